This is an optimization exercise on Yosys and OpenROAD, whose aim is small area and a short achievable clock period, not a production implementation.
Where RTL was checked, it was by simulation tests only, not by an equivalence proof against the original.
The runs stand in the order in which they began. Some may have run side by side, so a run need not build on the results above it, and the first need not be the original design.
Some runs may be left out. An edit can pass the tests and still lose a function that they never use.
Function not checked in runs 4 to 10, 12 to 14, 16 to 18, 20, 25 and 26: the RTL went through the layout flow alone.

==> flow/design.v <==
module barrel_sll_32bit(in, shamt, out);
	input [31:0] in;
	input [4:0] shamt;
	output [31:0] out;
	wire [31:0] barIn [5:0];
	wire [31:0] shiftResult [4:0];
	assign barIn[5] = in;
	genvar i4;
	generate
		for (i4 = 4; i4 >= 0; i4 = i4 - 1) begin: loop0i4
			barrel_sll myBarrel(.in(barIn[i4+1]), .shamt(2**i4), .out(shiftResult[i4]));
			mux_2to1 myMux(.in0(barIn[i4+1]), .in1(shiftResult[i4]), .select(shamt[i4]), .out(barIn[i4]));
		end
	endgenerate
	assign out = barIn[0];
endmodule
module barrel_sll(in, shamt, out);
	input [31:0] in;
	input [4:0] shamt;
	output [31:0] out;
	assign out = (in << shamt);
endmodule
module barrel_sra_32bit(in, shamt, out);
	input [31:0] in;
	input [4:0] shamt;
	output [31:0] out;
	wire [31:0] barIn [5:0];
	wire [31:0] shiftResult [4:0];
	assign barIn[5] = in;
	genvar i5;
	generate
		for (i5 = 4; i5 >= 0; i5 = i5 - 1) begin: loop0i5
			barrel_sra myBarrel(.in(barIn[i5+1]), .shamt(2**i5), .out(shiftResult[i5]));
			mux_2to1 myMux(.in0(barIn[i5+1]), .in1(shiftResult[i5]), .select(shamt[i5]), .out(barIn[i5]));
		end
	endgenerate
	assign out = barIn[0];
endmodule
module barrel_sra(in, shamt, out);
	input signed [31:0] in;
	input [4:0] shamt;
	output signed [31:0] out;
	assign out = (in >>> shamt);
endmodule
module mux_2to1(in0, in1, select, out);
	input [31:0] in0;
	input [31:0] in1;
	input select;
	output [31:0] out;
	assign out = select ? in1 : in0;
endmodule
module mux_2to1_5bit(in0, in1, select, out);
	input [4:0] in0;
	input [4:0] in1;
	input select;
	output [4:0] out;
	assign out = select ? in1 : in0;
endmodule
module decoder1(inputBin, outputHot);
	input [4:0] inputBin;
	output [31:0] outputHot;
	wire [31:0] outputHot;
	assign outputHot = (1 << inputBin);
endmodule
module decoder8(in, out);
	input[1:0] in;
	output[3:0] out;
	assign out = (1 << in);
endmodule
module my_dff(d, aclr, clk, q);
	input d, aclr, clk;
	output q;
	reg q;
	always @(posedge clk or
			posedge aclr) begin
		if(aclr) begin
			q = 1'b0;
		end 
		else begin
			q = d;
		end
	end
endmodule
module convert(in, out);
	input signed[31:0] in;
	output signed[31:0] out;
	wire signed[31:0] in_negated;
	wire [31:0] one;
	assign in_negated = ~in;
	assign one[31:1] = 0;
	assign one[0] = 1;
	thirtytwo_bit_adder adder(.A(in_negated), .B(one), .C_in(1'b0), .S(out));
endmodule
module multdiv_control(sel, ctrl_shift, ctrl_alu, alu_enable);
	input[2:0] sel;
	output ctrl_shift, ctrl_alu, alu_enable;
	assign ctrl_shift = (sel[2] & ~sel[1] & ~sel[0]) | (~sel[2] & sel[1] & sel[0]);
	assign ctrl_alu = (sel[2] & ~sel[1] & ~sel[0]) | (sel[2] & sel[1] & ~sel[0]) | (sel[2] & ~sel[1] & sel[0]);
	assign alu_enable = ~((~sel[2] & ~sel[1] & ~sel[0]) | (sel[2] & sel[1] & sel[0]));
endmodule
module multdiv_alu(alu_enable, ctrl_alu, inA, inB, out);
	input alu_enable, ctrl_alu;
	input signed [31:0] inA, inB;
	wire signed [31:0] result_add, result_sub, result_mux;
	output signed [31:0] out;
	thirtytwo_bit_adder ba1(.A(inA), .B(inB), .C_in(1'b0), .S(result_add));
	thirtytwo_bit_adder ba2(.A(inA), .B(~inB), .C_in(1'b1), .S(result_sub));
	mux2to1 muxxy(.inA(result_add), .inB(result_sub), .sel(ctrl_alu), .out(result_mux));
	assign out = alu_enable ? result_mux : inA;
endmodule
module mux2to1(inA, inB, sel, out);
	input[31:0] inA, inB;
	input sel;
	output[31:0] out;
	assign out = (sel) ? inB : inA;
endmodule
module one_bit_adder(A, B, C_in, S, P, G);
	input A, B, C_in;
	output S, P, G;
	assign P = (A | B);
	assign G = (A & B);
	assign S = (A ^ B ^ C_in);
endmodule
module four_bit_adder(A, B, C_in, S, PG, GG);
	input signed [3:0] A, B;
	input C_in;
	output signed [3:0] S;
	output PG, GG;
	wire p0, g0, p1, g1, p2, g2, p3, g3, c1, c2, c3;
	one_bit_adder oba1(.A(A[0]), .B(B[0]), .C_in(C_in), .S(S[0]), .P(p0), .G(g0));
	assign c1 = (g0 | (p0 & C_in));
	one_bit_adder oba2(.A(A[1]), .B(B[1]), .C_in(c1), .S(S[1]), .P(p1), .G(g1));
	assign c2 = (g1 | (p1 & c1));
	one_bit_adder oba3(.A(A[2]), .B(B[2]), .C_in(c2), .S(S[2]), .P(p2), .G(g2));
	assign c3 = (g2 | (p2 & c2));
	one_bit_adder oba4(.A(A[3]), .B(B[3]), .C_in(c3), .S(S[3]), .P(p3), .G(g3));
	assign PG = (p0 & p1 & p2 & p3);
	assign GG = (g3 | (g2 & p3) | (g1 & p3 & p2) | (g0 & p3 & p2 & p1));
endmodule
module sixteen_bit_adder(A, B, C_in, S, PG, GG);
	input signed [15:0] A, B;
	input C_in;
	output signed [15:0] S;
	output PG, GG;
	wire p0, g0, p1, g1, p2, g2, p3, g3, c1, c2, c3;
	four_bit_adder fba1(.A(A[3:0]), .B(B[3:0]), .C_in(C_in), .S(S[3:0]), .PG(p0), .GG(g0));
	assign c1 = (g0 | (p0 & C_in));
	four_bit_adder fba2(.A(A[7:4]), .B(B[7:4]), .C_in(c1), .S(S[7:4]), .PG(p1), .GG(g1));
	assign c2 = (g1 | (p1 & c1));
	four_bit_adder fba3(.A(A[11:8]), .B(B[11:8]), .C_in(c2), .S(S[11:8]), .PG(p2), .GG(g2));
	assign c3 = (g2 | (p2 & c2));
	four_bit_adder fba4(.A(A[15:12]), .B(B[15:12]), .C_in(c3), .S(S[15:12]), .PG(p3), .GG(g3));
	assign PG = (p0 & p1 & p2 & p3);
	assign GG = (g3 | (g2 & p3) | (g1 & p3 & p2) | (g0 & p3 & p2 & p1));
endmodule
module thirtytwo_bit_adder(A, B, C_in, S);
	input signed [31:0] A, B;
	input C_in;
	output signed [31:0] S;
	assign S = A + B + {31'd0, C_in};
endmodule
module fault(currVal, stuckAtVal, ctrl, outVal);
	input currVal, stuckAtVal, ctrl;
	output outVal;
	assign outVal = ctrl ? stuckAtVal : currVal;
endmodule
module flip_bit(currVal, ctrl, outVal);
	input currVal, ctrl;
	output outVal;
	assign outVal = ctrl ? ~currVal : currVal;
endmodule
module abl17_adder_32bit(a, b, cin, sum);
	input [31:0] a;
	input [31:0] b;
	input cin;
	output [31:0] sum;
	wire [1:0] cin1;
	wire [1:0] gen1;
	wire [1:0] prop1;
	abl17_adder_16bit adder_16bit_1(.a(a[15:0]), .b(b[15:0]), .cin(cin), .gen(gen1[0]), .prop(prop1[0]), .sum(sum[15:0]));
	abl17_adder_16bit adder_16bit_2(.a(a[31:16]), .b(b[31:16]), .cin(cin1[0]), .gen(gen1[1]), .prop(prop1[1]), .sum(sum[31:16]));
	assign cin1[0] = gen1[0] | (prop1[0] & cin);
	assign cin1[1] = gen1[1] | (gen1[0] & prop1[1]) | (cin & prop1[0] & prop1[1]) ;
endmodule
module abl17_adder_32bit_fault(a, b, cin, ctrl_flip_16, ctrl_flip_4, sum);
	input [31:0] a;
	input [31:0] b;
	input cin;
	input ctrl_flip_16, ctrl_flip_4;
	output [31:0] sum;
	wire [1:0] cin1;
	wire [1:0] gen1;
	wire [1:0] prop1;
	abl17_adder_16bit_fault adder_16bit_1(.a(a[15:0]), .b(b[15:0]), .cin(cin), .ctrl_flip_16(ctrl_flip_16), .ctrl_flip_4(1'b0), .gen(gen1[0]), .prop(prop1[0]), .sum(sum[15:0]));
	abl17_adder_16bit_fault adder_16bit_2(.a(a[31:16]), .b(b[31:16]), .cin(cin1[0]), .ctrl_flip_16(1'b0), .ctrl_flip_4(ctrl_flip_4), .gen(gen1[1]), .prop(prop1[1]), .sum(sum[31:16]));
	assign cin1[0] = gen1[0] | (prop1[0] & cin);
	assign cin1[1] = gen1[1] | (gen1[0] & prop1[1]) | (cin & prop1[0] & prop1[1]) ;
endmodule
module abl17_adder_16bit(a, b, cin, gen, prop, sum);
	input [15:0] a;
	input [15:0] b;
	input cin;
	output gen;
	output prop;
	output [15:0] sum;
	wire [3:0] cin1;
	wire [3:0] gen1;
	wire [3:0] prop1;
	abl17_adder_4bit adder_4bit_1(.a(a[3:0]), .b(b[3:0]), .cin(cin), .gen(gen1[0]), .prop(prop1[0]), .sum(sum[3:0]));
	abl17_adder_4bit adder_4bit_2(.a(a[7:4]), .b(b[7:4]), .cin(cin1[0]), .gen(gen1[1]), .prop(prop1[1]), .sum(sum[7:4]));
	abl17_adder_4bit adder_4bit_3(.a(a[11:8]), .b(b[11:8]), .cin(cin1[1]), .gen(gen1[2]), .prop(prop1[2]), .sum(sum[11:8]));
	abl17_adder_4bit adder_4bit_4(.a(a[15:12]), .b(b[15:12]), .cin(cin1[2]), .gen(gen1[3]), .prop(prop1[3]), .sum(sum[15:12]));
	assign cin1[0] = gen1[0] | (prop1[0] & cin);
	assign cin1[1] = gen1[1] | (gen1[0] & prop1[1]) | (cin & prop1[0] & prop1[1]) ;
	assign cin1[2] = gen1[2] | (gen1[1] & prop1[2]) | (gen1[0] & prop1[1] & prop1[2]) | (cin & prop1[0] & prop1[1] & prop1[2]);
	assign cin1[3] = gen1[3] | (gen1[2] & prop1[3]) | (gen1[1] & prop1[2] & prop1[3]) | (gen1[0] & prop1[1] & prop1[2] & prop1[3]) | (cin & prop1[0] & prop1[1] & prop1[2] & prop1[3]);
	assign gen = gen1[3] | (gen1[2] & prop1[3]) | (gen1[1] & prop1[3] & prop1[2]) | (gen1[0] & prop1[3] & prop1[2] & prop1[1]);
	assign prop = prop1[0] & prop1[1] & prop1[2] & prop1[3];
endmodule
module abl17_adder_16bit_fault(a, b, cin, ctrl_flip_16, ctrl_flip_4, gen, prop, sum);
	input [15:0] a;
	input [15:0] b;
	input cin;
	input ctrl_flip_16, ctrl_flip_4;
	output gen;
	output prop;
	output [15:0] sum;
	wire [3:0] cin1;
	wire temp_cin1bit2;
	wire [3:0] gen1;
	wire [3:0] prop1;
	abl17_adder_4bit_fault adder_4bit_1(.a(a[3:0]), .b(b[3:0]), .cin(cin), .ctrl_flip_4(1'b0), .gen(gen1[0]), .prop(prop1[0]), .sum(sum[3:0]));
	abl17_adder_4bit_fault adder_4bit_2(.a(a[7:4]), .b(b[7:4]), .cin(cin1[0]), .ctrl_flip_4(1'b0), .gen(gen1[1]), .prop(prop1[1]), .sum(sum[7:4]));
	abl17_adder_4bit_fault adder_4bit_3(.a(a[11:8]), .b(b[11:8]), .cin(cin1[1]), .ctrl_flip_4(ctrl_flip_4), .gen(gen1[2]), .prop(prop1[2]), .sum(sum[11:8]));
	abl17_adder_4bit_fault adder_4bit_4(.a(a[15:12]), .b(b[15:12]), .cin(cin1[2]), .ctrl_flip_4(1'b0), .gen(gen1[3]), .prop(prop1[3]), .sum(sum[15:12]));
	assign cin1[0] = gen1[0] | (prop1[0] & cin);
	assign cin1[1] = gen1[1] | (gen1[0] & prop1[1]) | (cin & prop1[0] & prop1[1]) ;
	assign temp_cin1bit2 = gen1[2] | (gen1[1] & prop1[2]) | (gen1[0] & prop1[1] & prop1[2]) | (cin & prop1[0] & prop1[1] & prop1[2]);
	assign cin1[3] = gen1[3] | (gen1[2] & prop1[3]) | (gen1[1] & prop1[2] & prop1[3]) | (gen1[0] & prop1[1] & prop1[2] & prop1[3]) | (cin & prop1[0] & prop1[1] & prop1[2] & prop1[3]);
	flip_bit fault3(.currVal(temp_cin1bit2), .ctrl(ctrl_flip_16), .outVal(cin1[2]));
	assign gen = gen1[3] | (gen1[2] & prop1[3]) | (gen1[1] & prop1[3] & prop1[2]) | (gen1[0] & prop1[3] & prop1[2] & prop1[1]);
	assign prop = prop1[0] & prop1[1] & prop1[2] & prop1[3];
endmodule
module abl17_adder_4bit(a, b, cin, gen, prop, sum);
	input [3:0] a;
	input [3:0] b;
	input cin;
	output gen;
	output prop;
	output [3:0] sum;
	wire [3:0] cin1, gen1, prop1;
	abl17_adder_1bit adder1(.a(a[0]), .b(b[0]), .cin(cin), .gen(gen1[0]), .prop(prop1[0]), .sum(sum[0]));
	abl17_adder_1bit adder2(.a(a[1]), .b(b[1]), .cin(cin1[0]), .gen(gen1[1]), .prop(prop1[1]), .sum(sum[1]));
	abl17_adder_1bit adder3(.a(a[2]), .b(b[2]), .cin(cin1[1]), .gen(gen1[2]), .prop(prop1[2]), .sum(sum[2]));
	abl17_adder_1bit adder4(.a(a[3]), .b(b[3]), .cin(cin1[2]), .gen(gen1[3]), .prop(prop1[3]), .sum(sum[3]));
	assign cin1[0] = gen1[0] | (prop1[0] & cin);
	assign cin1[1] = gen1[1] | (gen1[0] & prop1[1]) | (cin & prop1[0] & prop1[1]) ;
	assign cin1[2] = gen1[2] | (gen1[1] & prop1[2]) | (gen1[0] & prop1[1] & prop1[2]) | (cin & prop1[0] & prop1[1] & prop1[2]);
	assign cin1[3] = gen1[3] | (gen1[2] & prop1[3]) | (gen1[1] & prop1[2] & prop1[3]) | (gen1[0] & prop1[1] & prop1[2] & prop1[3]) | (cin & prop1[0] & prop1[1] & prop1[2] & prop1[3]);
	assign gen = gen1[3] | (gen1[2] & prop1[3]) | (gen1[1] & prop1[3] & prop1[2]) | (gen1[0] & prop1[3] & prop1[2] & prop1[1]);
	assign prop = prop1[0] & prop1[1] & prop1[2] & prop1[3];
endmodule
module abl17_adder_4bit_fault(a, b, cin, ctrl_flip_4, gen, prop, sum);
	input [3:0] a;
	input [3:0] b;
	input cin;
	input ctrl_flip_4;
	output gen;
	output prop;
	output [3:0] sum;
	wire [3:0] cin1, gen1, prop1;
	wire temp_cin1bit1;
	abl17_adder_1bit adder1(.a(a[0]), .b(b[0]), .cin(cin), .gen(gen1[0]), .prop(prop1[0]), .sum(sum[0]));
	abl17_adder_1bit adder2(.a(a[1]), .b(b[1]), .cin(cin1[0]), .gen(gen1[1]), .prop(prop1[1]), .sum(sum[1]));
	abl17_adder_1bit adder3(.a(a[2]), .b(b[2]), .cin(cin1[1]), .gen(gen1[2]), .prop(prop1[2]), .sum(sum[2]));
	abl17_adder_1bit adder4(.a(a[3]), .b(b[3]), .cin(cin1[2]), .gen(gen1[3]), .prop(prop1[3]), .sum(sum[3]));
	assign cin1[0] = gen1[0] | (prop1[0] & cin);
	assign temp_cin1bit1 = gen1[1] | (gen1[0] & prop1[1]) | (cin & prop1[0] & prop1[1]) ;
	assign cin1[2] = gen1[2] | (gen1[1] & prop1[2]) | (gen1[0] & prop1[1] & prop1[2]) | (cin & prop1[0] & prop1[1] & prop1[2]);
	assign cin1[3] = gen1[3] | (gen1[2] & prop1[3]) | (gen1[1] & prop1[2] & prop1[3]) | (gen1[0] & prop1[1] & prop1[2] & prop1[3]) | (cin & prop1[0] & prop1[1] & prop1[2] & prop1[3]);
	flip_bit fault4(.currVal(temp_cin1bit1), .ctrl(ctrl_flip_4), .outVal(cin1[1]));
	assign gen = gen1[3] | (gen1[2] & prop1[3]) | (gen1[1] & prop1[3] & prop1[2]) | (gen1[0] & prop1[3] & prop1[2] & prop1[1]);
	assign prop = prop1[0] & prop1[1] & prop1[2] & prop1[3];
endmodule
module abl17_adder_1bit(a, b, cin, gen, prop, sum);
	input a;
	input b;
	input cin;
	output gen;
	output prop;
	output sum;
	assign gen = a & b;
	assign prop = a | b;
	assign sum = (~a & ~b & cin) | (~a & b & ~cin) | (a & ~b & ~cin) | (a & b & cin);
endmodule
module sra_checker(a, ctrl_shiftamt, sra_result, err);
	input [31:0] a, sra_result;
	input [4:0] ctrl_shiftamt;
	output err;
	wire[31:0] shifted_input;
	wire[31:0] temp;
	assign temp = $signed(a) >>> ctrl_shiftamt;  
	assign err = |(temp^sra_result);
endmodule
module sll_checker(a, ctrl_shiftamt, sll_result, err);
	input [31:0] a, sll_result;
	input [4:0] ctrl_shiftamt;
	output err;
	wire[31:0] shifted_input;
	wire[31:0] temp, mask, mask_shifted, masked_result;
	assign temp = sll_result >>> ctrl_shiftamt;
	assign mask = 32'b11111111111111111111111111111111 >> ctrl_shiftamt;
	assign masked_result = mask & a;
	assign err = |(temp^masked_result);
endmodule
module adder_checker(a, b, cin, sum, error);
	input[31:0] a;
	input[31:0] b;
	input cin;
	input[31:0] sum;
	output error;
	wire cout[31:0];
	wire[31:0] and_gate_inputs;
	one_bit_subchecker one_bit_subchecker_0(.a(a[0]), .b(b[0]), .cin(cin), .s(sum[0]), .cout(cout[0]), .err(and_gate_inputs[0]));
	genvar i;
	generate
	for (i=1; i<32; i=i+1) begin: loop1
		one_bit_subchecker one_bit_subchecker_i(.a(a[i]), .b(b[i]), .cin(cout[i-1]), .s(sum[i]), .cout(cout[i]), .err(and_gate_inputs[i]));
	end
	endgenerate
	assign error = |and_gate_inputs;
endmodule
module one_bit_subchecker(a, b, cin, s, cout, err);
	input a;
	input b;
	input cin;
	input s;
	output cout;
	output err;
	wire xor1, xor2;
	assign xor1 = a^b;
	assign xor2 = xor1^s;
	assign err = xor2^cin;
	assign cout = xor1 ? xor2 : b;
endmodule
module abl17_alu_argus_fault(data_operandA, data_operandB, ctrl_ALUopcode, ctrl_shiftamt, ctrl_adder_flip1, ctrl_adder_flip2, ctrl_shift_flip, data_result, isNotEqual, isLessThan, adder_has_error, sra_has_error, sll_has_error);
   input [31:0] data_operandA, data_operandB;
   input [4:0] ctrl_ALUopcode, ctrl_shiftamt;
	input ctrl_adder_flip1, ctrl_adder_flip2, ctrl_shift_flip;
   output [31:0] data_result;
   output isNotEqual, isLessThan;
	output adder_has_error, sra_has_error, sll_has_error;
	parameter add_opcode = 0;
	parameter subtract_opcode = 1;
	parameter and_opcode = 2;
	parameter or_opcode = 3;
	parameter sll_opcode = 4;
	parameter sra_opcode = 5;
	wire [31:0] negateB;
	assign negateB = ~data_operandB;
	wire subOpcode_cin;
	assign subOpcode_cin =
			ctrl_ALUopcode == subtract_opcode ? 1'b1 :  
			1'b0;  
	wire [31:0] notB_mux_result;
	mux_2to1 notB_mux(.in0(data_operandB), .in1(negateB), .select(subOpcode_cin), .out(notB_mux_result));
	wire[31:0] adder_result;
	abl17_adder_32bit_fault adder1(.a(data_operandA), .b(notB_mux_result), .cin(subOpcode_cin), .ctrl_flip_16(ctrl_adder_flip1), .ctrl_flip_4(ctrl_adder_flip2), .sum(adder_result));
	wire [31:0] and_result;
	assign and_result = data_operandA & data_operandB;
	wire [31:0] or_result;
	assign or_result = data_operandA | data_operandB;
	wire [4:0] flip_shiftamt;  
	flip_bit fault_ho(.currVal(ctrl_shiftamt[0]), .ctrl(ctrl_shift_flip), .outVal(flip_shiftamt[0]));
	assign flip_shiftamt[4:1] = ctrl_shiftamt[4:1];
	wire[31:0] sll_result;
	barrel_sll_32bit barrel_sll(.in(data_operandA), .shamt(flip_shiftamt), .out(sll_result));  
	wire[31:0] sra_result;
	barrel_sra_32bit barrel_sra(.in(data_operandA), .shamt(flip_shiftamt), .out(sra_result));  
	wire [31:0] decoder_output;
	decoder1 myDecoder(.inputBin(ctrl_ALUopcode), .outputHot(decoder_output));
	wire [31:0] tristate_input [5:0];
	assign tristate_input[0] = adder_result;
	assign tristate_input[1] = adder_result;
	assign tristate_input[2] = and_result;
	assign tristate_input[3] = or_result;
	assign tristate_input[4] = sll_result;
	assign tristate_input[5] = sra_result;
	assign data_result = ({32{decoder_output[0]}} & tristate_input[0]) |
	                     ({32{decoder_output[1]}} & tristate_input[1]) |
	                     ({32{decoder_output[2]}} & tristate_input[2]) |
	                     ({32{decoder_output[3]}} & tristate_input[3]) |
	                     ({32{decoder_output[4]}} & tristate_input[4]) |
	                     ({32{decoder_output[5]}} & tristate_input[5]);
	assign isNotEqual = |(adder_result);
	assign isLessThan = (data_operandA[31] & !(data_operandB[31])) | 
								(adder_result[31] & !(data_operandA[31]) & !(data_operandB[31])) |
								(adder_result[31] & data_operandA[31] & data_operandB[31]);  
	wire adder_error, sra_error, sll_error;
	assign adder_has_error = adder_error;
	assign sra_has_error = sra_error;
	assign sll_has_error = sll_error;
	adder_checker my_checker(.a(data_operandA), .b(notB_mux_result), .cin(subOpcode_cin), .sum(adder_result), .error(adder_error));
	sra_checker my_sra_checker(.a(data_operandA), .ctrl_shiftamt(ctrl_shiftamt), .sra_result(sra_result), .err(sra_error));
	sll_checker my_sll_checker(.a(data_operandA), .ctrl_shiftamt(ctrl_shiftamt), .sll_result(sll_result), .err(sll_error));
endmodule
module mult_fault(data_operandA, data_operandB, result, mult_exception, clock, ctrl_flip, datainput_ready, dataoutput_ready);
	input signed [31:0] data_operandA;
   input signed [15:0] data_operandB;
	input clock;
	input ctrl_flip;
	output signed [31:0] result;
	output datainput_ready, dataoutput_ready;
	output mult_exception;
	wire [15:0] exception;	
	wire signed [48:0] initial_data[8:0], temp_wire[7:0];  
	wire signed [31:0] shift_wire[7:0], alu_result_wire[7:0];  
	wire signed [7:0] ctrl_shift, ctrl_alu, alu_enable;  
	assign initial_data[0][48:17] = 1'b0;  
	assign initial_data[0][16:1]  = data_operandB;  
	assign initial_data[0][0] = 1'b0;  
	wire[9:0] dff_array;
	wire nor_wire = ~|dff_array;
	assign datainput_ready = 1'b1;
	my_dff dff5(.d(nor_wire), .aclr(1'b0), .clk(clock), .q(dff_array[0]));
	genvar i, j, k, l;
	generate
	for (i=0; i<8; i=i+1) begin: loop1
		multdiv_control mdc1(.sel(initial_data[i][2:0]), 
									.ctrl_shift(ctrl_shift[i]), 
									.ctrl_alu(ctrl_alu[i]), 
									.alu_enable(alu_enable[i]));
		assign shift_wire[i] = ctrl_shift[i] ? (data_operandA << 1) : data_operandA;
		multdiv_alu alu(.alu_enable(alu_enable[i]), 
						.ctrl_alu(ctrl_alu[i]), 
						.inA(initial_data[i][48:17]), 
						.inB(shift_wire[i]), 
						.out(alu_result_wire[i]));
		for (j=48; j>16; j=j-1) begin: loop2
			assign temp_wire[i][j] = alu_result_wire[i][j-17];
		end
		for (k=16; k>-1; k=k-1) begin: loop3
			assign temp_wire[i][k] = initial_data[i][k];
		end
		assign initial_data[i+1] = temp_wire[i]>>>2;
		my_dff dff6(.d(dff_array[i]), .aclr(1'b0), .clk(clock), .q(dff_array[i+1]));
	end
	my_dff dff7(.d(dff_array[8]), .aclr(1'b0), .clk(clock), .q(dff_array[9]));
	assign dataoutput_ready = 1'b1;
	assign result[31:8] = initial_data[8][32:9];
	assign result[6:0] = initial_data[8][7:1];
	flip_bit fault5(.currVal(initial_data[8][8]), .ctrl(ctrl_flip), .outVal(result[7]));
	wire [15:0] exception_wire;
	for (l=32; l<48; l=l+1) begin: loop4
		assign exception_wire[l-32] = initial_data[8][l] ^ (data_operandA[31] ^ data_operandB[15]);
	end
	assign mult_exception = |exception_wire;
	endgenerate
endmodule
module div_fault(data_operandA, data_operandB, result, clock, ctrl_flip, datainput_ready, dataoutput_ready, outputRemainder);
	input signed [31:0] data_operandA;
	input signed [15:0] data_operandB;
	input clock, ctrl_flip;
	output signed [31:0] result;
	output datainput_ready, dataoutput_ready;
	output [31:0] outputRemainder; assign outputRemainder = remainder[0];
	wire[32:0] dff_array;
	wire nor_wire = ~|dff_array;
	assign datainput_ready = 1'b1;
	my_dff dff0(.d(nor_wire), .aclr(1'b0), .clk(clock), .q(dff_array[32]));
	wire[31:0] denominator;
	assign denominator[15:0] = data_operandB[15:0];
	assign denominator[31:16] = data_operandB >>> 16;
	wire[31:0] converted_denominator;
	convert conv(.in(denominator), .out(converted_denominator));
	wire[31:0] positive_denominator;
	assign positive_denominator = denominator[31] ? converted_denominator : denominator;
	wire[31:0] converted_numerator;
	convert conv2(.in(data_operandA), .out(converted_numerator));
	wire[31:0] positive_numerator;
	assign positive_numerator = data_operandA[31] ? converted_numerator : data_operandA;
	wire[31:0] remainder[32:0];
	wire[31:0] quotient;
	assign remainder[32] = 32'b0;
	wire isNotEqual[31:0];
	wire isLessThan[31:0];
	wire[31:0] alu_result_wire[31:0];
	wire[31:0] temp_wire[31:0];
	wire[31:0] temp_wire2[31:0];
	genvar i;
   generate
	for (i=31; i>=0; i=i-1) begin: loop2
		assign temp_wire2[i] = (remainder[i+1]<<1);
		assign temp_wire[i][31:1] = temp_wire2[i][31:1];
		assign temp_wire[i][0] = positive_numerator[i];
		thirtytwo_bit_adder ba1(.A(temp_wire[i]), 
										.B(~positive_denominator), 
										.C_in(1'b1), 
										.S(alu_result_wire[i]));
		assign isLessThan[i] = ((temp_wire[i][31] & ~positive_denominator[31])|
								(alu_result_wire[i][31] & ~temp_wire[i][31] & ~positive_denominator[31]) |
								(alu_result_wire[i][31] & temp_wire[i][31] & positive_denominator[31]));
		assign remainder[i] = isLessThan[i] ? temp_wire[i] : alu_result_wire[i];
		assign quotient[i] = isLessThan[i] ? 1'b0 : 1'b1;
		my_dff dff(.d(dff_array[i+1]), .aclr(1'b0), .clk(clock), .q(dff_array[i]));
	end
	endgenerate
	wire blah;
	my_dff dff32(.d(dff_array[0]), .aclr(1'b0), .clk(clock), .q(blah));
	assign dataoutput_ready = 1'b1;
	wire quotient_sign;
	wire[31:0] converted_quotient;
	assign quotient_sign = (denominator[31] ^ data_operandA[31]);
	convert conv3(.in(quotient), .out(converted_quotient));
	assign result[31:3] = quotient_sign ? converted_quotient[31:3] : quotient[31:3];
	assign result[1:0] = quotient_sign ? converted_quotient[1:0] : quotient[1:0];
	wire temp;
	assign temp = quotient_sign ? converted_quotient[2] : quotient[2];
	flip_bit fault6(.currVal(temp), .ctrl(ctrl_flip), .outVal(result[2]));
endmodule
module multdiv_fault(data_operandA, data_operandB, ctrl_MULT, ctrl_DIV, clock, ctrl_flip_mult, ctrl_flip_div, data_result, out_remainder, data_exception, data_inputRDY, data_resultRDY);
   input signed [31:0] data_operandA;
   input signed [15:0] data_operandB;
   input ctrl_MULT, ctrl_DIV, clock;
	input ctrl_flip_mult, ctrl_flip_div;
   output signed [31:0] data_result; 
	output [31:0] out_remainder;
   output data_exception, data_inputRDY, data_resultRDY;
	wire [2:0] datainput_readys, dataresult_readys;
	wire signed [31:0] results[2:0];
	wire [1:0] enable;
	wire[31:0]my_tristates[3:0];
	wire my_tristates2[3:0];
	wire my_tristates3[3:0];
	wire [3:0] decoder_result;
	assign data_result = ({32{decoder_result[0]}} & my_tristates[0]) |
	                     ({32{decoder_result[1]}} & my_tristates[1]) |
	                     ({32{decoder_result[2]}} & my_tristates[2]);
	assign data_inputRDY = (decoder_result[0] & my_tristates2[0]) |
	                       (decoder_result[1] & my_tristates2[1]) |
	                       (decoder_result[2] & my_tristates2[2]);
	assign data_resultRDY = (decoder_result[0] & my_tristates3[0]) |
	                        (decoder_result[1] & my_tristates3[1]) |
	                        (decoder_result[2] & my_tristates3[2]);
	assign my_tristates[0] = 32'b0;
	assign my_tristates2[0] = 1'b1;
	assign my_tristates3[0] = 1'b0;
	assign enable[0] = ctrl_MULT;
	assign enable[1] = ctrl_DIV;
	decoder8 mydecoder(enable, decoder_result);
	wire mult_exception;
	mult_fault mult1(data_operandA, data_operandB, my_tristates[1], mult_exception, clock, ctrl_flip_mult, my_tristates2[1], my_tristates3[1]);
	div_fault div1(data_operandA, data_operandB, my_tristates[2], clock, ctrl_flip_div, my_tristates2[2], my_tristates3[2], out_remainder);
	assign data_exception = ((~|data_operandB[15:0] & ctrl_DIV) | (mult_exception & ctrl_MULT));
endmodule
module multdiv_checker(inA, inB, inMultDivResult, ctrl_MULT, ctrl_DIV, inRemainder, outError, enable);
	input signed [31:0] inA;
	input signed [15:0] inB;
	input ctrl_MULT, ctrl_DIV;
	input signed [31:0] inMultDivResult;
	input [31:0] inRemainder;
	output outError;
	output enable;
	function [4:0] red62;
		input [5:0] v;
		reg [5:0] t;
		begin
			t = v - 6'd31;
			if (v >= 6'd62) red62 = v - 6'd62;
			else if (v >= 6'd31) red62 = t[4:0];
			else red62 = v[4:0];
		end
	endfunction
	function [4:0] mod31_32;
		input [31:0] x;
		reg [7:0] s;
		reg [5:0] u;
		begin
			s = {3'd0, x[4:0]} + {3'd0, x[9:5]} + {3'd0, x[14:10]} + {3'd0, x[19:15]} +
			    {3'd0, x[24:20]} + {3'd0, x[29:25]} + {6'd0, x[31:30]};
			u = {1'b0, s[4:0]} + {3'd0, s[7:5]};
			mod31_32 = red62(u);
		end
	endfunction
	function [4:0] mod31_10;
		input [9:0] x;
		reg [5:0] u;
		begin
			u = {1'b0, x[4:0]} + {1'b0, x[9:5]};
			mod31_10 = red62(u);
		end
	endfunction
	assign enable = ctrl_MULT | ctrl_DIV;
	wire [31:0] neg_rem = ~inRemainder + {31'd0, ctrl_DIV};
	wire [31:0] m1_in = ctrl_DIV ? inMultDivResult : inA;
	wire [31:0] m3_in = ctrl_DIV ? inA : inMultDivResult;
	wire [4:0] mod1 = mod31_32(m1_in);
	wire [4:0] mod2 = mod31_32({16'd0, inB});
	wire [4:0] mod3 = mod31_32(m3_in);
	wire [4:0] mod4 = ctrl_DIV ? mod31_32(neg_rem) : 5'd0;
	wire [9:0] prod = mod1 * mod2;
	wire [4:0] c1 = mod31_10(prod);
	wire [4:0] c2 = red62({1'b0, mod3} + {1'b0, mod4});
	assign outError = (c1 != c2);
endmodule
module argus_exec(clk, a, b, alu_op, shamt, mult, div,
                  flip_adder16, flip_adder4, flip_shift, flip_mult, flip_div,
                  alu_result, alu_ne, alu_lt, adder_err, sra_err, sll_err,
                  md_result, md_remainder, md_exception, md_err, md_chk_en);
	input clk;
	input [31:0] a, b;
	input [4:0] alu_op, shamt;
	input mult, div;
	input flip_adder16, flip_adder4, flip_shift, flip_mult, flip_div;
	output reg [31:0] alu_result;
	output reg alu_ne, alu_lt, adder_err, sra_err, sll_err;
	output reg [31:0] md_result, md_remainder;
	output reg md_exception, md_err, md_chk_en;
	reg [31:0] a_q, b_q;
	reg [4:0] op_q, shamt_q;
	reg mult_q, div_q;
	reg f_add16_q, f_add4_q, f_shift_q, f_mult_q, f_div_q;
	always @(posedge clk) begin
		a_q <= a;
		b_q <= b;
		op_q <= alu_op;
		shamt_q <= shamt;
		mult_q <= mult;
		div_q <= div;
		f_add16_q <= flip_adder16;
		f_add4_q <= flip_adder4;
		f_shift_q <= flip_shift;
		f_mult_q <= flip_mult;
		f_div_q <= flip_div;
	end
	wire [31:0] alu_result_X;
	wire a_ne_b_X, a_lt_b_X, adder_has_error_X, sra_has_error_X, sll_has_error_X;
	abl17_alu_argus_fault my_alu(.data_operandA(a_q),
	                             .data_operandB(b_q),
	                             .ctrl_ALUopcode(op_q),
	                             .ctrl_shiftamt(shamt_q),
	                             .ctrl_adder_flip1(f_add16_q),
	                             .ctrl_adder_flip2(f_add4_q),
	                             .ctrl_shift_flip(f_shift_q),
	                             .data_result(alu_result_X),
	                             .isNotEqual(a_ne_b_X),
	                             .isLessThan(a_lt_b_X),
	                             .adder_has_error(adder_has_error_X),
	                             .sra_has_error(sra_has_error_X),
	                             .sll_has_error(sll_has_error_X));
	wire [31:0] multDiv_result_X, multDiv_remainder_X;
	wire multDiv_status_1bit_X, multDiv_inputRDY_X, multDiv_resultRDY_X;
	wire multdiv_output_has_error_X, multdiv_checker_is_enabled_X;
	multdiv_fault multdiv1(.data_operandA(a_q),
	                       .data_operandB(b_q[15:0]),
	                       .ctrl_MULT(mult_q),
	                       .ctrl_DIV(div_q),
	                       .clock(clk),
	                       .ctrl_flip_mult(f_mult_q),
	                       .ctrl_flip_div(f_div_q),
	                       .data_result(multDiv_result_X),
	                       .out_remainder(multDiv_remainder_X),
	                       .data_exception(multDiv_status_1bit_X),
	                       .data_inputRDY(multDiv_inputRDY_X),
	                       .data_resultRDY(multDiv_resultRDY_X));
	multdiv_checker multdiv_argus_checker(.inA(a_q),
	                                      .inB(b_q[15:0]),
	                                      .inMultDivResult(multDiv_result_X),
	                                      .ctrl_MULT(mult_q),
	                                      .ctrl_DIV(div_q),
	                                      .inRemainder(multDiv_remainder_X),
	                                      .outError(multdiv_output_has_error_X),
	                                      .enable(multdiv_checker_is_enabled_X));
	always @(posedge clk) begin
		alu_result <= alu_result_X;
		alu_ne <= a_ne_b_X;
		alu_lt <= a_lt_b_X;
		adder_err <= adder_has_error_X;
		sra_err <= sra_has_error_X;
		sll_err <= sll_has_error_X;
		md_result <= multDiv_result_X;
		md_remainder <= multDiv_remainder_X;
		md_exception <= multDiv_status_1bit_X;
		md_err <= multdiv_output_has_error_X;
		md_chk_en <= multdiv_checker_is_enabled_X;
	end
endmodule
==> flow/run.sh <==
#!/bin/bash
# synth_recipe.tcl (not shown) runs the flow's synth.tcl, then flattens the netlist and writes it again
# the make line also repeats each setting of config.mk as NAME=value (left out here)
make -C /OpenROAD-flow-scripts/flow DESIGN_CONFIG=/design/flow/config.mk WORK_HOME=/design/flow/orfs CLKGATE_MAP_FILE= SYNTH_SCRIPT=/design/flow/synth_recipe.tcl finish
==> flow/config.mk <==
export PLATFORM = sky130hd
export DESIGN_NAME = argus_exec
export DESIGN_NICKNAME = argus_exec
export VERILOG_FILES = /design/flow/design.v
export SDC_FILE = /design/flow/constraint.sdc
export NUM_CORES = 4
export LEC_CHECK = 0
export CAP_MARGIN = 20
export CORE_MARGIN = 2
export CORE_UTILIZATION = 40
export CTS_BUF_LIST = sky130_fd_sc_hd__clkbuf_4 sky130_fd_sc_hd__clkbuf_8 sky130_fd_sc_hd__clkbuf_16
export CTS_CLUSTER_DIAMETER = 60
export CTS_CLUSTER_SIZE = 12
export SLEW_MARGIN = 20
==> flow/constraint.sdc <==
create_clock -name core_clock -period 250.0 [get_ports {clk}]
set_input_delay 50.0000 -clock core_clock [delete_from_list [all_inputs] [get_ports {clk}]]
set_output_delay 50.0000 -clock core_clock [all_outputs]
set_load 0.01 [all_outputs]
==> results of run 1 <==
[cell usage after synthesis (297+ instances only)]
cell         n  share of area (%)
a21o_1     720                4.9
a21oi_1   1367                6.2
clkbuf_1   630                2.2
ha_1      1601                 18
inv_1      979                3.4
mux2i_1    311                2.8
nand2_1   1429                4.9
nand3_1    297                1.4
nor2_1    1674                5.7
nor3_1     377                1.7
o21ai_0   1160                5.3
xnor2_1    811                6.5
xor2_1     425                3.4
[per-stage QoR]
step           utilization [%]  cell area [sq um]  std cells  setup slack [ps]  hold slack [ps]
2_1_floorplan                -             111000      16400             85480              461
3_5_place_dp              43.1             118000      19700             72240              643
5_1_grt                   43.5             119000      19900             54200              688
3_3_place_gp              43.1             118000      19700             76150              626
4_1_cts                   43.4             119000      19800             71500              659
6_report                  43.5             119000      19900             67750              653
[state kept, by name, indices dropped and copies added (netlist names), 5 cells and up]
register,flops
alu_result,32
shamt_q,5
b_q,32
a_q,32
md_remainder,32
md_result,32
op_q,5
[per-layer routing]
| layer | GRT usage [%] | part of all wire, % | vias up | wire length (microns) |
|---|---|---|---|---|
| li1 | - | - | 58000 | - |
| met4 | 20.6 | 6.8 | 10 | 34300 |
| met1 | 46.2 | 42 | 57700 | 212000 |
| met5 | 0 | 0.013 | - | 66 |
| met3 | 5.96 | 9.9 | 1218 | 49400 |
| met2 | 50.7 | 41 | 5939 | 205000 |
[cells by family (layout without fill, tap and decap cells)]
family / after synthesis / count (layout)
AOI/OAI and AO/OA: 5512 / 5512
and+or+nand+nor: 4884 / 4884
adders and majority gates: 1813 / 1813
buffers and inverters: 1760 / 1518
xor gates and xnor gates: 1237 / 1237
muxes: 534 / 534
DFF: 185 / 185
other: 2 / 610
[cell type report]
| type | count | area (sq um) | area share [%] |
|---|---|---|---|
| timing repair buffer | 485 | 4130 | 3.47 |
| antenna | 100 | 250 | 0.211 |
| inverter | 1000 | 3750 | 3.16 |
| multi-input combinational | 14500 | 102000 | 85.6 |
| clock buffer | 28 | 661 | 0.556 |
| sequential | 185 | 3770 | 3.17 |
| tap | 3589 | 4490 | 3.78 |
| clock inverter | 5 | 109 | 0.0916 |
==> summary.txt, run 1 <==
- The routed layout has 123000 vias.
- The number of global-route vias before repair is 111000.
- For this block, the initial DRC count from the detailed router was approximately 14000.
- The number of cells on the worst reg-to-reg path is between 700 and 800.
- After Yosys synthesis, and, or, nand and nor cells account for between 20 and 25% of the synthesized area.
- The count of nets after finishing is between 15000 and 20000.
- STA puts the critical path data required time at around 250000 ps.
- The first TritonRoute pass finished after 6 iterations.
- The number of top-level pins is 186.
- The clock tree from TritonCTS is done.
- The aggregate global-route resource usage is roughly 34%.
- The number of sinks driven by the clock tree is 185.
- The initial antenna violation count is 53.
- The startpoint identified for the worst register-to-register timing path is b_q[1]$_DFF_P_.
- Buffers inserted to repair hold after CTS numbered 0.
- The largest individual stage delay along the critical path comes from the cell nor2_1.
- Entering global routing, the biggest net connects 75 pins.
- The start point of the critical path is b_q[1]$_DFF_P_.
- The min-delay analysis places its worst path in the category register to register.
- The die outline area is roughly 280000 sq um.
- The final cycle utilization of the critical path is between 70% and 80%.
- The count of input and output buffers is around 190.
- The master cell of the clock root buffer is clkbuf_16.
- The average footprint of a synthesized cell is 6.88 sq um.
- The congestion estimate from routability-driven global placement came to 1.03.
- The final-report max-slew violation count came to 0.
- Based on the critical path, the design can be clocked at up to between 5 and 6 MHz.
- The Yosys step of the flow raised 10 warnings.
- The remaining design rule violation count is 0.
- The proportion of synthesized flip-flops having asynchronous set or reset is 0%.
- Of the total synthesized cell area, the portion taken by XOR and XNOR cells is between 9 and 10%.
- The summed instance area of the synthesized netlist is 110000 sq um.
- The clock-pin slew reported for the worst setup and hold paths after clock tree synthesis is ~130 ps.
- The number of enable flip-flop cells after synthesis is 0.
- The destination of the critical timing path is md_err$_DFF_P_.
- For this run, the leading register cell type out of synthesis is dfxtp_1.
- The core region is 273000 sq um.
- Setup repair after global routing left no endpoint under its margin.
- The most common library cell in the layout ignoring fill and taps is nor2_1.
- The worst hold endpoint is alu_result[27]$_DFF_P_.
- In this run, distinct cell masters in the synthesized netlist total 111.
- In the layout the commonest cells are nor2_1, ha_1, nand2_1.
- The cell family contributing the most delay on the critical path is compound AO/OA/AOI/OAI gates.
- The flow ran to the end and the layout has no timing, DRC or antenna violations.
- The mean number of vias per cell is 6.18.
- The first global-routing pass estimated 729000 microns of wire.
- Along the worst path, the maximum fanout reaches 64.
- The height of the die is around 530 microns.
- The dominant combinational cell family by area after synthesis is compound AO/OA/AOI/OAI gates.
- After detailed routing, the average wire length per cell comes to 25.2 microns.
- The critical path contains buffers and inverters numbering 80 combined.
- The gate count of the mapped netlist is approximately 16000.
- The maximum buffer depth of the clock tree is 3.
- The startpoint kind of the worst setup timing path is a register.
- Across the run, the number of max-cap violations was 0.
- The slew at the pin with the worst max-slew slack is between 1000 and 1500 ps.
- Counting the buffers created by CTS gives 25.
- The arrival time of the worst setup path is between 150000 and 200000 ps.
- From left edge to right edge, the die measures approximately 530 microns.
- The maximum single-stage delay on the critical path is 1130 ps.
- The critical path depth in cells is 713.
- The final critical delay including setup and external delays is between 150000 and 200000 ps.
- The reg-to-reg setup timing slack is 67750 ps.
- The setup-violating endpoint count in the final report is 0.
- Sequential cells were found to cover 3.38% of the synthesized design area.
- The worst hold path begins at b_q[27]$_DFF_P_.
- The endpoint class of the critical path is a register.
- The summed negative setup slack over all endpoints is 0 ps.
- The setup fix buffers added after clock tree synthesis is 0.
- The worst setup path is of the register to register kind.
- Once detailed placement completed, the half-perimeter wirelength came to between 300000 and 400000 microns.
- The worst hold path was traced through 3 stages.
- In this run the critical register-to-register path is captured at md_err$_DFF_P_.
- The detailed-route wire length is 501000 microns.
- The post-route antenna net violation count is 0.
- The total overflow left after global routing is 0.
- The clock tree synthesis step divided the H-tree into 4 levels.
- The number of gates resized after CTS was 0.
- Clock skew on the completed layout was measured at roughly 68 ps.
- The count of final hold-check violations is 0.
- In this run the core area contains 192 standard-cell rows.
- After filler insertion, the fill cell instance count of the layout stands at ~29000.
- Summing the areas of all compound-gate instances in the mapped netlist gives about 33% of the synthesized area.
- The multiplexer fraction of the synthesized cell area is under 10%.
- The effective utilization at floorplan is roughly two fifths.
- The cell with the most instances on the worst path is a21oi_1.
- The worst relative slew slack is 9.59%.
- The post-synthesis share of cell area spent on full adders, half adders and majority gates is 21.9%.
- The synthesized flop and latch total is around 190.
- For the worst-skew pair, the clock arrives at the later sink with an insertion delay of around 640 ps.
- The share of post-route cells with drive strength above 1 is under 10%.
- From synthesis to final layout, the design area changed by 8.50%.
Power of run 1 is not shown: the default activity estimate is doubtful for this run.
==> inputs of run 2 (changes only) <==
==> flow/design.v (replaced) <==
module argus_exec(clk, a, b, alu_op, shamt, mult, div,
                  flip_adder16, flip_adder4, flip_shift, flip_mult, flip_div,
                  alu_result, alu_ne, alu_lt, adder_err, sra_err, sll_err,
                  md_result, md_remainder, md_exception, md_err, md_chk_en);
	input clk;
	input [31:0] a, b;
	input [4:0] alu_op, shamt;
	input mult, div;
	input flip_adder16, flip_adder4, flip_shift, flip_mult, flip_div;
	output reg [31:0] alu_result;
	output reg alu_ne, alu_lt, adder_err, sra_err, sll_err;
	output reg [31:0] md_result, md_remainder;
	output reg md_exception, md_err, md_chk_en;
	reg [31:0] a_q, b_q;
	reg [4:0] op_q, shamt_q;
	reg mult_q, div_q;
	reg f_add16_q, f_add4_q, f_shift_q, f_mult_q, f_div_q;
	always @(posedge clk) begin
		a_q <= a;
		b_q <= b;
		op_q <= alu_op;
		shamt_q <= shamt;
		mult_q <= mult;
		div_q <= div;
		f_add16_q <= flip_adder16;
		f_add4_q <= flip_adder4;
		f_shift_q <= flip_shift;
		f_mult_q <= flip_mult;
		f_div_q <= flip_div;
	end
	wire [31:0] alu_res_x;
	wire alu_ne_x, alu_lt_x, adder_err_x, sra_err_x, sll_err_x;
	alu_unit u_alu(.A(a_q), .B(b_q), .op(op_q), .shamt(shamt_q),
	               .f16(f_add16_q), .f4(f_add4_q), .fsh(f_shift_q),
	               .result(alu_res_x), .ne(alu_ne_x), .lt(alu_lt_x),
	               .adder_err(adder_err_x), .sra_err(sra_err_x), .sll_err(sll_err_x));
	wire [31:0] prod, quo, rem;
	wire ovf, dz;
	booth_mult u_mul(.A(a_q), .B(b_q[15:0]), .flip(f_mult_q), .prod(prod), .ovf(ovf));
	div_unit u_div(.A(a_q), .B(b_q[15:0]), .flip(f_div_q), .quo(quo), .rem(rem), .dz(dz));
	wire [31:0] md_res_x = (mult_q & ~div_q) ? prod : (div_q & ~mult_q) ? quo : 32'd0;
	wire md_exc_x = (div_q & dz) | (mult_q & ovf);
	wire md_err_x;
	residue_check u_chk(.A(a_q), .B(b_q[15:0]), .res(md_res_x), .rem(rem), .div(div_q), .err(md_err_x));
	always @(posedge clk) begin
		alu_result <= alu_res_x;
		alu_ne <= alu_ne_x;
		alu_lt <= alu_lt_x;
		adder_err <= adder_err_x;
		sra_err <= sra_err_x;
		sll_err <= sll_err_x;
		md_result <= md_res_x;
		md_remainder <= rem;
		md_exception <= md_exc_x;
		md_err <= md_err_x;
		md_chk_en <= mult_q | div_q;
	end
endmodule
module alu_unit(A, B, op, shamt, f16, f4, fsh, result, ne, lt, adder_err, sra_err, sll_err);
	input [31:0] A, B;
	input [4:0] op, shamt;
	input f16, f4, fsh;
	output [31:0] result;
	output ne, lt, adder_err, sra_err, sll_err;
	wire sub = (op == 5'd1);
	wire [31:0] Bn = B ^ {32{sub}};
	wire [12:0] lo = {1'b0, A[11:0]} + {1'b0, Bn[11:0]} + {12'd0, sub};
	wire c12 = lo[12];
	wire [3:0] nib = A[15:12] + Bn[15:12] + {3'd0, c12 ^ f16};
	wire g = 1'b0;
	wire [4:0] tnib = {1'b0, A[15:12]} + {1'b0, Bn[15:12]} + {4'd0, c12};
	wire c16 = tnib[4];
	wire [15:0] hi = A[31:16] + Bn[31:16] + {15'd0, c16};
	wire [31:0] S = {hi[15:11], hi[10] ^ f4, hi[9:0], nib, lo[11:0]};
	assign ne = |S;
	assign lt = (A[31] & ~B[31]) | (S[31] & ~A[31] & ~B[31]) | (S[31] & A[31] & B[31]);
	assign adder_err = f16 | f4;
	wire [4:0] sh = {shamt[4:1], shamt[0] ^ fsh};
	wire [31:0] Ar;
	genvar i;
	generate for (i = 0; i < 32; i = i + 1) begin : rv
		assign Ar[i] = A[31 - i];
	end endgenerate
	wire [31:0] X = op[0] ? A : Ar;
	wire fill = op[0] & A[31];
	wire [31:0] Y = $signed({fill, X}) >>> sh;
	wire [31:0] Yr;
	generate for (i = 0; i < 32; i = i + 1) begin : rv2
		assign Yr[i] = Y[31 - i];
	end endgenerate
	assign result = (op == 5'd0 || op == 5'd1) ? S :
	                (op == 5'd2) ? (A & B) :
	                (op == 5'd3) ? (A | B) :
	                (op == 5'd4) ? Yr :
	                (op == 5'd5) ? Y : 32'd0;
	wire [30:0] E = A[30:0] ^ A[31:1];
	wire [31:0] PZ, PE;      
	wire [30:0] SE;          
	assign PZ[0] = A[0];
	assign PE[0] = E[0];
	assign SE[30] = E[30];
	generate for (i = 1; i < 32; i = i + 1) begin : pz
		assign PZ[i] = PZ[i-1] | A[i];
	end endgenerate
	generate for (i = 1; i < 31; i = i + 1) begin : pe
		assign PE[i] = PE[i-1] | E[i];
		assign SE[30-i] = SE[31-i] | E[30-i];
	end endgenerate
	assign PE[31] = PE[30];
	wire [4:0] s0 = {shamt[4:1], 1'b0};
	assign sra_err = fsh & SE[s0];
	wire [4:0] m = 5'd31 - shamt;
	assign sll_err = fsh & (shamt[0] ? PE[m] : PZ[m]);
endmodule
module booth_mult(A, B, flip, prod, ovf);
	input [31:0] A;
	input [15:0] B;
	input flip;
	output [31:0] prod;
	output ovf;
	wire [31:0] acc [0:8];
	wire [1:0] pb [0:7];
	wire [16:0] bb = {B, 1'b0};
	assign acc[0] = 32'd0;
	genvar k;
	generate for (k = 0; k < 8; k = k + 1) begin : st
		wire [2:0] s = bb[2*k+2:2*k];
		wire neg = s[2] & ~(s[1] & s[0]);
		wire one = s[1] ^ s[0];
		wire two = (s == 3'd3) | (s == 3'd4);
		wire [31:0] M = (({32{one}} & A) | ({32{two}} & {A[30:0], 1'b0})) ^ {32{neg}};
		wire [31:0] sum;
		rca #(32) add(.a(acc[k]), .b(M), .ci(neg), .s(sum));
		assign pb[k] = sum[1:0];
		assign acc[k+1] = {sum[31], sum[31], sum[31:2]};
	end endgenerate
	wire [31:0] p = {acc[8][15:0], pb[7], pb[6], pb[5], pb[4], pb[3], pb[2], pb[1], pb[0]};
	assign prod = {p[31:8], p[7] ^ flip, p[6:0]};
	assign ovf = acc[8][30:15] != {16{A[31] ^ B[15]}};
endmodule
module rca(a, b, ci, s);
	parameter W = 32;
	input [W-1:0] a, b;
	input ci;
	output [W-1:0] s;
	wire [W:0] c;
	assign c[0] = ci;
	genvar i;
	generate for (i = 0; i < W; i = i + 1) begin : fa
		assign s[i] = a[i] ^ b[i] ^ c[i];
		assign c[i+1] = (a[i] & b[i]) | (a[i] & c[i]) | (b[i] & c[i]);
	end endgenerate
endmodule
module div_unit(A, B, flip, quo, rem, dz);
	input [31:0] A;
	input [15:0] B;
	input flip;
	output [31:0] quo, rem;
	output dz;
	wire [31:0] N = A[31] ? -A : A;
	wire [15:0] D = B[15] ? -B : B;
	assign dz = (B == 16'd0);
	wire [15:0] r [0:32];
	wire [31:0] q;
	assign r[32] = 16'd0;
	genvar i;
	generate for (i = 31; i >= 0; i = i - 1) begin : st
		localparam W = (32 - i) < 16 ? (32 - i) : 16;
		wire [W-1:0] t = {r[i+1][W-2 >= 0 ? W-2 : 0:0], N[i]};
		wire [W:0] d = {1'b0, t} - {1'b0, D[W-1:0]};
		wire hi_nz;
		if (W < 16) begin : nz
			assign hi_nz = |D[15:W];
		end else begin : z
			assign hi_nz = 1'b0;
		end
		wire lt = hi_nz | d[W];
		assign q[i] = ~lt;
		wire [W-1:0] rn = lt ? t : d[W-1:0];
		assign r[i] = {{(16-W){1'b0}}, rn} & 16'h7fff;
	end endgenerate
	wire [31:0] qq = dz ? {31'h7fffffff, ~N[31]} : q;
	wire [31:0] qs = (A[31] ^ B[15]) ? -qq : qq;
	assign quo = {qs[31:3], qs[2] ^ flip, qs[1:0]};
	assign rem = dz ? N : {17'd0, r[0][14:0]};
endmodule
module residue_check(A, B, res, rem, div, err);
	input [31:0] A;
	input [15:0] B;
	input [31:0] res, rem;
	input div;
	output err;
	function [9:0] csa;
		input [4:0] x, y, z;
		reg [4:0] c;
		begin
			c = (x & y) | (x & z) | (y & z);
			csa = {c[3:0], c[4], x ^ y ^ z};
		end
	endfunction
	function [4:0] eadd;
		input [4:0] x, y;
		reg [5:0] t;
		begin
			t = {1'b0, x} + {1'b0, y};
			eadd = t[4:0] + {4'd0, t[5]};
		end
	endfunction
	function [4:0] r32;
		input [31:0] x;
		reg [9:0] u, v, w, z;
		begin
			u = csa(x[4:0], x[9:5], x[14:10]);
			v = csa(x[19:15], x[24:20], x[29:25]);
			w = csa(u[4:0], u[9:5], v[4:0]);
			z = csa(w[4:0], w[9:5], v[9:5]);
			u = csa(z[4:0], z[9:5], {3'd0, x[31:30]});
			r32 = eadd(u[4:0], u[9:5]);
		end
	endfunction
	function [4:0] rot;
		input [4:0] x;
		input integer k;
		reg [9:0] t;
		begin
			t = {x, x} << k;
			rot = t[9:5];
		end
	endfunction
	wire [4:0] rA = r32(A);
	wire [4:0] rB = r32({16'd0, B});
	wire [4:0] rR = r32(res);
	wire [4:0] rM = r32(rem);
	wire nz = |rem;
	wire [4:0] r1 = div ? rR : rA;
	wire [4:0] r3 = div ? rA : rR;
	wire [4:0] p0 = rB[0] ? r1 : 5'd0;
	wire [4:0] p1 = rB[1] ? rot(r1, 1) : 5'd0;
	wire [4:0] p2 = rB[2] ? rot(r1, 2) : 5'd0;
	wire [4:0] p3 = rB[3] ? rot(r1, 3) : 5'd0;
	wire [4:0] p4 = rB[4] ? rot(r1, 4) : 5'd0;
	wire [4:0] n3 = ~r3;
	wire [4:0] n4a = div ? rM : 5'd0;
	wire [4:0] n4b = (div & nz) ? 5'd27 : 5'd0;
	wire [9:0] l1 = csa(p0, p1, p2);
	wire [9:0] l2 = csa(p3, p4, n3);
	wire [9:0] l3 = csa(l1[4:0], l1[9:5], l2[4:0]);
	wire [9:0] l4 = csa(l2[9:5], n4a, n4b);
	wire [9:0] l5 = csa(l3[4:0], l3[9:5], l4[4:0]);
	wire [9:0] l6 = csa(l5[4:0], l5[9:5], l4[9:5]);
	wire [4:0] x = l6[4:0], y = l6[9:5];
	assign err = ~(((x ^ y) == 5'd31) | ((x | y) == 5'd0) | ((x & y) == 5'd31));
endmodule
==> run 2 against run 1 <==
Effect of this change:
- still clean
- maximum frequency up 100%
- sequential cell count unchanged
- register-to-register slack better by 93000 ps
- worst hold slack worse by 110 ps
- non-clock buffer count down 151
- final area down 55%
- setup slack better by 93000 ps
- count of clock-buffer cells in the layout down 10
- area after synthesis down 55%
- wire length down 59%
- utilization up 0.69 points
- synthesized cell count down 61%
==> summary.txt, run 2 <==
- The maximum clock frequency came to 11.2 MHz (was 5.49 MHz).
- The clock network latency to the later pin of the worst-skew pair is 540 ps (was 640 ps).
- The count of final hold-check violations is 0 (unchanged).
- The cell type contributing the most total cell area after synthesis is ha_1 (unchanged).
- The summed instance area of the synthesized netlist is 49400 sq um (was 110000 sq um).
- The area added between synthesis and finish was 9.32% (was 8.50%).
- The post-route antenna net violation count is 0 (unchanged).
- The mean number of vias per cell came to 6.30 (was 6.18).
- Highest-count cells in the layout ignoring fill and taps: ha_1, nand2_1, xnor2_1 (was nor2_1, ha_1, nand2_1).
- The proportion of synthesized flip-flops having asynchronous set or reset is 0% (unchanged).
- The count of input and output buffers came to 185 (unchanged).
- The number of detailed-route iterations in the first pass came to 6 (unchanged).
- The number of enable flip-flop cells after synthesis was 0 (unchanged).
- The area used by sequential logic in the layout is 3720 sq um (was 3770 sq um).
- RSZ-0062 raised after global routing: no (unchanged).
- The clock-pin slew reported for the worst setup and hold paths after clock tree synthesis is 90 ps (was 130 ps).
- The setup-violating endpoint count in the final report is 0 (unchanged).
- The proportion of netlist area held by the largest area contributor is 14.3% (was 18.3%).
- The initial antenna violation count is 13 (was 53).
- Status: timing/DRC/antenna clean (unchanged).
- The row count is 128 (was 192).
- The gate count of the mapped netlist is 6222 (was 15900).
- The worst relative slew slack is 17.0% (was 9.59%).
- The detailed-route wire length is 206000 microns (was 501000 microns).
- The dominant cell by count in the synthesized netlist is ha_1 (was nor2_1).
- The final-report max-slew violation count came to 0 (unchanged).
- The setup fix buffers added after clock tree synthesis is 0 (unchanged).
- The number of global-route vias before repair was 47500 (was 111000).
- The most common library cell in the layout ignoring fill and taps is ha_1 (was nor2_1).
- The clock tree from TritonCTS is done (unchanged).
- The master cell of the clock root buffer is clkbuf_16 (unchanged).
- The portion of the post-synthesis area used by sequential elements is 7.49% (was 3.38%).
- The aggregate global routing overflow was 0 (unchanged).
- The number of fill cells in the layout is 12300 (was 28900).
- The routability congestion estimate is 1.02 (was 1.03).
- The number of DRC markers in iteration 0 came to 5725 (was 13600).
- The path type of the worst min-delay path is register to register (unchanged).
- The post-cts hold buffer count came to 0 (unchanged).
- The startpoint kind of the worst setup timing path is a register (unchanged).
- The area of combinational cells with multiple inputs is 43100 sq um (was 102000 sq um).
- The first-pass GRT wire length is 304000 microns (was 729000 microns).
- The number of sinks driven by the clock tree is 185 (unchanged).
- The share of post-route cells with drive strength above 1 came to 6.68% (was 5.54%).
- The largest clock skew in the final design is 38.0 ps (was 67.8 ps).
- The maximum number of pins on one net before global-route repair is 71 (was 75).
- The maximum fanout along the worst path is 31 (was 64).
- The number of top-level pins was 186 (unchanged).
- The number of max-cap violations is 0 (unchanged).
- The remaining design rule violation count is 0 (unchanged).
- The aggregate global-route resource usage was 31.7% (was 34.3%).
- The final cycle utilization of the critical path came to 35.8% (was 72.9%).
- The detailed-placement wirelength estimate is 160000 microns (was 397000 microns).
- The arrival time of the worst setup path is 90050 ps (was 182780 ps).
- The hold path startpoint is f_add4_q$_DFF_P_ (was b_q[27]$_DFF_P_).
- Largest cells by area after synthesis: ha_1, fa_1, xnor2_1 (was ha_1, xnor2_1, a21oi_1).
- The count of distinct cell types in the synthesized netlist is 121 (was 111).
- The start point of the critical path is b_q[11]$_DFF_P_ (was b_q[1]$_DFF_P_).
- The slew at the pin with the worst max-slew slack is 1210 ps (was 1340 ps).
- The effective utilization at floorplan came to 40.4% (was 40.1%).
- The area of the core region came to 122000 sq um (was 273000 sq um).
- The most frequently used flop master after synthesis is dfxtp_1 (unchanged).
- The final critical delay including setup and external delays came to 89590 ps (was 182250 ps).
- The maximum buffer depth of the clock tree is 2 (was 3).
- The summed negative setup slack over all endpoints is 0 ps (unchanged).
- The kind of critical path is register to register (unchanged).
- The number of H-tree levels is 4 (unchanged).
- The endpoint class of the critical path is a register (unchanged).
- The overall via count from detail_route is 49800 (was 123000).
- The total of warnings raised by yosys is 4 (was 10).
- The required time reported for the critical path endpoint is 250450 ps (was 250530 ps).
- The startpoint of the worst register-to-register path is b_q[11]$_DFF_P_ (was b_q[1]$_DFF_P_).
- The cell at the slowest stage of the critical path is dfxtp_1 (was nor2_1).
- The average footprint of a synthesized cell is 7.94 sq um (was 6.88 sq um).
- The number of gates resized after CTS is 0 (unchanged).
- The maximum single-stage delay on the critical path is 1010 ps (was 1130 ps).
- The average routed wire per standard cell is 26.0 microns (was 25.2 microns).
- The die width came to 356 microns (was 527 microns).
- The cell with the most instances on the worst path is ha_1 (was a21oi_1).
- Top post-synthesis cells by count: ha_1, nand2_1, xnor2_1 (was nor2_1, ha_1, nand2_1).
- The height of the die is 356 microns (was 527 microns).
- The synthesized flop and latch total came to 185 (unchanged).
- The count of nets after finishing is 7255 (was 18100).
- The die outline area came to 126000 sq um (was 278000 sq um).
- The number of buffers created by CTS is 17 (was 25).
## run 2: path summary, 6_finish.rpt
check | end | slack [ps] | depth (start not counted)
hold reg to reg | adder_err$_DFF_P_ | 540 | 1
hold / removal | adder_err$_DFF_P_ | 540 | 1
setup reg to reg | md_err$_DFF_P_ | 160410 | 295
setup / recovery | md_err$_DFF_P_ | 160410 | 295
## run 2: layer usage
metal  up-vias  share of wire [%]  wire length, microns  GRT usage (%)
met5         -              0.023                    48              0
li1      22500                  -                     -              -
met2      2724                 43                 87900           48.4
met1     24000                 42                 86000           42.7
met4         8                5.3                 10900           14.5
met3       521                 10                 20900           6.42
## run 2: layout make-up
cell class	instances	area share [%]
multi-input combinational	5300	79.7
sequential	185	6.88
timing repair buffer	334	5.52
tap	1625	3.76
inverter	421	2.92
clock buffer	18	0.834
clock inverter	14	0.324
antenna	3	0.0139
## run 2: cells by family after synthesis
| logic type | after synthesis | synth area share, % |
|---|---|---|
| buf+inv | 737 | 5.71 |
| xor+xnor | 639 | 11.3 |
| simple gates | 1656 | 16.1 |
| flops | 185 | 7.49 |
| fa+ha+maj | 927 | 28.7 |
| mux | 180 | 4.69 |
| compound gates | 1898 | 25.9 |
## run 2: critical path, delay by kind of cell, from the launching register on
| kind | cells | cell delay (ps) |
|---|---|---|
| adders and majority gates | 45 | 16490 |
| xor gates and xnor gates | 3 | 610 |
| muxes | 6 | 2340 |
| AOI/OAI and AO/OA | 134 | 39130 |
| DFF | 1 | 1010 |
| and+or+nand+nor | 82 | 25310 |
| buffers and inverters | 25 | 4410 |
## run 2: metrics by stage
step	util [%]	std cells	area [sq um]	hold WS (ps)	setup WS [ps]
after floorplan	-	6222	49400	437	177900
after global placement	43.7	7865	53400	534	163660
after detailed placement	43.7	7865	53400	533	162970
after CTS	44.2	7897	54000	550	162680
after global routing	44.2	7897	54000	564	155470
final	44.2	7900	54000	541	160410
Power of run 2 is not shown: default switching activity piles up to over one toggle a cycle in this logic, so the estimate is an artifact.
==> inputs of run 3 (changes only) <==
==> flow/design.v (replaced) <==
module alu_unit(A, B, op, shamt, f16, f4, fsh, result, ne, lt, adder_err, sra_err, sll_err);
	input [31:0] A, B;
	input [4:0] op, shamt;
	input f16, f4, fsh;
	output [31:0] result;
	output ne, lt, adder_err, sra_err, sll_err;
	wire sub = (op == 5'd1);
	wire [31:0] Bn = B ^ {32{sub}};
	wire [32:0] c;
	wire [16:12] cf;
	wire [31:0] T;
	assign c[0] = sub;
	genvar j;
	generate for (j = 0; j < 32; j = j + 1) begin : add
		assign T[j] = A[j] ^ Bn[j] ^ c[j];
		assign c[j+1] = (A[j] & Bn[j]) | (A[j] & c[j]) | (Bn[j] & c[j]);
	end endgenerate
	assign cf[12] = c[12] ^ f16;
	generate for (j = 12; j < 16; j = j + 1) begin : fadd
		assign cf[j+1] = (A[j] & Bn[j]) | (A[j] & cf[j]) | (Bn[j] & cf[j]);
	end endgenerate
	wire [3:0] nib = A[15:12] ^ Bn[15:12] ^ cf[15:12];
	wire [31:0] S = {T[31:27], T[26] ^ f4, T[25:16], nib, T[11:0]};
	assign ne = |S;
	assign lt = (A[31] & ~B[31]) | (S[31] & ~A[31] & ~B[31]) | (S[31] & A[31] & B[31]);
	assign adder_err = f16 | f4;
	wire [4:0] sh = {shamt[4:1], shamt[0] ^ fsh};
	wire [31:0] Ar;
	genvar i;
	generate for (i = 0; i < 32; i = i + 1) begin : rv
		assign Ar[i] = A[31 - i];
	end endgenerate
	wire [31:0] X = op[0] ? A : Ar;
	wire fill = op[0] & A[31];
	wire [31:0] Y = $signed({fill, X}) >>> sh;
	wire [31:0] Yr;
	generate for (i = 0; i < 32; i = i + 1) begin : rv2
		assign Yr[i] = Y[31 - i];
	end endgenerate
	assign result = (op == 5'd0 || op == 5'd1) ? S :
	                (op == 5'd2) ? (A & B) :
	                (op == 5'd3) ? (A | B) :
	                (op == 5'd4) ? Yr :
	                (op == 5'd5) ? Y : 32'd0;
	wire [30:0] E = A[30:0] ^ A[31:1];
	wire [31:0] PZ, PE;      
	wire [30:0] SE;          
	assign PZ[0] = A[0];
	assign PE[0] = E[0];
	assign SE[30] = E[30];
	generate for (i = 1; i < 32; i = i + 1) begin : pz
		assign PZ[i] = PZ[i-1] | A[i];
	end endgenerate
	generate for (i = 1; i < 31; i = i + 1) begin : pe
		assign PE[i] = PE[i-1] | E[i];
		assign SE[30-i] = SE[31-i] | E[30-i];
	end endgenerate
	assign PE[31] = PE[30];
	wire [4:0] s0 = {shamt[4:1], 1'b0};
	assign sra_err = fsh & SE[s0];
	wire [4:0] m = 5'd31 - shamt;
	assign sll_err = fsh & (shamt[0] ? PE[m] : PZ[m]);
endmodule
module booth_mult(A, B, flip, prod, ovf);
	input [31:0] A;
	input [15:0] B;
	input flip;
	output [31:0] prod;
	output ovf;
	wire [31:0] acc [0:8];
	wire [1:0] pb [0:7];
	wire [16:0] bb = {B, 1'b0};
	assign acc[0] = 32'd0;
	genvar k;
	generate for (k = 0; k < 8; k = k + 1) begin : st
		wire [2:0] s = bb[2*k+2:2*k];
		wire neg = s[2] & ~(s[1] & s[0]);
		wire one = s[1] ^ s[0];
		wire two = (s == 3'd3) | (s == 3'd4);
		wire [31:0] M = (({32{one}} & A) | ({32{two}} & {A[30:0], 1'b0})) ^ {32{neg}};
		wire [31:0] sum;
		rca #(32) add(.a(acc[k]), .b(M), .ci(neg), .s(sum));
		assign pb[k] = sum[1:0];
		assign acc[k+1] = {sum[31], sum[31], sum[31:2]};
	end endgenerate
	wire [31:0] p = {acc[8][15:0], pb[7], pb[6], pb[5], pb[4], pb[3], pb[2], pb[1], pb[0]};
	assign prod = {p[31:8], p[7] ^ flip, p[6:0]};
	assign ovf = acc[8][30:15] != {16{A[31] ^ B[15]}};
endmodule
module rca(a, b, ci, s);
	parameter W = 32;
	input [W-1:0] a, b;
	input ci;
	output [W-1:0] s;
	wire [W:0] c;
	assign c[0] = ci;
	genvar i;
	generate for (i = 0; i < W; i = i + 1) begin : fa
		assign s[i] = a[i] ^ b[i] ^ c[i];
		assign c[i+1] = (a[i] & b[i]) | (a[i] & c[i]) | (b[i] & c[i]);
	end endgenerate
endmodule
module div_stage(rin, n, D, rout, q);
	parameter I = 31;
	localparam W = (32 - I) < 16 ? (32 - I) : 16;
	input [14:0] rin;
	input n;
	input [15:0] D;
	output [14:0] rout;
	output q;
	wire [W-1:0] t;
	generate if (W > 1) begin : wide
		assign t = {rin[W-2:0], n};
	end else begin : one
		assign t = n;
	end endgenerate
	wire [W:0] d = {1'b0, t} - {1'b0, D[W-1:0]};
	wire hi_nz;
	generate if (W < 16) begin : nz
		assign hi_nz = |D[15:W];
	end else begin : z
		assign hi_nz = 1'b0;
	end endgenerate
	wire lt = hi_nz | d[W];
	assign q = ~lt;
	wire [W-1:0] rn = lt ? t : d[W-1:0];
	generate if (W < 16) begin : pad
		assign rout = {{(15-W){1'b0}}, rn};
	end else begin : trunc
		assign rout = rn[14:0];
	end endgenerate
endmodule
module residue_check(rA, rB, s, sl, k1, k2, m0, m1, m2, nz, div, err);
	input [4:0] rA, rB, s, sl, k1, k2, m0, m1, m2;
	input nz, div;
	output err;
	function [9:0] csa;
		input [4:0] x, y, z;
		reg [4:0] c;
		begin
			c = (x & y) | (x & z) | (y & z);
			csa = {c[3:0], c[4], x ^ y ^ z};
		end
	endfunction
	function [4:0] rot;
		input [4:0] x;
		input integer k;
		reg [9:0] t;
		begin
			t = {x, x} << k;
			rot = t[9:5];
		end
	endfunction
	function [4:0] eadd;
		input [4:0] x, y;
		reg [5:0] t;
		begin
			t = {1'b0, x} + {1'b0, y};
			eadd = t[4:0] + {4'd0, t[5]};
		end
	endfunction
	wire [9:0] k0 = csa(s, sl, k1);
	wire [9:0] kk = csa(k0[4:0], k0[9:5], k2);
	wire [4:0] rR = eadd(kk[4:0], kk[9:5]);
	wire [4:0] r1 = div ? rR : rA;
	wire [4:0] r3 = div ? rA : rR;
	wire [4:0] p0 = rB[0] ? r1 : 5'd0;
	wire [4:0] p1 = rB[1] ? rot(r1, 1) : 5'd0;
	wire [4:0] p2 = rB[2] ? rot(r1, 2) : 5'd0;
	wire [4:0] p3 = rB[3] ? rot(r1, 3) : 5'd0;
	wire [4:0] p4 = rB[4] ? rot(r1, 4) : 5'd0;
	wire [4:0] n3 = ~r3;
	wire [9:0] mm = csa(m0, m1, m2);
	wire [4:0] n4a = div ? mm[4:0] : 5'd0;
	wire [4:0] n4c = div ? mm[9:5] : 5'd0;
	wire [4:0] n4b = (div & nz) ? 5'd27 : 5'd0;
	wire [9:0] l1 = csa(p0, p1, p2);
	wire [9:0] l2 = csa(p3, p4, n3);
	wire [9:0] l4 = csa(n4a, n4c, n4b);
	wire [9:0] l3 = csa(l1[4:0], l1[9:5], l2[4:0]);
	wire [9:0] l7 = csa(l2[9:5], l4[4:0], l4[9:5]);
	wire [9:0] l5 = csa(l3[4:0], l3[9:5], l7[4:0]);
	wire [9:0] l6 = csa(l5[4:0], l5[9:5], l7[9:5]);
	wire [4:0] x = l6[4:0], y = l6[9:5];
	assign err = ~(((x ^ y) == 5'd31) | ((x | y) == 5'd0) | ((x & y) == 5'd31));
endmodule
module res31(x, r);
	input [31:0] x;
	output [4:0] r;
	function [9:0] csa;
		input [4:0] a, b, c;
		reg [4:0] m;
		begin
			m = (a & b) | (a & c) | (b & c);
			csa = {m[3:0], m[4], a ^ b ^ c};
		end
	endfunction
	wire [9:0] u = csa(x[4:0], x[9:5], x[14:10]);
	wire [9:0] v = csa(x[19:15], x[24:20], x[29:25]);
	wire [9:0] w = csa(u[4:0], u[9:5], v[4:0]);
	wire [9:0] z = csa(w[4:0], w[9:5], v[9:5]);
	wire [9:0] y = csa(z[4:0], z[9:5], {3'd0, x[31:30]});
	wire [5:0] t = {1'b0, y[4:0]} + {1'b0, y[9:5]};
	assign r = t[4:0] + {4'd0, t[5]};
endmodule
module argus_exec(clk, a, b, alu_op, shamt, mult, div,
                  flip_adder16, flip_adder4, flip_shift, flip_mult, flip_div,
                  alu_result, alu_ne, alu_lt, adder_err, sra_err, sll_err,
                  md_result, md_remainder, md_exception, md_err, md_chk_en);
	input clk;
	input [31:0] a, b;
	input [4:0] alu_op, shamt;
	input mult, div;
	input flip_adder16, flip_adder4, flip_shift, flip_mult, flip_div;
	output reg [31:0] alu_result;
	output reg alu_ne, alu_lt, adder_err, sra_err, sll_err;
	output [31:0] md_result;
	output reg [31:0] md_remainder;
	output reg md_exception, md_chk_en;
	output md_err;
	parameter J = 5;     
	wire [31:0] n0 = a[31] ? -a : a;
	wire [15:0] d0 = b[15] ? -b[15:0] : b[15:0];
	wire [14:0] r0 [32-J:32];
	assign r0[32] = 15'd0;
	wire [31:32-J] q0;
	genvar i;
	generate for (i = 31; i >= 32 - J; i = i - 1) begin : s1
		div_stage #(.I(i)) st(.rin(r0[i+1]), .n(n0[i]), .D(d0), .rout(r0[i]), .q(q0[i]));
	end endgenerate
	reg [31:0] a_q, b_q;
	reg [4:0] op_q, shamt_q;
	reg mult_q, div_q;
	reg f_add16_q, f_add4_q, f_shift_q, f_mult_q, f_div_q;
	reg [J-1:0] dr_q;         
	reg [31:32-J] dq_q;       
	reg [31-J:0] dn_q;        
	reg [15:0] dd_q;          
	reg dz_q, dsg_q;          
	always @(posedge clk) begin
		a_q <= a;
		b_q <= b;
		op_q <= alu_op;
		shamt_q <= shamt;
		mult_q <= mult;
		div_q <= div;
		f_add16_q <= flip_adder16;
		f_add4_q <= flip_adder4;
		f_shift_q <= flip_shift;
		f_mult_q <= flip_mult;
		f_div_q <= flip_div;
		dr_q <= r0[32-J][J-1:0];
		dq_q <= q0;
		dn_q <= n0[31-J:0];
		dd_q <= d0;
		dz_q <= (b[15:0] == 16'd0);
		dsg_q <= a[31] ^ b[15];
	end
	wire [31:0] alu_res_x;
	wire alu_ne_x, alu_lt_x, adder_err_x, sra_err_x, sll_err_x;
	alu_unit u_alu(.A(a_q), .B(b_q), .op(op_q), .shamt(shamt_q),
	               .f16(f_add16_q), .f4(f_add4_q), .fsh(f_shift_q),
	               .result(alu_res_x), .ne(alu_ne_x), .lt(alu_lt_x),
	               .adder_err(adder_err_x), .sra_err(sra_err_x), .sll_err(sll_err_x));
	wire [31:0] prod;
	wire ovf;
	booth_mult u_mul(.A(a_q), .B(b_q[15:0]), .flip(f_mult_q), .prod(prod), .ovf(ovf));
	wire [14:0] r1 [0:32-J];
	assign r1[32-J] = {{(15-J){1'b0}}, dr_q};
	wire [31-J:0] q1;
	generate for (i = 31 - J; i >= 0; i = i - 1) begin : s2
		div_stage #(.I(i)) st(.rin(r1[i+1]), .n(dn_q[i]), .D(dd_q), .rout(r1[i]), .q(q1[i]));
	end endgenerate
	wire [31:0] nmag = {dr_q, dn_q};
	wire [31:0] qq = dz_q ? {31'h7fffffff, ~nmag[31]} : {dq_q, q1};
	wire [31:0] rem_x = dz_q ? nmag : {17'd0, r1[0]};
	wire monly = mult_q & ~div_q;
	wire donly = div_q & ~mult_q;
	wire [4:0] ra_x, rb_x, rpr_x, rqh_x, rn_x;
	res31 u_ra(.x(a_q), .r(ra_x));
	res31 u_rb(.x({16'd0, b_q[15:0]}), .r(rb_x));
	res31 u_rp(.x({prod[31:5], 5'd0}), .r(rpr_x));
	res31 u_rq(.x({dq_q, q1[31-J:5], 5'd0}), .r(rqh_x));
	res31 u_rn(.x(nmag), .r(rn_x));
	reg [31:0] pre_q;         
	reg zero_q, neg_q, fdb_q, div2_q;
	reg [4:0] ra_q, rb_q;     
	reg [4:0] rp_q, rn_q;     
	reg pz_q, dz2_q;          
	always @(posedge clk) begin
		alu_result <= alu_res_x;
		alu_ne <= alu_ne_x;
		alu_lt <= alu_lt_x;
		adder_err <= adder_err_x;
		sra_err <= sra_err_x;
		sll_err <= sll_err_x;
		pre_q <= monly ? prod : qq;
		zero_q <= ~(monly | donly);
		neg_q <= donly & dsg_q;
		fdb_q <= donly & f_div_q;
		div2_q <= div_q;
		md_remainder <= rem_x;
		md_exception <= (div_q & dz_q) | (mult_q & ovf);
		md_chk_en <= mult_q | div_q;
		ra_q <= ra_x;
		rb_q <= rb_x;
		rp_q <= monly ? rpr_x : (dz_q ? 5'd3 : rqh_x);
		pz_q <= ~dz_q & ~(|{dq_q, q1});
		rn_q <= rn_x;
		dz2_q <= dz_q;
	end
	wire [31:0] negpre = -pre_q;
	assign md_result = zero_q ? 32'd0 : ((neg_q ? negpre : pre_q) ^ {29'd0, fdb_q, 2'd0});
	wire b2 = neg_q ? (pre_q[2] ^ (pre_q[1] | pre_q[0])) : pre_q[2];
	wire [4:0] k4 = (neg_q & ~pz_q) ? 5'd4 : 5'd0;
	wire [4:0] kf = fdb_q ? (b2 ? 5'd27 : 5'd4) : 5'd0;
	wire [4:0] sp = zero_q ? 5'd0 : (neg_q ? ~rp_q : rp_q);
	wire [4:0] sl = zero_q ? 5'd0 : (neg_q ? ~pre_q[4:0] : pre_q[4:0]);
	wire [4:0] m0 = dz2_q ? rn_q : md_remainder[4:0];
	wire [4:0] m1 = dz2_q ? 5'd0 : md_remainder[9:5];
	wire [4:0] m2 = dz2_q ? 5'd0 : md_remainder[14:10];
	residue_check u_chk(.rA(ra_q), .rB(rb_q), .s(sp), .sl(sl), .k1(k4), .k2(kf),
	                    .m0(m0), .m1(m1), .m2(m2), .nz(|md_remainder), .div(div2_q), .err(md_err));
endmodule
==> run 3 against run 2 <==
Effect of this change:
- final area is 3.7% higher
- sequential share of layout area grew 2.5 points
- maximum frequency grew 24%
- area after synthesis is 3.7% higher
- still clean on timing, DRC and antenna
- register-to-register slack improved by 17000 ps
- count of clock-buffer cells in the layout rose by 26
- sequential cell count grew 78
- non-clock buffer count shrank 59
- clock skew is 4.0 ps higher
- final cell count increased by 0.76%
- global-route usage is 1.2 points lower
==> summary.txt, run 3 <==
- The share of post-route cells with drive strength above 1 is 5.62% (was 6.68%).
- The number of cells on the worst reg-to-reg path is 237 (was 295).
- The final design area excluding fillers is 56000 sq um (was 54000 sq um).
- The number of top-level pins is 186 (unchanged).
- The hold path startpoint is dsg_q$_DFF_P_ (was f_add4_q$_DFF_P_).
- The number of enable flip-flop cells after synthesis was 0 (unchanged).
- The row count is 131 (was 128).
- The count of cells along the worst hold path is 1 (unchanged).
- The cell with the most instances on the worst path is ha_1 (unchanged).
- The remaining design rule violation count is 0 (unchanged).
- The endpoint class of the critical path is a register (unchanged).
- The post-cts hold buffer count was 0 (unchanged).
- The startpoint of the worst register-to-register path is dd_q[0]$_DFF_P_ (was b_q[11]$_DFF_P_).
- The height of the die came to 362 microns (was 356 microns).
- The gate count of the mapped netlist is 6280 (was 6222).
- The number of fill cells in the layout is 12500 (was 12300).
- The summed negative setup slack over all endpoints is 0 ps (unchanged).
- The count of final hold-check violations is 0 (unchanged).
- The most common library cell in the layout ignoring fill and taps is ha_1 (unchanged).
- The required time reported for the critical path endpoint is 250440 ps (was 250450 ps).
- The overall via count from detail_route is 48600 (was 49800).
- The cell type contributing the most total cell area after synthesis is fa_1 (was ha_1).
- The count of nets after finishing is 7303 (was 7255).
- The destination of the worst register-to-register timing path is md_remainder[6]$_DFF_P_ (was md_err$_DFF_P_).
- The proportion of synthesized flip-flops having asynchronous set or reset is 0% (unchanged).
- The detailed-route wire length is 205000 microns (was 206000 microns).
- The cell at the slowest stage of the critical path is o31ai_1 (was dfxtp_1).
- The final cycle utilization of the critical path came to 28.9% (was 35.8%).
- The area used by sequential logic in the layout came to 5280 sq um (was 3720 sq um).
- The maximum single-stage delay on the critical path was 920 ps (was 1010 ps).
- The kind of critical path is register to register (unchanged).
- In the final layout, the registers with the most flip-flops are alu_result (32), md_remainder (32), pre_q (32).
- The maximum number of pins on one net before global-route repair is 98 (was 71).
- The number of max-cap violations is 0 (unchanged).
- The number of gates resized after CTS is 0 (unchanged).
- Status: timing/DRC/antenna clean (unchanged).
- The number of sinks driven by the clock tree was 263 (was 185).
- The largest clock skew in the final design is 42.0 ps (was 38.0 ps).
- The number of global-route vias before repair is 46800 (was 47500).
- The arrival time of the worst setup path is 72790 ps (was 90050 ps).
- The dominant cell by count in the synthesized netlist is ha_1 (unchanged).
- RSZ-0062 raised after global routing: no (unchanged).
- The number of DRC markers in iteration 0 came to 5568 (was 5725).
- The routability congestion estimate was 1.01 (was 1.02).
- The number of buffers created by CTS is 39 (was 17).
- Highest-count cells in the layout ignoring fill and taps: ha_1, inv_1, xnor2_1 (was ha_1, nand2_1, xnor2_1).
- The clock network latency to the later pin of the worst-skew pair is 600 ps (was 540 ps).
- The cell area after placement is 54700 sq um (was 53400 sq um).
- The maximum buffer depth of the clock tree was 3 (was 2).
- The maximum fanout along the worst path is 32 (was 31).
- The synthesized flop and latch total is 263 (was 185).
- The number of H-tree levels is 2 (was 4).
- The final critical delay including setup and external delays is 72350 ps (was 89590 ps).
- The die outline area is 131000 sq um (was 126000 sq um).
- The worst relative slew slack was 20.8% (was 17.0%).
- The average routed wire per standard cell was 25.8 microns (was 26.0 microns).
- The clock tree from TritonCTS is done (unchanged).
- The worst hold endpoint was neg_q$_DFF_P_ (was adder_err$_DFF_P_).
- The most frequently used flop master after synthesis is dfxtp_1 (unchanged).
- Top post-synthesis cells by count: ha_1, inv_1, xnor2_1 (was ha_1, nand2_1, xnor2_1).
- The master cell of the clock root buffer is clkbuf_16 (unchanged).
- The start point of the critical path is dd_q[0]$_DFF_P_ (was b_q[11]$_DFF_P_).
- The proportion of netlist area held by the largest area contributor is 15.8% (was 14.3%).
- The post-route antenna net violation count is 0 (unchanged).
- The detailed-placement wirelength estimate was 158000 microns (was 160000 microns).
- The portion of the post-synthesis area used by sequential elements is 10.3% (was 7.49%).
- The aggregate global-route resource usage is 30.4% (was 31.7%).
- The area added between synthesis and finish is 9.32% (about the same).
- The aggregate global routing overflow was 0 (unchanged).
- The area of the core region came to 127000 sq um (was 122000 sq um).
- The summed instance area of the synthesized netlist was 51300 sq um (was 49400 sq um).
- The total of warnings raised by yosys is 4 (unchanged).
- The mean number of vias per cell is 6.11 (was 6.30).
- The initial antenna violation count is 4 (was 13).
- The final-report max-slew violation count was 0 (unchanged).
- The reg-to-reg setup timing slack was 177660 ps (was 160410 ps).
- The number of detailed-route iterations in the first pass is 7 (was 6).
- The setup-violating endpoint count in the final report was 0 (unchanged).
- The startpoint kind of the worst setup timing path is a register (unchanged).
- The worst hold slack after final layout was 437 ps (was 541 ps).
- The slew at the pin with the worst max-slew slack is 1180 ps (was 1210 ps).
- The first-pass GRT wire length was 303000 microns (was 304000 microns).
- The effective utilization at floorplan is 40.2% (was 40.4%).
- The setup fix buffers added after clock tree synthesis was 0 (unchanged).
- The count of input and output buffers is 185 (unchanged).
- The die width was 362 microns (was 356 microns).
- The path type of the worst min-delay path is register to register (unchanged).
- The maximum clock frequency is 13.8 MHz (was 11.2 MHz).
- The clock-pin slew reported for the worst setup and hold paths after clock tree synthesis is 60 ps (was 90 ps).
- The average footprint of a synthesized cell is 8.16 sq um (was 7.94 sq um).
- Largest cells by area after synthesis: fa_1, ha_1, dfxtp_1 (was ha_1, fa_1, xnor2_1).
- The count of distinct cell types in the synthesized netlist was 91 (was 121).
- The area of combinational cells with multiple inputs is 42900 sq um (was 43100 sq um).
## run 3: how the worst max path moves through the flow
stage	endpoint	slack (ps)	cells past startpoint
floorplan	dr_q[2]$_DFF_P_	192110	30
global placement	md_remainder[6]$_DFF_P_	182110	239
detailed placement	md_remainder[6]$_DFF_P_	179740	234
CTS	md_remainder[6]$_DFF_P_	179540	234
global route	md_remainder[6]$_DFF_P_	172940	243
finish	md_remainder[6]$_DFF_P_	177660	237
## run 3: stage by stage
| stage | cells | setup slack, ps | util (%) |
|---|---|---|---|
| floorplan | 6280 | 192110 | - |
| global placement | 7894 | 182110 | 43.0 |
| detailed placement | 7894 | 179740 | 43.0 |
| CTS | 7958 | 179540 | 44.0 |
| global route | 7958 | 172940 | 44.0 |
| finish | 7960 | 177660 | 44.0 |
## run 3: layout make-up
class	instances	share of cell area, %
well taps	1662	3.71
clock inverters	20	0.447
clock buffers	44	1.85
diodes	2	0.00893
multi-input cells	5169	76.5
repair buffers	275	4.51
flip-flops and latches	263	9.43
inverters	525	3.52
## run 3: cell families (layout without fill, tap and decap cells)
logic type      Yosys count  count (layout)  synth area share (%)
compound gates         1815            1815                  23.6
xor+xnor                643             643                  11.0
fa+ha+maj               968             968                  29.5
buf+inv                 848             864                  6.22
flops                   263             263                  10.3
mux                     205             205                  5.02
other cells               0               2                     0
simple gates           1538            1538                  14.4
## run 3: critical path: cells and delay by family (launching register included)
| family | cells | cell delay, ps |
|---|---|---|
| compound gates | 121 | 36170 |
| fa+ha+maj | 28 | 9600 |
| buf+inv | 36 | 12810 |
| flops | 1 | 800 |
| mux | 5 | 1950 |
| simple gates | 47 | 10550 |
## run 3: per-layer routing
metal / vias to the layer above / wire [microns] / global-route usage [%]
met1: 23600 / 86800 / 41.1
met2: 2309 / 90200 / 48.2
met3: 413 / 18000 / 4.68
met4: 2 / 10000 / 12.7
met5: - / 13 / 0
li1: 22300 / - / -
Power of run 3 is left out for the same reason.
==> inputs of run 4 (changes only) <==
--- a/flow/design.v
+++ b/flow/design.v
@@ -131,57 +131,68 @@
 	end endgenerate
 endmodule
-module residue_check(rA, rB, s, sl, k1, k2, m0, m1, m2, nz, div, err);
-	input [4:0] rA, rB, s, sl, k1, k2, m0, m1, m2;
-	input nz, div;
+module csa31(x, y, z, s, c);
+	input [4:0] x, y, z;
+	output [4:0] s, c;
+	wire [4:0] m = (x & y) | (x & z) | (y & z);
+	assign s = x ^ y ^ z;
+	assign c = {m[3:0], m[4]};
+endmodule
+module mul31(x, y, p);
+	input [4:0] x, y;
+	output [4:0] p;
+	wire [4:0] p0 = y[0] ? x : 5'd0;
+	wire [4:0] p1 = y[1] ? {x[3:0], x[4]} : 5'd0;
+	wire [4:0] p2 = y[2] ? {x[2:0], x[4:3]} : 5'd0;
+	wire [4:0] p3 = y[3] ? {x[1:0], x[4:2]} : 5'd0;
+	wire [4:0] p4 = y[4] ? {x[0], x[4:1]} : 5'd0;
+	wire [4:0] s1, c1, s2, c2, s3, c3;
+	csa31 a1(p0, p1, p2, s1, c1);
+	csa31 a2(s1, c1, p3, s2, c2);
+	csa31 a3(s2, c2, p4, s3, c3);
+	wire [5:0] t = {1'b0, s3} + {1'b0, c3};
+	assign p = t[4:0] + {4'd0, t[5]};
+endmodule
+module residue_pre(rA, rB, rP, monly, donly, div, neg, c, m);
+	input [4:0] rA, rB, rP;
+	input monly, donly, div, neg;
+	output [4:0] c, m;
+	wire [4:0] ab, pb;
+	mul31 u_ab(rA, rB, ab);
+	mul31 u_pb(rP, rB, pb);
+	wire [4:0] t1 = donly ? (neg ? ~pb : pb) : (div ? 5'd0 : ab);
+	wire [4:0] t2 = monly ? ~rP : (div ? ~rA : 5'd0);
+	wire [5:0] t = {1'b0, t1} + {1'b0, t2};
+	assign c = t[4:0] + {4'd0, t[5]};
+	assign m = monly ? 5'd30 : donly ? (neg ? ~rB : rB) : 5'd0;
+endmodule
+module residue_post(c, m, pl, rB, k4, kf, kneg, rem, rn, dz, div, err);
+	input [4:0] c, m, pl, rB, rn;
+	input k4, kf, kneg, dz, div;
+	input [31:0] rem;
 	output err;
-	function [9:0] csa;
-		input [4:0] x, y, z;
-		reg [4:0] c;
-		begin
-			c = (x & y) | (x & z) | (y & z);
-			csa = {c[3:0], c[4], x ^ y ^ z};
-		end
-	endfunction
-	function [4:0] rot;
-		input [4:0] x;
-		input integer k;
-		reg [9:0] t;
-		begin
-			t = {x, x} << k;
-			rot = t[9:5];
-		end
-	endfunction
-	function [4:0] eadd;
-		input [4:0] x, y;
-		reg [5:0] t;
-		begin
-			t = {1'b0, x} + {1'b0, y};
-			eadd = t[4:0] + {4'd0, t[5]};
-		end
-	endfunction
-	wire [9:0] k0 = csa(s, sl, k1);
-	wire [9:0] kk = csa(k0[4:0], k0[9:5], k2);
-	wire [4:0] rR = eadd(kk[4:0], kk[9:5]);
-	wire [4:0] r1 = div ? rR : rA;
-	wire [4:0] r3 = div ? rA : rR;
-	wire [4:0] p0 = rB[0] ? r1 : 5'd0;
-	wire [4:0] p1 = rB[1] ? rot(r1, 1) : 5'd0;
-	wire [4:0] p2 = rB[2] ? rot(r1, 2) : 5'd0;
-	wire [4:0] p3 = rB[3] ? rot(r1, 3) : 5'd0;
-	wire [4:0] p4 = rB[4] ? rot(r1, 4) : 5'd0;
-	wire [4:0] n3 = ~r3;
-	wire [9:0] mm = csa(m0, m1, m2);
-	wire [4:0] n4a = div ? mm[4:0] : 5'd0;
-	wire [4:0] n4c = div ? mm[9:5] : 5'd0;
-	wire [4:0] n4b = (div & nz) ? 5'd27 : 5'd0;
-	wire [9:0] l1 = csa(p0, p1, p2);
-	wire [9:0] l2 = csa(p3, p4, n3);
-	wire [9:0] l4 = csa(n4a, n4c, n4b);
-	wire [9:0] l3 = csa(l1[4:0], l1[9:5], l2[4:0]);
-	wire [9:0] l7 = csa(l2[9:5], l4[4:0], l4[9:5]);
-	wire [9:0] l5 = csa(l3[4:0], l3[9:5], l7[4:0]);
-	wire [9:0] l6 = csa(l5[4:0], l5[9:5], l7[9:5]);
-	wire [4:0] x = l6[4:0], y = l6[9:5];
-	assign err = ~(((x ^ y) == 5'd31) | ((x | y) == 5'd0) | ((x & y) == 5'd31));
+	wire [4:0] q0 = pl[0] ? m : 5'd0;
+	wire [4:0] q1 = pl[1] ? {m[3:0], m[4]} : 5'd0;
+	wire [4:0] q2 = pl[2] ? {m[2:0], m[4:3]} : 5'd0;
+	wire [4:0] q3 = pl[3] ? {m[1:0], m[4:2]} : 5'd0;
+	wire [4:0] q4 = pl[4] ? {m[0], m[4:1]} : 5'd0;
+	wire [4:0] b4 = {rB[2:0], rB[4:3]};
+	wire [4:0] e1 = k4 ? b4 : 5'd0;
+	wire [4:0] e2 = kf ? (kneg ? ~b4 : b4) : 5'd0;
+	wire [4:0] m0 = ~div ? 5'd0 : dz ? rn : rem[4:0];
+	wire [4:0] m1 = (~div | dz) ? 5'd0 : rem[9:5];
+	wire [4:0] m2 = (~div | dz) ? 5'd0 : rem[14:10];
+	wire [4:0] n4 = (div & (|rem)) ? 5'd27 : 5'd0;
+	wire [4:0] s1, c1, s2, c2, s3, c3, s4, c4, s5, c5, s6, c6, s7, c7, s8, c8, s9, c9, s10, c10;
+	csa31 a1(q0, q1, q2, s1, c1);
+	csa31 a2(q3, q4, c, s2, c2);
+	csa31 a3(e1, e2, m0, s3, c3);
+	csa31 a4(m1, m2, n4, s4, c4);
+	csa31 a5(s1, c1, s2, s5, c5);
+	csa31 a6(c2, s3, c3, s6, c6);
+	csa31 a7(s4, c4, s5, s7, c7);
+	csa31 a8(c5, s6, c6, s8, c8);
+	csa31 a9(s7, c7, s8, s9, c9);
+	csa31 a10(s9, c9, c8, s10, c10);
+	assign err = ~(((s10 ^ c10) == 5'd31) | ((s10 | c10) == 5'd0) | ((s10 & c10) == 5'd31));
 endmodule
 module res31(x, r);
@@ -219,5 +230,5 @@
 	output reg md_exception, md_chk_en;
 	output md_err;
-	parameter J = 5;     
+	parameter J = 7;     
 	wire [31:0] n0 = a[31] ? -a : a;
 	wire [15:0] d0 = b[15] ? -b[15:0] : b[15:0];
@@ -283,9 +294,12 @@
 	res31 u_rq(.x({dq_q, q1[31-J:5], 5'd0}), .r(rqh_x));
 	res31 u_rn(.x(nmag), .r(rn_x));
+	wire neg_x = donly & dsg_q;
+	wire [4:0] rp_x = monly ? rpr_x : (dz_q ? 5'd3 : rqh_x);
+	wire [4:0] c_x, m_x;
+	residue_pre u_rpre(.rA(ra_x), .rB(rb_x), .rP(rp_x), .monly(monly), .donly(donly),
+	                   .div(div_q), .neg(neg_x), .c(c_x), .m(m_x));
 	reg [31:0] pre_q;         
-	reg zero_q, neg_q, fdb_q, div2_q;
-	reg [4:0] ra_q, rb_q;     
-	reg [4:0] rp_q, rn_q;     
-	reg pz_q, dz2_q;          
+	reg zero_q, neg_q, fdb_q, div2_q, pz_q, dz2_q;
+	reg [4:0] rb_q, rn_q, c_q, m_q;
 	always @(posedge clk) begin
 		alu_result <= alu_res_x;
@@ -297,5 +311,5 @@
 		pre_q <= monly ? prod : qq;
 		zero_q <= ~(monly | donly);
-		neg_q <= donly & dsg_q;
+		neg_q <= neg_x;
 		fdb_q <= donly & f_div_q;
 		div2_q <= div_q;
@@ -303,9 +317,9 @@
 		md_exception <= (div_q & dz_q) | (mult_q & ovf);
 		md_chk_en <= mult_q | div_q;
-		ra_q <= ra_x;
 		rb_q <= rb_x;
-		rp_q <= monly ? rpr_x : (dz_q ? 5'd3 : rqh_x);
-		pz_q <= ~dz_q & ~(|{dq_q, q1});
 		rn_q <= rn_x;
+		c_q <= c_x;
+		m_q <= m_x;
+		pz_q <= ~dz_q & ~(|{dq_q, q1});
 		dz2_q <= dz_q;
 	end
@@ -313,12 +327,6 @@
 	assign md_result = zero_q ? 32'd0 : ((neg_q ? negpre : pre_q) ^ {29'd0, fdb_q, 2'd0});
 	wire b2 = neg_q ? (pre_q[2] ^ (pre_q[1] | pre_q[0])) : pre_q[2];
-	wire [4:0] k4 = (neg_q & ~pz_q) ? 5'd4 : 5'd0;
-	wire [4:0] kf = fdb_q ? (b2 ? 5'd27 : 5'd4) : 5'd0;
-	wire [4:0] sp = zero_q ? 5'd0 : (neg_q ? ~rp_q : rp_q);
-	wire [4:0] sl = zero_q ? 5'd0 : (neg_q ? ~pre_q[4:0] : pre_q[4:0]);
-	wire [4:0] m0 = dz2_q ? rn_q : md_remainder[4:0];
-	wire [4:0] m1 = dz2_q ? 5'd0 : md_remainder[9:5];
-	wire [4:0] m2 = dz2_q ? 5'd0 : md_remainder[14:10];
-	residue_check u_chk(.rA(ra_q), .rB(rb_q), .s(sp), .sl(sl), .k1(k4), .k2(kf),
-	                    .m0(m0), .m1(m1), .m2(m2), .nz(|md_remainder), .div(div2_q), .err(md_err));
+	residue_post u_rpost(.c(c_q), .m(m_q), .pl(pre_q[4:0]), .rB(rb_q),
+	                     .k4(neg_q & ~pz_q), .kf(fdb_q), .kneg(b2),
+	                     .rem(md_remainder), .rn(rn_q), .dz(dz2_q), .div(div2_q), .err(md_err));
 endmodule
--- a/flow/config.mk
+++ b/flow/config.mk
@@ -6,5 +6,6 @@
 export NUM_CORES = 4
 export LEC_CHECK = 0
-export CAP_MARGIN = 20
+export ABC_AREA = 1
+export CAP_MARGIN = 50
 export CORE_MARGIN = 2
 export CORE_UTILIZATION = 40
@@ -12,3 +13,3 @@
 export CTS_CLUSTER_DIAMETER = 60
 export CTS_CLUSTER_SIZE = 12
-export SLEW_MARGIN = 20
+export SLEW_MARGIN = 70
==> run 4 against run 3 <==
Effect of this change:
- still clean on timing, DRC and antenna
- via count rose by 1.3%
- maximum frequency increased by 17%
- setup slack improved by 11000 ps
- first-iteration DRC count fell by 23%
- sequential cell count grew 2
- non-clock buffer count grew 37
- utilization is 1.1 points higher
- register-to-register slack better by 17000 ps
- die area is 1.3% lower
- synthesized cell count is 14% higher
- count of clock-buffer cells in the layout rose by 3
- final area increased by 1.0%
- critical path type is now primary input to register
==> summary.txt, run 4 <==
- Status: timing/DRC/antenna clean (unchanged).
- The detailed-placement wirelength estimate was 153000 microns (was 158000 microns).
- The synthesized flop and latch total is 265 (was 263).
- The clock tree from TritonCTS is done (unchanged).
- The master cell of the clock root buffer is clkbuf_16 (unchanged).
- The portion of the post-synthesis area used by sequential elements is 10.5% (was 10.3%).
- Largest cells by area after synthesis: fa_1, ha_1, dfxtp_1 (unchanged).
- The share of the synthesized netlist area taken by xor and xnor gates is 10.2% (was 11.0%).
- The aggregate global-route resource usage is 28.9% (was 30.4%).
- The path type of the worst min-delay path is register to register (unchanged).
- The proportion of synthesized flip-flops having asynchronous set or reset came to 0% (unchanged).
- RSZ-0062 raised after global routing: no (unchanged).
- The count of final hold-check violations is 0 (unchanged).
- The number of cells on the worst reg-to-reg path is 336 (was 237).
- The die width is 360 microns (was 362 microns).
- The reg-to-reg setup timing slack is 194170 ps (was 177660 ps).
- The cell area after placement is 55000 sq um (was 54700 sq um).
- The area fraction in compound gates after synthesis is 16.5% (was 23.6%).
- The destination of the critical timing path is dr_q[6]$_DFF_P_ (was md_remainder[6]$_DFF_P_).
- The number of enable flip-flop cells after synthesis is 0 (unchanged).
- Highest-count cells in the layout ignoring fill and taps: nand2_1, inv_1, ha_1 (was ha_1, inv_1, xnor2_1).
- The final critical delay including setup and external delays came to 61590 ps (was 72350 ps).
- The die outline area came to 129000 sq um (was 131000 sq um).
- The number of global-route vias before repair is 48400 (was 46800).
- The final core utilization was 45.1% (was 44.0%).
- The maximum clock frequency is 16.2 MHz (was 13.8 MHz).
- The pre-CTS worst setup slack is 187600 ps (was 179740 ps).
- Top flop regs: alu_result (32), md_remainder (32), pre_q (32) (unchanged).
- The post-cts hold buffer count is 0 (unchanged).
- The count of distinct cell types in the synthesized netlist is 57 (was 91).
- The most frequently used flop master after synthesis is dfxtp_1 (unchanged).
- The dominant cell by count in the synthesized netlist is nand2_1 (was ha_1).
- The first-pass GRT wire length is 290000 microns (was 303000 microns).
- The number of max-cap violations is 0 (unchanged).
- The average footprint of a synthesized cell is 7.05 sq um (was 8.16 sq um).
- The setup-violating endpoint count in the final report was 0 (unchanged).
- The gate count of the mapped netlist is 7182 (was 6280).
- The post-route antenna net violation count came to 0 (unchanged).
- The maximum number of pins on one net before global-route repair is 67 (was 98).
- The effective utilization at floorplan came to 40.3% (was 40.2%).
- The area of the core region is 126000 sq um (was 127000 sq um).
- The remaining design rule violation count is 0 (unchanged).
- The aggregate global routing overflow came to 0 (unchanged).
- The cell type contributing the most total cell area after synthesis was fa_1 (unchanged).
- The startpoint of the worst register-to-register path is dd_q[15]$_DFF_P_ (was dd_q[0]$_DFF_P_).
- The final design area excluding fillers is 56600 sq um (was 56000 sq um).
- The destination of the worst register-to-register timing path is md_remainder[8]$_DFF_P_ (was md_remainder[6]$_DFF_P_).
- The endpoint class of the critical path is a register (unchanged).
- The number of gates resized after CTS came to 0 (unchanged).
- The required time reported for the critical path endpoint was 250510 ps (was 250440 ps).
- The count of nets after finishing is 8348 (was 7303).
- The overall via count from detail_route is 49300 (was 48600).
- The cell at the slowest stage of the critical path is clkdlybuf4s50_1 (was o31ai_1).
- The most common library cell in the layout ignoring fill and taps is nand2_1 (was ha_1).
- The total of warnings raised by yosys came to 3 (was 4).
- The area fraction in and, or, nand and nor cells after synthesis is 21.0% (was 14.4%).
- The number of buffers and inverters on the critical path came to 10 (was 36).
- The clock network latency to the later pin of the worst-skew pair came to 640 ps (was 600 ps).
- The critical path depth in cells is 69 (was 237).
- The setup fix buffers added after clock tree synthesis is 0 (unchanged).
- The maximum fanout along the worst path is 14 (was 32).
- The initial antenna violation count is 11 (was 4).
- The setup slack of the critical path after layout is 188410 ps (was 177660 ps).
- The maximum buffer depth of the clock tree is 3 (unchanged).
- The final-report max-slew violation count is 0 (unchanged).
- The routability congestion estimate was 1.03 (was 1.01).
- The startpoint kind of the worst setup timing path is a primary input (was register).
- The summed instance area of the synthesized netlist was 50600 sq um (was 51300 sq um).
- The arrival time of the worst setup path is 62100 ps (was 72790 ps).
- The family with the most delay on the worst path is simple AND/OR/NAND/NOR gates (was compound AO/OA/AOI/OAI gates).
- The start point of the critical path is a[2] (was dd_q[0]$_DFF_P_).
- The dominant combinational cell family by area after synthesis is adder cells (unchanged).
- The area added between synthesis and finish is 11.9% (was 9.32%).
- Top post-synthesis cells by count: nand2_1, inv_1, ha_1 (was ha_1, inv_1, xnor2_1).
- The final cycle utilization of the critical path is 24.6% (was 28.9%).
- The number of sinks driven by the clock tree is 265 (was 263).
- The count of input and output buffers came to 185 (unchanged).
- The worst relative slew slack is 67.4% (was 20.8%).
- The maximum single-stage delay on the critical path was 470 ps (was 920 ps).
- The kind of critical path is primary input to register (was register to register).
- The hold path startpoint is f_div_q$_DFF_P_ (was dsg_q$_DFF_P_).
- The share of post-route cells with drive strength above 1 came to 6.74% (was 5.62%).
- The number of top-level pins came to 186 (unchanged).
- The largest clock skew in the final design is 31.8 ps (was 42.0 ps).
- The height of the die was 360 microns (was 362 microns).
- The multiplexer fraction of the synthesized cell area came to 0.257% (was 5.02%).
- The cell with the most instances on the worst path is nand2_1 (was ha_1).
- The number of H-tree levels is 2 (unchanged).
- The summed negative setup slack over all endpoints is 0 ps (unchanged).
- The row count is 130 (was 131).
- The detailed-route wire length was 189000 microns (was 205000 microns).
- The number of DRC markers in iteration 0 is 4281 (was 5568).
- The post-synthesis share of cell area spent on full adders, half adders and majority gates is 31.1% (was 29.5%).
- The number of buffers created by CTS is 43 (was 39).
- The mean number of vias per cell is 5.50 (was 6.11).
- The clock-pin slew reported for the worst setup and hold paths after clock tree synthesis was 60 ps (about the same).
- The slew at the pin with the worst max-slew slack is 484 ps (was 1180 ps).
- The proportion of netlist area held by the largest area contributor is 17.4% (was 15.8%).
- The average routed wire per standard cell came to 21.1 microns (was 25.8 microns).
- The number of detailed-route iterations in the first pass came to 8 (was 7).
[run 4: cell count changes after synthesis, sizes merged, moves of 96 or more]
| cell | previous run | this run |
|---|---|---|
| a21o | 122 | 18 |
| a22oi | 237 | 26 |
| inv | 517 | 1118 |
| mux2i | 109 | 13 |
| nand2 | 443 | 1347 |
| nand3 | 106 | 440 |
| nor2b | 112 | 0 |
| o22ai | 8 | 272 |
| xnor2 | 465 | 106 |
| xor2 | 176 | 480 |
[run 4: logic make-up after synthesis]
| family | Yosys count |
|---|---|
| AND/OR/NAND/NOR | 2468 |
| AO/OA/AOI/OAI | 1448 |
| buffers and inverters | 1410 |
| adder cells (fa/ha/maj) | 992 |
| XOR/XNOR | 586 |
| flip-flops | 265 |
| multiplexers | 13 |
[run 4: layer usage]
layer	global-route usage (%)	vias to the layer above	share of wire [%]
li1	-	23700	-
met3	4.34	391	7.2
met4	14.2	10	5.5
met5	0	-	0.035
met1	38.0	23500	43
met2	46.2	1724	44
[run 4: worst min path at each step]
stage | endpoint | slack (ps) | cells after the start
final | fdb_q$_DFF_P_ | 430 | 2
after global routing | fdb_q$_DFF_P_ | 460 | 2
after CTS | fdb_q$_DFF_P_ | 430 | 2
after detailed placement | fdb_q$_DFF_P_ | 420 | 2
after global placement | fdb_q$_DFF_P_ | 420 | 2
after floorplan | fdb_q$_DFF_P_ | 390 | 2
[run 4: layout make-up]
type                       instances  area, sq um
sequential                       265         5350
tap                             1650         2060
clock inverter                    29          333
clock buffer                      47         1110
timing repair buffer             312         2890
inverter                        1145         4360
antenna                            4         10.0
fill                           12800        69000
multi-input combinational       5507        40500
[run 4: worst register-to-register path, delay by kind of cell, from the launching register on]
kind | cells | cell delay, ps
compound gates | 119 | 20430
simple gates | 140 | 17810
fa+ha+maj | 24 | 8830
buf+inv | 49 | 7710
xor+xnor | 4 | 640
flops | 1 | 300
[run 4: per-stage QoR]
step / hold slack, ps / cells
final: 430 / 8959
after global routing: 456 / 8957
after CTS: 430 / 8954
after detailed placement: 418 / 8878
after global placement: 422 / 8859
after floorplan: 390 / 7182
Power of run 4 is left out for the same reason.
==> inputs of run 5 (changes only) <==
--- a/flow/design.v
+++ b/flow/design.v
@@ -186,8 +186,8 @@
 	csa31 a1(q0, q1, q2, s1, c1);
 	csa31 a2(q3, q4, c, s2, c2);
-	csa31 a3(e1, e2, m0, s3, c3);
-	csa31 a4(m1, m2, n4, s4, c4);
-	csa31 a5(s1, c1, s2, s5, c5);
-	csa31 a6(c2, s3, c3, s6, c6);
+	csa31 a3(m0, m1, m2, s3, c3);
+	csa31 a4(s1, c1, s2, s4, c4);
+	csa31 a5(c2, s3, c3, s5, c5);
+	csa31 a6(e1, e2, n4, s6, c6);
 	csa31 a7(s4, c4, s5, s7, c7);
 	csa31 a8(c5, s6, c6, s8, c8);
--- a/flow/config.mk
+++ b/flow/config.mk
@@ -7,5 +7,5 @@
 export LEC_CHECK = 0
 export ABC_AREA = 1
-export CAP_MARGIN = 50
+export CAP_MARGIN = 70
 export CORE_MARGIN = 2
 export CORE_UTILIZATION = 40
@@ -13,3 +13,3 @@
 export CTS_CLUSTER_DIAMETER = 60
 export CTS_CLUSTER_SIZE = 12
-export SLEW_MARGIN = 70
+export SLEW_MARGIN = 85
==> run 5 against run 4 <==
Effect of this change:
- non-clock buffer count increased by 386
- final cell count increased by 4.4%
- sequential share of layout area decreased by 1.6 points
- highest routed layer unchanged
- synthesized cell count about the same
- global-route usage increased by 0.67 points
- clock skew decreased by 8.2 ps
- critical endpoint unchanged
==> summary.txt, run 5 <==
- The most common library cell in the layout ignoring fill and taps is nand2_1 (unchanged).
- Top post-synthesis cells by count: nand2_1, inv_1, ha_1 (unchanged).
- The portion of the post-synthesis area used by sequential elements is 10.5% (about the same).
- The aggregate global routing overflow is 0 (unchanged).
- The row count is 130 (unchanged).
- The number of enable flip-flop cells after synthesis is 0 (unchanged).
- The proportion of synthesized flip-flops having asynchronous set or reset is 0% (unchanged).
- The clock network latency to the later pin of the worst-skew pair is 630 ps (was 640 ps).
- The cell type contributing the most total cell area after synthesis is fa_1 (unchanged).
- The arrival time of the worst setup path is 61740 ps (was 62100 ps).
- The clock tree from TritonCTS is done (unchanged).
- The most frequently used flop master after synthesis was dfxtp_1 (unchanged).
- The area fraction in compound gates after synthesis came to 16.8% (was 16.5%).
- The number of gates resized after CTS is 0 (unchanged).
- The number of global-route vias before repair is 52000 (was 48400).
- The total of warnings raised by yosys is 3 (unchanged).
- The proportion of netlist area held by the largest area contributor is 17.4% (about the same).
- The number of fill cells in the layout is 11000 (was 12800).
- The endpoint class of the critical path is a register (unchanged).
- The multiplexer fraction of the synthesized cell area is 0.178% (was 0.257%).
- The clock-pin slew reported for the worst setup and hold paths after clock tree synthesis is 60 ps (about the same).
- The master cell of the clock root buffer is clkbuf_16 (unchanged).
- The initial antenna violation count is 11 (unchanged).
- The routability congestion estimate was 0.947 (was 1.03).
- The area fraction in and, or, nand and nor cells after synthesis is 20.8% (was 21.0%).
- The count of final hold-check violations is 0 (unchanged).
- The area of the core region is 126000 sq um (about the same).
- The height of the die is 360 microns (about the same).
- The post-synthesis share of cell area spent on full adders, half adders and majority gates was 31.0% (was 31.1%).
- The share of post-route cells with drive strength above 1 came to 25.6% (was 6.74%).
- The maximum single-stage delay on the critical path is 540 ps (was 470 ps).
- The first-pass GRT wire length came to 300000 microns (was 290000 microns).
- The path type of the worst min-delay path is register to register (unchanged).
- The number of sinks driven by the clock tree is 265 (unchanged).
- The remaining design rule violation count is 0 (unchanged).
- RSZ-0062 raised after global routing: no (unchanged).
- The count of distinct cell types in the synthesized netlist is 61 (was 57).
- The dominant combinational cell family by area after synthesis was adder cells (unchanged).
- The synthesized flop and latch total is 265 (unchanged).
- The gate count of the mapped netlist is 7187 (was 7182).
- The maximum number of pins on one net before global-route repair came to 30 (was 67).
- The cell with the most instances on the worst path is nand2_1 (unchanged).
- The cell area after placement is 66600 sq um (was 55000 sq um).
- The mean number of vias per cell was 5.52 (was 5.50).
- The die outline area is 130000 sq um (was 129000 sq um).
- The maximum fanout along the worst path is 14 (unchanged).
- The slew at the pin with the worst max-slew slack is 251 ps (was 484 ps).
- The die width came to 360 microns (about the same).
- The maximum buffer depth of the clock tree is 3 (unchanged).
- The number of top-level pins came to 186 (unchanged).
- The number of max-cap violations was 0 (unchanged).
- Largest cells by area after synthesis: fa_1, ha_1, dfxtp_1 (unchanged).
- The required time reported for the critical path endpoint came to 250500 ps (was 250510 ps).
- The setup-violating endpoint count in the final report is 0 (unchanged).
- The number of DRC markers in iteration 0 is 3660 (was 4281).
- The count of input and output buffers came to 185 (unchanged).
- The summed negative setup slack over all endpoints came to 0 ps (unchanged).
- The area added between synthesis and finish is 39.5% (was 11.9%).
- Status: timing/DRC/antenna clean (unchanged).
- The cell at the slowest stage of the critical path is clkdlybuf4s50_1 (unchanged).
- The setup fix buffers added after clock tree synthesis was 0 (unchanged).
- The overall via count from detail_route came to 51600 (was 49300).
- The final-report max-slew violation count is 0 (unchanged).
- The detailed-route wire length was 197000 microns (was 189000 microns).
- The kind of critical path was primary input to register (unchanged).
- Highest-count cells in the layout ignoring fill and taps: nand2_1, inv_1, ha_1 (unchanged).
- The aggregate global-route resource usage is 29.5% (was 28.9%).
- Top flop regs: alu_result (32), md_remainder (32), pre_q (32) (unchanged).
- The share of the synthesized netlist area taken by xor and xnor gates is 10.4% (was 10.2%).
- The largest clock skew in the final design is 23.6 ps (was 31.8 ps).
- The average footprint of a synthesized cell was 7.06 sq um (was 7.05 sq um).
- The startpoint kind of the worst setup timing path was a primary input (unchanged).
- The number of H-tree levels was 2 (unchanged).
- The average routed wire per standard cell is 21.0 microns (was 21.1 microns).
- The maximum clock frequency is 16.3 MHz (was 16.2 MHz).
- The post-route antenna net violation count is 0 (unchanged).
- The effective utilization at floorplan came to 40.3% (about the same).
- The worst relative slew slack came to 83.2% (was 67.4%).
- The post-cts hold buffer count is 0 (unchanged).
- The final design area excluding fillers came to 70800 sq um (was 56600 sq um).
- The number of buffers created by CTS came to 42 (was 43).
- The dominant cell by count in the synthesized netlist is nand2_1 (unchanged).
- The summed instance area of the synthesized netlist was 50700 sq um (was 50600 sq um).
- The final critical delay including setup and external delays is 61240 ps (was 61590 ps).
- The final cycle utilization of the critical path came to 24.5% (was 24.6%).
- The count of nets after finishing is 8735 (was 8348).
- The detailed-placement wirelength estimate is 162000 microns (was 153000 microns).
- The number of detailed-route iterations in the first pass is 5 (was 8).
-- run 5: cell count changes after synthesis, moves of 10 or more --
cell	before	now
inv_2	10	105
inv_1	1108	992
or2_1	2	17
or2_2	96	74
o21ai_0	416	217
o311ai_0	12	2
o21ai_1	38	268
nor2_1	346	324
o21bai_1	68	53
o21a_1	8	35
nand2_1	1344	1365
a21oi_1	433	408
-- run 5: critical path: cells and delay by family --
| kind | cells | cell delay, ps |
|---|---|---|
| fa+ha+maj | 7 | 2280 |
| buf+inv | 15 | 3670 |
| compound gates | 17 | 2200 |
| simple gates | 31 | 3560 |
-- run 5: cell families after synthesis --
group                    count (synthesis)
AO/OA/AOI/OAI                         1476
XOR/XNOR                               597
flip-flops                             265
AND/OR/NAND/NOR                       2448
buffers and inverters                 1400
adder cells (fa/ha/maj)                992
multiplexers                             9
-- run 5: final cells by class --
| type | count | area, sq um | area share, % |
|---|---|---|---|
| diodes | 6 | 15.0 | 0.0212 |
| clock buffers | 52 | 1180 | 1.67 |
| clock inverters | 24 | 265 | 0.375 |
| inverters | 1132 | 4710 | 6.65 |
| multi-input cells | 5522 | 49100 | 69.4 |
| flip-flops and latches | 265 | 5540 | 7.83 |
| well taps | 1650 | 2060 | 2.92 |
| repair buffers | 698 | 7900 | 11.2 |
-- run 5: worst paths after layout --
check	startpoint	endpoint	slack, ps	cells past startpoint
worst min-delay path	f_div_q$_DFF_P_	fdb_q$_DFF_P_	420	2
worst max-delay path	a[2]	dr_q[6]$_DFF_P_	188760	70
worst min register to register	f_div_q$_DFF_P_	fdb_q$_DFF_P_	420	2
worst max register to register	dd_q[1]$_DFF_P_	md_remainder[1]$_DFF_P_	193130	357
-- run 5: layer usage --
layer  vias to the layer above  routed length (microns)  track usage [%]
met5                         -                       46                0
met4                         8                    11900             14.4
met3                       544                    13600             5.02
met2                      1720                    90700             48.9
met1                     24800                    80300             37.2
li1                      24600                        -                -
-- run 5: through the flow --
stage	std cells	utilization, %	hold WS, ps	setup WS, ps
finish	9349	56.3	424	188760
CTS	9316	54.2	424	189160
global placement	8843	43.2	404	188390
floorplan	7187	-	379	191070
global route	9343	56.3	433	187970
detailed placement	9240	53.0	400	188590
Power of run 5 is left out for the same reason.
==> inputs of run 6 (changes only) <==
--- a/flow/design.v
+++ b/flow/design.v
@@ -230,5 +230,5 @@
 	output reg md_exception, md_chk_en;
 	output md_err;
-	parameter J = 7;     
+	parameter J = 6;     
 	wire [31:0] n0 = a[31] ? -a : a;
 	wire [15:0] d0 = b[15] ? -b[15:0] : b[15:0];
--- a/flow/config.mk
+++ b/flow/config.mk
@@ -7,5 +7,5 @@
 export LEC_CHECK = 0
 export ABC_AREA = 1
-export CAP_MARGIN = 70
+export CAP_MARGIN = 50
 export CORE_MARGIN = 2
 export CORE_UTILIZATION = 40
@@ -13,3 +13,3 @@
 export CTS_CLUSTER_DIAMETER = 60
 export CTS_CLUSTER_SIZE = 12
-export SLEW_MARGIN = 85
+export SLEW_MARGIN = 70
==> run 6 against run 5 <==
Effect of this change:
- via count decreased by 4.9%
- utilization decreased by 11 points
- synthesized cell count decreased by 0.11%
- sequential cell count decreased by 1
- first-iteration DRC count increased by 18%
- final cell count decreased by 4.4%
- non-clock buffer count decreased by 404
==> summary.txt, run 6 <==
- The area used by sequential logic in the layout is 5330 sq um (was 5540 sq um).
- The summed negative setup slack over all endpoints is 0 ps (unchanged).
- The kind of critical path is primary input to register (unchanged).
- The most frequently used flop master after synthesis was dfxtp_1 (unchanged).
- The count of input and output buffers is 185 (unchanged).
- The startpoint kind of the worst setup timing path is a primary input (unchanged).
- The area of the core region was 126000 sq um (unchanged).
- The post-cts hold buffer count was 0 (unchanged).
- The detailed-route wire length was 187000 microns (was 197000 microns).
- The pre-CTS worst setup slack is 190250 ps (was 188590 ps).
- The number of enable flip-flop cells after synthesis is 0 (unchanged).
- The share of post-route cells with drive strength above 1 is 6.95% (was 25.6%).
- The gate count of the mapped netlist is 7179 (was 7187).
- The slew at the pin with the worst max-slew slack is 489 ps (was 251 ps).
- The master cell of the clock root buffer is clkbuf_16 (unchanged).
- The die outline area was 130000 sq um (about the same).
- The synthesized flop and latch total is 264 (was 265).
- The proportion of netlist area held by the largest area contributor is 17.4% (about the same).
- The final core utilization was 45.1% (was 56.3%).
- The final critical delay including setup and external delays is 59260 ps (was 61240 ps).
- Status: timing/DRC/antenna clean (unchanged).
- The height of the die came to 360 microns (about the same).
- The path type of the worst min-delay path is register to register (unchanged).
- The endpoint class of the critical path is a register (unchanged).
- The maximum clock frequency is 16.9 MHz (was 16.3 MHz).
- The proportion of synthesized flip-flops having asynchronous set or reset is 0% (unchanged).
- The mean number of vias per cell was 5.49 (was 5.52).
- The area added between synthesis and finish is 11.8% (was 39.5%).
- The clock-pin slew reported for the worst setup and hold paths after clock tree synthesis is 50 ps (was 60 ps).
- The clock network latency to the later pin of the worst-skew pair is 650 ps (was 630 ps).
- The number of fill cells in the layout came to 12800 (was 11000).
- The count of final hold-check violations was 0 (unchanged).
- The number of H-tree levels is 2 (unchanged).
- Top post-synthesis cells by count: nand2_1, inv_1, ha_1 (unchanged).
- The cell at the slowest stage of the critical path is clkdlybuf4s50_1 (unchanged).
- The number of DRC markers in iteration 0 was 4322 (was 3660).
- The number of top-level pins is 186 (unchanged).
- The maximum number of pins on one net before global-route repair is 69 (was 30).
- The final cycle utilization of the critical path is 23.7% (was 24.5%).
- The detailed-placement wirelength estimate came to 150000 microns (was 162000 microns).
- The maximum single-stage delay on the critical path was 500 ps (was 540 ps).
- The setup-violating endpoint count in the final report is 0 (unchanged).
- The final-report max-slew violation count is 0 (unchanged).
- RSZ-0062 raised after global routing: no (unchanged).
- The worst relative slew slack was 67.3% (was 83.2%).
- The count of nets after finishing is 8326 (was 8735).
- The average routed wire per standard cell is 20.9 microns (was 21.0 microns).
- The number of max-cap violations is 0 (unchanged).
- The effective utilization at floorplan is 40.4% (was 40.3%).
- The average footprint of a synthesized cell was 7.07 sq um (was 7.06 sq um).
- The largest clock skew in the final design was 30.4 ps (was 23.6 ps).
- The number of global-route vias before repair came to 48200 (was 52000).
- The maximum fanout along the worst path is 12 (was 14).
- The most common library cell in the layout ignoring fill and taps is nand2_1 (unchanged).
- The count of distinct cell types in the synthesized netlist is 63 (was 61).
- The die width is 360 microns (about the same).
- The final design area excluding fillers is 56700 sq um (was 70800 sq um).
- The overall via count from detail_route is 49100 (was 51600).
- The maximum buffer depth of the clock tree is 3 (unchanged).
- The remaining design rule violation count is 0 (unchanged).
- The cell area after placement is 55100 sq um (was 66600 sq um).
- The portion of the post-synthesis area used by sequential elements is 10.4% (was 10.5%).
- The cell with the most instances on the worst path is nand2_1 (unchanged).
- The row count was 130 (unchanged).
- The arrival time of the worst setup path came to 59750 ps (was 61740 ps).
- The number of gates resized after CTS is 0 (unchanged).
- The aggregate global routing overflow came to 0 (unchanged).
- The cell type contributing the most total cell area after synthesis is fa_1 (unchanged).
- The initial antenna violation count is 13 (was 11).
- Top flop regs: alu_result (32), md_remainder (32), pre_q (32) (unchanged).
- Largest cells by area after synthesis: fa_1, ha_1, dfxtp_1 (unchanged).
- The clock tree from TritonCTS is done (unchanged).
- The required time reported for the critical path endpoint is 250490 ps (was 250500 ps).
- The number of buffers created by CTS came to 44 (was 42).
- The post-route antenna net violation count is 0 (unchanged).
- The number of sinks driven by the clock tree is 264 (was 265).
- The number of detailed-route iterations in the first pass came to 6 (was 5).
- The total of warnings raised by yosys is 3 (unchanged).
- The setup fix buffers added after clock tree synthesis is 0 (unchanged).
- The first-pass GRT wire length is 288000 microns (was 300000 microns).
- The dominant cell by count in the synthesized netlist was nand2_1 (unchanged).
- The routability congestion estimate is 1.01 (was 0.947).
- The aggregate global-route resource usage was 28.6% (was 29.5%).
- Highest-count cells in the layout ignoring fill and taps: nand2_1, inv_1, ha_1 (unchanged).
- The summed instance area of the synthesized netlist came to 50800 sq um (was 50700 sq um).
- The area of combinational cells with multiple inputs was 40700 sq um (was 49100 sq um).
- The setup slack of the critical path after layout is 190740 ps (was 188760 ps).
## run 6: changes by cell type after synthesis, moves of 42 or more
cell,delta
inv_1,+99
o21ai_1,-211
nor2_1,+42
o21ai_0,+166
inv_2,-89
## run 6: logic make-up after synthesis
family          after synthesis  share of synthesized area (%)
compound gates             1445                           16.6
xor+xnor                    600                           10.4
fa+ha+maj                   992                           31.0
buf+inv                    1396                           10.4
flops                       264                           10.4
mux                          16                          0.316
simple gates               2466                           20.9
## run 6: path summary, 6_finish.rpt
path	start	endpoint	slack (ps)	cells after the start
worst max-delay path	a[1]	dr_q[3]$_DFF_P_	190740	51
worst min-delay path	f_div_q$_DFF_P_	fdb_q$_DFF_P_	420	2
worst max register to register	dd_q[14]$_DFF_P_	pz_q$_DFF_P_	195830	346
worst min register to register	f_div_q$_DFF_P_	fdb_q$_DFF_P_	420	2
## run 6: worst max-delay path, delay by kind of cell
kind	cells	cell delay, ps
and+or+nand+nor	21	3670
AOI/OAI and AO/OA	15	2520
adders and majority gates	7	2280
buffers and inverters	7	1070
xor gates and xnor gates	1	200
## run 6: metrics by stage
step	instances	hold WS, ps
final	8937	417
after CTS	8934	418
after detailed placement	8856	408
after floorplan	7179	363
after global routing	8936	446
after global placement	8841	404
## run 6: area by class of cell
type | count | area share [%]
Multi-Input combinational cell | 5519 | 71.7
Sequential cell | 264 | 9.40
Inverter | 1129 | 7.61
Timing Repair Buffer | 294 | 4.89
Tap cell | 1650 | 3.64
Clock buffer | 51 | 2.14
Clock inverter | 27 | 0.622
Antenna cell | 3 | 0.0132
## run 6: layer usage
layer | track usage (%) | wire length (microns) | vias up
li1 | - | - | 23700
met1 | 38.5 | 80800 | 23200
met5 | 0 | 57 | -
met4 | 12.2 | 9480 | 10
met2 | 45.9 | 82900 | 1811
met3 | 3.97 | 13900 | 359
Power of run 6 is left out for the same reason.
==> inputs of run 7 (changes only) <==
--- a/flow/config.mk
+++ b/flow/config.mk
@@ -7,5 +7,5 @@
 export LEC_CHECK = 0
 export ABC_AREA = 1
-export CAP_MARGIN = 50
+export CAP_MARGIN = 20
 export CORE_MARGIN = 2
 export CORE_UTILIZATION = 40
@@ -13,3 +13,3 @@
 export CTS_CLUSTER_DIAMETER = 60
 export CTS_CLUSTER_SIZE = 12
-export SLEW_MARGIN = 70
+export SLEW_MARGIN = 60
==> run 7 against run 6 <==
Effect of this change:
- final area down 0.89%
- non-clock buffer count down 5
- wire length up 0.11%
- global-route usage about the same
- first-iteration DRC count down 7.4%
- worst hold slack better by 4.1 ps
- critical path depth down 1
- still clean
- synthesized cell count unchanged
- critical path type unchanged
==> summary.txt, run 7 <==
- The post-cts hold buffer count is 0 (unchanged).
- The final critical delay including setup and external delays came to 59600 ps (was 59260 ps).
- The area added between synthesis and finish is 10.8% (was 11.8%).
- The most common library cell in the layout ignoring fill and taps is nand2_1 (unchanged).
- RSZ-0062 raised after global routing: no (unchanged).
- The dominant cell by count in the synthesized netlist is nand2_1 (unchanged).
- Highest-count cells in the layout ignoring fill and taps: nand2_1, inv_1, ha_1 (unchanged).
- The detailed-placement wirelength estimate is 150000 microns (about the same).
- The clock-pin slew reported for the worst setup and hold paths after clock tree synthesis is 60 ps (was 50 ps).
- The endpoint class of the critical path is a register (unchanged).
- The setup fix buffers added after clock tree synthesis is 0 (unchanged).
- The master cell of the clock root buffer is clkbuf_16 (unchanged).
- The number of fill cells in the layout is 12900 (was 12800).
- The summed instance area of the synthesized netlist is 50800 sq um (unchanged).
- The post-route antenna net violation count came to 0 (unchanged).
- The maximum buffer depth of the clock tree came to 3 (unchanged).
- The number of max-cap violations is 0 (unchanged).
- The die width is 360 microns (unchanged).
- The synthesized flop and latch total was 264 (unchanged).
- The clock tree from TritonCTS is done (unchanged).
- The worst relative slew slack came to 54.3% (was 67.3%).
- The setup-violating endpoint count in the final report is 0 (unchanged).
- Largest cells by area after synthesis: fa_1, ha_1, dfxtp_1 (unchanged).
- The proportion of netlist area held by the largest area contributor is 17.4% (unchanged).
- The maximum single-stage delay on the critical path was 490 ps (was 500 ps).
- The detailed-route wire length is 187000 microns (about the same).
- Status: timing/DRC/antenna clean (unchanged).
- The number of top-level pins is 186 (unchanged).
- The height of the die is 360 microns (unchanged).
- The average footprint of a synthesized cell came to 7.07 sq um (unchanged).
- The clock network latency to the later pin of the worst-skew pair is 620 ps (was 650 ps).
- The number of sinks driven by the clock tree is 264 (unchanged).
- The slew at the pin with the worst max-slew slack was 685 ps (was 489 ps).
- The final-report max-slew violation count is 0 (unchanged).
- The number of gates resized after CTS came to 0 (unchanged).
- Top flop regs: alu_result (32), md_remainder (32), pre_q (32) (unchanged).
- The cell type contributing the most total cell area after synthesis is fa_1 (unchanged).
- The number of enable flip-flop cells after synthesis is 0 (unchanged).
- The overall via count from detail_route came to 49100 (about the same).
- The count of final hold-check violations is 0 (unchanged).
- The number of H-tree levels was 2 (unchanged).
- The aggregate global routing overflow is 0 (unchanged).
- The average routed wire per standard cell came to 21.0 microns (was 20.9 microns).
- The effective utilization at floorplan is 40.4% (unchanged).
- Top post-synthesis cells by count: nand2_1, inv_1, ha_1 (unchanged).
- The summed negative setup slack over all endpoints was 0 ps (unchanged).
- The maximum fanout along the worst path is 12 (unchanged).
- The share of post-route cells with drive strength above 1 is 6.09% (was 6.95%).
- The number of detailed-route iterations in the first pass came to 9 (was 6).
- The count of input and output buffers is 185 (unchanged).
- The final cycle utilization of the critical path is 23.8% (was 23.7%).
- The path type of the worst min-delay path is register to register (unchanged).
- The number of global-route vias before repair was 48400 (was 48200).
- The count of nets after finishing is 8321 (was 8326).
- The mean number of vias per cell came to 5.49 (about the same).
- The die outline area is 130000 sq um (unchanged).
- The total of warnings raised by yosys was 3 (unchanged).
- The maximum clock frequency is 16.8 MHz (was 16.9 MHz).
- The cell with the most instances on the worst path is nand2_1 (unchanged).
- The number of DRC markers in iteration 0 is 4003 (was 4322).
- The first-pass GRT wire length is 288000 microns (about the same).
- The proportion of synthesized flip-flops having asynchronous set or reset is 0% (unchanged).
- The family with the most delay on the worst path is simple AND/OR/NAND/NOR gates (unchanged).
- The aggregate global-route resource usage is 28.6% (about the same).
- The routability congestion estimate is 1.01 (unchanged).
- The largest clock skew in the final design is 27.5 ps (was 30.4 ps).
- The startpoint kind of the worst setup timing path was a primary input (unchanged).
- The portion of the post-synthesis area used by sequential elements is 10.4% (unchanged).
- The most frequently used flop master after synthesis is dfxtp_1 (unchanged).
- The cell at the slowest stage of the critical path is clkdlybuf4s50_1 (unchanged).
- The required time reported for the critical path endpoint is 250460 ps (was 250490 ps).
- The remaining design rule violation count was 0 (unchanged).
- The count of distinct cell types in the synthesized netlist was 63 (unchanged).
- The number of buffers and inverters on the critical path is 7 (unchanged).
- The kind of critical path is primary input to register (unchanged).
- The maximum number of pins on one net before global-route repair was 69 (unchanged).
- The initial antenna violation count is 12 (was 13).
- The area of the core region came to 126000 sq um (unchanged).
- The number of buffers created by CTS is 44 (unchanged).
- The gate count of the mapped netlist is 7179 (unchanged).
- The row count is 130 (unchanged).
- The arrival time of the worst setup path was 60060 ps (was 59750 ps).
-- run 7: cell counts after synthesis --
Identical to the previous run, type by type.
-- run 7: logic make-up after synthesis --
| group | Yosys count | synth area share, % |
|---|---|---|
| and+or+nand+nor | 2466 | 20.9 |
| xor gates and xnor gates | 600 | 10.4 |
| muxes | 16 | 0.316 |
| AOI/OAI and AO/OA | 1445 | 16.6 |
| adders and majority gates | 992 | 31.0 |
| buffers and inverters | 1396 | 10.4 |
| DFF | 264 | 10.4 |
-- run 7: layout make-up --
class | instances | area, sq um | area share [%]
tap | 1650 | 2060 | 3.67
multi-input combinational | 5519 | 40400 | 71.9
inverter | 1129 | 4270 | 7.59
antenna | 7 | 17.5 | 0.0311
timing repair buffer | 289 | 2650 | 4.71
clock inverter | 30 | 352 | 0.625
clock buffer | 47 | 1150 | 2.04
sequential | 264 | 5320 | 9.45
-- run 7: worst register-to-register path: cells and delay by family, from the launching register on --
kind / cells / cell delay, ps
flops: 1 / 290
buf+inv: 52 / 8360
compound gates: 111 / 17320
fa+ha+maj: 25 / 8970
simple gates: 153 / 19550
xor+xnor: 7 / 1100
-- run 7: final timing paths --
check	depth (start not counted)	from	end	slack (ps)
hold / removal	2	f_div_q$_DFF_P_	fdb_q$_DFF_P_	420
setup reg to reg	348	dd_q[14]$_DFF_P_	md_remainder[2]$_DFF_P_	194280
setup / recovery	50	a[1]	dr_q[3]$_DFF_P_	190400
hold reg to reg	2	f_div_q$_DFF_P_	fdb_q$_DFF_P_	420
-- run 7: per-stage QoR --
step	instance area (sq um)	std cells	util [%]	worst slack (ps)	hold WS, ps
2_1_floorplan	50800	7179	-	192430	363
3_3_place_gp	54400	8841	43.3	189180	404
3_5_place_dp	54700	8850	43.5	190020	406
4_1_cts	56200	8927	44.7	190600	422
5_1_grt	56200	8933	44.7	188730	454
6_report	56200	8935	44.7	190400	421
-- run 7: per-layer routing --
| metal | wire, microns | track usage, % | up-vias |
|---|---|---|---|
| met5 | 37 | 0 | - |
| met4 | 9650 | 13.0 | 6 |
| met3 | 13300 | 3.75 | 346 |
| met2 | 82800 | 45.7 | 1757 |
| met1 | 81600 | 38.3 | 23300 |
| li1 | - | - | 23700 |
Power of run 7 is left out for the same reason.
==> inputs of run 8 (changes only) <==
--- a/flow/design.v
+++ b/flow/design.v
@@ -230,7 +230,9 @@
 	output reg md_exception, md_chk_en;
 	output md_err;
-	parameter J = 6;     
-	wire [31:0] n0 = a[31] ? -a : a;
-	wire [15:0] d0 = b[15] ? -b[15:0] : b[15:0];
+	parameter J = 5;     
+	wire [31:0] n0;
+	wire [15:0] d0;
+	abs_val #(32) u_an(.x(a), .y(n0));
+	abs_val #(16) u_ad(.x(b[15:0]), .y(d0));
 	wire [14:0] r0 [32-J:32];
 	assign r0[32] = 15'd0;
@@ -331,2 +333,21 @@
 	                     .rem(md_remainder), .rn(rn_q), .dz(dz2_q), .div(div2_q), .err(md_err));
 endmodule
+module abs_val(x, y);
+	parameter W = 32;
+	localparam L = (W > 16) ? 5 : (W > 8) ? 4 : (W > 4) ? 3 : 2;
+	input [W-1:0] x;
+	output [W-1:0] y;
+	wire [W-1:0] o [0:L];
+	assign o[0] = x;
+	genvar l, j;
+	generate for (l = 0; l < L; l = l + 1) begin : lv
+		for (j = 0; j < W; j = j + 1) begin : b
+			if (((j >> l) & 1) == 1) begin : m
+				assign o[l+1][j] = o[l][j] | o[l][((j >> l) << l) - 1];
+			end else begin : c
+				assign o[l+1][j] = o[l][j];
+			end
+		end
+	end endgenerate
+	assign y = x ^ ({W{x[W-1]}} & {o[L][W-2:0], 1'b0});
+endmodule
--- a/flow/config.mk
+++ b/flow/config.mk
@@ -7,5 +7,5 @@
 export LEC_CHECK = 0
 export ABC_AREA = 1
-export CAP_MARGIN = 20
+export CAP_MARGIN = 50
 export CORE_MARGIN = 2
 export CORE_UTILIZATION = 40
@@ -13,3 +13,3 @@
 export CTS_CLUSTER_DIAMETER = 60
 export CTS_CLUSTER_SIZE = 12
-export SLEW_MARGIN = 60
+export SLEW_MARGIN = 70
==> run 8 against run 7 <==
Effect of this change:
- still clean
- global-route usage rose by 1.5 points
- final cell count up 0.13%
- sequential share of layout area shrank 0.072 points
- worst hold slack lost 5.0 ps
- wire length grew 5.5%
- utilization increased by 0.25 points
- count of clock-buffer cells in the layout down 4
- maximum frequency rose by 3.3%
- via count grew 0.73%
==> summary.txt, run 8 <==
- The row count came to 130 (unchanged).
- The detailed-route wire length is 198000 microns (was 187000 microns).
- Highest-count cells in the layout ignoring fill and taps: nand2_1, inv_1, ha_1 (unchanged).
- The mean number of vias per cell is 5.52 (was 5.49).
- Top post-synthesis cells by count: nand2_1, inv_1, ha_1 (unchanged).
- The number of max-cap violations is 0 (unchanged).
- The average footprint of a synthesized cell came to 7.07 sq um (about the same).
- The initial antenna violation count is 11 (was 12).
- The final cycle utilization of the critical path is 23.1% (was 23.8%).
- The cell type contributing the most total cell area after synthesis is fa_1 (unchanged).
- The height of the die was 361 microns (was 360 microns).
- The proportion of synthesized flip-flops having asynchronous set or reset is 0% (unchanged).
- The final critical delay including setup and external delays was 57710 ps (was 59600 ps).
- Top flop regs: alu_result (32), md_remainder (32), pre_q (32) (unchanged).
- The maximum single-stage delay on the critical path is 610 ps (was 490 ps).
- The dominant cell by count in the synthesized netlist is nand2_1 (unchanged).
- The number of sinks driven by the clock tree is 263 (was 264).
- The average routed wire per standard cell came to 22.1 microns (was 21.0 microns).
- The portion of the post-synthesis area used by sequential elements came to 10.4% (about the same).
- The count of nets after finishing came to 8343 (was 8321).
- The number of detailed-route iterations in the first pass is 6 (was 9).
- The aggregate global-route resource usage is 30.0% (was 28.6%).
- The proportion of netlist area held by the largest area contributor is 17.4% (about the same).
- The area added between synthesis and finish came to 11.4% (was 10.8%).
- The endpoint class of the critical path is a register (unchanged).
- Status: timing/DRC/antenna clean (unchanged).
- Largest cells by area after synthesis: fa_1, ha_1, dfxtp_1 (unchanged).
- The setup-violating endpoint count in the final report is 0 (unchanged).
- The cell at the slowest stage of the critical path is clkdlybuf4s50_1 (unchanged).
- The post-route antenna net violation count was 0 (unchanged).
- The required time reported for the critical path endpoint is 250560 ps (was 250460 ps).
- The detailed-placement wirelength estimate is 160000 microns (was 150000 microns).
- The die width is 361 microns (was 360 microns).
- The largest clock skew in the final design is 40.8 ps (was 27.5 ps).
- The kind of critical path was primary input to register (unchanged).
- The gate count of the mapped netlist is 7194 (was 7179).
- The total of warnings raised by yosys came to 5 (was 3).
- The summed instance area of the synthesized netlist is 50800 sq um (about the same).
- The path type of the worst min-delay path is register to register (unchanged).
- The arrival time of the worst setup path is 58270 ps (was 60060 ps).
- The critical path depth in cells was 46 (was 50).
- The startpoint kind of the worst setup timing path is a primary input (unchanged).
- The number of DRC markers in iteration 0 was 4260 (was 4003).
- The summed negative setup slack over all endpoints is 0 ps (unchanged).
- The count of distinct cell types in the synthesized netlist is 70 (was 63).
- The number of fill cells in the layout came to 13000 (was 12900).
- The post-cts hold buffer count came to 0 (unchanged).
- The setup fix buffers added after clock tree synthesis is 0 (unchanged).
- The number of gates resized after CTS is 0 (unchanged).
- The area of the core region is 126000 sq um (about the same).
- The master cell of the clock root buffer is clkbuf_16 (unchanged).
- The count of cells along the worst hold path was 2 (unchanged).
- The number of global-route vias before repair is 48500 (was 48400).
- The maximum fanout along the worst path is 8 (was 12).
- The first-pass GRT wire length is 299000 microns (was 288000 microns).
- The worst relative slew slack is 68.3% (was 54.3%).
- The synthesized flop and latch total was 263 (was 264).
- The most frequently used flop master after synthesis is dfxtp_1 (unchanged).
- The share of post-route cells with drive strength above 1 is 7.62% (was 6.09%).
- The maximum clock frequency came to 17.3 MHz (was 16.8 MHz).
- The most common library cell in the layout ignoring fill and taps is nand2_1 (unchanged).
- RSZ-0062 raised after global routing: no (unchanged).
- The number of H-tree levels is 2 (unchanged).
- The number of buffers and inverters on the critical path is 3 (was 7).
- The routability congestion estimate is 1.01 (about the same).
- The clock tree from TritonCTS is done (unchanged).
- The maximum number of pins on one net before global-route repair is 67 (was 69).
- The aggregate global routing overflow is 0 (unchanged).
- The overall via count from detail_route came to 49400 (was 49100).
- The cell with the most instances on the worst path is nand2_1 (unchanged).
- The count of final hold-check violations is 0 (unchanged).
- The final-report max-slew violation count was 0 (unchanged).
- The die outline area came to 130000 sq um (about the same).
- The count of input and output buffers is 185 (unchanged).
- The family with the most delay on the worst path is simple AND/OR/NAND/NOR gates (unchanged).
- The number of enable flip-flop cells after synthesis came to 0 (unchanged).
- The number of cells on the worst reg-to-reg path is 364 (was 348).
- The remaining design rule violation count is 0 (unchanged).
- The effective utilization at floorplan was 40.4% (about the same).
- The number of buffers created by CTS is 39 (was 44).
- The clock-pin slew reported for the worst setup and hold paths after clock tree synthesis came to 60 ps (about the same).
- The number of top-level pins is 186 (unchanged).
- The clock network latency to the later pin of the worst-skew pair came to 630 ps (was 620 ps).
- The maximum buffer depth of the clock tree is 3 (unchanged).
- The slew at the pin with the worst max-slew slack came to 474 ps (was 685 ps).
run 8: cell types whose count changed in the layout (fill, tap and decap cells not counted), sizes merged, moves of 10 or more:
cell           before   now
buf               104   128
nand2            1354  1398
clkdlybuf4s50     183   166
a21oi             423   413
o21bai             67    51
nor2              372   391
inv              1121  1094
o21ai             458   415
nand4              23    33
nand3             410   441
run 8: logic make-up after synthesis:
group	after synthesis	synth area share, %
simple gates	2577	22.0
compound gates	1388	16.0
buf+inv	1371	10.2
fa+ha+maj	990	30.9
xor+xnor	590	10.3
flops	263	10.4
mux	15	0.295
run 8: tightest hold or removal path, cell delays in order (launching register included):
cell and delay, ps:
dfxtp_1 300, nand2_1 50, inv_1 40
run 8: final cells by class:
type	count	area [sq um]	share of cell area (%)
repair buffers	302	2800	4.94
clock inverters	22	255	0.451
multi-input cells	5560	41000	72.4
well taps	1650	2060	3.65
diodes	2	5.00	0.00884
flip-flops and latches	263	5310	9.38
inverters	1105	4180	7.38
clock buffers	43	1010	1.78
run 8: through the flow:
stage          setup WS [ps]  instance area (sq um)  hold slack (ps)  cells  utilization (%)
2_1_floorplan         193700                  50800              390   7194                -
3_3_place_gp          190110                  54500              407   8855             43.3
3_5_place_dp          191750                  55200              410   8876             43.9
4_1_cts               192330                  56500              418   8941             44.9
5_1_grt               186590                  56600              444   8945             45.0
6_report              192300                  56600              416   8947             45.0
run 8: per-layer routing:
metal / track usage [%] / vias to the layer above / routed length [microns]
li1: - / 23700 / -
met1: 39.8 / 23600 / 86000
met2: 48.9 / 1733 / 89300
met3: 3.72 / 370 / 12300
met4: 13.3 / 8 / 10000
met5: 0 / - / 59
run 8: worst paths after layout:
kind / from / to / slack [ps]
hold reg to reg: f_div_q$_DFF_P_ / fdb_q$_DFF_P_ / 420
setup / recovery: a[0] / dr_q[1]$_DFF_P_ / 192300
setup reg to reg: dn_q[26]$_DFF_P_ / md_remainder[8]$_DFF_P_ / 193260
hold / removal: f_div_q$_DFF_P_ / fdb_q$_DFF_P_ / 420
Power of run 8 is left out for the same reason.
==> inputs of run 9 (changes only) <==
--- a/flow/design.v
+++ b/flow/design.v
@@ -115,5 +115,30 @@
 		assign t = n;
 	end endgenerate
-	wire [W:0] d = {1'b0, t} - {1'b0, D[W-1:0]};
+	wire [W-1:0] Dw = D[W-1:0];
+	wire [W-1:0] g0 = ~t & Dw;
+	wire [W-1:0] p0 = ~(t ^ Dw);
+	localparam L = (W > 8) ? 4 : (W > 4) ? 3 : (W > 2) ? 2 : (W > 1) ? 1 : 0;
+	wire [W-1:0] G [0:L];
+	wire [W-1:0] P [0:L];
+	assign G[0] = g0;
+	assign P[0] = p0;
+	genvar l, j;
+	generate for (l = 0; l < L; l = l + 1) begin : lv
+		for (j = 0; j < W; j = j + 1) begin : b
+			if (((j >> l) & 1) == 1) begin : m
+				assign G[l+1][j] = G[l][j] | (P[l][j] & G[l][((j >> l) << l) - 1]);
+				assign P[l+1][j] = P[l][j] & P[l][((j >> l) << l) - 1];
+			end else begin : c
+				assign G[l+1][j] = G[l][j];
+				assign P[l+1][j] = P[l][j];
+			end
+		end
+	end endgenerate
+	wire [W-1:0] bin;    
+	generate if (W > 1) begin : bw
+		assign bin = {G[L][W-2:0], 1'b0};
+	end else begin : b1
+		assign bin = 1'b0;
+	end endgenerate
 	wire hi_nz;
 	generate if (W < 16) begin : nz
@@ -122,7 +147,8 @@
 		assign hi_nz = 1'b0;
 	end endgenerate
-	wire lt = hi_nz | d[W];
+	wire lt = hi_nz | G[L][W-1];
 	assign q = ~lt;
-	wire [W-1:0] rn = lt ? t : d[W-1:0];
+	wire [W-1:0] d = ~p0 ^ bin;
+	wire [W-1:0] rn = lt ? t : d;
 	generate if (W < 16) begin : pad
 		assign rout = {{(15-W){1'b0}}, rn};
==> run 9 against run 8 <==
Effect of this change:
- final area down 2.0%
- final cell count down 5.1%
- global-route usage down 2.2 points
- critical endpoint is now dr_q[4]$_DFF_P_
- count of clock-buffer cells in the layout up 2
- synthesized cell count down 6.5%
- via count down 6.0%
- sequential share of layout area up 0.25 points
==> summary.txt, run 9 <==
- Status: timing/DRC/antenna clean (unchanged).
- The effective utilization at floorplan came to 40.2% (was 40.4%).
- The remaining design rule violation count is 0 (unchanged).
- The path type of the worst min-delay path is register to register (unchanged).
- The master cell of the clock root buffer is clkbuf_16 (unchanged).
- The destination of the worst register-to-register timing path is md_remainder[2]$_DFF_P_ (was md_remainder[8]$_DFF_P_).
- The average routed wire per standard cell is 20.9 microns (was 22.1 microns).
- The placed instance count came to 8410 (was 8876).
- The synthesized flop and latch total came to 263 (unchanged).
- The largest clock skew in the final design is 39.9 ps (was 40.8 ps).
- The die outline area was 127000 sq um (was 130000 sq um).
- The detailed-placement wirelength estimate came to 144000 microns (was 160000 microns).
- The final-report max-slew violation count came to 0 (unchanged).
- The cell at the slowest stage of the critical path is clkdlybuf4s50_1 (unchanged).
- The number of enable flip-flop cells after synthesis came to 0 (unchanged).
- The number of max-cap violations is 0 (unchanged).
- The required time reported for the critical path endpoint is 250500 ps (was 250560 ps).
- The maximum number of pins on one net before global-route repair is 68 (was 67).
- The count of final hold-check violations is 0 (unchanged).
- The count of distinct cell types in the synthesized netlist came to 69 (was 70).
- The multiplexer fraction of the synthesized cell area is 0.363% (was 0.295%).
- The area fraction in and, or, nand and nor cells after synthesis is 21.1% (was 22.0%).
- The maximum clock frequency was 17.4 MHz (was 17.3 MHz).
- The number of detailed-route iterations in the first pass is 8 (was 6).
- The count of cells along the worst hold path is 2 (unchanged).
- The number of global-route vias before repair is 45500 (was 48500).
- The area added between synthesis and finish is 11.7% (was 11.4%).
- The average footprint of a synthesized cell came to 7.39 sq um (was 7.07 sq um).
- The setup fix buffers added after clock tree synthesis was 0 (unchanged).
- Largest cells by area after synthesis: fa_1, ha_1, dfxtp_1 (unchanged).
- The mean number of vias per cell is 5.47 (was 5.52).
- The number of gates resized after CTS came to 0 (unchanged).
- The cell type contributing the most total cell area after synthesis is fa_1 (unchanged).
- The clock tree from TritonCTS is done (unchanged).
- The gate count of the mapped netlist is 6726 (was 7194).
- The area of the core region is 123000 sq um (was 126000 sq um).
- The dominant combinational cell family by area after synthesis is adder cells (unchanged).
- The reg-to-reg setup timing slack is 198460 ps (was 193260 ps).
- The maximum single-stage delay on the critical path was 460 ps (was 610 ps).
- The number of cells on the worst reg-to-reg path came to 311 (was 364).
- The family with the most delay on the worst path was simple AND/OR/NAND/NOR gates (unchanged).
- The aggregate global routing overflow is 0 (unchanged).
- Highest-count cells in the layout ignoring fill and taps: nand2_1, inv_1, fa_1 (was nand2_1, inv_1, ha_1).
- Top post-synthesis cells by count: nand2_1, inv_1, fa_1 (was nand2_1, inv_1, ha_1).
- The area fraction in compound gates after synthesis is 13.6% (was 16.0%).
- The post-cts hold buffer count is 0 (unchanged).
- The first-pass GRT wire length is 271000 microns (was 299000 microns).
- The hold path startpoint was f_div_q$_DFF_P_ (unchanged).
- The number of top-level pins is 186 (unchanged).
- The count of nets after finishing is 7935 (was 8343).
- The maximum fanout along the worst path is 8 (unchanged).
- The die width was 356 microns (was 361 microns).
- The number of buffers and inverters on the critical path was 8 (was 3).
- The most common library cell in the layout ignoring fill and taps is nand2_1 (unchanged).
- The share of the synthesized netlist area taken by xor and xnor gates was 10.1% (was 10.3%).
- The summed instance area of the synthesized netlist is 49700 sq um (was 50800 sq um).
- The kind of critical path was primary input to register (unchanged).
- The number of buffers created by CTS is 41 (was 39).
- The slew at the pin with the worst max-slew slack is 493 ps (was 474 ps).
- The cell with the most instances on the worst path is nand2_1 (unchanged).
- The endpoint class of the critical path is a register (unchanged).
- The number of H-tree levels is 2 (unchanged).
- The clock network latency to the later pin of the worst-skew pair is 630 ps (about the same).
- The number of sinks driven by the clock tree is 263 (unchanged).
- The worst relative slew slack is 67.2% (was 68.3%).
- The count of input and output buffers is 185 (unchanged).
- Top flop regs: alu_result (32), md_remainder (32), pre_q (32) (unchanged).
- The summed negative setup slack over all endpoints was 0 ps (unchanged).
- The setup-violating endpoint count in the final report is 0 (unchanged).
- The number of DRC markers in iteration 0 came to 4026 (was 4260).
- The final cycle utilization of the critical path is 23.0% (was 23.1%).
- The startpoint of the worst register-to-register path is dd_q[0]$_DFF_P_ (was dn_q[26]$_DFF_P_).
- The portion of the post-synthesis area used by sequential elements came to 10.6% (was 10.4%).
- The post-route antenna net violation count is 0 (unchanged).
- The maximum buffer depth of the clock tree is 3 (unchanged).
- The detailed-route wire length is 177000 microns (was 198000 microns).
- The routability congestion estimate was 0.978 (was 1.01).
- The proportion of synthesized flip-flops having asynchronous set or reset is 0% (unchanged).
- RSZ-0062 raised after global routing: no (unchanged).
- The post-synthesis share of cell area spent on full adders, half adders and majority gates is 34.0% (was 30.9%).
- The aggregate global-route resource usage came to 27.8% (was 30.0%).
- The worst hold endpoint is fdb_q$_DFF_P_ (unchanged).
- The initial antenna violation count is 12 (was 11).
- The row count is 129 (was 130).
- The dominant cell by count in the synthesized netlist is nand2_1 (unchanged).
- The startpoint kind of the worst setup timing path is a primary input (unchanged).
- The count of placed standard cells in the final layout, fillers left out is 8487 (was 8947).
- The share of post-route cells with drive strength above 1 is 8.01% (was 7.62%).
- The overall via count from detail_route was 46500 (was 49400).
- The arrival time of the worst setup path is 58110 ps (was 58270 ps).
- The final critical delay including setup and external delays was 57610 ps (was 57710 ps).
- The clock-pin slew reported for the worst setup and hold paths after clock tree synthesis is 60 ps (about the same).
- The most frequently used flop master after synthesis is dfxtp_1 (unchanged).
- The proportion of netlist area held by the largest area contributor is 21.0% (was 17.4%).
- The height of the die is 356 microns (was 361 microns).
- The total of warnings raised by yosys is 37 (was 5).
run 9: worst max path at each step:
stage,from,to,slack (ps),depth (start not counted)
2_1_floorplan,a[1],dr_q[4]$_DFF_P_,193200,49
3_3_place_gp,a[1],dr_q[4]$_DFF_P_,191660,48
3_5_place_dp,a[1],dr_q[4]$_DFF_P_,191680,48
4_1_cts,a[1],dr_q[4]$_DFF_P_,192290,48
5_1_grt,a[1],dr_q[4]$_DFF_P_,191440,50
6_report,a[1],dr_q[4]$_DFF_P_,192390,50
run 9: area by class of cell:
class / count / area [sq um]
antenna: 6 / 15.0
clock buffer: 45 / 1060
timing repair buffer: 318 / 2940
inverter: 1036 / 3910
tap: 1637 / 2050
fill: 12400 / 68000
multi-input combinational: 5156 / 39900
sequential: 263 / 5350
clock inverter: 26 / 275
run 9: kinds of logic (layout without fill, tap and decap cells):
logic type | count (synthesis) | after routing
flops | 263 | 263
compound gates | 1141 | 1141
xor+xnor | 567 | 567
mux | 18 | 18
simple gates | 2393 | 2393
fa+ha+maj | 1037 | 1037
buf+inv | 1307 | 1425
other cells | 0 | 6
run 9: metal layers:
layer | global-route usage [%] | vias up | part of all wire [%]
met1 | 37.2 | 22300 | 43
met4 | 11.9 | 0 | 4.6
li1 | - | 22100 | -
met5 | 0 | - | 0
met3 | 4.40 | 362 | 7.9
met2 | 44.5 | 1742 | 45
run 9: through the flow:
step	worst slack (ps)	hold WS (ps)	utilization, %	cell area, sq um
after global placement	191660	402	43.2	53300
after CTS	192290	430	44.9	55400
after floorplan	193200	329	-	49700
final	192390	434	44.9	55500
after global routing	191440	470	44.9	55500
after detailed placement	191680	416	43.8	54100
run 9: worst reg2reg max path: cells and delay by family, from the launching register on:
family	cells	cell delay, ps
AOI/OAI and AO/OA	45	8090
xor gates and xnor gates	2	180
adders and majority gates	30	9820
buffers and inverters	53	10660
DFF	1	610
and+or+nand+nor	181	22140
Power of run 9 is left out for the same reason.
==> inputs of run 10 (changes only) <==
--- a/flow/design.v
+++ b/flow/design.v
@@ -256,5 +256,6 @@
 	output reg md_exception, md_chk_en;
 	output md_err;
-	parameter J = 5;     
+	parameter J = 4;     
+	parameter R = 2;     
 	wire [31:0] n0;
 	wire [15:0] d0;
@@ -274,5 +275,5 @@
 	reg [J-1:0] dr_q;         
 	reg [31:32-J] dq_q;       
-	reg [31-J:0] dn_q;        
+	reg [31-J:32-J-R] dn_q;   
 	reg [15:0] dd_q;          
 	reg dz_q, dsg_q;          
@@ -291,5 +292,5 @@
 		dr_q <= r0[32-J][J-1:0];
 		dq_q <= q0;
-		dn_q <= n0[31-J:0];
+		dn_q <= n0[31-J:32-J-R];
 		dd_q <= d0;
 		dz_q <= (b[15:0] == 16'd0);
@@ -308,20 +309,23 @@
 	assign r1[32-J] = {{(15-J){1'b0}}, dr_q};
 	wire [31-J:0] q1;
+	wire [31:0] n1;
+	abs_val #(32) u_an1(.x(a_q), .y(n1));
+	wire [31-J:0] dn = {dn_q, n1[31-J-R:0]};
 	generate for (i = 31 - J; i >= 0; i = i - 1) begin : s2
-		div_stage #(.I(i)) st(.rin(r1[i+1]), .n(dn_q[i]), .D(dd_q), .rout(r1[i]), .q(q1[i]));
+		div_stage #(.I(i)) st(.rin(r1[i+1]), .n(dn[i]), .D(dd_q), .rout(r1[i]), .q(q1[i]));
 	end endgenerate
-	wire [31:0] nmag = {dr_q, dn_q};
+	wire [31:0] nmag = {dr_q, dn};
 	wire [31:0] qq = dz_q ? {31'h7fffffff, ~nmag[31]} : {dq_q, q1};
 	wire [31:0] rem_x = dz_q ? nmag : {17'd0, r1[0]};
 	wire monly = mult_q & ~div_q;
 	wire donly = div_q & ~mult_q;
-	wire [4:0] ra_x, rb_x, rpr_x, rqh_x, rn_x;
+	wire [4:0] ra_x, rb_x, rp_x;
+	wire [31:0] pre_x = monly ? prod : qq;
 	res31 u_ra(.x(a_q), .r(ra_x));
 	res31 u_rb(.x({16'd0, b_q[15:0]}), .r(rb_x));
-	res31 u_rp(.x({prod[31:5], 5'd0}), .r(rpr_x));
-	res31 u_rq(.x({dq_q, q1[31-J:5], 5'd0}), .r(rqh_x));
-	res31 u_rn(.x(nmag), .r(rn_x));
+	res31 u_rp(.x({pre_x[31:5], 5'd0}), .r(rp_x));
+	wire [5:0] rna = {1'b0, ~ra_x} + 6'd4;
+	wire [4:0] rn_x = a_q[31] ? (rna[4:0] + {4'd0, rna[5]}) : ra_x;
 	wire neg_x = donly & dsg_q;
-	wire [4:0] rp_x = monly ? rpr_x : (dz_q ? 5'd3 : rqh_x);
 	wire [4:0] c_x, m_x;
 	residue_pre u_rpre(.rA(ra_x), .rB(rb_x), .rP(rp_x), .monly(monly), .donly(donly),
@@ -337,5 +341,5 @@
 		sra_err <= sra_err_x;
 		sll_err <= sll_err_x;
-		pre_q <= monly ? prod : qq;
+		pre_q <= pre_x;
 		zero_q <= ~(monly | donly);
 		neg_q <= neg_x;
==> run 10 against run 9 <==
Effect of this change:
- critical path type unchanged
- via count decreased by 2.4%
- critical path depth decreased by 17
- maximum frequency increased by 2.2%
- register-to-register slack got worse by 640 ps
- wire length increased by 0.11%
- die area decreased by 4.1%
- worst hold slack got worse by 8.8 ps
- synthesized cell count decreased by 2.7%
==> summary.txt, run 10 <==
- Status: timing/DRC/antenna clean (unchanged).
- The setup-violating endpoint count in the final report came to 0 (unchanged).
- The maximum clock frequency is 17.7 MHz (was 17.4 MHz).
- The cell at the slowest stage of the critical path is clkdlybuf4s50_1 (unchanged).
- The total of warnings raised by yosys is 37 (unchanged).
- The arrival time of the worst setup path came to 56910 ps (was 58110 ps).
- The post-cts hold buffer count is 0 (unchanged).
- The detailed-route wire length is 177000 microns (about the same).
- The share of post-route cells with drive strength above 1 is 7.62% (was 8.01%).
- The portion of the post-synthesis area used by sequential elements is 9.96% (was 10.6%).
- The master cell of the clock root buffer is clkbuf_16 (unchanged).
- The startpoint kind of the worst setup timing path is a primary input (unchanged).
- The number of fill cells in the layout was 11800 (was 12400).
- The path type of the worst min-delay path is register to register (unchanged).
- The first-pass GRT wire length came to 269000 microns (was 271000 microns).
- The number of global-route vias before repair is 44100 (was 45500).
- The area of the core region is 118000 sq um (was 123000 sq um).
- The row count is 126 (was 129).
- The routability congestion estimate is 0.990 (was 0.978).
- The aggregate global-route resource usage is 29.0% (was 27.8%).
- The number of top-level pins is 186 (unchanged).
- The detailed-placement wirelength estimate came to 141000 microns (was 144000 microns).
- The summed negative setup slack over all endpoints was 0 ps (unchanged).
- The proportion of synthesized flip-flops having asynchronous set or reset is 0% (unchanged).
- RSZ-0062 raised after global routing: no (unchanged).
- The area used by sequential logic in the layout is 4810 sq um (was 5350 sq um).
- The synthesized flop and latch total is 237 (was 263).
- The clock tree from TritonCTS is done (unchanged).
- The overall via count from detail_route is 45400 (was 46500).
- The final cycle utilization of the critical path is 22.5% (was 23.0%).
- The placed instance count is 8113 (was 8410).
- The number of max-cap violations is 0 (unchanged).
- The proportion of netlist area held by the largest area contributor was 20.2% (was 21.0%).
- The count of nets after finishing was 7684 (was 7935).
- The count of placed standard cells in the final layout, fillers left out is 8175 (was 8487).
- The area added between synthesis and finish is 12.2% (was 11.7%).
- The mean number of vias per cell is 5.55 (was 5.47).
- Top post-synthesis cells by count: nand2_1, inv_1, ha_1, nand3_1, fa_1 (was nand2_1, inv_1, fa_1).
- The most frequently used flop master after synthesis was dfxtp_1 (unchanged).
- The kind of critical path is primary input to register (unchanged).
- The height of the die is 349 microns (was 356 microns).
- The count of final hold-check violations was 0 (unchanged).
- The remaining design rule violation count is 0 (unchanged).
- The dominant cell by count in the synthesized netlist is nand2_1 (unchanged).
- The required time reported for the critical path endpoint is 250540 ps (was 250500 ps).
- The pre-CTS worst setup slack is 193060 ps (was 191680 ps).
- The post-route antenna net violation count is 0 (unchanged).
- The number of buffers created by CTS is 35 (was 41).
- The initial antenna violation count is 7 (was 12).
- Largest cells by area after synthesis: fa_1, ha_1, nand2_1 (was fa_1, ha_1, dfxtp_1).
- The number of DRC markers in iteration 0 is 3923 (was 4026).
- Highest-count cells in the layout ignoring fill and taps: nand2_1, inv_1, ha_1 (was nand2_1, inv_1, fa_1).
- The largest clock skew in the final design came to 34.7 ps (was 39.9 ps).
- The average routed wire per standard cell is 21.7 microns (was 20.9 microns).
- The summed instance area of the synthesized netlist came to 47600 sq um (was 49700 sq um).
- The area of combinational cells with multiple inputs is 39300 sq um (was 39900 sq um).
- The average footprint of a synthesized cell is 7.27 sq um (was 7.39 sq um).
- The clock network latency to the later pin of the worst-skew pair was 610 ps (was 630 ps).
- The die outline area is 122000 sq um (was 127000 sq um).
- The gate count of the mapped netlist was 6547 (was 6726).
- The slew at the pin with the worst max-slew slack is 476 ps (was 493 ps).
- The clock-pin slew reported for the worst setup and hold paths after clock tree synthesis was 70 ps (was 60 ps).
- The final critical delay including setup and external delays is 56370 ps (was 57610 ps).
- The worst relative slew slack is 68.1% (was 67.2%).
- The maximum fanout along the worst path is 5 (was 8).
- The number of H-tree levels came to 2 (unchanged).
- The setup fix buffers added after clock tree synthesis came to 0 (unchanged).
- The count of distinct cell types in the synthesized netlist is 61 (was 69).
- The aggregate global routing overflow is 0 (unchanged).
- The final-report max-slew violation count came to 0 (unchanged).
- The maximum buffer depth of the clock tree came to 3 (unchanged).
- The number of detailed-route iterations in the first pass came to 6 (was 8).
- The number of sinks driven by the clock tree came to 237 (was 263).
- The worst hold slack after final layout is 425 ps (was 434 ps).
- The count of input and output buffers is 185 (unchanged).
- The cell with the most instances on the worst path is nand2_1 (unchanged).
- The setup slack of the critical path after layout was 193630 ps (was 192390 ps).
- The die width was 349 microns (was 356 microns).
- The cell type contributing the most total cell area after synthesis is fa_1 (unchanged).
- The effective utilization at floorplan is 40.3% (was 40.2%).
- The number of enable flip-flop cells after synthesis is 0 (unchanged).
- The endpoint class of the critical path is a register (unchanged).
- The maximum number of pins on one net before global-route repair is 67 (was 68).
- The maximum single-stage delay on the critical path is 630 ps (was 460 ps).
- The most common library cell in the layout ignoring fill and taps is nand2_1 (unchanged).
- The number of gates resized after CTS is 0 (unchanged).
## run 10: cell count changes in the layout (fill, tap and decap cells not counted), sizes merged, moves of 28 or more
cell / before / now
o21a: 8 / 36
nand3: 440 / 506
fa: 522 / 481
inv: 1026 / 889
o21ai: 329 / 298
## run 10: final timing paths
| check | startpoint | end | slack [ps] | cells past startpoint |
|---|---|---|---|---|
| worst min-delay path | f_div_q$_DFF_P_ | fdb_q$_DFF_P_ | 430 | 2 |
| worst min register to register | f_div_q$_DFF_P_ | fdb_q$_DFF_P_ | 430 | 2 |
| worst max register to register | dd_q[3]$_DFF_P_ | md_remainder[2]$_DFF_P_ | 197820 | 293 |
| worst max-delay path | a[10] | dr_q[2]$_DFF_P_ | 193630 | 33 |
## run 10: layout make-up
class | instances | area share [%]
multi-input combinational | 5125 | 73.5
inverter | 907 | 6.44
clock inverter | 17 | 0.300
sequential | 237 | 9.00
clock buffer | 41 | 1.80
tap | 1536 | 3.60
timing repair buffer | 310 | 5.30
antenna | 2 | 0.00937
## run 10: metrics by stage
step                      utilization (%)  instance area, sq um
after floorplan                         -                 47600
after global placement               43.4                 51300
after detailed placement             44.2                 52100
after CTS                            45.1                 53300
after global routing                 45.2                 53400
final                                45.2                 53400
## run 10: cell families (layout without fill, tap and decap cells)
logic type / Yosys count / after routing / synth area share, %
other: 0 / 2 / 0
AND/OR/NAND/NOR: 2477 / 2477 / 22.9
multiplexers: 18 / 18 / 0.378
buffers and inverters: 1185 / 1275 / 9.39
adder cells (fa/ha/maj): 986 / 986 / 33.5
AO/OA/AOI/OAI: 1095 / 1095 / 13.7
XOR/XNOR: 549 / 549 / 10.2
flip-flops: 237 / 237 / 9.96
## run 10: worst max-delay path, delay by kind of cell
kind                       cells  cell delay, ps
and+or+nand+nor               20            3820
adders and majority gates      5            1440
buffers and inverters          6            1110
AOI/OAI and AO/OA              1             340
muxes                          1             190
## run 10: per-layer routing
layer / GRT usage (%) / vias up / wire [microns] / part of all wire [%]
met3: 5.30 / 428 / 13800 / 7.8
met2: 45.7 / 1711 / 77400 / 44
met1: 38.4 / 21500 / 76400 / 43
met5: 0 / - / 61 / 0.034
li1: - / 21700 / - / -
met4: 13.4 / 10 / 9720 / 5.5
Power of run 10 is left out for the same reason.
==> inputs of run 11 (changes only) <==
--- a/flow/design.v
+++ b/flow/design.v
@@ -256,6 +256,5 @@
 	output reg md_exception, md_chk_en;
 	output md_err;
-	parameter J = 4;     
-	parameter R = 2;     
+	parameter J = 5;     
 	wire [31:0] n0;
 	wire [15:0] d0;
@@ -275,5 +274,5 @@
 	reg [J-1:0] dr_q;         
 	reg [31:32-J] dq_q;       
-	reg [31-J:32-J-R] dn_q;   
+	reg [31-J:0] dn_q;        
 	reg [15:0] dd_q;          
 	reg dz_q, dsg_q;          
@@ -292,5 +291,5 @@
 		dr_q <= r0[32-J][J-1:0];
 		dq_q <= q0;
-		dn_q <= n0[31-J:32-J-R];
+		dn_q <= n0[31-J:0];
 		dd_q <= d0;
 		dz_q <= (b[15:0] == 16'd0);
@@ -309,11 +308,8 @@
 	assign r1[32-J] = {{(15-J){1'b0}}, dr_q};
 	wire [31-J:0] q1;
-	wire [31:0] n1;
-	abs_val #(32) u_an1(.x(a_q), .y(n1));
-	wire [31-J:0] dn = {dn_q, n1[31-J-R:0]};
 	generate for (i = 31 - J; i >= 0; i = i - 1) begin : s2
-		div_stage #(.I(i)) st(.rin(r1[i+1]), .n(dn[i]), .D(dd_q), .rout(r1[i]), .q(q1[i]));
+		div_stage #(.I(i)) st(.rin(r1[i+1]), .n(dn_q[i]), .D(dd_q), .rout(r1[i]), .q(q1[i]));
 	end endgenerate
-	wire [31:0] nmag = {dr_q, dn};
+	wire [31:0] nmag = {dr_q, dn_q};
 	wire [31:0] qq = dz_q ? {31'h7fffffff, ~nmag[31]} : {dq_q, q1};
 	wire [31:0] rem_x = dz_q ? nmag : {17'd0, r1[0]};
==> run 11 against run 10 <==
Effect of this change:
- still clean on timing, DRC and antenna
- worst hold slack better by 6.6 ps
- first-iteration DRC count is 11% lower
- clock skew is 2.9 ps higher
- critical path depth is 15 higher
- count of clock-buffer cells in the layout is 2 lower
- setup slack worse by 2100 ps
- via count is 1.4% lower
- sequential share of layout area is 0.94 points higher
==> summary.txt, run 11 <==
- Status: timing/DRC/antenna clean (unchanged).
- The effective utilization at floorplan is 40.5% (was 40.3%).
- The die width came to 350 microns (was 349 microns).
- Top post-synthesis cells by count: nand2_1, inv_1, ha_1 (was nand2_1, inv_1, ha_1, nand3_1, fa_1).
- Largest cells by area after synthesis: fa_1, ha_1, dfxtp_1 (was fa_1, ha_1, nand2_1).
- The clock-pin slew reported for the worst setup and hold paths after clock tree synthesis is 60 ps (was 70 ps).
- The count of final hold-check violations is 0 (unchanged).
- The overall via count from detail_route was 44700 (was 45400).
- The number of sinks driven by the clock tree is 263 (was 237).
- The setup-violating endpoint count in the final report is 0 (unchanged).
- The path type of the worst min-delay path is register to register (unchanged).
- The number of H-tree levels is 2 (unchanged).
- The synthesized flop and latch total is 263 (was 237).
- The routability congestion estimate was 0.963 (was 0.990).
- The clock tree from TritonCTS is done (unchanged).
- The initial antenna violation count is 15 (was 7).
- The height of the die is 350 microns (was 349 microns).
- The detailed-route wire length is 168000 microns (was 177000 microns).
- The final-report max-slew violation count came to 0 (unchanged).
- The aggregate global routing overflow was 0 (unchanged).
- The number of buffers created by CTS is 36 (was 35).
- The final cycle utilization of the critical path is 23.4% (was 22.5%).
- The area added between synthesis and finish is 11.8% (was 12.2%).
- The total of warnings raised by yosys is 37 (unchanged).
- The average routed wire per standard cell is 20.3 microns (was 21.7 microns).
- The detailed-placement wirelength estimate came to 136000 microns (was 141000 microns).
- The number of top-level pins was 186 (unchanged).
- The number of DRC markers in iteration 0 is 3500 (was 3923).
- The hold path startpoint is f_div_q$_DFF_P_ (unchanged).
- The required time reported for the critical path endpoint is 250460 ps (was 250540 ps).
- The largest clock skew in the final design was 37.6 ps (was 34.7 ps).
- The worst relative slew slack was 66.5% (was 68.1%).
- The proportion of netlist area held by the largest area contributor is 20.1% (was 20.2%).
- The slew at the pin with the worst max-slew slack is 501 ps (was 476 ps).
- The largest registers in the layout are alu_result (32), md_remainder (32), pre_q (32).
- The maximum fanout along the worst path was 8 (was 5).
- The dominant cell by count in the synthesized netlist is nand2_1 (unchanged).
- The most common library cell in the layout ignoring fill and taps is nand2_1 (unchanged).
- The average footprint of a synthesized cell was 7.30 sq um (was 7.27 sq um).
- The portion of the post-synthesis area used by sequential elements is 11.0% (was 9.96%).
- The number of buffers and inverters on the critical path is 4 (was 6).
- Highest-count cells in the layout ignoring fill and taps: nand2_1, inv_1, ha_1 (unchanged).
- The summed negative setup slack over all endpoints is 0 ps (unchanged).
- The count of nets after finishing is 7705 (was 7684).
- The post-cts hold buffer count is 0 (unchanged).
- The count of input and output buffers is 185 (unchanged).
- The kind of critical path was primary input to register (unchanged).
- The proportion of synthesized flip-flops having asynchronous set or reset is 0% (unchanged).
- The area of the core region is 118000 sq um (about the same).
- The start point of the critical path is a[1] (was a[10]).
- The master cell of the clock root buffer is clkbuf_16 (unchanged).
- The number of detailed-route iterations in the first pass is 6 (unchanged).
- The clock network latency to the later pin of the worst-skew pair came to 600 ps (was 610 ps).
- RSZ-0062 raised after global routing: no (unchanged).
- The number of enable flip-flop cells after synthesis came to 0 (unchanged).
- The number of gates resized after CTS is 0 (unchanged).
- The final critical delay including setup and external delays was 58460 ps (was 56370 ps).
- The post-route antenna net violation count came to 0 (unchanged).
- The family with the most delay on the worst path is simple AND/OR/NAND/NOR gates (unchanged).
- The mean number of vias per cell is 5.40 (was 5.55).
- The gate count of the mapped netlist was 6560 (was 6547).
- The row count came to 126 (unchanged).
- The number of max-cap violations is 0 (unchanged).
- The number of global-route vias before repair is 43900 (was 44100).
- The first-pass GRT wire length is 259000 microns (was 269000 microns).
- The maximum single-stage delay on the critical path was 500 ps (was 630 ps).
- The final design area excluding fillers was 53500 sq um (was 53400 sq um).
- The die outline area is 123000 sq um (was 122000 sq um).
- The aggregate global-route resource usage is 27.3% (was 29.0%).
- The cell area after placement is 52200 sq um (was 52100 sq um).
- The summed instance area of the synthesized netlist is 47900 sq um (was 47600 sq um).
- The arrival time of the worst setup path is 58920 ps (was 56910 ps).
- The remaining design rule violation count is 0 (unchanged).
- The cell with the most instances on the worst path is nand2_1 (unchanged).
- The endpoint class of the critical path is a register (unchanged).
- The maximum clock frequency is 17.1 MHz (was 17.7 MHz).
- The count of distinct cell types in the synthesized netlist is 62 (was 61).
- The cell type contributing the most total cell area after synthesis was fa_1 (unchanged).
- The share of post-route cells with drive strength above 1 came to 7.16% (was 7.62%).
- The setup fix buffers added after clock tree synthesis is 0 (unchanged).
- The most frequently used flop master after synthesis is dfxtp_1 (unchanged).
- The maximum number of pins on one net before global-route repair is 68 (was 67).
- The cell at the slowest stage of the critical path is clkdlybuf4s50_1 (unchanged).
- The startpoint of the worst register-to-register path is dd_q[1]$_DFF_P_ (was dd_q[3]$_DFF_P_).
- The maximum buffer depth of the clock tree is 3 (unchanged).
- The startpoint kind of the worst setup timing path is a primary input (unchanged).
## run 11: layout make-up
class                   count  area, sq um
fillers                 12000        64900
multi-input cells        5087        38600
flip-flops and latches    263         5320
inverters                 942         3580
repair buffers            317         2890
well taps                1600         2000
clock buffers              39          947
clock inverters            18          208
diodes                      8         20.0
## run 11: worst min-delay path, cell delays in order, from the launching register on
cell,delay (ps)
dfxtp_1,300
nand2_1,50
inv_1,50
## run 11: per-layer routing
| metal | track usage, % | wire length [microns] | vias up |
|---|---|---|---|
| li1 | - | - | 21600 |
| met1 | 35.9 | 72700 | 21400 |
| met2 | 44.9 | 76100 | 1367 |
| met3 | 4.21 | 11500 | 327 |
| met4 | 11.0 | 7760 | 12 |
| met5 | 0 | 78 | - |
## run 11: cells by family after synthesis
kind of cell,count (synthesis),synth area share [%]
multiplexers,18,0.376
buffers and inverters,1210,9.54
AND/OR/NAND/NOR,2404,21.9
AO/OA/AOI/OAI,1126,13.8
XOR/XNOR,563,10.3
adder cells (fa/ha/maj),976,33.0
flip-flops,263,11.0
## run 11: stage by stage
stage / setup WS, ps / cells / utilization, % / hold WS [ps]
global route: 190530 / 8269 / 45.2 / 459
CTS: 191430 / 8262 / 45.1 / 437
floorplan: 192920 / 6560 / - / 354
finish: 191540 / 8274 / 45.2 / 432
global placement: 190740 / 8194 / 43.6 / 427
detailed placement: 190830 / 8205 / 44.1 / 425
## run 11: final timing paths
kind | to | slack, ps | depth (start not counted)
worst max register to register | md_remainder[11]$_DFF_P_ | 197950 | 310
worst max-delay path | dr_q[4]$_DFF_P_ | 191540 | 48
worst min register to register | fdb_q$_DFF_P_ | 430 | 2
worst min-delay path | fdb_q$_DFF_P_ | 430 | 2
Power of run 11 is left out for the same reason.
==> inputs of run 12 (changes only) <==
--- a/flow/design.v
+++ b/flow/design.v
@@ -188,5 +188,8 @@
 	wire [4:0] t1 = donly ? (neg ? ~pb : pb) : (div ? 5'd0 : ab);
 	wire [4:0] t2 = monly ? ~rP : (div ? ~rA : 5'd0);
-	wire [5:0] t = {1'b0, t1} + {1'b0, t2};
+	wire [4:0] t3 = div ? 5'd27 : 5'd0;
+	wire [4:0] u1, u2;
+	csa31 a1(t1, t2, t3, u1, u2);
+	wire [5:0] t = {1'b0, u1} + {1'b0, u2};
 	assign c = t[4:0] + {4'd0, t[5]};
 	assign m = monly ? 5'd30 : donly ? (neg ? ~rB : rB) : 5'd0;
@@ -203,11 +206,13 @@
 	wire [4:0] q4 = pl[4] ? {m[0], m[4:1]} : 5'd0;
 	wire [4:0] b4 = {rB[2:0], rB[4:3]};
-	wire [4:0] e1 = k4 ? b4 : 5'd0;
-	wire [4:0] e2 = kf ? (kneg ? ~b4 : b4) : 5'd0;
+	wire [4:0] b8 = {rB[1:0], rB[4:2]};
+	wire two = k4 & kf & ~kneg;
+	wire one = (k4 & ~kf) | (~k4 & kf & ~kneg);
+	wire mone = ~k4 & kf & kneg;
+	wire [4:0] e = two ? b8 : one ? b4 : mone ? ~b4 : 5'd0;
 	wire [4:0] m0 = ~div ? 5'd0 : dz ? rn : rem[4:0];
 	wire [4:0] m1 = (~div | dz) ? 5'd0 : rem[9:5];
 	wire [4:0] m2 = (~div | dz) ? 5'd0 : rem[14:10];
-	wire [4:0] n4 = (div & (|rem)) ? 5'd27 : 5'd0;
-	wire [4:0] s1, c1, s2, c2, s3, c3, s4, c4, s5, c5, s6, c6, s7, c7, s8, c8, s9, c9, s10, c10;
+	wire [4:0] s1, c1, s2, c2, s3, c3, s4, c4, s5, c5, s6, c6, s7, c7, s8, c8, s9, c9;
 	csa31 a1(q0, q1, q2, s1, c1);
 	csa31 a2(q3, q4, c, s2, c2);
@@ -215,10 +220,11 @@
 	csa31 a4(s1, c1, s2, s4, c4);
 	csa31 a5(c2, s3, c3, s5, c5);
-	csa31 a6(e1, e2, n4, s6, c6);
-	csa31 a7(s4, c4, s5, s7, c7);
-	csa31 a8(c5, s6, c6, s8, c8);
-	csa31 a9(s7, c7, s8, s9, c9);
-	csa31 a10(s9, c9, c8, s10, c10);
-	assign err = ~(((s10 ^ c10) == 5'd31) | ((s10 | c10) == 5'd0) | ((s10 & c10) == 5'd31));
+	csa31 a6(s4, c4, s5, s6, c6);
+	csa31 a7(c5, e, s6, s7, c7);
+	csa31 a8(s7, c7, c6, s8, c8);
+	csa31 a9(s8, c8, 5'd4, s9, c9);
+	wire z0 = ((s8 ^ c8) == 5'd31) | ((s8 | c8) == 5'd0) | ((s8 & c8) == 5'd31);
+	wire z4 = ((s9 ^ c9) == 5'd31) | ((s9 | c9) == 5'd0) | ((s9 & c9) == 5'd31);
+	assign err = ~((div & ~(|rem)) ? z4 : z0);
 endmodule
 module res31(x, r);
@@ -256,5 +262,6 @@
 	output reg md_exception, md_chk_en;
 	output md_err;
-	parameter J = 5;     
+	parameter J = 4;     
+	parameter R = 2;     
 	wire [31:0] n0;
 	wire [15:0] d0;
@@ -274,5 +281,5 @@
 	reg [J-1:0] dr_q;         
 	reg [31:32-J] dq_q;       
-	reg [31-J:0] dn_q;        
+	reg [31-J:32-J-R] dn_q;   
 	reg [15:0] dd_q;          
 	reg dz_q, dsg_q;          
@@ -291,5 +298,5 @@
 		dr_q <= r0[32-J][J-1:0];
 		dq_q <= q0;
-		dn_q <= n0[31-J:0];
+		dn_q <= n0[31-J:32-J-R];
 		dd_q <= d0;
 		dz_q <= (b[15:0] == 16'd0);
@@ -308,8 +315,11 @@
 	assign r1[32-J] = {{(15-J){1'b0}}, dr_q};
 	wire [31-J:0] q1;
+	wire [31:0] n1;
+	abs_val #(32) u_an1(.x(a_q), .y(n1));
+	wire [31-J:0] dn = {dn_q, n1[31-J-R:0]};
 	generate for (i = 31 - J; i >= 0; i = i - 1) begin : s2
-		div_stage #(.I(i)) st(.rin(r1[i+1]), .n(dn_q[i]), .D(dd_q), .rout(r1[i]), .q(q1[i]));
+		div_stage #(.I(i)) st(.rin(r1[i+1]), .n(dn[i]), .D(dd_q), .rout(r1[i]), .q(q1[i]));
 	end endgenerate
-	wire [31:0] nmag = {dr_q, dn_q};
+	wire [31:0] nmag = {dr_q, dn};
 	wire [31:0] qq = dz_q ? {31'h7fffffff, ~nmag[31]} : {dq_q, q1};
 	wire [31:0] rem_x = dz_q ? nmag : {17'd0, r1[0]};
==> flow/flow/run.sh (new file) <==
#!/bin/bash
set -euo pipefail
export BUFFER_PORTS_ARGS="-buffer_cell sky130_fd_sc_hd__buf_2"
bash standard.sh finish > standard_flow.log 2>&1
==> flow/standard.sh (new file) <==
#!/bin/bash
# synth_recipe.tcl (not shown) runs the flow's synth.tcl, then flattens the netlist and writes it again
# the make line also repeats each setting of config.mk as NAME=value (left out here)
make -C /OpenROAD-flow-scripts/flow DESIGN_CONFIG=/design/flow/config.mk WORK_HOME=/design/flow/orfs CLKGATE_MAP_FILE= SYNTH_SCRIPT=/design/flow/synth_recipe.tcl "${@:-finish}"
removed: flow/run.sh
==> run 12 against run 11 <==
Effect of this change:
- die area about the same
- worst hold slack got worse by 17 ps
- synthesized cell count about the same
- clock skew decreased by 12 ps
- still clean on timing, DRC and antenna
- via count increased by 0.42%
- global-route usage increased by 0.25 points
- register-to-register slack improved by 780 ps
- non-clock buffer count decreased by 18
- final area decreased by 0.98%
==> summary.txt, run 12 <==
- Status: timing/DRC/antenna clean (unchanged).
- The kind of critical path is primary input to register (unchanged).
- The detailed-route wire length is 169000 microns (was 168000 microns).
- The master cell of the clock root buffer was clkbuf_16 (unchanged).
- The number of fill cells in the layout is 12000 (about the same).
- The wire length on met2 came to 73600 microns (was 76100 microns).
- The placed instance count was 8172 (was 8205).
- The arrival time of the worst setup path is 56920 ps (was 58920 ps).
- The initial antenna violation count was 10 (was 15).
- The cell type contributing the most total cell area after synthesis is fa_1 (unchanged).
- The number of top-level pins is 186 (unchanged).
- The routability congestion estimate is 0.979 (was 0.963).
- The effective utilization at floorplan was 40.4% (was 40.5%).
- The number of DRC markers in iteration 0 is 4270 (was 3500).
- The path type of the worst min-delay path is register to register (unchanged).
- The final-report max-slew violation count came to 0 (unchanged).
- The pre-CTS worst setup slack was 193090 ps (was 190830 ps).
- The row count is 126 (unchanged).
- Largest cells by area after synthesis: fa_1, ha_1, nand2_1 (was fa_1, ha_1, dfxtp_1).
- The count of input and output buffers is 185 (unchanged).
- The most frequently used flop master after synthesis is dfxtp_1 (unchanged).
- The remaining design rule violation count was 0 (unchanged).
- RSZ-0062 raised after global routing: no (unchanged).
- The family with the most delay on the worst path was simple AND/OR/NAND/NOR gates (unchanged).
- The clock-pin slew reported for the worst setup and hold paths after clock tree synthesis is 50 ps (was 60 ps).
- The largest clock skew in the final design is 26.1 ps (was 37.6 ps).
- The hold path startpoint is f_div_q$_DFF_P_ (unchanged).
- The die outline area is 122000 sq um (was 123000 sq um).
- The endpoint class of the critical path is a register (unchanged).
- The startpoint of the worst register-to-register path is dn_q[27]$_DFF_P_ (was dd_q[1]$_DFF_P_).
- The destination of the worst register-to-register timing path is md_remainder[4]$_DFF_P_ (was md_remainder[11]$_DFF_P_).
- The total of warnings raised by yosys is 37 (unchanged).
- The setup-violating endpoint count in the final report was 0 (unchanged).
- The reg-to-reg setup timing slack is 198730 ps (was 197950 ps).
- The number of cells on the worst reg-to-reg path is 302 (was 310).
- The length of routed met3 wiring was 14200 microns (was 11500 microns).
- The most common library cell in the layout ignoring fill and taps is nand2_1 (unchanged).
- The share of post-route cells with drive strength above 1 came to 11.2% (was 7.16%).
- The synthesized flop and latch total is 237 (was 263).
- The gate count of the mapped netlist is 6555 (was 6560).
- The average footprint of a synthesized cell was 7.30 sq um (about the same).
- The final critical delay including setup and external delays is 56370 ps (was 58460 ps).
- The setup slack of the critical path after layout came to 193630 ps (was 191540 ps).
- The count of distinct cell types in the synthesized netlist came to 67 (was 62).
- The aggregate global-route resource usage is 27.6% (was 27.3%).
- The required time reported for the critical path endpoint was 250550 ps (was 250460 ps).
- The mean number of vias per cell is 5.44 (was 5.40).
- The count of final hold-check violations was 0 (unchanged).
- The number of global-route vias before repair is 43400 (was 43900).
- The area of the core region is 118000 sq um (unchanged).
- The cell at the slowest stage of the critical path is mux2_2 (was clkdlybuf4s50_1).
- The number of gates resized after CTS was 0 (unchanged).
- The maximum fanout along the worst path is 5 (was 8).
- The final cycle utilization of the critical path is 22.5% (was 23.4%).
- Top post-synthesis cells by count: nand2_1, inv_1, ha_1 (unchanged).
- The worst relative slew slack is 67.7% (was 66.5%).
- The count of nets after finishing was 7692 (was 7705).
- The proportion of netlist area held by the largest area contributor was 19.9% (was 20.1%).
- The height of the die is 350 microns (about the same).
- The maximum clock frequency was 17.7 MHz (was 17.1 MHz).
- The area added between synthesis and finish came to 10.8% (was 11.8%).
- The maximum number of pins on one net before global-route repair was 68 (unchanged).
- The clock network latency to the later pin of the worst-skew pair came to 620 ps (was 600 ps).
- The post-cts hold buffer count is 0 (unchanged).
- The detailed-placement wirelength estimate is 134000 microns (was 136000 microns).
- The maximum buffer depth of the clock tree came to 3 (unchanged).
- The number of max-cap violations was 0 (unchanged).
- The post-route antenna net violation count is 0 (unchanged).
- The summed instance area of the synthesized netlist came to 47900 sq um (about the same).
- Highest-count cells in the layout ignoring fill and taps: nand2_1, inv_1, ha_1 (unchanged).
- The uppermost layer routed is met5 (unchanged).
- The number of H-tree levels is 2 (unchanged).
- The maximum single-stage delay on the critical path is 420 ps (was 500 ps).
- The number of buffers created by CTS is 39 (was 36).
- The cell with the most instances on the worst path is inv_1 (was nand2_1).
- The slew at the pin with the worst max-slew slack is 484 ps (was 501 ps).
- The number of sinks driven by the clock tree is 237 (was 263).
- The setup fix buffers added after clock tree synthesis is 0 (unchanged).
- The portion of the post-synthesis area used by sequential elements is 9.91% (was 11.0%).
- The count of placed standard cells in the final layout, fillers left out is 8247 (was 8274).
- The average routed wire per standard cell came to 20.5 microns (was 20.3 microns).
- The startpoint kind of the worst setup timing path is a primary input (unchanged).
- The dominant cell by count in the synthesized netlist is nand2_1 (unchanged).
- The aggregate global routing overflow was 0 (unchanged).
- The proportion of synthesized flip-flops having asynchronous set or reset is 0% (unchanged).
- The clock tree from TritonCTS is done (unchanged).
- The overall via count from detail_route was 44900 (was 44700).
- The die width is 350 microns (about the same).
- The count of cells along the worst hold path is 2 (unchanged).
- The number of enable flip-flop cells after synthesis is 0 (unchanged).
- The summed negative setup slack over all endpoints is 0 ps (unchanged).
- The number of detailed-route iterations in the first pass is 7 (was 6).
- The first-pass GRT wire length is 259000 microns (about the same).
- The worst hold slack after final layout is 415 ps (was 432 ps).
- The number of buffers and inverters on the critical path is 11 (was 4).
- The worst hold endpoint is fdb_q$_DFF_P_ (unchanged).
- The routed length on met1 is 74500 microns (was 72700 microns).
[run 12: cell count changes in the layout (fill, tap and decap cells not counted), moves of 29 or more]
| cell | before | now |
|---|---|---|
| clkdlybuf4s50_1 | 183 | 1 |
| buf_2 | 6 | 190 |
| o21ai_0 | 277 | 245 |
| xor2_1 | 439 | 409 |
| dfxtp_1 | 223 | 189 |
| inv_1 | 895 | 850 |
| o21a_1 | 9 | 38 |
| nor2_1 | 310 | 274 |
| nand3_1 | 448 | 482 |
| a21oi_1 | 291 | 254 |
[run 12: worst register-to-register path: cells and delay by family, from the launching register on]
kind,cells,cell delay [ps]
adder cells (fa/ha/maj),31,10070
flip-flops,1,400
XOR/XNOR,3,470
buffers and inverters,43,7040
AO/OA/AOI/OAI,59,11240
AND/OR/NAND/NOR,166,22020
[run 12: final cells by class]
| cell class | count | area [sq um] | share of cell area, % |
|---|---|---|---|
| multi-input combinational | 5123 | 39400 | 74.3 |
| sequential | 237 | 4820 | 9.09 |
| inverter | 917 | 3490 | 6.58 |
| tap | 1600 | 2000 | 3.78 |
| timing repair buffer | 299 | 1920 | 3.62 |
| clock buffer | 45 | 1060 | 1.99 |
| clock inverter | 23 | 314 | 0.592 |
| antenna | 3 | 7.51 | 0.0142 |
[run 12: routing by layer]
metal / track usage, % / vias to the layer above
met5: 0 / -
met4: 9.80 / 12
met3: 4.85 / 322
met2: 43.2 / 1591
met1: 38.1 / 21300
li1: - / 21600
[run 12: stage by stage]
step,area [sq um],util (%)
finish,53000,44.8
global route,53000,44.8
CTS,52900,44.7
detailed placement,51500,43.5
global placement,50500,42.7
floorplan,47900,-
[run 12: logic make-up (layout without fill, tap and decap cells)]
logic type      count (synthesis)  in the layout  share of synthesized area (%)
simple gates                 2448           2448                           22.6
buf+inv                      1195           1284                           9.50
compound gates               1107           1107                           13.9
fa+ha+maj                     993            993                           33.4
xor+xnor                      556            556                           10.3
flops                         237            237                           9.91
mux                            19             19                          0.400
other cells                     0              3                              0
[run 12: worst max path at each step]
stage,from,end,slack (ps),cells past startpoint
after floorplan,a[14],dr_q[2]$_DFF_P_,194400,35
after global placement,dn_q[27]$_DFF_P_,md_remainder[4]$_DFF_P_,189180,292
after detailed placement,a[2],dr_q[2]$_DFF_P_,193090,38
after CTS,a[2],dr_q[2]$_DFF_P_,193730,38
after global routing,a[2],dr_q[2]$_DFF_P_,193130,38
final,a[6],dr_q[2]$_DFF_P_,193630,37
Power of run 12 is left out for the same reason.
==> inputs of run 13 (changes only) <==
--- a/flow/design.v
+++ b/flow/design.v
@@ -262,5 +262,5 @@
 	output reg md_exception, md_chk_en;
 	output md_err;
-	parameter J = 4;     
+	parameter J = 3;     
 	parameter R = 2;     
 	wire [31:0] n0;
==> run 13 against run 12 <==
Effect of this change:
- still clean on timing, DRC and antenna
- die area is 0.61% lower
- synthesized cell count is 0.50% lower
- clock skew is 7.5 ps higher
==> summary.txt, run 13 <==
- The dominant combinational cell family by area after synthesis is adder cells (unchanged).
- Top post-synthesis cells by count: nand2_1, inv_1, ha_1 (unchanged).
- The clock-pin slew reported for the worst setup and hold paths after clock tree synthesis is 60 ps (was 50 ps).
- The area fraction in and, or, nand and nor cells after synthesis is 22.0% (was 22.6%).
- Highest-count cells in the layout ignoring fill and taps: nand2_1, inv_1, ha_1 (unchanged).
- The synthesized flop and latch total is 235 (was 237).
- The proportion of netlist area held by the largest area contributor came to 20.0% (was 19.9%).
- The cell at the slowest stage of the critical path is fa_1 (was mux2_2).
- The setup fix buffers added after clock tree synthesis is 0 (unchanged).
- The detailed-placement wirelength estimate is 137000 microns (was 134000 microns).
- The maximum fanout along the worst path is 10 (was 5).
- The number of enable flip-flop cells after synthesis came to 0 (unchanged).
- The first-pass GRT wire length came to 262000 microns (was 259000 microns).
- The multiplexer fraction of the synthesized cell area came to 0.442% (was 0.400%).
- The die outline area is 122000 sq um (about the same).
- Largest cells by area after synthesis: fa_1, ha_1, dfxtp_1 (was fa_1, ha_1, nand2_1).
- The effective utilization at floorplan is 40.3% (was 40.4%).
- The clock network latency to the later pin of the worst-skew pair came to 580 ps (was 620 ps).
- The number of max-cap violations is 0 (unchanged).
- The count of nets after finishing is 7661 (was 7692).
- The post-cts hold buffer count is 0 (unchanged).
- The row count is 126 (unchanged).
- The gate count of the mapped netlist came to 6522 (was 6555).
- The number of cells on the worst reg-to-reg path was 299 (was 302).
- The area of the core region is 118000 sq um (about the same).
- The number of H-tree levels is 2 (unchanged).
- The final cycle utilization of the critical path is 22.2% (was 22.5%).
- The largest clock skew in the final design came to 33.7 ps (was 26.1 ps).
- The detailed-route wire length is 171000 microns (was 169000 microns).
- The path type of the worst min-delay path was register to register (unchanged).
- The maximum number of pins on one net before global-route repair is 69 (was 68).
- The post-synthesis share of cell area spent on full adders, half adders and majority gates is 33.7% (was 33.4%).
- The average footprint of a synthesized cell is 7.29 sq um (was 7.30 sq um).
- The hold path startpoint is dr_q[0]$_DFF_P_ (was f_div_q$_DFF_P_).
- The number of buffers and inverters on the critical path was 5 (was 11).
- The critical path goes through inv_1, nand2_1, nor2_1, fa_1, fa_1, inv_1, fa_1, fa_1, inv_1, fa_1, ha_1, inv_1, ha_1, nand3_1, nand3b_1, o221ai_1, mux2i_4, buf_2.
- The number of gates resized after CTS came to 0 (unchanged).
- The die width is 349 microns (was 350 microns).
- The count of placed standard cells in the final layout, fillers left out was 8143 (was 8247).
- The maximum single-stage delay on the critical path is 520 ps (was 420 ps).
- The initial antenna violation count is 6 (was 10).
- The maximum buffer depth of the clock tree is 3 (unchanged).
- The cell with the most instances on the worst path is fa_1 (was inv_1).
- The overall via count from detail_route is 45000 (was 44900).
- The pre-CTS worst setup slack came to 195050 ps (was 193090 ps).
- The number of detailed-route iterations in the first pass is 6 (was 7).
- The summed negative setup slack over all endpoints was 0 ps (unchanged).
- The proportion of synthesized flip-flops having asynchronous set or reset is 0% (unchanged).
- Status: timing/DRC/antenna clean (unchanged).
- The startpoint of the worst register-to-register path was dd_q[15]$_DFF_P_ (was dn_q[27]$_DFF_P_).
- The final critical delay including setup and external delays is 55550 ps (was 56370 ps).
- The family with the most delay on the worst path is adder cells (was simple AND/OR/NAND/NOR gates).
- The post-route antenna net violation count is 0 (unchanged).
- The dominant cell by count in the synthesized netlist is nand2_1 (unchanged).
- The reg-to-reg setup timing slack is 198200 ps (was 198730 ps).
- The area added between synthesis and finish came to 10.7% (was 10.8%).
- The kind of critical path is register to primary output (was primary input to register).
- The most common library cell in the layout ignoring fill and taps is nand2_1 (unchanged).
- The count of distinct cell types in the synthesized netlist is 63 (was 67).
- The count of input and output buffers came to 185 (unchanged).
- The count of final hold-check violations is 0 (unchanged).
- The slew at the pin with the worst max-slew slack is 481 ps (was 484 ps).
- The mean number of vias per cell came to 5.52 (was 5.44).
- The maximum clock frequency is 18.0 MHz (was 17.7 MHz).
- The worst hold slack after final layout is 445 ps (was 415 ps).
- The worst relative slew slack is 67.8% (was 67.7%).
- The count of cells along the worst hold path was 2 (unchanged).
- The startpoint kind of the worst setup timing path is a register (was primary input).
- The remaining design rule violation count came to 0 (unchanged).
- The portion of the post-synthesis area used by sequential elements was 9.89% (was 9.91%).
- The routability congestion estimate is 0.969 (was 0.979).
- The worst hold endpoint is md_remainder[29]$_SDFF_PN0_ (was fdb_q$_DFF_P_).
- The setup-violating endpoint count in the final report was 0 (unchanged).
- The destination of the worst register-to-register timing path was md_remainder[2]$_DFF_P_ (was md_remainder[4]$_DFF_P_).
- The required time reported for the critical path endpoint is 200000 ps (was 250550 ps).
- The endpoint class of the critical path is a primary output (was register).
- The final-report max-slew violation count came to 0 (unchanged).
- The number of DRC markers in iteration 0 is 4045 (was 4270).
- The aggregate global routing overflow was 0 (unchanged).
- The number of global-route vias before repair is 44000 (was 43400).
- The average routed wire per standard cell is 21.0 microns (was 20.5 microns).
- RSZ-0062 raised after global routing: no (unchanged).
- The number of buffers created by CTS came to 34 (was 39).
- The master cell of the clock root buffer is clkbuf_16 (unchanged).
- The height of the die is 349 microns (was 350 microns).
- The placed instance count is 8079 (was 8172).
- The number of top-level pins came to 186 (unchanged).
- The share of post-route cells with drive strength above 1 is 10.4% (was 11.2%).
- The area fraction in compound gates after synthesis was 14.1% (was 13.9%).
- The arrival time of the worst setup path was 5550 ps (was 56920 ps).
- The total of warnings raised by yosys is 37 (unchanged).
- The cell type contributing the most total cell area after synthesis is fa_1 (unchanged).
- The aggregate global-route resource usage was 28.0% (was 27.6%).
- The most frequently used flop master after synthesis is dfxtp_1 (unchanged).
- The share of the synthesized netlist area taken by xor and xnor gates is 10.5% (was 10.3%).
- The summed instance area of the synthesized netlist is 47600 sq um (was 47900 sq um).
- The clock tree from TritonCTS is done (unchanged).
- The setup slack of the critical path after layout came to 194450 ps (was 193630 ps).
- The number of sinks driven by the clock tree came to 235 (was 237).
run 13: changes by cell type after synthesis, sizes merged, moves of 12 or more:
| cell | before | now |
|---|---|---|
| nand2 | 1302 | 1234 |
| a21oi | 260 | 290 |
| nor3 | 78 | 54 |
| o21ai | 316 | 339 |
| clkbuf | 212 | 231 |
| buf | 66 | 49 |
| nor4 | 33 | 46 |
| nor2 | 287 | 275 |
run 13: stage by stage:
stage	util (%)	area [sq um]
floorplan	-	47600
global placement	42.5	50200
detailed placement	43.3	51200
CTS	44.3	52400
global route	44.6	52700
finish	44.6	52700
run 13: cell families (layout without fill, tap and decap cells):
group                      count (synthesis)  in the layout
and+or+nand+nor                         2374           2374
buffers and inverters                   1201           1285
AOI/OAI and AO/OA                       1134           1134
adders and majority gates                994            994
xor gates and xnor gates                 563            563
DFF                                      235            235
muxes                                     21             21
other                                      0              1
run 13: how the worst max path moves through the flow:
stage	startpoint	end	slack, ps	depth (start not counted)
floorplan	dz2_q$_DFF_P_	md_err	195710	16
finish	dz2_q$_DFF_P_	md_err	194450	18
detailed placement	dz2_q$_DFF_P_	md_err	195050	16
CTS	dz2_q$_DFF_P_	md_err	194420	16
global placement	dd_q[15]$_DFF_P_	md_remainder[13]$_DFF_P_	191650	290
global route	dd_q[15]$_DFF_P_	md_remainder[2]$_DFF_P_	192910	306
run 13: final cells by class:
type | count | area, sq um
Multi-Input combinational cell | 5086 | 39300
Sequential cell | 235 | 4760
Clock buffer | 38 | 887
Tap cell | 1536 | 1920
Timing Repair Buffer | 307 | 1980
Clock inverter | 19 | 290
Inverter | 921 | 3500
Antenna cell | 1 | 2.50
Fill cell | 12000 | 65400
run 13: tightest hold or removal path, delay by kind of cell, from the launching register on:
kind | cells | cell delay [ps]
buf+inv | 1 | 30
flops | 1 | 310
simple gates | 1 | 60
run 13: routing by layer:
layer | track usage (%) | wire (microns) | vias to the layer above
li1 | - | - | 21500
met1 | 36.6 | 72400 | 21400
met2 | 45.4 | 77000 | 1646
met3 | 5.02 | 13700 | 337
met4 | 11.4 | 8060 | 4
met5 | 0 | 28 | -
Power of run 13 is left out for the same reason.
==> inputs of run 14 (changes only) <==
--- a/flow/config.mk
+++ b/flow/config.mk
@@ -9,7 +9,8 @@
 export CAP_MARGIN = 50
 export CORE_MARGIN = 2
-export CORE_UTILIZATION = 40
+export CORE_UTILIZATION = 50
 export CTS_BUF_LIST = sky130_fd_sc_hd__clkbuf_4 sky130_fd_sc_hd__clkbuf_8 sky130_fd_sc_hd__clkbuf_16
 export CTS_CLUSTER_DIAMETER = 60
 export CTS_CLUSTER_SIZE = 12
+export PLACE_DENSITY = 0.72
 export SLEW_MARGIN = 70
==> run 14 against run 13 <==
Effect of this change:
- sequential share of layout area grew 0.16 points
- sequential cell count is the same
- setup slack lost 370 ps
- critical endpoint unchanged
==> summary.txt, run 14 <==
- The most common library cell in the layout ignoring fill and taps was nand2_1 (unchanged).
- The number of top-level pins is 186 (unchanged).
- The detailed-placement wirelength estimate is 133000 microns (was 137000 microns).
- The aggregate global routing overflow is 0 (unchanged).
- The dominant cell by count in the synthesized netlist is nand2_1 (unchanged).
- The portion of the post-synthesis area used by sequential elements is 9.89% (unchanged).
- The detailed-route wire length is 167000 microns (was 171000 microns).
- The number of H-tree levels came to 1 (was 2).
- The area used by sequential logic in the layout is 4770 sq um (was 4760 sq um).
- The maximum buffer depth of the clock tree is 3 (unchanged).
- The post-route antenna net violation count came to 0 (unchanged).
- The area of the core region was 94600 sq um (was 118000 sq um).
- Top post-synthesis cells by count: nand2_1, inv_1, ha_1 (unchanged).
- The final critical delay including setup and external delays is 55920 ps (was 55550 ps).
- Largest cells by area after synthesis: fa_1, ha_1, dfxtp_1 (unchanged).
- The clock tree from TritonCTS is done (unchanged).
- The final cycle utilization of the critical path came to 22.4% (was 22.2%).
- The startpoint kind of the worst setup timing path was a register (unchanged).
- The clock-pin slew reported for the worst setup and hold paths after clock tree synthesis was 60 ps (about the same).
- The setup-violating endpoint count in the final report is 0 (unchanged).
- The summed negative setup slack over all endpoints is 0 ps (unchanged).
- The gate count of the mapped netlist is 6522 (unchanged).
- RSZ-0062 raised after global routing: no (unchanged).
- The cell type contributing the most total cell area after synthesis is fa_1 (unchanged).
- The area added between synthesis and finish came to 9.10% (was 10.7%).
- The summed instance area of the synthesized netlist is 47600 sq um (unchanged).
- The arrival time of the worst setup path is 5920 ps (was 5550 ps).
- The kind of critical path is register to primary output (unchanged).
- The final-report max-slew violation count came to 0 (unchanged).
- The number of sinks driven by the clock tree came to 235 (unchanged).
- The number of max-cap violations is 0 (unchanged).
- The proportion of synthesized flip-flops having asynchronous set or reset was 0% (unchanged).
- The die width was 312 microns (was 349 microns).
- The setup fix buffers added after clock tree synthesis came to 0 (unchanged).
- The required time reported for the critical path endpoint is 200000 ps (about the same).
- The cell at the slowest stage of the critical path was fa_1 (unchanged).
- The aggregate global-route resource usage came to 33.7% (was 28.0%).
- The most frequently used flop master after synthesis was dfxtp_1 (unchanged).
- The mean number of vias per cell is 5.85 (was 5.52).
- The number of enable flip-flop cells after synthesis is 0 (unchanged).
- The number of buffers and inverters on the critical path was 4 (was 5).
- The count of distinct cell types in the synthesized netlist is 63 (unchanged).
- The clock network latency to the later pin of the worst-skew pair is 620 ps (was 580 ps).
- Highest-count cells in the layout ignoring fill and taps: nand2_1, inv_1, ha_1 (unchanged).
- The effective utilization at floorplan is 50.3% (was 40.3%).
- The maximum clock frequency came to 17.9 MHz (was 18.0 MHz).
- Status: timing/DRC/antenna clean (unchanged).
- The synthesized flop and latch total is 235 (unchanged).
- The first-pass GRT wire length is 258000 microns (was 262000 microns).
- The routability congestion estimate was 1.02 (was 0.969).
- The proportion of netlist area held by the largest area contributor is 20.0% (unchanged).
- The height of the die came to 312 microns (was 349 microns).
- The share of post-route cells with drive strength above 1 is 10.3% (was 10.4%).
- The family with the most delay on the worst path is adder cells (unchanged).
- The count of final hold-check violations is 0 (unchanged).
- The maximum single-stage delay on the critical path is 530 ps (was 520 ps).
- The reg-to-reg setup timing slack is 197870 ps (was 198200 ps).
- The number of gates resized after CTS is 0 (unchanged).
- The cell with the most instances on the worst path is fa_1 (unchanged).
- The remaining design rule violation count is 0 (unchanged).
- The endpoint class of the critical path is a primary output (unchanged).
- The total of warnings raised by yosys came to 37 (unchanged).
- The average routed wire per standard cell is 21.2 microns (was 21.0 microns).
- The post-cts hold buffer count is 0 (unchanged).
- The number of detailed-route iterations in the first pass is 6 (unchanged).
- The slew at the pin with the worst max-slew slack is 481 ps (about the same).
- The number of fill cells in the layout was 8955 (was 12000).
- The number of global-route vias before repair is 44900 (was 44000).
- The row count is 113 (was 126).
- The worst relative slew slack is 67.7% (was 67.8%).
- The maximum number of pins on one net before global-route repair came to 68 (was 69).
- The area of combinational cells with multiple inputs is 39300 sq um (about the same).
- The average footprint of a synthesized cell is 7.29 sq um (unchanged).
- The count of nets after finishing is 7653 (was 7661).
- The maximum fanout along the worst path is 10 (unchanged).
- The die outline area is 97600 sq um (was 122000 sq um).
- The largest clock skew in the final design is 26.0 ps (was 33.7 ps).
- The number of buffers created by CTS is 29 (was 34).
- The path type of the worst min-delay path is register to register (unchanged).
- The master cell of the clock root buffer is clkbuf_16 (unchanged).
- Worst path cell trace: inv_1, nand2_1, nor2_1, fa_1, fa_1, inv_1, fa_1, fa_1, inv_1, fa_1, ha_1, ha_1, nand3_1, o221ai_1, mux2i_2, buf_2 (was inv_1, nand2_1, nor2_1, fa_1, fa_1, inv_1, fa_1, fa_1, inv_1, fa_1, ha_1, inv_1, ha_1, nand3_1, nand3b_1, o221ai_1, mux2i_4, buf_2).
- The number of DRC markers in iteration 0 was 4325 (was 4045).
- The initial antenna violation count is 9 (was 6).
- The overall via count from detail_route is 45900 (was 45000).
- The count of input and output buffers was 185 (unchanged).
run 14: tightest hold or removal path, stage by stage (launching register included):
cell and delay, ps:
dfxtp_1 310, nand2_1 50, inv_1 50
run 14: per-stage QoR:
stage / util [%] / worst slack [ps] / cells / hold WS, ps / instance area (sq um)
global placement: 52.7 / 192690 / 7797 / 418 / 49900
floorplan: - / 195710 / 6522 / 390 / 47600
global route: 54.9 / 192430 / 7856 / 452 / 51900
CTS: 54.6 / 194100 / 7851 / 451 / 51600
finish: 54.9 / 194080 / 7858 / 435 / 51900
detailed placement: 53.6 / 194790 / 7806 / 409 / 50700
run 14: path summary, 6_finish.rpt:
check	startpoint	to	cells after the start
max	dz2_q$_DFF_P_	md_err	16
min	f_div_q$_DFF_P_	fdb_q$_DFF_P_	2
max reg2reg	dd_q[15]$_DFF_P_	md_remainder[7]$_DFF_P_	294
min reg2reg	f_div_q$_DFF_P_	fdb_q$_DFF_P_	2
run 14: kinds of logic (layout without fill, tap and decap cells):
family / after synthesis / after routing / synth area share [%]
compound gates: 1134 / 1134 / 14.1
xor+xnor: 563 / 563 / 10.5
fa+ha+maj: 994 / 994 / 33.7
buf+inv: 1201 / 1270 / 9.53
flops: 235 / 235 / 9.89
mux: 21 / 21 / 0.442
other cells: 0 / 2 / 0
simple gates: 2374 / 2374 / 22.0
run 14: layer usage:
layer	part of all wire (%)	vias up	track usage, %
li1	-	21500	-
met1	40	21700	43.4
met2	44	2224	53.7
met3	9.3	490	5.79
met4	6.7	4	18.8
met5	0.016	-	0
run 14: final cells by class:
cell class,instances,share of cell area (%)
clock inverters,11,0.181
clock buffers,34,1.49
flip-flops and latches,235,9.20
multi-input cells,5086,75.7
diodes,2,0.00964
repair buffers,304,3.70
well taps,1265,3.05
inverters,921,6.70
Power of run 14 is left out for the same reason.
==> inputs of run 15 (changes only) <==
--- a/flow/design.v
+++ b/flow/design.v
@@ -33,14 +33,21 @@
 	wire [31:0] X = op[0] ? A : Ar;
 	wire fill = op[0] & A[31];
-	wire [31:0] Y = $signed({fill, X}) >>> sh;
+	wire [31:0] Y0 = sh[0] ? {fill, X[31:1]} : X;
+	wire [31:0] Y1 = sh[1] ? {{2{fill}}, Y0[31:2]} : Y0;
+	wire [31:0] Y2 = sh[2] ? {{4{fill}}, Y1[31:4]} : Y1;
+	wire [31:0] Y3 = sh[3] ? {{8{fill}}, Y2[31:8]} : Y2;
+	wire [31:0] Y = sh[4] ? {{16{fill}}, Y3[31:16]} : Y3;
 	wire [31:0] Yr;
 	generate for (i = 0; i < 32; i = i + 1) begin : rv2
 		assign Yr[i] = Y[31 - i];
 	end endgenerate
-	assign result = (op == 5'd0 || op == 5'd1) ? S :
-	                (op == 5'd2) ? (A & B) :
-	                (op == 5'd3) ? (A | B) :
-	                (op == 5'd4) ? Yr :
-	                (op == 5'd5) ? Y : 32'd0;
+	wire hi0 = (op[4:3] == 2'b00);
+	wire s_add = hi0 & (op[2:1] == 2'b00);
+	wire s_and = hi0 & (op[2:0] == 3'd2);
+	wire s_or = hi0 & (op[2:0] == 3'd3);
+	wire s_sll = hi0 & (op[2:0] == 3'd4);
+	wire s_sra = hi0 & (op[2:0] == 3'd5);
+	assign result = ({32{s_add}} & S) | ({32{s_and}} & (A & B)) | ({32{s_or}} & (A | B)) |
+	                ({32{s_sll}} & Yr) | ({32{s_sra}} & Y);
 	wire [30:0] E = A[30:0] ^ A[31:1];
 	wire [31:0] PZ, PE;      
@@ -195,36 +202,42 @@
 	assign m = monly ? 5'd30 : donly ? (neg ? ~rB : rB) : 5'd0;
 endmodule
-module residue_post(c, m, pl, rB, k4, kf, kneg, rem, rn, dz, div, err);
-	input [4:0] c, m, pl, rB, rn;
-	input k4, kf, kneg, dz, div;
-	input [31:0] rem;
-	output err;
-	wire [4:0] q0 = pl[0] ? m : 5'd0;
+module residue_mid(c, m, pl, r, rn, dz, div, cs, cc, ms, mc);
+	input [4:0] c, m, rn;
+	input [4:1] pl;
+	input [14:0] r;
+	input dz, div;
+	output [4:0] cs, cc, ms, mc;
 	wire [4:0] q1 = pl[1] ? {m[3:0], m[4]} : 5'd0;
 	wire [4:0] q2 = pl[2] ? {m[2:0], m[4:3]} : 5'd0;
 	wire [4:0] q3 = pl[3] ? {m[1:0], m[4:2]} : 5'd0;
 	wire [4:0] q4 = pl[4] ? {m[0], m[4:1]} : 5'd0;
+	wire [4:0] s1, c1, s2, c2;
+	csa31 a1(q1, q2, q3, s1, c1);
+	csa31 a2(q4, c, s1, s2, c2);
+	csa31 a3(s2, c2, c1, cs, cc);
+	wire [4:0] t1, t2;
+	csa31 a4(r[4:0], r[9:5], r[14:10], t1, t2);
+	assign ms = ~div ? 5'd0 : dz ? rn : t1;
+	assign mc = (~div | dz) ? 5'd0 : t2;
+endmodule
+module residue_post(cs, cc, ms, mc, m, p0, rB, k4, kf, kneg, remz, err);
+	input [4:0] cs, cc, ms, mc, m, rB;
+	input p0, k4, kf, kneg, remz;
+	output err;
+	wire [4:0] q0 = p0 ? m : 5'd0;
 	wire [4:0] b4 = {rB[2:0], rB[4:3]};
 	wire [4:0] b8 = {rB[1:0], rB[4:2]};
-	wire two = k4 & kf & ~kneg;
-	wire one = (k4 & ~kf) | (~k4 & kf & ~kneg);
-	wire mone = ~k4 & kf & kneg;
-	wire [4:0] e = two ? b8 : one ? b4 : mone ? ~b4 : 5'd0;
-	wire [4:0] m0 = ~div ? 5'd0 : dz ? rn : rem[4:0];
-	wire [4:0] m1 = (~div | dz) ? 5'd0 : rem[9:5];
-	wire [4:0] m2 = (~div | dz) ? 5'd0 : rem[14:10];
-	wire [4:0] s1, c1, s2, c2, s3, c3, s4, c4, s5, c5, s6, c6, s7, c7, s8, c8, s9, c9;
-	csa31 a1(q0, q1, q2, s1, c1);
-	csa31 a2(q3, q4, c, s2, c2);
-	csa31 a3(m0, m1, m2, s3, c3);
-	csa31 a4(s1, c1, s2, s4, c4);
-	csa31 a5(c2, s3, c3, s5, c5);
-	csa31 a6(s4, c4, s5, s6, c6);
-	csa31 a7(c5, e, s6, s7, c7);
-	csa31 a8(s7, c7, c6, s8, c8);
-	csa31 a9(s8, c8, 5'd4, s9, c9);
-	wire z0 = ((s8 ^ c8) == 5'd31) | ((s8 | c8) == 5'd0) | ((s8 & c8) == 5'd31);
-	wire z4 = ((s9 ^ c9) == 5'd31) | ((s9 | c9) == 5'd0) | ((s9 & c9) == 5'd31);
-	assign err = ~((div & ~(|rem)) ? z4 : z0);
+	wire [4:0] e0 = kf ? (k4 ? b8 : b4) : (k4 ? b4 : 5'd0);    
+	wire [4:0] e1 = kf ? (k4 ? 5'd0 : ~b4) : (k4 ? b4 : 5'd0);  
+	wire [4:0] e = kneg ? e1 : e0;
+	wire [4:0] s1, c1, s2, c2, s3, c3, s4, c4, s5, c5;
+	csa31 a1(cs, cc, ms, s1, c1);
+	csa31 a2(mc, q0, s1, s2, c2);
+	csa31 a3(c1, s2, c2, s3, c3);
+	csa31 a4(s3, c3, e, s4, c4);
+	csa31 a5(s4, c4, 5'd4, s5, c5);
+	wire z0 = ((s4 ^ c4) == 5'd31) | ((s4 | c4) == 5'd0) | ((s4 & c4) == 5'd31);
+	wire z4 = ((s5 ^ c5) == 5'd31) | ((s5 | c5) == 5'd0) | ((s5 & c5) == 5'd31);
+	assign err = ~(remz ? z4 : z0);
 endmodule
 module res31(x, r);
@@ -334,10 +347,12 @@
 	wire [4:0] rn_x = a_q[31] ? (rna[4:0] + {4'd0, rna[5]}) : ra_x;
 	wire neg_x = donly & dsg_q;
-	wire [4:0] c_x, m_x;
+	wire [4:0] c_x, m_x, cs_x, cc_x, ms_x, mc_x;
 	residue_pre u_rpre(.rA(ra_x), .rB(rb_x), .rP(rp_x), .monly(monly), .donly(donly),
 	                   .div(div_q), .neg(neg_x), .c(c_x), .m(m_x));
+	residue_mid u_rmid(.c(c_x), .m(m_x), .pl(pre_x[4:1]), .r(r1[0]), .rn(rn_x),
+	                   .dz(dz_q), .div(div_q), .cs(cs_x), .cc(cc_x), .ms(ms_x), .mc(mc_x));
 	reg [31:0] pre_q;         
-	reg zero_q, neg_q, fdb_q, div2_q, pz_q, dz2_q;
-	reg [4:0] rb_q, rn_q, c_q, m_q;
+	reg zero_q, neg_q, fdb_q, div2_q, pz_q;
+	reg [4:0] rb_q, m_q, cs_q, cc_q, ms_q, mc_q;
 	always @(posedge clk) begin
 		alu_result <= alu_res_x;
@@ -356,16 +371,17 @@
 		md_chk_en <= mult_q | div_q;
 		rb_q <= rb_x;
-		rn_q <= rn_x;
-		c_q <= c_x;
 		m_q <= m_x;
+		cs_q <= cs_x;
+		cc_q <= cc_x;
+		ms_q <= ms_x;
+		mc_q <= mc_x;
 		pz_q <= ~dz_q & ~(|{dq_q, q1});
-		dz2_q <= dz_q;
 	end
 	wire [31:0] negpre = -pre_q;
 	assign md_result = zero_q ? 32'd0 : ((neg_q ? negpre : pre_q) ^ {29'd0, fdb_q, 2'd0});
 	wire b2 = neg_q ? (pre_q[2] ^ (pre_q[1] | pre_q[0])) : pre_q[2];
-	residue_post u_rpost(.c(c_q), .m(m_q), .pl(pre_q[4:0]), .rB(rb_q),
-	                     .k4(neg_q & ~pz_q), .kf(fdb_q), .kneg(b2),
-	                     .rem(md_remainder), .rn(rn_q), .dz(dz2_q), .div(div2_q), .err(md_err));
+	residue_post u_rpost(.cs(cs_q), .cc(cc_q), .ms(ms_q), .mc(mc_q), .m(m_q), .p0(pre_q[0]),
+	                     .rB(rb_q), .k4(neg_q & ~pz_q), .kf(fdb_q), .kneg(b2),
+	                     .remz(div2_q & ~(|md_remainder)), .err(md_err));
 endmodule
 module abs_val(x, y);
--- a/flow/config.mk
+++ b/flow/config.mk
@@ -9,8 +9,7 @@
 export CAP_MARGIN = 50
 export CORE_MARGIN = 2
-export CORE_UTILIZATION = 50
+export CORE_UTILIZATION = 40
 export CTS_BUF_LIST = sky130_fd_sc_hd__clkbuf_4 sky130_fd_sc_hd__clkbuf_8 sky130_fd_sc_hd__clkbuf_16
 export CTS_CLUSTER_DIAMETER = 60
 export CTS_CLUSTER_SIZE = 12
-export PLACE_DENSITY = 0.72
 export SLEW_MARGIN = 70
==> run 15 against run 14 <==
Effect of this change:
- setup slack improved by 1100 ps
- still clean
- register-to-register slack lost 2700 ps
- sequential share of layout area increased by 0.18 points
- area after synthesis about the same
- critical endpoint is now ms_q[1]$_SDFF_PN0_
==> summary.txt, run 15 <==
- The routability congestion estimate is 0.974 (was 1.02).
- The maximum buffer depth of the clock tree is 3 (unchanged).
- The arrival time of the worst setup path is 55240 ps (was 5920 ps).
- The family with the most delay on the worst path was simple AND/OR/NAND/NOR gates (was adder cells).
- The overall via count from detail_route is 45300 (was 45900).
- The count of nets after finishing is 7668 (was 7653).
- The clock network latency to the later pin of the worst-skew pair was 600 ps (was 620 ps).
- Top post-synthesis cells by count: nand2_1, inv_1, ha_1 (unchanged).
- The gate count of the mapped netlist is 6509 (was 6522).
- The setup fix buffers added after clock tree synthesis is 0 (unchanged).
- The clock tree from TritonCTS is done (unchanged).
- The dominant cell by count in the synthesized netlist is nand2_1 (unchanged).
- The number of DRC markers in iteration 0 was 4176 (was 4325).
- The number of buffers and inverters on the critical path is 43 (was 4).
- The number of H-tree levels came to 2 (was 1).
- The worst hold endpoint is fdb_q$_DFF_P_ (unchanged).
- The maximum fanout along the worst path came to 24 (was 10).
- The hold path startpoint is f_div_q$_DFF_P_ (unchanged).
- The synthesized flop and latch total is 244 (was 235).
- The number of global-route vias before repair was 43400 (was 44900).
- The cell with the most instances on the worst path is nand2_1 (was fa_1).
- The count of distinct cell types in the synthesized netlist was 59 (was 63).
- The average footprint of a synthesized cell came to 7.31 sq um (was 7.29 sq um).
- The cell type contributing the most total cell area after synthesis is fa_1 (unchanged).
- The kind of critical path is register to register (was register to primary output).
- The final critical delay including setup and external delays came to 54790 ps (was 55920 ps).
- The destination of the worst register-to-register timing path is ms_q[1]$_SDFF_PN0_ (was md_remainder[7]$_DFF_P_).
- The startpoint of the worst register-to-register path is dd_q[15]$_DFF_P_ (unchanged).
- The multiplexer fraction of the synthesized cell area is 0.505% (was 0.442%).
- The post-route antenna net violation count came to 0 (unchanged).
- The count of input and output buffers was 185 (unchanged).
- The remaining design rule violation count came to 0 (unchanged).
- The startpoint kind of the worst setup timing path is a register (unchanged).
- The final design area excluding fillers is 52500 sq um (was 51900 sq um).
- The height of the die is 349 microns (was 312 microns).
- The final core utilization is 44.5% (was 54.9%).
- The aggregate global-route resource usage was 28.3% (was 33.7%).
- The placed instance count came to 8087 (was 7806).
- The initial antenna violation count was 10 (was 9).
- The share of the synthesized netlist area taken by xor and xnor gates is 10.4% (was 10.5%).
- The final cycle utilization of the critical path is 21.9% (was 22.4%).
- The aggregate global routing overflow was 0 (unchanged).
- The required time reported for the critical path endpoint was 250450 ps (was 200000 ps).
- The number of top-level pins is 186 (unchanged).
- The number of buffers created by CTS is 36 (was 29).
- The count of final hold-check violations was 0 (unchanged).
- The share of post-route cells with drive strength above 1 is 10.5% (was 10.3%).
- The row count was 126 (was 113).
- The post-synthesis share of cell area spent on full adders, half adders and majority gates is 33.7% (about the same).
- The mean number of vias per cell is 5.56 (was 5.85).
- The slew at the pin with the worst max-slew slack came to 483 ps (was 481 ps).
- The area fraction in compound gates after synthesis is 13.7% (was 14.1%).
- The setup-violating endpoint count in the final report is 0 (unchanged).
- The final-report max-slew violation count is 0 (unchanged).
- The cell area after placement is 51200 sq um (was 50700 sq um).
- The post-cts hold buffer count came to 0 (unchanged).
- The summed instance area of the synthesized netlist came to 47600 sq um (about the same).
- The area added between synthesis and finish is 10.4% (was 9.10%).
- The first-pass GRT wire length is 264000 microns (was 258000 microns).
- The path type of the worst min-delay path is register to register (unchanged).
- The average routed wire per standard cell is 21.4 microns (was 21.2 microns).
- The most common library cell in the layout ignoring fill and taps is nand2_1 (unchanged).
- Largest cells by area after synthesis: fa_1, ha_1, dfxtp_1 (unchanged).
- The maximum number of pins on one net before global-route repair is 69 (was 68).
- The worst relative slew slack came to 67.4% (was 67.7%).
- The portion of the post-synthesis area used by sequential elements came to 10.3% (was 9.89%).
- The number of detailed-route iterations in the first pass is 8 (was 6).
- The area of combinational cells with multiple inputs is 39100 sq um (was 39300 sq um).
- The maximum single-stage delay on the critical path is 460 ps (was 530 ps).
- Highest-count cells in the layout ignoring fill and taps: nand2_1, inv_1, ha_1 (unchanged).
- The number of max-cap violations is 0 (unchanged).
- The number of sinks driven by the clock tree is 244 (was 235).
- The maximum clock frequency is 18.3 MHz (was 17.9 MHz).
- The number of gates resized after CTS is 0 (unchanged).
- RSZ-0062 raised after global routing: no (unchanged).
- The die width is 349 microns (was 312 microns).
- The clock-pin slew reported for the worst setup and hold paths after clock tree synthesis is 60 ps (about the same).
- The area used by sequential logic in the layout came to 4920 sq um (was 4770 sq um).
- The area fraction in and, or, nand and nor cells after synthesis came to 22.4% (was 22.0%).
- The cell at the slowest stage of the critical path is fa_1 (unchanged).
- The count of cells along the worst hold path is 2 (unchanged).
- The master cell of the clock root buffer is clkbuf_16 (unchanged).
- The number of fill cells in the layout is 12000 (was 8955).
- The largest clock skew in the final design is 27.6 ps (was 26.0 ps).
- The proportion of synthesized flip-flops having asynchronous set or reset is 0% (unchanged).
- The die outline area is 122000 sq um (was 97600 sq um).
- The number of cells on the worst reg-to-reg path is 307 (was 294).
- The endpoint class of the critical path was a register (was primary output).
- The summed negative setup slack over all endpoints is 0 ps (unchanged).
- The area of the core region was 118000 sq um (was 94600 sq um).
- Status: timing/DRC/antenna clean (unchanged).
- The number of enable flip-flop cells after synthesis is 0 (unchanged).
- The proportion of netlist area held by the largest area contributor is 20.0% (about the same).
- The detailed-route wire length is 174000 microns (was 167000 microns).
- The effective utilization at floorplan came to 40.3% (was 50.3%).
- The reg-to-reg setup timing slack is 195210 ps (was 197870 ps).
- The total of warnings raised by yosys is 37 (unchanged).
- The dominant combinational cell family by area after synthesis is adder cells (unchanged).
- The detailed-placement wirelength estimate is 141000 microns (was 133000 microns).
- The count of placed standard cells in the final layout, fillers left out was 8148 (was 7858).
- The most frequently used flop master after synthesis is dfxtp_1 (unchanged).
==> run 15: worst max-delay path by stage <==
stage,from,endpoint,slack [ps],cells after the start
floorplan,b[1],dr_q[2]$_DFF_P_,196450,29
global placement,dd_q[0]$_DFF_P_,ms_q[1]$_SDFF_PN0_,189530,316
detailed placement,dd_q[15]$_DFF_P_,ms_q[1]$_SDFF_PN0_,194130,309
CTS,dd_q[15]$_DFF_P_,ms_q[1]$_SDFF_PN0_,193840,309
global route,dd_q[15]$_DFF_P_,ms_q[1]$_SDFF_PN0_,189620,315
finish,dd_q[15]$_DFF_P_,ms_q[1]$_SDFF_PN0_,195210,307
==> run 15: logic make-up (layout without fill, tap and decap cells) <==
family | Yosys count | after routing
buffers and inverters | 1151 | 1252
DFF | 244 | 244
xor gates and xnor gates | 561 | 561
adders and majority gates | 995 | 995
other | 0 | 2
muxes | 24 | 24
and+or+nand+nor | 2423 | 2423
AOI/OAI and AO/OA | 1111 | 1111
==> run 15: worst reg2reg max path, delay by kind of cell, from the launching register on <==
kind                     cells  cell delay [ps]
flip-flops                   1              300
AND/OR/NAND/NOR            163            21930
buffers and inverters       43             8040
multiplexers                 3             1110
XOR/XNOR                     4              410
adder cells (fa/ha/maj)     33            10630
AO/OA/AOI/OAI               61            12220
==> run 15: stage by stage <==
step / setup slack [ps] / hold slack [ps]
after floorplan: 196450 / 390
after global placement: 189530 / 400
after detailed placement: 194130 / 404
after CTS: 193840 / 418
after global routing: 189620 / 449
final: 195210 / 413
==> run 15: routing by layer <==
metal | vias up | track usage [%] | wire (microns)
met4 | 8 | 10.8 | 7790
met2 | 1699 | 43.8 | 75200
li1 | 21600 | - | -
met5 | - | 0.360 | 106
met1 | 21700 | 38.7 | 76500
met3 | 337 | 5.60 | 14500
==> run 15: final cells by class <==
class                   instances  share of cell area, %
multi-input cells            5114                   74.5
flip-flops and latches        244                   9.37
inverters                     870                   6.30
repair buffers                325                   4.01
well taps                    1536                   3.66
clock buffers                  37                   1.73
clock inverters                20                  0.417
diodes                          2                0.00953
Power of run 15 is left out for the same reason.
==> inputs of run 16 (changes only) <==
--- a/flow/design.v
+++ b/flow/design.v
@@ -108,5 +108,5 @@
 	end endgenerate
 endmodule
-module div_stage(rin, n, D, rout, q);
+module div_stage(rin, n, D, rout, q, tt, dt, lto);
 	parameter I = 31;
 	localparam W = (32 - I) < 16 ? (32 - I) : 16;
@@ -116,4 +116,6 @@
 	output [14:0] rout;
 	output q;
+	output [14:0] tt, dt;
+	output lto;
 	wire [W-1:0] t;
 	generate if (W > 1) begin : wide
@@ -158,8 +160,13 @@
 	wire [W-1:0] d = ~p0 ^ bin;
 	wire [W-1:0] rn = lt ? t : d;
+	assign lto = lt;
 	generate if (W < 16) begin : pad
 		assign rout = {{(15-W){1'b0}}, rn};
+		assign tt = {{(15-W){1'b0}}, t};
+		assign dt = {{(15-W){1'b0}}, d};
 	end else begin : trunc
 		assign rout = rn[14:0];
+		assign tt = t[14:0];
+		assign dt = d[14:0];
 	end endgenerate
 endmodule
@@ -202,9 +209,9 @@
 	assign m = monly ? 5'd30 : donly ? (neg ? ~rB : rB) : 5'd0;
 endmodule
-module residue_mid(c, m, pl, r, rn, dz, div, cs, cc, ms, mc);
+module residue_mid(c, m, pl, rt, rd, lt, rn, dz, div, cs, cc, ms, mc);
 	input [4:0] c, m, rn;
 	input [4:1] pl;
-	input [14:0] r;
-	input dz, div;
+	input [14:0] rt, rd;     
+	input lt, dz, div;
 	output [4:0] cs, cc, ms, mc;
 	wire [4:0] q1 = pl[1] ? {m[3:0], m[4]} : 5'd0;
@@ -216,8 +223,11 @@
 	csa31 a2(q4, c, s1, s2, c2);
 	csa31 a3(s2, c2, c1, cs, cc);
-	wire [4:0] t1, t2;
-	csa31 a4(r[4:0], r[9:5], r[14:10], t1, t2);
-	assign ms = ~div ? 5'd0 : dz ? rn : t1;
-	assign mc = (~div | dz) ? 5'd0 : t2;
+	wire [4:0] ts, tc, ds, dc;
+	csa31 a4(rt[4:0], rt[9:5], rt[14:10], ts, tc);
+	csa31 a5(rd[4:0], rd[9:5], rd[14:10], ds, dc);
+	wire [4:0] ms0 = lt ? ts : ds;
+	wire [4:0] mc0 = lt ? tc : dc;
+	assign ms = ~div ? 5'd0 : dz ? rn : ms0;
+	assign mc = (~div | dz) ? 5'd0 : mc0;
 endmodule
 module residue_post(cs, cc, ms, mc, m, p0, rB, k4, kf, kneg, remz, err);
@@ -286,5 +296,6 @@
 	genvar i;
 	generate for (i = 31; i >= 32 - J; i = i - 1) begin : s1
-		div_stage #(.I(i)) st(.rin(r0[i+1]), .n(n0[i]), .D(d0), .rout(r0[i]), .q(q0[i]));
+		div_stage #(.I(i)) st(.rin(r0[i+1]), .n(n0[i]), .D(d0), .rout(r0[i]), .q(q0[i]),
+		                      .tt(), .dt(), .lto());
 	end endgenerate
 	reg [31:0] a_q, b_q;
@@ -331,7 +342,12 @@
 	abs_val #(32) u_an1(.x(a_q), .y(n1));
 	wire [31-J:0] dn = {dn_q, n1[31-J-R:0]};
-	generate for (i = 31 - J; i >= 0; i = i - 1) begin : s2
-		div_stage #(.I(i)) st(.rin(r1[i+1]), .n(dn[i]), .D(dd_q), .rout(r1[i]), .q(q1[i]));
+	wire [14:0] lt_t, lt_d;
+	wire lt_0;
+	generate for (i = 31 - J; i >= 1; i = i - 1) begin : s2
+		div_stage #(.I(i)) st(.rin(r1[i+1]), .n(dn[i]), .D(dd_q), .rout(r1[i]), .q(q1[i]),
+		                      .tt(), .dt(), .lto());
 	end endgenerate
+	div_stage #(.I(0)) st0(.rin(r1[1]), .n(dn[0]), .D(dd_q), .rout(r1[0]), .q(q1[0]),
+	                       .tt(lt_t), .dt(lt_d), .lto(lt_0));
 	wire [31:0] nmag = {dr_q, dn};
 	wire [31:0] qq = dz_q ? {31'h7fffffff, ~nmag[31]} : {dq_q, q1};
@@ -350,5 +366,5 @@
 	residue_pre u_rpre(.rA(ra_x), .rB(rb_x), .rP(rp_x), .monly(monly), .donly(donly),
 	                   .div(div_q), .neg(neg_x), .c(c_x), .m(m_x));
-	residue_mid u_rmid(.c(c_x), .m(m_x), .pl(pre_x[4:1]), .r(r1[0]), .rn(rn_x),
+	residue_mid u_rmid(.c(c_x), .m(m_x), .pl(pre_x[4:1]), .rt(lt_t), .rd(lt_d), .lt(lt_0), .rn(rn_x),
 	                   .dz(dz_q), .div(div_q), .cs(cs_x), .cc(cc_x), .ms(ms_x), .mc(mc_x));
 	reg [31:0] pre_q;         
--- a/flow/config.mk
+++ b/flow/config.mk
@@ -9,7 +9,8 @@
 export CAP_MARGIN = 50
 export CORE_MARGIN = 2
-export CORE_UTILIZATION = 40
+export CORE_UTILIZATION = 50
 export CTS_BUF_LIST = sky130_fd_sc_hd__clkbuf_4 sky130_fd_sc_hd__clkbuf_8 sky130_fd_sc_hd__clkbuf_16
 export CTS_CLUSTER_DIAMETER = 60
 export CTS_CLUSTER_SIZE = 12
+export PLACE_DENSITY = 0.72
 export SLEW_MARGIN = 70
==> run 16 against run 15 <==
Effect of this change:
- still clean
- final cell count decreased by 3.2%
- via count increased by 1.6%
- wire length decreased by 4.7%
- count of clock-buffer cells in the layout increased by 2
- final area decreased by 0.53%
- largest cell class unchanged
- highest routed layer unchanged
==> summary.txt, run 16 <==
- The share of post-route cells with drive strength above 1 is 10.8% (was 10.5%).
- The gate count of the mapped netlist is 6536 (was 6509).
- The aggregate global-route resource usage was 33.3% (was 28.3%).
- The first-pass GRT wire length is 256000 microns (was 264000 microns).
- The maximum fanout along the worst path came to 25 (was 24).
- The post-synthesis share of cell area spent on full adders, half adders and majority gates is 33.7% (about the same).
- The maximum single-stage delay on the critical path is 520 ps (was 460 ps).
- The dominant combinational cell family by area after synthesis is adder cells (unchanged).
- The number of max-cap violations is 0 (unchanged).
- The worst hold slack after final layout was 414 ps (was 413 ps).
- The aggregate global routing overflow is 0 (unchanged).
- The die outline area is 98200 sq um (was 122000 sq um).
- The area used by sequential logic in the layout was 4930 sq um (was 4920 sq um).
- The maximum buffer depth of the clock tree is 3 (unchanged).
- The synthesized flop and latch total is 244 (unchanged).
- The detailed-route wire length is 166000 microns (was 174000 microns).
- The height of the die is 313 microns (was 349 microns).
- Largest cells by area after synthesis: fa_1, ha_1, dfxtp_1 (unchanged).
- The cell at the slowest stage of the critical path is dfxtp_4 (was fa_1).
- The detailed-placement wirelength estimate is 132000 microns (was 141000 microns).
- The setup fix buffers added after clock tree synthesis is 0 (unchanged).
- The post-route antenna net violation count was 0 (unchanged).
- The proportion of netlist area held by the largest area contributor is 20.1% (was 20.0%).
- The proportion of synthesized flip-flops having asynchronous set or reset was 0% (unchanged).
- The kind of critical path is register to register (unchanged).
- The number of enable flip-flop cells after synthesis is 0 (unchanged).
- RSZ-0062 raised after global routing: no (unchanged).
- The final-report max-slew violation count is 0 (unchanged).
- The maximum number of pins on one net before global-route repair is 69 (unchanged).
- The area of the core region came to 94900 sq um (was 118000 sq um).
- The number of gates resized after CTS is 0 (unchanged).
- The area added between synthesis and finish came to 9.16% (was 10.4%).
- The worst relative slew slack was 68.6% (was 67.4%).
- The portion of the post-synthesis area used by sequential elements is 10.2% (was 10.3%).
- The clock network latency to the later pin of the worst-skew pair is 570 ps (was 600 ps).
- The final critical delay including setup and external delays was 56320 ps (was 54790 ps).
- The area fraction in and, or, nand and nor cells after synthesis is 22.4% (about the same).
- The number of buffers created by CTS is 34 (was 36).
- The count of nets after finishing is 7684 (was 7668).
- The setup slack of the critical path after layout is 193680 ps (was 195210 ps).
- The number of global-route vias before repair was 44700 (was 43400).
- The average footprint of a synthesized cell is 7.32 sq um (was 7.31 sq um).
- The setup-violating endpoint count in the final report is 0 (unchanged).
- The post-cts hold buffer count came to 0 (unchanged).
- The pre-CTS worst setup slack is 193270 ps (was 194130 ps).
- The overall via count from detail_route is 46100 (was 45300).
- The maximum clock frequency is 17.8 MHz (was 18.3 MHz).
- The total of warnings raised by yosys is 37 (unchanged).
- The number of sinks driven by the clock tree is 244 (unchanged).
- The slew at the pin with the worst max-slew slack came to 457 ps (was 483 ps).
- The mean number of vias per cell is 5.84 (was 5.56).
- The count of cells along the worst hold path is 2 (unchanged).
- The cell type contributing the most total cell area after synthesis is fa_1 (unchanged).
- The average routed wire per standard cell is 21.0 microns (was 21.4 microns).
- The dominant cell by count in the synthesized netlist is nand2_1 (unchanged).
- The effective utilization at floorplan is 50.5% (was 40.3%).
- The row count came to 113 (was 126).
- The multiplexer fraction of the synthesized cell area is 0.314% (was 0.505%).
- The summed instance area of the synthesized netlist is 47900 sq um (was 47600 sq um).
- Status: timing/DRC/antenna clean (unchanged).
- The clock tree from TritonCTS is done (unchanged).
- The count of placed standard cells in the final layout, fillers left out is 7885 (was 8148).
- The share of the synthesized netlist area taken by xor and xnor gates is 10.2% (was 10.4%).
- The count of distinct cell types in the synthesized netlist came to 63 (was 59).
- The endpoint class of the critical path is a register (unchanged).
- The number of H-tree levels was 2 (unchanged).
- The routability congestion estimate is 1.06 (was 0.974).
- The cell with the most instances on the worst path is nand2_1 (unchanged).
- The path type of the worst min-delay path was register to register (unchanged).
- The initial antenna violation count is 7 (was 10).
- The largest clock skew in the final design is 40.2 ps (was 27.6 ps).
- The number of top-level pins came to 186 (unchanged).
- Highest-count cells in the layout ignoring fill and taps: nand2_1, inv_1, ha_1 (unchanged).
- The count of input and output buffers is 185 (unchanged).
- The master cell of the clock root buffer was clkbuf_16 (unchanged).
- The placed instance count is 7828 (was 8087).
- The startpoint kind of the worst setup timing path is a register (unchanged).
- The most common library cell in the layout ignoring fill and taps is nand2_1 (unchanged).
- The arrival time of the worst setup path was 56740 ps (was 55240 ps).
- The number of fill cells in the layout came to 9119 (was 12000).
- The number of detailed-route iterations in the first pass was 6 (was 8).
- The required time reported for the critical path endpoint is 250410 ps (was 250450 ps).
- The number of DRC markers in iteration 0 is 4125 (was 4176).
- The count of final hold-check violations is 0 (unchanged).
- The final cycle utilization of the critical path came to 22.5% (was 21.9%).
- The number of cells on the worst reg-to-reg path is 325 (was 307).
- The summed negative setup slack over all endpoints came to 0 ps (unchanged).
- The die width is 313 microns (was 349 microns).
- The remaining design rule violation count is 0 (unchanged).
- Top post-synthesis cells by count: nand2_1, inv_1, ha_1 (unchanged).
- The most frequently used flop master after synthesis was dfxtp_1 (unchanged).
- The area fraction in compound gates after synthesis is 13.9% (was 13.7%).
- The clock-pin slew reported for the worst setup and hold paths after clock tree synthesis was 60 ps (about the same).
- The area of combinational cells with multiple inputs is 39300 sq um (was 39100 sq um).
## run 16: cell count changes after synthesis, moves of 9 or more
cell / change
clkbuf_1: -15
nor2_1: -20
inv_1: +24
xnor2_1: -15
nand2_1: +14
buf_2: +16
mux2i_1: -9
o21ai_0: -13
or2_2: +25
nand3_1: -22
o21ai_1: +9
## run 16: layout make-up
type	count	share of cell area [%]
Antenna cell	1	0.00479
Multi-Input combinational cell	5118	75.1
Inverter	898	6.55
Tap cell	1265	3.03
Clock buffer	39	1.81
Clock inverter	14	0.333
Sequential cell	244	9.44
Timing Repair Buffer	306	3.70
## run 16: per-stage QoR
| stage | util, % | area [sq um] |
|---|---|---|
| after detailed placement | 53.6 | 50800 |
| after floorplan | - | 47900 |
| after global placement | 52.9 | 50200 |
| after global routing | 55.1 | 52200 |
| after CTS | 54.8 | 52000 |
| final | 55.1 | 52200 |
## run 16: final timing paths
path | slack, ps | from | to
worst max-delay path | 193680 | dd_q[2]$_DFF_P_ | ms_q[4]$_SDFF_PN0_
worst max register to register | 193680 | dd_q[2]$_DFF_P_ | ms_q[4]$_SDFF_PN0_
worst min register to register | 410 | f_div_q$_DFF_P_ | fdb_q$_DFF_P_
worst min-delay path | 410 | f_div_q$_DFF_P_ | fdb_q$_DFF_P_
## run 16: cell families (layout without fill, tap and decap cells)
group,after synthesis,in the layout
adder cells (fa/ha/maj),1000,1000
multiplexers,15,15
flip-flops,244,244
buffers and inverters,1174,1257
other,0,1
XOR/XNOR,555,555
AND/OR/NAND/NOR,2426,2426
AO/OA/AOI/OAI,1122,1122
## run 16: metal layers
metal	part of all wire, %	global-route usage, %	wire, microns	vias up
li1	-	-	-	21600
met1	41	43.3	68000	21900
met2	44	53.3	73700	2077
met3	8.6	5.98	14300	467
met4	6.0	16.7	9960	8
met5	0.034	0	56	-
## run 16: critical path: cells and delay by family, from the launching register on
family          cells  cell delay (ps)
compound gates     56            10400
xor+xnor            3              520
fa+ha+maj          34            11170
buf+inv            51             9160
flops               1              520
mux                 2              760
simple gates      179            23460
Power of run 16 is left out for the same reason.
==> inputs of run 17 (changes only) <==
--- a/flow/design.v
+++ b/flow/design.v
@@ -108,5 +108,5 @@
 	end endgenerate
 endmodule
-module div_stage(rin, n, D, rout, q, tt, dt, lto);
+module div_stage(rin, n, D, rout, q);
 	parameter I = 31;
 	localparam W = (32 - I) < 16 ? (32 - I) : 16;
@@ -116,6 +116,4 @@
 	output [14:0] rout;
 	output q;
-	output [14:0] tt, dt;
-	output lto;
 	wire [W-1:0] t;
 	generate if (W > 1) begin : wide
@@ -160,13 +158,8 @@
 	wire [W-1:0] d = ~p0 ^ bin;
 	wire [W-1:0] rn = lt ? t : d;
-	assign lto = lt;
 	generate if (W < 16) begin : pad
 		assign rout = {{(15-W){1'b0}}, rn};
-		assign tt = {{(15-W){1'b0}}, t};
-		assign dt = {{(15-W){1'b0}}, d};
 	end else begin : trunc
 		assign rout = rn[14:0];
-		assign tt = t[14:0];
-		assign dt = d[14:0];
 	end endgenerate
 endmodule
@@ -209,9 +202,9 @@
 	assign m = monly ? 5'd30 : donly ? (neg ? ~rB : rB) : 5'd0;
 endmodule
-module residue_mid(c, m, pl, rt, rd, lt, rn, dz, div, cs, cc, ms, mc);
+module residue_mid(c, m, pl, r, rn, dz, div, cs, cc, ms, mc);
 	input [4:0] c, m, rn;
 	input [4:1] pl;
-	input [14:0] rt, rd;     
-	input lt, dz, div;
+	input [14:0] r;
+	input dz, div;
 	output [4:0] cs, cc, ms, mc;
 	wire [4:0] q1 = pl[1] ? {m[3:0], m[4]} : 5'd0;
@@ -223,11 +216,8 @@
 	csa31 a2(q4, c, s1, s2, c2);
 	csa31 a3(s2, c2, c1, cs, cc);
-	wire [4:0] ts, tc, ds, dc;
-	csa31 a4(rt[4:0], rt[9:5], rt[14:10], ts, tc);
-	csa31 a5(rd[4:0], rd[9:5], rd[14:10], ds, dc);
-	wire [4:0] ms0 = lt ? ts : ds;
-	wire [4:0] mc0 = lt ? tc : dc;
-	assign ms = ~div ? 5'd0 : dz ? rn : ms0;
-	assign mc = (~div | dz) ? 5'd0 : mc0;
+	wire [4:0] t1, t2;
+	csa31 a4(r[4:0], r[9:5], r[14:10], t1, t2);
+	assign ms = ~div ? 5'd0 : dz ? rn : t1;
+	assign mc = (~div | dz) ? 5'd0 : t2;
 endmodule
 module residue_post(cs, cc, ms, mc, m, p0, rB, k4, kf, kneg, remz, err);
@@ -285,5 +275,5 @@
 	output reg md_exception, md_chk_en;
 	output md_err;
-	parameter J = 3;     
+	parameter J = 4;     
 	parameter R = 2;     
 	wire [31:0] n0;
@@ -296,6 +286,5 @@
 	genvar i;
 	generate for (i = 31; i >= 32 - J; i = i - 1) begin : s1
-		div_stage #(.I(i)) st(.rin(r0[i+1]), .n(n0[i]), .D(d0), .rout(r0[i]), .q(q0[i]),
-		                      .tt(), .dt(), .lto());
+		div_stage #(.I(i)) st(.rin(r0[i+1]), .n(n0[i]), .D(d0), .rout(r0[i]), .q(q0[i]));
 	end endgenerate
 	reg [31:0] a_q, b_q;
@@ -342,12 +331,7 @@
 	abs_val #(32) u_an1(.x(a_q), .y(n1));
 	wire [31-J:0] dn = {dn_q, n1[31-J-R:0]};
-	wire [14:0] lt_t, lt_d;
-	wire lt_0;
-	generate for (i = 31 - J; i >= 1; i = i - 1) begin : s2
-		div_stage #(.I(i)) st(.rin(r1[i+1]), .n(dn[i]), .D(dd_q), .rout(r1[i]), .q(q1[i]),
-		                      .tt(), .dt(), .lto());
+	generate for (i = 31 - J; i >= 0; i = i - 1) begin : s2
+		div_stage #(.I(i)) st(.rin(r1[i+1]), .n(dn[i]), .D(dd_q), .rout(r1[i]), .q(q1[i]));
 	end endgenerate
-	div_stage #(.I(0)) st0(.rin(r1[1]), .n(dn[0]), .D(dd_q), .rout(r1[0]), .q(q1[0]),
-	                       .tt(lt_t), .dt(lt_d), .lto(lt_0));
 	wire [31:0] nmag = {dr_q, dn};
 	wire [31:0] qq = dz_q ? {31'h7fffffff, ~nmag[31]} : {dq_q, q1};
@@ -366,5 +350,5 @@
 	residue_pre u_rpre(.rA(ra_x), .rB(rb_x), .rP(rp_x), .monly(monly), .donly(donly),
 	                   .div(div_q), .neg(neg_x), .c(c_x), .m(m_x));
-	residue_mid u_rmid(.c(c_x), .m(m_x), .pl(pre_x[4:1]), .rt(lt_t), .rd(lt_d), .lt(lt_0), .rn(rn_x),
+	residue_mid u_rmid(.c(c_x), .m(m_x), .pl(pre_x[4:1]), .r(r1[0]), .rn(rn_x),
 	                   .dz(dz_q), .div(div_q), .cs(cs_x), .cc(cc_x), .ms(ms_x), .mc(mc_x));
 	reg [31:0] pre_q;         
==> run 17 against run 16 <==
Effect of this change:
- critical endpoint is now dr_q[2]$_DFF_P_
- critical path type is now primary input to register
- still clean
- die area is 0.22% lower
- final cell count decreased by 0.49%
- via count decreased by 0.45%
- count of clock-buffer cells in the layout grew 6
- worst hold slack gained 10 ps
- synthesized cell count down 0.72%
- maximum frequency is 0.57% higher
==> summary.txt, run 17 <==
- RSZ-0062 raised after global routing: no (unchanged).
- The maximum single-stage delay on the critical path is 430 ps (was 520 ps).
- The path type of the worst min-delay path was register to register (unchanged).
- The summed instance area of the synthesized netlist is 47800 sq um (was 47900 sq um).
- Status: timing/DRC/antenna clean (unchanged).
- The post-route antenna net violation count is 0 (unchanged).
- The final critical delay including setup and external delays is 56010 ps (was 56320 ps).
- The number of buffers created by CTS was 38 (was 34).
- The mean number of vias per cell was 5.84 (about the same).
- The arrival time of the worst setup path is 56460 ps (was 56740 ps).
- The maximum buffer depth of the clock tree was 3 (unchanged).
- The worst relative slew slack is 67.1% (was 68.6%).
- The maximum number of pins on one net before global-route repair is 69 (unchanged).
- The aggregate global-route resource usage is 33.4% (was 33.3%).
- The setup-violating endpoint count in the final report was 0 (unchanged).
- The effective utilization at floorplan is 50.3% (was 50.5%).
- The number of enable flip-flop cells after synthesis is 0 (unchanged).
- The required time reported for the critical path endpoint was 250450 ps (was 250410 ps).
- The detailed-route wire length was 166000 microns (about the same).
- The portion of the post-synthesis area used by sequential elements is 10.3% (was 10.2%).
- The endpoint class of the critical path is a register (unchanged).
- The final cycle utilization of the critical path is 22.4% (was 22.5%).
- The clock tree from TritonCTS was done (unchanged).
- The clock network latency to the later pin of the worst-skew pair is 590 ps (was 570 ps).
- The number of global-route vias before repair is 44100 (was 44700).
- The cell type contributing the most total cell area after synthesis was fa_1 (unchanged).
- The proportion of synthesized flip-flops having asynchronous set or reset was 0% (unchanged).
- The number of sinks driven by the clock tree is 246 (was 244).
- The kind of critical path was primary input to register (was register to register).
- The share of post-route cells with drive strength above 1 came to 10.6% (was 10.8%).
- The post-cts hold buffer count is 0 (unchanged).
- The cell at the slowest stage of the critical path is mux2i_2 (was dfxtp_4).
- The startpoint kind of the worst setup timing path is a primary input (was register).
- The clock-pin slew reported for the worst setup and hold paths after clock tree synthesis is 60 ps (about the same).
- The initial antenna violation count is 5 (was 7).
- The number of detailed-route iterations in the first pass is 8 (was 6).
- The number of H-tree levels was 2 (unchanged).
- The slew at the pin with the worst max-slew slack is 491 ps (was 457 ps).
- The number of DRC markers in iteration 0 was 5069 (was 4125).
- The synthesized flop and latch total is 246 (was 244).
- The summed negative setup slack over all endpoints was 0 ps (unchanged).
- The master cell of the clock root buffer is clkbuf_16 (unchanged).
- The area of the core region is 94900 sq um (unchanged).
- The overall via count from detail_route is 45800 (was 46100).
- The maximum clock frequency is 17.9 MHz (was 17.8 MHz).
- The maximum fanout along the worst path is 6 (was 25).
- The die width is 313 microns (about the same).
- The setup fix buffers added after clock tree synthesis is 0 (unchanged).
- Largest cells by area after synthesis: fa_1, ha_1, dfxtp_1 (unchanged).
- The count of nets after finishing came to 7632 (was 7684).
- The number of gates resized after CTS is 0 (unchanged).
- The number of max-cap violations is 0 (unchanged).
- The dominant cell by count in the synthesized netlist was nand2_1 (unchanged).
- The largest clock skew in the final design is 24.8 ps (was 40.2 ps).
- The height of the die came to 313 microns (about the same).
- The detailed-placement wirelength estimate is 133000 microns (was 132000 microns).
- The area added between synthesis and finish was 9.14% (was 9.16%).
- The most frequently used flop master after synthesis is dfxtp_1 (unchanged).
- The worst hold slack after final layout came to 425 ps (was 414 ps).
- The first-pass GRT wire length is 255000 microns (was 256000 microns).
- The aggregate global routing overflow is 0 (unchanged).
- The proportion of netlist area held by the largest area contributor came to 20.0% (was 20.1%).
- The count of final hold-check violations is 0 (unchanged).
- The most common library cell in the layout ignoring fill and taps is nand2_1 (unchanged).
- The gate count of the mapped netlist came to 6489 (was 6536).
- The total of warnings raised by yosys is 37 (unchanged).
- The number of top-level pins is 186 (unchanged).
- The final-report max-slew violation count was 0 (unchanged).
- Top post-synthesis cells by count: nand2_1, inv_1, ha_1 (unchanged).
- The average routed wire per standard cell is 21.2 microns (was 21.0 microns).
- The die outline area is 98000 sq um (was 98200 sq um).
- The routability congestion estimate is 1.04 (was 1.06).
- The setup slack of the critical path after layout came to 193990 ps (was 193680 ps).
- The remaining design rule violation count came to 0 (unchanged).
- The count of distinct cell types in the synthesized netlist is 73 (was 63).
- The pre-CTS worst setup slack came to 193580 ps (was 193270 ps).
- The average footprint of a synthesized cell was 7.36 sq um (was 7.32 sq um).
- The count of input and output buffers is 185 (unchanged).
- The row count is 113 (unchanged).
- The number of fill cells in the layout is 9003 (was 9119).
- Highest-count cells in the layout ignoring fill and taps: nand2_1, inv_1, ha_1 (unchanged).
[run 17: cell types whose count changed in the layout (fill, tap and decap cells not counted), sizes merged, moves of 7 or more]
cell     before   now
nor2        262   281
inv         879   861
xnor2       105   120
o21ai       321   332
nand2      1296  1281
nand4        62    44
or2         138   112
o2111ai       7    17
xor2        450   438
a22oi        19    12
mux2i        15    25
[run 17: final timing paths]
path	startpoint	depth (start not counted)	to	slack, ps
worst max-delay path	a[13]	33	dr_q[2]$_DFF_P_	193990
worst min-delay path	dr_q[2]$_DFF_P_	2	md_remainder[30]$_SDFF_PN0_	420
worst max register to register	dd_q[2]$_DFF_P_	316	ms_q[1]$_SDFF_PN0_	197130
worst min register to register	dr_q[2]$_DFF_P_	2	md_remainder[30]$_SDFF_PN0_	420
[run 17: cell type report]
cell class              instances  area, sq um  share of cell area (%)
clock buffers                  45         1040                    1.99
flip-flops and latches        246         4980                    9.55
diodes                          1         2.50                 0.00480
inverters                     872         3310                    6.34
clock inverters                19          199                   0.382
repair buffers                305         1900                    3.65
well taps                    1265         1580                    3.04
multi-input cells            5093        39100                    75.0
[run 17: cell families after synthesis]
group,after synthesis,share of synthesized area (%)
AOI/OAI and AO/OA,1128,14.0
buffers and inverters,1150,9.18
adders and majority gates,994,33.5
DFF,246,10.3
and+or+nand+nor,2388,22.1
muxes,25,0.524
xor gates and xnor gates,558,10.3
[run 17: per-layer routing]
metal | GRT usage (%) | share of wire (%)
met5 | 0 | 0.0072
met4 | 14.1 | 5.2
met3 | 5.95 | 10
met2 | 52.1 | 43
met1 | 45.5 | 41
[run 17: through the flow]
step / instance area (sq um) / cells / utilization, %
after floorplan: 47800 / 6489 / -
after global placement: 50000 / 7769 / 52.7
after detailed placement: 50700 / 7779 / 53.4
after CTS: 51900 / 7843 / 54.7
after global routing: 52100 / 7845 / 54.9
final: 52100 / 7846 / 54.9
[run 17: worst max-delay path, delay by kind of cell]
family        cells  cell delay, ps
simple gates     18            3200
fa+ha+maj         5            1380
mux               2             830
buf+inv           8            1050
Power of run 17 is left out for the same reason.
==> inputs of run 18 (changes only) <==
--- a/flow/design.v
+++ b/flow/design.v
@@ -108,5 +108,5 @@
 	end endgenerate
 endmodule
-module div_stage(rin, n, D, rout, q);
+module div_stage(rin, n, D, rout, q, tt, dt, lto);
 	parameter I = 31;
 	localparam W = (32 - I) < 16 ? (32 - I) : 16;
@@ -116,4 +116,6 @@
 	output [14:0] rout;
 	output q;
+	output [14:0] tt, dt;
+	output lto;
 	wire [W-1:0] t;
 	generate if (W > 1) begin : wide
@@ -158,8 +160,13 @@
 	wire [W-1:0] d = ~p0 ^ bin;
 	wire [W-1:0] rn = lt ? t : d;
+	assign lto = lt;
 	generate if (W < 16) begin : pad
 		assign rout = {{(15-W){1'b0}}, rn};
+		assign tt = {{(15-W){1'b0}}, t};
+		assign dt = {{(15-W){1'b0}}, d};
 	end else begin : trunc
 		assign rout = rn[14:0];
+		assign tt = t[14:0];
+		assign dt = d[14:0];
 	end endgenerate
 endmodule
@@ -202,9 +209,9 @@
 	assign m = monly ? 5'd30 : donly ? (neg ? ~rB : rB) : 5'd0;
 endmodule
-module residue_mid(c, m, pl, r, rn, dz, div, cs, cc, ms, mc);
+module residue_mid(c, m, pl, rt, rd, lt, rn, dz, div, cs, cc, ms, mc);
 	input [4:0] c, m, rn;
 	input [4:1] pl;
-	input [14:0] r;
-	input dz, div;
+	input [14:0] rt, rd;     
+	input lt, dz, div;
 	output [4:0] cs, cc, ms, mc;
 	wire [4:0] q1 = pl[1] ? {m[3:0], m[4]} : 5'd0;
@@ -216,8 +223,11 @@
 	csa31 a2(q4, c, s1, s2, c2);
 	csa31 a3(s2, c2, c1, cs, cc);
-	wire [4:0] t1, t2;
-	csa31 a4(r[4:0], r[9:5], r[14:10], t1, t2);
-	assign ms = ~div ? 5'd0 : dz ? rn : t1;
-	assign mc = (~div | dz) ? 5'd0 : t2;
+	wire [4:0] ts, tc, ds, dc;
+	csa31 a4(rt[4:0], rt[9:5], rt[14:10], ts, tc);
+	csa31 a5(rd[4:0], rd[9:5], rd[14:10], ds, dc);
+	wire [4:0] ms0 = lt ? ts : ds;
+	wire [4:0] mc0 = lt ? tc : dc;
+	assign ms = ~div ? 5'd0 : dz ? rn : ms0;
+	assign mc = (~div | dz) ? 5'd0 : mc0;
 endmodule
 module residue_post(cs, cc, ms, mc, m, p0, rB, k4, kf, kneg, remz, err);
@@ -286,5 +296,6 @@
 	genvar i;
 	generate for (i = 31; i >= 32 - J; i = i - 1) begin : s1
-		div_stage #(.I(i)) st(.rin(r0[i+1]), .n(n0[i]), .D(d0), .rout(r0[i]), .q(q0[i]));
+		div_stage #(.I(i)) st(.rin(r0[i+1]), .n(n0[i]), .D(d0), .rout(r0[i]), .q(q0[i]),
+		                      .tt(), .dt(), .lto());
 	end endgenerate
 	reg [31:0] a_q, b_q;
@@ -331,7 +342,12 @@
 	abs_val #(32) u_an1(.x(a_q), .y(n1));
 	wire [31-J:0] dn = {dn_q, n1[31-J-R:0]};
-	generate for (i = 31 - J; i >= 0; i = i - 1) begin : s2
-		div_stage #(.I(i)) st(.rin(r1[i+1]), .n(dn[i]), .D(dd_q), .rout(r1[i]), .q(q1[i]));
+	wire [14:0] lt_t, lt_d;
+	wire lt_0;
+	generate for (i = 31 - J; i >= 1; i = i - 1) begin : s2
+		div_stage #(.I(i)) st(.rin(r1[i+1]), .n(dn[i]), .D(dd_q), .rout(r1[i]), .q(q1[i]),
+		                      .tt(), .dt(), .lto());
 	end endgenerate
+	div_stage #(.I(0)) st0(.rin(r1[1]), .n(dn[0]), .D(dd_q), .rout(r1[0]), .q(q1[0]),
+	                       .tt(lt_t), .dt(lt_d), .lto(lt_0));
 	wire [31:0] nmag = {dr_q, dn};
 	wire [31:0] qq = dz_q ? {31'h7fffffff, ~nmag[31]} : {dq_q, q1};
@@ -350,9 +366,9 @@
 	residue_pre u_rpre(.rA(ra_x), .rB(rb_x), .rP(rp_x), .monly(monly), .donly(donly),
 	                   .div(div_q), .neg(neg_x), .c(c_x), .m(m_x));
-	residue_mid u_rmid(.c(c_x), .m(m_x), .pl(pre_x[4:1]), .r(r1[0]), .rn(rn_x),
+	residue_mid u_rmid(.c(c_x), .m(m_x), .pl(pre_x[4:1]), .rt(lt_t), .rd(lt_d), .lt(lt_0), .rn(rn_x),
 	                   .dz(dz_q), .div(div_q), .cs(cs_x), .cc(cc_x), .ms(ms_x), .mc(mc_x));
 	reg [31:0] pre_q;         
 	reg zero_q, neg_q, fdb_q, div2_q, pz_q;
-	reg [4:0] rb_q, m_q, cs_q, cc_q, ms_q, mc_q;
+	reg [4:0] m_q, cs_q, cc_q, ms_q, mc_q;
 	always @(posedge clk) begin
 		alu_result <= alu_res_x;
@@ -370,5 +386,4 @@
 		md_exception <= (div_q & dz_q) | (mult_q & ovf);
 		md_chk_en <= mult_q | div_q;
-		rb_q <= rb_x;
 		m_q <= m_x;
 		cs_q <= cs_x;
@@ -382,5 +397,5 @@
 	wire b2 = neg_q ? (pre_q[2] ^ (pre_q[1] | pre_q[0])) : pre_q[2];
 	residue_post u_rpost(.cs(cs_q), .cc(cc_q), .ms(ms_q), .mc(mc_q), .m(m_q), .p0(pre_q[0]),
-	                     .rB(rb_q), .k4(neg_q & ~pz_q), .kf(fdb_q), .kneg(b2),
+	                     .rB(neg_q ? ~m_q : m_q), .k4(neg_q & ~pz_q), .kf(fdb_q), .kneg(b2),
 	                     .remz(div2_q & ~(|md_remainder)), .err(md_err));
 endmodule
==> run 18 against run 17 <==
Effect of this change:
- still clean on timing, DRC and antenna
- count of clock-buffer cells in the layout decreased by 11
- setup slack better by 270 ps
- sequential cell count is 5 lower
- final cell count increased by 0.61%
==> summary.txt, run 18 <==
- The global-route met2 utilization came to 55.0% (was 52.1%).
- The arrival time of the worst setup path is 56230 ps (was 56460 ps).
- The number of sinks driven by the clock tree is 241 (was 246).
- The height of the die came to 313 microns (about the same).
- The synthesized flop and latch total was 241 (was 246).
- The detailed-route wire length is 170000 microns (was 166000 microns).
- The summed instance area of the synthesized netlist was 47800 sq um (about the same).
- The share of post-route cells with drive strength above 1 is 10.6% (about the same).
- The gate count of the mapped netlist is 6561 (was 6489).
- The row count was 113 (unchanged).
- The total of warnings raised by yosys is 37 (unchanged).
- The number of global-route vias before repair was 45000 (was 44100).
- The post-route antenna net violation count is 0 (unchanged).
- The routing usage on met3 came to 6.23% (was 5.95%).
- The detailed-placement wirelength estimate is 134000 microns (was 133000 microns).
- The routability congestion estimate is 0.991 (was 1.04).
- The area of the core region is 94900 sq um (unchanged).
- The maximum number of pins on one net before global-route repair is 69 (unchanged).
- The slew at the pin with the worst max-slew slack came to 472 ps (was 491 ps).
- The dominant combinational cell family by area after synthesis is adder cells (unchanged).
- The setup fix buffers added after clock tree synthesis is 0 (unchanged).
- The remaining design rule violation count is 0 (unchanged).
- The path type of the worst min-delay path is register to register (unchanged).
- The global routing usage on met1 is 44.4% (was 45.5%).
- Status: timing/DRC/antenna clean (unchanged).
- The startpoint kind of the worst setup timing path is a primary input (unchanged).
- The dominant cell by count in the synthesized netlist is nand2_1 (unchanged).
- The most common library cell in the layout ignoring fill and taps is nand2_1 (unchanged).
- The aggregate global routing overflow is 0 (unchanged).
- The proportion of synthesized flip-flops having asynchronous set or reset is 0% (unchanged).
- The share of the synthesized netlist area taken by xor and xnor gates is 10.2% (was 10.3%).
- The number of top-level pins is 186 (unchanged).
- The setup-violating endpoint count in the final report is 0 (unchanged).
- The overall via count from detail_route came to 46100 (was 45800).
- The maximum single-stage delay on the critical path is 400 ps (was 430 ps).
- The first-pass GRT wire length is 260000 microns (was 255000 microns).
- The maximum buffer depth of the clock tree is 3 (unchanged).
- The final-report max-slew violation count is 0 (unchanged).
- The average routed wire per standard cell is 21.5 microns (was 21.2 microns).
- Largest cells by area after synthesis: fa_1, ha_1, nand2_1 (was fa_1, ha_1, dfxtp_1).
- The most utilized layer in the global route result is met2 (unchanged).
- The cell type contributing the most total cell area after synthesis is fa_1 (unchanged).
- Highest-count cells in the layout ignoring fill and taps: nand2_1, inv_1, ha_1 (unchanged).
- The maximum fanout along the worst path is 5 (was 6).
- The portion of the post-synthesis area used by sequential elements is 10.1% (was 10.3%).
- The count of distinct cell types in the synthesized netlist is 68 (was 73).
- The post-synthesis share of cell area spent on full adders, half adders and majority gates was 33.7% (was 33.5%).
- The cell at the slowest stage of the critical path is nor4_4 (was mux2i_2).
- The die outline area came to 98000 sq um (about the same).
- The largest clock skew in the final design came to 22.5 ps (was 24.8 ps).
- The initial antenna violation count came to 9 (was 5).
- Top post-synthesis cells by count: nand2_1, inv_1, ha_1 (unchanged).
- The number of DRC markers in iteration 0 is 4632 (was 5069).
- The clock tree from TritonCTS is done (unchanged).
- The area fraction in compound gates after synthesis was 13.6% (was 14.0%).
- The number of H-tree levels is 1 (was 2).
- The count of nets after finishing came to 7692 (was 7632).
- The effective utilization at floorplan was 50.4% (was 50.3%).
- The final critical delay including setup and external delays is 55740 ps (was 56010 ps).
- The count of input and output buffers came to 185 (unchanged).
- The multiplexer fraction of the synthesized cell area is 0.377% (was 0.524%).
- The mean number of vias per cell is 5.84 (about the same).
- The number of enable flip-flop cells after synthesis came to 0 (unchanged).
- By instance count, the cell type seen most on the critical path is nand2_1.
- The die width came to 313 microns (about the same).
- The clock network latency to the later pin of the worst-skew pair is 630 ps (was 590 ps).
- The average footprint of a synthesized cell was 7.28 sq um (was 7.36 sq um).
- The number of max-cap violations came to 0 (unchanged).
- The number of detailed-route iterations in the first pass is 6 (was 8).
- The count of final hold-check violations is 0 (unchanged).
- The master cell of the clock root buffer is clkbuf_16 (unchanged).
- The post-cts hold buffer count is 0 (unchanged).
- The proportion of netlist area held by the largest area contributor was 20.2% (was 20.0%).
- The summed negative setup slack over all endpoints was 0 ps (unchanged).
- The number of gates resized after CTS is 0 (unchanged).
- The final cycle utilization of the critical path was 22.3% (was 22.4%).
- The aggregate global-route resource usage is 34.2% (was 33.4%).
- The area added between synthesis and finish is 9.23% (was 9.14%).
- The endpoint class of the critical path is a register (unchanged).
- The worst relative slew slack was 68.3% (was 67.1%).
- The clock-pin slew reported for the worst setup and hold paths after clock tree synthesis is 60 ps (about the same).
- The most frequently used flop master after synthesis is dfxtp_1 (unchanged).
- The maximum clock frequency is 17.9 MHz (about the same).
- RSZ-0062 raised after global routing: no (unchanged).
- The kind of critical path is primary input to register (unchanged).
- The required time reported for the critical path endpoint came to 250490 ps (was 250450 ps).
- The number of fill cells in the layout is 9086 (was 9003).
- The number of buffers created by CTS is 31 (was 38).
- The area fraction in and, or, nand and nor cells after synthesis is 22.7% (was 22.1%).
-- run 18: cell families (layout without fill, tap and decap cells) --
logic type               after synthesis  in the layout
XOR/XNOR                             554            554
buffers and inverters               1176           1242
other                                  0              2
AND/OR/NAND/NOR                     2464           2464
flip-flops                           241            241
multiplexers                          18             18
adder cells (fa/ha/maj)              999            999
AO/OA/AOI/OAI                       1109           1109
-- run 18: per-stage QoR --
step | area, sq um | util, % | hold slack [ps] | setup WS (ps) | instances
2_1_floorplan | 47800 | - | 390 | 195170 | 6561
3_3_place_gp | 50000 | 52.7 | 449 | 190330 | 7831
3_5_place_dp | 50900 | 53.7 | 443 | 193800 | 7839
4_1_cts | 51900 | 54.8 | 444 | 194450 | 7888
5_1_grt | 52200 | 55.0 | 457 | 190270 | 7893
6_report | 52200 | 55.0 | 449 | 194260 | 7894
-- run 18: path summary, 6_finish.rpt --
path / depth (start not counted) / end / slack (ps) / from
worst min register to register: 2 / fdb_q$_DFF_P_ / 450 / f_div_q$_DFF_P_
worst max register to register: 328 / ms_q[4]$_SDFF_PN0_ / 195720 / dd_q[2]$_DFF_P_
worst min-delay path: 2 / fdb_q$_DFF_P_ / 450 / f_div_q$_DFF_P_
worst max-delay path: 32 / dr_q[2]$_DFF_P_ / 194260 / a[7]
-- run 18: metal layers --
metal | wire length [microns] | part of all wire (%) | up-vias
li1 | - | - | 21600
met1 | 68000 | 40 | 21800
met2 | 76200 | 45 | 2202
met3 | 16400 | 9.7 | 458
met4 | 9170 | 5.4 | 6
met5 | 32 | 0.019 | -
-- run 18: area by class of cell --
type | count | area [sq um] | share of cell area, %
Sequential cell | 241 | 4890 | 9.38
Clock inverter | 15 | 209 | 0.400
Clock buffer | 34 | 805 | 1.54
Timing Repair Buffer | 296 | 1870 | 3.59
Antenna cell | 2 | 5.00 | 0.00959
Multi-Input combinational cell | 5144 | 39400 | 75.5
Tap cell | 1265 | 1580 | 3.03
Inverter | 897 | 3420 | 6.56
-- run 18: worst max-delay path, delay by kind of cell --
| family | cells | cell delay, ps |
|---|---|---|
| simple gates | 19 | 3170 |
| fa+ha+maj | 5 | 1440 |
| buf+inv | 5 | 820 |
| mux | 2 | 660 |
| compound gates | 1 | 140 |
Power of run 18 is left out for the same reason.
==> inputs of run 19 (changes only) <==
==> flow/design.v: back to that of run 15 <==
==> run 19 against run 18 <==
Effect of this change:
- global-route usage is 1.2 points lower
- final cell count is 0.37% lower
- worst hold slack better by 5.8 ps
- sequential cell count is 3 higher
- die area is 0.40% lower
- register-to-register slack better by 270 ps
- utilization hardly changed
- area after synthesis is 0.40% lower
- count of clock-buffer cells in the layout is 10 higher
==> summary.txt, run 19 <==
- The number of fill cells in the layout is 8899 (was 9086).
- The arrival time of the worst setup path is 4450 ps (was 56230 ps).
- The summed negative setup slack over all endpoints is 0 ps (unchanged).
- The required time reported for the critical path endpoint was 200000 ps (was 250490 ps).
- The first-pass GRT wire length was 253000 microns (was 260000 microns).
- The maximum buffer depth of the clock tree is 3 (unchanged).
- RSZ-0062 raised after global routing: no (unchanged).
- The number of max-cap violations is 0 (unchanged).
- Top post-synthesis cells by count: nand2_1, inv_1, ha_1 (unchanged).
- The portion of the post-synthesis area used by sequential elements is 10.3% (was 10.1%).
- The final-report max-slew violation count is 0 (unchanged).
- The effective utilization at floorplan was 50.3% (was 50.4%).
- The maximum number of pins on one net before global-route repair is 69 (unchanged).
- The number of gates resized after CTS came to 0 (unchanged).
- The clock network latency to the later pin of the worst-skew pair is 620 ps (was 630 ps).
- The multiplexer fraction of the synthesized cell area is 0.505% (was 0.377%).
- The final critical delay including setup and external delays is 54450 ps (was 55740 ps).
- Highest-count cells in the layout ignoring fill and taps: nand2_1, inv_1, ha_1 (unchanged).
- The setup-violating endpoint count in the final report came to 0 (unchanged).
- The slew at the pin with the worst max-slew slack was 496 ps (was 472 ps).
- The height of the die was 312 microns (was 313 microns).
- The startpoint kind of the worst setup timing path is a register (was primary input).
- The aggregate global routing overflow was 0 (unchanged).
- The routability congestion estimate came to 1.02 (was 0.991).
- The maximum clock frequency is 18.4 MHz (was 17.9 MHz).
- The setup fix buffers added after clock tree synthesis is 0 (unchanged).
- The die outline area is 97600 sq um (was 98000 sq um).
- The share of the synthesized netlist area taken by xor and xnor gates is 10.4% (was 10.2%).
- The worst relative slew slack is 66.6% (was 68.3%).
- The area of the core region is 94600 sq um (was 94900 sq um).
- The dominant cell by count in the synthesized netlist was nand2_1 (unchanged).
- The area fraction in and, or, nand and nor cells after synthesis is 22.4% (was 22.7%).
- The row count is 113 (unchanged).
- The dominant combinational cell family by area after synthesis is adder cells (unchanged).
- The count of nets after finishing came to 7652 (was 7692).
- The number of DRC markers in iteration 0 is 4337 (was 4632).
- The detailed-placement wirelength estimate is 131000 microns (was 134000 microns).
- The kind of critical path is register to primary output (was primary input to register).
- The path type of the worst min-delay path was register to register (unchanged).
- The number of global-route vias before repair is 44700 (was 45000).
- The total of warnings raised by yosys is 37 (unchanged).
- The cell type contributing the most total cell area after synthesis is fa_1 (unchanged).
- The share of post-route cells with drive strength above 1 is 10.3% (was 10.6%).
- The aggregate global-route resource usage is 33.0% (was 34.2%).
- The post-synthesis share of cell area spent on full adders, half adders and majority gates is 33.7% (about the same).
- The overall via count from detail_route came to 46200 (was 46100).
- The area fraction in compound gates after synthesis is 13.7% (was 13.6%).
- The most frequently used flop master after synthesis is dfxtp_1 (unchanged).
- The master cell of the clock root buffer is clkbuf_16 (unchanged).
- The endpoint class of the critical path is a primary output (was register).
- The count of distinct cell types in the synthesized netlist is 59 (was 68).
- The average footprint of a synthesized cell came to 7.31 sq um (was 7.28 sq um).
- The summed instance area of the synthesized netlist is 47600 sq um (was 47800 sq um).
- Status: timing/DRC/antenna clean (unchanged).
- The remaining design rule violation count is 0 (unchanged).
- The initial antenna violation count was 6 (was 9).
- The number of enable flip-flop cells after synthesis is 0 (unchanged).
- The gate count of the mapped netlist was 6509 (was 6561).
- The most common library cell in the layout ignoring fill and taps is nand2_1 (unchanged).
- The number of buffers created by CTS came to 36 (was 31).
- The die width is 312 microns (was 313 microns).
- The final core utilization is 55.0% (about the same).
- The final cycle utilization of the critical path was 21.8% (was 22.3%).
- The number of H-tree levels was 2 (was 1).
- The clock-pin slew reported for the worst setup and hold paths after clock tree synthesis is 60 ps (about the same).
- The detailed-route wire length was 164000 microns (was 170000 microns).
- The number of detailed-route iterations in the first pass is 7 (was 6).
- The average routed wire per standard cell is 20.8 microns (was 21.5 microns).
- Largest cells by area after synthesis: fa_1, ha_1, dfxtp_1 (was fa_1, ha_1, nand2_1).
- The mean number of vias per cell is 5.87 (was 5.84).
- The maximum fanout along the worst path came to 7 (was 5).
- The number of sinks driven by the clock tree was 244 (was 241).
- The proportion of netlist area held by the largest area contributor is 20.0% (was 20.2%).
- The count of input and output buffers is 185 (unchanged).
- The post-route antenna net violation count is 0 (unchanged).
- The number of top-level pins was 186 (unchanged).
- The proportion of synthesized flip-flops having asynchronous set or reset is 0% (unchanged).
- The synthesized flop and latch total came to 244 (was 241).
- The largest clock skew in the final design was 45.5 ps (was 22.5 ps).
- The post-cts hold buffer count was 0 (unchanged).
- The count of final hold-check violations is 0 (unchanged).
- The clock tree from TritonCTS is done (unchanged).
- The area added between synthesis and finish was 9.30% (was 9.23%).
-- run 19: cell types whose count changed after synthesis, sizes merged, moves of 6 or more --
cell	previous run	this run
xor2	430	441
or2	122	110
mux2i	18	24
nor3	72	66
o21ai	333	324
nand2	1312	1276
o221ai	11	5
inv	873	847
buf	51	58
o21bai	14	22
and2	88	96
-- run 19: final timing paths --
path | cells after the start | slack [ps] | startpoint | endpoint
setup / recovery | 19 | 195550 | pre_q[0]$_DFF_P_ | md_err
hold / removal | 2 | 450 | f_div_q$_DFF_P_ | fdb_q$_DFF_P_
setup reg to reg | 302 | 195990 | dd_q[15]$_DFF_P_ | ms_q[1]$_SDFF_PN0_
hold reg to reg | 2 | 450 | f_div_q$_DFF_P_ | fdb_q$_DFF_P_
-- run 19: layout make-up --
cell class / count / area (sq um) / share of cell area, %
Inverter: 870 / 3310 / 6.37
Tap cell: 1265 / 1580 / 3.04
Clock buffer: 44 / 980 / 1.88
Antenna cell: 2 / 5.00 / 0.00962
Timing Repair Buffer: 309 / 1940 / 3.73
Sequential cell: 244 / 4930 / 9.48
Clock inverter: 17 / 173 / 0.332
Multi-Input combinational cell: 5114 / 39100 / 75.2
-- run 19: per-layer routing --
metal	share of wire, %	global-route usage (%)	vias to the layer above
met4	6.6	18.5	2
li1	-	-	21500
met2	43	50.5	2249
met3	10	7.07	502
met5	0.0073	0	-
met1	40	43.3	21900
-- run 19: stage by stage --
stage | instance area [sq um] | cells | hold WS (ps) | worst slack (ps)
4_1_cts | 51800 | 7862 | 450 | 194520
6_report | 52000 | 7865 | 454 | 195550
2_1_floorplan | 47600 | 6509 | 390 | 196450
3_3_place_gp | 49900 | 7788 | 428 | 190470
3_5_place_dp | 50700 | 7801 | 431 | 194690
5_1_grt | 52000 | 7863 | 466 | 190590
-- run 19: critical path: stages, from the launching register on --
cell and delay, ps:
dfxtp_1 560, inv_1 160, ha_1 210, inv_1 80, nand2_1 60, xor2_1 280
inv_1 170, nor2_1 270, inv_1 90, o21ai_0 160, a31oi_1 100, fa_1 490
ha_1 330, inv_1 60, ha_1 190, nand3_1 80, nand3b_1 110, o221ai_1 130
mux2i_1 160, buf_2 160
-- run 19: cell families (layout without fill, tap and decap cells) --
family                   count (synthesis)  after routing
AO/OA/AOI/OAI                         1111           1111
flip-flops                             244            244
other                                    0              2
adder cells (fa/ha/maj)                995            995
XOR/XNOR                               561            561
AND/OR/NAND/NOR                       2423           2423
buffers and inverters                 1151           1240
multiplexers                            24             24
Power of run 19 is left out for the same reason.
==> inputs of run 20 (changes only) <==
--- a/flow/design.v
+++ b/flow/design.v
@@ -202,10 +202,8 @@
 	assign m = monly ? 5'd30 : donly ? (neg ? ~rB : rB) : 5'd0;
 endmodule
-module residue_mid(c, m, pl, r, rn, dz, div, cs, cc, ms, mc);
-	input [4:0] c, m, rn;
+module residue_mid(c, m, pl, cs, cc);
+	input [4:0] c, m;
 	input [4:1] pl;
-	input [14:0] r;
-	input dz, div;
-	output [4:0] cs, cc, ms, mc;
+	output [4:0] cs, cc;
 	wire [4:0] q1 = pl[1] ? {m[3:0], m[4]} : 5'd0;
 	wire [4:0] q2 = pl[2] ? {m[2:0], m[4:3]} : 5'd0;
@@ -216,14 +214,14 @@
 	csa31 a2(q4, c, s1, s2, c2);
 	csa31 a3(s2, c2, c1, cs, cc);
-	wire [4:0] t1, t2;
-	csa31 a4(r[4:0], r[9:5], r[14:10], t1, t2);
-	assign ms = ~div ? 5'd0 : dz ? rn : t1;
-	assign mc = (~div | dz) ? 5'd0 : t2;
 endmodule
-module residue_post(cs, cc, ms, mc, m, p0, rB, k4, kf, kneg, remz, err);
-	input [4:0] cs, cc, ms, mc, m, rB;
-	input p0, k4, kf, kneg, remz;
+module residue_post(cs, cc, rem, rn, dz, div, m, p0, rB, k4, kf, kneg, remz, err);
+	input [4:0] cs, cc, m, rB, rn;
+	input [31:0] rem;
+	input dz, div, p0, k4, kf, kneg, remz;
 	output err;
 	wire [4:0] q0 = p0 ? m : 5'd0;
+	wire [4:0] m0 = ~div ? 5'd0 : dz ? rn : rem[4:0];
+	wire [4:0] m1 = (~div | dz) ? 5'd0 : rem[9:5];
+	wire [4:0] m2 = (~div | dz) ? 5'd0 : rem[14:10];
 	wire [4:0] b4 = {rB[2:0], rB[4:3]};
 	wire [4:0] b8 = {rB[1:0], rB[4:2]};
@@ -231,12 +229,13 @@
 	wire [4:0] e1 = kf ? (k4 ? 5'd0 : ~b4) : (k4 ? b4 : 5'd0);  
 	wire [4:0] e = kneg ? e1 : e0;
-	wire [4:0] s1, c1, s2, c2, s3, c3, s4, c4, s5, c5;
-	csa31 a1(cs, cc, ms, s1, c1);
-	csa31 a2(mc, q0, s1, s2, c2);
-	csa31 a3(c1, s2, c2, s3, c3);
-	csa31 a4(s3, c3, e, s4, c4);
-	csa31 a5(s4, c4, 5'd4, s5, c5);
-	wire z0 = ((s4 ^ c4) == 5'd31) | ((s4 | c4) == 5'd0) | ((s4 & c4) == 5'd31);
-	wire z4 = ((s5 ^ c5) == 5'd31) | ((s5 | c5) == 5'd0) | ((s5 & c5) == 5'd31);
+	wire [4:0] s1, c1, s2, c2, s3, c3, s4, c4, s5, c5, s6, c6;
+	csa31 a1(cs, cc, m0, s1, c1);
+	csa31 a2(m1, m2, q0, s2, c2);
+	csa31 a3(s1, c1, s2, s3, c3);
+	csa31 a4(s3, c3, c2, s4, c4);
+	csa31 a5(s4, c4, e, s5, c5);
+	csa31 a6(s5, c5, 5'd4, s6, c6);
+	wire z0 = ((s5 ^ c5) == 5'd31) | ((s5 | c5) == 5'd0) | ((s5 & c5) == 5'd31);
+	wire z4 = ((s6 ^ c6) == 5'd31) | ((s6 | c6) == 5'd0) | ((s6 & c6) == 5'd31);
 	assign err = ~(remz ? z4 : z0);
 endmodule
@@ -347,12 +346,11 @@
 	wire [4:0] rn_x = a_q[31] ? (rna[4:0] + {4'd0, rna[5]}) : ra_x;
 	wire neg_x = donly & dsg_q;
-	wire [4:0] c_x, m_x, cs_x, cc_x, ms_x, mc_x;
+	wire [4:0] c_x, m_x, cs_x, cc_x;
 	residue_pre u_rpre(.rA(ra_x), .rB(rb_x), .rP(rp_x), .monly(monly), .donly(donly),
 	                   .div(div_q), .neg(neg_x), .c(c_x), .m(m_x));
-	residue_mid u_rmid(.c(c_x), .m(m_x), .pl(pre_x[4:1]), .r(r1[0]), .rn(rn_x),
-	                   .dz(dz_q), .div(div_q), .cs(cs_x), .cc(cc_x), .ms(ms_x), .mc(mc_x));
+	residue_mid u_rmid(.c(c_x), .m(m_x), .pl(pre_x[4:1]), .cs(cs_x), .cc(cc_x));
 	reg [31:0] pre_q;         
-	reg zero_q, neg_q, fdb_q, div2_q, pz_q;
-	reg [4:0] rb_q, m_q, cs_q, cc_q, ms_q, mc_q;
+	reg zero_q, neg_q, fdb_q, div2_q, pz_q, dz2_q;
+	reg [4:0] rb_q, m_q, cs_q, cc_q, rn_q;
 	always @(posedge clk) begin
 		alu_result <= alu_res_x;
@@ -374,12 +372,13 @@
 		cs_q <= cs_x;
 		cc_q <= cc_x;
-		ms_q <= ms_x;
-		mc_q <= mc_x;
-		pz_q <= ~dz_q & ~(|{dq_q, q1});
+		rn_q <= rn_x;
+		dz2_q <= dz_q;
+		pz_q <= ~dz_q & ~(|n1[31:16]) & (n1[15:0] < dd_q);
 	end
 	wire [31:0] negpre = -pre_q;
 	assign md_result = zero_q ? 32'd0 : ((neg_q ? negpre : pre_q) ^ {29'd0, fdb_q, 2'd0});
 	wire b2 = neg_q ? (pre_q[2] ^ (pre_q[1] | pre_q[0])) : pre_q[2];
-	residue_post u_rpost(.cs(cs_q), .cc(cc_q), .ms(ms_q), .mc(mc_q), .m(m_q), .p0(pre_q[0]),
+	residue_post u_rpost(.cs(cs_q), .cc(cc_q), .rem(md_remainder), .rn(rn_q), .dz(dz2_q), .div(div2_q),
+	                     .m(m_q), .p0(pre_q[0]),
 	                     .rB(rb_q), .k4(neg_q & ~pz_q), .kf(fdb_q), .kneg(b2),
 	                     .remz(div2_q & ~(|md_remainder)), .err(md_err));
==> run 20 against run 19 <==
Effect of this change:
- via count is 0.75% lower
- still clean on timing, DRC and antenna
- first-iteration DRC count is 6.0% higher
- maximum frequency fell by 1.1%
- die area is 0.31% higher
- worst hold slack worse by 29 ps
- sequential cell count down 4
- area after synthesis grew 0.31%
- critical endpoint unchanged
- final area up 0.31%
- sequential share of layout area down 0.17 points
- final cell count fell by 0.17%
==> summary.txt, run 20 <==
- Status: timing/DRC/antenna clean (unchanged).
- The row count came to 113 (unchanged).
- The clock-pin slew reported for the worst setup and hold paths after clock tree synthesis came to 60 ps (about the same).
- The cell type contributing the most total cell area after synthesis is fa_1 (unchanged).
- Highest-count cells in the layout ignoring fill and taps: nand2_1, inv_1, ha_1 (unchanged).
- The routability congestion estimate is 1.01 (was 1.02).
- The largest clock skew in the final design is 41.7 ps (was 45.5 ps).
- The mean number of vias per cell is 5.84 (was 5.87).
- The gate count of the mapped netlist is 6506 (was 6509).
- The number of max-cap violations was 0 (unchanged).
- RSZ-0062 raised after global routing: no (unchanged).
- The share of post-route cells with drive strength above 1 is 10.7% (was 10.3%).
- The startpoint of the worst register-to-register path is dd_q[1]$_DFF_P_ (was dd_q[15]$_DFF_P_).
- The number of fill cells in the layout is 9047 (was 8899).
- The endpoint class of the critical path was a primary output (unchanged).
- The clock network latency to the later pin of the worst-skew pair came to 640 ps (was 620 ps).
- The count of input and output buffers is 185 (unchanged).
- The summed instance area of the synthesized netlist was 47700 sq um (was 47600 sq um).
- The summed negative setup slack over all endpoints came to 0 ps (unchanged).
- The area of the core region is 94700 sq um (was 94600 sq um).
- The most frequently used flop master after synthesis is dfxtp_1 (unchanged).
- The number of enable flip-flop cells after synthesis is 0 (unchanged).
- The die width is 313 microns (was 312 microns).
- The maximum number of pins on one net before global-route repair is 69 (unchanged).
- The aggregate global-route resource usage is 33.6% (was 33.0%).
- The area added between synthesis and finish is 9.30% (about the same).
- The reg-to-reg setup timing slack is 195920 ps (was 195990 ps).
- The effective utilization at floorplan is 50.4% (was 50.3%).
- The slew at the pin with the worst max-slew slack is 531 ps (was 496 ps).
- The number of cells on the worst reg-to-reg path is 310 (was 302).
- The final cycle utilization of the critical path was 22.0% (was 21.8%).
- The average footprint of a synthesized cell is 7.34 sq um (was 7.31 sq um).
- The arrival time of the worst setup path is 5070 ps (was 4450 ps).
- The die outline area was 97900 sq um (was 97600 sq um).
- The setup-violating endpoint count in the final report was 0 (unchanged).
- The proportion of netlist area held by the largest area contributor came to 20.0% (about the same).
- The aggregate global routing overflow is 0 (unchanged).
- The count of cells along the worst hold path came to 2 (unchanged).
- The count of final hold-check violations is 0 (unchanged).
- The synthesized flop and latch total is 240 (was 244).
- The setup fix buffers added after clock tree synthesis is 0 (unchanged).
- The maximum clock frequency is 18.2 MHz (was 18.4 MHz).
- The total of warnings raised by yosys is 37 (unchanged).
- The number of top-level pins came to 186 (unchanged).
- The kind of critical path is register to primary output (unchanged).
- The first-pass GRT wire length is 257000 microns (was 253000 microns).
- The startpoint kind of the worst setup timing path is a register (unchanged).
- The post-cts hold buffer count is 0 (unchanged).
- The maximum fanout along the worst path is 10 (was 7).
- Top post-synthesis cells by count: nand2_1, inv_1, ha_1 (unchanged).
- The worst hold endpoint is fdb_q$_DFF_P_ (unchanged).
- The number of sinks driven by the clock tree is 240 (was 244).
- The worst relative slew slack was 64.4% (was 66.6%).
- The number of detailed-route iterations in the first pass is 6 (was 7).
- The detailed-route wire length is 167000 microns (was 164000 microns).
- The wire length on met2 is 73100 microns (was 69600 microns).
- The uppermost layer routed is met5 (unchanged).
- The overall via count from detail_route is 45800 (was 46200).
- The detailed-placement wirelength estimate is 133000 microns (was 131000 microns).
- The length of routed met3 wiring came to 15700 microns (was 16900 microns).
- The maximum buffer depth of the clock tree is 3 (unchanged).
- The path type of the worst min-delay path is register to register (unchanged).
- The initial antenna violation count came to 5 (was 6).
- The final critical delay including setup and external delays is 55070 ps (was 54450 ps).
- The hold path startpoint is f_div_q$_DFF_P_ (unchanged).
- The destination of the worst register-to-register timing path is md_remainder[8]$_DFF_P_ (was ms_q[1]$_SDFF_PN0_).
- The post-route antenna net violation count was 0 (unchanged).
- The routed length on met1 is 68000 microns (was 66100 microns).
- The number of DRC markers in iteration 0 was 4596 (was 4337).
- The count of nets after finishing is 7662 (was 7652).
- The clock tree from TritonCTS is done (unchanged).
- The count of distinct cell types in the synthesized netlist came to 63 (was 59).
- The number of buffers created by CTS came to 31 (was 36).
- The number of global-route vias before repair came to 44400 (was 44700).
- The proportion of synthesized flip-flops having asynchronous set or reset is 0% (unchanged).
- The number of H-tree levels came to 1 (was 2).
- The master cell of the clock root buffer is clkbuf_16 (unchanged).
- The remaining design rule violation count is 0 (unchanged).
- The portion of the post-synthesis area used by sequential elements is 10.1% (was 10.3%).
- The most common library cell in the layout ignoring fill and taps is nand2_1 (unchanged).
- The dominant cell by count in the synthesized netlist is nand2_1 (unchanged).
- The height of the die was 313 microns (was 312 microns).
- The final-report max-slew violation count is 0 (unchanged).
- The required time reported for the critical path endpoint came to 200000 ps (about the same).
- The number of gates resized after CTS was 0 (unchanged).
- Largest cells by area after synthesis: fa_1, ha_1, dfxtp_1 (unchanged).
- The average routed wire per standard cell is 21.3 microns (was 20.8 microns).
-- run 20: critical path, stage by stage, from the launching register on --
cell and delay [ps]:
dfxtp_1 370, clkinv_1 210, nand2_1 310, nor2_1 110
fa_1 550, inv_1 50, fa_1 470, fa_1 570
inv_1 70, fa_1 520, ha_1 340, ha_1 210
nand3_1 70, nand3b_1 100, o221ai_1 140, mux2i_1 160
buf_2 190
-- run 20: cells by family (layout without fill, tap and decap cells) --
family	Yosys count	after routing	synth area share, %
DFF	240	240	10.1
AOI/OAI and AO/OA	1122	1122	13.9
xor gates and xnor gates	566	566	10.5
adders and majority gates	1012	1012	34.0
muxes	22	22	0.464
buffers and inverters	1161	1238	9.13
other	0	4	0
and+or+nand+nor	2383	2383	21.9
-- run 20: area by class of cell --
cell class	instances	area [sq um]	share of cell area, %
Antenna cell	4	10.0	0.0192
Sequential cell	240	4860	9.31
Inverter	891	3380	6.48
Clock buffer	35	812	1.56
Multi-Input combinational cell	5105	39400	75.6
Clock inverter	13	160	0.307
Tap cell	1265	1580	3.03
Timing Repair Buffer	299	1950	3.74
-- run 20: through the flow --
stage               utilization (%)  instances  hold WS [ps]  setup WS (ps)  cell area, sq um
detailed placement             53.6       7796           410         195200             50800
global route                   55.1       7848           468         190360             52200
floorplan                         -       6506           363         196050             47700
CTS                            54.7       7844           426         194920             51800
global placement               52.8       7784           411         191360             50000
finish                         55.1       7852           425         194930             52200
-- run 20: routing by layer --
layer / up-vias / global-route usage [%]
met1: 21800 / 44.4
li1: 21500 / -
met5: - / 0
met3: 482 / 6.21
met2: 2094 / 52.9
met4: 2 / 16.7
-- run 20: how the worst max path moves through the flow --
| stage | start | endpoint | depth (start not counted) |
|---|---|---|---|
| 4_1_cts | dz2_q$_DFF_P_ | md_err | 17 |
| 3_5_place_dp | dd_q[2]$_DFF_P_ | md_remainder[1]$_DFF_P_ | 309 |
| 6_report | dz2_q$_DFF_P_ | md_err | 16 |
| 5_1_grt | dd_q[1]$_DFF_P_ | md_remainder[8]$_DFF_P_ | 328 |
| 3_3_place_gp | dd_q[2]$_DFF_P_ | md_remainder[1]$_DFF_P_ | 314 |
| 2_1_floorplan | dz2_q$_DFF_P_ | md_err | 16 |
Power of run 20 is left out for the same reason.
==> inputs of run 21 (changes only) <==
==> flow/design.v: back to that of run 15 <==
--- a/flow/config.mk
+++ b/flow/config.mk
@@ -10,5 +10,5 @@
 export CORE_MARGIN = 2
 export CORE_UTILIZATION = 50
-export CTS_BUF_LIST = sky130_fd_sc_hd__clkbuf_4 sky130_fd_sc_hd__clkbuf_8 sky130_fd_sc_hd__clkbuf_16
+export CTS_BUF_LIST = sky130_fd_sc_hd__clkbuf_8
 export CTS_CLUSTER_DIAMETER = 60
 export CTS_CLUSTER_SIZE = 12
==> run 21 against run 20 <==
Effect of this change:
- still clean
- via count increased by 0.59%
- sequential share of layout area is 0.25 points higher
- area after synthesis is 0.31% lower
- first-iteration DRC count is 5.5% lower
- register-to-register slack gained 40 ps
- highest routed layer is now met4
==> summary.txt, run 21 <==
- The number of H-tree levels is 2 (was 1).
- The aggregate global-route resource usage came to 32.9% (was 33.6%).
- The remaining design rule violation count came to 0 (unchanged).
- The number of global-route vias before repair is 44400 (about the same).
- The number of sinks driven by the clock tree came to 244 (was 240).
- The clock tree from TritonCTS was done (unchanged).
- The required time reported for the critical path endpoint is 200000 ps (about the same).
- The aggregate global routing overflow is 0 (unchanged).
- The number of gates resized after CTS is 0 (unchanged).
- The slew at the pin with the worst max-slew slack is 481 ps (was 531 ps).
- The final design area excluding fillers is 51600 sq um (was 52200 sq um).
- The area of the core region came to 94600 sq um (was 94700 sq um).
- The die width is 312 microns (was 313 microns).
- The number of top-level pins is 186 (unchanged).
- The maximum buffer depth of the clock tree is 3 (unchanged).
- The arrival time of the worst setup path came to 4540 ps (was 5070 ps).
- The uppermost layer routed is met4 (was met5).
- The dominant cell by count in the synthesized netlist is nand2_1 (unchanged).
- The area added between synthesis and finish is 8.38% (was 9.30%).
- The number of fill cells in the layout came to 8968 (was 9047).
- The share of post-route cells with drive strength above 1 is 10.2% (was 10.7%).
- The wire length on met2 is 69700 microns (was 73100 microns).
- The kind of critical path was register to primary output (unchanged).
- The detailed-route wire length is 163000 microns (was 167000 microns).
- The placed instance count is 7801 (was 7796).
- The path type of the worst min-delay path is register to register (unchanged).
- The maximum fanout along the worst path was 7 (was 10).
- The count of nets after finishing is 7652 (was 7662).
- Largest cells by area after synthesis: fa_1, ha_1, dfxtp_1 (unchanged).
- The number of enable flip-flop cells after synthesis is 0 (unchanged).
- The count of distinct cell types in the synthesized netlist was 59 (was 63).
- The clock network latency to the later pin of the worst-skew pair is 720 ps (was 640 ps).
- The final-report max-slew violation count is 0 (unchanged).
- The proportion of synthesized flip-flops having asynchronous set or reset was 0% (unchanged).
- The most frequently used flop master after synthesis was dfxtp_1 (unchanged).
- The routed length on met1 is 66100 microns (was 68000 microns).
- The maximum clock frequency is 18.3 MHz (was 18.2 MHz).
- The detailed-placement wirelength estimate is 131000 microns (was 133000 microns).
- The pre-CTS worst setup slack came to 194690 ps (was 195200 ps).
- The summed negative setup slack over all endpoints is 0 ps (unchanged).
- The master cell of the clock root buffer is clkbuf_8 (was clkbuf_16).
- The post-cts hold buffer count was 0 (unchanged).
- The overall via count from detail_route is 46100 (was 45800).
- The routability congestion estimate was 1.02 (was 1.01).
- The post-route antenna net violation count was 0 (unchanged).
- The clock-pin slew reported for the worst setup and hold paths after clock tree synthesis is 80 ps (was 60 ps).
- The number of max-cap violations is 0 (unchanged).
- The mean number of vias per cell is 5.86 (was 5.84).
- The endpoint class of the critical path is a primary output (unchanged).
- Top post-synthesis cells by count: nand2_1, inv_1, ha_1 (unchanged).
- RSZ-0062 raised after global routing: no (unchanged).
- The count of placed standard cells in the final layout, fillers left out is 7866 (was 7852).
- The setup fix buffers added after clock tree synthesis came to 0 (unchanged).
- The average footprint of a synthesized cell is 7.31 sq um (was 7.34 sq um).
- The final cycle utilization of the critical path was 21.8% (was 22.0%).
- The worst relative slew slack is 67.6% (was 64.4%).
- The synthesized flop and latch total is 244 (was 240).
- The cell type contributing the most total cell area after synthesis is fa_1 (unchanged).
- The setup-violating endpoint count in the final report was 0 (unchanged).
- The initial antenna violation count is 6 (was 5).
- The first-pass GRT wire length is 252000 microns (was 257000 microns).
- The effective utilization at floorplan is 50.3% (was 50.4%).
- The gate count of the mapped netlist is 6509 (was 6506).
- The portion of the post-synthesis area used by sequential elements is 10.3% (was 10.1%).
- The die outline area is 97600 sq um (was 97900 sq um).
- The proportion of netlist area held by the largest area contributor is 20.0% (about the same).
- The most common library cell in the layout ignoring fill and taps is nand2_1 (unchanged).
- The average routed wire per standard cell was 20.7 microns (was 21.3 microns).
- The summed instance area of the synthesized netlist is 47600 sq um (was 47700 sq um).
- The startpoint kind of the worst setup timing path is a register (unchanged).
- The row count is 113 (unchanged).
- The number of DRC markers in iteration 0 came to 4344 (was 4596).
- The setup slack of the critical path after layout was 195460 ps (was 194930 ps).
- The count of final hold-check violations is 0 (unchanged).
- The number of buffers created by CTS was 36 (was 31).
- Highest-count cells in the layout ignoring fill and taps: nand2_1, inv_1, ha_1 (unchanged).
- The cell area after placement came to 50700 sq um (was 50800 sq um).
- The maximum number of pins on one net before global-route repair was 69 (unchanged).
- Status: timing/DRC/antenna clean (unchanged).
- The length of routed met3 wiring was 16500 microns (was 15700 microns).
- The count of input and output buffers is 185 (unchanged).
- The largest clock skew in the final design is 67.3 ps (was 41.7 ps).
- The height of the die is 312 microns (was 313 microns).
- The final critical delay including setup and external delays is 54540 ps (was 55070 ps).
- The number of detailed-route iterations in the first pass is 7 (was 6).
- The total of warnings raised by yosys was 37 (unchanged).
run 21: worst paths after layout:
kind	startpoint	end	slack (ps)	cells after the start
max	pre_q[0]$_DFF_P_	md_err	195460	19
min	f_div_q$_DFF_P_	fdb_q$_DFF_P_	460	2
max reg2reg	dd_q[15]$_DFF_P_	ms_q[1]$_SDFF_PN0_	195960	302
min reg2reg	f_div_q$_DFF_P_	fdb_q$_DFF_P_	460	2
run 21: per-layer routing:
metal | vias to the layer above | global-route usage (%)
met2 | 2218 | 50.2
met5 | - | 0
met1 | 21900 | 43.2
met4 | 0 | 18.8
li1 | 21500 | -
met3 | 480 | 7.07
run 21: logic make-up (layout without fill, tap and decap cells):
family / Yosys count / count (layout) / synth area share (%)
and+or+nand+nor: 2423 / 2423 / 22.4
buffers and inverters: 1151 / 1240 / 9.12
AOI/OAI and AO/OA: 1111 / 1111 / 13.7
adders and majority gates: 995 / 995 / 33.7
xor gates and xnor gates: 561 / 561 / 10.4
DFF: 244 / 244 / 10.3
muxes: 24 / 24 / 0.505
other: 0 / 3 / 0
run 21: critical path, cell delays in order, from the launching register on:
cell and delay [ps]:
dfxtp_1 560, inv_1 160, ha_1 210, inv_1 80, nand2_1 60, xor2_1 280
inv_1 170, nor2_1 280, inv_1 100, o21ai_0 170, a31oi_1 100, fa_1 490
ha_1 330, inv_1 60, ha_1 190, nand3_1 80, nand3b_1 110, o221ai_1 130
mux2i_1 160, buf_2 170
run 21: stage by stage:
stage               utilization, %  hold slack, ps
global route                  54.5             472
CTS                           54.3             454
floorplan                        -             390
global placement              52.8             428
finish                        54.5             461
detailed placement            53.6             431
run 21: cell type report:
class | count | area (sq um) | area share, %
tap | 1265 | 1580 | 3.07
sequential | 244 | 4930 | 9.56
clock buffer | 39 | 537 | 1.04
clock inverter | 22 | 174 | 0.337
antenna | 3 | 7.51 | 0.0146
inverter | 870 | 3310 | 6.43
timing repair buffer | 309 | 1940 | 3.76
multi-input combinational | 5114 | 39100 | 75.8
Power of run 21 is left out for the same reason.
==> inputs of run 22 (changes only) <==
==> flow/flow/run.sh (replaced) <==
#!/bin/bash
set -euo pipefail
export BUFFER_PORTS_ARGS="-buffer_cell sky130_fd_sc_hd__buf_1"
bash standard.sh finish > standard_flow.log 2>&1
--- a/flow/config.mk
+++ b/flow/config.mk
@@ -10,5 +10,5 @@
 export CORE_MARGIN = 2
 export CORE_UTILIZATION = 50
-export CTS_BUF_LIST = sky130_fd_sc_hd__clkbuf_8
+export CTS_BUF_LIST = sky130_fd_sc_hd__clkbuf_4 sky130_fd_sc_hd__clkbuf_8 sky130_fd_sc_hd__clkbuf_16
 export CTS_CLUSTER_DIAMETER = 60
 export CTS_CLUSTER_SIZE = 12
==> run 22 against run 21 <==
Effect of this change:
- still clean
- utilization up 0.39 points
- wire length increased by 0.38%
- die area is the same
- maximum frequency barely moved
- final area rose by 0.72%
- sequential cell count is the same
- count of clock-buffer cells in the layout is 6 higher
- sequential share of layout area shrank 0.071 points
- clock skew shrank 20 ps
- synthesized cell count is the same
- worst hold slack worse by 41 ps
- largest cell class unchanged
==> summary.txt, run 22 <==
- The setup-violating endpoint count in the final report is 0 (unchanged).
- Largest cells by area after synthesis: fa_1, ha_1, dfxtp_1 (unchanged).
- The synthesized flop and latch total is 244 (unchanged).
- The maximum buffer depth of the clock tree was 3 (unchanged).
- The number of global-route vias before repair is 43900 (was 44400).
- The number of detailed-route iterations in the first pass is 8 (was 7).
- The clock tree from TritonCTS is done (unchanged).
- The master cell of the clock root buffer is clkbuf_16 (was clkbuf_8).
- The gate count of the mapped netlist is 6509 (unchanged).
- The overall via count from detail_route is 46000 (was 46100).
- The endpoint class of the critical path was a primary output (unchanged).
- The area added between synthesis and finish is 9.16% (was 8.38%).
- The proportion of netlist area held by the largest area contributor is 20.0% (unchanged).
- The maximum number of pins on one net before global-route repair came to 69 (unchanged).
- The number of top-level pins came to 186 (unchanged).
- The count of final hold-check violations was 0 (unchanged).
- The number of DRC markers in iteration 0 is 4449 (was 4344).
- The clock-pin slew reported for the worst setup and hold paths after clock tree synthesis is 60 ps (was 80 ps).
- The number of cells on the worst reg-to-reg path is 318 (was 302).
- The destination of the worst register-to-register timing path is ms_q[1]$_SDFF_PN0_ (unchanged).
- The most frequently used flop master after synthesis is dfxtp_1 (unchanged).
- The aggregate global-route resource usage is 32.8% (was 32.9%).
- The number of fill cells in the layout was 9080 (was 8968).
- The die outline area is 97600 sq um (unchanged).
- The number of buffers created by CTS is 37 (was 36).
- The slew at the pin with the worst max-slew slack is 502 ps (was 481 ps).
- The average footprint of a synthesized cell was 7.31 sq um (unchanged).
- The proportion of synthesized flip-flops having asynchronous set or reset is 0% (unchanged).
- The number of H-tree levels is 2 (unchanged).
- The summed instance area of the synthesized netlist came to 47600 sq um (unchanged).
- The count of cells along the worst hold path is 2 (unchanged).
- The effective utilization at floorplan is 50.3% (unchanged).
- The detailed-route wire length is 164000 microns (was 163000 microns).
- The clock network latency to the later pin of the worst-skew pair is 630 ps (was 720 ps).
- The row count is 113 (unchanged).
- The arrival time of the worst setup path is 4570 ps (was 4540 ps).
- The number of max-cap violations is 0 (unchanged).
- The aggregate global routing overflow is 0 (unchanged).
- The hold path startpoint is f_div_q$_DFF_P_ (unchanged).
- The count of placed standard cells in the final layout, fillers left out came to 7866 (unchanged).
- The count of distinct cell types in the synthesized netlist is 59 (unchanged).
- The first-pass GRT wire length is 251000 microns (was 252000 microns).
- The number of gates resized after CTS is 0 (unchanged).
- The summed negative setup slack over all endpoints came to 0 ps (unchanged).
- The setup fix buffers added after clock tree synthesis is 0 (unchanged).
- The number of enable flip-flop cells after synthesis came to 0 (unchanged).
- The worst relative slew slack is 66.3% (was 67.6%).
- The total of warnings raised by yosys is 37 (unchanged).
- The path type of the worst min-delay path is register to register (unchanged).
- Highest-count cells in the layout ignoring fill and taps: nand2_1, inv_1, ha_1 (unchanged).
- The required time reported for the critical path endpoint is 200000 ps (about the same).
- The reg-to-reg setup timing slack is 195670 ps (was 195960 ps).
- The height of the die is 312 microns (unchanged).
- The kind of critical path is register to primary output (unchanged).
- The die width is 312 microns (unchanged).
- The post-cts hold buffer count came to 0 (unchanged).
- RSZ-0062 raised after global routing: no (unchanged).
- Status: timing/DRC/antenna clean (unchanged).
- The portion of the post-synthesis area used by sequential elements is 10.3% (unchanged).
- The initial antenna violation count came to 3 (was 6).
- The final-report max-slew violation count is 0 (unchanged).
- The largest clock skew in the final design is 47.3 ps (was 67.3 ps).
- The placed instance count is 7802 (was 7801).
- The cell type contributing the most total cell area after synthesis is fa_1 (unchanged).
- The dominant cell by count in the synthesized netlist is nand2_1 (unchanged).
- The area of the core region is 94600 sq um (unchanged).
- The final cycle utilization of the critical path is 21.8% (about the same).
- The routability congestion estimate is 1.01 (was 1.02).
- The number of sinks driven by the clock tree is 244 (unchanged).
- The maximum clock frequency is 18.3 MHz (about the same).
- The detailed-placement wirelength estimate came to 131000 microns (about the same).
- The most common library cell in the layout ignoring fill and taps is nand2_1 (unchanged).
- The share of post-route cells with drive strength above 1 is 7.50% (was 10.2%).
- The count of nets after finishing is 7653 (was 7652).
- The count of input and output buffers is 185 (unchanged).
- The average routed wire per standard cell came to 20.8 microns (was 20.7 microns).
- The remaining design rule violation count is 0 (unchanged).
- The worst hold endpoint was fdb_q$_DFF_P_ (unchanged).
- The startpoint of the worst register-to-register path is dd_q[14]$_DFF_P_ (was dd_q[15]$_DFF_P_).
- The final critical delay including setup and external delays was 54570 ps (was 54540 ps).
- The mean number of vias per cell is 5.84 (was 5.86).
- The post-route antenna net violation count is 0 (unchanged).
- The startpoint kind of the worst setup timing path is a register (unchanged).
- The maximum fanout along the worst path is 7 (unchanged).
- Top post-synthesis cells by count: nand2_1, inv_1, ha_1 (unchanged).
## run 22: cell counts after synthesis
Identical to the previous run, type by type.
## run 22: worst max-delay path: stages, from the launching register on
cell and delay (ps):
dfxtp_1 560, inv_1 160, ha_1 210, inv_1 70, nand2_1 60, xor2_1 290
inv_1 180, nor2_1 270, inv_1 90, o21ai_0 160, a31oi_1 100, fa_1 500
ha_1 340, inv_1 60, ha_1 190, nand3_1 80, nand3b_1 100, o221ai_1 150
mux2i_1 170, buf_1 220
## run 22: through the flow
stage	setup WS [ps]	util [%]	hold slack, ps	cell area (sq um)
6_report	195430	54.9	420	51900
5_1_grt	190390	54.9	433	51900
2_1_floorplan	196450	-	390	47600
3_5_place_dp	194370	53.3	413	50400
3_3_place_gp	189660	52.5	399	49700
4_1_cts	194130	54.6	422	51700
## run 22: cell type report
cell class | count | area (sq um) | share of cell area (%)
Inverter | 870 | 3310 | 6.38
Antenna cell | 2 | 5.00 | 0.00964
Clock inverter | 17 | 235 | 0.453
Timing Repair Buffer | 309 | 1730 | 3.33
Sequential cell | 244 | 4930 | 9.49
Clock buffer | 45 | 1010 | 1.95
Multi-Input combinational cell | 5114 | 39100 | 75.3
Tap cell | 1265 | 1580 | 3.05
## run 22: kinds of logic after synthesis
kind of cell | count (synthesis) | share of synthesized area, %
buffers and inverters | 1151 | 9.12
adders and majority gates | 995 | 33.7
muxes | 24 | 0.505
AOI/OAI and AO/OA | 1111 | 13.7
and+or+nand+nor | 2423 | 22.4
DFF | 244 | 10.3
xor gates and xnor gates | 561 | 10.4
## run 22: worst max path at each step
stage,startpoint,to,slack (ps),cells after the start
floorplan,b[1],dr_q[2]$_DFF_P_,196450,29
global placement,dd_q[4]$_DFF_P_,ms_q[1]$_SDFF_PN0_,189660,317
detailed placement,dd_q[14]$_DFF_P_,ms_q[1]$_SDFF_PN0_,194370,308
CTS,dd_q[14]$_DFF_P_,ms_q[1]$_SDFF_PN0_,194130,308
global route,dd_q[14]$_DFF_P_,ms_q[1]$_SDFF_PN0_,190390,323
finish,pre_q[0]$_DFF_P_,md_err,195430,19
## run 22: routing by layer
metal  vias up  global-route usage, %  share of wire, %
met3       462                   6.81               9.4
li1      21600                      -                 -
met4         2                   16.8               6.0
met1     21800                   43.0                41
met5         -                   1.26              0.11
met2      2159                   51.0                43
Power of run 22 is left out for the same reason.
==> inputs of run 23 (changes only) <==
==> flow/flow/run.sh (replaced) <==
#!/bin/bash
set -euo pipefail
export BUFFER_PORTS_ARGS="-buffer_cell sky130_fd_sc_hd__buf_2"
bash standard.sh finish > standard_flow.log 2>&1
--- a/flow/config.mk
+++ b/flow/config.mk
@@ -10,7 +10,7 @@
 export CORE_MARGIN = 2
 export CORE_UTILIZATION = 50
-export CTS_BUF_LIST = sky130_fd_sc_hd__clkbuf_4 sky130_fd_sc_hd__clkbuf_8 sky130_fd_sc_hd__clkbuf_16
+export CTS_BUF_LIST = sky130_fd_sc_hd__clkbuf_8
 export CTS_CLUSTER_DIAMETER = 60
 export CTS_CLUSTER_SIZE = 12
 export PLACE_DENSITY = 0.72
-export SLEW_MARGIN = 70
+export SLEW_MARGIN = 76
==> run 23 against run 22 <==
Effect of this change:
- non-clock buffer count grew 27
- setup slack gained 210 ps
- largest cell class unchanged
- count of clock-buffer cells in the layout decreased by 8
- critical endpoint unchanged
- critical path type unchanged
- sequential cell count unchanged
- wire length is 0.35% higher
==> summary.txt, run 23 <==
- The portion of the post-synthesis area used by sequential elements is 10.3% (unchanged).
- The reg-to-reg setup timing slack was 197040 ps (was 195670 ps).
- The count of input and output buffers was 185 (unchanged).
- The routability congestion estimate is 1.02 (was 1.01).
- The number of fill cells in the layout came to 8878 (was 9080).
- The count of distinct cell types in the synthesized netlist is 59 (unchanged).
- The cell type contributing the most total cell area after synthesis is fa_1 (unchanged).
- The area used by sequential logic in the layout came to 4970 sq um (was 4930 sq um).
- The endpoint class of the critical path is a primary output (unchanged).
- The clock-pin slew reported for the worst setup and hold paths after clock tree synthesis came to 80 ps (was 60 ps).
- The total of warnings raised by yosys is 37 (unchanged).
- Worst path cell trace: fa_1, inv_1, fa_1, fa_1, inv_1, fa_1, ha_1, ha_1, nand3_1, o221ai_1, mux2i_1, buf_2 (was inv_1, ha_1, inv_1, nand2_1, xor2_1, inv_1, nor2_1, inv_1, o21ai_0, a31oi_1, fa_1, ha_1, inv_1, ha_1, nand3_1, nand3b_1, o221ai_1, mux2i_1, buf_1).
- The proportion of synthesized flip-flops having asynchronous set or reset is 0% (unchanged).
- The number of top-level pins is 186 (unchanged).
- Top post-synthesis cells by count: nand2_1, inv_1, ha_1 (unchanged).
- The setup-violating endpoint count in the final report was 0 (unchanged).
- The startpoint kind of the worst setup timing path is a register (unchanged).
- The post-cts hold buffer count is 0 (unchanged).
- The kind of critical path was register to primary output (unchanged).
- The aggregate global routing overflow is 0 (unchanged).
- The length of routed met3 wiring is 16300 microns (was 15300 microns).
- The number of global-route vias before repair came to 44300 (was 43900).
- The effective utilization at floorplan is 50.3% (unchanged).
- The remaining design rule violation count is 0 (unchanged).
- The mean number of vias per cell is 5.85 (was 5.84).
- The share of post-route cells with drive strength above 1 came to 11.8% (was 7.50%).
- The number of gates resized after CTS is 0 (unchanged).
- The die width is 312 microns (unchanged).
- The clock network latency to the later pin of the worst-skew pair is 690 ps (was 630 ps).
- The arrival time of the worst setup path was 4360 ps (was 4570 ps).
- The area added between synthesis and finish is 10.7% (was 9.16%).
- The path type of the worst min-delay path is register to register (unchanged).
- The slew at the pin with the worst max-slew slack is 395 ps (was 502 ps).
- The number of buffers and inverters on the critical path was 3 (was 6).
- The routed length on met1 is 66900 microns (was 67200 microns).
- The count of final hold-check violations is 0 (unchanged).
- The average footprint of a synthesized cell is 7.31 sq um (unchanged).
- The wire length on met2 is 71000 microns (about the same).
- The destination of the worst register-to-register timing path is ms_q[1]$_SDFF_PN0_ (unchanged).
- The post-route antenna net violation count is 0 (unchanged).
- The synthesized flop and latch total is 244 (unchanged).
- The detailed-route wire length was 164000 microns (about the same).
- The number of max-cap violations is 0 (unchanged).
- The overall via count from detail_route is 46200 (was 46000).
- The height of the die is 312 microns (unchanged).
- The critical path depth in cells is 12 (was 19).
- The final-report max-slew violation count came to 0 (unchanged).
- The gate count of the mapped netlist is 6509 (unchanged).
- The die outline area is 97600 sq um (unchanged).
- The required time reported for the critical path endpoint is 200000 ps (about the same).
- The maximum clock frequency is 18.4 MHz (was 18.3 MHz).
- The number of buffers created by CTS is 36 (was 37).
- Highest-count cells in the layout ignoring fill and taps: nand2_1, inv_1, ha_1 (unchanged).
- The maximum single-stage delay on the critical path is 510 ps (was 560 ps).
- The count of nets after finishing is 7679 (was 7653).
- The dominant cell by count in the synthesized netlist is nand2_1 (unchanged).
- The uppermost layer routed is met5 (unchanged).
- The most common library cell in the layout ignoring fill and taps is nand2_1 (unchanged).
- The start point of the critical path is ms_q[2]$_SDFF_PN0_ (was pre_q[0]$_DFF_P_).
- The number of DRC markers in iteration 0 is 4816 (was 4449).
- The final critical delay including setup and external delays is 54360 ps (was 54570 ps).
- The worst relative slew slack was 73.4% (was 66.3%).
- The largest clock skew in the final design came to 62.1 ps (was 47.3 ps).
- The maximum fanout along the worst path is 3 (was 7).
- The number of sinks driven by the clock tree is 244 (unchanged).
- The setup fix buffers added after clock tree synthesis was 0 (unchanged).
- The detailed-placement wirelength estimate is 132000 microns (was 131000 microns).
- The master cell of the clock root buffer is clkbuf_8 (was clkbuf_16).
- The number of cells on the worst reg-to-reg path is 296 (was 318).
- The family with the most delay on the worst path is adder cells (unchanged).
- The number of detailed-route iterations in the first pass was 6 (was 8).
- The clock tree from TritonCTS is done (unchanged).
- The initial antenna violation count came to 5 (was 3).
- The destination of the critical timing path is md_err (unchanged).
- The average routed wire per standard cell was 20.8 microns (about the same).
- The cell with the most instances on the worst path is fa_1 (was inv_1).
- The most frequently used flop master after synthesis is dfxtp_1 (unchanged).
- Status: timing/DRC/antenna clean (unchanged).
- The number of H-tree levels is 2 (unchanged).
- RSZ-0062 raised after global routing: no (unchanged).
- The maximum buffer depth of the clock tree came to 3 (unchanged).
- The cell at the slowest stage of the critical path is fa_1 (was dfxtp_1).
- The summed negative setup slack over all endpoints is 0 ps (unchanged).
- The startpoint of the worst register-to-register path was dd_q[2]$_DFF_P_ (was dd_q[14]$_DFF_P_).
- The proportion of netlist area held by the largest area contributor came to 20.0% (unchanged).
- Largest cells by area after synthesis: fa_1, ha_1, dfxtp_1 (unchanged).
- The first-pass GRT wire length is 253000 microns (was 251000 microns).
- The aggregate global-route resource usage is 33.1% (was 32.8%).
- The row count was 113 (unchanged).
- The maximum number of pins on one net before global-route repair is 69 (unchanged).
- The final cycle utilization of the critical path is 21.7% (was 21.8%).
- The number of enable flip-flop cells after synthesis is 0 (unchanged).
- The summed instance area of the synthesized netlist is 47600 sq um (unchanged).
- The area of the core region is 94600 sq um (unchanged).
- The area of combinational cells with multiple inputs is 39700 sq um (was 39100 sq um).
-- run 23: cell count changes in the layout (fill, tap and decap cells not counted), sizes merged --
cell / before / now
clkbuf: 47 / 40
clkdlybuf4s15: 0 / 2
clkdlybuf4s50: 0 / 4
buf: 307 / 327
inv: 849 / 866
clkinvlp: 2 / 3
clkinv: 35 / 26
-- run 23: cells by family after synthesis --
| kind of cell | synth area share (%) |
|---|---|
| AOI/OAI and AO/OA | 13.7 |
| adders and majority gates | 33.7 |
| and+or+nand+nor | 22.4 |
| DFF | 10.3 |
| xor gates and xnor gates | 10.4 |
| muxes | 0.505 |
| buffers and inverters | 9.12 |
-- run 23: worst min path at each step --
stage                                from             to  slack, ps  cells after the start
final                     f_div_q$_DFF_P_  fdb_q$_DFF_P_        460                      2
after global routing      f_div_q$_DFF_P_  fdb_q$_DFF_P_        480                      2
after CTS                 f_div_q$_DFF_P_  fdb_q$_DFF_P_        460                      2
after detailed placement  f_div_q$_DFF_P_  fdb_q$_DFF_P_        440                      2
after global placement    f_div_q$_DFF_P_  fdb_q$_DFF_P_        430                      2
after floorplan           f_div_q$_DFF_P_  fdb_q$_DFF_P_        390                      2
-- run 23: area by class of cell --
cell class                      instances  share of cell area [%]
Multi-Input combinational cell       5114                    75.3
Sequential cell                       244                    9.43
Inverter                              870                    6.38
Timing Repair Buffer                  336                    4.47
Tap cell                             1265                    3.00
Clock buffer                           37                   0.967
Clock inverter                         26                   0.413
Antenna cell                            2                 0.00950
-- run 23: through the flow --
step | util [%] | hold WS (ps) | cell area [sq um] | worst slack, ps | cells
4_1_cts | 55.2 | 459 | 52200 | 195570 | 7887
6_report | 55.7 | 461 | 52700 | 195640 | 7894
3_3_place_gp | 52.8 | 428 | 49900 | 190470 | 7788
3_5_place_dp | 54.5 | 437 | 51500 | 195320 | 7824
2_1_floorplan | - | 390 | 47600 | 196450 | 6509
5_1_grt | 55.7 | 479 | 52700 | 192250 | 7893
-- run 23: worst min-delay path, cell delays in order, from the launching register on --
cell and delay [ps]:
dfxtp_1 320, nand2_1 70, inv_1 50
-- run 23: metal layers --
layer,vias up,global-route usage (%)
met2,2188,51.1
met5,-,0
met1,21900,43.6
li1,21600,-
met3,469,7.11
met4,2,16.9
Power of run 23 is left out for the same reason.
==> inputs of run 24 (changes only) <==
--- a/flow/config.mk
+++ b/flow/config.mk
@@ -12,5 +12,5 @@
 export CTS_BUF_LIST = sky130_fd_sc_hd__clkbuf_8
 export CTS_CLUSTER_DIAMETER = 60
-export CTS_CLUSTER_SIZE = 12
+export CTS_CLUSTER_SIZE = 16
 export PLACE_DENSITY = 0.72
-export SLEW_MARGIN = 76
+export SLEW_MARGIN = 70
==> run 24 against run 23 <==
Effect of this change:
- wire length down 0.92%
- non-clock buffer count down 27
- worst hold slack worse by 6.6 ps
- highest routed layer unchanged
==> summary.txt, run 24 <==
- The final-report max-slew violation count is 0 (unchanged).
- The gate count of the mapped netlist is 6509 (unchanged).
- The required time reported for the critical path endpoint came to 200000 ps (about the same).
- The number of DRC markers in iteration 0 is 4551 (was 4816).
- The number of H-tree levels is 1 (was 2).
- The average footprint of a synthesized cell is 7.31 sq um (unchanged).
- The effective utilization at floorplan is 50.3% (unchanged).
- The number of cells on the worst reg-to-reg path is 306 (was 296).
- The share of post-route cells with drive strength above 1 came to 10.1% (was 11.8%).
- The number of max-cap violations is 0 (unchanged).
- Highest-count cells in the layout ignoring fill and taps: nand2_1, inv_1, ha_1 (unchanged).
- The detailed-route wire length came to 163000 microns (was 164000 microns).
- The final cycle utilization of the critical path is 21.8% (was 21.7%).
- The slew at the pin with the worst max-slew slack came to 486 ps (was 395 ps).
- The number of enable flip-flop cells after synthesis is 0 (unchanged).
- The post-cts hold buffer count was 0 (unchanged).
- The most common library cell in the layout ignoring fill and taps is nand2_1 (unchanged).
- The number of fill cells in the layout is 8968 (was 8878).
- The clock-pin slew reported for the worst setup and hold paths after clock tree synthesis is 90 ps (was 80 ps).
- Top post-synthesis cells by count: nand2_1, inv_1, ha_1 (unchanged).
- The area of the core region is 94600 sq um (unchanged).
- The aggregate global routing overflow is 0 (unchanged).
- The detailed-placement wirelength estimate came to 131000 microns (was 132000 microns).
- The synthesized flop and latch total is 244 (unchanged).
- The clock tree from TritonCTS is done (unchanged).
- RSZ-0062 raised after global routing: no (unchanged).
- The initial antenna violation count is 7 (was 5).
- The die outline area was 97600 sq um (unchanged).
- The destination of the worst register-to-register timing path is ms_q[1]$_SDFF_PN0_ (unchanged).
- The most frequently used flop master after synthesis is dfxtp_1 (unchanged).
- The post-route antenna net violation count is 0 (unchanged).
- The first-pass GRT wire length was 252000 microns (was 253000 microns).
- The startpoint of the worst register-to-register path is dd_q[15]$_DFF_P_ (was dd_q[2]$_DFF_P_).
- The height of the die is 312 microns (unchanged).
- The final design area excluding fillers is 51500 sq um (was 52700 sq um).
- The reg-to-reg setup timing slack was 196030 ps (was 197040 ps).
- The start point of the critical path is pre_q[0]$_DFF_P_ (was ms_q[2]$_SDFF_PN0_).
- The summed negative setup slack over all endpoints came to 0 ps (unchanged).
- The endpoint class of the critical path is a primary output (unchanged).
- The final critical delay including setup and external delays is 54560 ps (was 54360 ps).
- The kind of critical path is register to primary output (unchanged).
- The count of input and output buffers is 185 (unchanged).
- The path type of the worst min-delay path was register to register (unchanged).
- The proportion of netlist area held by the largest area contributor is 20.0% (unchanged).
- The remaining design rule violation count is 0 (unchanged).
- The routability congestion estimate is 1.02 (unchanged).
- The summed instance area of the synthesized netlist was 47600 sq um (unchanged).
- The area added between synthesis and finish is 8.31% (was 10.7%).
- The cell type contributing the most total cell area after synthesis was fa_1 (unchanged).
- The cell area after placement is 50700 sq um (was 51500 sq um).
- The maximum clock frequency was 18.3 MHz (was 18.4 MHz).
- The setup fix buffers added after clock tree synthesis was 0 (unchanged).
- The number of detailed-route iterations in the first pass is 8 (was 6).
- The area of combinational cells with multiple inputs is 39100 sq um (was 39700 sq um).
- The row count was 113 (unchanged).
- The setup-violating endpoint count in the final report was 0 (unchanged).
- The final core utilization is 54.5% (was 55.7%).
- The startpoint kind of the worst setup timing path is a register (unchanged).
- The die width came to 312 microns (unchanged).
- The overall via count from detail_route is 46000 (was 46200).
- The count of final hold-check violations is 0 (unchanged).
- The number of gates resized after CTS came to 0 (unchanged).
- The aggregate global-route resource usage was 32.9% (was 33.1%).
- The maximum buffer depth of the clock tree is 3 (unchanged).
- The dominant cell by count in the synthesized netlist is nand2_1 (unchanged).
- The portion of the post-synthesis area used by sequential elements came to 10.3% (unchanged).
- The proportion of synthesized flip-flops having asynchronous set or reset is 0% (unchanged).
- The number of global-route vias before repair is 44400 (was 44300).
- The count of nets after finishing is 7646 (was 7679).
- The worst relative slew slack was 67.5% (was 73.4%).
- The number of top-level pins came to 186 (unchanged).
- The largest clock skew in the final design is 23.3 ps (was 62.1 ps).
- The maximum fanout along the worst path is 7 (was 3).
- The arrival time of the worst setup path is 4560 ps (was 4360 ps).
- The number of sinks driven by the clock tree is 244 (unchanged).
- The total of warnings raised by yosys is 37 (unchanged).
- The maximum number of pins on one net before global-route repair came to 69 (unchanged).
- Status: timing/DRC/antenna clean (unchanged).
- The count of distinct cell types in the synthesized netlist is 59 (unchanged).
- The average routed wire per standard cell is 20.7 microns (was 20.8 microns).
- The master cell of the clock root buffer is clkbuf_8 (unchanged).
- The mean number of vias per cell is 5.86 (was 5.85).
- The number of buffers created by CTS is 30 (was 36).
- The area used by sequential logic in the layout is 4930 sq um (was 4970 sq um).
- Largest cells by area after synthesis: fa_1, ha_1, dfxtp_1 (unchanged).
- The destination of the critical timing path is md_err (unchanged).
- The clock network latency to the later pin of the worst-skew pair is 720 ps (was 690 ps).
==> run 24: logic make-up after synthesis <==
family	synth area share, %
AOI/OAI and AO/OA	13.7
xor gates and xnor gates	10.4
adders and majority gates	33.7
buffers and inverters	9.12
DFF	10.3
muxes	0.505
and+or+nand+nor	22.4
==> run 24: worst min-delay path by stage <==
stage | start | to | slack (ps) | cells after the start
4_1_cts | f_div_q$_DFF_P_ | fdb_q$_DFF_P_ | 450 | 2
6_report | f_div_q$_DFF_P_ | fdb_q$_DFF_P_ | 450 | 2
3_5_place_dp | f_div_q$_DFF_P_ | fdb_q$_DFF_P_ | 430 | 2
2_1_floorplan | f_div_q$_DFF_P_ | fdb_q$_DFF_P_ | 390 | 2
3_3_place_gp | f_div_q$_DFF_P_ | fdb_q$_DFF_P_ | 430 | 2
5_1_grt | f_div_q$_DFF_P_ | fdb_q$_DFF_P_ | 460 | 2
==> run 24: worst max-delay path, stage by stage, from the launching register on <==
cell and delay [ps]:
dfxtp_1 550, inv_1 160, ha_1 210, inv_1 80, nand2_1 60, xor2_1 280, inv_1 170, nor2_1 270
inv_1 90, o21ai_0 160, a31oi_1 100, fa_1 490, ha_1 330, inv_1 60, ha_1 190, nand3_1 80
nand3b_1 110, o221ai_1 130, mux2i_1 160, buf_2 160
==> run 24: area by class of cell <==
| cell class | count | area share [%] |
|---|---|---|
| multi-input combinational | 5114 | 75.8 |
| clock buffer | 32 | 0.855 |
| antenna | 5 | 0.0243 |
| timing repair buffer | 309 | 3.76 |
| inverter | 870 | 6.43 |
| clock inverter | 21 | 0.471 |
| tap | 1265 | 3.07 |
| sequential | 244 | 9.57 |
==> run 24: metrics by stage <==
step	setup slack [ps]	std cells	hold WS, ps
2_1_floorplan	196450	6509	390
5_1_grt	190620	7856	462
6_report	195440	7860	454
3_5_place_dp	194690	7801	431
4_1_cts	194510	7854	451
3_3_place_gp	190470	7788	428
==> run 24: routing by layer <==
layer | track usage, % | wire (microns) | vias to the layer above
li1 | - | - | 21500
met1 | 43.4 | 66100 | 21800
met2 | 50.5 | 69400 | 2182
met3 | 6.72 | 16700 | 479
met4 | 17.6 | 10400 | 4
met5 | 0 | 28 | -
Power of run 24 is left out for the same reason.
==> inputs of run 25 (changes only) <==
--- a/flow/design.v
+++ b/flow/design.v
@@ -190,8 +190,7 @@
 	input monly, donly, div, neg;
 	output [4:0] c, m;
-	wire [4:0] ab, pb;
-	mul31 u_ab(rA, rB, ab);
-	mul31 u_pb(rP, rB, pb);
-	wire [4:0] t1 = donly ? (neg ? ~pb : pb) : (div ? 5'd0 : ab);
+	wire [4:0] pb;
+	mul31 u_pb(donly ? rP : rA, rB, pb);
+	wire [4:0] t1 = donly ? (neg ? ~pb : pb) : (div ? 5'd0 : pb);
 	wire [4:0] t2 = monly ? ~rP : (div ? ~rA : 5'd0);
 	wire [4:0] t3 = div ? 5'd27 : 5'd0;
--- a/flow/config.mk
+++ b/flow/config.mk
@@ -12,5 +12,5 @@
 export CTS_BUF_LIST = sky130_fd_sc_hd__clkbuf_8
 export CTS_CLUSTER_DIAMETER = 60
-export CTS_CLUSTER_SIZE = 16
+export CTS_CLUSTER_SIZE = 12
 export PLACE_DENSITY = 0.72
 export SLEW_MARGIN = 70
==> run 25 against run 24 <==
Effect of this change:
- utilization hardly changed
- setup slack worse by 26 ps
- critical endpoint unchanged
- non-clock buffer count is 19 lower
- clock skew is 35 ps higher
- critical path type unchanged
- first-iteration DRC count is 3.2% lower
==> summary.txt, run 25 <==
- The portion of the post-synthesis area used by sequential elements is 10.4% (was 10.3%).
- The effective utilization at floorplan is 50.4% (was 50.3%).
- The path type of the worst min-delay path was register to register (unchanged).
- The setup fix buffers added after clock tree synthesis was 0 (unchanged).
- The cell type contributing the most total cell area after synthesis is fa_1 (unchanged).
- The number of buffers created by CTS is 30 (unchanged).
- The number of cells on the worst reg-to-reg path is 292 (was 306).
- The post-route antenna net violation count is 0 (unchanged).
- The maximum buffer depth of the clock tree is 3 (unchanged).
- The detailed-route wire length is 162000 microns (was 163000 microns).
- The reg-to-reg setup timing slack is 196590 ps (was 196030 ps).
- The clock network latency to the later pin of the worst-skew pair came to 710 ps (was 720 ps).
- The summed negative setup slack over all endpoints is 0 ps (unchanged).
- Worst path cell trace: buf_4, clkinv_2, nor2_2, inv_1, nor2_1, nor2_1, a221oi_1, fa_1, ha_1, ha_1, nand3_1, o221ai_1, mux2i_1, buf_2 (was inv_1, ha_1, inv_1, nand2_1, xor2_1, inv_1, nor2_1, inv_1, o21ai_0, a31oi_1, fa_1, ha_1, inv_1, ha_1, nand3_1, nand3b_1, o221ai_1, mux2i_1, buf_2).
- The worst hold endpoint was fdb_q$_DFF_P_ (unchanged).
- The share of post-route cells with drive strength above 1 is 10.9% (was 10.1%).
- The routability congestion estimate was 1.05 (was 1.02).
- The arrival time of the worst setup path is 4590 ps (was 4560 ps).
- The required time reported for the critical path endpoint is 200000 ps (about the same).
- The row count is 112 (was 113).
- The total of warnings raised by yosys is 37 (unchanged).
- The number of global-route vias before repair is 43700 (was 44400).
- The proportion of synthesized flip-flops having asynchronous set or reset is 0% (unchanged).
- The kind of critical path is register to primary output (unchanged).
- The dominant cell by count in the synthesized netlist is nand2_1 (unchanged).
- The worst relative slew slack came to 67.7% (was 67.5%).
- The final-report max-slew violation count was 0 (unchanged).
- The number of DRC markers in iteration 0 is 4407 (was 4551).
- The initial antenna violation count is 5 (was 7).
- The height of the die is 310 microns (was 312 microns).
- The aggregate global-route resource usage is 33.6% (was 32.9%).
- The remaining design rule violation count is 0 (unchanged).
- The maximum fanout along the worst path is 23 (was 7).
- RSZ-0062 raised after global routing: no (unchanged).
- The multiplexer fraction of the synthesized cell area is 0.405% (was 0.505%).
- Largest cells by area after synthesis: fa_1, ha_1, dfxtp_1 (unchanged).
- The maximum clock frequency is 18.3 MHz (about the same).
- Top post-synthesis cells by count: nand2_1, inv_1, ha_1 (unchanged).
- The count of input and output buffers is 185 (unchanged).
- The startpoint kind of the worst setup timing path was a register (unchanged).
- The count of nets after finishing was 7485 (was 7646).
- The final cycle utilization of the critical path is 21.8% (about the same).
- The placed instance count came to 7649 (was 7801).
- The setup-violating endpoint count in the final report was 0 (unchanged).
- The post-cts hold buffer count is 0 (unchanged).
- The number of detailed-route iterations in the first pass is 8 (unchanged).
- The area fraction in compound gates after synthesis was 14.0% (was 13.7%).
- The post-synthesis share of cell area spent on full adders, half adders and majority gates came to 33.3% (was 33.7%).
- The maximum single-stage delay on the critical path came to 500 ps (was 550 ps).
- The master cell of the clock root buffer is clkbuf_8 (unchanged).
- The number of max-cap violations was 0 (unchanged).
- The slew at the pin with the worst max-slew slack is 480 ps (was 486 ps).
- The die width is 310 microns (was 312 microns).
- The mean number of vias per cell is 5.85 (was 5.86).
- The hold path startpoint is f_div_q$_DFF_P_ (unchanged).
- The number of enable flip-flop cells after synthesis is 0 (unchanged).
- The share of the synthesized netlist area taken by xor and xnor gates is 10.6% (was 10.4%).
- The most common library cell in the layout ignoring fill and taps is nand2_1 (unchanged).
- The clock-pin slew reported for the worst setup and hold paths after clock tree synthesis is 70 ps (was 90 ps).
- The average routed wire per standard cell is 21.0 microns (was 20.7 microns).
- The number of sinks driven by the clock tree is 244 (unchanged).
- The average footprint of a synthesized cell is 7.35 sq um (was 7.31 sq um).
- The overall via count from detail_route came to 45100 (was 46000).
- The proportion of netlist area held by the largest area contributor was 19.6% (was 20.0%).
- The synthesized flop and latch total came to 244 (unchanged).
- The area of the core region is 93200 sq um (was 94600 sq um).
- The gate count of the mapped netlist is 6382 (was 6509).
- The count of distinct cell types in the synthesized netlist came to 69 (was 59).
- The detailed-placement wirelength estimate was 130000 microns (was 131000 microns).
- The cell at the slowest stage of the critical path is fa_1 (was dfxtp_1).
- The count of cells along the worst hold path is 2 (unchanged).
- The die outline area is 96300 sq um (was 97600 sq um).
- The aggregate global routing overflow is 0 (unchanged).
- The count of final hold-check violations was 0 (unchanged).
- The final core utilization is 54.5% (about the same).
- The number of gates resized after CTS is 0 (unchanged).
- The summed instance area of the synthesized netlist is 46900 sq um (was 47600 sq um).
- The endpoint class of the critical path is a primary output (unchanged).
- The largest clock skew in the final design is 58.3 ps (was 23.3 ps).
- The first-pass GRT wire length came to 250000 microns (was 252000 microns).
- Status: timing/DRC/antenna clean (unchanged).
- The maximum number of pins on one net before global-route repair is 69 (unchanged).
- The dominant combinational cell family by area after synthesis is adder cells (unchanged).
- The area added between synthesis and finish came to 8.24% (was 8.31%).
- Highest-count cells in the layout ignoring fill and taps: nand2_1, inv_1, ha_1 (unchanged).
- The startpoint of the worst register-to-register path was dd_q[1]$_DFF_P_ (was dd_q[15]$_DFF_P_).
- The count of placed standard cells in the final layout, fillers left out is 7705 (was 7860).
- The destination of the worst register-to-register timing path is ms_q[0]$_SDFF_PN0_ (was ms_q[1]$_SDFF_PN0_).
- The number of H-tree levels is 1 (unchanged).
- The number of top-level pins is 186 (unchanged).
- The most frequently used flop master after synthesis is dfxtp_1 (unchanged).
- The area fraction in and, or, nand and nor cells after synthesis is 22.4% (about the same).
- The clock tree from TritonCTS is done (unchanged).
- The final critical delay including setup and external delays is 54590 ps (was 54560 ps).
[run 25: changes by cell type after synthesis, sizes merged, moves of 7 or more]
cell / before / now
inv: 847 / 801
clkbuf: 223 / 193
o21ai: 324 / 336
o2111ai: 13 / 6
a21oi: 302 / 290
a221oi: 4 / 11
nand3: 471 / 452
fa: 476 / 460
nor2: 281 / 268
xor2: 441 / 450
buf: 58 / 81
[run 25: worst max-delay path by stage]
stage | from | to | slack [ps] | cells after the start
floorplan | b[0] | dr_q[1]$_DFF_P_ | 196480 | 28
global placement | dd_q[0]$_DFF_P_ | ms_q[2]$_SDFF_PN0_ | 190900 | 301
detailed placement | dd_q[0]$_DFF_P_ | ms_q[2]$_SDFF_PN0_ | 195330 | 303
CTS | dd_q[1]$_DFF_P_ | ms_q[2]$_SDFF_PN0_ | 195150 | 305
global route | dd_q[1]$_DFF_P_ | ms_q[2]$_SDFF_PN0_ | 190900 | 313
finish | neg_q$_DFF_P_ | md_err | 195410 | 14
[run 25: worst max-delay path: cells and delay by family (launching register included)]
family	cells	cell delay (ps)
compound gates	2	480
simple gates	4	880
flops	1	320
fa+ha+maj	3	1140
buf+inv	4	950
mux	1	140
[run 25: logic make-up (layout without fill, tap and decap cells)]
group / after synthesis / count (layout)
other cells: 0 / 5
xor+xnor: 564 / 564
compound gates: 1109 / 1109
mux: 19 / 19
flops: 244 / 244
simple gates: 2376 / 2376
fa+ha+maj: 973 / 973
buf+inv: 1097 / 1161
[run 25: routing by layer]
| layer | vias up | track usage, % | wire length, microns |
|---|---|---|---|
| met5 | - | 0 | 0 |
| li1 | 21100 | - | - |
| met1 | 21500 | 42.8 | 64500 |
| met4 | 0 | 16.2 | 9150 |
| met3 | 458 | 5.84 | 15000 |
| met2 | 2009 | 55.2 | 73500 |
[run 25: cell type report]
type                            count  area (sq um)
Fill cell                        8884         42400
Multi-Input combinational cell   5041         38700
Sequential cell                   244          4950
Inverter                          823          3120
Timing Repair Buffer              290          1860
Tap cell                         1254          1570
Clock buffer                       32           440
Clock inverter                     16           163
Antenna cell                        5          12.5
[run 25: per-stage QoR]
stage,worst slack (ps),hold WS (ps),cell area [sq um]
floorplan,196480,390,46900
global route,190900,455,50800
global placement,190900,431,49100
detailed placement,195330,425,50000
CTS,195150,441,50600
finish,195410,433,50800
Power of run 25 is left out for the same reason.
==> inputs of run 26 (changes only) <==
--- a/flow/config.mk
+++ b/flow/config.mk
@@ -14,3 +14,3 @@
 export CTS_CLUSTER_SIZE = 12
 export PLACE_DENSITY = 0.72
-export SLEW_MARGIN = 70
+export SLEW_MARGIN = 76
==> run 26 against run 25 <==
Effect of this change:
- clock skew grew 5.1 ps
- register-to-register slack improved by 570 ps
- wire length up 0.72%
- global-route usage rose by 0.15 points
- final area rose by 2.2%
- worst hold slack gained 5.2 ps
- largest cell class unchanged
==> summary.txt, run 26 <==
- The detailed-placement wirelength estimate was 131000 microns (was 130000 microns).
- The maximum single-stage delay on the critical path is 580 ps (was 500 ps).
- The number of top-level pins came to 186 (unchanged).
- The mean number of vias per cell is 5.86 (was 5.85).
- The cell area after placement was 51000 sq um (was 50000 sq um).
- The setup-violating endpoint count in the final report is 0 (unchanged).
- The setup fix buffers added after clock tree synthesis is 0 (unchanged).
- The startpoint kind of the worst setup timing path is a register (unchanged).
- The clock tree from TritonCTS is done (unchanged).
- The final cycle utilization of the critical path was 21.9% (was 21.8%).
- The maximum number of pins on one net before global-route repair is 69 (unchanged).
- The summed negative setup slack over all endpoints is 0 ps (unchanged).
- The area of the core region was 93200 sq um (unchanged).
- The final core utilization came to 55.7% (was 54.5%).
- The final critical delay including setup and external delays was 54730 ps (was 54590 ps).
- The number of buffers created by CTS came to 27 (was 30).
- The maximum clock frequency came to 18.3 MHz (about the same).
- The largest clock skew in the final design is 63.4 ps (was 58.3 ps).
- Worst path cell trace: buf_4, clkinv_4, nor2_1, nand2_1, nand2_1, inv_1, nor2_2, a211oi_1, a221oi_1, clkdlybuf4s50_1, fa_1, ha_1, ha_1, nand3_1, nand3b_1, o221ai_1, mux2i_1, buf_2 (was buf_4, clkinv_2, nor2_2, inv_1, nor2_1, nor2_1, a221oi_1, fa_1, ha_1, ha_1, nand3_1, o221ai_1, mux2i_1, buf_2).
- The number of detailed-route iterations in the first pass was 6 (was 8).
- The clock network latency to the later pin of the worst-skew pair is 680 ps (was 710 ps).
- The clock-pin slew reported for the worst setup and hold paths after clock tree synthesis came to 90 ps (was 70 ps).
- The number of max-cap violations is 0 (unchanged).
- The worst relative slew slack is 74.0% (was 67.7%).
- The dominant cell by count in the synthesized netlist is nand2_1 (unchanged).
- RSZ-0062 raised after global routing: no (unchanged).
- The area added between synthesis and finish is 10.7% (was 8.24%).
- The height of the die is 310 microns (unchanged).
- The number of enable flip-flop cells after synthesis came to 0 (unchanged).
- The start point of the critical path is neg_q$_DFF_P_ (unchanged).
- The row count came to 112 (unchanged).
- The average footprint of a synthesized cell is 7.35 sq um (unchanged).
- The post-cts hold buffer count was 0 (unchanged).
- The summed instance area of the synthesized netlist is 46900 sq um (unchanged).
- The die outline area came to 96300 sq um (unchanged).
- The number of buffers and inverters on the critical path is 5 (was 4).
- The post-route antenna net violation count is 0 (unchanged).
- The count of distinct cell types in the synthesized netlist was 69 (unchanged).
- Highest-count cells in the layout ignoring fill and taps: nand2_1, inv_1, ha_1 (unchanged).
- The final design area excluding fillers is 51900 sq um (was 50800 sq um).
- The required time reported for the critical path endpoint is 200000 ps (about the same).
- The master cell of the clock root buffer is clkbuf_8 (unchanged).
- The overall via count from detail_route came to 45300 (was 45100).
- The aggregate global routing overflow is 0 (unchanged).
- The share of post-route cells with drive strength above 1 was 12.6% (was 10.9%).
- The count of nets after finishing is 7519 (was 7485).
- Top post-synthesis cells by count: nand2_1, inv_1, ha_1 (unchanged).
- The number of gates resized after CTS is 0 (unchanged).
- The area of combinational cells with multiple inputs is 39300 sq um (was 38700 sq um).
- The detailed-route wire length was 163000 microns (was 162000 microns).
- The first-pass GRT wire length is 251000 microns (was 250000 microns).
- The cell at the slowest stage of the critical path was clkdlybuf4s50_1 (was fa_1).
- The kind of critical path is register to primary output (unchanged).
- The maximum fanout along the worst path is 23 (unchanged).
- The slew at the pin with the worst max-slew slack is 387 ps (was 480 ps).
- The number of DRC markers in iteration 0 is 4711 (was 4407).
- The proportion of synthesized flip-flops having asynchronous set or reset came to 0% (unchanged).
- The average routed wire per standard cell is 21.1 microns (was 21.0 microns).
- The final-report max-slew violation count is 0 (unchanged).
- The startpoint of the worst register-to-register path is dd_q[0]$_DFF_P_ (was dd_q[1]$_DFF_P_).
- Status: timing/DRC/antenna clean (unchanged).
- The number of H-tree levels was 1 (unchanged).
- The number of global-route vias before repair is 44200 (was 43700).
- The maximum buffer depth of the clock tree came to 3 (unchanged).
- The hold path startpoint is f_div_q$_DFF_P_ (unchanged).
- The most frequently used flop master after synthesis was dfxtp_1 (unchanged).
- The endpoint class of the critical path is a primary output (unchanged).
- The total of warnings raised by yosys is 37 (unchanged).
- The remaining design rule violation count is 0 (unchanged).
- The number of fill cells in the layout is 8825 (was 8884).
- The gate count of the mapped netlist is 6382 (unchanged).
- The area used by sequential logic in the layout came to 4990 sq um (was 4950 sq um).
- The effective utilization at floorplan is 50.4% (unchanged).
- The routability congestion estimate is 1.05 (unchanged).
- The cell type contributing the most total cell area after synthesis is fa_1 (unchanged).
- Largest cells by area after synthesis: fa_1, ha_1, dfxtp_1 (unchanged).
- The most common library cell in the layout ignoring fill and taps is nand2_1 (unchanged).
- The die width was 310 microns (unchanged).
- The count of final hold-check violations was 0 (unchanged).
- The synthesized flop and latch total is 244 (unchanged).
- The proportion of netlist area held by the largest area contributor is 19.6% (unchanged).
- The number of sinks driven by the clock tree is 244 (unchanged).
- The family with the most delay on the worst path was buffers and inverters (was adder cells).
- The arrival time of the worst setup path is 4730 ps (was 4590 ps).
- The aggregate global-route resource usage is 33.7% (was 33.6%).
- The path type of the worst min-delay path was register to register (unchanged).
- The count of input and output buffers is 185 (unchanged).
- The portion of the post-synthesis area used by sequential elements is 10.4% (unchanged).
- The initial antenna violation count is 6 (was 5).
[run 26: final cells by class]
cell class | count | area share [%]
multi-input combinational | 5041 | 75.7
sequential | 244 | 9.61
inverter | 823 | 6.10
timing repair buffer | 327 | 4.61
tap | 1254 | 3.02
clock buffer | 29 | 0.768
clock inverter | 13 | 0.145
antenna | 5 | 0.0241
[run 26: worst register-to-register path, delay by kind of cell (launching register included)]
kind | cells | cell delay [ps]
muxes | 2 | 710
DFF | 1 | 330
buffers and inverters | 41 | 8510
xor gates and xnor gates | 4 | 560
adders and majority gates | 36 | 11630
and+or+nand+nor | 156 | 21210
AOI/OAI and AO/OA | 50 | 9780
[run 26: cells by family after synthesis]
kind of cell    count (synthesis)  synth area share [%]
xor+xnor                      564                  10.6
flops                         244                  10.4
buf+inv                      1097                  8.91
fa+ha+maj                     973                  33.3
compound gates               1109                  14.0
mux                            19                 0.405
simple gates                 2376                  22.4
[run 26: worst paths after layout]
kind,endpoint,cells past startpoint,slack (ps)
worst max-delay path,md_err,18,195270
worst min-delay path,fdb_q$_DFF_P_,2,440
worst max register to register,ms_q[1]$_SDFF_PN0_,289,197160
worst min register to register,fdb_q$_DFF_P_,2,440
[run 26: stage by stage]
step / hold slack (ps) / instances / setup slack (ps)
final: 438 / 7736 / 195270
after global routing: 468 / 7733 / 192470
after CTS: 441 / 7723 / 195250
after detailed placement: 420 / 7681 / 195780
after global placement: 431 / 7641 / 190900
after floorplan: 390 / 6382 / 196480
[run 26: metal layers]
layer | track usage, % | vias up | part of all wire, %
met5 | 0 | - | 0.0080
met4 | 17.0 | 2 | 6.2
met3 | 5.50 | 488 | 9.1
met2 | 55.5 | 2038 | 45
met1 | 42.8 | 21600 | 39
li1 | - | 21200 | -
Power of run 26 is left out for the same reason.
==> inputs of run 27 (changes only) <==
--- a/flow/design.v
+++ b/flow/design.v
@@ -272,6 +272,6 @@
 	output [31:0] md_result;
 	output reg [31:0] md_remainder;
-	output reg md_exception, md_chk_en;
-	output md_err;
+	output reg md_exception;
+	output md_err, md_chk_en;
 	parameter J = 3;     
 	parameter R = 2;     
@@ -353,5 +353,5 @@
 	reg [31:0] pre_q;         
 	reg zero_q, neg_q, fdb_q, div2_q, pz_q;
-	reg [4:0] rb_q, m_q, cs_q, cc_q, ms_q, mc_q;
+	reg [4:0] m_q, cs_q, cc_q, ms_q, mc_q;
 	always @(posedge clk) begin
 		alu_result <= alu_res_x;
@@ -368,6 +368,4 @@
 		md_remainder <= rem_x;
 		md_exception <= (div_q & dz_q) | (mult_q & ovf);
-		md_chk_en <= mult_q | div_q;
-		rb_q <= rb_x;
 		m_q <= m_x;
 		cs_q <= cs_x;
@@ -377,9 +375,10 @@
 		pz_q <= ~dz_q & ~(|{dq_q, q1});
 	end
+	assign md_chk_en = ~zero_q | div2_q;
 	wire [31:0] negpre = -pre_q;
 	assign md_result = zero_q ? 32'd0 : ((neg_q ? negpre : pre_q) ^ {29'd0, fdb_q, 2'd0});
 	wire b2 = neg_q ? (pre_q[2] ^ (pre_q[1] | pre_q[0])) : pre_q[2];
 	residue_post u_rpost(.cs(cs_q), .cc(cc_q), .ms(ms_q), .mc(mc_q), .m(m_q), .p0(pre_q[0]),
-	                     .rB(rb_q), .k4(neg_q & ~pz_q), .kf(fdb_q), .kneg(b2),
+	                     .rB(neg_q ? ~m_q : m_q), .k4(neg_q & ~pz_q), .kf(fdb_q), .kneg(b2),
 	                     .remz(div2_q & ~(|md_remainder)), .err(md_err));
 endmodule
--- a/flow/config.mk
+++ b/flow/config.mk
@@ -14,3 +14,3 @@
 export CTS_CLUSTER_SIZE = 12
 export PLACE_DENSITY = 0.72
-export SLEW_MARGIN = 76
+export SLEW_MARGIN = 65
==> run 27 against run 26 <==
Effect of this change:
- non-clock buffer count decreased by 34
- still clean on timing, DRC and antenna
- critical path type is now register to register
- sequential cell count decreased by 6
- worst hold slack improved by 45 ps
==> summary.txt, run 27 <==
- Status: timing/DRC/antenna clean (unchanged).
- The proportion of netlist area held by the largest area contributor came to 19.7% (was 19.6%).
- The number of global-route vias before repair is 42200 (was 44200).
- The aggregate global-route resource usage is 32.0% (was 33.7%).
- The height of the die is 310 microns (about the same).
- The family with the most delay on the worst path is simple AND/OR/NAND/NOR gates (was buffers and inverters).
- The average routed wire per standard cell is 20.2 microns (was 21.1 microns).
- The most common library cell in the layout ignoring fill and taps is nand2_1 (unchanged).
- The cell at the slowest stage of the critical path is a2111oi_1 (was clkdlybuf4s50_1).
- The path type of the worst min-delay path is register to register (unchanged).
- The most frequently used flop master after synthesis was dfxtp_1 (unchanged).
- The setup-violating endpoint count in the final report came to 0 (unchanged).
- The initial antenna violation count was 6 (unchanged).
- Largest cells by area after synthesis: fa_1, ha_1, dfxtp_1 (unchanged).
- The cell area after placement came to 49400 sq um (was 51000 sq um).
- The cell type contributing the most total cell area after synthesis is fa_1 (unchanged).
- The first-pass GRT wire length is 240000 microns (was 251000 microns).
- The summed instance area of the synthesized netlist is 46800 sq um (was 46900 sq um).
- The count of nets after finishing was 7486 (was 7519).
- The worst relative slew slack came to 62.2% (was 74.0%).
- The largest clock skew in the final design is 45.4 ps (was 63.4 ps).
- The number of enable flip-flop cells after synthesis came to 0 (unchanged).
- The number of max-cap violations is 0 (unchanged).
- The maximum buffer depth of the clock tree is 3 (unchanged).
- The average footprint of a synthesized cell came to 7.32 sq um (was 7.35 sq um).
- The post-cts hold buffer count was 0 (unchanged).
- The maximum clock frequency is 18.0 MHz (was 18.3 MHz).
- The number of buffers created by CTS was 28 (was 27).
- The synthesized flop and latch total is 238 (was 244).
- The detailed-route wire length was 155000 microns (was 163000 microns).
- The slew at the pin with the worst max-slew slack came to 567 ps (was 387 ps).
- The area of the core region was 93000 sq um (was 93200 sq um).
- The dominant cell by count in the synthesized netlist is nand2_1 (unchanged).
- Highest-count cells in the layout ignoring fill and taps: nand2_1, inv_1, ha_1 (unchanged).
- The maximum fanout along the worst path is 26 (was 23).
- The number of buffers and inverters on the critical path was 39 (was 5).
- The number of detailed-route iterations in the first pass was 8 (was 6).
- The arrival time of the worst setup path was 56070 ps (was 4730 ps).
- The row count is 112 (unchanged).
- The summed negative setup slack over all endpoints came to 0 ps (unchanged).
- The setup fix buffers added after clock tree synthesis is 0 (unchanged).
- The required time reported for the critical path endpoint was 250520 ps (was 200000 ps).
- The final critical delay including setup and external delays is 55550 ps (was 54730 ps).
- The remaining design rule violation count came to 0 (unchanged).
- The number of H-tree levels is 1 (unchanged).
- The clock network latency to the later pin of the worst-skew pair came to 680 ps (about the same).
- The effective utilization at floorplan is 50.2% (was 50.4%).
- The final-report max-slew violation count is 0 (unchanged).
- The share of post-route cells with drive strength above 1 came to 9.50% (was 12.6%).
- The master cell of the clock root buffer is clkbuf_8 (unchanged).
- The count of final hold-check violations is 0 (unchanged).
- The maximum number of pins on one net before global-route repair is 69 (unchanged).
- The count of distinct cell types in the synthesized netlist was 63 (was 69).
- The reg-to-reg setup timing slack came to 194450 ps (was 197160 ps).
- The maximum single-stage delay on the critical path is 500 ps (was 580 ps).
- The count of input and output buffers came to 185 (unchanged).
- The total of warnings raised by yosys came to 37 (unchanged).
- The kind of critical path is register to register (was register to primary output).
- The overall via count from detail_route is 44500 (was 45300).
- The detailed-placement wirelength estimate is 126000 microns (was 131000 microns).
- The portion of the post-synthesis area used by sequential elements came to 10.2% (was 10.4%).
- The gate count of the mapped netlist is 6390 (was 6382).
- Top post-synthesis cells by count: nand2_1, inv_1, ha_1 (unchanged).
- The most numerous cell type found on the critical path is nand2_1.
- The die outline area is 96000 sq um (was 96300 sq um).
- RSZ-0062 raised after global routing: no (unchanged).
- The number of DRC markers in iteration 0 is 4043 (was 4711).
- The clock-pin slew reported for the worst setup and hold paths after clock tree synthesis is 80 ps (was 90 ps).
- The aggregate global routing overflow came to 0 (unchanged).
- The startpoint kind of the worst setup timing path is a register (unchanged).
- The number of sinks driven by the clock tree was 238 (was 244).
- The final cycle utilization of the critical path was 22.2% (was 21.9%).
- The number of top-level pins came to 186 (unchanged).
- The final design area excluding fillers is 50100 sq um (was 51900 sq um).
- The number of gates resized after CTS is 0 (unchanged).
- The mean number of vias per cell was 5.78 (was 5.86).
- The proportion of synthesized flip-flops having asynchronous set or reset was 0% (unchanged).
- The area added between synthesis and finish is 7.06% (was 10.7%).
- The post-route antenna net violation count is 0 (unchanged).
- The endpoint class of the critical path is a register (was primary output).
- The clock tree from TritonCTS is done (unchanged).
- The routability congestion estimate is 1.02 (was 1.05).
- The die width is 310 microns (about the same).
run 27: path summary, 6_finish.rpt:
| kind | start | cells after the start | end |
|---|---|---|---|
| max reg2reg | dd_q[15]$_DFF_P_ | 298 | ms_q[3]$_SDFF_PN0_ |
| max | dd_q[15]$_DFF_P_ | 298 | ms_q[3]$_SDFF_PN0_ |
| min reg2reg | dr_q[1]$_DFF_P_ | 2 | md_remainder[30]$_SDFF_PN0_ |
| min | dr_q[1]$_DFF_P_ | 2 | md_remainder[30]$_SDFF_PN0_ |
run 27: logic make-up after synthesis:
logic type / Yosys count / synth area share, %
AOI/OAI and AO/OA: 1136 / 14.2
muxes: 22 / 0.471
adders and majority gates: 972 / 33.4
xor gates and xnor gates: 565 / 10.6
buffers and inverters: 1103 / 8.94
and+or+nand+nor: 2354 / 22.2
DFF: 238 / 10.2
run 27: area by class of cell:
cell class	count	area, sq um
diodes	1	2.50
clock buffers	29	399
clock inverters	13	140
fillers	9144	43000
inverters	822	3110
multi-input cells	5049	38200
flip-flops and latches	238	4800
well taps	1254	1570
repair buffers	293	1800
run 27: per-stage QoR:
step | hold slack (ps) | util (%) | std cells | setup slack (ps)
floorplan | 390 | - | 6390 | 196520
global placement | 471 | 52.7 | 7650 | 190820
detailed placement | 474 | 53.1 | 7655 | 195230
CTS | 485 | 53.7 | 7697 | 195070
global route | 531 | 53.8 | 7699 | 188840
finish | 484 | 53.8 | 7699 | 194450
run 27: per-layer routing:
metal  share of wire [%]  vias up  track usage [%]
li1                    -    21100                -
met1                  41    21100             42.0
met2                  45     1835             51.4
met3                 8.8      398             5.56
met4                 5.3        6             14.1
met5               0.026        -                0
run 27: tightest hold or removal path, delay by kind of cell (launching register included):
| kind | cells | cell delay, ps |
|---|---|---|
| AND/OR/NAND/NOR | 1 | 70 |
| buffers and inverters | 1 | 30 |
| flip-flops | 1 | 340 |
Power of run 27 is left out for the same reason.
==> inputs of run 28 (changes only) <==
--- a/flow/config.mk
+++ b/flow/config.mk
@@ -14,3 +14,3 @@
 export CTS_CLUSTER_SIZE = 12
 export PLACE_DENSITY = 0.72
-export SLEW_MARGIN = 65
+export SLEW_MARGIN = 70
==> run 28 against run 27 <==
Effect of this change:
- die area unchanged
- maximum frequency up 2.1%
- critical path depth shrank 280
- final cell count rose by 0.13%
- final area grew 0.79%
- clock skew shrank 19 ps
- utilization up 0.43 points
- sequential cell count stayed put
- critical endpoint is now md_err
- setup slack better by 1100 ps
- still clean
==> summary.txt, run 28 <==
- The master cell of the clock root buffer is clkbuf_8 (unchanged).
- The final cycle utilization of the critical path was 21.8% (was 22.2%).
- The summed negative setup slack over all endpoints is 0 ps (unchanged).
- The average footprint of a synthesized cell came to 7.32 sq um (unchanged).
- The final critical delay including setup and external delays was 54430 ps (was 55550 ps).
- The maximum clock frequency is 18.4 MHz (was 18.0 MHz).
- The maximum fanout along the worst path is 33 (was 26).
- The cell with the most instances on the worst path was inv_1 (was nand2_1).
- The path type of the worst min-delay path was register to register (unchanged).
- The overall via count from detail_route is 44600 (was 44500).
- The post-synthesis share of cell area spent on full adders, half adders and majority gates is 33.4% (unchanged).
- The remaining design rule violation count was 0 (unchanged).
- The dominant combinational cell family by area after synthesis is adder cells (unchanged).
- The endpoint class of the critical path is a primary output (was register).
- The clock-pin slew reported for the worst setup and hold paths after clock tree synthesis came to 80 ps (about the same).
- The number of H-tree levels came to 1 (unchanged).
- The final design area excluding fillers came to 50500 sq um (was 50100 sq um).
- Traced cell by cell, the critical path runs through buf_4, clkinv_2, nor2_1, nand2_1, nand2_1, inv_1, nor2_1, inv_1, o221a_2, fa_1, ha_1, inv_1, ha_1, nand3_1, nand3b_1, o221ai_1, mux2i_1, buf_2.
- The worst relative slew slack is 64.1% (was 62.2%).
- The post-route antenna net violation count is 0 (unchanged).
- The aggregate global-route resource usage is 32.2% (was 32.0%).
- The cell at the slowest stage of the critical path is fa_1 (was a2111oi_1).
- Largest cells by area after synthesis: fa_1, ha_1, dfxtp_1 (unchanged).
- The number of fill cells in the layout is 9008 (was 9144).
- The effective utilization at floorplan is 50.2% (unchanged).
- The number of buffers created by CTS is 28 (unchanged).
- The number of max-cap violations came to 0 (unchanged).
- The maximum buffer depth of the clock tree is 3 (unchanged).
- The share of the synthesized netlist area taken by xor and xnor gates came to 10.6% (unchanged).
- The row count is 112 (unchanged).
- The multiplexer fraction of the synthesized cell area is 0.471% (unchanged).
- The count of placed standard cells in the final layout, fillers left out is 7709 (was 7699).
- The gate count of the mapped netlist came to 6390 (unchanged).
- The area of combinational cells with multiple inputs is 38500 sq um (was 38200 sq um).
- The number of detailed-route iterations in the first pass was 7 (was 8).
- The count of final hold-check violations is 0 (unchanged).
- The area fraction in and, or, nand and nor cells after synthesis is 22.2% (unchanged).
- The clock network latency to the later pin of the worst-skew pair is 680 ps (about the same).
- The required time reported for the critical path endpoint is 200000 ps (was 250520 ps).
- The slew at the pin with the worst max-slew slack is 532 ps (was 567 ps).
- The cell area after placement is 49700 sq um (was 49400 sq um).
- The share of post-route cells with drive strength above 1 is 10.1% (was 9.50%).
- The final-report max-slew violation count is 0 (unchanged).
- The setup fix buffers added after clock tree synthesis is 0 (unchanged).
- The die width is 310 microns (unchanged).
- The startpoint kind of the worst setup timing path was a register (unchanged).
- The count of distinct cell types in the synthesized netlist is 63 (unchanged).
- The summed instance area of the synthesized netlist is 46800 sq um (unchanged).
- The clock tree from TritonCTS is done (unchanged).
- The aggregate global routing overflow is 0 (unchanged).
- The count of input and output buffers is 185 (unchanged).
- RSZ-0062 raised after global routing: no (unchanged).
- The synthesized flop and latch total is 238 (unchanged).
- The area added between synthesis and finish came to 7.91% (was 7.06%).
- The area used by sequential logic in the layout is 4810 sq um (was 4800 sq um).
- The post-cts hold buffer count is 0 (unchanged).
- The number of DRC markers in iteration 0 is 3980 (was 4043).
- The first-pass GRT wire length is 242000 microns (was 240000 microns).
- The dominant cell by count in the synthesized netlist is nand2_1 (unchanged).
- The placed instance count is 7661 (was 7655).
- The most common library cell in the layout ignoring fill and taps was nand2_1 (unchanged).
- The kind of critical path is register to primary output (was register to register).
- Top post-synthesis cells by count: nand2_1, inv_1, ha_1 (unchanged).
- The total of warnings raised by yosys is 37 (unchanged).
- The maximum single-stage delay on the critical path came to 460 ps (was 500 ps).
- The number of sinks driven by the clock tree is 238 (unchanged).
- The number of global-route vias before repair is 42700 (was 42200).
- The cell type contributing the most total cell area after synthesis is fa_1 (unchanged).
- The average routed wire per standard cell was 20.2 microns (about the same).
- The routability congestion estimate is 1.02 (unchanged).
- Status: timing/DRC/antenna clean (unchanged).
- The largest clock skew in the final design is 26.3 ps (was 45.4 ps).
- The proportion of synthesized flip-flops having asynchronous set or reset was 0% (unchanged).
- The area of the core region is 93000 sq um (unchanged).
- The count of nets after finishing is 7492 (was 7486).
- The portion of the post-synthesis area used by sequential elements came to 10.2% (unchanged).
- The die outline area came to 96000 sq um (unchanged).
- The number of enable flip-flop cells after synthesis is 0 (unchanged).
- The detailed-route wire length is 156000 microns (was 155000 microns).
- The setup-violating endpoint count in the final report was 0 (unchanged).
- The proportion of netlist area held by the largest area contributor came to 19.7% (unchanged).
- The arrival time of the worst setup path is 4430 ps (was 56070 ps).
- The detailed-placement wirelength estimate is 126000 microns (about the same).
- The number of top-level pins is 186 (unchanged).
- The area fraction in compound gates after synthesis is 14.2% (unchanged).
- The number of gates resized after CTS is 0 (unchanged).
- The height of the die is 310 microns (unchanged).
- The mean number of vias per cell is 5.79 (was 5.78).
- The most frequently used flop master after synthesis is dfxtp_1 (unchanged).
- The maximum number of pins on one net before global-route repair is 69 (unchanged).
- Highest-count cells in the layout ignoring fill and taps: nand2_1, inv_1, ha_1 (unchanged).
- The initial antenna violation count is 8 (was 6).
==> run 28: cell counts after synthesis <==
No cell type changed its count.
==> run 28: cell type report <==
| cell class | count | share of cell area [%] |
|---|---|---|
| Antenna cell | 4 | 0.0198 |
| Clock inverter | 14 | 0.238 |
| Timing Repair Buffer | 299 | 3.71 |
| Inverter | 822 | 6.21 |
| Clock buffer | 29 | 0.791 |
| Sequential cell | 238 | 9.53 |
| Tap cell | 1254 | 3.11 |
| Multi-Input combinational cell | 5049 | 76.4 |
==> run 28: metrics by stage <==
stage | setup slack, ps | utilization, % | hold WS, ps
after floorplan | 196520 | - | 390
after global placement | 190820 | 52.7 | 471
after detailed placement | 195850 | 53.4 | 473
after CTS | 195520 | 54.0 | 485
after global routing | 191500 | 54.2 | 514
final | 195570 | 54.2 | 485
==> run 28: final timing paths <==
kind / from / to / slack (ps) / cells past startpoint
max: neg_q$_DFF_P_ / md_err / 195570 / 18
min reg2reg: dr_q[1]$_DFF_P_ / md_remainder[30]$_SDFF_PN0_ / 480 / 2
max reg2reg: dd_q[15]$_DFF_P_ / ms_q[3]$_SDFF_PN0_ / 196700 / 298
min: dr_q[1]$_DFF_P_ / md_remainder[30]$_SDFF_PN0_ / 480 / 2
==> run 28: metal layers <==
metal	wire (microns)	vias up	global-route usage (%)
li1	-	21200	-
met1	63600	21200	42.0
met2	69800	1828	51.7
met3	14000	447	6.13
met4	8260	10	14.7
met5	70	-	0
==> run 28: cells by family after synthesis <==
logic type                 count (synthesis)
and+or+nand+nor                         2354
AOI/OAI and AO/OA                       1136
buffers and inverters                   1103
adders and majority gates                972
xor gates and xnor gates                 565
DFF                                      238
muxes                                     22
==> run 28: critical path: cells and delay by family (launching register included) <==
family,cells,cell delay (ps)
multiplexers,1,140
flip-flops,1,320
AND/OR/NAND/NOR,6,710
adder cells (fa/ha/maj),3,980
AO/OA/AOI/OAI,2,430
buffers and inverters,6,1140
Power of run 28 is left out for the same reason.

port drivers added, routing unchanged:
The results above use ideal ports. As a check the final layouts listed here were re-extracted and re-timed, cells and wires unchanged. Step 1 (the two cells are an assumption about what drives the block):
set clk [get_ports {clk}]
set_driving_cell -lib_cell sky130_fd_sc_hd__clkbuf_16 $clk
set_driving_cell -lib_cell sky130_fd_sc_hd__buf_2 [delete_from_list [all_inputs] $clk]
Step 2, shift: input delay + t, output delay - t, t = (earliest + latest rising clock arrival at the registers) / 2. This alone moves slack from input paths to output paths. Three values: ideal, step 1, step 2; two values: the first two.
run	t, ns	setup slack, ns	slew at the worst register clock pin (ns)
run 1	0.693	67.754 / 67.754 / 67.754	0.13 / 0.13
run 2	0.590	160.407 / 160.407 / 160.407	0.11 / 0.11
run 3	0.642	177.655 / 177.655 / 177.655	0.07 / 0.07
run 4	0.700	188.414 / 188.469 / 187.769	0.06 / 0.06
run 5	0.691	188.763 / 188.809 / 188.118	0.07 / 0.07
run 6	0.708	190.742 / 190.787 / 190.080	0.06 / 0.06
run 7	0.683	190.399 / 190.445 / 189.762	0.06 / 0.06
run 8	0.681	192.295 / 192.340 / 191.659	0.06 / 0.06
run 9	0.686	192.391 / 192.445 / 191.759	0.06 / 0.06
run 10	0.667	193.634 / 193.688 / 193.021	0.07 / 0.07
run 11	0.647	191.543 / 191.590 / 190.943	0.06 / 0.06
run 12	0.686	193.630 / 193.685 / 192.999	0.06 / 0.06
run 13	0.629	194.452 / 194.388 / 195.017	0.06 / 0.06
run 14	0.678	194.081 / 194.014 / 194.692	0.06 / 0.06
run 15	0.653	195.212 / 195.212 / 195.212	0.06 / 0.06
run 16	0.615	193.677 / 193.677 / 193.677	0.06 / 0.06
run 17	0.647	193.994 / 194.040 / 193.393	0.07 / 0.07
run 18	0.695	194.264 / 194.317 / 193.622	0.06 / 0.06
run 19	0.669	195.553 / 195.481 / 195.288	0.06 / 0.06
run 20	0.682	194.931 / 194.864 / 195.471	0.06 / 0.06
run 21	0.744	195.457 / 195.396 / 195.311	0.08 / 0.08
run 22	0.689	195.428 / 195.351 / 195.192	0.06 / 0.06
run 23	0.722	195.638 / 195.571 / 195.352	0.09 / 0.09
run 24	0.781	195.437 / 195.369 / 195.298	0.10 / 0.10
run 25	0.740	195.411 / 195.356 / 195.491	0.08 / 0.08
run 26	0.709	195.268 / 195.207 / 195.671	0.09 / 0.09
run 27	0.720	194.447 / 194.447 / 194.447	0.09 / 0.09
run 28	0.734	195.572 / 195.503 / 195.783	0.10 / 0.10
After both steps setup and hold are still met in every run listed. For run 6, which loses most, drivers alone change the setup slack by +0.045 ns; drivers and shift together by -0.662 ns.
